From an optimization exercise on the open Yosys and OpenROAD flow, aimed at small area; shortcuts taken in it are not production practice. RTL that was checked went through simulation tests only; none was proved equivalent to the original. Runs are listed by start time; runs that overlapped did not see each other's results, and the first one shown may already differ from the original design. The series may have gaps, and a smaller design here may also do less where the tests do not look. For run 1, only the layout was checked, not whether the RTL still works. In runs 14 to 22 the design's own scripts or RTL, not TritonCTS, make the clock network. The flow treats the clock pin as an ideal source. Dropping or thinning the clock tree relies on that and would not hold on a real chip.

==> flow/design.v <==
`timescale 1ns / 1ns
module Bin2BCD(Binary, BCD);
   input [9:0] Binary;
	output reg [15:0] BCD;
	reg [25:0] Temp;
   integer i;
	always @(Binary) begin
	   Temp = {16'h0000, Binary};
		for(i=0; i<9; i=i+1) begin
  	      Temp = Temp << 1;
			if(Temp[13:10] > 4) Temp[13:10] = Temp[13:10] + 3;
			if(Temp[17:14] > 4) Temp[17:14] = Temp[17:14] + 3;
			if(Temp[21:18] > 4) Temp[21:18] = Temp[21:18] + 3;
			if(Temp[25:22] > 4) Temp[25:22] = Temp[25:22] + 3;
		end
	   Temp = Temp << 1;
		BCD <= Temp[25:10];
	end
endmodule
`timescale 1ns/1ns
module LCDCntrl(Rst, Clk, Go, Display, DataValue, Command, Clear, Write, Busy, Ready);
   input Rst, Clk;
   input Go, Busy, Ready;
   input [8*16:1] Display;
   output reg [7:0] DataValue;
   output reg Command, Clear, Write;
	reg [4:0] CharsDisplayed;
   parameter S_Init0 = 0,
             S_Init1 = 1,
             S_PosInit = 2,
             S_PosWait = 3,
             S_PosAck = 4,
             S_PosDone = 5,
             S_StrInit = 6,
             S_StrWait = 7,
             S_StrAck = 8,
             S_StrIter = 9,
             S_Wait = 14;
   parameter C8_0 = 0;
   reg [3:0] State;
	reg [8*16:1] DisplayInt;
   always @ (posedge Clk) begin
      if( Rst == 1 ) begin
         DataValue <= 0;
         Clear <= 0;
         Command <= 0;
         Write <= 0;
         DisplayInt <= 0;
         CharsDisplayed <= 0;
         State <= S_Init0;
      end
      else begin
         DataValue <= 0;
         Clear <= 0;
         Command <= 0;
         Write <= 0;
         case( State )
            S_Init0: begin
               DisplayInt <= 0;
               CharsDisplayed <= 0;
               if( Busy == 0 ) State <= S_Init0;
               else State <= S_Init1;
            end
            S_Init1: begin
               if( Busy == 1 ) State <= S_Init1;
               else State <= S_PosInit;
            end
            S_PosInit: begin
               DataValue <= 8'b10000000;
               Command <= 1;
               Write <= 1;
               DisplayInt <= Display;
               State <= S_PosWait;
            end
            S_PosWait: begin
               DataValue <= 8'b10000000;
               Command <= 1;
               Write <= 1;
               if( Busy == 0 ) State <= S_PosWait;
               else State <= S_PosAck;
            end
            S_PosAck: begin
               DataValue <= 8'b10000000;
               Command <= 1;
               Write <= 1;
               if( Busy == 1 ) State <= S_PosAck;
               else State <= S_PosDone;
            end
            S_PosDone: begin
               Write <= 0;
               if( Ready == 0 ) begin
  					   CharsDisplayed <= 0;
                  State <= S_PosDone;
					end	
               else begin
                  State <= S_StrInit;
					end
            end
            S_StrInit: begin
		         DataValue <= DisplayInt[8*16:8*15+1];
               Command <= 0;
               Write <= 1;
               State <= S_StrWait;
            end
            S_StrWait: begin
               DataValue <= DisplayInt[8*16:8*15+1];
               Command <= 0;
               Write <= 1;
               if( Busy == 0 ) State <= S_StrWait;
               else State <= S_StrAck;
            end
            S_StrAck: begin
               DataValue <= DisplayInt[8*16:8*15+1];
               Command <= 0;
               Write <= 1;
               if( Busy == 1 ) State <= S_StrAck;
               else State <= S_StrIter;
            end
            S_StrIter: begin
               Write <= 0;
               if( Ready == 0 ) State <= S_StrIter;
               else begin
					   if( CharsDisplayed == 15 ) begin
						   State <= S_Wait;
						end
						else begin
						   CharsDisplayed <= CharsDisplayed + 1;
							DisplayInt <= DisplayInt << 8;
							State <= S_StrInit;
						end
					end
            end
            S_Wait: begin
				   if( Go == 1 ) State <= S_PosInit;
					else State <= S_Wait;
				end
        endcase
      end
   end
endmodule
`timescale 1ns/1ns
module LCDDriver(Rst, Clk, DataValue, Command, Clear, Write, Busy, Ready, LCD_Data, LCD_E, LCD_RS, LCD_RW);
   input Rst, Clk;
   input [7:0] DataValue;
   input Command, Clear, Write;
   output Busy, Ready;
   reg Busy, Ready;
   output reg [11:8] LCD_Data;
   output reg LCD_E, LCD_RS, LCD_RW;
   parameter INIT_S0    = 0;
   parameter INIT_S1    = 1;
   parameter INIT_S1e   = 41;
   parameter INIT_S2    = 2;
   parameter INIT_S3    = 3;
   parameter INIT_S4    = 4;
   parameter INIT_S5    = 5;
   parameter INIT_S6    = 6;
   parameter INIT_S7    = 7;
   parameter INIT_S7e   = 42;
   parameter INIT_S8    = 8;
   parameter INIT_S9    = 9;
   parameter INIT_S10   = 10;
   parameter INIT_S11   = 11;
   parameter INIT_S12   = 12;
   parameter INIT_S13   = 13;
   parameter INIT_S14   = 14;
   parameter INIT_S15   = 15;
   parameter INIT_S16   = 16;
   parameter INIT_S17   = 17;
   parameter INIT_S18   = 18;
   parameter INIT_S19   = 19;
   parameter INIT_S20   = 20;
   parameter INIT_S21   = 21;
   parameter INIT_S22   = 22;
   parameter INIT_S23   = 23;
   parameter INIT_S24   = 24;
   parameter WAIT       = 25;
   parameter Clear_S0   = 26;
   parameter Clear_S1   = 27;
   parameter Clear_S2   = 28;
   parameter Clear_S3   = 29;
   parameter Clear_S4   = 30;
   parameter WR_CMD_S0  = 31;
   parameter WR_CMD_S1  = 32;
   parameter WR_CMD_S2  = 33;
   parameter WR_CMD_S3  = 34;
   parameter WR_CMD_S4  = 35;
   parameter WR_DATA_S0 = 36;
   parameter WR_DATA_S1 = 37;
   parameter WR_DATA_S2 = 38;
   parameter WR_DATA_S3 = 39;
   parameter WR_DATA_S4 = 40;
   parameter C9_0   = 9'b000000000;
   parameter C9_2   = 9'b000000010;
   parameter C9_3   = 9'b000000011;
   parameter C9_42  = 9'b000101010;
   parameter C9_103 = 9'b001100111;
   parameter C9_200 = 9'b011001000;
   parameter C9_375 = 9'b101110111;
   reg [5:0] State;
   reg [8:0] Counter;
   always @ (posedge Clk) begin
      if( Rst == 1 ) begin
         Counter <= 0;
         State <= INIT_S0;
         Busy <= 0;
         Ready <= 0;
         LCD_E <= 0;
         LCD_RS <= 0;
         LCD_RW <= 0;
         LCD_Data <= 4'b0000;
      end
      else begin
         Busy <= 0;
         LCD_E <= 0;
         LCD_RS <= 0;
         LCD_RW <= 0;
         LCD_Data <= 4'b0000;
         Ready <= 0;
         case( State )
            INIT_S0: begin
               Busy <= 1;
               State <= INIT_S1;
            end
            INIT_S1: begin
               Counter <= C9_0;
               Busy <= 1;
               LCD_Data <= 4'b0011;
               State <= INIT_S1e;
            end
            INIT_S1e: begin
               Counter <= C9_0;
               Busy <= 1;
               LCD_Data <= 4'b0011;
               LCD_E <= 1;
               State <= INIT_S2;
            end
            INIT_S2: begin
               Busy <= 1;
               LCD_Data <= 4'b0011;
               LCD_E <= 0;
	            State <= INIT_S3;
            end
            INIT_S3: begin
               Counter <= C9_0;
               Busy <= 1;
               LCD_Data <= 4'b0011;
               LCD_E <= 1;
               State <= INIT_S4;
            end
            INIT_S4: begin
               Busy <= 1;
               LCD_E <= 0;
               LCD_Data <= 4'b0011;
               State <= INIT_S5;
            end
            INIT_S5: begin
               Busy <= 1;
               Counter <= C9_0;
               LCD_Data <= 4'b0011;
               LCD_E <= 1;
               State <= INIT_S6;
            end
            INIT_S6: begin
               Busy <= 1;
               LCD_Data <= 4'b0011;
               LCD_E <= 0;
               State <= INIT_S7;
            end
            INIT_S7: begin
               Counter <= C9_0;
               Busy <= 1;
               LCD_Data <= 4'b0010;
               State <= INIT_S7e;
            end
            INIT_S7e: begin
               Counter <= C9_0;
               Busy <= 1;
               LCD_Data <= 4'b0010;
               LCD_E <= 1;
               State <= INIT_S8;
            end
            INIT_S8: begin
               Busy <= 1;
               LCD_Data <= 4'b0010;
               LCD_E <= 0;
               State <= INIT_S9;
            end
            INIT_S9: begin
               Counter <= C9_0;
               Busy <= 1;
               LCD_Data <= 4'b0010;
               LCD_E <= 1;
               State <= INIT_S10;
            end
            INIT_S10: begin
               Busy <= 1;
               LCD_E <= 0;
               State <= INIT_S11;
            end
            INIT_S11: begin
               Busy <= 1;
               LCD_Data <= 4'b1000;
               LCD_E <= 1;
               State <= INIT_S12;
            end
            INIT_S12: begin
               Busy <= 1;
               LCD_E <= 0;
               State <= INIT_S13;
            end
            INIT_S13: begin
               Busy <= 1;
               LCD_Data <= 4'b0000;
               LCD_E <= 1;
               State <= INIT_S14;
            end
            INIT_S14: begin
               Busy <= 1;
               LCD_E <= 0;
               State <= INIT_S15;
            end
            INIT_S15: begin
               Busy <= 1;
               LCD_Data <= 4'b0110;
               LCD_E <= 1;
               State <= INIT_S16;
            end
            INIT_S16: begin
               Busy <= 1;
               LCD_E <= 0;
               State <= INIT_S17;
            end
            INIT_S17: begin
               Busy <= 1;
               LCD_Data <= 4'b0000;
               LCD_E <= 1;
               State <= INIT_S18;
            end
            INIT_S18: begin
               Busy <= 1;
               LCD_E <= 0;
               State <= INIT_S19;
            end
            INIT_S19: begin
               Busy <= 1;
               LCD_Data <= 4'b1100;
               LCD_E <= 1;
               State <= INIT_S20;
            end
            INIT_S20: begin
               Busy <= 1;
               LCD_E <= 0;
               State <= INIT_S21;
            end
            INIT_S21: begin
               Busy <= 1;
               LCD_Data <= 4'b0000;
               LCD_E <= 1;
               State <= INIT_S22;
            end
            INIT_S22: begin
               Busy <= 1;
               LCD_E <= 0;
               State <= INIT_S23;
            end
            INIT_S23: begin
               Counter <= C9_0;
               Busy <= 1;
               LCD_Data <= 4'b0001;
               LCD_E <= 1;
               State <= INIT_S24;
            end
            INIT_S24: begin
               Busy <= 1;
               LCD_E <= 0;
               if( Counter == C9_42 ) begin
                  State <= WAIT;
               end
               else begin
                  Counter <= Counter + 1;
                  State <= INIT_S24;
               end
            end
            WAIT: begin
               Busy <= 0;
               Ready <= 1;
               if( Clear == 1 ) begin
                  State <= Clear_S0;
               end
               else if( Command == 1 && Write == 1) begin
                  State <= WR_CMD_S0;
               end
               else if( Command == 0 && Write == 1) begin
                  State <= WR_DATA_S0;
               end
               else begin
                  State <= WAIT;
               end
            end
            Clear_S0: begin
               Busy <= 1;
               LCD_Data <= 4'b0000;
               LCD_E <= 1;
               State <= Clear_S1;
            end
            Clear_S1: begin
               Busy <= 1;
               LCD_E <= 0;
               State <= Clear_S2;
            end
            Clear_S2: begin
               Counter <= C9_0;
               Busy <= 1;
               LCD_Data <= 4'b0001;
               LCD_E <= 1;
               State <= Clear_S3;
            end
            Clear_S3: begin
               Busy <= 1;
               LCD_E <= 0;
               if( Counter == C9_42 ) begin
                  State <= Clear_S4;
               end
               else begin
                  Counter <= Counter + 1;
                  State <= Clear_S3;
               end
            end
            Clear_S4: begin
               Busy <= 0;
               if( Clear == 1 ) begin
                  State <= Clear_S4;
               end
               else begin
                  State <= WAIT;
               end
            end
            WR_CMD_S0: begin
               Busy <= 1;
               LCD_Data <= DataValue[7:4];
               LCD_RS <= 0;
               LCD_RW <= 0;
               LCD_E <= 1;
               State <= WR_CMD_S1;
            end
            WR_CMD_S1: begin
               Busy <= 1;
               LCD_E <= 0;
               State <= WR_CMD_S2;
            end
            WR_CMD_S2: begin
               Busy <= 1;
               LCD_Data <= DataValue[3:0];
               LCD_RS <= 0;
               LCD_RW <= 0;
               LCD_E <= 1;
               State <= WR_CMD_S3;
            end
            WR_CMD_S3: begin
               Busy <= 1;
               LCD_E <= 0;
               State <= WR_CMD_S4;
            end
            WR_CMD_S4: begin
               Busy <= 0;
               if( Write == 1 ) begin
                  State <= WR_CMD_S4;
               end
               else begin
                  State <= WAIT;
               end					
            end
            WR_DATA_S0: begin
               Busy <= 1;
               LCD_Data <= DataValue[7:4];
               LCD_RS <= 1;
               LCD_RW <= 0;
               LCD_E <= 1;
               State <= WR_DATA_S1;
            end
            WR_DATA_S1: begin
               Busy <= 1;
               LCD_RS <= 1;
               LCD_E <= 0;
               State <= WR_DATA_S2;
            end
            WR_DATA_S2: begin
               Busy <= 1;
               LCD_Data <= DataValue[3:0];
               LCD_RS <= 1;
               LCD_RW <= 0;
               LCD_E <= 1;
               State <= WR_DATA_S3;
            end
            WR_DATA_S3: begin
               Busy <= 1;
               LCD_RS <= 1;
               LCD_E <= 0;
               State <= WR_DATA_S4;
            end
            WR_DATA_S4: begin
               Busy <= 0;
               if( Write == 1 ) begin
                  State <= WR_DATA_S4;
               end
               else begin
                  State <= WAIT;
               end					
            end
         endcase
      end
   end
endmodule
`timescale 1ns / 1ns
module LcdInterface(Rst, Clk, Go, Display, LCD_Data, LCD_E, LCD_RS, LCD_RW);
   input Clk, Rst;
	input Go;
   input [8*16:1] Display;
   output [11:8] LCD_Data;
   output LCD_E, LCD_RS, LCD_RW;
   wire LCD_Clk;
   wire [7:0] DataValue;
   wire Command, Clear, Write, Busy, Ready;
   LCDCntrl LCDCntrl_0 (Rst, Clk, Go, Display, DataValue, Command, Clear, Write, Busy, Ready);
   LCDDriver LCDDriver_0 (Rst, Clk, DataValue, Command, Clear, Write, Busy, Ready, LCD_Data, LCD_E, LCD_RS, LCD_RW);
endmodule
`timescale 1ns / 1ns
module LCDDisplay(Clk, Rst, Cheat, Slow, Wait, ReactionTime, LCDUpdate, LCDAck, LCD_Data, LCD_E, LCD_RS, LCD_RW);
   input Clk, Rst;
	input Cheat, Slow, Wait;
   input [9:0] ReactionTime;
	input LCDUpdate;
   output reg LCDAck;
   output [11:8] LCD_Data;
   output LCD_E, LCD_RS, LCD_RW;
   parameter InitString =     "Reaction Timer  ";
   parameter CheatString =    "No Cheating!    ";
   parameter SlowString =     "Too Slow!       ";
   parameter WaitString =     "Wait for LEDs...";
   parameter ReactionString = "0.000 s         ";
   parameter S_Init = 0, 
	          S_Wait = 1, 
				 S_Reaction = 2, 
				 S_LCDAck = 3,
	          S_Cheat = 4,
				 S_Slow = 5,
				 S_WaitString = 6;
   reg [8*16:1] Display;
	wire [15:0] BCD;
   reg [3:0] State;
	reg GO;
   LcdInterface LcdInterface_0 (Rst, Clk, GO, Display, LCD_Data, LCD_E, LCD_RS, LCD_RW);
	Bin2BCD Bin2BCD_0 (ReactionTime, BCD);
   always @(posedge Clk) begin
      if( Rst == 1 ) begin
         State <= S_Init;
			LCDAck <= 0;
			GO <= 0;
		   Display <= InitString;
      end
      else begin
			LCDAck <= 0;
         case( State )
            S_Init: begin
				   Display <= InitString;
					GO <= 1;
					State <= S_Wait;
            end
            S_Wait: begin
					GO <= 0;
					if (Cheat == 1 && LCDUpdate == 1) begin
                  State <= S_Cheat;
					end
					else if (Slow == 1 && LCDUpdate == 1) begin
                  State <= S_Slow;
					end
					else if (Wait == 1 && LCDUpdate == 1) begin
                  State <= S_WaitString;
					end
					else if (LCDUpdate == 1) begin
                  State <= S_Reaction;
					end
					else begin
					   State <= S_Wait;
					end
            end
            S_Cheat: begin
					GO <= 1;
				   Display <= CheatString;
               State <= S_LCDAck;
            end
            S_Slow: begin
					GO <= 1;
				   Display <= SlowString;
               State <= S_LCDAck;
            end
            S_WaitString: begin
					GO <= 1;
				   Display <= WaitString;
               State <= S_LCDAck;
            end
            S_Reaction: begin
					GO <= 1;
				   Display <= ReactionString;
               Display[112:105] <= 8'h30 + BCD[11:8];
               Display[104:97]  <= 8'h30 + BCD[7:4];
               Display[96:89]   <= 8'h30 + BCD[3:0];
               State <= S_LCDAck;
            end
            S_LCDAck: begin
				   LCDAck <= 1;
				   if (LCDUpdate == 1) begin
                  State <= S_LCDAck;
					end
					else begin
					   State <= S_Wait;
					end
            end
         endcase
      end
   end
endmodule
==> flow/run.sh <==
#!/bin/bash
# synth_recipe.tcl (not shown) runs the flow's synth.tcl, then flattens the netlist and writes it again
# the make line also repeats each setting of config.mk as NAME=value (left out here)
make -C /OpenROAD-flow-scripts/flow DESIGN_CONFIG=/design/flow/config.mk WORK_HOME=/design/flow/orfs CLKGATE_MAP_FILE= SYNTH_SCRIPT=/design/flow/synth_recipe.tcl finish
==> flow/config.mk <==
export PLATFORM = sky130hd
export DESIGN_NAME = LCDDisplay
export DESIGN_NICKNAME = LCDDisplay
export VERILOG_FILES = /design/flow/design.v
export SDC_FILE = /design/flow/constraint.sdc
export NUM_CORES = 4
export LEC_CHECK = 0
export CAP_MARGIN = 20
export CORE_MARGIN = 2
export CORE_UTILIZATION = 40
export SLEW_MARGIN = 20
==> flow/constraint.sdc <==
create_clock -name core_clock -period 10.0 [get_ports {Clk}]
set_input_delay 2.0000 -clock core_clock [delete_from_list [all_inputs] [get_ports {Clk}]]
set_output_delay 2.0000 -clock core_clock [all_outputs]
set_load 0.01 [all_outputs]
==> results.rst, run 1 <==
.. list-table::
   :header-rows: 1

   * - Metric
     - Value
   * - Worst Setup Path Type
     - in2reg
   * - Total nets after synthesis
     - 1336
   * - Crit Path Max Fanout
     - 11
   * - WL final
     - 24200 µm
   * - Count of cells resized by post-cts repair
     - 0
   * - Fraction of registers with async set or reset after synthesis
     - 0
   * - Total negative slack for setup checks
     - 0 ps
   * - Port-buffer cells
     - 22
   * - Number of buffers created by CTS
     - 17
   * - Library cell used as clock root buffer
     - sky130_fd_sc_hd__clkbuf_16
   * - Remaining antenna violation count
     - 0
   * - Placement Rows
     - 57
   * - Class of the worst hold path
     - reg2reg
   * - Worst slew margin relative to its limit
     - 0.288
   * - Fin Hold WS
     - 440 ps
   * - Antenna violations before repair
     - 0
   * - Layout overhead on the synthesized area
     - 7.92%
   * - Initial core utilization
     - 0.405
   * - Number of maximum-capacitance constraint violations
     - 0
   * - Detailed-route vias per instance
     - 5.69
   * - Die height
     - 160 µm
   * - Total number of yosys warnings
     - 4
   * - CP Data Required Time
     - 10350 ps
   * - Status
     - complete, no violations
   * - Clock tree sinks
     - 179
   * - # diodes
     - 0
   * - Maximum number of pins on one net before global-route repair
     - 98
   * - Multi-input logic area
     - 0.00558 mm²
   * - Clock-pin slew on the worst setup and hold paths
     - 70 ps
   * - Hold-critical path depth
     - 2
   * - Layout cell share with drive strength beyond 1
     - 0.0716
   * - TritonCTS clock tree
     - yes
   * - Library cells used by synthesis
     - 98
   * - Die Width
     - 160 µm
   * - Gate count after technology mapping
     - 1300
   * - Setup repair after global routing missed its margin
     - false
   * - Fillers
     - 2460
   * - Syn Area/Cell
     - 7.54 µm²
   * - Final design area excluding fillers
     - 0.0106 mm²
   * - Share of the synthesized area in the top cell type
     - 0.366
   * - Maximum level of the CTS H-tree
     - 4
   * - Highest clock rate
     - 0.136 GHz
   * - Cell type with the largest total area after synthesis
     - sky130_fd_sc_hd__dfxtp_1
   * - Final core occ
     - 0.437
   * - Overflow left after global routing
     - 0
   * - Share of the yosys chip area belonging to registers
     - 0.366
   * - Final period utilization
     - 0.738
   * - Insertion delay of the later-clocked pin in the worst-skew pair
     - 430 ps
   * - Startpoint kind of the worst setup timing path
     - input port
   * - GRT Total Usage
     - 0.190
   * - Vias in the first global route
     - 8182
   * - Endpoint arrival time on the critical path
     - 7730 ps
   * - Least-Margin Pin Slew
     - 1070 ps
   * - Number of enable-type register cells in the synthesized netlist
     - 0
   * - Final number of hold-violating endpoints
     - 0
   * - Number of post-CTS setup repair buffers
     - 0
   * - Sort of element at the end of the critical path
     - register
   * - Seq cells post-synth
     - 179
   * - Cell types with the highest counts after synthesis
     - sky130_fd_sc_hd__nor2_1, sky130_fd_sc_hd__dfxtp_1, sky130_fd_sc_hd__a21oi_1
   * - Post-DP HPWL
     - 15600 µm
   * - Max-slew violation total from the final report
     - 0
   * - Total core area
     - 0.0242 mm²
   * - Drt drc
     - 0
   * - Register area
     - 0.00358 mm²
   * - Post-layout min period
     - 7380 ps
   * - Clock skew
     - 7.80 ps
   * - Detail-routed net length per standard cell
     - 15.3 µm
   * - Global-route wire length before repair
     - 41100 µm
   * - Overall die area
     - 0.0258 mm²
   * - Final Wtd Congestion
     - 0.887
   * - Number of optimization iterations in the first detailed-route pass
     - 5
   * - Buffer depth of the longest clock path
     - 2
   * - Via count of the routed design
     - 8994
   * - Number of hold-repair buffers added at the cts stage
     - 0
   * - Top_reg_cell synth
     - sky130_fd_sc_hd__dfxtp_1
   * - DRC violation total after the first TritonRoute iteration
     - 1169
   * - Final Setup Violations
     - 0
   * - Post-synthesis instance area
     - 0.00980 mm²
   * - Cell area reported after detailed placement
     - 0.0100 mm²
   * - Cell depth of the worst flop-to-flop path
     - 6
   * - Post-layout nets
     - 1281
   * - Most repeated cell in the gate-level netlist after synthesis
     - sky130_fd_sc_hd__nor2_1
   * - Synth top area cells
     - sky130_fd_sc_hd__dfxtp_1, sky130_fd_sc_hd__a21oi_1, sky130_fd_sc_hd__nor2_1
   * - I/O pin count
     - 24
==> final cells by class <==
type                       count  area share
timing repair buffer          38      0.0320
clock inverter                10     0.00734
sequential                   179       0.339
clock buffer                  21      0.0426
multi-input combinational    973       0.528
inverter                      36      0.0128
tap                          324      0.0383
==> cell families after synthesis <==
logic type | Yosys count | synth area share
mux | 9 | 0.0102
fa+ha+maj | 20 | 0.0255
compound gates | 397 | 0.264
simple gates | 526 | 0.249
other cells | 1 | 0.000383
xor+xnor | 20 | 0.0194
buf+inv | 148 | 0.0653
flops | 179 | 0.366
==> final timing paths <==
check                                                        to                                             start  slack (ps)
max                                    Display[91]$_SDFFE_PP1P_                                   ReactionTime[7]        2620
min                                    Display[94]$_SDFFE_PP1P_                          Display[94]$_SDFFE_PP1P_         440
max reg2reg  LcdInterface_0.LCDDriver_0.Counter[4]$_SDFFE_PP0P_  LcdInterface_0.LCDDriver_0.State[4]$_SDFFE_PP0P_        6830
min reg2reg                            Display[94]$_SDFFE_PP1P_                          Display[94]$_SDFFE_PP1P_         440
==> registers in the layout, summed over array words and instances, names as in the netlist <==
| name | cells |
|---|---|
| LcdInterface_0.LCDCntrl_0.DisplayInt | 99 |
| Display | 33 |
| LcdInterface_0.LCDDriver_0.Counter | 9 |
| LcdInterface_0.LCDCntrl_0.DataValue | 8 |
| LcdInterface_0.LCDDriver_0.State | 6 |
| LcdInterface_0.LCDCntrl_0.CharsDisplayed | 5 |
| LcdInterface_0.LCDCntrl_0.State | 4 |
| LcdInterface_0.LCDDriver_0.LCD_Data | 4 |
| State | 3 |
| GO | 1 |
| LCDAck | 1 |
| LcdInterface_0.LCDCntrl_0.Command | 1 |
| LcdInterface_0.LCDCntrl_0.Write | 1 |
| LcdInterface_0.LCDDriver_0.Busy | 1 |
| LcdInterface_0.LCDDriver_0.LCD_E | 1 |
| LcdInterface_0.LCDDriver_0.LCD_RS | 1 |
| LcdInterface_0.LCDDriver_0.Ready | 1 |
==> cell usage in the layout, fill, tap and decap left out, drive strengths merged, types with 8 or more instances in the layout <==
master           n
or2              8
a31oi           14
ha              20
and3            12
nor4            10
and2            12
nand3           36
clkdlybuf4s50   21
dfxtp          179
nor2           196
o31ai           12
inv             36
a22oi            8
xor2            11
xnor2            9
clkbuf          21
a211oi          23
nand2          104
nor3           104
o21ai           89
o22ai           12
buf             17
a21oi          152
clkinv           9
nor2b           13
==> layer usage <==
metal,part of all wire,vias to the layer above,track usage
met5,0,-,0
met4,0.021,0,0.0553
met3,0.039,39,0.0356
met2,0.46,219,0.298
met1,0.48,4203,0.265
li1,-,4533,-
==> worst max-delay path, stage by stage <==
cell,delay [ps]
sky130_fd_sc_hd__clkdlybuf4s50_1,660
sky130_fd_sc_hd__inv_1,100
sky130_fd_sc_hd__ha_1,250
sky130_fd_sc_hd__inv_1,70
sky130_fd_sc_hd__ha_1,420
sky130_fd_sc_hd__xor2_2,480
sky130_fd_sc_hd__o311ai_1,190
sky130_fd_sc_hd__a21oi_1,370
sky130_fd_sc_hd__o31a_1,480
sky130_fd_sc_hd__xnor2_1,120
sky130_fd_sc_hd__a221oi_1,510
sky130_fd_sc_hd__ha_1,320
sky130_fd_sc_hd__and2_1,140
sky130_fd_sc_hd__o21ai_0,70
sky130_fd_sc_hd__a21oi_1,200
sky130_fd_sc_hd__nor3_1,130
sky130_fd_sc_hd__xnor2_1,280
sky130_fd_sc_hd__ha_1,200
sky130_fd_sc_hd__inv_1,60
sky130_fd_sc_hd__a21boi_2,180
sky130_fd_sc_hd__mux2_2,360
sky130_fd_sc_hd__a22oi_1,130
==> through the flow <==
| stage | cells | setup WS [ps] |
|---|---|---|
| 3_3_place_gp | 1550 | 2360 |
| 4_1_cts | 1581 | 2670 |
| 6_report | 1581 | 2620 |
| 5_1_grt | 1581 | 2060 |
| 2_1_floorplan | 1300 | 3510 |
| 3_5_place_dp | 1550 | 2230 |
Power of run 1 is not shown: the default activity estimate is doubtful for this run.
==> run 2, diff against run 1 <==
==> flow/design.v (replaced) <==
`timescale 1ns / 1ns
module Bin2BCD(Binary, BCD);
   input [9:0] Binary;
   output reg [11:0] BCD;
   reg [23:0] Temp;
   integer i;
   always @(Binary) begin
      Temp = {14'd0, Binary};
      for (i = 0; i < 9; i = i + 1) begin
         Temp = Temp << 1;
         if (Temp[13:10] > 4) Temp[13:10] = Temp[13:10] + 3;
         if (Temp[17:14] > 4) Temp[17:14] = Temp[17:14] + 3;
         if (Temp[21:18] > 4) Temp[21:18] = Temp[21:18] + 3;
      end
      Temp = Temp << 1;
      BCD = Temp[21:10];
   end
endmodule
`timescale 1ns / 1ns
module LcdInterface(Rst, Clk, Go, DispType, DispTime, LCD_Data, LCD_E, LCD_RS, LCD_RW);
   input Clk, Rst;
   input Go;
   input [2:0] DispType;
   input [9:0] DispTime;
   output reg [11:8] LCD_Data;
   output reg LCD_E, LCD_RS;
   output LCD_RW;
   assign LCD_RW = 1'b0;
   reg [4:0] Slot;
   reg [3:0] Phase;
   reg [2:0] LineType;
   reg [9:0] LineTime;
   always @(posedge Clk) begin
      if (Rst) begin
         Slot <= 5'd9;
         Phase <= 4'd1;
      end
      else if (Slot == 5'd0) begin
         if (Go) Slot <= 5'd15;
      end
      else if (Phase == 4'd11) begin
         Phase <= 4'd0;
         Slot <= Slot + 5'd1;
      end
      else
         Phase <= Phase + 4'd1;
   end
   always @(posedge Clk)
      if (Slot == 5'd15 && Phase == 4'd0) begin
         LineType <= DispType;
         LineTime <= DispTime;
      end
   wire [11:0] BCD;
   Bin2BCD Bin2BCD_0 (LineTime, BCD);
   reg [7:0] Char;
   always @(*) begin
      Char = 8'h20;
      case (LineType)
         3'd0: case (Slot[3:0])    
            4'd0: Char = "R";  4'd1: Char = "e";  4'd2: Char = "a";  4'd3: Char = "c";
            4'd4: Char = "t";  4'd5: Char = "i";  4'd6: Char = "o";  4'd7: Char = "n";
            4'd8: Char = " ";  4'd9: Char = "T";  4'd10: Char = "i"; 4'd11: Char = "m";
            4'd12: Char = "e"; 4'd13: Char = "r"; 4'd14: Char = " "; 4'd15: Char = " ";
         endcase
         3'd1: case (Slot[3:0])    
            4'd0: Char = "N";  4'd1: Char = "o";  4'd2: Char = " ";  4'd3: Char = "C";
            4'd4: Char = "h";  4'd5: Char = "e";  4'd6: Char = "a";  4'd7: Char = "t";
            4'd8: Char = "i";  4'd9: Char = "n";  4'd10: Char = "g"; 4'd11: Char = "!";
            default: Char = " ";
         endcase
         3'd2: case (Slot[3:0])    
            4'd0: Char = "T";  4'd1: Char = "o";  4'd2: Char = "o";  4'd3: Char = " ";
            4'd4: Char = "S";  4'd5: Char = "l";  4'd6: Char = "o";  4'd7: Char = "w";
            4'd8: Char = "!";
            default: Char = " ";
         endcase
         3'd3: case (Slot[3:0])    
            4'd0: Char = "W";  4'd1: Char = "a";  4'd2: Char = "i";  4'd3: Char = "t";
            4'd4: Char = " ";  4'd5: Char = "f";  4'd6: Char = "o";  4'd7: Char = "r";
            4'd8: Char = " ";  4'd9: Char = "L";  4'd10: Char = "E"; 4'd11: Char = "D";
            4'd12: Char = "s"; 4'd13: Char = "."; 4'd14: Char = "."; 4'd15: Char = ".";
         endcase
         default: case (Slot[3:0])    
            4'd0: Char = "0";  4'd1: Char = ".";
            4'd2: Char = {4'h3, BCD[11:8]};
            4'd3: Char = {4'h3, BCD[7:4]};
            4'd4: Char = {4'h3, BCD[3:0]};
            4'd5: Char = " ";  4'd6: Char = "s";
            default: Char = " ";
         endcase
      endcase
   end
   always @(*) begin
      LCD_Data = 4'h0;
      LCD_E = 1'b0;
      LCD_RS = 1'b0;
      if (Slot[4]) begin
         LCD_RS = (Phase >= 4'd3 && Phase <= 4'd6);
         if (Phase == 4'd3) begin LCD_E = 1'b1; LCD_Data = Char[7:4]; end
         if (Phase == 4'd5) begin LCD_E = 1'b1; LCD_Data = Char[3:0]; end
      end
      else if (Slot == 5'd15) begin
         if (Phase == 4'd3) begin LCD_E = 1'b1; LCD_Data = 4'h8; end
         if (Phase == 4'd5) LCD_E = 1'b1;
      end
      else if (Slot != 5'd0) begin
         case ({Slot[2:0], Phase})
            {3'd1, 4'd3}: begin LCD_Data = 4'h3; end
            {3'd1, 4'd4}: begin LCD_E = 1'b1; LCD_Data = 4'h3; end
            {3'd1, 4'd5}: begin LCD_Data = 4'h3; end
            {3'd1, 4'd6}: begin LCD_E = 1'b1; LCD_Data = 4'h3; end
            {3'd1, 4'd7}: begin LCD_Data = 4'h3; end
            {3'd1, 4'd8}: begin LCD_E = 1'b1; LCD_Data = 4'h3; end
            {3'd1, 4'd9}: begin LCD_Data = 4'h3; end
            {3'd1, 4'd10}: begin LCD_Data = 4'h2; end
            {3'd1, 4'd11}: begin LCD_E = 1'b1; LCD_Data = 4'h2; end
            {3'd2, 4'd0}: begin LCD_Data = 4'h2; end
            {3'd2, 4'd1}: begin LCD_E = 1'b1; LCD_Data = 4'h2; end
            {3'd2, 4'd3}: begin LCD_E = 1'b1; LCD_Data = 4'h8; end
            {3'd2, 4'd5}: begin LCD_E = 1'b1; end
            {3'd2, 4'd7}: begin LCD_E = 1'b1; LCD_Data = 4'h6; end
            {3'd2, 4'd9}: begin LCD_E = 1'b1; end
            {3'd2, 4'd11}: begin LCD_E = 1'b1; LCD_Data = 4'hc; end
            {3'd3, 4'd1}: begin LCD_E = 1'b1; end
            {3'd3, 4'd3}: begin LCD_E = 1'b1; LCD_Data = 4'h1; end
            default: ;
         endcase
      end
   end
endmodule
`timescale 1ns / 1ns
module LCDDisplay(Clk, Rst, Cheat, Slow, Wait, ReactionTime, LCDUpdate, LCDAck, LCD_Data, LCD_E, LCD_RS, LCD_RW);
   input Clk, Rst;
   input Cheat, Slow, Wait;
   input [9:0] ReactionTime;
   input LCDUpdate;
   output reg LCDAck;
   output [11:8] LCD_Data;
   output LCD_E, LCD_RS, LCD_RW;
   localparam T_Init = 3'd0, T_Cheat = 3'd1, T_Slow = 3'd2, T_Wait = 3'd3, T_Reaction = 3'd4;
   localparam S_Wait = 3'd0,
              S_Cheat = 3'd1,
              S_Slow = 3'd2,
              S_WaitString = 3'd3,
              S_Reaction = 3'd4,
              S_LCDAck = 3'd5,
              S_Init = 3'd6;
   reg [2:0] State;
   reg [2:0] DispType;
   reg [9:0] DispTime;
   wire GO = (State == S_LCDAck) | LCDAck;
   LcdInterface LcdInterface_0 (Rst, Clk, GO, DispType, DispTime, LCD_Data, LCD_E, LCD_RS, LCD_RW);
   always @(posedge Clk) begin
      if (Rst) begin
         State <= S_Init;
         LCDAck <= 0;
         DispType <= T_Init;
      end
      else begin
         LCDAck <= (State == S_LCDAck);
         case (State)
            S_Wait: begin
               if (LCDUpdate) begin
                  if (Cheat) State <= S_Cheat;
                  else if (Slow) State <= S_Slow;
                  else if (Wait) State <= S_WaitString;
                  else State <= S_Reaction;
               end
            end
            S_Cheat, S_Slow, S_WaitString, S_Reaction: begin
               DispType <= State;
               State <= S_LCDAck;
            end
            S_LCDAck: begin
               if (!LCDUpdate) State <= S_Wait;
            end
            default: State <= S_Wait;
         endcase
      end
   end
   always @(posedge Clk)
      if (State == S_Reaction) DispTime <= ReactionTime;
endmodule
==> run 2 against run 1 <==
  * Still clean on timing, DRC and antenna
  * Die area fell by 47%
  * Sequential cell count fell by 112
  * Clock skew fell by 1.8 ps
  * Synthesized cell count fell by 53%
  * Critical endpoint is now LCD_Data[9]
  * Highest routed layer unchanged
==> results.rst, run 2 <==
.. list-table::
   :header-rows: 1

   * - Metric
     - Value
   * - Status
     - complete, no violations (unchanged)
   * - Post-DP HPWL
     - 9960 µm (was 15600 µm)
   * - Endpoint arrival time on the critical path
     - 7330 ps (was 7730 ps)
   * - Number of hold-repair buffers added at the cts stage
     - 0 (unchanged)
   * - DRT met1 WL
     - 5720 µm (was 11600 µm)
   * - Least-Margin Pin Slew
     - 1040 ps (was 1070 ps)
   * - I/O pin count
     - 24 (unchanged)
   * - Worst Setup Path Type
     - reg2out (was in2reg)
   * - Vias in the first global route
     - 4456 (was 8182)
   * - Met2 wirelength from detailed routing
     - 6740 µm (was 11100 µm)
   * - Fillers
     - 1254 (was 2460)
   * - Share of the synthesized area in the top cell type
     - 0.173 (was 0.366)
   * - Fraction of registers with async set or reset after synthesis
     - 0 (unchanged)
   * - Clock-pin slew on the worst setup and hold paths
     - 60 ps (was 70 ps)
   * - Total number of yosys warnings
     - 3 (was 4)
   * - Highest clock rate
     - 0.107 GHz (was 0.136 GHz)
   * - Final Wtd Congestion
     - 0.928 (was 0.887)
   * - Highest-count cells in the layout ignoring fill and taps
     - sky130_fd_sc_hd__nand2_1, sky130_fd_sc_hd__nor2_1, sky130_fd_sc_hd__dfxtp_1 (was sky130_fd_sc_hd__nor2_1, sky130_fd_sc_hd__dfxtp_1, sky130_fd_sc_hd__a21oi_1)
   * - Synth top area cells
     - sky130_fd_sc_hd__dfxtp_1, sky130_fd_sc_hd__edfxtp_1, sky130_fd_sc_hd__ha_1 (was sky130_fd_sc_hd__dfxtp_1, sky130_fd_sc_hd__a21oi_1, sky130_fd_sc_hd__nor2_1)
   * - Most repeated cell in the gate-level netlist after synthesis
     - sky130_fd_sc_hd__nand2_1 (was sky130_fd_sc_hd__nor2_1)
   * - Final Setup Violations
     - 0 (unchanged)
   * - Syn Area/Cell
     - 8.34 µm² (was 7.54 µm²)
   * - Total core area
     - 0.0125 mm² (was 0.0242 mm²)
   * - Worst flop-to-flop path startpoint
     - LcdInterface_0.Slot[1]$_SDFFE_PP0N_ (was LcdInterface_0.LCDDriver_0.State[4]$_SDFFE_PP0P_)
   * - Setup repair after global routing missed its margin
     - false (unchanged)
   * - Insertion delay of the later-clocked pin in the worst-skew pair
     - 330 ps (was 430 ps)
   * - Die Width
     - 117 µm (was 160 µm)
   * - GRT Total Usage
     - 0.204 (was 0.190)
   * - CP Data Required Time
     - 8000 ps (was 10350 ps)
   * - Top_reg_cell synth
     - sky130_fd_sc_hd__dfxtp_1 (unchanged)
   * - Number of maximum-capacitance constraint violations
     - 0 (unchanged)
   * - Number of optimization iterations in the first detailed-route pass
     - 7 (was 5)
   * - Initial core utilization
     - 0.407 (was 0.405)
   * - Commonest non-fill, non-tap cell in the layout
     - sky130_fd_sc_hd__nand2_1 (was sky130_fd_sc_hd__nor2_1)
   * - Number of buffers created by CTS
     - 9 (was 17)
   * - Highest metal layer with signal wires
     - met4 (unchanged)
   * - Placement Rows
     - 41 (was 57)
   * - Global-route wire length before repair
     - 22000 µm (was 41100 µm)
   * - Crit Path Max Fanout
     - 13 (was 11)
   * - Library cell used as clock root buffer
     - sky130_fd_sc_hd__clkbuf_16 (unchanged)
   * - Worst slew margin relative to its limit
     - 0.309 (was 0.288)
   * - Drt drc
     - 0 (unchanged)
   * - Port-buffer cells
     - 22 (unchanged)
   * - Hold-critical path depth
     - 0 (was 2)
   * - Startpoint kind of the worst setup timing path
     - register (was input port)
   * - Maximum number of pins on one net before global-route repair
     - 27 (was 98)
   * - Critical path origin
     - LcdInterface_0.LineTime[7]$_DFFE_PP_ (was ReactionTime[7])
   * - DRC violation total after the first TritonRoute iteration
     - 394 (was 1169)
   * - Seq cells post-synth
     - 67 (was 179)
   * - Final number of hold-violating endpoints
     - 0 (unchanged)
   * - Layout cell share with drive strength beyond 1
     - 0.0793 (was 0.0716)
   * - Share of the yosys chip area belonging to registers
     - 0.308 (was 0.366)
   * - Remaining antenna violation count
     - 0 (unchanged)
   * - Post-synthesis instance area
     - 0.00510 mm² (was 0.00980 mm²)
   * - Start point of the worst min-delay path
     - DispTime[0]$_DFFE_PN_ (was Display[94]$_SDFFE_PP1P_)
   * - Class of the worst hold path
     - reg2reg (unchanged)
   * - Post-layout min period
     - 9330 ps (was 7380 ps)
   * - Overall die area
     - 0.0137 mm² (was 0.0258 mm²)
   * - Detail-routed net length per standard cell
     - 16.8 µm (was 15.3 µm)
   * - Clock skew
     - 6.03 ps (was 7.80 ps)
   * - Count of cells resized by post-cts repair
     - 0 (unchanged)
   * - Cell type with the largest total area after synthesis
     - sky130_fd_sc_hd__dfxtp_1 (unchanged)
   * - TritonCTS clock tree
     - yes (unchanged)
   * - Number of post-CTS setup repair buffers
     - 0 (unchanged)
   * - WL final
     - 13300 µm (was 24200 µm)
   * - Met3 wire length
     - 534 µm (was 954 µm)
   * - Antenna violations before repair
     - 0 (unchanged)
   * - Overflow left after global routing
     - 0 (unchanged)
   * - Library cells used by synthesis
     - 84 (was 98)
   * - # diodes
     - 0 (unchanged)
   * - Die height
     - 117 µm (was 160 µm)
   * - Maximum level of the CTS H-tree
     - 3 (was 4)
   * - Layout overhead on the synthesized area
     - 12.0% (was 7.92%)
   * - Sort of element at the end of the critical path
     - output port (was register)
   * - Gate count after technology mapping
     - 611 (was 1300)
   * - Final period utilization
     - 0.933 (was 0.738)
   * - Post-layout nets
     - 659 (was 1281)
   * - Detailed-route vias per instance
     - 5.97 (was 5.69)
   * - Via count of the routed design
     - 4715 (was 8994)
   * - Buffer depth of the longest clock path
     - 2 (unchanged)
   * - Total nets after synthesis
     - 657 (was 1336)
   * - Cell depth of the worst flop-to-flop path
     - 12 (was 6)
   * - Total negative slack for setup checks
     - 0 ps (unchanged)
   * - Number of enable-type register cells in the synthesized netlist
     - 23 (was 0)
   * - Cell types with the highest counts after synthesis
     - sky130_fd_sc_hd__nand2_1, sky130_fd_sc_hd__nor2_1, sky130_fd_sc_hd__dfxtp_1 (was sky130_fd_sc_hd__nor2_1, sky130_fd_sc_hd__dfxtp_1, sky130_fd_sc_hd__a21oi_1)
   * - Max-slew violation total from the final report
     - 0 (unchanged)
   * - Clock tree sinks
     - 67 (was 179)
[run 2: worst max-delay path, cell delays in order, from the launching register on]
cell and delay (ps):
sky130_fd_sc_hd__edfxtp_1 490, sky130_fd_sc_hd__inv_1 120, sky130_fd_sc_hd__ha_1 190, sky130_fd_sc_hd__inv_1 50, sky130_fd_sc_hd__ha_1 340, sky130_fd_sc_hd__xnor2_1 410, sky130_fd_sc_hd__o21ai_0 240, sky130_fd_sc_hd__nand2_1 380
sky130_fd_sc_hd__nor2_1 150, sky130_fd_sc_hd__nand2_1 90, sky130_fd_sc_hd__o21ai_0 90, sky130_fd_sc_hd__a222oi_1 370, sky130_fd_sc_hd__ha_1 410, sky130_fd_sc_hd__inv_1 180, sky130_fd_sc_hd__o2bb2ai_1 160, sky130_fd_sc_hd__a211o_1 350
sky130_fd_sc_hd__and3_1 200, sky130_fd_sc_hd__nor2_1 180, sky130_fd_sc_hd__ha_1 210, sky130_fd_sc_hd__nor2_1 50, sky130_fd_sc_hd__mux2i_1 290, sky130_fd_sc_hd__ha_1 420, sky130_fd_sc_hd__nor3_1 110, sky130_fd_sc_hd__a311o_1 350
sky130_fd_sc_hd__a2111oi_4 260, sky130_fd_sc_hd__mux2i_1 230, sky130_fd_sc_hd__o32a_1 160, sky130_fd_sc_hd__clkdlybuf4s50_1 530
[run 2: path summary, 6_finish.rpt]
kind                                          endpoint  slack (ps)
hold / removal    LcdInterface_0.LineTime[0]$_DFFE_PP_         410
hold reg to reg   LcdInterface_0.LineTime[0]$_DFFE_PP_         410
setup reg to reg                              register        5640
setup / recovery                           LCD_Data[9]         670
[run 2: area by class of cell]
class | count | area, µm² | share of cell area
inverter | 30 | 113 | 0.0197
timing repair buffer | 26 | 250 | 0.0438
sequential | 67 | 1570 | 0.275
clock inverter | 7 | 81.3 | 0.0142
multi-input combinational | 479 | 3250 | 0.570
tap | 172 | 215 | 0.0377
clock buffer | 9 | 225 | 0.0395
[run 2: through the flow]
| stage | hold slack, ps | utilization | setup slack (ps) | area (µm²) | cells |
|---|---|---|---|---|---|
| CTS | 416 | 0.456 | 684 | 5710 | 790 |
| floorplan | 400 | - | 2390 | 5100 | 611 |
| detailed placement | 405 | 0.432 | 1070 | 5400 | 774 |
| global placement | 402 | 0.432 | 1280 | 5400 | 774 |
| finish | 412 | 0.456 | 668 | 5710 | 790 |
| global route | 424 | 0.456 | 22.2 | 5710 | 790 |
[run 2: metal layers]
metal  track usage  up-vias
met2         0.349      132
met1         0.263     2265
met3        0.0304       20
li1              -     2298
met5             0        -
met4        0.0729        0
[run 2: cells by family after synthesis]
| group | synth area share |
|---|---|
| XOR/XNOR | 0.0172 |
| buffers and inverters | 0.0538 |
| AO/OA/AOI/OAI | 0.266 |
| adder cells (fa/ha/maj) | 0.0736 |
| AND/OR/NAND/NOR | 0.220 |
| flip-flops | 0.308 |
| other | 0.000736 |
| multiplexers | 0.0601 |
Power of run 2 is not shown: the default activity estimate is doubtful for this run.
==> run 3, diff against run 2 <==
--- a/flow/design.v
+++ b/flow/design.v
@@ -1,20 +1,25 @@
 `timescale 1ns / 1ns
-module Bin2BCD(Binary, BCD);
-   input [9:0] Binary;
-   output reg [11:0] BCD;
-   reg [23:0] Temp;
-   integer i;
-   always @(Binary) begin
-      Temp = {14'd0, Binary};
-      for (i = 0; i < 9; i = i + 1) begin
-         Temp = Temp << 1;
-         if (Temp[13:10] > 4) Temp[13:10] = Temp[13:10] + 3;
-         if (Temp[17:14] > 4) Temp[17:14] = Temp[17:14] + 3;
-         if (Temp[21:18] > 4) Temp[21:18] = Temp[21:18] + 3;
+module Bin2BCD(Ring, Step, Next);
+   input [11:0] Ring;
+   input [3:0] Step;
+   output [11:0] Next;
+   function [3:0] fix;
+      input [3:0] d;
+      begin
+         fix[3] = d[3] | (d[2] & d[1]) | (d[2] & d[0]);
+         fix[2] = (d[3] & d[0]) | (d[2] & ~d[1] & ~d[0]);
+         fix[1] = (d[3] & ~d[0]) | (~d[2] & d[1]) | (d[1] & d[0]);
+         fix[0] = (d[3] & ~d[0]) | (~d[3] & ~d[2] & d[0]) | (d[2] & d[1] & ~d[0]);
       end
-      Temp = Temp << 1;
-      BCD = Temp[21:10];
-   end
+   endfunction
+   wire [3:0] Ones = {Ring[1:0], Ring[11:10]};
+   wire [3:0] Tens = Ring[5:2];
+   wire [3:0] FixOnes = (Step >= 4'd3) ? fix(Ones) : Ones;
+   wire [3:0] FixTens = (Step >= 4'd7) ? fix(Tens) : Tens;
+   wire [3:0] FixHund = fix({1'b0, Ring[8:6]});
+   wire [2:0] Hund = (Step == 4'd10) ? FixHund[2:0] : Ring[8:6];
+   wire [11:0] Fixed = {FixOnes[1:0], Ring[9], Hund, FixTens, FixOnes[3:2]};
+   assign Next = {Fixed[10:0], Fixed[11]};
 endmodule
 `timescale 1ns / 1ns
 module LcdInterface(Rst, Clk, Go, DispType, DispTime, LCD_Data, LCD_E, LCD_RS, LCD_RW);
@@ -29,7 +34,7 @@
    reg [4:0] Slot;
    reg [3:0] Phase;
    reg [2:0] LineType;
-   reg [9:0] LineTime;
+   reg [11:0] Digits;
    always @(posedge Clk) begin
       if (Rst) begin
          Slot <= 5'd9;
@@ -45,49 +50,37 @@
       else
          Phase <= Phase + 4'd1;
    end
+   wire Load = (Slot == 5'd15) && (Phase == 4'd0);
+   wire Step = (Slot == 5'd15) && (Phase != 4'd0) && (Phase != 4'd11);
+   wire [11:0] NextDigits;
+   Bin2BCD Bin2BCD_0 (Digits, Phase, NextDigits);
    always @(posedge Clk)
-      if (Slot == 5'd15 && Phase == 4'd0) begin
+      if (Load) begin
          LineType <= DispType;
-         LineTime <= DispTime;
+         Digits <= {2'b00, DispTime};
       end
-   wire [11:0] BCD;
-   Bin2BCD Bin2BCD_0 (LineTime, BCD);
+      else if (Step)
+         Digits <= NextDigits;
+   wire [11:0] BCD = {Digits[9:0], Digits[11:10]};
+   localparam [127:0] InitString = "Reaction Timer  ",
+                      CheatString = "No Cheating!    ",
+                      SlowString = "Too Slow!       ",
+                      WaitString = "Wait for LEDs...",
+                      ReactionString = "0.000 s         ";
+   wire [3:0] Idx = ~Slot[3:0];    
    reg [7:0] Char;
    always @(*) begin
-      Char = 8'h20;
       case (LineType)
-         3'd0: case (Slot[3:0])    
-            4'd0: Char = "R";  4'd1: Char = "e";  4'd2: Char = "a";  4'd3: Char = "c";
-            4'd4: Char = "t";  4'd5: Char = "i";  4'd6: Char = "o";  4'd7: Char = "n";
-            4'd8: Char = " ";  4'd9: Char = "T";  4'd10: Char = "i"; 4'd11: Char = "m";
-            4'd12: Char = "e"; 4'd13: Char = "r"; 4'd14: Char = " "; 4'd15: Char = " ";
-         endcase
-         3'd1: case (Slot[3:0])    
-            4'd0: Char = "N";  4'd1: Char = "o";  4'd2: Char = " ";  4'd3: Char = "C";
-            4'd4: Char = "h";  4'd5: Char = "e";  4'd6: Char = "a";  4'd7: Char = "t";
-            4'd8: Char = "i";  4'd9: Char = "n";  4'd10: Char = "g"; 4'd11: Char = "!";
-            default: Char = " ";
-         endcase
-         3'd2: case (Slot[3:0])    
-            4'd0: Char = "T";  4'd1: Char = "o";  4'd2: Char = "o";  4'd3: Char = " ";
-            4'd4: Char = "S";  4'd5: Char = "l";  4'd6: Char = "o";  4'd7: Char = "w";
-            4'd8: Char = "!";
-            default: Char = " ";
-         endcase
-         3'd3: case (Slot[3:0])    
-            4'd0: Char = "W";  4'd1: Char = "a";  4'd2: Char = "i";  4'd3: Char = "t";
-            4'd4: Char = " ";  4'd5: Char = "f";  4'd6: Char = "o";  4'd7: Char = "r";
-            4'd8: Char = " ";  4'd9: Char = "L";  4'd10: Char = "E"; 4'd11: Char = "D";
-            4'd12: Char = "s"; 4'd13: Char = "."; 4'd14: Char = "."; 4'd15: Char = ".";
-         endcase
-         default: case (Slot[3:0])    
-            4'd0: Char = "0";  4'd1: Char = ".";
-            4'd2: Char = {4'h3, BCD[11:8]};
-            4'd3: Char = {4'h3, BCD[7:4]};
-            4'd4: Char = {4'h3, BCD[3:0]};
-            4'd5: Char = " ";  4'd6: Char = "s";
-            default: Char = " ";
-         endcase
+         3'd0: Char = InitString[{Idx, 3'b000} +: 8];
+         3'd1: Char = CheatString[{Idx, 3'b000} +: 8];
+         3'd2: Char = SlowString[{Idx, 3'b000} +: 8];
+         3'd3: Char = WaitString[{Idx, 3'b000} +: 8];
+         default: begin
+            Char = ReactionString[{Idx, 3'b000} +: 8];
+            if (Slot[3:0] == 4'd2) Char[3:0] = BCD[11:8];
+            if (Slot[3:0] == 4'd3) Char[3:0] = BCD[7:4];
+            if (Slot[3:0] == 4'd4) Char[3:0] = BCD[3:0];
+         end
       endcase
    end
    always @(*) begin
--- a/flow/config.mk
+++ b/flow/config.mk
@@ -5,6 +5,7 @@
 export SDC_FILE = /design/flow/constraint.sdc
 export NUM_CORES = 4
 export LEC_CHECK = 0
+export ABC_AREA = 1
 export CAP_MARGIN = 20
 export CORE_MARGIN = 2
 export CORE_UTILIZATION = 40
==> run 3 against run 2 <==
  * Clock skew is 1.0 ps higher
  * Utilization is 0.23 points higher
  * Synthesized cell count is 23% lower
  * Critical path depth is 16 lower
  * Sequential share of layout area is 2.3 points higher
  * Global-route usage is 0.18 points higher
  * Largest cell class unchanged
==> results.rst, run 3 <==
.. list-table::
   :header-rows: 1

   * - Metric
     - Value
   * - Post-place setup slack
     - 5310 ps (was 1070 ps)
   * - Sort of element at the end of the critical path
     - output port (unchanged)
   * - Library cells used by synthesis
     - 38 (was 84)
   * - Largest delay share family, worst path
     - buffers and inverters (was compound AO/OA/AOI/OAI gates)
   * - Cell count after placement
     - 581 (was 774)
   * - Least-Margin Pin Slew
     - 965 ps (was 1040 ps)
   * - Cell type with the largest total area after synthesis
     - sky130_fd_sc_hd__edfxtp_1 (was sky130_fd_sc_hd__dfxtp_1)
   * - Worst slew margin relative to its limit
     - 0.356 (was 0.309)
   * - Die Width
     - 93.0 µm (was 117 µm)
   * - Top_reg_cell synth
     - sky130_fd_sc_hd__edfxtp_1 (was sky130_fd_sc_hd__dfxtp_1)
   * - Critical Path Stages
     - 11 (was 27)
   * - # diodes
     - 0 (unchanged)
   * - Endpoint arrival time on the critical path
     - 3060 ps (was 7330 ps)
   * - Fillers
     - 812 (was 1254)
   * - Share of the synthesized area in the top cell type
     - 0.218 (was 0.173)
   * - Placement Rows
     - 32 (was 41)
   * - Post-layout nets
     - 517 (was 659)
   * - Total number of yosys warnings
     - 3 (unchanged)
   * - Worst path bufs/invs
     - 3 (was 4)
   * - DRC violation total after the first TritonRoute iteration
     - 180 (was 394)
   * - Layout overhead on the synthesized area
     - 11.3% (was 12.0%)
   * - Cell types with the highest counts after synthesis
     - sky130_fd_sc_hd__nand2_1, sky130_fd_sc_hd__inv_1, sky130_fd_sc_hd__nor2_1 (was sky130_fd_sc_hd__nand2_1, sky130_fd_sc_hd__nor2_1, sky130_fd_sc_hd__dfxtp_1)
   * - WL final
     - 8520 µm (was 13300 µm)
   * - Final Wtd Congestion
     - 0.981 (was 0.928)
   * - Fraction of registers with async set or reset after synthesis
     - 0 (unchanged)
   * - Buffer depth of the longest clock path
     - 2 (unchanged)
   * - Port-buffer cells
     - 22 (unchanged)
   * - GRT Total Usage
     - 0.206 (was 0.204)
   * - Final core occ
     - 0.458 (was 0.456)
   * - Seq cells post-synth
     - 41 (was 67)
   * - Die height
     - 93.0 µm (was 117 µm)
   * - Overall die area
     - 0.00864 mm² (was 0.0137 mm²)
   * - Number of buffers created by CTS
     - 5 (was 9)
   * - TritonCTS clock tree
     - yes (unchanged)
   * - Startpoint kind of the worst setup timing path
     - register (unchanged)
   * - Number of optimization iterations in the first detailed-route pass
     - 5 (was 7)
   * - Detailed-route vias per instance
     - 5.32 (was 5.97)
   * - Number of post-CTS setup repair buffers
     - 0 (unchanged)
   * - Most repeated cell in the gate-level netlist after synthesis
     - sky130_fd_sc_hd__nand2_1 (unchanged)
   * - Worst Setup Path Type
     - reg2out (unchanged)
   * - Clock tree sinks
     - 41 (was 67)
   * - Registers with the highest flip-flop counts
     - DispTime (10), LcdInterface_0.Digits (10), LcdInterface_0.Slot (5)
   * - Drt drc
     - 0 (unchanged)
   * - Synth Area in XOR/XNOR
     - 0.00553 (was 0.0172)
   * - Count of non-filler cells in the finished layout
     - 589 (was 790)
   * - Clock-pin slew on the worst setup and hold paths
     - 80 ps (was 60 ps)
   * - Number of enable-type register cells in the synthesized netlist
     - 23 (unchanged)
   * - Overflow left after global routing
     - 0 (unchanged)
   * - Library cell used as clock root buffer
     - sky130_fd_sc_hd__clkbuf_8 (was sky130_fd_sc_hd__clkbuf_16)
   * - Total negative slack for setup checks
     - 0 ps (unchanged)
   * - Gate count after technology mapping
     - 472 (was 611)
   * - Simple-gate area share of the yosys netlist
     - 0.347 (was 0.220)
   * - Critical path origin
     - LcdInterface_0.Slot[3]$_SDFFE_PP1P_ (was LcdInterface_0.LineTime[7]$_DFFE_PP_)
   * - Max stage delay on crit path
     - 900 ps (was 530 ps)
   * - Max stage delay cell, worst path
     - sky130_fd_sc_hd__dfxtp_1 (was sky130_fd_sc_hd__clkdlybuf4s50_1)
   * - Crit Path Max Fanout
     - 24 (was 13)
   * - Layout cell share with drive strength beyond 1
     - 0.0513 (was 0.0793)
   * - Cell-by-cell listing of the critical path
     - inv_2 > nor2_1 > ha_1 > nor2_1 > nand2_1 > inv_1 > nand2_1 > nor2_1 > a21oi_1 > nand2_1 > clkdlybuf4s50_1
   * - Insertion delay of the later-clocked pin in the worst-skew pair
     - 300 ps (was 330 ps)
   * - Multiplexer area fraction after synthesis
     - 0 (was 0.0601)
   * - Status
     - complete, no violations (unchanged)
   * - Post-DP HPWL
     - 6610 µm (was 9960 µm)
   * - Highest-count cells in the layout ignoring fill and taps
     - sky130_fd_sc_hd__nand2_1, sky130_fd_sc_hd__inv_1, sky130_fd_sc_hd__nor2_1 (was sky130_fd_sc_hd__nand2_1, sky130_fd_sc_hd__nor2_1, sky130_fd_sc_hd__dfxtp_1)
   * - Commonest non-fill, non-tap cell in the layout
     - sky130_fd_sc_hd__nand2_1 (unchanged)
   * - Reg2Reg Setup Slack
     - 6880 ps (was 5640 ps)
   * - Post-layout min period
     - 5060 ps (was 9330 ps)
   * - Initial core utilization
     - 0.412 (was 0.407)
   * - Post-route worst setup slack
     - 4940 ps (was 668 ps)
   * - Detail-routed net length per standard cell
     - 14.5 µm (was 16.8 µm)
   * - Highest clock rate
     - 0.198 GHz (was 0.107 GHz)
   * - Number of hold-repair buffers added at the cts stage
     - 0 (unchanged)
   * - Dominant combinational cell family by area after synthesis
     - simple AND/OR/NAND/NOR gates (was compound AO/OA/AOI/OAI gates)
   * - Synthesized-area fraction occupied by adder cells
     - 0.0593 (was 0.0736)
   * - Count of cells resized by post-cts repair
     - 0 (unchanged)
   * - Setup repair after global routing missed its margin
     - false (unchanged)
   * - Post-synthesis instance area
     - 0.00317 mm² (was 0.00510 mm²)
   * - Class of the worst hold path
     - reg2reg (unchanged)
   * - Number of maximum-capacitance constraint violations
     - 0 (unchanged)
   * - Max-slew violation total from the final report
     - 0 (unchanged)
   * - Maximum level of the CTS H-tree
     - 2 (was 3)
   * - Synth top area cells
     - sky130_fd_sc_hd__edfxtp_1, sky130_fd_sc_hd__nand2_1, sky130_fd_sc_hd__dfxtp_1 (was sky130_fd_sc_hd__dfxtp_1, sky130_fd_sc_hd__edfxtp_1, sky130_fd_sc_hd__ha_1)
   * - Maximum number of pins on one net before global-route repair
     - 28 (was 27)
   * - Area fraction in compound gates after synthesis
     - 0.153 (was 0.266)
   * - I/O pin count
     - 24 (unchanged)
   * - Final period utilization
     - 0.506 (was 0.933)
   * - Total core area
     - 0.00769 mm² (was 0.0125 mm²)
   * - Final Setup Violations
     - 0 (unchanged)
   * - Total nets after synthesis
     - 503 (was 657)
   * - Share of the yosys chip area belonging to registers
     - 0.332 (was 0.308)
   * - Worst flop-to-flop path startpoint
     - LcdInterface_0.Slot[3]$_SDFFE_PP1P_ (was LcdInterface_0.Slot[1]$_SDFFE_PP0N_)
   * - Clock skew
     - 7.08 ps (was 6.03 ps)
   * - Remaining antenna violation count
     - 0 (unchanged)
   * - Final number of hold-violating endpoints
     - 0 (unchanged)
   * - CP Data Required Time
     - 8000 ps (about the same)
   * - Global-route wire length before repair
     - 14000 µm (was 22000 µm)
   * - Vias in the first global route
     - 2942 (was 4456)
   * - Cell depth of the worst flop-to-flop path
     - 7 (was 12)
   * - Via count of the routed design
     - 3132 (was 4715)
   * - Syn Area/Cell
     - 6.71 µm² (was 8.34 µm²)
   * - Antenna violations before repair
     - 0 (unchanged)
   * - Worst setup path endpoint
     - LCD_Data[8] (was LCD_Data[9])
==> run 3: kinds of logic after synthesis <==
family                   Yosys count
buffers and inverters             72
flip-flops                        41
other                              1
XOR/XNOR                           2
AO/OA/AOI/OAI                     88
adder cells (fa/ha/maj)           15
AND/OR/NAND/NOR                  253
==> run 3: area by class of cell <==
type                            instances  area (µm²)  area share
Clock inverter                          3        43.8      0.0124
Timing Repair Buffer                   22         220      0.0625
Sequential cell                        41        1050       0.298
Multi-Input combinational cell        359        1790       0.509
Inverter                               57         219      0.0621
Clock buffer                            5        68.8      0.0195
Tap cell                              102         128      0.0362
==> run 3: stage by stage <==
stage	hold slack, ps	area, µm²
floorplan	403	3170
global placement	419	3410
detailed placement	420	3410
CTS	443	3520
global route	459	3520
finish	439	3520
==> run 3: worst min-delay path by stage <==
| stage | to | depth (start not counted) | start |
|---|---|---|---|
| after floorplan | LcdInterface_0.LineType[2]$_DFFE_PP_ | 0 | DispType[2]$_SDFFE_PP0P_ |
| after global placement | LcdInterface_0.LineType[2]$_DFFE_PP_ | 0 | DispType[2]$_SDFFE_PP0P_ |
| after detailed placement | LcdInterface_0.LineType[2]$_DFFE_PP_ | 0 | DispType[2]$_SDFFE_PP0P_ |
| after CTS | LcdInterface_0.LineType[2]$_DFFE_PP_ | 0 | DispType[2]$_SDFFE_PP0P_ |
| after global routing | LcdInterface_0.LineType[2]$_DFFE_PP_ | 0 | DispType[2]$_SDFFE_PP0P_ |
| final | LcdInterface_0.LineType[2]$_DFFE_PP_ | 0 | DispType[2]$_SDFFE_PP0P_ |
==> run 3: per-layer routing <==
layer | GRT usage | up-vias | part of all wire | wire length, µm
li1 | - | 1585 | - | -
met1 | 0.263 | 1410 | 0.44 | 3780
met2 | 0.335 | 106 | 0.45 | 3860
met3 | 0.0220 | 31 | 0.047 | 402
met4 | 0.120 | 0 | 0.056 | 478
met5 | 0 | - | 0 | 0
==> run 3: worst register-to-register path, cell delays in order (launching register included) <==
cell	delay, ps
sky130_fd_sc_hd__dfxtp_1	900
sky130_fd_sc_hd__inv_2	390
sky130_fd_sc_hd__nor2_1	210
sky130_fd_sc_hd__ha_1	270
sky130_fd_sc_hd__inv_1	90
sky130_fd_sc_hd__nor2_2	500
sky130_fd_sc_hd__inv_2	260
sky130_fd_sc_hd__a31oi_1	230
Power of run 3 is not shown: the default activity estimate is doubtful for this run.
==> run 4, diff against run 3 <==
==> flow/flow/run.sh (new file) <==
#!/bin/bash
# Layout flow: the standard ORFS flow (standard.sh), with three changes
# that only affect how the logic is mapped to cells:
#  - synthesis maps the logic with an area-oriented ABC script (abc_area.script
#    here) instead of ORFS's delay-oriented one with up-sizing;
#  - Yosys's full/half-adder extraction is skipped (ADDER_MAP_FILE empty), so
#    ABC sees the counters as plain logic;
#  - the port buffers are the smallest buffer, sky130_fd_sc_hd__buf_1.
# Everything else (synthesis script, floorplan, power grid, tap cells,
# placement, CTS, routing) is ORFS's, run through standard.sh.
set -euo pipefail
W=$PWD
rm -rf "$W/scripts"
cp -r "$FLOW_HOME/scripts" "$W/scripts"
cp "$W/flow/abc_area.script" "$W/scripts/abc_area.script"
bash standard.sh SCRIPTS_DIR="$W/scripts" ABC_AREA=1 ADDER_MAP_FILE= \
  "BUFFER_PORTS_ARGS=-buffer_cell sky130_fd_sc_hd__buf_1" finish > "$W/flow.log" 2>&1
==> flow/flow/abc_area.script (new file) <==
strash
dc2
dch -f
map -a
topo
==> flow/standard.sh (new file) <==
#!/bin/bash
# synth_recipe.tcl (not shown) runs the flow's synth.tcl, then flattens the netlist and writes it again
# the make line also repeats each setting of config.mk as NAME=value (left out here)
make -C /OpenROAD-flow-scripts/flow DESIGN_CONFIG=/design/flow/config.mk WORK_HOME=/design/flow/orfs CLKGATE_MAP_FILE= SYNTH_SCRIPT=/design/flow/synth_recipe.tcl "${@:-finish}"
--- a/flow/config.mk
+++ b/flow/config.mk
@@ -5,7 +5,6 @@
 export SDC_FILE = /design/flow/constraint.sdc
 export NUM_CORES = 4
 export LEC_CHECK = 0
-export ABC_AREA = 1
 export CAP_MARGIN = 20
 export CORE_MARGIN = 2
 export CORE_UTILIZATION = 40
removed: flow/run.sh
==> run 4 against run 3 <==
  * First-iteration DRC count increased by 35%
  * Sequential cell count unchanged
  * Register-to-register slack got worse by 260 ps
  * Critical path depth unchanged
  * Clock skew decreased by 3.1 ps
  * Sequential share of layout area increased by 7.6 points
  * Clock-buffer cell count unchanged
  * Setup slack improved by 12 ps
  * Non-clock buffer count increased by 1
  * Largest cell class unchanged
==> results.rst, run 4 <==
.. list-table::
   :header-rows: 1

   * - Metric
     - Value
   * - Number of enable-type register cells in the synthesized netlist
     - 23 (unchanged)
   * - Library cells used by synthesis
     - 29 (was 38)
   * - Final Wtd Congestion
     - 1.04 (was 0.981)
   * - Commonest non-fill, non-tap cell in the layout
     - sky130_fd_sc_hd__nor2_1 (was sky130_fd_sc_hd__nand2_1)
   * - Total number of yosys warnings
     - 3 (unchanged)
   * - Gate count after technology mapping
     - 358 (was 472)
   * - Total core area
     - 0.00603 mm² (was 0.00769 mm²)
   * - Crit Path Max Fanout
     - 12 (was 24)
   * - Status
     - complete, no violations (unchanged)
   * - Layout overhead on the synthesized area
     - 11.3% (about the same)
   * - Cell-by-cell listing of the critical path
     - clkinv_1 > nor2_1 > clkinv_1 > nor2_1 > clkinv_1 > o21ai_0 > o22ai_1 > nand2_1 > o2111ai_1 > a221o_2 > buf_1 (was inv_2 > nor2_1 > ha_1 > nor2_1 > nand2_1 > inv_1 > nand2_1 > nor2_1 > a21oi_1 > nand2_1 > clkdlybuf4s50_1)
   * - DRC violation total after the first TritonRoute iteration
     - 243 (was 180)
   * - Register area
     - 0.00105 mm² (unchanged)
   * - Maximum number of pins on one net before global-route repair
     - 21 (was 28)
   * - Clock-pin slew on the worst setup and hold paths
     - 80 ps (about the same)
   * - GR peak layer
     - met2 (unchanged)
   * - Reg2Reg Setup Slack
     - 6620 ps (was 6880 ps)
   * - Remaining antenna violation count
     - 0 (unchanged)
   * - Post-layout nets
     - 403 (was 517)
   * - Final design area excluding fillers
     - 0.00281 mm² (was 0.00352 mm²)
   * - Max stage delay on crit path
     - 600 ps (was 900 ps)
   * - Die height
     - 83.5 µm (was 93.0 µm)
   * - Number of hold-repair buffers added at the cts stage
     - 0 (unchanged)
   * - Drt drc
     - 0 (unchanged)
   * - Highest-count cells in the layout ignoring fill and taps
     - sky130_fd_sc_hd__nor2_1, sky130_fd_sc_hd__clkinv_1, sky130_fd_sc_hd__nand2_1 (was sky130_fd_sc_hd__nand2_1, sky130_fd_sc_hd__inv_1, sky130_fd_sc_hd__nor2_1)
   * - Number of optimization iterations in the first detailed-route pass
     - 9 (was 5)
   * - Post-route worst setup slack
     - 4960 ps (was 4940 ps)
   * - Seq cells post-synth
     - 41 (unchanged)
   * - Final period utilization
     - 0.504 (was 0.506)
   * - Cell type with the largest total area after synthesis
     - sky130_fd_sc_hd__edfxtp_1 (unchanged)
   * - Final core occ
     - 0.467 (was 0.458)
   * - Share of the synthesized area in the top cell type
     - 0.274 (was 0.218)
   * - Sort of element at the end of the critical path
     - output port (unchanged)
   * - Antenna violations before repair
     - 0 (unchanged)
   * - Overall die area
     - 0.00696 mm² (was 0.00864 mm²)
   * - Highest clock rate
     - 0.198 GHz (about the same)
   * - Clock skew
     - 4.03 ps (was 7.08 ps)
   * - Max-slew violation total from the final report
     - 0 (unchanged)
   * - Maximum level of the CTS H-tree
     - 2 (unchanged)
   * - Layout cell share with drive strength beyond 1
     - 0.0309 (was 0.0513)
   * - Placement Rows
     - 28 (was 32)
   * - Worst reg2reg path endpoint
     - LcdInterface_0.Digits[10]$_SDFFE_PP0P_
   * - Met2 demand-to-capacity share in global routing
     - 0.342 (was 0.335)
   * - Via count of the routed design
     - 2643 (was 3132)
   * - Cell area reported after detailed placement
     - 0.00270 mm² (was 0.00341 mm²)
   * - Number of post-CTS setup repair buffers
     - 0 (unchanged)
   * - Total nets after synthesis
     - 374 (was 503)
   * - CP Data Required Time
     - 8000 ps (about the same)
   * - I/O pin count
     - 24 (unchanged)
   * - Cell depth of the worst flop-to-flop path
     - 11 (was 7)
   * - Cell types with the highest counts after synthesis
     - sky130_fd_sc_hd__nor2_1, sky130_fd_sc_hd__clkinv_1, sky130_fd_sc_hd__nand2_1 (was sky130_fd_sc_hd__nand2_1, sky130_fd_sc_hd__inv_1, sky130_fd_sc_hd__nor2_1)
   * - GRT Total Usage
     - 0.210 (was 0.206)
   * - Synth top area cells
     - sky130_fd_sc_hd__edfxtp_1, sky130_fd_sc_hd__dfxtp_1, sky130_fd_sc_hd__nor2_1 (was sky130_fd_sc_hd__edfxtp_1, sky130_fd_sc_hd__nand2_1, sky130_fd_sc_hd__dfxtp_1)
   * - # diodes
     - 0 (unchanged)
   * - Library cell used as clock root buffer
     - sky130_fd_sc_hd__clkbuf_8 (unchanged)
   * - Share of the yosys chip area belonging to registers
     - 0.416 (was 0.332)
   * - Count of cells resized by post-cts repair
     - 0 (unchanged)
   * - Syn Area/Cell
     - 7.05 µm² (was 6.71 µm²)
   * - Post-layout min period
     - 5040 ps (was 5060 ps)
   * - Global-route wire length before repair
     - 11900 µm (was 14000 µm)
   * - Buffer depth of the longest clock path
     - 2 (unchanged)
   * - Setup repair after global routing missed its margin
     - false (unchanged)
   * - Post-synthesis instance area
     - 0.00252 mm² (was 0.00317 mm²)
   * - Most numerous cell on the critical path
     - sky130_fd_sc_hd__clkinv_1
   * - Detail-routed net length per standard cell
     - 15.4 µm (was 14.5 µm)
   * - WL final
     - 7140 µm (was 8520 µm)
   * - Detailed-route vias per instance
     - 5.71 (was 5.32)
   * - Port-buffer cells
     - 22 (unchanged)
   * - Top_reg_cell synth
     - sky130_fd_sc_hd__edfxtp_1 (unchanged)
   * - Die Width
     - 83.5 µm (was 93.0 µm)
   * - Vias in the first global route
     - 2530 (was 2942)
   * - Insertion delay of the later-clocked pin in the worst-skew pair
     - 300 ps (about the same)
   * - Initial core utilization
     - 0.419 (was 0.412)
   * - Post-place setup slack
     - 5370 ps (was 5310 ps)
   * - Fillers
     - 627 (was 812)
   * - Start point of the worst min-delay path
     - DispType[2]$_SDFFE_PP0P_ (unchanged)
   * - Hold worst-path end
     - LcdInterface_0.LineType[2]$_DFFE_PP_ (unchanged)
   * - Clock tree sinks
     - 41 (unchanged)
   * - Max stage delay cell, worst path
     - sky130_fd_sc_hd__dfxtp_1 (unchanged)
   * - Overflow left after global routing
     - 0 (unchanged)
   * - Number of buffers created by CTS
     - 5 (unchanged)
   * - Fraction of met1 tracks used by global routing
     - 0.278 (was 0.263)
   * - Number of maximum-capacitance constraint violations
     - 0 (unchanged)
   * - Worst slew margin relative to its limit
     - 0.441 (was 0.356)
   * - Registers with the highest flip-flop counts
     - DispTime (10), LcdInterface_0.Digits (10), LcdInterface_0.Slot (5) (unchanged)
   * - Least-Margin Pin Slew
     - 836 ps (was 965 ps)
   * - Startpoint kind of the worst setup timing path
     - register (unchanged)
   * - Endpoint arrival time on the critical path
     - 3040 ps (was 3060 ps)
   * - Final number of hold-violating endpoints
     - 0 (unchanged)
   * - Post-DP HPWL
     - 5450 µm (was 6610 µm)
   * - TritonCTS clock tree
     - yes (unchanged)
   * - Met3 capacity usage during global routing
     - 0.0356 (was 0.0220)
   * - Multi-input logic area
     - 0.00125 mm² (was 0.00179 mm²)
   * - Final Setup Violations
     - 0 (unchanged)
   * - Total negative slack for setup checks
     - 0 ps (unchanged)
   * - Worst flop-to-flop path startpoint
     - LcdInterface_0.Slot[0]$_SDFFE_PP1P_ (was LcdInterface_0.Slot[3]$_SDFFE_PP1P_)
   * - Class of the worst hold path
     - reg2reg (unchanged)
   * - Worst Setup Path Type
     - reg2out (unchanged)
   * - Most repeated cell in the gate-level netlist after synthesis
     - sky130_fd_sc_hd__nor2_1 (was sky130_fd_sc_hd__nand2_1)
   * - Hold-critical path depth
     - 0 (unchanged)
   * - Fraction of registers with async set or reset after synthesis
     - 0 (unchanged)
==> run 4: cell count changes in the layout (fill, tap and decap cells not counted), moves of 27 or more <==
cell / previous run / this run
sky130_fd_sc_hd__nor2_1: 50 / 77
sky130_fd_sc_hd__clkinv_1: 0 / 58
sky130_fd_sc_hd__inv_1: 51 / 0
sky130_fd_sc_hd__nand2_1: 136 / 45
sky130_fd_sc_hd__nand3_1: 44 / 10
==> run 4: metal layers <==
metal	routed length (µm)	vias to the layer above
li1	-	1316
met5	0	-
met3	483	36
met1	3190	1156
met4	246	0
met2	3220	135
==> run 4: area by class of cell <==
type	count	share of cell area
Timing Repair Buffer	23	0.0320
Multi-Input combinational cell	259	0.445
Tap cell	75	0.0334
Inverter	57	0.0761
Sequential cell	41	0.374
Clock inverter	3	0.0147
Clock buffer	5	0.0245
==> run 4: cell families (layout without fill, tap and decap cells) <==
| kind of cell | after synthesis | in the layout | synth area share |
|---|---|---|---|
| buffers and inverters | 58 | 88 | 0.0877 |
| DFF | 41 | 41 | 0.416 |
| other | 1 | 1 | 0.00149 |
| and+or+nand+nor | 149 | 149 | 0.238 |
| AOI/OAI and AO/OA | 109 | 109 | 0.256 |
==> run 4: worst max-delay path by stage <==
stage | endpoint | slack (ps) | startpoint
3_5_place_dp | LCD_Data[9] | 5370 | LcdInterface_0.Slot[2]$_SDFFE_PP0P_
3_3_place_gp | LCD_Data[9] | 5240 | LcdInterface_0.Slot[2]$_SDFFE_PP0P_
6_report | LCD_Data[9] | 4960 | LcdInterface_0.Slot[2]$_SDFFE_PP0P_
4_1_cts | LCD_Data[9] | 5020 | LcdInterface_0.Slot[2]$_SDFFE_PP0P_
5_1_grt | LCD_Data[9] | 4710 | LcdInterface_0.Slot[2]$_SDFFE_PP0P_
2_1_floorplan | LCD_Data[9] | 6030 | LcdInterface_0.Slot[2]$_SDFFE_PP0P_
==> run 4: per-stage QoR <==
stage / instances / hold WS [ps]
floorplan: 358 / 402
global placement: 455 / 461
detailed placement: 455 / 454
CTS: 463 / 475
global route: 463 / 495
finish: 463 / 465
==> run 4: critical path: cells and delay by family (launching register included) <==
family,cells,cell delay (ps)
buffers and inverters,4,860
and+or+nand+nor,3,650
AOI/OAI and AO/OA,4,640
DFF,1,600
Power of run 4 is not shown: the default activity estimate is doubtful for this run.
==> run 5, diff against run 4 <==
--- a/flow/flow/run.sh
+++ b/flow/flow/run.sh
@@ -14,4 +14,5 @@
 cp -r "$FLOW_HOME/scripts" "$W/scripts"
 cp "$W/flow/abc_area.script" "$W/scripts/abc_area.script"
 bash standard.sh SCRIPTS_DIR="$W/scripts" ABC_AREA=1 ADDER_MAP_FILE= \
-  "BUFFER_PORTS_ARGS=-buffer_cell sky130_fd_sc_hd__buf_1" finish > "$W/flow.log" 2>&1
+  "BUFFER_PORTS_ARGS=-buffer_cell sky130_fd_sc_hd__buf_1" \
+  "CTS_ARGS=-sink_clustering_enable -repair_clock_nets -dont_use_dummy_load -buf_list sky130_fd_sc_hd__clkbuf_8 -sink_clustering_size 50 -sink_clustering_max_diameter 500" finish > "$W/flow.log" 2>&1
==> run 5 against run 4 <==
  * Critical path depth did not move
  * Cell count fell by 0.65%
  * Area after synthesis did not move
  * Setup slack got worse by 0.99 ps
  * Utilization fell by 0.69 points
  * Non-clock buffer count did not move
  * Clock-buffer cell count did not move
  * Clock skew rose by 8.9 ps
  * Sequential cell count did not move
  * Fmax barely moved
  * Routed wire length fell by 0.77%
==> results.rst, run 5 <==
.. list-table::
   :header-rows: 1

   * - Metric
     - Value
   * - Top_reg_cell synth
     - sky130_fd_sc_hd__edfxtp_1 (unchanged)
   * - Overflow left after global routing
     - 0 (unchanged)
   * - Dominant combinational cell family by area after synthesis
     - compound AO/OA/AOI/OAI gates (unchanged)
   * - DRC violation total after the first TritonRoute iteration
     - 276 (was 243)
   * - Class of the worst hold path
     - reg2reg (unchanged)
   * - TritonCTS clock tree
     - yes (unchanged)
   * - Synth top area cells
     - sky130_fd_sc_hd__edfxtp_1, sky130_fd_sc_hd__dfxtp_1, sky130_fd_sc_hd__nor2_1 (unchanged)
   * - Crit Path Max Fanout
     - 12 (unchanged)
   * - Synth Area in XOR/XNOR
     - 0 (unchanged)
   * - Insertion delay of the later-clocked pin in the worst-skew pair
     - 300 ps (about the same)
   * - Maximum number of pins on one net before global-route repair
     - 21 (unchanged)
   * - Fin Hold WS
     - 471 ps (was 465 ps)
   * - Highest-count cells in the layout ignoring fill and taps
     - sky130_fd_sc_hd__nor2_1, sky130_fd_sc_hd__clkinv_1, sky130_fd_sc_hd__nand2_1 (unchanged)
   * - Sort of element at the end of the critical path
     - output port (unchanged)
   * - Commonest non-fill, non-tap cell in the layout
     - sky130_fd_sc_hd__nor2_1 (unchanged)
   * - Synthesized-area fraction occupied by adder cells
     - 0 (unchanged)
   * - Die height
     - 83.5 µm (unchanged)
   * - Final period utilization
     - 0.505 (was 0.504)
   * - Total negative slack for setup checks
     - 0 ps (unchanged)
   * - Worst slew margin relative to its limit
     - 0.453 (was 0.441)
   * - Placement Rows
     - 28 (unchanged)
   * - Number of buffers created by CTS
     - 5 (unchanged)
   * - Simple-gate area share of the yosys netlist
     - 0.238 (unchanged)
   * - Share of the yosys chip area belonging to registers
     - 0.416 (unchanged)
   * - Max-slew violation total from the final report
     - 0 (unchanged)
   * - Highest clock rate
     - 0.198 GHz (about the same)
   * - Layout cell share with drive strength beyond 1
     - 0.0260 (was 0.0309)
   * - Fraction of registers with async set or reset after synthesis
     - 0 (unchanged)
   * - GRT Total Usage
     - 0.209 (was 0.210)
   * - Initial core utilization
     - 0.419 (unchanged)
   * - Clock skew
     - 13.0 ps (was 4.03 ps)
   * - Seq cells post-synth
     - 41 (unchanged)
   * - Startpoint kind of the worst setup timing path
     - register (unchanged)
   * - Number of optimization iterations in the first detailed-route pass
     - 7 (was 9)
   * - Total nets after synthesis
     - 374 (unchanged)
   * - Share of the synthesized area in the top cell type
     - 0.274 (unchanged)
   * - Layout overhead on the synthesized area
     - 9.71% (was 11.3%)
   * - # diodes
     - 0 (unchanged)
   * - Registers with the highest flip-flop counts
     - DispTime (10), LcdInterface_0.Digits (10), LcdInterface_0.Slot (5) (unchanged)
   * - Detail-routed net length per standard cell
     - 15.4 µm (about the same)
   * - Post-place setup slack
     - 5370 ps (unchanged)
   * - Gate count after technology mapping
     - 358 (unchanged)
   * - Number of enable-type register cells in the synthesized netlist
     - 23 (unchanged)
   * - Number of maximum-capacitance constraint violations
     - 0 (unchanged)
   * - Total core area
     - 0.00603 mm² (unchanged)
   * - Antenna violations before repair
     - 0 (unchanged)
   * - Endpoint arrival time on the critical path
     - 3050 ps (was 3040 ps)
   * - Total number of yosys warnings
     - 3 (unchanged)
   * - Post-layout nets
     - 403 (unchanged)
   * - Cell type with the largest total area after synthesis
     - sky130_fd_sc_hd__edfxtp_1 (unchanged)
   * - Maximum level of the CTS H-tree
     - 2 (unchanged)
   * - Final Setup Violations
     - 0 (unchanged)
   * - Cell types with the highest counts after synthesis
     - sky130_fd_sc_hd__nor2_1, sky130_fd_sc_hd__clkinv_1, sky130_fd_sc_hd__nand2_1 (unchanged)
   * - Least-Margin Pin Slew
     - 818 ps (was 836 ps)
   * - Final core occ
     - 0.460 (was 0.467)
   * - Buffer depth of the longest clock path
     - 2 (unchanged)
   * - Setup repair after global routing missed its margin
     - false (unchanged)
   * - Number of hold-repair buffers added at the cts stage
     - 0 (unchanged)
   * - Post-DP HPWL
     - 5450 µm (unchanged)
   * - Reg2Reg Setup Slack
     - 6610 ps (was 6620 ps)
   * - Count of cells resized by post-cts repair
     - 0 (unchanged)
   * - WL final
     - 7090 µm (was 7140 µm)
   * - Clock tree sinks
     - 41 (unchanged)
   * - Final Wtd Congestion
     - 1.04 (unchanged)
   * - Vias in the first global route
     - 2529 (was 2530)
   * - Overall die area
     - 0.00696 mm² (unchanged)
   * - Post-layout min period
     - 5050 ps (was 5040 ps)
   * - Remaining antenna violation count
     - 0 (unchanged)
   * - Port-buffer cells
     - 22 (unchanged)
   * - Via count of the routed design
     - 2642 (was 2643)
   * - Post-synthesis instance area
     - 0.00252 mm² (unchanged)
   * - Global-route wire length before repair
     - 11900 µm (about the same)
   * - Area fraction in compound gates after synthesis
     - 0.256 (unchanged)
   * - Multiplexer area fraction after synthesis
     - 0 (unchanged)
   * - Library cells used by synthesis
     - 29 (unchanged)
   * - Syn Area/Cell
     - 7.05 µm² (unchanged)
   * - Post-route worst setup slack
     - 4950 ps (was 4960 ps)
   * - Most repeated cell in the gate-level netlist after synthesis
     - sky130_fd_sc_hd__nor2_1 (unchanged)
   * - Clock-pin slew on the worst setup and hold paths
     - 70 ps (was 80 ps)
   * - Final number of hold-violating endpoints
     - 0 (unchanged)
   * - Worst Setup Path Type
     - reg2out (unchanged)
   * - Drt drc
     - 0 (unchanged)
   * - Number of post-CTS setup repair buffers
     - 0 (unchanged)
   * - CP Data Required Time
     - 8000 ps (about the same)
   * - Library cell used as clock root buffer
     - sky130_fd_sc_hd__clkbuf_8 (unchanged)
   * - I/O pin count
     - 24 (unchanged)
   * - Status
     - complete, no violations (unchanged)
   * - Die Width
     - 83.5 µm (unchanged)
   * - Detailed-route vias per instance
     - 5.74 (was 5.71)
## run 5: per-layer routing
metal,routed length [µm],share of wire,global-route usage,vias to the layer above
li1,-,-,-,1318
met1,3250,0.46,0.278,1156
met2,3150,0.44,0.340,135
met3,465,0.066,0.0356,33
met4,226,0.032,0.0836,0
met5,0,0,0,-
## run 5: kinds of logic after synthesis
logic type | count (synthesis)
compound gates | 109
buf+inv | 58
flops | 41
other cells | 1
simple gates | 149
## run 5: metrics by stage
| step | area, µm² | instances |
|---|---|---|
| final | 2770 | 460 |
| after global routing | 2770 | 460 |
| after CTS | 2770 | 460 |
| after detailed placement | 2700 | 455 |
| after global placement | 2700 | 455 |
| after floorplan | 2520 | 358 |
## run 5: area by class of cell
type	count	area (µm²)
repair buffers	23	90.1
multi-input cells	259	1250
inverters	57	214
fillers	629	3260
flip-flops and latches	41	1050
clock buffers	5	68.8
well taps	75	93.8
## run 5: final timing paths
check / start / endpoint / depth (start not counted)
worst max-delay path: LcdInterface_0.Slot[2]$_SDFFE_PP0P_ / LCD_Data[9] / 11
worst min-delay path: DispType[2]$_SDFFE_PP0P_ / LcdInterface_0.LineType[2]$_DFFE_PP_ / 0
worst max register to register: LcdInterface_0.Slot[0]$_SDFFE_PP1P_ / LcdInterface_0.Digits[11]$_SDFFE_PP0P_ / 10
worst min register to register: DispType[2]$_SDFFE_PP0P_ / LcdInterface_0.LineType[2]$_DFFE_PP_ / 0
## run 5: critical path, stage by stage (launching register included)
cell and delay (ps):
sky130_fd_sc_hd__dfxtp_1 610, sky130_fd_sc_hd__clkinv_1 440, sky130_fd_sc_hd__nor2_1 370, sky130_fd_sc_hd__clkinv_1 130, sky130_fd_sc_hd__nor2_1 210, sky130_fd_sc_hd__clkinv_1 150
sky130_fd_sc_hd__o21ai_0 100, sky130_fd_sc_hd__o22ai_1 90, sky130_fd_sc_hd__nand2_1 80, sky130_fd_sc_hd__o2111ai_1 120, sky130_fd_sc_hd__a221o_2 340, sky130_fd_sc_hd__buf_1 130
Power of run 5 is not shown: the default activity estimate is doubtful for this run.
==> run 6, diff against run 5 <==
--- a/flow/flow/run.sh
+++ b/flow/flow/run.sh
@@ -15,4 +15,4 @@
 cp "$W/flow/abc_area.script" "$W/scripts/abc_area.script"
 bash standard.sh SCRIPTS_DIR="$W/scripts" ABC_AREA=1 ADDER_MAP_FILE= \
   "BUFFER_PORTS_ARGS=-buffer_cell sky130_fd_sc_hd__buf_1" \
-  "CTS_ARGS=-sink_clustering_enable -repair_clock_nets -dont_use_dummy_load -buf_list sky130_fd_sc_hd__clkbuf_8 -sink_clustering_size 50 -sink_clustering_max_diameter 500" finish > "$W/flow.log" 2>&1
+  "CTS_ARGS=-sink_clustering_enable -repair_clock_nets -dont_use_dummy_load -buf_list sky130_fd_sc_hd__clkbuf_4" finish > "$W/flow.log" 2>&1
==> run 6 against run 5 <==
  * Utilization down 0.52 points
  * Still clean on timing, DRC and antenna
  * Area after synthesis unchanged
  * Synthesized cell count unchanged
  * Sequential share of layout area up 0.43 points
  * Worst hold slack better by 16 ps
  * Clock-buffer cell count unchanged
  * Setup slack worse by 37 ps
  * Highest routed layer unchanged
  * Sequential cell count unchanged
  * Design area down 1.1%
  * Register-to-register slack better by 20 ps
  * First-iteration DRC count down 8.7%
==> results.rst, run 6 <==
.. list-table::
   :header-rows: 1

   * - Metric
     - Value
   * - Max stage delay cell, worst path
     - sky130_fd_sc_hd__dfxtp_1 (unchanged)
   * - Synth top area cells
     - sky130_fd_sc_hd__edfxtp_1, sky130_fd_sc_hd__dfxtp_1, sky130_fd_sc_hd__nor2_1 (unchanged)
   * - Post-synthesis instance area
     - 0.00252 mm² (unchanged)
   * - Post-route worst setup slack
     - 4920 ps (was 4950 ps)
   * - Commonest non-fill, non-tap cell in the layout
     - sky130_fd_sc_hd__nor2_1 (unchanged)
   * - DRC violation total after the first TritonRoute iteration
     - 252 (was 276)
   * - Placement Rows
     - 28 (unchanged)
   * - Number of hold-repair buffers added at the cts stage
     - 0 (unchanged)
   * - Cell type with the largest total area after synthesis
     - sky130_fd_sc_hd__edfxtp_1 (unchanged)
   * - Start point of the worst min-delay path
     - DispType[2]$_SDFFE_PP0P_ (unchanged)
   * - Overall die area
     - 0.00696 mm² (unchanged)
   * - Registers with the highest flip-flop counts
     - DispTime (10), LcdInterface_0.Digits (10), LcdInterface_0.Slot (5) (unchanged)
   * - Die height
     - 83.5 µm (unchanged)
   * - Seq cells post-synth
     - 41 (unchanged)
   * - Number of maximum-capacitance constraint violations
     - 0 (unchanged)
   * - Drt drc
     - 0 (unchanged)
   * - Worst flop-to-flop path startpoint
     - LcdInterface_0.Slot[0]$_SDFFE_PP1P_ (unchanged)
   * - Gate count after technology mapping
     - 358 (unchanged)
   * - Status
     - complete, no violations (unchanged)
   * - Sort of element at the end of the critical path
     - output port (unchanged)
   * - Final core occ
     - 0.455 (was 0.460)
   * - Total negative slack for setup checks
     - 0 ps (unchanged)
   * - Startpoint kind of the worst setup timing path
     - register (unchanged)
   * - Buffer depth of the longest clock path
     - 2 (unchanged)
   * - Clock tree sinks
     - 41 (unchanged)
   * - Maximum level of the CTS H-tree
     - 2 (unchanged)
   * - Post-layout min period
     - 5080 ps (was 5050 ps)
   * - Crit Path Max Fanout
     - 12 (unchanged)
   * - Detailed-route vias per instance
     - 5.75 (was 5.74)
   * - Syn Area/Cell
     - 7.05 µm² (unchanged)
   * - WL final
     - 7080 µm (was 7090 µm)
   * - Global-route wire length before repair
     - 11900 µm (about the same)
   * - Worst Setup Path Type
     - reg2out (unchanged)
   * - Reg2Reg Setup Slack
     - 6630 ps (was 6610 ps)
   * - Post-place setup slack
     - 5370 ps (unchanged)
   * - TritonCTS clock tree
     - yes (unchanged)
   * - Final number of hold-violating endpoints
     - 0 (unchanged)
   * - CP Data Required Time
     - 8000 ps (about the same)
   * - Number of buffers created by CTS
     - 5 (unchanged)
   * - Maximum number of pins on one net before global-route repair
     - 21 (unchanged)
   * - Cell depth of the worst flop-to-flop path
     - 10 (unchanged)
   * - Overflow left after global routing
     - 0 (unchanged)
   * - Antenna violations before repair
     - 0 (unchanged)
   * - Die Width
     - 83.5 µm (unchanged)
   * - Library cells used by synthesis
     - 29 (unchanged)
   * - Number of post-CTS setup repair buffers
     - 0 (unchanged)
   * - Hold-critical path depth
     - 0 (unchanged)
   * - Highest clock rate
     - 0.197 GHz (was 0.198 GHz)
   * - # diodes
     - 0 (unchanged)
   * - Most numerous cell on the critical path
     - sky130_fd_sc_hd__clkinv_1 (unchanged)
   * - Hold worst-path end
     - LcdInterface_0.LineType[2]$_DFFE_PP_ (unchanged)
   * - Max-slew violation total from the final report
     - 0 (unchanged)
   * - Highest-count cells in the layout ignoring fill and taps
     - sky130_fd_sc_hd__nor2_1, sky130_fd_sc_hd__clkinv_1, sky130_fd_sc_hd__nand2_1 (unchanged)
   * - Layout overhead on the synthesized area
     - 8.47% (was 9.71%)
   * - Least-Margin Pin Slew
     - 816 ps (was 818 ps)
   * - Total core area
     - 0.00603 mm² (unchanged)
   * - Total number of yosys warnings
     - 3 (unchanged)
   * - Max stage delay on crit path
     - 620 ps (was 610 ps)
   * - Share of the synthesized area in the top cell type
     - 0.274 (unchanged)
   * - Endpoint arrival time on the critical path
     - 3080 ps (was 3050 ps)
   * - Total nets after synthesis
     - 374 (unchanged)
   * - Class of the worst hold path
     - reg2reg (unchanged)
   * - Final Wtd Congestion
     - 1.04 (unchanged)
   * - Insertion delay of the later-clocked pin in the worst-skew pair
     - 340 ps (was 300 ps)
   * - I/O pin count
     - 24 (unchanged)
   * - Worst slew margin relative to its limit
     - 0.454 (was 0.453)
   * - Most repeated cell in the gate-level netlist after synthesis
     - sky130_fd_sc_hd__nor2_1 (unchanged)
   * - Cell-by-cell listing of the critical path
     - clkinv_1 > nor2_1 > clkinv_1 > nor2_1 > clkinv_1 > o21ai_0 > o22ai_1 > nand2_1 > o2111ai_1 > a221o_2 > buf_1 (unchanged)
   * - Cell area reported after detailed placement
     - 0.00270 mm² (unchanged)
   * - Detail-routed net length per standard cell
     - 15.4 µm (about the same)
   * - Layout cell share with drive strength beyond 1
     - 0.0260 (unchanged)
   * - Cell types with the highest counts after synthesis
     - sky130_fd_sc_hd__nor2_1, sky130_fd_sc_hd__clkinv_1, sky130_fd_sc_hd__nand2_1 (unchanged)
   * - Final period utilization
     - 0.508 (was 0.505)
   * - GRT Total Usage
     - 0.208 (was 0.209)
   * - Remaining antenna violation count
     - 0 (unchanged)
   * - Vias in the first global route
     - 2528 (was 2529)
   * - Number of enable-type register cells in the synthesized netlist
     - 23 (unchanged)
   * - Clock-pin slew on the worst setup and hold paths
     - 110 ps (was 70 ps)
   * - Fillers
     - 631 (was 629)
   * - Top_reg_cell synth
     - sky130_fd_sc_hd__edfxtp_1 (unchanged)
   * - Count of cells resized by post-cts repair
     - 0 (unchanged)
   * - Post-DP HPWL
     - 5450 µm (unchanged)
   * - Library cell used as clock root buffer
     - sky130_fd_sc_hd__clkbuf_4 (was sky130_fd_sc_hd__clkbuf_8)
   * - Share of the yosys chip area belonging to registers
     - 0.416 (unchanged)
   * - Post-layout nets
     - 403 (unchanged)
   * - Port-buffer cells
     - 22 (unchanged)
   * - Setup repair after global routing missed its margin
     - false (unchanged)
   * - Clock skew
     - 20.4 ps (was 13.0 ps)
   * - Final Setup Violations
     - 0 (unchanged)
   * - Final design area excluding fillers
     - 0.00274 mm² (was 0.00277 mm²)
   * - Via count of the routed design
     - 2645 (was 2642)
   * - Worst reg2reg path endpoint
     - LcdInterface_0.Digits[11]$_SDFFE_PP0P_ (unchanged)
   * - Initial core utilization
     - 0.419 (unchanged)
   * - Fraction of registers with async set or reset after synthesis
     - 0 (unchanged)
   * - Number of optimization iterations in the first detailed-route pass
     - 6 (was 7)
## run 6: final cells by class
type,count,area [µm²],area share
multi-input cells,259,1250,0.457
flip-flops and latches,41,1050,0.384
inverters,57,214,0.0781
well taps,75,93.8,0.0343
repair buffers,23,90.1,0.0329
clock buffers,5,37.5,0.0137
## run 6: critical path: cells and delay by family, from the launching register on
family | cells | cell delay [ps]
and+or+nand+nor | 3 | 640
buffers and inverters | 4 | 840
AOI/OAI and AO/OA | 4 | 680
DFF | 1 | 620
## run 6: layer usage
metal / routed length (µm) / GRT usage / share of wire / vias up
li1: - / - / - / 1320
met1: 3180 / 0.278 / 0.45 / 1154
met2: 3200 / 0.341 / 0.45 / 138
met3: 502 / 0.0356 / 0.071 / 33
met4: 192 / 0.0748 / 0.027 / 0
met5: 0 / 0 / 0 / -
## run 6: kinds of logic after synthesis
logic type             share of synthesized area
AND/OR/NAND/NOR                            0.238
other                                    0.00149
buffers and inverters                     0.0877
AO/OA/AOI/OAI                              0.256
flip-flops                                 0.416
## run 6: worst max-delay path by stage
stage | startpoint | end | slack, ps | depth (start not counted)
final | LcdInterface_0.Slot[2]$_SDFFE_PP0P_ | LCD_Data[9] | 4920 | 11
after global routing | LcdInterface_0.Slot[2]$_SDFFE_PP0P_ | LCD_Data[9] | 4670 | 11
after CTS | LcdInterface_0.Slot[2]$_SDFFE_PP0P_ | LCD_Data[9] | 4990 | 11
after detailed placement | LcdInterface_0.Slot[2]$_SDFFE_PP0P_ | LCD_Data[9] | 5370 | 11
after global placement | LcdInterface_0.Slot[2]$_SDFFE_PP0P_ | LCD_Data[9] | 5240 | 11
after floorplan | LcdInterface_0.Slot[2]$_SDFFE_PP0P_ | LCD_Data[9] | 6030 | 10
## run 6: metrics by stage
stage	hold WS, ps	instances
6_report	488	460
5_1_grt	518	460
4_1_cts	498	460
3_5_place_dp	454	455
3_3_place_gp	461	455
2_1_floorplan	402	358
Power of run 6 is not shown: the default activity estimate is doubtful for this run.
==> run 7, diff against run 6 <==
==> flow/design.v (replaced) <==
`timescale 1ns / 1ns
module Bin2BCD(Clk, Load, Binary, En, Step, Ring);
   input Clk;
   input Load;
   input [11:0] Binary;
   input En;
   input [3:0] Step;
   output reg [11:0] Ring;
   wire [3:0] Ones = {Ring[1:0], Ring[11:10]};
   wire [3:0] Tens = Ring[5:2];
   wire [2:0] Hund = Ring[8:6];
   wire AddOnes = En && (Step >= 4'd3) && (Ones > 4'd4);
   wire AddTens = En && (Step >= 4'd7) && (Tens > 4'd4);
   wire [3:0] FixOnes = Ones + {2'b00, AddOnes, AddOnes};
   wire [3:0] FixTens = Tens + {2'b00, AddTens, AddTens};
   wire [2:0] FixHund = Hund & ~{3{En && (Step == 4'd10) && (Hund == 3'd5)}};
   wire [11:0] Fixed = {FixOnes[1:0], Ring[9], FixHund, FixTens, FixOnes[3:2]};
   always @(posedge Clk)
      if (Load) Ring <= Binary;
      else Ring <= {Fixed[10:0], Fixed[11]};
endmodule
`timescale 1ns / 1ns
module LcdInterface(Rst, Clk, Go, DispReact, DispTime, LCD_Data, LCD_E, LCD_RS, LCD_RW);
   input Clk, Rst;
   input Go;
   input DispReact;
   input [9:0] DispTime;
   output reg [11:8] LCD_Data;
   output reg LCD_E, LCD_RS;
   output LCD_RW;
   assign LCD_RW = 1'b0;
   reg [4:0] Slot;
   reg [3:0] Phase;
   reg LineReact;
   always @(posedge Clk) begin
      if (Rst) begin
         Slot <= 5'd9;
         Phase <= 4'd1;
      end
      else if (Slot == 5'd0) begin
         if (Go) Slot <= 5'd15;
      end
      else if (Phase == 4'd11) begin
         Phase <= 4'd0;
         Slot <= Slot + 5'd1;
      end
      else
         Phase <= Phase + 4'd1;
   end
   wire Load = (Slot == 5'd15) && (Phase == 4'd0);
   wire [11:0] Digits;
   Bin2BCD Bin2BCD_0 (Clk, Load, {DispTime[1:0] & {2{~DispReact}}, DispTime},
                      (Slot == 5'd15) && LineReact && (Phase != 4'd11), Phase, Digits);
   always @(posedge Clk)
      if (Load) LineReact <= DispReact;
   wire [1:0] LineCode = Digits[3:2];
   localparam [127:0] InitString = "Reaction Timer  ",
                      CheatString = "No Cheating!    ",
                      SlowString = "Too Slow!       ",
                      WaitString = "Wait for LEDs...",
                      ReactionString = "0.000 s         ";
   wire [3:0] Idx = ~Slot[3:0];    
   reg [7:0] Char;
   always @(*) begin
      if (LineReact) begin
         Char = ReactionString[{Idx, 3'b000} +: 8];
         if (Slot[3:0] == 4'd2) Char[3:0] = Digits[3:0];
         if (Slot[3:0] == 4'd3) Char[3:0] = Digits[11:8];
         if (Slot[3:0] == 4'd4) Char[3:0] = Digits[7:4];
      end
      else case (LineCode)
         2'd0: Char = InitString[{Idx, 3'b000} +: 8];
         2'd1: Char = CheatString[{Idx, 3'b000} +: 8];
         2'd2: Char = SlowString[{Idx, 3'b000} +: 8];
         default: Char = WaitString[{Idx, 3'b000} +: 8];
      endcase
   end
   always @(*) begin
      LCD_Data = 4'h0;
      LCD_E = 1'b0;
      LCD_RS = 1'b0;
      if (Slot[4]) begin
         LCD_RS = (Phase >= 4'd3 && Phase <= 4'd6);
         if (Phase == 4'd3) begin LCD_E = 1'b1; LCD_Data = Char[7:4]; end
         if (Phase == 4'd5) begin LCD_E = 1'b1; LCD_Data = Char[3:0]; end
      end
      else if (Slot == 5'd15) begin
         if (Phase == 4'd3) begin LCD_E = 1'b1; LCD_Data = 4'h8; end
         if (Phase == 4'd5) LCD_E = 1'b1;
      end
      else if (Slot != 5'd0) begin
         case ({Slot[2:0], Phase})
            {3'd1, 4'd3}: begin LCD_Data = 4'h3; end
            {3'd1, 4'd4}: begin LCD_E = 1'b1; LCD_Data = 4'h3; end
            {3'd1, 4'd5}: begin LCD_Data = 4'h3; end
            {3'd1, 4'd6}: begin LCD_E = 1'b1; LCD_Data = 4'h3; end
            {3'd1, 4'd7}: begin LCD_Data = 4'h3; end
            {3'd1, 4'd8}: begin LCD_E = 1'b1; LCD_Data = 4'h3; end
            {3'd1, 4'd9}: begin LCD_Data = 4'h3; end
            {3'd1, 4'd10}: begin LCD_Data = 4'h2; end
            {3'd1, 4'd11}: begin LCD_E = 1'b1; LCD_Data = 4'h2; end
            {3'd2, 4'd0}: begin LCD_Data = 4'h2; end
            {3'd2, 4'd1}: begin LCD_E = 1'b1; LCD_Data = 4'h2; end
            {3'd2, 4'd3}: begin LCD_E = 1'b1; LCD_Data = 4'h8; end
            {3'd2, 4'd5}: begin LCD_E = 1'b1; end
            {3'd2, 4'd7}: begin LCD_E = 1'b1; LCD_Data = 4'h6; end
            {3'd2, 4'd9}: begin LCD_E = 1'b1; end
            {3'd2, 4'd11}: begin LCD_E = 1'b1; LCD_Data = 4'hc; end
            {3'd3, 4'd1}: begin LCD_E = 1'b1; end
            {3'd3, 4'd3}: begin LCD_E = 1'b1; LCD_Data = 4'h1; end
            default: ;
         endcase
      end
   end
endmodule
`timescale 1ns / 1ns
module LCDDisplay(Clk, Rst, Cheat, Slow, Wait, ReactionTime, LCDUpdate, LCDAck, LCD_Data, LCD_E, LCD_RS, LCD_RW);
   input Clk, Rst;
   input Cheat, Slow, Wait;
   input [9:0] ReactionTime;
   input LCDUpdate;
   output reg LCDAck;
   output [11:8] LCD_Data;
   output LCD_E, LCD_RS, LCD_RW;
   localparam M_Init = 2'd0, M_Cheat = 2'd1, M_Slow = 2'd2, M_Wait = 2'd3;
   localparam S_Wait = 3'd0,
              S_LCDAck = 3'd1,
              S_Init = 3'd2,
              S_Reaction = {1'b1, M_Init},
              S_Cheat = {1'b1, M_Cheat},
              S_Slow = {1'b1, M_Slow},
              S_WaitString = {1'b1, M_Wait};
   reg [2:0] State;
   reg DispReact;
   reg [9:0] DispTime;
   wire GO = (State == S_LCDAck) | LCDAck;
   LcdInterface LcdInterface_0 (Rst, Clk, GO, DispReact, DispTime, LCD_Data, LCD_E, LCD_RS, LCD_RW);
   always @(posedge Clk) begin
      if (Rst) begin
         State <= S_Init;
         LCDAck <= 0;
      end
      else begin
         LCDAck <= (State == S_LCDAck);
         case (State)
            S_Wait: begin
               if (LCDUpdate) begin
                  if (Cheat) State <= S_Cheat;
                  else if (Slow) State <= S_Slow;
                  else if (Wait) State <= S_WaitString;
                  else State <= S_Reaction;
               end
            end
            S_LCDAck: begin
               if (!LCDUpdate) State <= S_Wait;
            end
            S_Init: State <= S_Wait;
            default: State <= S_LCDAck;    
         endcase
      end
   end
   always @(posedge Clk) begin
      if (Rst) begin
         DispReact <= 0;
         DispTime[1:0] <= M_Init;
      end
      else if (State[2]) begin
         DispReact <= (State == S_Reaction);
         DispTime[1:0] <= (State == S_Reaction) ? ReactionTime[1:0] : State[1:0];
      end
   end
   always @(posedge Clk)
      if (State == S_Reaction) DispTime[9:2] <= ReactionTime[9:2];
endmodule
==> flow/flow/run.sh (replaced) <==
#!/bin/bash
# Layout flow: the standard ORFS flow (standard.sh), with four changes
# that only affect which cells make up the layout:
#  - synthesis maps the logic with an area-oriented ABC script (abc_area.script
#    here) instead of ORFS's delay-oriented one with up-sizing;
#  - Yosys's full/half-adder extraction is skipped (ADDER_MAP_FILE empty), so
#    ABC sees the counters as plain logic;
#  - the port buffers are the smallest buffer, sky130_fd_sc_hd__buf_1;
#  - clock tree synthesis uses sky130_fd_sc_hd__clkbuf_8 and adds no dummy
#    loads.
# Everything else (synthesis script, floorplan, power grid, tap cells,
# placement, CTS, routing) is ORFS's, run through standard.sh.
set -euo pipefail
W=$PWD
rm -rf "$W/scripts"
cp -r "$FLOW_HOME/scripts" "$W/scripts"
cp "$W/flow/abc_area.script" "$W/scripts/abc_area.script"
bash standard.sh SCRIPTS_DIR="$W/scripts" ABC_AREA=1 ADDER_MAP_FILE= \
  "BUFFER_PORTS_ARGS=-buffer_cell sky130_fd_sc_hd__buf_1" \
  "CTS_ARGS=-sink_clustering_enable -repair_clock_nets -dont_use_dummy_load -buf_list sky130_fd_sc_hd__clkbuf_8 -sink_clustering_size 50 -sink_clustering_max_diameter 500" finish > "$W/flow.log" 2>&1
==> flow/flow/abc_area.script (replaced) <==
strash
&get -n
&deepsyn -T 60
&put
dch -f
map -a
topo
==> run 7 against run 6 <==
  * Routed wire length shrank 9.5%
  * Still clean on timing, DRC and antenna
  * Global-route usage grew 1.2 points
  * Via count shrank 8.2%
  * Largest cell class unchanged
==> results.rst, run 7 <==
.. list-table::
   :header-rows: 1

   * - Metric
     - Value
   * - Worst slew margin relative to its limit
     - 0.489 (was 0.454)
   * - Least-Margin Pin Slew
     - 764 ps (was 816 ps)
   * - Layout overhead on the synthesized area
     - 10.5% (was 8.47%)
   * - Count of cells resized by post-cts repair
     - 0 (unchanged)
   * - Startpoint kind of the worst setup timing path
     - register (unchanged)
   * - Number of maximum-capacitance constraint violations
     - 0 (unchanged)
   * - I/O pin count
     - 24 (unchanged)
   * - Number of hold-repair buffers added at the cts stage
     - 0 (unchanged)
   * - Fillers
     - 544 (was 631)
   * - Placement Rows
     - 26 (was 28)
   * - Share of the synthesized area in the top cell type
     - 0.255 (was 0.274)
   * - Total negative slack for setup checks
     - 0 ps (unchanged)
   * - Total core area
     - 0.00520 mm² (was 0.00603 mm²)
   * - Drt drc
     - 0 (unchanged)
   * - Layout cell share with drive strength beyond 1
     - 0.0171 (was 0.0260)
   * - Class of the worst hold path
     - reg2reg (unchanged)
   * - Die Width
     - 78.1 µm (was 83.5 µm)
   * - Detailed-route vias per instance
     - 5.78 (was 5.75)
   * - Registers with the highest flip-flop counts
     - LcdInterface_0.Bin2BCD_0.Ring (12), DispTime (10), LcdInterface_0.Slot (5) (was DispTime (10), LcdInterface_0.Digits (10), LcdInterface_0.Slot (5))
   * - Final Wtd Congestion
     - 1.01 (was 1.04)
   * - Total number of yosys warnings
     - 3 (unchanged)
   * - Hold-critical path depth
     - 2 (was 0)
   * - Syn Area/Cell
     - 6.78 µm² (was 7.05 µm²)
   * - Most repeated cell in the gate-level netlist after synthesis
     - sky130_fd_sc_hd__nor2_1 (unchanged)
   * - Clock tree sinks
     - 37 (was 41)
   * - Fraction of registers with async set or reset after synthesis
     - 0 (unchanged)
   * - Number of flip-flops in the largest register
     - 12
   * - Final period utilization
     - 0.503 (was 0.508)
   * - WL final
     - 6400 µm (was 7080 µm)
   * - Remaining antenna violation count
     - 0 (unchanged)
   * - Sort of element at the end of the critical path
     - output port (unchanged)
   * - Cell type with the largest total area after synthesis
     - sky130_fd_sc_hd__dfxtp_1 (was sky130_fd_sc_hd__edfxtp_1)
   * - Post-layout min period
     - 5030 ps (was 5080 ps)
   * - Top_reg_cell synth
     - sky130_fd_sc_hd__dfxtp_1 (was sky130_fd_sc_hd__edfxtp_1)
   * - Max-slew violation total from the final report
     - 0 (unchanged)
   * - Maximum number of pins on one net before global-route repair
     - 14 (was 21)
   * - Post-synthesis instance area
     - 0.00220 mm² (was 0.00252 mm²)
   * - Worst Setup Path Type
     - reg2out (unchanged)
   * - Endpoint arrival time on the critical path
     - 3030 ps (was 3080 ps)
   * - Status
     - complete, no violations (unchanged)
   * - Library cells used by synthesis
     - 34 (was 29)
   * - Overall die area
     - 0.00610 mm² (was 0.00696 mm²)
   * - Via count of the routed design
     - 2427 (was 2645)
   * - Final number of hold-violating endpoints
     - 0 (unchanged)
   * - Setup repair after global routing missed its margin
     - false (unchanged)
   * - Port-buffer cells
     - 22 (unchanged)
   * - Number of buffers created by CTS
     - 5 (unchanged)
   * - Clock-pin slew on the worst setup and hold paths
     - 70 ps (was 110 ps)
   * - Total nets after synthesis
     - 340 (was 374)
   * - CP Data Required Time
     - 8000 ps (about the same)
   * - Overflow left after global routing
     - 0 (unchanged)
   * - Highest clock rate
     - 0.199 GHz (was 0.197 GHz)
   * - Crit Path Max Fanout
     - 12 (unchanged)
   * - Number of optimization iterations in the first detailed-route pass
     - 6 (unchanged)
   * - Detail-routed net length per standard cell
     - 15.2 µm (was 15.4 µm)
   * - Highest-count cells in the layout ignoring fill and taps
     - sky130_fd_sc_hd__nor2_1, sky130_fd_sc_hd__clkinv_1, sky130_fd_sc_hd__nand2_1 (unchanged)
   * - Library cell used as clock root buffer
     - sky130_fd_sc_hd__clkbuf_8 (was sky130_fd_sc_hd__clkbuf_4)
   * - Cell types with the highest counts after synthesis
     - sky130_fd_sc_hd__nor2_1, sky130_fd_sc_hd__clkinv_1, sky130_fd_sc_hd__nand2_1 (unchanged)
   * - TritonCTS clock tree
     - yes (unchanged)
   * - Initial core utilization
     - 0.422 (was 0.419)
   * - Largest Register
     - LcdInterface_0.Bin2BCD_0.Ring
   * - GRT Total Usage
     - 0.220 (was 0.208)
   * - Vias in the first global route
     - 2203 (was 2528)
   * - Clock skew
     - 15.3 ps (was 20.4 ps)
   * - # diodes
     - 0 (unchanged)
   * - Antenna violations before repair
     - 0 (unchanged)
   * - Insertion delay of the later-clocked pin in the worst-skew pair
     - 280 ps (was 340 ps)
   * - Final Setup Violations
     - 0 (unchanged)
   * - Number of post-CTS setup repair buffers
     - 0 (unchanged)
   * - Cell depth of the worst flop-to-flop path
     - 16 (was 10)
   * - Maximum level of the CTS H-tree
     - 2 (unchanged)
   * - Post-DP HPWL
     - 4970 µm (was 5450 µm)
   * - Seq cells post-synth
     - 37 (was 41)
   * - Share of the yosys chip area belonging to registers
     - 0.378 (was 0.416)
   * - Commonest non-fill, non-tap cell in the layout
     - sky130_fd_sc_hd__nor2_1 (unchanged)
   * - Die height
     - 78.1 µm (was 83.5 µm)
   * - Post-layout nets
     - 368 (was 403)
   * - Number of enable-type register cells in the synthesized netlist
     - 9 (was 23)
   * - Synth top area cells
     - sky130_fd_sc_hd__dfxtp_1, sky130_fd_sc_hd__edfxtp_1, sky130_fd_sc_hd__nor2_1 (was sky130_fd_sc_hd__edfxtp_1, sky130_fd_sc_hd__dfxtp_1, sky130_fd_sc_hd__nor2_1)
   * - Gate count after technology mapping
     - 324 (was 358)
   * - Buffer depth of the longest clock path
     - 2 (unchanged)
   * - DRC violation total after the first TritonRoute iteration
     - 371 (was 252)
   * - Global-route wire length before repair
     - 10600 µm (was 11900 µm)
## run 7: cell count changes after synthesis, moves of 3 or more
cell / delta
sky130_fd_sc_hd__edfxtp_1: -14
sky130_fd_sc_hd__o21ai_0: -12
sky130_fd_sc_hd__dfxtp_1: +10
sky130_fd_sc_hd__nor2_1: -7
sky130_fd_sc_hd__a21oi_1: -4
sky130_fd_sc_hd__a31oi_1: -4
sky130_fd_sc_hd__nor3_1: -4
sky130_fd_sc_hd__o32ai_1: +3
sky130_fd_sc_hd__xor2_1: +3
## run 7: path summary, 6_finish.rpt
check                                            from                                  endpoint  slack [ps]
setup / recovery  LcdInterface_0.Slot[0]$_SDFFE_PP1P_                              LCD_Data[11]        4970
hold / removal                  DispTime[8]$_DFFE_PP_  LcdInterface_0.Bin2BCD_0.Ring[8]$_DFF_P_         440
setup reg to reg  LcdInterface_0.Slot[0]$_SDFFE_PP1P_  LcdInterface_0.Bin2BCD_0.Ring[0]$_DFF_P_        6480
hold reg to reg                 DispTime[8]$_DFFE_PP_  LcdInterface_0.Bin2BCD_0.Ring[8]$_DFF_P_         440
## run 7: cell type report
type	instances	area, µm²	share of cell area
inverter	55	206	0.0850
clock buffer	5	68.8	0.0283
sequential	37	831	0.342
timing repair buffer	22	82.6	0.0340
multi-input combinational	231	1150	0.474
tap	70	87.6	0.0361
## run 7: per-stage QoR
step                      hold WS [ps]  cells   util  worst slack (ps)  cell area, µm²
after global routing               484    420  0.467              4900            2430
after CTS                          442    420  0.467              5140            2430
after detailed placement           423    415  0.453              5450            2360
final                              444    420  0.467              4970            2430
after global placement             418    415  0.453              5340            2360
after floorplan                    412    324      -              6100            2200
## run 7: critical path, cell delays in order, from the launching register on
cell,delay [ps]
sky130_fd_sc_hd__dfxtp_1,590
sky130_fd_sc_hd__clkinv_1,360
sky130_fd_sc_hd__nor2_1,410
sky130_fd_sc_hd__clkinv_1,220
sky130_fd_sc_hd__nor2_1,130
sky130_fd_sc_hd__clkinv_1,140
sky130_fd_sc_hd__nor2_1,250
sky130_fd_sc_hd__nor2_1,70
sky130_fd_sc_hd__o22ai_1,200
sky130_fd_sc_hd__a32o_1,210
sky130_fd_sc_hd__buf_1,150
## run 7: cells by family (layout without fill, tap and decap cells)
kind of cell / count (synthesis) / after routing / synth area share
and+or+nand+nor: 132 / 132 / 0.238
buffers and inverters: 56 / 82 / 0.0974
other: 1 / 1 / 0.00171
AOI/OAI and AO/OA: 94 / 94 / 0.269
xor gates and xnor gates: 4 / 4 / 0.0159
DFF: 37 / 37 / 0.378
## run 7: per-layer routing
| layer | track usage | wire length (µm) | vias up |
|---|---|---|---|
| met3 | 0.0425 | 542 | 38 |
| met2 | 0.341 | 2750 | 161 |
| met5 | 0 | 0 | - |
| met1 | 0.288 | 2780 | 1060 |
| li1 | - | - | 1168 |
| met4 | 0.121 | 335 | 0 |
Power of run 7 is not shown: the default activity estimate is doubtful for this run.
==> run 8, diff against run 7 <==
--- a/flow/flow/run.sh
+++ b/flow/flow/run.sh
@@ -17,4 +17,4 @@
 cp "$W/flow/abc_area.script" "$W/scripts/abc_area.script"
 bash standard.sh SCRIPTS_DIR="$W/scripts" ABC_AREA=1 ADDER_MAP_FILE= \
   "BUFFER_PORTS_ARGS=-buffer_cell sky130_fd_sc_hd__buf_1" \
-  "CTS_ARGS=-sink_clustering_enable -repair_clock_nets -dont_use_dummy_load -buf_list sky130_fd_sc_hd__clkbuf_8 -sink_clustering_size 50 -sink_clustering_max_diameter 500" finish > "$W/flow.log" 2>&1
+  "CTS_ARGS=-sink_clustering_enable -repair_clock_nets -dont_use_dummy_load -buf_list sky130_fd_sc_hd__clkbuf_16 -sink_clustering_size 50 -sink_clustering_max_diameter 1000" finish > "$W/flow.log" 2>&1
==> run 8 against run 7 <==
  * Setup slack improved by 69 ps
  * Worst hold slack got worse by 1.7 ps
  * Cell count unchanged
  * Clock-buffer cell count unchanged
  * Critical path type unchanged
==> results.rst, run 8 <==
.. list-table::
   :header-rows: 1

   * - Metric
     - Value
   * - Status
     - complete, no violations (unchanged)
   * - Placement Rows
     - 26 (unchanged)
   * - Number of post-CTS setup repair buffers
     - 0 (unchanged)
   * - Via count of the routed design
     - 2420 (was 2427)
   * - Number of optimization iterations in the first detailed-route pass
     - 5 (was 6)
   * - Maximum level of the CTS H-tree
     - 2 (unchanged)
   * - Insertion delay of the later-clocked pin in the worst-skew pair
     - 280 ps (about the same)
   * - WL final
     - 6390 µm (was 6400 µm)
   * - Detail-routed net length per standard cell
     - 15.2 µm (about the same)
   * - Total core area
     - 0.00520 mm² (unchanged)
   * - Highest-count cells in the layout ignoring fill and taps
     - sky130_fd_sc_hd__nor2_1, sky130_fd_sc_hd__clkinv_1, sky130_fd_sc_hd__nand2_1 (unchanged)
   * - Library cells used by synthesis
     - 34 (unchanged)
   * - Drt drc
     - 0 (unchanged)
   * - Post-DP HPWL
     - 4970 µm (unchanged)
   * - Clock-pin slew on the worst setup and hold paths
     - 60 ps (was 70 ps)
   * - Total number of yosys warnings
     - 3 (unchanged)
   * - Synth top area cells
     - sky130_fd_sc_hd__dfxtp_1, sky130_fd_sc_hd__edfxtp_1, sky130_fd_sc_hd__nor2_1 (unchanged)
   * - Syn Area/Cell
     - 6.78 µm² (unchanged)
   * - Detailed-route vias per instance
     - 5.76 (was 5.78)
   * - Setup repair after global routing missed its margin
     - false (unchanged)
   * - Die height
     - 78.1 µm (unchanged)
   * - Sort of element at the end of the critical path
     - output port (unchanged)
   * - Worst Setup Path Type
     - reg2out (unchanged)
   * - Total negative slack for setup checks
     - 0 ps (unchanged)
   * - Final design area excluding fillers
     - 0.00248 mm² (was 0.00243 mm²)
   * - Cell area reported after detailed placement
     - 0.00236 mm² (unchanged)
   * - Fraction of registers with async set or reset after synthesis
     - 0 (unchanged)
   * - Max-slew violation total from the final report
     - 0 (unchanged)
   * - Post-layout min period
     - 4960 ps (was 5030 ps)
   * - Library cell used as clock root buffer
     - sky130_fd_sc_hd__clkbuf_16 (was sky130_fd_sc_hd__clkbuf_8)
   * - Top_reg_cell synth
     - sky130_fd_sc_hd__dfxtp_1 (unchanged)
   * - Initial core utilization
     - 0.422 (unchanged)
   * - Global-route wire length before repair
     - 10600 µm (about the same)
   * - Least-Margin Pin Slew
     - 767 ps (was 764 ps)
   * - Final Setup Violations
     - 0 (unchanged)
   * - Post-layout nets
     - 368 (unchanged)
   * - CP Data Required Time
     - 8000 ps (about the same)
   * - I/O pin count
     - 24 (unchanged)
   * - Layout cell share with drive strength beyond 1
     - 0.0171 (unchanged)
   * - Number of hold-repair buffers added at the cts stage
     - 0 (unchanged)
   * - Total nets after synthesis
     - 340 (unchanged)
   * - Antenna violations before repair
     - 0 (unchanged)
   * - Overflow left after global routing
     - 0 (unchanged)
   * - Cell type with the largest total area after synthesis
     - sky130_fd_sc_hd__dfxtp_1 (unchanged)
   * - Crit Path Max Fanout
     - 12 (unchanged)
   * - Clock skew
     - 14.0 ps (was 15.3 ps)
   * - Overall die area
     - 0.00610 mm² (unchanged)
   * - Worst slew margin relative to its limit
     - 0.487 (was 0.489)
   * - Number of buffers created by CTS
     - 5 (unchanged)
   * - Seq cells post-synth
     - 37 (unchanged)
   * - # diodes
     - 0 (unchanged)
   * - TritonCTS clock tree
     - yes (unchanged)
   * - Endpoint arrival time on the critical path
     - 2960 ps (was 3030 ps)
   * - Final number of hold-violating endpoints
     - 0 (unchanged)
   * - Number of enable-type register cells in the synthesized netlist
     - 9 (unchanged)
   * - DRC violation total after the first TritonRoute iteration
     - 375 (was 371)
   * - Gate count after technology mapping
     - 324 (unchanged)
   * - Number of maximum-capacitance constraint violations
     - 0 (unchanged)
   * - Most repeated cell in the gate-level netlist after synthesis
     - sky130_fd_sc_hd__nor2_1 (unchanged)
   * - Post-synthesis instance area
     - 0.00220 mm² (unchanged)
   * - Registers with the highest flip-flop counts
     - LcdInterface_0.Bin2BCD_0.Ring (12), DispTime (10), LcdInterface_0.Slot (5) (unchanged)
   * - Buffer depth of the longest clock path
     - 2 (unchanged)
   * - Port-buffer cells
     - 22 (unchanged)
   * - Die Width
     - 78.1 µm (unchanged)
   * - Cell types with the highest counts after synthesis
     - sky130_fd_sc_hd__nor2_1, sky130_fd_sc_hd__clkinv_1, sky130_fd_sc_hd__nand2_1 (unchanged)
   * - Vias in the first global route
     - 2194 (was 2203)
   * - Share of the synthesized area in the top cell type
     - 0.255 (unchanged)
   * - Remaining antenna violation count
     - 0 (unchanged)
   * - Number of flip-flops in the largest register
     - 12 (unchanged)
   * - Largest Register
     - LcdInterface_0.Bin2BCD_0.Ring (unchanged)
   * - Maximum number of pins on one net before global-route repair
     - 14 (unchanged)
   * - Share of the yosys chip area belonging to registers
     - 0.378 (unchanged)
   * - Class of the worst hold path
     - reg2reg (unchanged)
   * - Commonest non-fill, non-tap cell in the layout
     - sky130_fd_sc_hd__nor2_1 (unchanged)
   * - Layout overhead on the synthesized area
     - 13.1% (was 10.5%)
   * - GRT Total Usage
     - 0.220 (about the same)
   * - Startpoint kind of the worst setup timing path
     - register (unchanged)
   * - Count of cells resized by post-cts repair
     - 0 (unchanged)
   * - Highest clock rate
     - 0.202 GHz (was 0.199 GHz)
   * - Final Wtd Congestion
     - 1.01 (unchanged)
   * - Clock tree sinks
     - 37 (unchanged)
   * - Final period utilization
     - 0.496 (was 0.503)
==> run 8: cell types whose count changed in the layout (fill, tap and decap cells not counted) <==
cell                        delta
sky130_fd_sc_hd__clkbuf_16     +5
sky130_fd_sc_hd__clkbuf_8      -5
==> run 8: kinds of logic (layout without fill, tap and decap cells) <==
group	after synthesis	in the layout	share of synthesized area
XOR/XNOR	4	4	0.0159
buffers and inverters	56	82	0.0974
AO/OA/AOI/OAI	94	94	0.269
flip-flops	37	37	0.378
other	1	1	0.00171
AND/OR/NAND/NOR	132	132	0.238
==> run 8: routing by layer <==
layer / up-vias / GRT usage / wire length, µm
met3: 35 / 0.0333 / 457
met4: 0 / 0.114 / 283
met2: 141 / 0.351 / 2790
met1: 1071 / 0.289 / 2860
met5: - / 0 / 0
li1: 1173 / - / -
==> run 8: final cells by class <==
type,instances,area [µm²]
clock buffers,5,125
well taps,70,87.6
fillers,534,2720
inverters,55,206
repair buffers,22,82.6
multi-input cells,231,1150
flip-flops and latches,37,831
==> run 8: final timing paths <==
path,slack [ps],end,depth (start not counted),from
worst max-delay path,5040,LCD_Data[11],10,LcdInterface_0.Slot[0]$_SDFFE_PP1P_
worst max register to register,6500,LcdInterface_0.Bin2BCD_0.Ring[0]$_DFF_P_,16,LcdInterface_0.Slot[0]$_SDFFE_PP1P_
worst min register to register,440,LcdInterface_0.Bin2BCD_0.Ring[8]$_DFF_P_,2,DispTime[8]$_DFFE_PP_
worst min-delay path,440,LcdInterface_0.Bin2BCD_0.Ring[8]$_DFF_P_,2,DispTime[8]$_DFFE_PP_
==> run 8: worst max-delay path, cell delays in order, from the launching register on <==
cell and delay, ps:
sky130_fd_sc_hd__dfxtp_1 570, sky130_fd_sc_hd__clkinv_1 360, sky130_fd_sc_hd__nor2_1 380, sky130_fd_sc_hd__clkinv_1 210
sky130_fd_sc_hd__nor2_1 130, sky130_fd_sc_hd__clkinv_1 150, sky130_fd_sc_hd__nor2_1 260, sky130_fd_sc_hd__nor2_1 70
sky130_fd_sc_hd__o22ai_1 190, sky130_fd_sc_hd__a32o_1 210, sky130_fd_sc_hd__buf_1 150
==> run 8: through the flow <==
stage / setup slack, ps / utilization / instances / hold WS, ps
after CTS: 5150 / 0.477 / 420 / 437
after floorplan: 6100 / - / 324 / 412
final: 5040 / 0.477 / 420 / 443
after detailed placement: 5450 / 0.453 / 415 / 423
after global placement: 5340 / 0.453 / 415 / 418
after global routing: 4930 / 0.477 / 420 / 479
Power of run 8 is not shown: the default activity estimate is doubtful for this run.
==> run 9, diff against run 8 <==
--- a/flow/design.v
+++ b/flow/design.v
@@ -6,14 +6,24 @@
    input En;
    input [3:0] Step;
    output reg [11:0] Ring;
+   function [3:0] fix;
+      input [3:0] d;
+      input Add;
+      begin
+         fix[3] = d[3] | Add;
+         fix[2] = (~Add & d[2]) | (Add & d[3] & d[0]);
+         fix[1] = (~Add & d[1]) | (Add & ((d[2] & d[1] & d[0]) | (d[3] & ~d[0])));
+         fix[0] = (~Add & d[0]) | (Add & ~d[0] & (d[3] | (d[2] & d[1])));
+      end
+   endfunction
    wire [3:0] Ones = {Ring[1:0], Ring[11:10]};
    wire [3:0] Tens = Ring[5:2];
    wire [2:0] Hund = Ring[8:6];
-   wire AddOnes = En && (Step >= 4'd3) && (Ones > 4'd4);
-   wire AddTens = En && (Step >= 4'd7) && (Tens > 4'd4);
-   wire [3:0] FixOnes = Ones + {2'b00, AddOnes, AddOnes};
-   wire [3:0] FixTens = Tens + {2'b00, AddTens, AddTens};
-   wire [2:0] FixHund = Hund & ~{3{En && (Step == 4'd10) && (Hund == 3'd5)}};
+   wire AddOnes = En & (Step >= 4'd3) & (Ones[3] | (Ones[2] & (Ones[1] | Ones[0])));
+   wire AddTens = En & (Step >= 4'd7) & (Tens[3] | (Tens[2] & (Tens[1] | Tens[0])));
+   wire [3:0] FixOnes = fix(Ones, AddOnes);
+   wire [3:0] FixTens = fix(Tens, AddTens);
+   wire [2:0] FixHund = Hund & ~{3{En & (Step == 4'd10) & Hund[2] & ~Hund[1] & Hund[0]}};
    wire [11:0] Fixed = {FixOnes[1:0], Ring[9], FixHund, FixTens, FixOnes[3:2]};
    always @(posedge Clk)
       if (Load) Ring <= Binary;
==> flow/flow/run.sh (replaced) <==
#!/bin/bash
# Layout flow: the standard ORFS flow (standard.sh), with these changes,
# which only affect which cells make up the layout:
#  - synthesis maps the logic with an area-oriented ABC script (abc_area.script
#    here: deep AIG optimisation, then area mapping) instead of ORFS's
#    delay-oriented one with up-sizing. The synthesis is run three times, with
#    three random seeds for the AIG optimisation, each in its own ORFS work
#    folder (orfs_<seed>); the run with the smallest cell area is kept and the
#    layout continues from it in orfs/;
#  - Yosys's full/half-adder extraction is skipped (ADDER_MAP_FILE empty), so
#    ABC sees the counters as plain logic;
#  - the port buffers are the smallest buffer, sky130_fd_sc_hd__buf_1;
#  - clock tree synthesis uses sky130_fd_sc_hd__clkbuf_8 and adds no dummy
#    loads.
# Everything else (synthesis script, floorplan, power grid, tap cells,
# placement, routing) is ORFS's, run through standard.sh.
set -euo pipefail
W=$PWD
SEEDS="1 2 3"
for s in $SEEDS; do
  rm -rf "$W/scripts_$s" "$W/orfs_$s"
  cp -r "$FLOW_HOME/scripts" "$W/scripts_$s"
  sed "s/@SEED@/$s/" "$W/flow/abc_area.script" > "$W/scripts_$s/abc_area.script"
done
pids=""
for s in $SEEDS; do
  bash standard.sh WORK_HOME="$W/orfs_$s" SCRIPTS_DIR="$W/scripts_$s" ABC_AREA=1 \
    ADDER_MAP_FILE= synth > "$W/synth_$s.log" 2>&1 &
  pids="$pids $!"
done
for p in $pids; do wait "$p"; done
best=""
best_area=""
for s in $SEEDS; do
  a=$(grep "Chip area for module" "$W/orfs_$s/reports/sky130hd/LCDDisplay/base/synth_stat.txt" | awk '{print $NF}')
  echo "seed $s: synthesis cell area $a" | tee -a "$W/seeds.log"
  if [[ -z "$best" ]] || awk -v a="$a" -v b="$best_area" 'BEGIN { exit !(a < b) }'; then
    best=$s
    best_area=$a
  fi
done
echo "kept seed $best" | tee -a "$W/seeds.log"
rm -rf "$W/orfs"
cp -a "$W/orfs_$best" "$W/orfs"
bash standard.sh SCRIPTS_DIR="$W/scripts_$best" ABC_AREA=1 ADDER_MAP_FILE= \
  "BUFFER_PORTS_ARGS=-buffer_cell sky130_fd_sc_hd__buf_1" \
  "CTS_ARGS=-sink_clustering_enable -repair_clock_nets -dont_use_dummy_load -buf_list sky130_fd_sc_hd__clkbuf_8 -sink_clustering_size 50 -sink_clustering_max_diameter 500" \
  finish > "$W/flow.log" 2>&1
==> flow/flow/abc_area.script (replaced) <==
strash
&get -n
&deepsyn -T 240 -S @SEED@
&put
dch -f
map -a
topo
==> run 9 against run 8 <==
  * Critical path depth grew 2
  * Via count shrank 4.8%
  * First-iteration DRC count shrank 31%
  * Sequential share of layout area grew 1.7 points
  * Die area shrank 2.7%
  * Cell count shrank 3.6%
  * Worst hold slack lost 7.6 ps
  * Sequential cell count is the same
  * Clock skew shrank 6.0 ps
  * Routed wire length shrank 9.0%
  * Design area shrank 4.7%
  * Fmax shrank 4.3%
  * Highest routed layer unchanged
==> results.rst, run 9 <==
.. list-table::
   :header-rows: 1

   * - Metric
     - Value
   * - Status
     - complete, no violations (unchanged)
   * - Post-DP HPWL
     - 4520 µm (was 4970 µm)
   * - Layout cell share with drive strength beyond 1
     - 0.0179 (was 0.0171)
   * - Highest-count cells in the layout ignoring fill and taps
     - sky130_fd_sc_hd__nor2_1, sky130_fd_sc_hd__nand2_1, sky130_fd_sc_hd__clkinv_1 (was sky130_fd_sc_hd__nor2_1, sky130_fd_sc_hd__clkinv_1, sky130_fd_sc_hd__nand2_1)
   * - Endpoint arrival time on the critical path
     - 3180 ps (was 2960 ps)
   * - Total nets after synthesis
     - 325 (was 340)
   * - Final number of hold-violating endpoints
     - 0 (unchanged)
   * - Total number of yosys warnings
     - 3 (unchanged)
   * - Share of the synthesized area in the top cell type
     - 0.262 (was 0.255)
   * - Buffer depth of the longest clock path
     - 2 (unchanged)
   * - Detailed-route vias per instance
     - 5.69 (was 5.76)
   * - Fraction of registers with async set or reset after synthesis
     - 0 (unchanged)
   * - Least-Margin Pin Slew
     - 680 ps (was 767 ps)
   * - WL final
     - 5810 µm (was 6390 µm)
   * - Clock tree sinks
     - 37 (unchanged)
   * - Number of post-CTS setup repair buffers
     - 0 (unchanged)
   * - Clock skew
     - 7.97 ps (was 14.0 ps)
   * - Library cells used by synthesis
     - 33 (was 34)
   * - Post-layout nets
     - 353 (was 368)
   * - Drt drc
     - 0 (unchanged)
   * - Cell type with the largest total area after synthesis
     - sky130_fd_sc_hd__dfxtp_1 (unchanged)
   * - Maximum level of the CTS H-tree
     - 2 (unchanged)
   * - # diodes
     - 0 (unchanged)
   * - I/O pin count
     - 24 (unchanged)
   * - CP Data Required Time
     - 8000 ps (about the same)
   * - Layout overhead on the synthesized area
     - 10.8% (was 13.1%)
   * - Count of cells resized by post-cts repair
     - 0 (unchanged)
   * - Post-layout min period
     - 5180 ps (was 4960 ps)
   * - Registers with the highest flip-flop counts
     - LcdInterface_0.Bin2BCD_0.Ring (12), DispTime (10), LcdInterface_0.Slot (5) (unchanged)
   * - Maximum number of pins on one net before global-route repair
     - 18 (was 14)
   * - Final period utilization
     - 0.518 (was 0.496)
   * - Top_reg_cell synth
     - sky130_fd_sc_hd__dfxtp_1 (unchanged)
   * - Overflow left after global routing
     - 0 (unchanged)
   * - Seq cells post-synth
     - 37 (unchanged)
   * - Library cell used as clock root buffer
     - sky130_fd_sc_hd__clkbuf_8 (was sky130_fd_sc_hd__clkbuf_16)
   * - Cell types with the highest counts after synthesis
     - sky130_fd_sc_hd__nor2_1, sky130_fd_sc_hd__nand2_1, sky130_fd_sc_hd__clkinv_1 (was sky130_fd_sc_hd__nor2_1, sky130_fd_sc_hd__clkinv_1, sky130_fd_sc_hd__nand2_1)
   * - Via count of the routed design
     - 2304 (was 2420)
   * - TritonCTS clock tree
     - yes (unchanged)
   * - Total negative slack for setup checks
     - 0 ps (unchanged)
   * - Share of the yosys chip area belonging to registers
     - 0.389 (was 0.378)
   * - Number of optimization iterations in the first detailed-route pass
     - 5 (unchanged)
   * - Initial core utilization
     - 0.416 (was 0.422)
   * - GRT Total Usage
     - 0.195 (was 0.220)
   * - Post-synthesis instance area
     - 0.00214 mm² (was 0.00220 mm²)
   * - Number of buffers created by CTS
     - 5 (unchanged)
   * - Detail-routed net length per standard cell
     - 14.4 µm (was 15.2 µm)
   * - Commonest non-fill, non-tap cell in the layout
     - sky130_fd_sc_hd__nor2_1 (unchanged)
   * - Sort of element at the end of the critical path
     - output port (unchanged)
   * - Number of enable-type register cells in the synthesized netlist
     - 9 (unchanged)
   * - Vias in the first global route
     - 2015 (was 2194)
   * - DRC violation total after the first TritonRoute iteration
     - 257 (was 375)
   * - Most repeated cell in the gate-level netlist after synthesis
     - sky130_fd_sc_hd__nor2_1 (unchanged)
   * - Clock-pin slew on the worst setup and hold paths
     - 70 ps (was 60 ps)
   * - Global-route wire length before repair
     - 9380 µm (was 10600 µm)
   * - Die height
     - 77.1 µm (was 78.1 µm)
   * - Placement Rows
     - 26 (unchanged)
   * - Max-slew violation total from the final report
     - 0 (unchanged)
   * - Number of flip-flops in the largest register
     - 12 (unchanged)
   * - Crit Path Max Fanout
     - 11 (was 12)
   * - Setup repair after global routing missed its margin
     - false (unchanged)
   * - Worst slew margin relative to its limit
     - 0.545 (was 0.487)
   * - Die Width
     - 77.1 µm (was 78.1 µm)
   * - Overall die area
     - 0.00594 mm² (was 0.00610 mm²)
   * - Worst Setup Path Type
     - reg2out (unchanged)
   * - Total core area
     - 0.00514 mm² (was 0.00520 mm²)
   * - Port-buffer cells
     - 22 (unchanged)
   * - Gate count after technology mapping
     - 309 (was 324)
   * - Synth top area cells
     - sky130_fd_sc_hd__dfxtp_1, sky130_fd_sc_hd__edfxtp_1, sky130_fd_sc_hd__nor2_1 (unchanged)
   * - Antenna violations before repair
     - 0 (unchanged)
   * - Number of hold-repair buffers added at the cts stage
     - 0 (unchanged)
   * - Insertion delay of the later-clocked pin in the worst-skew pair
     - 280 ps (about the same)
   * - Syn Area/Cell
     - 6.91 µm² (was 6.78 µm²)
   * - Number of maximum-capacitance constraint violations
     - 0 (unchanged)
   * - Class of the worst hold path
     - reg2reg (unchanged)
   * - Highest clock rate
     - 0.193 GHz (was 0.202 GHz)
   * - Largest Register
     - LcdInterface_0.Bin2BCD_0.Ring (unchanged)
   * - Startpoint kind of the worst setup timing path
     - register (unchanged)
   * - Remaining antenna violation count
     - 0 (unchanged)
   * - Reg2Reg Setup Slack
     - 7160 ps (was 6500 ps)
   * - Final Setup Violations
     - 0 (unchanged)
   * - Final Wtd Congestion
     - 0.951 (was 1.01)
[run 9: cells by family after synthesis]
kind of cell,share of synthesized area
simple gates,0.238
compound gates,0.277
buf+inv,0.0773
flops,0.389
xor+xnor,0.0123
mux,0.00469
other cells,0.00176
[run 9: worst max-delay path, stage by stage, from the launching register on]
cell and delay, ps:
sky130_fd_sc_hd__dfxtp_1 530, sky130_fd_sc_hd__clkinv_1 390, sky130_fd_sc_hd__nor2_1 430, sky130_fd_sc_hd__o21ai_0 170, sky130_fd_sc_hd__o311ai_0 120, sky130_fd_sc_hd__o21ai_0 220, sky130_fd_sc_hd__a21oi_1 310, sky130_fd_sc_hd__nand2_1 90
sky130_fd_sc_hd__a21oi_1 180, sky130_fd_sc_hd__clkinv_1 110, sky130_fd_sc_hd__a31oi_1 140, sky130_fd_sc_hd__o21ai_0 90, sky130_fd_sc_hd__buf_1 130
[run 9: through the flow]
step | setup slack, ps | hold slack [ps] | util | cell area (µm²) | instances
2_1_floorplan | 5920 | 412 | - | 2140 | 309
3_3_place_gp | 5130 | 419 | 0.447 | 2300 | 400
3_5_place_dp | 5270 | 421 | 0.447 | 2300 | 400
4_1_cts | 4940 | 438 | 0.461 | 2370 | 405
5_1_grt | 4560 | 459 | 0.461 | 2370 | 405
6_report | 4820 | 435 | 0.461 | 2370 | 405
[run 9: worst paths after layout]
kind,start,cells after the start,end
worst max-delay path,LcdInterface_0.Slot[2]$_SDFFE_PP0P_,12,LCD_Data[8]
worst min register to register,DispTime[8]$_DFFE_PP_,2,LcdInterface_0.Bin2BCD_0.Ring[8]$_DFF_P_
worst min-delay path,DispTime[8]$_DFFE_PP_,2,LcdInterface_0.Bin2BCD_0.Ring[8]$_DFF_P_
worst max register to register,LcdInterface_0.Slot[0]$_SDFFE_PP1P_,9,LcdInterface_0.Bin2BCD_0.Ring[11]$_DFF_P_
[run 9: layout make-up]
| cell class | count | area (µm²) |
|---|---|---|
| Multi-Input combinational cell | 229 | 1140 |
| Timing Repair Buffer | 22 | 82.6 |
| Clock buffer | 5 | 68.8 |
| Sequential cell | 37 | 831 |
| Inverter | 42 | 158 |
| Fill cell | 571 | 2770 |
| Tap cell | 70 | 87.6 |
[run 9: layer usage]
layer  vias to the layer above  wire length [µm]  global-route usage
met4                         0                84              0.0607
li1                       1131                 -                   -
met5                         -                 0                   0
met2                       125              2650               0.316
met3                        12               409              0.0424
met1                      1036              2670               0.259
Power of run 9 is not shown: the default activity estimate is doubtful for this run.
==> run 10, diff against run 9 <==
==> flow/flow/run.sh (replaced) <==
#!/bin/bash
# Layout flow: the standard ORFS flow (standard.sh), with four changes
# that only affect which cells make up the layout:
#  - synthesis maps the logic with an area-oriented ABC script (abc_area.script
#    here) instead of ORFS's delay-oriented one with up-sizing;
#  - Yosys's full/half-adder extraction is skipped (ADDER_MAP_FILE empty), so
#    ABC sees the counters as plain logic;
#  - the port buffers are the smallest buffer, sky130_fd_sc_hd__buf_1;
#  - clock tree synthesis uses sky130_fd_sc_hd__clkbuf_8 and adds no dummy
#    loads.
# Everything else (synthesis script, floorplan, power grid, tap cells,
# placement, CTS, routing) is ORFS's, run through standard.sh.
set -euo pipefail
W=$PWD
rm -rf "$W/scripts"
cp -r "$FLOW_HOME/scripts" "$W/scripts"
cp "$W/flow/abc_area.script" "$W/scripts/abc_area.script"
bash standard.sh SCRIPTS_DIR="$W/scripts" ABC_AREA=1 ADDER_MAP_FILE= \
  "BUFFER_PORTS_ARGS=-buffer_cell sky130_fd_sc_hd__buf_1" \
  "CTS_ARGS=-repair_clock_nets -dont_use_dummy_load -buf_list sky130_fd_sc_hd__clkbuf_8" finish > "$W/flow.log" 2>&1
==> flow/flow/abc_area.script (replaced) <==
strash
dc2
dch -f
map -a
topo
==> run 10 against run 9 <==
  * Still clean on timing, DRC and antenna
  * Setup slack better by 81 ps
  * Sequential cell count is the same
  * Utilization is 0.23 points lower
  * Clock skew decreased by 1.6 ps
  * Sequential share of layout area decreased by 2.4 points
  * Routed wire length is 16% higher
  * Via count is 12% higher
  * Synthesized cell count is 14% higher
==> results.rst, run 10 <==
.. list-table::
   :header-rows: 1

   * - Metric
     - Value
   * - Highest metal layer with signal wires
     - met4 (unchanged)
   * - Library cell used as clock root buffer
     - sky130_fd_sc_hd__clkbuf_8 (unchanged)
   * - Final Setup Violations
     - 0 (unchanged)
   * - Detail-routed net length per standard cell
     - 15.0 µm (was 14.4 µm)
   * - Met2 wirelength from detailed routing
     - 3070 µm (was 2650 µm)
   * - Port-buffer cells
     - 22 (unchanged)
   * - Cell type with the largest total area after synthesis
     - sky130_fd_sc_hd__dfxtp_1 (unchanged)
   * - Die height
     - 79.9 µm (was 77.1 µm)
   * - Overall die area
     - 0.00638 mm² (was 0.00594 mm²)
   * - TritonCTS clock tree
     - yes (unchanged)
   * - Hold worst-path end
     - LcdInterface_0.Bin2BCD_0.Ring[4]$_DFF_P_ (was LcdInterface_0.Bin2BCD_0.Ring[8]$_DFF_P_)
   * - Placement Rows
     - 27 (was 26)
   * - Most repeated cell in the gate-level netlist after synthesis
     - sky130_fd_sc_hd__nor2_1 (unchanged)
   * - DRC violation total after the first TritonRoute iteration
     - 506 (was 257)
   * - Detailed-route vias per instance
     - 5.76 (was 5.69)
   * - Fillers
     - 608 (was 571)
   * - Number of maximum-capacitance constraint violations
     - 0 (unchanged)
   * - Registers with the highest flip-flop counts
     - LcdInterface_0.Bin2BCD_0.Ring (12), DispTime (10), LcdInterface_0.Slot (5) (unchanged)
   * - Clock skew
     - 6.35 ps (was 7.97 ps)
   * - Worst Setup Path Type
     - reg2out (unchanged)
   * - Total core area
     - 0.00554 mm² (was 0.00514 mm²)
   * - Maximum level of the CTS H-tree
     - 2 (unchanged)
   * - Endpoint arrival time on the critical path
     - 3100 ps (was 3180 ps)
   * - Overflow left after global routing
     - 0 (unchanged)
   * - DRT met1 WL
     - 2990 µm (was 2670 µm)
   * - Drt drc
     - 0 (unchanged)
   * - Class of the worst hold path
     - reg2reg (unchanged)
   * - Buffer depth of the longest clock path
     - 2 (unchanged)
   * - Library cells used by synthesis
     - 26 (was 33)
   * - Cell depth of the worst flop-to-flop path
     - 15 (was 9)
   * - Final Wtd Congestion
     - 0.932 (was 0.951)
   * - Share of the yosys chip area belonging to registers
     - 0.360 (was 0.389)
   * - Highest clock rate
     - 0.196 GHz (was 0.193 GHz)
   * - Reg2Reg Setup Slack
     - 6520 ps (was 7160 ps)
   * - Via count of the routed design
     - 2588 (was 2304)
   * - Least-Margin Pin Slew
     - 827 ps (was 680 ps)
   * - Syn Area/Cell
     - 6.57 µm² (was 6.91 µm²)
   * - Synth top area cells
     - sky130_fd_sc_hd__dfxtp_1, sky130_fd_sc_hd__nor2_1, sky130_fd_sc_hd__edfxtp_1 (was sky130_fd_sc_hd__dfxtp_1, sky130_fd_sc_hd__edfxtp_1, sky130_fd_sc_hd__nor2_1)
   * - Worst flop-to-flop path startpoint
     - LcdInterface_0.Slot[1]$_SDFFE_PP0P_ (was LcdInterface_0.Slot[0]$_SDFFE_PP1P_)
   * - WL final
     - 6750 µm (was 5810 µm)
   * - GRT Total Usage
     - 0.225 (was 0.195)
   * - Total negative slack for setup checks
     - 0 ps (unchanged)
   * - # diodes
     - 0 (unchanged)
   * - Startpoint kind of the worst setup timing path
     - register (unchanged)
   * - Final period utilization
     - 0.510 (was 0.518)
   * - Share of the synthesized area in the top cell type
     - 0.243 (was 0.262)
   * - Clock tree sinks
     - 37 (unchanged)
   * - Global-route wire length before repair
     - 11200 µm (was 9380 µm)
   * - Crit Path Max Fanout
     - 11 (unchanged)
   * - Layout cell share with drive strength beyond 1
     - 0.0159 (was 0.0179)
   * - Seq cells post-synth
     - 37 (unchanged)
   * - Number of post-CTS setup repair buffers
     - 0 (unchanged)
   * - Number of enable-type register cells in the synthesized netlist
     - 9 (unchanged)
   * - Setup repair after global routing missed its margin
     - false (unchanged)
   * - Maximum number of pins on one net before global-route repair
     - 17 (was 18)
   * - Total number of yosys warnings
     - 3 (unchanged)
   * - Highest-count cells in the layout ignoring fill and taps
     - sky130_fd_sc_hd__nor2_1, sky130_fd_sc_hd__clkinv_1, sky130_fd_sc_hd__nand2_1 (was sky130_fd_sc_hd__nor2_1, sky130_fd_sc_hd__nand2_1, sky130_fd_sc_hd__clkinv_1)
   * - Insertion delay of the later-clocked pin in the worst-skew pair
     - 290 ps (was 280 ps)
   * - Vias in the first global route
     - 2322 (was 2015)
   * - Final number of hold-violating endpoints
     - 0 (unchanged)
   * - Number of optimization iterations in the first detailed-route pass
     - 9 (was 5)
   * - Worst reg2reg path endpoint
     - LcdInterface_0.Bin2BCD_0.Ring[0]$_DFF_P_ (was LcdInterface_0.Bin2BCD_0.Ring[11]$_DFF_P_)
   * - Initial core utilization
     - 0.416 (about the same)
   * - Die Width
     - 79.9 µm (was 77.1 µm)
   * - Total nets after synthesis
     - 367 (was 325)
   * - Commonest non-fill, non-tap cell in the layout
     - sky130_fd_sc_hd__nor2_1 (unchanged)
   * - Sort of element at the end of the critical path
     - output port (unchanged)
   * - Antenna violations before repair
     - 0 (unchanged)
   * - Status
     - complete, no violations (unchanged)
   * - I/O pin count
     - 24 (unchanged)
   * - Gate count after technology mapping
     - 351 (was 309)
   * - CP Data Required Time
     - 8000 ps (about the same)
   * - Post-synthesis instance area
     - 0.00230 mm² (was 0.00214 mm²)
   * - Layout overhead on the synthesized area
     - 10.2% (was 10.8%)
   * - Cell types with the highest counts after synthesis
     - sky130_fd_sc_hd__nor2_1, sky130_fd_sc_hd__clkinv_1, sky130_fd_sc_hd__nand2_1 (was sky130_fd_sc_hd__nor2_1, sky130_fd_sc_hd__nand2_1, sky130_fd_sc_hd__clkinv_1)
   * - Number of hold-repair buffers added at the cts stage
     - 0 (unchanged)
   * - Largest Register
     - LcdInterface_0.Bin2BCD_0.Ring (unchanged)
   * - Start point of the worst min-delay path
     - DispTime[4]$_DFFE_PP_ (was DispTime[8]$_DFFE_PP_)
   * - Post-layout min period
     - 5100 ps (was 5180 ps)
   * - Number of flip-flops in the largest register
     - 12 (unchanged)
   * - Worst slew margin relative to its limit
     - 0.444 (was 0.545)
   * - Clock-pin slew on the worst setup and hold paths
     - 70 ps (about the same)
   * - Met3 wire length
     - 549 µm (was 409 µm)
   * - Count of cells resized by post-cts repair
     - 0 (unchanged)
   * - Hold-critical path depth
     - 2 (unchanged)
   * - Top_reg_cell synth
     - sky130_fd_sc_hd__dfxtp_1 (unchanged)
   * - Number of buffers created by CTS
     - 5 (unchanged)
   * - Fraction of registers with async set or reset after synthesis
     - 0 (unchanged)
   * - Post-DP HPWL
     - 5240 µm (was 4520 µm)
   * - Post-layout nets
     - 395 (was 353)
   * - Max-slew violation total from the final report
     - 0 (unchanged)
   * - Remaining antenna violation count
     - 0 (unchanged)
-- run 10: changes by cell type after synthesis, sizes merged, moves of 4 or more --
| cell | change |
|---|---|
| a21oi | +7 |
| clkinv | +14 |
| nand3 | -4 |
| nor2 | +20 |
| o21ai | +9 |
-- run 10: per-stage QoR --
step / std cells / utilization / area, µm² / setup WS [ps] / hold WS (ps)
after floorplan: 351 / - / 2300 / 6120 / 422
after global placement: 444 / 0.446 / 2470 / 5190 / 432
after detailed placement: 444 / 0.446 / 2470 / 5370 / 441
after CTS: 449 / 0.458 / 2540 / 5070 / 458
after global routing: 449 / 0.458 / 2540 / 4840 / 481
final: 449 / 0.458 / 2540 / 4900 / 456
-- run 10: critical path, stage by stage, from the launching register on --
cell                       delay, ps
sky130_fd_sc_hd__dfxtp_1         520
sky130_fd_sc_hd__clkinv_1        370
sky130_fd_sc_hd__nor2_1          420
sky130_fd_sc_hd__clkinv_1        250
sky130_fd_sc_hd__nor2_1          300
sky130_fd_sc_hd__clkinv_1        200
sky130_fd_sc_hd__nor3_1          240
sky130_fd_sc_hd__o21ai_0         130
sky130_fd_sc_hd__a21oi_1         120
sky130_fd_sc_hd__o21ai_0         120
sky130_fd_sc_hd__buf_1           150
-- run 10: layer usage --
| layer | GRT usage | up-vias |
|---|---|---|
| met1 | 0.304 | 1153 |
| met2 | 0.353 | 132 |
| li1 | - | 1283 |
| met4 | 0.0814 | 0 |
| met3 | 0.0452 | 20 |
| met5 | 0 | - |
-- run 10: how the worst max path moves through the flow --
| stage | endpoint | slack [ps] | cells after the start | start |
|---|---|---|---|---|
| floorplan | LCD_Data[11] | 6120 | 8 | LcdInterface_0.Slot[1]$_SDFFE_PP0P_ |
| global placement | LCD_Data[9] | 5190 | 10 | LcdInterface_0.Slot[2]$_SDFFE_PP0P_ |
| CTS | LCD_Data[9] | 5070 | 10 | LcdInterface_0.Slot[2]$_SDFFE_PP0P_ |
| detailed placement | LCD_Data[9] | 5370 | 10 | LcdInterface_0.Slot[2]$_SDFFE_PP0P_ |
| global route | LCD_Data[8] | 4840 | 10 | LcdInterface_0.Slot[2]$_SDFFE_PP0P_ |
| finish | LCD_Data[9] | 4900 | 10 | LcdInterface_0.Slot[2]$_SDFFE_PP0P_ |
-- run 10: kinds of logic (layout without fill, tap and decap cells) --
family | after synthesis | in the layout | synth area share
other | 1 | 1 | 0.00163
AO/OA/AOI/OAI | 117 | 117 | 0.301
AND/OR/NAND/NOR | 138 | 138 | 0.238
multiplexers | 1 | 1 | 0.00489
buffers and inverters | 57 | 83 | 0.0945
flip-flops | 37 | 37 | 0.360
-- run 10: final cells by class --
cell class | instances | area [µm²] | area share
well taps | 72 | 90.1 | 0.0355
multi-input cells | 257 | 1260 | 0.495
clock buffers | 5 | 68.8 | 0.0271
flip-flops and latches | 37 | 831 | 0.327
repair buffers | 22 | 82.6 | 0.0325
inverters | 56 | 210 | 0.0828
Power of run 10 is not shown: the default activity estimate is doubtful for this run.
==> run 11, diff against run 10 <==
--- a/flow/flow/run.sh
+++ b/flow/flow/run.sh
@@ -17,4 +17,4 @@
 cp "$W/flow/abc_area.script" "$W/scripts/abc_area.script"
 bash standard.sh SCRIPTS_DIR="$W/scripts" ABC_AREA=1 ADDER_MAP_FILE= \
   "BUFFER_PORTS_ARGS=-buffer_cell sky130_fd_sc_hd__buf_1" \
-  "CTS_ARGS=-repair_clock_nets -dont_use_dummy_load -buf_list sky130_fd_sc_hd__clkbuf_8" finish > "$W/flow.log" 2>&1
+  "CTS_ARGS=-sink_clustering_enable -repair_clock_nets -dont_use_dummy_load -buf_list sky130_fd_sc_hd__clkbuf_8 -sink_clustering_size 40 -sink_clustering_max_diameter 1000 -sink_buffer_max_cap_derate 1.0" finish > "$W/flow.log" 2>&1
==> run 11 against run 10 <==
  * Largest cell class unchanged
  * Design area did not move
  * Setup slack did not move
  * Sequential cell count unchanged
  * First-iteration DRC count did not move
  * Clock-buffer cell count unchanged
  * Sequential share of layout area unchanged
  * Utilization is the same
  * Non-clock buffer count unchanged
  * Global-route usage stayed put
  * Worst hold slack unchanged
  * Clock skew stayed put
  * Register-to-register slack is essentially flat
==> results.rst, run 11 <==
.. list-table::
   :header-rows: 1

   * - Metric
     - Value
   * - Clock tree sinks
     - 37 (unchanged)
   * - Antenna violations before repair
     - 0 (unchanged)
   * - Post-layout nets
     - 395 (unchanged)
   * - Cell types with the highest counts after synthesis
     - sky130_fd_sc_hd__nor2_1, sky130_fd_sc_hd__clkinv_1, sky130_fd_sc_hd__nand2_1 (unchanged)
   * - Highest clock rate
     - 0.196 GHz (unchanged)
   * - Number of optimization iterations in the first detailed-route pass
     - 9 (unchanged)
   * - WL final
     - 6750 µm (unchanged)
   * - Post-layout min period
     - 5100 ps (unchanged)
   * - Crit Path Max Fanout
     - 11 (unchanged)
   * - Buffer depth of the longest clock path
     - 2 (unchanged)
   * - Worst Setup Path Type
     - reg2out (unchanged)
   * - Class of the worst hold path
     - reg2reg (unchanged)
   * - Total nets after synthesis
     - 367 (unchanged)
   * - Most numerous cell on the critical path
     - sky130_fd_sc_hd__clkinv_1 (unchanged)
   * - Fraction of registers with async set or reset after synthesis
     - 0 (unchanged)
   * - Commonest non-fill, non-tap cell in the layout
     - sky130_fd_sc_hd__nor2_1 (unchanged)
   * - Clock skew
     - 6.35 ps (unchanged)
   * - Sort of element at the end of the critical path
     - output port (unchanged)
   * - Overall die area
     - 0.00638 mm² (unchanged)
   * - Insertion delay of the later-clocked pin in the worst-skew pair
     - 290 ps (about the same)
   * - Hold-critical path depth
     - 2 (unchanged)
   * - Total number of yosys warnings
     - 3 (unchanged)
   * - DRC violation total after the first TritonRoute iteration
     - 506 (unchanged)
   * - Worst slew margin relative to its limit
     - 0.444 (unchanged)
   * - Cell type with the largest total area after synthesis
     - sky130_fd_sc_hd__dfxtp_1 (unchanged)
   * - Share of the yosys chip area belonging to registers
     - 0.360 (unchanged)
   * - Seq cells post-synth
     - 37 (unchanged)
   * - Port-buffer cells
     - 22 (unchanged)
   * - Maximum level of the CTS H-tree
     - 2 (unchanged)
   * - Vias in the first global route
     - 2322 (unchanged)
   * - Largest Register
     - LcdInterface_0.Bin2BCD_0.Ring (unchanged)
   * - Final number of hold-violating endpoints
     - 0 (unchanged)
   * - Least-Margin Pin Slew
     - 827 ps (unchanged)
   * - Library cells used by synthesis
     - 26 (unchanged)
   * - Status
     - complete, no violations (unchanged)
   * - Critical Path Stages
     - 10 (unchanged)
   * - Registers with the highest flip-flop counts
     - LcdInterface_0.Bin2BCD_0.Ring (12), DispTime (10), LcdInterface_0.Slot (5) (unchanged)
   * - Library cell used as clock root buffer
     - sky130_fd_sc_hd__clkbuf_8 (unchanged)
   * - Layout cell share with drive strength beyond 1
     - 0.0159 (unchanged)
   * - Final period utilization
     - 0.510 (unchanged)
   * - Post-DP HPWL
     - 5240 µm (unchanged)
   * - Detail-routed net length per standard cell
     - 15.0 µm (unchanged)
   * - Number of flip-flops in the largest register
     - 12 (unchanged)
   * - Post-synthesis instance area
     - 0.00230 mm² (unchanged)
   * - CP Data Required Time
     - 8000 ps (about the same)
   * - Highest-count cells in the layout ignoring fill and taps
     - sky130_fd_sc_hd__nor2_1, sky130_fd_sc_hd__clkinv_1, sky130_fd_sc_hd__nand2_1 (unchanged)
   * - Max stage delay cell, worst path
     - sky130_fd_sc_hd__dfxtp_1 (unchanged)
   * - Max-slew violation total from the final report
     - 0 (unchanged)
   * - Number of enable-type register cells in the synthesized netlist
     - 9 (unchanged)
   * - Cell-by-cell listing of the critical path
     - clkinv_1 > nor2_1 > clkinv_1 > nor2_1 > clkinv_1 > nor3_1 > o21ai_0 > a21oi_1 > o21ai_0 > buf_1 (unchanged)
   * - Synth top area cells
     - sky130_fd_sc_hd__dfxtp_1, sky130_fd_sc_hd__nor2_1, sky130_fd_sc_hd__edfxtp_1 (unchanged)
   * - Die height
     - 79.9 µm (unchanged)
   * - Startpoint kind of the worst setup timing path
     - register (unchanged)
   * - Number of post-CTS setup repair buffers
     - 0 (unchanged)
   * - Most repeated cell in the gate-level netlist after synthesis
     - sky130_fd_sc_hd__nor2_1 (unchanged)
   * - Total core area
     - 0.00554 mm² (unchanged)
   * - Endpoint arrival time on the critical path
     - 3100 ps (about the same)
   * - Number of buffers created by CTS
     - 5 (unchanged)
   * - Max stage delay on crit path
     - 520 ps (about the same)
   * - Global-route wire length before repair
     - 11200 µm (unchanged)
   * - Number of maximum-capacitance constraint violations
     - 0 (unchanged)
   * - I/O pin count
     - 24 (unchanged)
   * - GRT Total Usage
     - 0.225 (unchanged)
   * - Drt drc
     - 0 (unchanged)
   * - Worst path bufs/invs
     - 4 (unchanged)
   * - Initial core utilization
     - 0.416 (unchanged)
   * - Share of the synthesized area in the top cell type
     - 0.243 (unchanged)
   * - Final Setup Violations
     - 0 (unchanged)
   * - Remaining antenna violation count
     - 0 (unchanged)
   * - Overflow left after global routing
     - 0 (unchanged)
   * - Syn Area/Cell
     - 6.57 µm² (unchanged)
   * - Cell depth of the worst flop-to-flop path
     - 15 (unchanged)
   * - Number of hold-repair buffers added at the cts stage
     - 0 (unchanged)
   * - Top_reg_cell synth
     - sky130_fd_sc_hd__dfxtp_1 (unchanged)
   * - Setup repair after global routing missed its margin
     - false (unchanged)
   * - Layout overhead on the synthesized area
     - 10.2% (unchanged)
   * - Clock-pin slew on the worst setup and hold paths
     - 70 ps (about the same)
   * - Die Width
     - 79.9 µm (unchanged)
   * - Total negative slack for setup checks
     - 0 ps (unchanged)
   * - Count of cells resized by post-cts repair
     - 0 (unchanged)
   * - Largest delay share family, worst path
     - buffers and inverters (unchanged)
   * - Maximum number of pins on one net before global-route repair
     - 17 (unchanged)
   * - Placement Rows
     - 27 (unchanged)
   * - # diodes
     - 0 (unchanged)
   * - Detailed-route vias per instance
     - 5.76 (unchanged)
   * - Gate count after technology mapping
     - 351 (unchanged)
   * - Final Wtd Congestion
     - 0.932 (unchanged)
   * - TritonCTS clock tree
     - yes (unchanged)
   * - Via count of the routed design
     - 2588 (unchanged)
[run 11: cell counts after synthesis]
No cell type changed its count.
[run 11: cells by family after synthesis]
group | synth area share
other | 0.00163
AOI/OAI and AO/OA | 0.301
and+or+nand+nor | 0.238
buffers and inverters | 0.0945
DFF | 0.360
muxes | 0.00489
[run 11: metrics by stage]
stage / instances / util / setup slack (ps) / hold slack (ps) / area, µm²
after detailed placement: 444 / 0.446 / 5370 / 441 / 2470
after global routing: 449 / 0.458 / 4840 / 481 / 2540
final: 449 / 0.458 / 4900 / 456 / 2540
after CTS: 449 / 0.458 / 5070 / 458 / 2540
after floorplan: 351 / - / 6120 / 422 / 2300
after global placement: 444 / 0.446 / 5190 / 432 / 2470
[run 11: worst register-to-register path, cell delays in order (launching register included)]
cell,delay [ps]
sky130_fd_sc_hd__dfxtp_1,430
sky130_fd_sc_hd__clkinv_1,420
sky130_fd_sc_hd__nor2_1,290
sky130_fd_sc_hd__clkinv_1,200
sky130_fd_sc_hd__nor3_1,370
sky130_fd_sc_hd__clkinv_1,130
sky130_fd_sc_hd__nor2_1,110
sky130_fd_sc_hd__clkinv_1,160
sky130_fd_sc_hd__nor3_1,230
sky130_fd_sc_hd__clkinv_1,130
sky130_fd_sc_hd__a21oi_1,290
sky130_fd_sc_hd__o21ai_0,270
sky130_fd_sc_hd__clkinv_1,110
sky130_fd_sc_hd__nand2_1,50
sky130_fd_sc_hd__o211ai_1,70
sky130_fd_sc_hd__o21ai_0,100
[run 11: layer usage]
layer  GRT usage  vias up  share of wire
met2       0.353      132           0.46
met1       0.304     1153           0.44
met4      0.0814        0          0.020
li1            -     1283              -
met3      0.0452       20          0.081
met5           0        -              0
[run 11: final cells by class]
class                   count  area, µm²
fillers                   608       3000
multi-input cells         257       1260
flip-flops and latches     37        831
inverters                  56        210
well taps                  72       90.1
repair buffers             22       82.6
clock buffers               5       68.8
[run 11: worst paths after layout]
check,startpoint,to,slack (ps)
worst max-delay path,LcdInterface_0.Slot[2]$_SDFFE_PP0P_,LCD_Data[9],4900
worst max register to register,LcdInterface_0.Slot[1]$_SDFFE_PP0P_,LcdInterface_0.Bin2BCD_0.Ring[0]$_DFF_P_,6520
worst min-delay path,DispTime[4]$_DFFE_PP_,LcdInterface_0.Bin2BCD_0.Ring[4]$_DFF_P_,460
worst min register to register,DispTime[4]$_DFFE_PP_,LcdInterface_0.Bin2BCD_0.Ring[4]$_DFF_P_,460
Power of run 11 is not shown: the default activity estimate is doubtful for this run.
==> run 12, diff against run 11 <==
--- a/flow/design.v
+++ b/flow/design.v
@@ -23,18 +23,20 @@
    wire AddTens = En & (Step >= 4'd7) & (Tens[3] | (Tens[2] & (Tens[1] | Tens[0])));
    wire [3:0] FixOnes = fix(Ones, AddOnes);
    wire [3:0] FixTens = fix(Tens, AddTens);
-   wire [2:0] FixHund = Hund & ~{3{En & (Step == 4'd10) & Hund[2] & ~Hund[1] & Hund[0]}};
+   wire HundFive = En & (Step == 4'd10) & Hund[2] & Hund[0];
+   wire [2:0] FixHund = {Hund[2] & ~HundFive, Hund[1], Hund[0] & ~HundFive};
    wire [11:0] Fixed = {FixOnes[1:0], Ring[9], FixHund, FixTens, FixOnes[3:2]};
    always @(posedge Clk)
       if (Load) Ring <= Binary;
       else Ring <= {Fixed[10:0], Fixed[11]};
 endmodule
 `timescale 1ns / 1ns
-module LcdInterface(Rst, Clk, Go, DispReact, DispTime, LCD_Data, LCD_E, LCD_RS, LCD_RW);
+module LcdInterface(Rst, Clk, Go, DispReact, DispTime, First, LCD_Data, LCD_E, LCD_RS, LCD_RW);
    input Clk, Rst;
    input Go;
    input DispReact;
    input [9:0] DispTime;
+   output First;    
    output reg [11:8] LCD_Data;
    output reg LCD_E, LCD_RS;
    output LCD_RW;
@@ -57,6 +59,7 @@
       else
          Phase <= Phase + 4'd1;
    end
+   assign First = (Slot == 5'd9) && (Phase == 4'd1);
    wire Load = (Slot == 5'd15) && (Phase == 4'd0);
    wire [11:0] Digits;
    Bin2BCD Bin2BCD_0 (Clk, Load, {DispTime[1:0] & {2{~DispReact}}, DispTime},
@@ -129,13 +132,14 @@
    input Cheat, Slow, Wait;
    input [9:0] ReactionTime;
    input LCDUpdate;
-   output reg LCDAck;
+   output LCDAck;
    output [11:8] LCD_Data;
    output LCD_E, LCD_RS, LCD_RW;
    localparam M_Init = 2'd0, M_Cheat = 2'd1, M_Slow = 2'd2, M_Wait = 2'd3;
    localparam S_Wait = 3'd0,
-              S_LCDAck = 3'd1,
-              S_Init = 3'd2,
+              S_WaitAck = 3'd1,
+              S_LCDAck = 3'd2,
+              S_LCDAckAck = 3'd3,
               S_Reaction = {1'b1, M_Init},
               S_Cheat = {1'b1, M_Cheat},
               S_Slow = {1'b1, M_Slow},
@@ -143,31 +147,25 @@
    reg [2:0] State;
    reg DispReact;
    reg [9:0] DispTime;
-   wire GO = (State == S_LCDAck) | LCDAck;
-   LcdInterface LcdInterface_0 (Rst, Clk, GO, DispReact, DispTime, LCD_Data, LCD_E, LCD_RS, LCD_RW);
+   assign LCDAck = ~State[2] & State[0];
+   wire GO = ~State[2] & (State[1] | State[0]);
+   wire First;
+   LcdInterface LcdInterface_0 (Rst, Clk, GO, DispReact, DispTime, First, LCD_Data, LCD_E, LCD_RS, LCD_RW);
    always @(posedge Clk) begin
-      if (Rst) begin
-         State <= S_Init;
-         LCDAck <= 0;
+      if (Rst)
+         State <= S_Wait;
+      else if (State[2])    
+         State <= S_LCDAck;
+      else if (State[1])    
+         State <= LCDUpdate ? S_LCDAckAck : S_WaitAck;
+      else if (LCDUpdate && !First) begin    
+         if (Cheat) State <= S_Cheat;
+         else if (Slow) State <= S_Slow;
+         else if (Wait) State <= S_WaitString;
+         else State <= S_Reaction;
       end
-      else begin
-         LCDAck <= (State == S_LCDAck);
-         case (State)
-            S_Wait: begin
-               if (LCDUpdate) begin
-                  if (Cheat) State <= S_Cheat;
-                  else if (Slow) State <= S_Slow;
-                  else if (Wait) State <= S_WaitString;
-                  else State <= S_Reaction;
-               end
-            end
-            S_LCDAck: begin
-               if (!LCDUpdate) State <= S_Wait;
-            end
-            S_Init: State <= S_Wait;
-            default: State <= S_LCDAck;    
-         endcase
-      end
+      else
+         State <= S_Wait;
    end
    always @(posedge Clk) begin
       if (Rst) begin
@@ -180,5 +178,5 @@
       end
    end
    always @(posedge Clk)
-      if (State == S_Reaction) DispTime[9:2] <= ReactionTime[9:2];
+      if (State[2]) DispTime[9:2] <= ReactionTime[9:2];
 endmodule
==> flow/flow/run.sh (replaced) <==
#!/bin/bash
# Layout flow: the standard ORFS flow (standard.sh), with these changes,
# which only affect which cells make up the layout:
#  - synthesis maps the logic with an area-oriented ABC script (abc_area.script
#    here: deep AIG optimisation, then area mapping) instead of ORFS's
#    delay-oriented one with up-sizing. The synthesis is run three times, with
#    three random seeds for the AIG optimisation, each in its own ORFS work
#    folder (orfs_<seed>); the run with the smallest cell area is kept and the
#    layout continues from it in orfs/;
#  - Yosys's full/half-adder extraction is skipped (ADDER_MAP_FILE empty), so
#    ABC sees the counters as plain logic;
#  - the port buffers are the smallest buffer, sky130_fd_sc_hd__buf_1;
#  - clock tree synthesis uses sky130_fd_sc_hd__clkbuf_8 and adds no dummy
#    loads.
# Everything else (synthesis script, floorplan, power grid, tap cells,
# placement, routing) is ORFS's, run through standard.sh.
set -euo pipefail
W=$PWD
SEEDS="1 2 3"
for s in $SEEDS; do
  rm -rf "$W/scripts_$s" "$W/orfs_$s"
  cp -r "$FLOW_HOME/scripts" "$W/scripts_$s"
  sed "s/@SEED@/$s/" "$W/flow/abc_area.script" > "$W/scripts_$s/abc_area.script"
done
pids=""
for s in $SEEDS; do
  bash standard.sh WORK_HOME="$W/orfs_$s" SCRIPTS_DIR="$W/scripts_$s" ABC_AREA=1 \
    ADDER_MAP_FILE= synth > "$W/synth_$s.log" 2>&1 &
  pids="$pids $!"
done
for p in $pids; do wait "$p"; done
best=""
best_area=""
for s in $SEEDS; do
  a=$(grep "Chip area for module" "$W/orfs_$s/reports/sky130hd/LCDDisplay/base/synth_stat.txt" | awk '{print $NF}')
  echo "seed $s: synthesis cell area $a" | tee -a "$W/seeds.log"
  if [[ -z "$best" ]] || awk -v a="$a" -v b="$best_area" 'BEGIN { exit !(a < b) }'; then
    best=$s
    best_area=$a
  fi
done
echo "kept seed $best" | tee -a "$W/seeds.log"
rm -rf "$W/orfs"
cp -a "$W/orfs_$best" "$W/orfs"
bash standard.sh SCRIPTS_DIR="$W/scripts_$best" ABC_AREA=1 ADDER_MAP_FILE= \
  "BUFFER_PORTS_ARGS=-buffer_cell sky130_fd_sc_hd__buf_1" \
  "CTS_ARGS=-sink_clustering_enable -repair_clock_nets -dont_use_dummy_load -buf_list sky130_fd_sc_hd__clkbuf_8 -sink_clustering_size 50 -sink_clustering_max_diameter 500" \
  finish > "$W/flow.log" 2>&1
==> flow/flow/abc_area.script (replaced) <==
strash
&get -n
&deepsyn -T 240 -S @SEED@
&put
dch -f
map -a
topo
==> run 12 against run 11 <==
  * Critical path depth up 2
  * Setup slack worse by 180 ps
  * Clock-buffer cell count unchanged
  * Routed wire length down 6.1%
  * Critical path type unchanged
  * Worst hold slack worse by 15 ps
  * Sequential cell count down 1
  * Via count down 12%
  * Area after synthesis down 7.9%
  * Synthesized cell count down 11%
  * Still clean on timing, DRC and antenna
==> results.rst, run 12 <==
.. list-table::
   :header-rows: 1

   * - Metric
     - Value
   * - Global-route wire length before repair
     - 10800 µm (was 11200 µm)
   * - Detailed-route vias per instance
     - 5.62 (was 5.76)
   * - Initial core utilization
     - 0.415 (was 0.416)
   * - Post-layout min period
     - 5270 ps (was 5100 ps)
   * - Fraction of registers with async set or reset after synthesis
     - 0 (unchanged)
   * - Total nets after synthesis
     - 327 (was 367)
   * - Endpoint arrival time on the critical path
     - 3270 ps (was 3100 ps)
   * - Buffer depth of the longest clock path
     - 2 (unchanged)
   * - Fillers
     - 547 (was 608)
   * - Post-layout nets
     - 355 (was 395)
   * - Number of buffers created by CTS
     - 5 (unchanged)
   * - Remaining antenna violation count
     - 0 (unchanged)
   * - Final number of hold-violating endpoints
     - 0 (unchanged)
   * - Fin Hold WS
     - 441 ps (was 456 ps)
   * - Status
     - complete, no violations (unchanged)
   * - Antenna violations before repair
     - 0 (unchanged)
   * - Number of flip-flops in the largest register
     - 12 (unchanged)
   * - Most repeated cell in the gate-level netlist after synthesis
     - sky130_fd_sc_hd__nor2_1 (unchanged)
   * - Worst Setup Path Type
     - reg2out (unchanged)
   * - Post-synthesis instance area
     - 0.00212 mm² (was 0.00230 mm²)
   * - Share of the synthesized area in the top cell type
     - 0.255 (was 0.243)
   * - Layout overhead on the synthesized area
     - 10.9% (was 10.2%)
   * - Clock-pin slew on the worst setup and hold paths
     - 70 ps (about the same)
   * - Largest Register
     - LcdInterface_0.Bin2BCD_0.Ring (unchanged)
   * - Worst slew margin relative to its limit
     - 0.551 (was 0.444)
   * - I/O pin count
     - 24 (unchanged)
   * - Die height
     - 76.8 µm (was 79.9 µm)
   * - Detail-routed net length per standard cell
     - 15.6 µm (was 15.0 µm)
   * - Maximum number of pins on one net before global-route repair
     - 18 (was 17)
   * - Top_reg_cell synth
     - sky130_fd_sc_hd__dfxtp_1 (unchanged)
   * - Reg2Reg Setup Slack
     - 6630 ps (was 6520 ps)
   * - Total negative slack for setup checks
     - 0 ps (unchanged)
   * - Sort of element at the end of the critical path
     - output port (unchanged)
   * - Final Setup Violations
     - 0 (unchanged)
   * - Highest clock rate
     - 0.190 GHz (was 0.196 GHz)
   * - Number of hold-repair buffers added at the cts stage
     - 0 (unchanged)
   * - Number of maximum-capacitance constraint violations
     - 0 (unchanged)
   * - Cell type with the largest total area after synthesis
     - sky130_fd_sc_hd__dfxtp_1 (unchanged)
   * - Number of enable-type register cells in the synthesized netlist
     - 9 (unchanged)
   * - Least-Margin Pin Slew
     - 672 ps (was 827 ps)
   * - Die Width
     - 76.8 µm (was 79.9 µm)
   * - Share of the yosys chip area belonging to registers
     - 0.382 (was 0.360)
   * - Worst path bufs/invs
     - 3 (was 4)
   * - Layout cell share with drive strength beyond 1
     - 0.0148 (was 0.0159)
   * - WL final
     - 6330 µm (was 6750 µm)
   * - GRT Total Usage
     - 0.228 (was 0.225)
   * - Number of post-CTS setup repair buffers
     - 0 (unchanged)
   * - Crit Path Max Fanout
     - 12 (was 11)
   * - Via count of the routed design
     - 2287 (was 2588)
   * - Registers with the highest flip-flop counts
     - LcdInterface_0.Bin2BCD_0.Ring (12), DispTime (10), LcdInterface_0.Slot (5) (unchanged)
   * - Library cell used as clock root buffer
     - sky130_fd_sc_hd__clkbuf_8 (unchanged)
   * - Max-slew violation total from the final report
     - 0 (unchanged)
   * - Syn Area/Cell
     - 6.82 µm² (was 6.57 µm²)
   * - Synth top area cells
     - sky130_fd_sc_hd__dfxtp_1, sky130_fd_sc_hd__edfxtp_1, sky130_fd_sc_hd__nor2_1 (was sky130_fd_sc_hd__dfxtp_1, sky130_fd_sc_hd__nor2_1, sky130_fd_sc_hd__edfxtp_1)
   * - Max stage delay cell, worst path
     - sky130_fd_sc_hd__dfxtp_1 (unchanged)
   * - # diodes
     - 0 (unchanged)
   * - Insertion delay of the later-clocked pin in the worst-skew pair
     - 280 ps (was 290 ps)
   * - Gate count after technology mapping
     - 311 (was 351)
   * - Final Wtd Congestion
     - 0.946 (was 0.932)
   * - Class of the worst hold path
     - reg2reg (unchanged)
   * - Library cells used by synthesis
     - 31 (was 26)
   * - Clock tree sinks
     - 36 (was 37)
   * - Overall die area
     - 0.00590 mm² (was 0.00638 mm²)
   * - Placement Rows
     - 26 (was 27)
   * - Drt drc
     - 0 (unchanged)
   * - DRC violation total after the first TritonRoute iteration
     - 238 (was 506)
   * - Startpoint kind of the worst setup timing path
     - register (unchanged)
   * - Seq cells post-synth
     - 36 (was 37)
   * - Setup repair after global routing missed its margin
     - false (unchanged)
   * - Total core area
     - 0.00511 mm² (was 0.00554 mm²)
   * - Cell count after placement
     - 402 (was 444)
   * - TritonCTS clock tree
     - yes (unchanged)
   * - Max stage delay on crit path
     - 430 ps (was 520 ps)
   * - Total number of yosys warnings
     - 3 (unchanged)
   * - Vias in the first global route
     - 2265 (was 2322)
   * - Cell types with the highest counts after synthesis
     - sky130_fd_sc_hd__nor2_1, sky130_fd_sc_hd__clkinv_1, sky130_fd_sc_hd__nand2_1 (unchanged)
   * - Port-buffer cells
     - 22 (unchanged)
   * - Overflow left after global routing
     - 0 (unchanged)
   * - Count of non-filler cells in the finished layout
     - 407 (was 449)
   * - Post-DP HPWL
     - 4900 µm (was 5240 µm)
   * - Final period utilization
     - 0.527 (was 0.510)
   * - Largest delay share family, worst path
     - compound AO/OA/AOI/OAI gates (was buffers and inverters)
   * - Maximum level of the CTS H-tree
     - 2 (unchanged)
   * - CP Data Required Time
     - 8000 ps (about the same)
   * - Cell-by-cell listing of the critical path
     - nor2_1 > clkinv_1 > nor3_1 > clkinv_1 > a21oi_1 > o22ai_1 > a31oi_1 > a21boi_0 > nand2_1 > a221oi_1 > o22ai_1 > buf_1 (was clkinv_1 > nor2_1 > clkinv_1 > nor2_1 > clkinv_1 > nor3_1 > o21ai_0 > a21oi_1 > o21ai_0 > buf_1)
   * - Commonest non-fill, non-tap cell in the layout
     - sky130_fd_sc_hd__nor2_1 (unchanged)
   * - Count of cells resized by post-cts repair
     - 0 (unchanged)
   * - Clock skew
     - 15.1 ps (was 6.35 ps)
   * - Number of optimization iterations in the first detailed-route pass
     - 5 (was 9)
   * - Highest-count cells in the layout ignoring fill and taps
     - sky130_fd_sc_hd__nor2_1, sky130_fd_sc_hd__clkinv_1, sky130_fd_sc_hd__nand2_1 (unchanged)
## run 12: changes by cell type in the layout (fill, tap and decap cells not counted), moves of 3 or more
cell,before,now
sky130_fd_sc_hd__o21ai_0,42,24
sky130_fd_sc_hd__nor2_1,73,58
sky130_fd_sc_hd__o22ai_1,0,7
sky130_fd_sc_hd__a31oi_1,8,3
sky130_fd_sc_hd__clkinv_1,56,51
sky130_fd_sc_hd__a21oi_1,35,31
sky130_fd_sc_hd__o211ai_1,8,5
sky130_fd_sc_hd__o311ai_0,4,1
## run 12: stage by stage
stage	utilization	worst slack, ps	cell area, µm²
4_1_cts	0.461	4780	2350
3_5_place_dp	0.447	5100	2280
3_3_place_gp	0.447	4950	2280
5_1_grt	0.461	4350	2350
2_1_floorplan	-	5730	2120
6_report	0.461	4730	2350
## run 12: worst register-to-register path, delay by kind of cell (launching register included)
kind | cells | cell delay (ps)
AO/OA/AOI/OAI | 1 | 130
flip-flops | 1 | 570
AND/OR/NAND/NOR | 9 | 1900
buffers and inverters | 3 | 670
## run 12: cells by family (layout without fill, tap and decap cells)
group	count (synthesis)	count (layout)	synth area share
simple gates	126	126	0.243
compound gates	94	94	0.271
buf+inv	52	78	0.0937
flops	36	36	0.382
xor+xnor	2	2	0.00826
other cells	1	1	0.00177
## run 12: layer usage
layer,global-route usage,vias up,wire length (µm)
li1,-,1144,-
met1,0.298,985,2830
met2,0.343,132,2700
met3,0.0541,26,543
met4,0.133,0,259
met5,0,-,0
## run 12: path summary, 6_finish.rpt
check                                                               from                                  endpoint  cells after the start
worst min-delay path            LcdInterface_0.Bin2BCD_0.Ring[8]$_DFF_P_  LcdInterface_0.Bin2BCD_0.Ring[7]$_DFF_P_                      1
worst max register to register       LcdInterface_0.Slot[0]$_SDFFE_PP1P_  LcdInterface_0.Bin2BCD_0.Ring[5]$_DFF_P_                     13
worst min register to register  LcdInterface_0.Bin2BCD_0.Ring[8]$_DFF_P_  LcdInterface_0.Bin2BCD_0.Ring[7]$_DFF_P_                      1
worst max-delay path                 LcdInterface_0.Slot[0]$_SDFFE_PP1P_                               LCD_Data[8]                     12
## run 12: area by class of cell
cell class / instances / area [µm²] / share of cell area
inverter: 51 / 191 / 0.0813
clock buffer: 5 / 68.8 / 0.0292
multi-input combinational: 223 / 1110 / 0.473
tap: 70 / 87.6 / 0.0372
sequential: 36 / 811 / 0.344
timing repair buffer: 22 / 82.6 / 0.0351
Power of run 12 is not shown: the default activity estimate is doubtful for this run.
==> run 13, diff against run 12 <==
==> flow/design.v: back to that of run 9 <==
==> flow/flow/run.sh (replaced) <==
#!/bin/bash
# Layout flow: the standard ORFS flow (standard.sh), with four changes
# that only affect which cells make up the layout:
#  - synthesis maps the logic with an area-oriented ABC script (abc_area.script
#    here) instead of ORFS's delay-oriented one with up-sizing;
#  - Yosys's full/half-adder extraction is skipped (ADDER_MAP_FILE empty), so
#    ABC sees the counters as plain logic;
#  - the port buffers are the smallest buffer, sky130_fd_sc_hd__buf_1;
#  - clock tree synthesis uses sky130_fd_sc_hd__clkbuf_8 and adds no dummy
#    loads.
# Everything else (synthesis script, floorplan, power grid, tap cells,
# placement, CTS, routing) is ORFS's, run through standard.sh.
set -euo pipefail
W=$PWD
rm -rf "$W/scripts"
cp -r "$FLOW_HOME/scripts" "$W/scripts"
cp "$W/flow/abc_area.script" "$W/scripts/abc_area.script"
bash standard.sh SCRIPTS_DIR="$W/scripts" ABC_AREA=1 ADDER_MAP_FILE= \
  "BUFFER_PORTS_ARGS=-buffer_cell sky130_fd_sc_hd__buf_1" \
  "CTS_ARGS=-sink_clustering_enable -repair_clock_nets -dont_use_dummy_load -buf_list sky130_fd_sc_hd__clkbuf_8 -sink_clustering_size 40 -sink_clustering_max_diameter 1000 -sink_clustering_levels 1 -sink_clustering_buffer sky130_fd_sc_hd__clkbuf_16 -root_buf sky130_fd_sc_hd__clkbuf_16" finish > "$W/flow.log" 2>&1
==> flow/flow/abc_area.script (replaced) <==
strash
dc2
dch -f
map -a
topo
==> run 13 against run 12 <==
  * Worst hold slack gained 11 ps
  * Die area up 8.2%
  * Cell count is 10% higher
  * First-iteration DRC count grew 130%
  * Routed wire length grew 7.2%
  * Sequential share of layout area decreased by 2.4 points
  * Via count grew 15%
  * Register-to-register slack lost 120 ps
  * Largest cell class unchanged
==> results.rst, run 13 <==
.. list-table::
   :header-rows: 1

   * - Metric
     - Value
   * - Number of flip-flops in the largest register
     - 12 (unchanged)
   * - Post-layout min period
     - 5060 ps (was 5270 ps)
   * - Largest delay share family, worst path
     - buffers and inverters (was compound AO/OA/AOI/OAI gates)
   * - Largest Register
     - LcdInterface_0.Bin2BCD_0.Ring (unchanged)
   * - Final Setup Violations
     - 0 (unchanged)
   * - Number of optimization iterations in the first detailed-route pass
     - 6 (was 5)
   * - Number of hold-repair buffers added at the cts stage
     - 0 (unchanged)
   * - Crit Path Max Fanout
     - 11 (was 12)
   * - Most repeated cell in the gate-level netlist after synthesis
     - sky130_fd_sc_hd__nor2_1 (unchanged)
   * - Final Wtd Congestion
     - 0.932 (was 0.946)
   * - Highest clock rate
     - 0.198 GHz (was 0.190 GHz)
   * - Overall die area
     - 0.00638 mm² (was 0.00590 mm²)
   * - Max-slew violation total from the final report
     - 0 (unchanged)
   * - Endpoint arrival time on the critical path
     - 3060 ps (was 3270 ps)
   * - Seq cells post-synth
     - 37 (was 36)
   * - Die height
     - 79.9 µm (was 76.8 µm)
   * - Gate count after technology mapping
     - 351 (was 311)
   * - Total number of yosys warnings
     - 3 (unchanged)
   * - Highest-count cells in the layout ignoring fill and taps
     - sky130_fd_sc_hd__nor2_1, sky130_fd_sc_hd__clkinv_1, sky130_fd_sc_hd__nand2_1 (unchanged)
   * - Syn Area/Cell
     - 6.57 µm² (was 6.82 µm²)
   * - GRT Total Usage
     - 0.229 (was 0.228)
   * - Number of enable-type register cells in the synthesized netlist
     - 9 (unchanged)
   * - Layout overhead on the synthesized area
     - 12.6% (was 10.9%)
   * - Maximum number of pins on one net before global-route repair
     - 17 (was 18)
   * - Global-route wire length before repair
     - 11300 µm (was 10800 µm)
   * - Worst Setup Path Type
     - reg2out (unchanged)
   * - Final period utilization
     - 0.506 (was 0.527)
   * - Share of the yosys chip area belonging to registers
     - 0.360 (was 0.382)
   * - Initial core utilization
     - 0.416 (was 0.415)
   * - Register area
     - 831 µm² (was 811 µm²)
   * - Overflow left after global routing
     - 0 (unchanged)
   * - Sort of element at the end of the critical path
     - output port (unchanged)
   * - Post-layout nets
     - 395 (was 355)
   * - Least-Margin Pin Slew
     - 830 ps (was 672 ps)
   * - Total core area
     - 0.00554 mm² (was 0.00511 mm²)
   * - Clock-pin slew on the worst setup and hold paths
     - 60 ps (was 70 ps)
   * - Maximum level of the CTS H-tree
     - 2 (unchanged)
   * - Via count of the routed design
     - 2629 (was 2287)
   * - Cell-by-cell listing of the critical path
     - clkinv_1 > nor2_1 > clkinv_1 > nor2_1 > clkinv_1 > nor3_1 > o21ai_0 > a21oi_1 > o21ai_0 > buf_1 (was nor2_1 > clkinv_1 > nor3_1 > clkinv_1 > a21oi_1 > o22ai_1 > a31oi_1 > a21boi_0 > nand2_1 > a221oi_1 > o22ai_1 > buf_1)
   * - Startpoint kind of the worst setup timing path
     - register (unchanged)
   * - # diodes
     - 0 (unchanged)
   * - Top_reg_cell synth
     - sky130_fd_sc_hd__dfxtp_1 (unchanged)
   * - Fillers
     - 606 (was 547)
   * - Worst slew margin relative to its limit
     - 0.443 (was 0.551)
   * - Multi-input logic area
     - 0.00126 mm² (was 0.00111 mm²)
   * - Remaining antenna violation count
     - 0 (unchanged)
   * - Class of the worst hold path
     - reg2reg (unchanged)
   * - Total nets after synthesis
     - 367 (was 327)
   * - Insertion delay of the later-clocked pin in the worst-skew pair
     - 280 ps (about the same)
   * - WL final
     - 6790 µm (was 6330 µm)
   * - Vias in the first global route
     - 2351 (was 2265)
   * - Final number of hold-violating endpoints
     - 0 (unchanged)
   * - Library cells used by synthesis
     - 26 (was 31)
   * - Antenna violations before repair
     - 0 (unchanged)
   * - Worst path bufs/invs
     - 4 (was 3)
   * - Share of the synthesized area in the top cell type
     - 0.243 (was 0.255)
   * - Post-synthesis instance area
     - 0.00230 mm² (was 0.00212 mm²)
   * - Total negative slack for setup checks
     - 0 ps (unchanged)
   * - Post-DP HPWL
     - 5240 µm (was 4900 µm)
   * - Layout cell share with drive strength beyond 1
     - 0.0159 (was 0.0148)
   * - I/O pin count
     - 24 (unchanged)
   * - Synth top area cells
     - sky130_fd_sc_hd__dfxtp_1, sky130_fd_sc_hd__nor2_1, sky130_fd_sc_hd__edfxtp_1 (was sky130_fd_sc_hd__dfxtp_1, sky130_fd_sc_hd__edfxtp_1, sky130_fd_sc_hd__nor2_1)
   * - Commonest non-fill, non-tap cell in the layout
     - sky130_fd_sc_hd__nor2_1 (unchanged)
   * - Port-buffer cells
     - 22 (unchanged)
   * - Most numerous cell on the critical path
     - sky130_fd_sc_hd__clkinv_1
   * - Buffer depth of the longest clock path
     - 2 (unchanged)
   * - CP Data Required Time
     - 8000 ps (about the same)
   * - Die Width
     - 79.9 µm (was 76.8 µm)
   * - DRC violation total after the first TritonRoute iteration
     - 549 (was 238)
   * - Clock tree sinks
     - 37 (was 36)
   * - Registers with the highest flip-flop counts
     - LcdInterface_0.Bin2BCD_0.Ring (12), DispTime (10), LcdInterface_0.Slot (5) (unchanged)
   * - TritonCTS clock tree
     - yes (unchanged)
   * - Library cell used as clock root buffer
     - sky130_fd_sc_hd__clkbuf_16 (was sky130_fd_sc_hd__clkbuf_8)
   * - Drt drc
     - 0 (unchanged)
   * - Setup repair after global routing missed its margin
     - false (unchanged)
   * - Clock skew
     - 6.92 ps (was 15.1 ps)
   * - Cell types with the highest counts after synthesis
     - sky130_fd_sc_hd__nor2_1, sky130_fd_sc_hd__clkinv_1, sky130_fd_sc_hd__nand2_1 (unchanged)
   * - Max stage delay on crit path
     - 520 ps (was 430 ps)
   * - Count of cells resized by post-cts repair
     - 0 (unchanged)
   * - Number of buffers created by CTS
     - 5 (unchanged)
   * - Status
     - complete, no violations (unchanged)
   * - Number of post-CTS setup repair buffers
     - 0 (unchanged)
   * - Fraction of registers with async set or reset after synthesis
     - 0 (unchanged)
   * - Placement Rows
     - 27 (was 26)
   * - Max stage delay cell, worst path
     - sky130_fd_sc_hd__dfxtp_1 (unchanged)
   * - Cell type with the largest total area after synthesis
     - sky130_fd_sc_hd__dfxtp_1 (unchanged)
   * - Number of maximum-capacitance constraint violations
     - 0 (unchanged)
   * - Detailed-route vias per instance
     - 5.86 (was 5.62)
   * - Detail-routed net length per standard cell
     - 15.1 µm (was 15.6 µm)
-- run 13: changes by cell type in the layout (fill, tap and decap cells not counted), moves of 5 or more --
cell                        previous run  this run
sky130_fd_sc_hd__o21ai_0              24        42
sky130_fd_sc_hd__nor2_1               58        73
sky130_fd_sc_hd__o22ai_1               7         0
sky130_fd_sc_hd__a31oi_1               3         8
sky130_fd_sc_hd__clkbuf_16             0         5
sky130_fd_sc_hd__clkbuf_8              5         0
sky130_fd_sc_hd__clkinv_1             51        56
-- run 13: worst paths after layout --
| path | cells after the start | from | slack, ps | end |
|---|---|---|---|---|
| max | 10 | LcdInterface_0.Slot[2]$_SDFFE_PP0P_ | 4940 | LCD_Data[9] |
| min | 2 | DispTime[4]$_DFFE_PP_ | 450 | LcdInterface_0.Bin2BCD_0.Ring[4]$_DFF_P_ |
| max reg2reg | 13 | LcdInterface_0.Slot[1]$_SDFFE_PP0P_ | 6510 | LcdInterface_0.Bin2BCD_0.Ring[1]$_DFF_P_ |
| min reg2reg | 2 | DispTime[4]$_DFFE_PP_ | 450 | LcdInterface_0.Bin2BCD_0.Ring[4]$_DFF_P_ |
-- run 13: stage by stage --
| step | cells | hold slack, ps | utilization | area [µm²] | setup slack (ps) |
|---|---|---|---|---|---|
| global placement | 444 | 432 | 0.446 | 2470 | 5190 |
| global route | 449 | 475 | 0.468 | 2590 | 4860 |
| detailed placement | 444 | 441 | 0.446 | 2470 | 5370 |
| finish | 449 | 452 | 0.468 | 2590 | 4940 |
| CTS | 449 | 454 | 0.468 | 2590 | 5090 |
| floorplan | 351 | 422 | - | 2300 | 6120 |
-- run 13: worst reg2reg max path, delay by kind of cell, from the launching register on --
family | cells | cell delay, ps
buf+inv | 5 | 1040
simple gates | 4 | 1000
compound gates | 4 | 890
flops | 1 | 440
-- run 13: logic make-up after synthesis --
logic type | after synthesis | share of synthesized area
buf+inv | 57 | 0.0945
mux | 1 | 0.00489
flops | 37 | 0.360
simple gates | 138 | 0.238
compound gates | 117 | 0.301
other cells | 1 | 0.00163
-- run 13: final cells by class --
class,count,area share
clock buffers,5,0.0482
inverters,56,0.0810
multi-input cells,257,0.484
flip-flops and latches,37,0.320
well taps,72,0.0347
repair buffers,22,0.0318
-- run 13: layer usage --
metal	wire length, µm	vias up	track usage
met5	0	-	0
met4	230	0	0.0983
met3	576	34	0.0464
met2	3050	142	0.356
met1	2940	1170	0.306
li1	-	1283	-
Power of run 13 is not shown: the default activity estimate is doubtful for this run.
==> run 14, diff against run 13 <==
==> flow/design.v: back to that of run 12 <==
==> flow/flow/run.sh (replaced) <==
#!/bin/bash
# Layout flow: the standard ORFS flow (standard.sh), with these changes,
# which only affect which cells make up the layout:
#  - synthesis maps the logic with an area-oriented ABC script (abc_area.script
#    here: deep AIG optimisation, then area mapping) instead of ORFS's
#    delay-oriented one with up-sizing. The synthesis is run three times, with
#    three random seeds for the AIG optimisation, each in its own ORFS work
#    folder (orfs_<seed>); the run with the smallest cell area is kept and the
#    layout continues from it in orfs/;
#  - Yosys's full/half-adder extraction is skipped (ADDER_MAP_FILE empty), so
#    ABC sees the counters as plain logic;
#  - the port buffers are the smallest buffer, sky130_fd_sc_hd__buf_1;
#  - clock tree synthesis uses sky130_fd_sc_hd__clkbuf_8 and adds no dummy
#    loads.
# Everything else (synthesis script, floorplan, power grid, tap cells,
# placement, routing) is ORFS's, run through standard.sh.
set -euo pipefail
W=$PWD
SEEDS="1"
for s in $SEEDS; do
  rm -rf "$W/scripts_$s" "$W/orfs_$s"
  cp -r "$FLOW_HOME/scripts" "$W/scripts_$s"
  sed "s/@SEED@/$s/" "$W/flow/abc_area.script" > "$W/scripts_$s/abc_area.script"
  sed -i "s|^log_cmd clock_tree_synthesis {\*}\$cts_args\$|source $W/flow/clock_buffer.tcl|" "$W/scripts_$s/cts.tcl"
done
pids=""
for s in $SEEDS; do
  bash standard.sh WORK_HOME="$W/orfs_$s" SCRIPTS_DIR="$W/scripts_$s" ABC_AREA=1 \
    ADDER_MAP_FILE= synth > "$W/synth_$s.log" 2>&1 &
  pids="$pids $!"
done
for p in $pids; do wait "$p"; done
best=""
best_area=""
for s in $SEEDS; do
  a=$(grep "Chip area for module" "$W/orfs_$s/reports/sky130hd/LCDDisplay/base/synth_stat.txt" | awk '{print $NF}')
  echo "seed $s: synthesis cell area $a" | tee -a "$W/seeds.log"
  if [[ -z "$best" ]] || awk -v a="$a" -v b="$best_area" 'BEGIN { exit !(a < b) }'; then
    best=$s
    best_area=$a
  fi
done
echo "kept seed $best" | tee -a "$W/seeds.log"
rm -rf "$W/orfs"
cp -a "$W/orfs_$best" "$W/orfs"
bash standard.sh SCRIPTS_DIR="$W/scripts_$best" ABC_AREA=1 ADDER_MAP_FILE= \
  "BUFFER_PORTS_ARGS=-buffer_cell sky130_fd_sc_hd__buf_1" \
  "CTS_ARGS=-sink_clustering_enable -repair_clock_nets -dont_use_dummy_load -buf_list sky130_fd_sc_hd__clkbuf_8 -sink_clustering_size 50 -sink_clustering_max_diameter 500" \
  finish > "$W/flow.log" 2>&1
==> flow/flow/clock_buffer.tcl (new file) <==
# Clock distribution for this small design: one sky130_fd_sc_hd__clkbuf_16,
# driven by the clock port, drives every register's clock pin. It is placed
# at the centre of the registers; detailed placement then legalises it.
set block [ord::get_db_block]
set clk_net [[$block findBTerm Clk] getNet]
set master [[ord::get_db] findMaster sky130_fd_sc_hd__clkbuf_16]
set buf [odb::dbInst_create $block $master clkbuf_root]
set net [odb::dbNet_create $block clknet_root]
$net setSigType CLOCK
set sx 0
set sy 0
set n 0
foreach it [$clk_net getITerms] {
  lassign [[$it getInst] getLocation] x y
  set sx [expr {$sx + $x}]
  set sy [expr {$sy + $y}]
  incr n
  $it disconnect
  $it connect $net
}
[$buf findITerm A] connect $clk_net
[$buf findITerm X] connect $net
$buf setLocation [expr {$sx / $n}] [expr {$sy / $n}]
$buf setPlacementStatus PLACED
puts "clock_buffer: clkbuf_root drives $n clock pins"
set_propagated_clock [all_clocks]
==> run 14 against run 13 <==
  * Sequential share of layout area up 1.0 points
  * Clock skew is essentially flat
  * Die area fell by 1.7%
  * Routed wire length is 0.28% lower
  * Critical path depth shrank 1
  * Register-to-register slack gained 440 ps
  * Utilization is 2.0 points lower
  * Fmax down 2.3%
  * Cell count fell by 1.1%
  * Sequential cell count is 1 lower
==> results.rst, run 14 <==
.. list-table::
   :header-rows: 1

   * - Metric
     - Value
   * - Start point of the worst min-delay path
     - DispTime[8]$_DFFE_PP_ (was DispTime[4]$_DFFE_PP_)
   * - Overflow left after global routing
     - 0 (unchanged)
   * - GRT Total Usage
     - 0.213 (was 0.229)
   * - Startpoint kind of the worst setup timing path
     - register (unchanged)
   * - Highest clock rate
     - 0.193 GHz (was 0.198 GHz)
   * - Total core area
     - 0.00547 mm² (was 0.00554 mm²)
   * - Final number of hold-violating endpoints
     - 0 (unchanged)
   * - Cell type with the largest total area after synthesis
     - sky130_fd_sc_hd__dfxtp_1 (unchanged)
   * - Initial core utilization
     - 0.414 (was 0.416)
   * - Status
     - complete, no violations (unchanged)
   * - Gate count after technology mapping
     - 350 (was 351)
   * - Cell area reported after detailed placement
     - 0.00243 mm² (was 0.00247 mm²)
   * - Commonest non-fill, non-tap cell in the layout
     - sky130_fd_sc_hd__nor2_1 (unchanged)
   * - Class of the worst hold path
     - reg2reg (unchanged)
   * - Registers with the highest flip-flop counts
     - LcdInterface_0.Bin2BCD_0.Ring (12), DispTime (10), LcdInterface_0.Slot (5) (unchanged)
   * - I/O pin count
     - 24 (unchanged)
   * - Setup repair after global routing missed its margin
     - false (unchanged)
   * - Reg2Reg Setup Slack
     - 6950 ps (was 6510 ps)
   * - Antenna violations before repair
     - 0 (unchanged)
   * - Die height
     - 79.2 µm (was 79.9 µm)
   * - Layout cell share with drive strength beyond 1
     - 0.00269 (was 0.0159)
   * - Clock-pin slew on the worst setup and hold paths
     - 120 ps (was 60 ps)
   * - Top_reg_cell synth
     - sky130_fd_sc_hd__dfxtp_1 (unchanged)
   * - Remaining antenna violation count
     - 0 (unchanged)
   * - Drt drc
     - 0 (unchanged)
   * - Cell types with the highest counts after synthesis
     - sky130_fd_sc_hd__nor2_1, sky130_fd_sc_hd__clkinv_1, sky130_fd_sc_hd__nand2_1 (unchanged)
   * - Detail-routed net length per standard cell
     - 15.2 µm (was 15.1 µm)
   * - Final Setup Violations
     - 0 (unchanged)
   * - Placement Rows
     - 27 (unchanged)
   * - Least-Margin Pin Slew
     - 684 ps (was 830 ps)
   * - Cell depth of the worst flop-to-flop path
     - 11 (was 13)
   * - Final design area excluding fillers
     - 0.00245 mm² (was 0.00259 mm²)
   * - Worst reg2reg path endpoint
     - LcdInterface_0.Bin2BCD_0.Ring[5]$_DFF_P_ (was LcdInterface_0.Bin2BCD_0.Ring[1]$_DFF_P_)
   * - Detailed-route vias per instance
     - 5.89 (was 5.86)
   * - Number of flip-flops in the largest register
     - 12 (unchanged)
   * - Post-layout min period
     - 5180 ps (was 5060 ps)
   * - Library cells used by synthesis
     - 27 (was 26)
   * - Max-slew violation total from the final report
     - 0 (unchanged)
   * - Worst flop-to-flop path startpoint
     - LcdInterface_0.Slot[1]$_SDFFE_PP0P_ (unchanged)
   * - Number of enable-type register cells in the synthesized netlist
     - 9 (unchanged)
   * - DRC violation total after the first TritonRoute iteration
     - 340 (was 549)
   * - Post-synthesis instance area
     - 0.00226 mm² (was 0.00230 mm²)
   * - Total nets after synthesis
     - 366 (was 367)
   * - Highest-count cells in the layout ignoring fill and taps
     - sky130_fd_sc_hd__nor2_1, sky130_fd_sc_hd__clkinv_1, sky130_fd_sc_hd__nand2_1 (unchanged)
   * - Seq cells post-synth
     - 36 (was 37)
   * - Post-DP HPWL
     - 5240 µm (about the same)
   * - Sort of element at the end of the critical path
     - output port (unchanged)
   * - Number of maximum-capacitance constraint violations
     - 0 (unchanged)
   * - Post-layout nets
     - 390 (was 395)
   * - Worst slew margin relative to its limit
     - 0.540 (was 0.443)
   * - Overall die area
     - 0.00628 mm² (was 0.00638 mm²)
   * - Number of post-CTS setup repair buffers
     - 0 (unchanged)
   * - Syn Area/Cell
     - 6.47 µm² (was 6.57 µm²)
   * - Die Width
     - 79.2 µm (was 79.9 µm)
   * - Count of cells resized by post-cts repair
     - 0 (unchanged)
   * - Via count of the routed design
     - 2615 (was 2629)
   * - Total number of yosys warnings
     - 3 (unchanged)
   * - CP Data Required Time
     - 8000 ps (about the same)
   * - Share of the synthesized area in the top cell type
     - 0.239 (was 0.243)
   * - Share of the yosys chip area belonging to registers
     - 0.358 (was 0.360)
   * - WL final
     - 6770 µm (was 6790 µm)
   * - Final period utilization
     - 0.518 (was 0.506)
   * - Hold worst-path end
     - LcdInterface_0.Bin2BCD_0.Ring[8]$_DFF_P_ (was LcdInterface_0.Bin2BCD_0.Ring[4]$_DFF_P_)
   * - Total negative slack for setup checks
     - 0 ps (unchanged)
   * - Worst Setup Path Type
     - reg2out (unchanged)
   * - Fin Hold WS
     - 458 ps (was 452 ps)
   * - Synth top area cells
     - sky130_fd_sc_hd__dfxtp_1, sky130_fd_sc_hd__edfxtp_1, sky130_fd_sc_hd__nor2_1 (was sky130_fd_sc_hd__dfxtp_1, sky130_fd_sc_hd__nor2_1, sky130_fd_sc_hd__edfxtp_1)
   * - Maximum number of pins on one net before global-route repair
     - 37 (was 17)
   * - Crit Path Max Fanout
     - 8 (was 11)
   * - Insertion delay of the later-clocked pin in the worst-skew pair
     - 180 ps (was 280 ps)
   * - Vias in the first global route
     - 2257 (was 2351)
   * - Endpoint arrival time on the critical path
     - 3180 ps (was 3060 ps)
   * - Clock skew
     - 6.74 ps (was 6.92 ps)
   * - Largest Register
     - LcdInterface_0.Bin2BCD_0.Ring (unchanged)
   * - Number of optimization iterations in the first detailed-route pass
     - 5 (was 6)
   * - Port-buffer cells
     - 22 (unchanged)
   * - Most repeated cell in the gate-level netlist after synthesis
     - sky130_fd_sc_hd__nor2_1 (unchanged)
   * - Hold-critical path depth
     - 2 (unchanged)
   * - Number of hold-repair buffers added at the cts stage
     - 0 (unchanged)
   * - Fraction of registers with async set or reset after synthesis
     - 0 (unchanged)
   * - Global-route wire length before repair
     - 10900 µm (was 11300 µm)
   * - Layout overhead on the synthesized area
     - 8.40% (was 12.6%)
   * - Final Wtd Congestion
     - 1.08 (was 0.932)
   * - # diodes
     - 0 (unchanged)
[run 14: cell count changes in the layout (fill, tap and decap cells not counted), moves of 3 or more]
| cell | previous run | this run |
|---|---|---|
| sky130_fd_sc_hd__nand3_1 | 8 | 19 |
| sky130_fd_sc_hd__o21ai_0 | 42 | 37 |
| sky130_fd_sc_hd__o211ai_1 | 8 | 3 |
| sky130_fd_sc_hd__o221ai_1 | 4 | 1 |
| sky130_fd_sc_hd__nor2_1 | 73 | 70 |
| sky130_fd_sc_hd__clkbuf_16 | 5 | 1 |
| sky130_fd_sc_hd__a21oi_1 | 35 | 29 |
| sky130_fd_sc_hd__a31oi_1 | 8 | 13 |
| sky130_fd_sc_hd__o22ai_1 | 0 | 7 |
[run 14: metrics by stage]
stage	setup WS (ps)	utilization	cells
after floorplan	5880	-	350
after global placement	5330	0.444	443
after detailed placement	5140	0.444	443
after CTS	4910	0.448	444
after global routing	4540	0.448	444
final	4820	0.448	444
[run 14: layer usage]
layer | track usage | vias up | routed length [µm]
li1 | - | 1268 | -
met1 | 0.295 | 1173 | 2920
met4 | 0.0534 | 0 | 163
met5 | 0 | - | 0
met3 | 0.0227 | 17 | 545
met2 | 0.356 | 157 | 3140
[run 14: how the worst max path moves through the flow]
stage	endpoint	start	slack, ps	cells after the start
final	LCD_Data[10]	LcdInterface_0.Slot[2]$_SDFFE_PP0P_	4820	9
after global routing	LCD_Data[10]	LcdInterface_0.Slot[2]$_SDFFE_PP0P_	4540	9
after CTS	LCD_Data[10]	LcdInterface_0.Slot[2]$_SDFFE_PP0P_	4910	9
after detailed placement	LCD_Data[10]	LcdInterface_0.Slot[2]$_SDFFE_PP0P_	5140	9
after global placement	LCD_Data[10]	LcdInterface_0.Slot[2]$_SDFFE_PP0P_	5330	9
after floorplan	LCD_Data[10]	LcdInterface_0.Slot[2]$_SDFFE_PP0P_	5880	8
[run 14: cells by family after synthesis]
family,after synthesis,synth area share
simple gates,151,0.273
compound gates,105,0.269
buf+inv,56,0.0945
xor+xnor,1,0.00387
flops,36,0.358
other cells,1,0.00166
[run 14: layout make-up]
class / instances / area, µm²
plain buffers: 1 / 25.0
fillers: 599 / 3020
inverters: 55 / 206
multi-input cells: 258 / 1240
flip-flops and latches: 36 / 811
well taps: 72 / 90.1
repair buffers: 22 / 82.6
[run 14: worst max-delay path, stage by stage, from the launching register on]
cell,delay [ps]
sky130_fd_sc_hd__dfxtp_1,400
sky130_fd_sc_hd__nor2_1,460
sky130_fd_sc_hd__clkinv_1,400
sky130_fd_sc_hd__nor3_1,620
sky130_fd_sc_hd__clkinv_1,330
sky130_fd_sc_hd__nand3_1,220
sky130_fd_sc_hd__clkinv_1,120
sky130_fd_sc_hd__o211ai_1,100
sky130_fd_sc_hd__o311ai_0,170
sky130_fd_sc_hd__buf_1,170
Power of run 14 is not shown: the default activity estimate is doubtful for this run.
==> run 15, diff against run 14 <==
==> flow/flow/clock_buffer.tcl (replaced) <==
# Clock distribution for this small design, in place of a clock tree: the
# registers are split by position into three groups of about the same size,
# and one sky130_fd_sc_hd__clkbuf_8, driven by the clock port, drives the
# clock pins of each group. Each buffer is placed at the centre of its group;
# detailed placement then legalises it.
set groups 3
set block [ord::get_db_block]
set clk_net [[$block findBTerm Clk] getNet]
set master [[ord::get_db] findMaster sky130_fd_sc_hd__clkbuf_8]
set sinks {}
foreach it [$clk_net getITerms] {
  lassign [[$it getInst] getLocation] x y
  lappend sinks [list $x $y $it]
}
set sinks [lsort -integer -index 0 $sinks]
set n [llength $sinks]
for {set g 0} {$g < $groups} {incr g} {
  set buf [odb::dbInst_create $block $master clkbuf_$g]
  set net [odb::dbNet_create $block clknet_$g]
  $net setSigType CLOCK
  set from [expr {$g * $n / $groups}]
  set to [expr {($g + 1) * $n / $groups - 1}]
  set sx 0
  set sy 0
  foreach s [lrange $sinks $from $to] {
    lassign $s x y it
    set sx [expr {$sx + $x}]
    set sy [expr {$sy + $y}]
    $it disconnect
    $it connect $net
  }
  set k [expr {$to - $from + 1}]
  [$buf findITerm A] connect $clk_net
  [$buf findITerm X] connect $net
  $buf setLocation [expr {$sx / $k}] [expr {$sy / $k}]
  $buf setPlacementStatus PLACED
  puts "clock_buffer: clkbuf_$g drives $k clock pins"
}
set_propagated_clock [all_clocks]
==> run 15 against run 14 <==
  * Global-route usage increased by 0.24 points
  * First-iteration DRC count increased by 14%
  * Via count decreased by 0.76%
  * Sequential share of layout area decreased by 0.22 points
  * Highest routed layer unchanged
  * Critical endpoint unchanged
  * Design area increased by 0.66%
  * Die area unchanged
  * Worst hold slack got worse by 21 ps
  * Clock skew increased by 12 ps
  * Cell count increased by 0.45%
  * Fmax increased by 1.8%
  * Area after synthesis unchanged
==> results.rst, run 15 <==
.. list-table::
   :header-rows: 1

   * - Metric
     - Value
   * - Worst slew margin relative to its limit
     - 0.535 (was 0.540)
   * - Post-layout nets
     - 392 (was 390)
   * - Number of flip-flops in the largest register
     - 12 (unchanged)
   * - Post-DP HPWL
     - 5240 µm (unchanged)
   * - Post-synthesis instance area
     - 0.00226 mm² (unchanged)
   * - Placement Rows
     - 27 (unchanged)
   * - Share of the yosys chip area belonging to registers
     - 0.358 (unchanged)
   * - Clock-pin slew on the worst setup and hold paths
     - 90 ps (was 120 ps)
   * - Startpoint kind of the worst setup timing path
     - register (unchanged)
   * - Max stage delay on crit path
     - 620 ps (about the same)
   * - Fillers
     - 603 (was 599)
   * - Port-buffer cells
     - 22 (unchanged)
   * - Commonest non-fill, non-tap cell in the layout
     - sky130_fd_sc_hd__nor2_1 (unchanged)
   * - Cell type with the largest total area after synthesis
     - sky130_fd_sc_hd__dfxtp_1 (unchanged)
   * - Most repeated cell in the gate-level netlist after synthesis
     - sky130_fd_sc_hd__nor2_1 (unchanged)
   * - CP Data Required Time
     - 8000 ps (about the same)
   * - Setup repair after global routing missed its margin
     - false (unchanged)
   * - Max-slew violation total from the final report
     - 0 (unchanged)
   * - Cell area reported after detailed placement
     - 0.00243 mm² (unchanged)
   * - Cell-by-cell listing of the critical path
     - nor2_1 > clkinv_1 > nor3_1 > clkinv_1 > nand3_1 > clkinv_1 > o211ai_1 > o311ai_0 > buf_1 (unchanged)
   * - Number of post-CTS setup repair buffers
     - 0 (unchanged)
   * - Overflow left after global routing
     - 0 (unchanged)
   * - Status
     - complete, no violations (unchanged)
   * - Count of cells resized by post-cts repair
     - 0 (unchanged)
   * - GRT Total Usage
     - 0.216 (was 0.213)
   * - Final Setup Violations
     - 0 (unchanged)
   * - Via count of the routed design
     - 2595 (was 2615)
   * - Final Wtd Congestion
     - 1.08 (unchanged)
   * - Endpoint arrival time on the critical path
     - 3080 ps (was 3180 ps)
   * - Detail-routed net length per standard cell
     - 15.2 µm (about the same)
   * - Hold-critical path depth
     - 2 (unchanged)
   * - Seq cells post-synth
     - 36 (unchanged)
   * - Number of hold-repair buffers added at the cts stage
     - 0 (unchanged)
   * - Sort of element at the end of the critical path
     - output port (unchanged)
   * - Die height
     - 79.2 µm (unchanged)
   * - Clock skew
     - 19.1 ps (was 6.74 ps)
   * - Max stage delay cell, worst path
     - sky130_fd_sc_hd__nor3_1 (unchanged)
   * - I/O pin count
     - 24 (unchanged)
   * - Total number of yosys warnings
     - 3 (unchanged)
   * - Library cells used by synthesis
     - 27 (unchanged)
   * - Vias in the first global route
     - 2276 (was 2257)
   * - Most numerous cell on the critical path
     - sky130_fd_sc_hd__clkinv_1 (unchanged)
   * - Die Width
     - 79.2 µm (unchanged)
   * - Cell types with the highest counts after synthesis
     - sky130_fd_sc_hd__nor2_1, sky130_fd_sc_hd__clkinv_1, sky130_fd_sc_hd__nand2_1 (unchanged)
   * - Detailed-route vias per instance
     - 5.82 (was 5.89)
   * - Number of maximum-capacitance constraint violations
     - 0 (unchanged)
   * - Fin Hold WS
     - 437 ps (was 458 ps)
   * - Share of the synthesized area in the top cell type
     - 0.239 (unchanged)
   * - Total nets after synthesis
     - 366 (unchanged)
   * - Class of the worst hold path
     - reg2reg (unchanged)
   * - Maximum number of pins on one net before global-route repair
     - 18 (was 37)
   * - Global-route wire length before repair
     - 11000 µm (was 10900 µm)
   * - Largest Register
     - LcdInterface_0.Bin2BCD_0.Ring (unchanged)
   * - # diodes
     - 0 (unchanged)
   * - Number of optimization iterations in the first detailed-route pass
     - 5 (unchanged)
   * - Final period utilization
     - 0.508 (was 0.518)
   * - Crit Path Max Fanout
     - 8 (unchanged)
   * - Top_reg_cell synth
     - sky130_fd_sc_hd__dfxtp_1 (unchanged)
   * - Final number of hold-violating endpoints
     - 0 (unchanged)
   * - WL final
     - 6780 µm (was 6770 µm)
   * - Least-Margin Pin Slew
     - 692 ps (was 684 ps)
   * - Highest-count cells in the layout ignoring fill and taps
     - sky130_fd_sc_hd__nor2_1, sky130_fd_sc_hd__clkinv_1, sky130_fd_sc_hd__nand2_1 (unchanged)
   * - Cell depth of the worst flop-to-flop path
     - 11 (unchanged)
   * - Highest clock rate
     - 0.197 GHz (was 0.193 GHz)
   * - DRC violation total after the first TritonRoute iteration
     - 387 (was 340)
   * - Gate count after technology mapping
     - 350 (unchanged)
   * - Post-layout min period
     - 5080 ps (was 5180 ps)
   * - Registers with the highest flip-flop counts
     - LcdInterface_0.Bin2BCD_0.Ring (12), DispTime (10), LcdInterface_0.Slot (5) (unchanged)
   * - Layout cell share with drive strength beyond 1
     - 0.00802 (was 0.00269)
   * - Remaining antenna violation count
     - 0 (unchanged)
   * - Antenna violations before repair
     - 0 (unchanged)
   * - Total negative slack for setup checks
     - 0 ps (unchanged)
   * - Insertion delay of the later-clocked pin in the worst-skew pair
     - 150 ps (was 180 ps)
   * - Syn Area/Cell
     - 6.47 µm² (unchanged)
   * - Fraction of registers with async set or reset after synthesis
     - 0 (unchanged)
   * - Worst Setup Path Type
     - reg2out (unchanged)
   * - Drt drc
     - 0 (unchanged)
   * - Final design area excluding fillers
     - 0.00247 mm² (was 0.00245 mm²)
   * - Synth top area cells
     - sky130_fd_sc_hd__dfxtp_1, sky130_fd_sc_hd__edfxtp_1, sky130_fd_sc_hd__nor2_1 (unchanged)
   * - Layout overhead on the synthesized area
     - 9.12% (was 8.40%)
   * - Overall die area
     - 0.00628 mm² (unchanged)
   * - Initial core utilization
     - 0.414 (unchanged)
   * - Number of enable-type register cells in the synthesized netlist
     - 9 (unchanged)
   * - Total core area
     - 0.00547 mm² (unchanged)
[run 15: cell counts after synthesis]
Identical to the previous run, type by type.
[run 15: kinds of logic after synthesis]
family | share of synthesized area
buffers and inverters | 0.0945
other | 0.00166
flip-flops | 0.358
AND/OR/NAND/NOR | 0.273
XOR/XNOR | 0.00387
AO/OA/AOI/OAI | 0.269
[run 15: cell type report]
cell class                      count  area [µm²]  share of cell area
Tap cell                           72        90.1              0.0365
Inverter                           55         206              0.0836
Buffer                              3        41.3              0.0167
Timing Repair Buffer               22        82.6              0.0334
Multi-Input combinational cell    258        1240               0.502
Sequential cell                    36         811               0.328
[run 15: worst paths after layout]
path                                                          start                                       end  slack [ps]
worst max register to register  LcdInterface_0.Slot[0]$_SDFFE_PP1P_  LcdInterface_0.Bin2BCD_0.Ring[5]$_DFF_P_        6950
worst max-delay path            LcdInterface_0.Slot[2]$_SDFFE_PP0P_                              LCD_Data[10]        4920
worst min register to register                DispTime[8]$_DFFE_PP_  LcdInterface_0.Bin2BCD_0.Ring[8]$_DFF_P_         440
worst min-delay path                          DispTime[8]$_DFFE_PP_  LcdInterface_0.Bin2BCD_0.Ring[8]$_DFF_P_         440
[run 15: per-stage QoR]
| stage | worst slack (ps) | std cells | util |
|---|---|---|---|
| finish | 4920 | 446 | 0.451 |
| global route | 4590 | 446 | 0.451 |
| CTS | 4950 | 446 | 0.451 |
| detailed placement | 5140 | 443 | 0.444 |
| global placement | 5330 | 443 | 0.444 |
| floorplan | 5880 | 350 | - |
[run 15: layer usage]
| metal | vias to the layer above | GRT usage | share of wire |
|---|---|---|---|
| met1 | 1162 | 0.292 | 0.43 |
| met3 | 21 | 0.0261 | 0.079 |
| li1 | 1265 | - | - |
| met2 | 147 | 0.366 | 0.47 |
| met4 | 0 | 0.0517 | 0.026 |
| met5 | - | 0 | 0 |
[run 15: critical path, delay by kind of cell, from the launching register on]
family	cells	cell delay [ps]
buffers and inverters	4	990
AO/OA/AOI/OAI	2	270
AND/OR/NAND/NOR	3	1270
flip-flops	1	390
Power of run 15 is not shown: the default activity estimate is doubtful for this run.
==> run 16, diff against run 15 <==
--- a/flow/flow/run.sh
+++ b/flow/flow/run.sh
@@ -10,18 +10,24 @@
 #  - Yosys's full/half-adder extraction is skipped (ADDER_MAP_FILE empty), so
 #    ABC sees the counters as plain logic;
 #  - the port buffers are the smallest buffer, sky130_fd_sc_hd__buf_1;
-#  - clock tree synthesis uses sky130_fd_sc_hd__clkbuf_8 and adds no dummy
-#    loads.
+#  - the clock step builds the clock network with clock_buffer.tcl here (three
+#    clock buffers driven by the clock port, each driving a third of the
+#    registers) in place of ORFS's clock tree synthesis; the rest of that step
+#    (legalisation, timing repair) is ORFS's.
 # Everything else (synthesis script, floorplan, power grid, tap cells,
-# placement, routing) is ORFS's, run through standard.sh.
+# placement, routing) is ORFS's, run through standard.sh. Each tool's output
+# is in the ORFS logs of orfs/ (and orfs_<seed>/ for the synthesis runs);
+# synth_<seed>.log and flow.log hold what the make runs print.
 set -euo pipefail
 W=$PWD
-SEEDS="1"
+SEEDS="1 2 3"
 for s in $SEEDS; do
   rm -rf "$W/scripts_$s" "$W/orfs_$s"
   cp -r "$FLOW_HOME/scripts" "$W/scripts_$s"
   sed "s/@SEED@/$s/" "$W/flow/abc_area.script" > "$W/scripts_$s/abc_area.script"
-  sed -i "s|^log_cmd clock_tree_synthesis {\*}\$cts_args\$|source $W/flow/clock_buffer.tcl|" "$W/scripts_$s/cts.tcl"
+  sed -i "s|^log_cmd clock_tree_synthesis {\*}\$cts_args\$|source $W/flow/clock_buffer.tcl|" \
+    "$W/scripts_$s/cts.tcl"
+  grep -q "clock_buffer.tcl" "$W/scripts_$s/cts.tcl"
 done
 pids=""
 for s in $SEEDS; do
@@ -45,5 +51,4 @@
 cp -a "$W/orfs_$best" "$W/orfs"
 bash standard.sh SCRIPTS_DIR="$W/scripts_$best" ABC_AREA=1 ADDER_MAP_FILE= \
   "BUFFER_PORTS_ARGS=-buffer_cell sky130_fd_sc_hd__buf_1" \
-  "CTS_ARGS=-sink_clustering_enable -repair_clock_nets -dont_use_dummy_load -buf_list sky130_fd_sc_hd__clkbuf_8 -sink_clustering_size 50 -sink_clustering_max_diameter 500" \
   finish > "$W/flow.log" 2>&1
==> flow/flow/abc_area.script (replaced) <==
strash
&get -n
&deepsyn -T 240 -S @SEED@
&put
dch -f
map -a
topo
==> run 16 against run 15 <==
  * Global-route usage is 0.21 points higher
  * Sequential cell count stayed put
  * Critical path type unchanged
  * Still clean
  * Register-to-register slack worse by 350 ps
  * Cell count is 9.2% lower
  * Routed wire length fell by 6.3%
  * Setup slack lost 93 ps
  * Synthesized cell count is 11% lower
  * Area after synthesis is 6.2% lower
  * Design area decreased by 5.8%
  * Via count down 10%
  * Die area down 5.9%
  * Critical endpoint is now LCD_Data[8]
==> results.rst, run 16 <==
.. list-table::
   :header-rows: 1

   * - Metric
     - Value
   * - Clock-pin slew on the worst setup and hold paths
     - 90 ps (about the same)
   * - Worst path bufs/invs
     - 3 (was 4)
   * - Endpoint arrival time on the critical path
     - 3180 ps (was 3080 ps)
   * - Final number of hold-violating endpoints
     - 0 (unchanged)
   * - Post-place setup slack
     - 5100 ps (was 5140 ps)
   * - Layout overhead on the synthesized area
     - 9.61% (was 9.12%)
   * - Max-slew violation total from the final report
     - 0 (unchanged)
   * - Least-Margin Pin Slew
     - 667 ps (was 692 ps)
   * - Multi-input logic area
     - 0.00111 mm² (was 0.00124 mm²)
   * - Number of post-CTS setup repair buffers
     - 0 (unchanged)
   * - Detail-routed net length per standard cell
     - 15.7 µm (was 15.2 µm)
   * - Gate count after technology mapping
     - 311 (was 350)
   * - Syn Area/Cell
     - 6.82 µm² (was 6.47 µm²)
   * - Library cells used by synthesis
     - 31 (was 27)
   * - Initial core utilization
     - 0.415 (was 0.414)
   * - Synthesized-area fraction occupied by adder cells
     - 0 (unchanged)
   * - Fillers
     - 548 (was 603)
   * - Final period utilization
     - 0.518 (was 0.508)
   * - Largest delay share family, worst path
     - compound AO/OA/AOI/OAI gates (was simple AND/OR/NAND/NOR gates)
   * - Final Wtd Congestion
     - 0.946 (was 1.08)
   * - DRT met1 WL
     - 2790 µm (was 2910 µm)
   * - Total number of yosys warnings
     - 3 (unchanged)
   * - Total negative slack for setup checks
     - 0 ps (unchanged)
   * - Synth Area in XOR/XNOR
     - 0.00825 (was 0.00387)
   * - Met2 wirelength from detailed routing
     - 2710 µm (was 3160 µm)
   * - Overflow left after global routing
     - 0 (unchanged)
   * - Antenna violations before repair
     - 0 (unchanged)
   * - Met3 wire length
     - 507 µm (was 538 µm)
   * - # diodes
     - 0 (unchanged)
   * - Maximum number of pins on one net before global-route repair
     - 18 (unchanged)
   * - Die height
     - 76.8 µm (was 79.2 µm)
   * - Worst slew margin relative to its limit
     - 0.555 (was 0.535)
   * - Highest metal layer with signal wires
     - met4 (unchanged)
   * - CP Data Required Time
     - 8000 ps (about the same)
   * - WL final
     - 6350 µm (was 6780 µm)
   * - Drt drc
     - 0 (unchanged)
   * - Start point of the worst min-delay path
     - DispTime[8]$_DFFE_PP_ (unchanged)
   * - Register area
     - 811 µm² (unchanged)
   * - Insertion delay of the later-clocked pin in the worst-skew pair
     - 150 ps (about the same)
   * - Share of the yosys chip area belonging to registers
     - 0.382 (was 0.358)
   * - I/O pin count
     - 24 (unchanged)
   * - DRC violation total after the first TritonRoute iteration
     - 276 (was 387)
   * - Status
     - complete, no violations (unchanged)
   * - Area fraction in compound gates after synthesis
     - 0.271 (was 0.269)
   * - Post-route worst setup slack
     - 4820 ps (was 4920 ps)
   * - Number of optimization iterations in the first detailed-route pass
     - 7 (was 5)
   * - Sort of element at the end of the critical path
     - output port (unchanged)
   * - Post-layout min period
     - 5180 ps (was 5080 ps)
   * - Overall die area
     - 0.00590 mm² (was 0.00628 mm²)
   * - Class of the worst hold path
     - reg2reg (unchanged)
   * - Placement Rows
     - 26 (was 27)
   * - Worst reg2reg path endpoint
     - LcdInterface_0.Bin2BCD_0.Ring[5]$_DFF_P_ (unchanged)
   * - Commonest non-fill, non-tap cell in the layout
     - sky130_fd_sc_hd__nor2_1 (unchanged)
   * - Highest clock rate
     - 0.193 GHz (was 0.197 GHz)
   * - Remaining antenna violation count
     - 0 (unchanged)
   * - Cell-by-cell listing of the critical path
     - nor2_1 > clkinv_1 > nor3_1 > clkinv_1 > a21oi_1 > o22ai_1 > a31oi_1 > a21boi_0 > nand2_1 > a221oi_1 > o22ai_1 > buf_1 (was nor2_1 > clkinv_1 > nor3_1 > clkinv_1 > nand3_1 > clkinv_1 > o211ai_1 > o311ai_0 > buf_1)
   * - Fraction of registers with async set or reset after synthesis
     - 0 (unchanged)
   * - Cell depth of the worst flop-to-flop path
     - 13 (was 11)
   * - Count of cells resized by post-cts repair
     - 0 (unchanged)
   * - Critical Path Stages
     - 12 (was 9)
   * - Post-layout nets
     - 353 (was 392)
   * - Top_reg_cell synth
     - sky130_fd_sc_hd__dfxtp_1 (unchanged)
   * - Total core area
     - 0.00511 mm² (was 0.00547 mm²)
   * - Fin Hold WS
     - 439 ps (was 437 ps)
   * - Final Setup Violations
     - 0 (unchanged)
   * - Share of the synthesized area in the top cell type
     - 0.255 (was 0.239)
   * - Synth top area cells
     - sky130_fd_sc_hd__dfxtp_1, sky130_fd_sc_hd__edfxtp_1, sky130_fd_sc_hd__nor2_1 (unchanged)
   * - Max stage delay cell, worst path
     - sky130_fd_sc_hd__dfxtp_1 (was sky130_fd_sc_hd__nor3_1)
   * - Crit Path Max Fanout
     - 12 (was 8)
   * - Startpoint kind of the worst setup timing path
     - register (unchanged)
   * - Post-synthesis instance area
     - 0.00212 mm² (was 0.00226 mm²)
   * - Clock skew
     - 18.0 ps (was 19.1 ps)
   * - GRT Total Usage
     - 0.218 (was 0.216)
   * - Setup repair after global routing missed its margin
     - false (unchanged)
   * - Die Width
     - 76.8 µm (was 79.2 µm)
   * - Via count of the routed design
     - 2333 (was 2595)
   * - Post-DP HPWL
     - 4900 µm (was 5240 µm)
   * - Vias in the first global route
     - 2278 (was 2276)
   * - Critical path origin
     - LcdInterface_0.Slot[0]$_SDFFE_PP1P_ (was LcdInterface_0.Slot[2]$_SDFFE_PP0P_)
   * - Number of hold-repair buffers added at the cts stage
     - 0 (unchanged)
   * - Worst setup path endpoint
     - LCD_Data[8] (was LCD_Data[10])
   * - Seq cells post-synth
     - 36 (unchanged)
   * - Reg2Reg Setup Slack
     - 6600 ps (was 6950 ps)
   * - Most repeated cell in the gate-level netlist after synthesis
     - sky130_fd_sc_hd__nor2_1 (unchanged)
   * - Detailed-route vias per instance
     - 5.76 (was 5.82)
   * - Worst Setup Path Type
     - reg2out (unchanged)
   * - Cell type with the largest total area after synthesis
     - sky130_fd_sc_hd__dfxtp_1 (unchanged)
   * - Largest Register
     - LcdInterface_0.Bin2BCD_0.Ring (unchanged)
   * - Highest-count cells in the layout ignoring fill and taps
     - sky130_fd_sc_hd__nor2_1, sky130_fd_sc_hd__clkinv_1, sky130_fd_sc_hd__nand2_1 (unchanged)
   * - Worst flop-to-flop path startpoint
     - LcdInterface_0.Slot[0]$_SDFFE_PP1P_ (unchanged)
   * - Number of maximum-capacitance constraint violations
     - 0 (unchanged)
   * - Registers with the highest flip-flop counts
     - LcdInterface_0.Bin2BCD_0.Ring (12), DispTime (10), LcdInterface_0.Slot (5) (unchanged)
   * - Dominant combinational cell family by area after synthesis
     - compound AO/OA/AOI/OAI gates (was simple AND/OR/NAND/NOR gates)
   * - Global-route wire length before repair
     - 10800 µm (was 11000 µm)
   * - Port-buffer cells
     - 22 (unchanged)
   * - Layout cell share with drive strength beyond 1
     - 0.00896 (was 0.00802)
   * - Number of enable-type register cells in the synthesized netlist
     - 9 (unchanged)
   * - Number of flip-flops in the largest register
     - 12 (unchanged)
   * - Max stage delay on crit path
     - 440 ps (was 620 ps)
   * - Multiplexer area fraction after synthesis
     - 0 (unchanged)
   * - Cell types with the highest counts after synthesis
     - sky130_fd_sc_hd__nor2_1, sky130_fd_sc_hd__clkinv_1, sky130_fd_sc_hd__nand2_1 (unchanged)
   * - Total nets after synthesis
     - 327 (was 366)
   * - Simple-gate area share of the yosys netlist
     - 0.243 (was 0.273)
## run 16: cell families (layout without fill, tap and decap cells)
logic type,Yosys count,count (layout)
AO/OA/AOI/OAI,94,94
XOR/XNOR,2,2
buffers and inverters,52,76
flip-flops,36,36
other,1,1
AND/OR/NAND/NOR,126,126
## run 16: layer usage
| metal | track usage | vias up |
|---|---|---|
| met5 | 0 | - |
| met4 | 0.102 | 0 |
| met3 | 0.0306 | 39 |
| met2 | 0.353 | 132 |
| met1 | 0.286 | 1020 |
| li1 | - | 1142 |
## run 16: worst min-delay path by stage
stage,to,slack [ps],cells past startpoint
2_1_floorplan,LcdInterface_0.Bin2BCD_0.Ring[8]$_DFF_P_,410,2
3_3_place_gp,LcdInterface_0.Bin2BCD_0.Ring[8]$_DFF_P_,430,2
3_5_place_dp,LcdInterface_0.Bin2BCD_0.Ring[8]$_DFF_P_,430,2
4_1_cts,LcdInterface_0.Bin2BCD_0.Ring[8]$_DFF_P_,450,2
5_1_grt,LcdInterface_0.Bin2BCD_0.Ring[8]$_DFF_P_,480,2
6_report,LcdInterface_0.Bin2BCD_0.Ring[8]$_DFF_P_,440,2
## run 16: worst min-delay path, stage by stage, from the launching register on
cell	delay (ps)
sky130_fd_sc_hd__edfxtp_1	330
sky130_fd_sc_hd__nand2_1	50
sky130_fd_sc_hd__nand2_1	40
## run 16: cell type report
class,instances,area share
plain buffers,3,0.0178
inverters,51,0.0823
multi-input cells,223,0.478
flip-flops and latches,36,0.349
well taps,70,0.0377
repair buffers,22,0.0355
## run 16: per-stage QoR
step                      area, µm²  utilization  instances
after floorplan                2120            -        311
after global placement         2280        0.447        402
after detailed placement       2280        0.447        402
after CTS                      2330        0.455        405
after global routing           2330        0.455        405
final                          2330        0.455        405
Power of run 16 is not shown: the default activity estimate is doubtful for this run.
==> run 17, diff against run 16 <==
--- a/flow/design.v
+++ b/flow/design.v
@@ -1,10 +1,9 @@
 `timescale 1ns / 1ns
-module Bin2BCD(Clk, Load, Binary, En, Step, Ring);
+module Bin2BCD(Clk, Load, Binary, FixOnes, FixTens, FixHund, Ring);
    input Clk;
    input Load;
    input [11:0] Binary;
-   input En;
-   input [3:0] Step;
+   input FixOnes, FixTens, FixHund;
    output reg [11:0] Ring;
    function [3:0] fix;
       input [3:0] d;
@@ -19,13 +18,13 @@
    wire [3:0] Ones = {Ring[1:0], Ring[11:10]};
    wire [3:0] Tens = Ring[5:2];
    wire [2:0] Hund = Ring[8:6];
-   wire AddOnes = En & (Step >= 4'd3) & (Ones[3] | (Ones[2] & (Ones[1] | Ones[0])));
-   wire AddTens = En & (Step >= 4'd7) & (Tens[3] | (Tens[2] & (Tens[1] | Tens[0])));
-   wire [3:0] FixOnes = fix(Ones, AddOnes);
-   wire [3:0] FixTens = fix(Tens, AddTens);
-   wire HundFive = En & (Step == 4'd10) & Hund[2] & Hund[0];
-   wire [2:0] FixHund = {Hund[2] & ~HundFive, Hund[1], Hund[0] & ~HundFive};
-   wire [11:0] Fixed = {FixOnes[1:0], Ring[9], FixHund, FixTens, FixOnes[3:2]};
+   wire AddOnes = FixOnes & (Ones[3] | (Ones[2] & (Ones[1] | Ones[0])));
+   wire AddTens = FixTens & (Tens[3] | (Tens[2] & (Tens[1] | Tens[0])));
+   wire [3:0] NewOnes = fix(Ones, AddOnes);
+   wire [3:0] NewTens = fix(Tens, AddTens);
+   wire HundFive = FixHund & Hund[2] & Hund[0];
+   wire [2:0] NewHund = {Hund[2] & ~HundFive, Hund[1], Hund[0] & ~HundFive};
+   wire [11:0] Fixed = {NewOnes[1:0], Ring[9], NewHund, NewTens, NewOnes[3:2]};
    always @(posedge Clk)
       if (Load) Ring <= Binary;
       else Ring <= {Fixed[10:0], Fixed[11]};
@@ -44,26 +43,39 @@
    reg [4:0] Slot;
    reg [3:0] Phase;
    reg LineReact;
+   wire Idle = ~Slot[4] & ~Slot[3];                          
+   wire AddrSlot = (Slot == 5'd15);
+   wire InitSlot = ~Slot[4] & Slot[3] & ~AddrSlot;          
+   wire Ph0 = (Phase == 4'd0);
+   wire Ph3 = (Phase == 4'd3);
+   wire Ph5 = Phase[2] & ~Phase[1] & Phase[0];
+   wire Ph3to6 = ~Phase[3] & (Phase[2] ^ (Phase[1] & Phase[0]));
+   wire Ph10 = Phase[3] & Phase[1] & ~Phase[0];
+   wire Ph11 = Phase[3] & Phase[1] & Phase[0];
    always @(posedge Clk) begin
       if (Rst) begin
          Slot <= 5'd9;
          Phase <= 4'd1;
       end
-      else if (Slot == 5'd0) begin
+      else if (Idle) begin
          if (Go) Slot <= 5'd15;
       end
-      else if (Phase == 4'd11) begin
-         Phase <= 4'd0;
-         Slot <= Slot + 5'd1;
+      else begin
+         Phase[0] <= ~Phase[0];
+         Phase[1] <= Phase[1] ^ Phase[0];
+         Phase[2] <= (Phase[2] ^ (Phase[1] & Phase[0])) & ~Phase[3];
+         Phase[3] <= (Phase[3] & ~(Phase[1] & Phase[0])) | (Phase[2] & Phase[1] & Phase[0]);
+         if (Ph11) Slot <= Slot + 5'd1;
       end
-      else
-         Phase <= Phase + 4'd1;
    end
-   assign First = (Slot == 5'd9) && (Phase == 4'd1);
-   wire Load = (Slot == 5'd15) && (Phase == 4'd0);
+   assign First = ~Slot[4] & ~Slot[2] & ~Slot[1] & Slot[0] & (Phase == 4'd1);    
+   wire Load = AddrSlot & Ph0;
+   wire Convert = AddrSlot & LineReact & ~Ph11;
    wire [11:0] Digits;
    Bin2BCD Bin2BCD_0 (Clk, Load, {DispTime[1:0] & {2{~DispReact}}, DispTime},
-                      (Slot == 5'd15) && LineReact && (Phase != 4'd11), Phase, Digits);
+                      Convert & (Phase[3] | Phase[2] | (Phase[1] & Phase[0])),    
+                      Convert & (Phase[3] | (Phase[2] & Phase[1] & Phase[0])),    
+                      Convert & Ph10, Digits);
    always @(posedge Clk)
       if (Load) LineReact <= DispReact;
    wire [1:0] LineCode = Digits[3:2];
@@ -93,15 +105,15 @@
       LCD_E = 1'b0;
       LCD_RS = 1'b0;
       if (Slot[4]) begin
-         LCD_RS = (Phase >= 4'd3 && Phase <= 4'd6);
-         if (Phase == 4'd3) begin LCD_E = 1'b1; LCD_Data = Char[7:4]; end
-         if (Phase == 4'd5) begin LCD_E = 1'b1; LCD_Data = Char[3:0]; end
+         LCD_RS = Ph3to6;
+         if (Ph3) begin LCD_E = 1'b1; LCD_Data = Char[7:4]; end
+         if (Ph5) begin LCD_E = 1'b1; LCD_Data = Char[3:0]; end
       end
-      else if (Slot == 5'd15) begin
-         if (Phase == 4'd3) begin LCD_E = 1'b1; LCD_Data = 4'h8; end
-         if (Phase == 4'd5) LCD_E = 1'b1;
+      else if (AddrSlot) begin
+         if (Ph3) begin LCD_E = 1'b1; LCD_Data = 4'h8; end
+         if (Ph5) LCD_E = 1'b1;
       end
-      else if (Slot != 5'd0) begin
+      else if (InitSlot) begin
          case ({Slot[2:0], Phase})
             {3'd1, 4'd3}: begin LCD_Data = 4'h3; end
             {3'd1, 4'd4}: begin LCD_E = 1'b1; LCD_Data = 4'h3; end
==> run 17 against run 16 <==
  * Highest routed layer unchanged
  * Worst hold slack improved by 20 ps
  * Via count decreased by 2.7%
  * Critical path depth unchanged
==> results.rst, run 17 <==
.. list-table::
   :header-rows: 1

   * - Metric
     - Value
   * - Status
     - complete, no violations (unchanged)
   * - Final Setup Violations
     - 0 (unchanged)
   * - Synth Area in XOR/XNOR
     - 0.0125 (was 0.00825)
   * - Final core occ
     - 0.453 (was 0.455)
   * - Met2 wirelength from detailed routing
     - 2780 µm (was 2710 µm)
   * - Number of hold-repair buffers added at the cts stage
     - 0 (unchanged)
   * - Detail-routed net length per standard cell
     - 15.1 µm (was 15.7 µm)
   * - Clock-pin slew on the worst setup and hold paths
     - 90 ps (about the same)
   * - Hold-critical path depth
     - 2 (unchanged)
   * - Total nets after synthesis
     - 326 (was 327)
   * - Class of the worst hold path
     - reg2reg (unchanged)
   * - Final period utilization
     - 0.489 (was 0.518)
   * - Vias in the first global route
     - 2102 (was 2278)
   * - I/O pin count
     - 24 (unchanged)
   * - Multiplexer area fraction after synthesis
     - 0 (unchanged)
   * - Post-synthesis instance area
     - 0.00211 mm² (was 0.00212 mm²)
   * - Dominant combinational cell family by area after synthesis
     - compound AO/OA/AOI/OAI gates (unchanged)
   * - Number of optimization iterations in the first detailed-route pass
     - 5 (was 7)
   * - Number of enable-type register cells in the synthesized netlist
     - 9 (unchanged)
   * - Sort of element at the end of the critical path
     - output port (unchanged)
   * - Highest clock rate
     - 0.204 GHz (was 0.193 GHz)
   * - Total number of yosys warnings
     - 3 (unchanged)
   * - Met3 wire length
     - 348 µm (was 507 µm)
   * - Final Wtd Congestion
     - 0.950 (was 0.946)
   * - Crit Path Max Fanout
     - 14 (was 12)
   * - Layout cell share with drive strength beyond 1
     - 0.0120 (was 0.00896)
   * - Max-slew violation total from the final report
     - 0 (unchanged)
   * - Worst slew margin relative to its limit
     - 0.649 (was 0.555)
   * - Worst Setup Path Type
     - reg2out (unchanged)
   * - Fin Hold WS
     - 459 ps (was 439 ps)
   * - Top_reg_cell synth
     - sky130_fd_sc_hd__dfxtp_1 (unchanged)
   * - Cell types with the highest counts after synthesis
     - sky130_fd_sc_hd__nor2_1, sky130_fd_sc_hd__clkinv_1, sky130_fd_sc_hd__nand2_1 (unchanged)
   * - DRT met1 WL
     - 2870 µm (was 2790 µm)
   * - Worst reg2reg path endpoint
     - LcdInterface_0.Bin2BCD_0.Ring[11]$_DFF_P_ (was LcdInterface_0.Bin2BCD_0.Ring[5]$_DFF_P_)
   * - Most repeated cell in the gate-level netlist after synthesis
     - sky130_fd_sc_hd__nor2_1 (unchanged)
   * - Library cells used by synthesis
     - 30 (was 31)
   * - Reg2Reg Setup Slack
     - 6940 ps (was 6600 ps)
   * - Synthesized-area fraction occupied by adder cells
     - 0 (unchanged)
   * - Maximum number of pins on one net before global-route repair
     - 15 (was 18)
   * - Remaining antenna violation count
     - 0 (unchanged)
   * - Antenna violations before repair
     - 0 (unchanged)
   * - Placement Rows
     - 26 (unchanged)
   * - Critical path origin
     - LcdInterface_0.Slot[2]$_SDFFE_PP0P_ (was LcdInterface_0.Slot[0]$_SDFFE_PP1P_)
   * - Count of non-filler cells in the finished layout
     - 404 (was 405)
   * - Initial core utilization
     - 0.413 (was 0.415)
   * - Number of flip-flops in the largest register
     - 12 (unchanged)
   * - Area fraction in compound gates after synthesis
     - 0.262 (was 0.271)
   * - Count of cells resized by post-cts repair
     - 0 (unchanged)
   * - Post-layout min period
     - 4890 ps (was 5180 ps)
   * - Cell type with the largest total area after synthesis
     - sky130_fd_sc_hd__dfxtp_1 (unchanged)
   * - Fraction of registers with async set or reset after synthesis
     - 0 (unchanged)
   * - Cell depth of the worst flop-to-flop path
     - 11 (was 13)
   * - Synth top area cells
     - sky130_fd_sc_hd__dfxtp_1, sky130_fd_sc_hd__edfxtp_1, sky130_fd_sc_hd__nor2_1 (unchanged)
   * - Endpoint arrival time on the critical path
     - 2890 ps (was 3180 ps)
   * - Total negative slack for setup checks
     - 0 ps (unchanged)
   * - Simple-gate area share of the yosys netlist
     - 0.258 (was 0.243)
   * - Highest metal layer with signal wires
     - met4 (unchanged)
   * - Highest-count cells in the layout ignoring fill and taps
     - sky130_fd_sc_hd__nor2_1, sky130_fd_sc_hd__clkinv_1, sky130_fd_sc_hd__nand2_1 (unchanged)
   * - Total core area
     - 0.00511 mm² (unchanged)
   * - Fillers
     - 558 (was 548)
   * - Global-route wire length before repair
     - 10300 µm (was 10800 µm)
   * - Largest Register
     - LcdInterface_0.Bin2BCD_0.Ring (unchanged)
   * - Number of maximum-capacitance constraint violations
     - 0 (unchanged)
   * - Startpoint kind of the worst setup timing path
     - register (unchanged)
   * - Share of the synthesized area in the top cell type
     - 0.256 (was 0.255)
   * - Worst setup path endpoint
     - LCD_Data[9] (was LCD_Data[8])
   * - Insertion delay of the later-clocked pin in the worst-skew pair
     - 150 ps (about the same)
   * - Port-buffer cells
     - 22 (unchanged)
   * - Setup repair after global routing missed its margin
     - false (unchanged)
   * - CP Data Required Time
     - 8000 ps (about the same)
   * - # diodes
     - 0 (unchanged)
   * - Commonest non-fill, non-tap cell in the layout
     - sky130_fd_sc_hd__nor2_1 (unchanged)
   * - Gate count after technology mapping
     - 310 (was 311)
   * - Post-layout nets
     - 352 (was 353)
   * - Overflow left after global routing
     - 0 (unchanged)
   * - Worst flop-to-flop path startpoint
     - LcdInterface_0.Slot[1]$_SDFFE_PP0P_ (was LcdInterface_0.Slot[0]$_SDFFE_PP1P_)
   * - Layout overhead on the synthesized area
     - 9.67% (was 9.61%)
   * - Share of the yosys chip area belonging to registers
     - 0.385 (was 0.382)
   * - DRC violation total after the first TritonRoute iteration
     - 221 (was 276)
   * - Drt drc
     - 0 (unchanged)
   * - Number of post-CTS setup repair buffers
     - 0 (unchanged)
   * - Die height
     - 76.6 µm (was 76.8 µm)
   * - Seq cells post-synth
     - 36 (unchanged)
   * - Registers with the highest flip-flop counts
     - LcdInterface_0.Bin2BCD_0.Ring (12), DispTime (10), LcdInterface_0.Slot (5) (unchanged)
   * - Clock skew
     - 17.2 ps (was 18.0 ps)
   * - Die Width
     - 76.6 µm (was 76.8 µm)
   * - Via count of the routed design
     - 2271 (was 2333)
   * - Overall die area
     - 0.00587 mm² (was 0.00590 mm²)
   * - Final number of hold-violating endpoints
     - 0 (unchanged)
   * - WL final
     - 6120 µm (was 6350 µm)
   * - Syn Area/Cell
     - 6.80 µm² (was 6.82 µm²)
   * - Detailed-route vias per instance
     - 5.62 (was 5.76)
   * - Least-Margin Pin Slew
     - 525 ps (was 667 ps)
   * - Post-DP HPWL
     - 4840 µm (was 4900 µm)
   * - Cell count after placement
     - 401 (was 402)
   * - GRT Total Usage
     - 0.209 (was 0.218)
==> run 17: cells by family after synthesis <==
family	Yosys count
other	1
XOR/XNOR	3
buffers and inverters	45
flip-flops	36
AO/OA/AOI/OAI	92
AND/OR/NAND/NOR	133
==> run 17: area by class of cell <==
| type | count | area [µm²] | share of cell area |
|---|---|---|---|
| Buffer | 3 | 41.3 | 0.0179 |
| Timing Repair Buffer | 22 | 82.6 | 0.0357 |
| Multi-Input combinational cell | 229 | 1120 | 0.486 |
| Inverter | 44 | 165 | 0.0714 |
| Tap cell | 70 | 87.6 | 0.0379 |
| Sequential cell | 36 | 811 | 0.351 |
==> run 17: worst min path at each step <==
stage	from	endpoint	slack (ps)
final	DispTime[8]$_DFFE_PP_	LcdInterface_0.Bin2BCD_0.Ring[8]$_DFF_P_	460
after floorplan	DispTime[8]$_DFFE_PP_	LcdInterface_0.Bin2BCD_0.Ring[8]$_DFF_P_	410
after CTS	DispTime[8]$_DFFE_PP_	LcdInterface_0.Bin2BCD_0.Ring[8]$_DFF_P_	470
after detailed placement	DispTime[8]$_DFFE_PP_	LcdInterface_0.Bin2BCD_0.Ring[8]$_DFF_P_	450
after global placement	DispTime[8]$_DFFE_PP_	LcdInterface_0.Bin2BCD_0.Ring[8]$_DFF_P_	450
after global routing	LcdInterface_0.Bin2BCD_0.Ring[6]$_DFF_P_	LcdInterface_0.Bin2BCD_0.Ring[7]$_DFF_P_	510
==> run 17: routing by layer <==
metal	vias to the layer above	global-route usage
li1	1128	-
met2	88	0.359
met4	0	0.0309
met3	14	0.0107
met5	-	0
met1	1041	0.298
==> run 17: through the flow <==
step,area [µm²],worst slack [ps]
global route,2310,4910
detailed placement,2270,5370
global placement,2270,5420
CTS,2310,5170
floorplan,2110,5980
finish,2310,5110
==> run 17: worst max-delay path, cell delays in order (launching register included) <==
cell and delay, ps:
sky130_fd_sc_hd__dfxtp_1 640, sky130_fd_sc_hd__clkinv_1 380, sky130_fd_sc_hd__nor2_1 280, sky130_fd_sc_hd__clkinv_1 180, sky130_fd_sc_hd__nor2_1 160, sky130_fd_sc_hd__clkinv_1 100, sky130_fd_sc_hd__nand2_1 70, sky130_fd_sc_hd__a221oi_1 70
sky130_fd_sc_hd__or2_2 290, sky130_fd_sc_hd__a31oi_1 180, sky130_fd_sc_hd__o21ai_0 110, sky130_fd_sc_hd__o2111ai_1 110, sky130_fd_sc_hd__buf_1 180
Power of run 17 is not shown: the default activity estimate is doubtful for this run.
==> run 18, diff against run 17 <==
--- a/flow/design.v
+++ b/flow/design.v
@@ -114,25 +114,23 @@
          if (Ph5) LCD_E = 1'b1;
       end
       else if (InitSlot) begin
-         case ({Slot[2:0], Phase})
-            {3'd1, 4'd3}: begin LCD_Data = 4'h3; end
-            {3'd1, 4'd4}: begin LCD_E = 1'b1; LCD_Data = 4'h3; end
-            {3'd1, 4'd5}: begin LCD_Data = 4'h3; end
-            {3'd1, 4'd6}: begin LCD_E = 1'b1; LCD_Data = 4'h3; end
-            {3'd1, 4'd7}: begin LCD_Data = 4'h3; end
-            {3'd1, 4'd8}: begin LCD_E = 1'b1; LCD_Data = 4'h3; end
-            {3'd1, 4'd9}: begin LCD_Data = 4'h3; end
-            {3'd1, 4'd10}: begin LCD_Data = 4'h2; end
-            {3'd1, 4'd11}: begin LCD_E = 1'b1; LCD_Data = 4'h2; end
-            {3'd2, 4'd0}: begin LCD_Data = 4'h2; end
-            {3'd2, 4'd1}: begin LCD_E = 1'b1; LCD_Data = 4'h2; end
-            {3'd2, 4'd3}: begin LCD_E = 1'b1; LCD_Data = 4'h8; end
-            {3'd2, 4'd5}: begin LCD_E = 1'b1; end
-            {3'd2, 4'd7}: begin LCD_E = 1'b1; LCD_Data = 4'h6; end
-            {3'd2, 4'd9}: begin LCD_E = 1'b1; end
-            {3'd2, 4'd11}: begin LCD_E = 1'b1; LCD_Data = 4'hc; end
-            {3'd3, 4'd1}: begin LCD_E = 1'b1; end
-            {3'd3, 4'd3}: begin LCD_E = 1'b1; LCD_Data = 4'h1; end
+         case (Slot[2:0])
+            3'd1: begin    
+               LCD_E = (~Phase[0] & (Phase[2] | (Phase[3] & ~Phase[1]))) | Ph11;    
+               LCD_Data[9] = Phase[3] | Phase[2] | (Phase[1] & Phase[0]);         
+               LCD_Data[8] = Phase[3] ? ~Phase[1] : (Phase[2] | (Phase[1] & Phase[0]));    
+            end
+            3'd2: begin    
+               LCD_E = Phase[0];                                                  
+               if (~Phase[3] & ~Phase[2] & ~Phase[1]) LCD_Data = 4'h2;           
+               if (Ph3) LCD_Data = 4'h8;
+               if (Phase[2] & Phase[1] & Phase[0]) LCD_Data = 4'h6;              
+               if (Ph11) LCD_Data = 4'hc;
+            end
+            3'd3: begin    
+               LCD_E = ~Phase[3] & ~Phase[2] & Phase[0];                         
+               if (Ph3) LCD_Data = 4'h1;
+            end
             default: ;
          endcase
       end
--- a/flow/flow/run.sh
+++ b/flow/flow/run.sh
@@ -3,8 +3,8 @@
 # which only affect which cells make up the layout:
 #  - synthesis maps the logic with an area-oriented ABC script (abc_area.script
 #    here: deep AIG optimisation, then area mapping) instead of ORFS's
-#    delay-oriented one with up-sizing. The synthesis is run three times, with
-#    three random seeds for the AIG optimisation, each in its own ORFS work
+#    delay-oriented one with up-sizing. The synthesis is run four times, with
+#    four random seeds for the AIG optimisation, each in its own ORFS work
 #    folder (orfs_<seed>); the run with the smallest cell area is kept and the
 #    layout continues from it in orfs/;
 #  - Yosys's full/half-adder extraction is skipped (ADDER_MAP_FILE empty), so
@@ -20,7 +20,7 @@
 # synth_<seed>.log and flow.log hold what the make runs print.
 set -euo pipefail
 W=$PWD
-SEEDS="1 2 3"
+SEEDS="1 2 3 4"
 for s in $SEEDS; do
   rm -rf "$W/scripts_$s" "$W/orfs_$s"
   cp -r "$FLOW_HOME/scripts" "$W/scripts_$s"
==> flow/flow/abc_area.script (replaced) <==
strash
&get -n
&deepsyn -T 300 -S @SEED@
&put
dch -f
map -a
topo
==> run 18 against run 17 <==
  * Design area about the same
  * Cell count down 0.99%
  * Highest routed layer unchanged
  * Sequential cell count unchanged
  * Worst hold slack worse by 14 ps
  * Global-route usage down 0.30 points
  * Synthesized cell count down 1.3%
  * Sequential share of layout area about the same
==> results.rst, run 18 <==
.. list-table::
   :header-rows: 1

   * - Metric
     - Value
   * - Detail-routed net length per standard cell
     - 15.6 µm (was 15.1 µm)
   * - Least-Margin Pin Slew
     - 561 ps (was 525 ps)
   * - Worst slew margin relative to its limit
     - 0.625 (was 0.649)
   * - I/O pin count
     - 24 (unchanged)
   * - Fraction of registers with async set or reset after synthesis
     - 0 (unchanged)
   * - Vias in the first global route
     - 2111 (was 2102)
   * - Antenna violations before repair
     - 0 (unchanged)
   * - Share of the synthesized area in the top cell type
     - 0.256 (about the same)
   * - Setup repair after global routing missed its margin
     - false (unchanged)
   * - Max stage delay cell, worst path
     - sky130_fd_sc_hd__dfxtp_1 (unchanged)
   * - Die Width
     - 76.6 µm (about the same)
   * - Library cells used by synthesis
     - 31 (was 30)
   * - Number of optimization iterations in the first detailed-route pass
     - 6 (was 5)
   * - Largest Register
     - LcdInterface_0.Bin2BCD_0.Ring (unchanged)
   * - Final Setup Violations
     - 0 (unchanged)
   * - Highest-count cells in the layout ignoring fill and taps
     - sky130_fd_sc_hd__clkinv_1, sky130_fd_sc_hd__nor2_1, sky130_fd_sc_hd__a21oi_1 (was sky130_fd_sc_hd__nor2_1, sky130_fd_sc_hd__clkinv_1, sky130_fd_sc_hd__nand2_1)
   * - Class of the worst hold path
     - reg2reg (unchanged)
   * - Number of maximum-capacitance constraint violations
     - 0 (unchanged)
   * - Syn Area/Cell
     - 6.89 µm² (was 6.80 µm²)
   * - Crit Path Max Fanout
     - 12 (was 14)
   * - Startpoint kind of the worst setup timing path
     - register (unchanged)
   * - Global-route wire length before repair
     - 10100 µm (was 10300 µm)
   * - Post-layout nets
     - 348 (was 352)
   * - Max stage delay on crit path
     - 520 ps (was 640 ps)
   * - Seq cells post-synth
     - 36 (unchanged)
   * - Placement Rows
     - 26 (unchanged)
   * - Final number of hold-violating endpoints
     - 0 (unchanged)
   * - Max-slew violation total from the final report
     - 0 (unchanged)
   * - Worst Setup Path Type
     - reg2out (unchanged)
   * - Commonest non-fill, non-tap cell in the layout
     - sky130_fd_sc_hd__clkinv_1 (was sky130_fd_sc_hd__nor2_1)
   * - Number of post-CTS setup repair buffers
     - 0 (unchanged)
   * - Total core area
     - 0.00511 mm² (unchanged)
   * - Clock skew
     - 21.1 ps (was 17.2 ps)
   * - Layout overhead on the synthesized area
     - 9.67% (about the same)
   * - Cell types with the highest counts after synthesis
     - sky130_fd_sc_hd__clkinv_1, sky130_fd_sc_hd__nor2_1, sky130_fd_sc_hd__a21oi_1 (was sky130_fd_sc_hd__nor2_1, sky130_fd_sc_hd__clkinv_1, sky130_fd_sc_hd__nand2_1)
   * - Gate count after technology mapping
     - 306 (was 310)
   * - Total negative slack for setup checks
     - 0 ps (unchanged)
   * - Via count of the routed design
     - 2344 (was 2271)
   * - Cell-by-cell listing of the critical path
     - clkinv_1 > nor2_1 > nand2_1 > clkinv_1 > o21ai_0 > o21ai_0 > a21oi_1 > o21ai_0 > a22oi_1 > a221oi_1 > o22ai_1 > or2_2 > a31oi_1 > nor2_1 > a21oi_1 > buf_1 (was clkinv_1 > nor2_1 > clkinv_1 > nor2_1 > clkinv_1 > nand2_1 > a221oi_1 > or2_2 > a31oi_1 > o21ai_0 > o2111ai_1 > buf_1)
   * - Most numerous cell on the critical path
     - sky130_fd_sc_hd__o21ai_0 (was sky130_fd_sc_hd__clkinv_1)
   * - Die height
     - 76.6 µm (about the same)
   * - DRC violation total after the first TritonRoute iteration
     - 346 (was 221)
   * - Registers with the highest flip-flop counts
     - LcdInterface_0.Bin2BCD_0.Ring (12), DispTime (10), LcdInterface_0.Slot (5) (unchanged)
   * - Initial core utilization
     - 0.413 (about the same)
   * - Number of flip-flops in the largest register
     - 12 (unchanged)
   * - Number of enable-type register cells in the synthesized netlist
     - 9 (unchanged)
   * - Post-synthesis instance area
     - 0.00211 mm² (about the same)
   * - Most repeated cell in the gate-level netlist after synthesis
     - sky130_fd_sc_hd__clkinv_1 (was sky130_fd_sc_hd__nor2_1)
   * - Port-buffer cells
     - 22 (unchanged)
   * - Highest clock rate
     - 0.189 GHz (was 0.204 GHz)
   * - Cell type with the largest total area after synthesis
     - sky130_fd_sc_hd__dfxtp_1 (unchanged)
   * - Status
     - complete, no violations (unchanged)
   * - Overflow left after global routing
     - 0 (unchanged)
   * - Layout cell share with drive strength beyond 1
     - 0.0182 (was 0.0120)
   * - Insertion delay of the later-clocked pin in the worst-skew pair
     - 150 ps (about the same)
   * - Endpoint arrival time on the critical path
     - 3300 ps (was 2890 ps)
   * - Drt drc
     - 0 (unchanged)
   * - Total number of yosys warnings
     - 3 (unchanged)
   * - # diodes
     - 0 (unchanged)
   * - CP Data Required Time
     - 8000 ps (about the same)
   * - Final period utilization
     - 0.530 (was 0.489)
   * - Remaining antenna violation count
     - 0 (unchanged)
   * - Maximum number of pins on one net before global-route repair
     - 15 (unchanged)
   * - Number of hold-repair buffers added at the cts stage
     - 0 (unchanged)
   * - Count of cells resized by post-cts repair
     - 0 (unchanged)
   * - Overall die area
     - 0.00587 mm² (about the same)
   * - Total nets after synthesis
     - 322 (was 326)
   * - WL final
     - 6230 µm (was 6120 µm)
   * - Detailed-route vias per instance
     - 5.86 (was 5.62)
   * - Share of the yosys chip area belonging to registers
     - 0.384 (was 0.385)
   * - Sort of element at the end of the critical path
     - output port (unchanged)
   * - Clock-pin slew on the worst setup and hold paths
     - 90 ps (about the same)
   * - Final Wtd Congestion
     - 0.971 (was 0.950)
   * - GRT Total Usage
     - 0.206 (was 0.209)
   * - Post-layout min period
     - 5300 ps (was 4890 ps)
   * - Post-DP HPWL
     - 4820 µm (was 4840 µm)
   * - Synth top area cells
     - sky130_fd_sc_hd__dfxtp_1, sky130_fd_sc_hd__edfxtp_1, sky130_fd_sc_hd__clkinv_1 (was sky130_fd_sc_hd__dfxtp_1, sky130_fd_sc_hd__edfxtp_1, sky130_fd_sc_hd__nor2_1)
   * - Top_reg_cell synth
     - sky130_fd_sc_hd__dfxtp_1 (unchanged)
-- run 18: through the flow --
step / hold WS, ps / area [µm²] / utilization / instances / setup slack (ps)
2_1_floorplan: 416 / 2110 / - / 306 / 5430
3_3_place_gp: 425 / 2270 / 0.445 / 397 / 5030
3_5_place_dp: 431 / 2270 / 0.445 / 397 / 4930
4_1_cts: 453 / 2310 / 0.453 / 400 / 4740
5_1_grt: 465 / 2310 / 0.453 / 400 / 4280
6_report: 445 / 2310 / 0.453 / 400 / 4700
-- run 18: final timing paths --
check                           slack [ps]  cells past startpoint                           startpoint                                        to
worst min-delay path                   440                      0               DispReact$_SDFFE_PP0P_        LcdInterface_0.LineReact$_DFFE_PP_
worst max register to register        6940                     13  LcdInterface_0.Slot[2]$_SDFFE_PP0P_  LcdInterface_0.Bin2BCD_0.Ring[5]$_DFF_P_
worst max-delay path                  4700                     16  LcdInterface_0.Slot[1]$_SDFFE_PP0P_                              LCD_Data[10]
worst min register to register         440                      0               DispReact$_SDFFE_PP0P_        LcdInterface_0.LineReact$_DFFE_PP_
-- run 18: logic make-up (layout without fill, tap and decap cells) --
group	Yosys count	in the layout	synth area share
simple gates	112	112	0.223
compound gates	100	100	0.283
buf+inv	55	79	0.0996
flops	36	36	0.384
xor+xnor	2	2	0.00831
other cells	1	1	0.00178
-- run 18: per-layer routing --
| layer | wire [µm] | global-route usage | up-vias |
|---|---|---|---|
| met1 | 2800 | 0.279 | 1052 |
| li1 | - | - | 1132 |
| met4 | 242 | 0.0709 | 0 |
| met2 | 2740 | 0.335 | 131 |
| met3 | 441 | 0.0320 | 29 |
| met5 | 0 | 0 | - |
-- run 18: critical path: cells and delay by family, from the launching register on --
| family | cells | cell delay (ps) |
|---|---|---|
| buffers and inverters | 3 | 570 |
| DFF | 1 | 520 |
| and+or+nand+nor | 4 | 830 |
| AOI/OAI and AO/OA | 9 | 1230 |
-- run 18: cell type report --
| cell class | count | area (µm²) |
|---|---|---|
| repair buffers | 22 | 82.6 |
| well taps | 70 | 87.6 |
| fillers | 556 | 2790 |
| plain buffers | 3 | 41.3 |
| flip-flops and latches | 36 | 811 |
| multi-input cells | 215 | 1090 |
| inverters | 54 | 203 |
Power of run 18 is not shown: the default activity estimate is doubtful for this run.
==> run 19, diff against run 18 <==
--- a/flow/flow/run.sh
+++ b/flow/flow/run.sh
@@ -20,7 +20,7 @@
 # synth_<seed>.log and flow.log hold what the make runs print.
 set -euo pipefail
 W=$PWD
-SEEDS="1 2 3 4"
+SEEDS="1"
 for s in $SEEDS; do
   rm -rf "$W/scripts_$s" "$W/orfs_$s"
   cp -r "$FLOW_HOME/scripts" "$W/scripts_$s"
==> flow/flow/abc_area.script (replaced) <==
strash
dc2
dch -f
map -a
topo
--- a/flow/flow/clock_buffer.tcl
+++ b/flow/flow/clock_buffer.tcl
@@ -6,7 +6,7 @@
 set groups 3
 set block [ord::get_db_block]
 set clk_net [[$block findBTerm Clk] getNet]
-set master [[ord::get_db] findMaster sky130_fd_sc_hd__clkbuf_8]
+set master [[ord::get_db] findMaster sky130_fd_sc_hd__buf_6]
 set sinks {}
 foreach it [$clk_net getITerms] {
   lassign [[$it getInst] getLocation] x y
==> run 19 against run 18 <==
  * Still clean
  * Global-route usage up 0.30 points
  * Routed wire length increased by 5.9%
  * Synthesized cell count increased by 10%
  * Die area is 6.1% higher
  * Sequential cell count is the same
  * Worst hold slack got worse by 7.5 ps
  * Critical path type unchanged
  * Critical endpoint is now LCD_Data[8]
==> results.rst, run 19 <==
.. list-table::
   :header-rows: 1

   * - Metric
     - Value
   * - Reg2Reg Setup Slack
     - 6260 ps (was 6940 ps)
   * - Final design area excluding fillers
     - 0.00245 mm² (was 0.00231 mm²)
   * - WL final
     - 6590 µm (was 6230 µm)
   * - Number of hold-repair buffers added at the cts stage
     - 0 (unchanged)
   * - Number of maximum-capacitance constraint violations
     - 0 (unchanged)
   * - Layout overhead on the synthesized area
     - 9.20% (was 9.67%)
   * - Overflow left after global routing
     - 0 (unchanged)
   * - Fillers
     - 593 (was 556)
   * - Initial core utilization
     - 0.410 (was 0.413)
   * - Cell depth of the worst flop-to-flop path
     - 15 (was 13)
   * - Cell types with the highest counts after synthesis
     - sky130_fd_sc_hd__nor2_1, sky130_fd_sc_hd__clkinv_1, sky130_fd_sc_hd__nand2_1 (was sky130_fd_sc_hd__clkinv_1, sky130_fd_sc_hd__nor2_1, sky130_fd_sc_hd__a21oi_1)
   * - Post-layout min period
     - 4830 ps (was 5300 ps)
   * - Detail-routed net length per standard cell
     - 15.2 µm (was 15.6 µm)
   * - Start point of the worst min-delay path
     - DispTime[3]$_DFFE_PP_ (was DispReact$_SDFFE_PP0P_)
   * - Multi-input logic area
     - 0.00122 mm² (was 0.00109 mm²)
   * - Worst slew margin relative to its limit
     - 0.550 (was 0.625)
   * - DRC violation total after the first TritonRoute iteration
     - 451 (was 346)
   * - Cell area reported after detailed placement
     - 0.00242 mm² (was 0.00227 mm²)
   * - Die height
     - 78.9 µm (was 76.6 µm)
   * - Insertion delay of the later-clocked pin in the worst-skew pair
     - 130 ps (was 150 ps)
   * - Endpoint arrival time on the critical path
     - 2830 ps (was 3300 ps)
   * - Layout cell share with drive strength beyond 1
     - 0.0110 (was 0.0182)
   * - Drt drc
     - 0 (unchanged)
   * - Number of post-CTS setup repair buffers
     - 0 (unchanged)
   * - Worst flop-to-flop path startpoint
     - LcdInterface_0.Slot[0]$_SDFFE_PP1P_ (was LcdInterface_0.Slot[2]$_SDFFE_PP0P_)
   * - Count of cells resized by post-cts repair
     - 0 (unchanged)
   * - Final Wtd Congestion
     - 0.998 (was 0.971)
   * - Critical path origin
     - LcdInterface_0.Slot[2]$_SDFFE_PP0P_ (was LcdInterface_0.Slot[1]$_SDFFE_PP0P_)
   * - Via count of the routed design
     - 2584 (was 2344)
   * - I/O pin count
     - 24 (unchanged)
   * - Total negative slack for setup checks
     - 0 ps (unchanged)
   * - Number of flip-flops in the largest register
     - 12 (unchanged)
   * - Highest clock rate
     - 0.207 GHz (was 0.189 GHz)
   * - Highest-count cells in the layout ignoring fill and taps
     - sky130_fd_sc_hd__nor2_1, sky130_fd_sc_hd__clkinv_1, sky130_fd_sc_hd__nand2_1 (was sky130_fd_sc_hd__clkinv_1, sky130_fd_sc_hd__nor2_1, sky130_fd_sc_hd__a21oi_1)
   * - Total nets after synthesis
     - 354 (was 322)
   * - Maximum number of pins on one net before global-route repair
     - 18 (was 15)
   * - Top_reg_cell synth
     - sky130_fd_sc_hd__dfxtp_1 (unchanged)
   * - Share of the yosys chip area belonging to registers
     - 0.361 (was 0.384)
   * - GRT Total Usage
     - 0.209 (was 0.206)
   * - Commonest non-fill, non-tap cell in the layout
     - sky130_fd_sc_hd__nor2_1 (was sky130_fd_sc_hd__clkinv_1)
   * - Cell type with the largest total area after synthesis
     - sky130_fd_sc_hd__dfxtp_1 (unchanged)
   * - Die Width
     - 78.9 µm (was 76.6 µm)
   * - Fraction of registers with async set or reset after synthesis
     - 0 (unchanged)
   * - # diodes
     - 0 (unchanged)
   * - Gate count after technology mapping
     - 338 (was 306)
   * - Crit Path Max Fanout
     - 13 (was 12)
   * - Share of the synthesized area in the top cell type
     - 0.241 (was 0.256)
   * - Detailed-route vias per instance
     - 5.94 (was 5.86)
   * - Remaining antenna violation count
     - 0 (unchanged)
   * - Post-place setup slack
     - 5420 ps (was 4930 ps)
   * - Syn Area/Cell
     - 6.64 µm² (was 6.89 µm²)
   * - Sort of element at the end of the critical path
     - output port (unchanged)
   * - Worst setup path endpoint
     - LCD_Data[8] (was LCD_Data[10])
   * - Final Setup Violations
     - 0 (unchanged)
   * - CP Data Required Time
     - 8000 ps (about the same)
   * - Library cells used by synthesis
     - 28 (was 31)
   * - Final core occ
     - 0.448 (was 0.453)
   * - Startpoint kind of the worst setup timing path
     - register (unchanged)
   * - Post-synthesis instance area
     - 0.00224 mm² (was 0.00211 mm²)
   * - Class of the worst hold path
     - reg2reg (unchanged)
   * - Setup repair after global routing missed its margin
     - false (unchanged)
   * - Overall die area
     - 0.00623 mm² (was 0.00587 mm²)
   * - Post-route worst setup slack
     - 5170 ps (was 4700 ps)
   * - Worst reg2reg path endpoint
     - LcdInterface_0.Bin2BCD_0.Ring[0]$_DFF_P_ (was LcdInterface_0.Bin2BCD_0.Ring[5]$_DFF_P_)
   * - Port-buffer cells
     - 22 (unchanged)
   * - Worst Setup Path Type
     - reg2out (unchanged)
   * - Seq cells post-synth
     - 36 (unchanged)
   * - Registers with the highest flip-flop counts
     - LcdInterface_0.Bin2BCD_0.Ring (12), DispTime (10), LcdInterface_0.Slot (5) (unchanged)
   * - Clock skew
     - 20.2 ps (was 21.1 ps)
   * - Placement Rows
     - 27 (was 26)
   * - Number of enable-type register cells in the synthesized netlist
     - 9 (unchanged)
   * - Least-Margin Pin Slew
     - 673 ps (was 561 ps)
   * - Max-slew violation total from the final report
     - 0 (unchanged)
   * - Global-route wire length before repair
     - 10900 µm (was 10100 µm)
   * - Clock-pin slew on the worst setup and hold paths
     - 100 ps (was 90 ps)
   * - Synth top area cells
     - sky130_fd_sc_hd__dfxtp_1, sky130_fd_sc_hd__edfxtp_1, sky130_fd_sc_hd__nor2_1 (was sky130_fd_sc_hd__dfxtp_1, sky130_fd_sc_hd__edfxtp_1, sky130_fd_sc_hd__clkinv_1)
   * - Register area
     - 811 µm² (unchanged)
   * - Total number of yosys warnings
     - 3 (unchanged)
   * - Final period utilization
     - 0.483 (was 0.530)
   * - Total core area
     - 0.00547 mm² (was 0.00511 mm²)
   * - Number of optimization iterations in the first detailed-route pass
     - 7 (was 6)
   * - Post-layout nets
     - 381 (was 348)
   * - Status
     - complete, no violations (unchanged)
   * - Vias in the first global route
     - 2299 (was 2111)
   * - Antenna violations before repair
     - 0 (unchanged)
   * - Final number of hold-violating endpoints
     - 0 (unchanged)
   * - Largest Register
     - LcdInterface_0.Bin2BCD_0.Ring (unchanged)
   * - Post-DP HPWL
     - 5090 µm (was 4820 µm)
   * - Most repeated cell in the gate-level netlist after synthesis
     - sky130_fd_sc_hd__nor2_1 (was sky130_fd_sc_hd__clkinv_1)
## run 19: changes by cell type after synthesis, sizes merged, moves of 5 or more
cell | previous run | this run
nor2 | 53 | 59
o22ai | 14 | 4
nand2 | 28 | 40
nand3 | 7 | 15
nor3 | 17 | 8
a31oi | 3 | 12
a21oi | 31 | 36
o21ai | 28 | 38
## run 19: cells by family (layout without fill, tap and decap cells)
group,count (synthesis),after routing,share of synthesized area
AO/OA/AOI/OAI,116,116,0.305
buffers and inverters,57,82,0.0970
flip-flops,36,36,0.361
other,1,1,0.00167
AND/OR/NAND/NOR,128,128,0.235
## run 19: worst max-delay path, stage by stage (launching register included)
cell	delay (ps)
sky130_fd_sc_hd__dfxtp_1	530
sky130_fd_sc_hd__clkinv_1	410
sky130_fd_sc_hd__nor2_1	400
sky130_fd_sc_hd__clkinv_1	200
sky130_fd_sc_hd__nor2_1	300
sky130_fd_sc_hd__nand2_1	80
sky130_fd_sc_hd__a31oi_1	240
sky130_fd_sc_hd__a21oi_1	80
sky130_fd_sc_hd__nor3_1	140
sky130_fd_sc_hd__nor2_1	60
sky130_fd_sc_hd__o21ai_0	90
sky130_fd_sc_hd__buf_1	170
## run 19: worst min path at each step
stage | to | slack (ps) | depth (start not counted)
6_report | LcdInterface_0.Bin2BCD_0.Ring[3]$_DFF_P_ | 440 | 2
5_1_grt | LcdInterface_0.Bin2BCD_0.Ring[7]$_DFF_P_ | 470 | 2
4_1_cts | LcdInterface_0.Bin2BCD_0.Ring[3]$_DFF_P_ | 440 | 2
3_5_place_dp | LcdInterface_0.Bin2BCD_0.Ring[7]$_DFF_P_ | 430 | 2
3_3_place_gp | LcdInterface_0.Bin2BCD_0.Ring[4]$_DFF_P_ | 430 | 2
2_1_floorplan | LcdInterface_0.Bin2BCD_0.Ring[8]$_DFF_P_ | 420 | 2
## run 19: final cells by class
class                           count  share of cell area
Buffer                              3              0.0138
Multi-Input combinational cell    245               0.496
Tap cell                           72              0.0368
Sequential cell                    36               0.331
Timing Repair Buffer               23              0.0368
Inverter                           56              0.0858
## run 19: through the flow
step / hold WS [ps] / instances
floorplan: 419 / 338
global route: 468 / 435
detailed placement: 430 / 432
CTS: 439 / 435
finish: 437 / 435
global placement: 430 / 432
## run 19: routing by layer
metal | vias up | wire (µm) | GRT usage
met4 | 0 | 284 | 0.0759
met1 | 1132 | 2790 | 0.290
met3 | 37 | 559 | 0.0205
met2 | 168 | 2960 | 0.340
li1 | 1247 | - | -
met5 | - | 0 | 0
Power of run 19 is not shown: the default activity estimate is doubtful for this run.
==> run 20, diff against run 19 <==
--- a/flow/flow/clock_buffer.tcl
+++ b/flow/flow/clock_buffer.tcl
@@ -3,10 +3,10 @@
 # and one sky130_fd_sc_hd__clkbuf_8, driven by the clock port, drives the
 # clock pins of each group. Each buffer is placed at the centre of its group;
 # detailed placement then legalises it.
-set groups 3
+set groups 4
 set block [ord::get_db_block]
 set clk_net [[$block findBTerm Clk] getNet]
-set master [[ord::get_db] findMaster sky130_fd_sc_hd__buf_6]
+set master [[ord::get_db] findMaster sky130_fd_sc_hd__buf_4]
 set sinks {}
 foreach it [$clk_net getITerms] {
   lassign [[$it getInst] getLocation] x y
==> run 20 against run 19 <==
  * First-iteration DRC count rose by 6.2%
  * Via count increased by 0.50%
  * Critical path type unchanged
  * Register-to-register slack gained 60 ps
  * Clock skew up 5.8 ps
  * Highest routed layer unchanged
  * Critical endpoint unchanged
  * Design area decreased by 0.15%
  * Fmax is 0.10% lower
  * Still clean on timing, DRC and antenna
  * Setup slack got worse by 5.0 ps
  * Critical path depth stayed put
  * Largest cell class unchanged
  * Sequential share of layout area up 0.051 points
  * Area after synthesis unchanged
==> results.rst, run 20 <==
.. list-table::
   :header-rows: 1

   * - Metric
     - Value
   * - Status
     - complete, no violations (unchanged)
   * - Cell depth of the worst flop-to-flop path
     - 16 (was 15)
   * - Highest-count cells in the layout ignoring fill and taps
     - sky130_fd_sc_hd__nor2_1, sky130_fd_sc_hd__clkinv_1, sky130_fd_sc_hd__nand2_1 (unchanged)
   * - Final period utilization
     - 0.484 (was 0.483)
   * - Post-synthesis instance area
     - 0.00224 mm² (unchanged)
   * - Overflow left after global routing
     - 0 (unchanged)
   * - Post-DP HPWL
     - 5090 µm (unchanged)
   * - Worst reg2reg path endpoint
     - LcdInterface_0.Bin2BCD_0.Ring[4]$_DFF_P_ (was LcdInterface_0.Bin2BCD_0.Ring[0]$_DFF_P_)
   * - Number of maximum-capacitance constraint violations
     - 0 (unchanged)
   * - Post-layout nets
     - 382 (was 381)
   * - Vias in the first global route
     - 2323 (was 2299)
   * - Count of cells resized by post-cts repair
     - 0 (unchanged)
   * - Layout cell share with drive strength beyond 1
     - 0.0137 (was 0.0110)
   * - Die Width
     - 78.9 µm (unchanged)
   * - Number of flip-flops in the largest register
     - 12 (unchanged)
   * - Worst flop-to-flop path startpoint
     - LcdInterface_0.Slot[0]$_SDFFE_PP1P_ (unchanged)
   * - Number of post-CTS setup repair buffers
     - 0 (unchanged)
   * - CP Data Required Time
     - 8000 ps (about the same)
   * - Library cells used by synthesis
     - 28 (unchanged)
   * - Insertion delay of the later-clocked pin in the worst-skew pair
     - 150 ps (was 130 ps)
   * - Drt drc
     - 0 (unchanged)
   * - Max stage delay on crit path
     - 540 ps (was 530 ps)
   * - I/O pin count
     - 24 (unchanged)
   * - Overall die area
     - 0.00623 mm² (unchanged)
   * - Most numerous cell on the critical path
     - sky130_fd_sc_hd__nor2_1 (unchanged)
   * - Seq cells post-synth
     - 36 (unchanged)
   * - Commonest non-fill, non-tap cell in the layout
     - sky130_fd_sc_hd__nor2_1 (unchanged)
   * - Clock skew
     - 26.0 ps (was 20.2 ps)
   * - Detail-routed net length per standard cell
     - 15.3 µm (was 15.2 µm)
   * - Die height
     - 78.9 µm (unchanged)
   * - Setup repair after global routing missed its margin
     - false (unchanged)
   * - Largest Register
     - LcdInterface_0.Bin2BCD_0.Ring (unchanged)
   * - Gate count after technology mapping
     - 338 (unchanged)
   * - Least-Margin Pin Slew
     - 645 ps (was 673 ps)
   * - Total number of yosys warnings
     - 3 (unchanged)
   * - Antenna violations before repair
     - 0 (unchanged)
   * - Reg2Reg Setup Slack
     - 6320 ps (was 6260 ps)
   * - Total nets after synthesis
     - 354 (unchanged)
   * - Port-buffer cells
     - 22 (unchanged)
   * - Fillers
     - 596 (was 593)
   * - Final Wtd Congestion
     - 0.998 (unchanged)
   * - Final design area excluding fillers
     - 0.00245 mm² (about the same)
   * - Via count of the routed design
     - 2597 (was 2584)
   * - Final core occ
     - 0.447 (was 0.448)
   * - Placement Rows
     - 27 (unchanged)
   * - Fraction of registers with async set or reset after synthesis
     - 0 (unchanged)
   * - Cell area reported after detailed placement
     - 0.00242 mm² (unchanged)
   * - Worst slew margin relative to its limit
     - 0.569 (was 0.550)
   * - Hold-critical path depth
     - 2 (unchanged)
   * - Total negative slack for setup checks
     - 0 ps (unchanged)
   * - Detailed-route vias per instance
     - 5.96 (was 5.94)
   * - Clock-pin slew on the worst setup and hold paths
     - 110 ps (was 100 ps)
   * - Endpoint arrival time on the critical path
     - 2840 ps (was 2830 ps)
   * - Final Setup Violations
     - 0 (unchanged)
   * - Most repeated cell in the gate-level netlist after synthesis
     - sky130_fd_sc_hd__nor2_1 (unchanged)
   * - Global-route wire length before repair
     - 11000 µm (was 10900 µm)
   * - Worst path bufs/invs
     - 3 (unchanged)
   * - Number of hold-repair buffers added at the cts stage
     - 0 (unchanged)
   * - Post-layout min period
     - 4840 ps (was 4830 ps)
   * - Maximum number of pins on one net before global-route repair
     - 18 (unchanged)
   * - Syn Area/Cell
     - 6.64 µm² (unchanged)
   * - DRC violation total after the first TritonRoute iteration
     - 479 (was 451)
   * - Startpoint kind of the worst setup timing path
     - register (unchanged)
   * - Synth top area cells
     - sky130_fd_sc_hd__dfxtp_1, sky130_fd_sc_hd__edfxtp_1, sky130_fd_sc_hd__nor2_1 (unchanged)
   * - Number of optimization iterations in the first detailed-route pass
     - 6 (was 7)
   * - Initial core utilization
     - 0.410 (unchanged)
   * - Registers with the highest flip-flop counts
     - LcdInterface_0.Bin2BCD_0.Ring (12), DispTime (10), LcdInterface_0.Slot (5) (unchanged)
   * - Share of the yosys chip area belonging to registers
     - 0.361 (unchanged)
   * - Largest delay share family, worst path
     - simple AND/OR/NAND/NOR gates (unchanged)
   * - # diodes
     - 0 (unchanged)
   * - Sort of element at the end of the critical path
     - output port (unchanged)
   * - Class of the worst hold path
     - reg2reg (unchanged)
   * - Worst Setup Path Type
     - reg2out (unchanged)
   * - Crit Path Max Fanout
     - 13 (unchanged)
   * - Cell-by-cell listing of the critical path
     - clkinv_1 > nor2_1 > clkinv_1 > nor2_1 > nand2_1 > a31oi_1 > a21oi_1 > nor3_1 > nor2_1 > o21ai_0 > buf_1 (unchanged)
   * - Share of the synthesized area in the top cell type
     - 0.241 (unchanged)
   * - Cell type with the largest total area after synthesis
     - sky130_fd_sc_hd__dfxtp_1 (unchanged)
   * - Max stage delay cell, worst path
     - sky130_fd_sc_hd__dfxtp_1 (unchanged)
   * - Total core area
     - 0.00547 mm² (unchanged)
   * - Hold worst-path end
     - LcdInterface_0.Bin2BCD_0.Ring[7]$_DFF_P_ (was LcdInterface_0.Bin2BCD_0.Ring[3]$_DFF_P_)
   * - Cell types with the highest counts after synthesis
     - sky130_fd_sc_hd__nor2_1, sky130_fd_sc_hd__clkinv_1, sky130_fd_sc_hd__nand2_1 (unchanged)
   * - Layout overhead on the synthesized area
     - 9.03% (was 9.20%)
   * - Final number of hold-violating endpoints
     - 0 (unchanged)
   * - Number of enable-type register cells in the synthesized netlist
     - 9 (unchanged)
   * - WL final
     - 6680 µm (was 6590 µm)
   * - GRT Total Usage
     - 0.212 (was 0.209)
   * - Remaining antenna violation count
     - 0 (unchanged)
   * - Max-slew violation total from the final report
     - 0 (unchanged)
   * - Highest clock rate
     - 0.207 GHz (about the same)
   * - Top_reg_cell synth
     - sky130_fd_sc_hd__dfxtp_1 (unchanged)
   * - Start point of the worst min-delay path
     - DispTime[7]$_DFFE_PP_ (was DispTime[3]$_DFFE_PP_)
## run 20: cell counts after synthesis
Identical to the previous run, type by type.
## run 20: metal layers
layer	global-route usage	vias to the layer above	wire, µm
li1	-	1250	-
met1	0.289	1153	2840
met2	0.349	156	3010
met3	0.0216	38	548
met4	0.0759	0	285
met5	0	-	0
## run 20: final cells by class
type	count	area, µm²	share of cell area
plain buffers	4	30.0	0.0123
inverters	56	210	0.0859
multi-input cells	245	1220	0.497
flip-flops and latches	36	811	0.331
well taps	72	90.1	0.0368
repair buffers	23	90.1	0.0368
## run 20: worst max path at each step
stage | startpoint | end | cells after the start
2_1_floorplan | LcdInterface_0.Slot[0]$_SDFFE_PP1P_ | LCD_Data[11] | 10
3_5_place_dp | LcdInterface_0.Slot[2]$_SDFFE_PP0P_ | LCD_Data[8] | 11
3_3_place_gp | LcdInterface_0.Slot[2]$_SDFFE_PP0P_ | LCD_Data[8] | 11
4_1_cts | LcdInterface_0.Slot[2]$_SDFFE_PP0P_ | LCD_Data[8] | 11
6_report | LcdInterface_0.Slot[2]$_SDFFE_PP0P_ | LCD_Data[8] | 11
5_1_grt | LcdInterface_0.Slot[2]$_SDFFE_PP0P_ | LCD_Data[8] | 11
## run 20: kinds of logic after synthesis
logic type	count (synthesis)	share of synthesized area
compound gates	116	0.305
buf+inv	57	0.0970
other cells	1	0.00167
flops	36	0.361
simple gates	128	0.235
## run 20: worst register-to-register path: cells and delay by family (launching register included)
kind                   cells  cell delay (ps)
AOI/OAI and AO/OA          5              810
buffers and inverters      6             1210
DFF                        1              600
and+or+nand+nor            5              970
## run 20: metrics by stage
step | setup WS (ps) | hold WS [ps] | cells
6_report | 5160 | 428 | 436
5_1_grt | 4810 | 453 | 436
4_1_cts | 5240 | 435 | 436
3_5_place_dp | 5420 | 430 | 432
3_3_place_gp | 5350 | 430 | 432
2_1_floorplan | 6060 | 419 | 338
Power of run 20 is not shown: the default activity estimate is doubtful for this run.
==> run 21, diff against run 20 <==
--- a/flow/flow/run.sh
+++ b/flow/flow/run.sh
@@ -20,7 +20,7 @@
 # synth_<seed>.log and flow.log hold what the make runs print.
 set -euo pipefail
 W=$PWD
-SEEDS="1"
+SEEDS="1 2 3 4"
 for s in $SEEDS; do
   rm -rf "$W/scripts_$s" "$W/orfs_$s"
   cp -r "$FLOW_HOME/scripts" "$W/scripts_$s"
==> flow/flow/abc_area.script (replaced) <==
strash
&get -n
&deepsyn -T 300 -S @SEED@
&put
dch -f
map -a
topo
--- a/flow/flow/clock_buffer.tcl
+++ b/flow/flow/clock_buffer.tcl
@@ -1,12 +1,12 @@
 # Clock distribution for this small design, in place of a clock tree: the
 # registers are split by position into three groups of about the same size,
-# and one sky130_fd_sc_hd__clkbuf_8, driven by the clock port, drives the
-# clock pins of each group. Each buffer is placed at the centre of its group;
+# and one sky130_fd_sc_hd__buf_6, driven by the clock port, drives the clock
+# pins of each group. Each buffer is placed at the centre of its group;
 # detailed placement then legalises it.
-set groups 4
+set groups 3
 set block [ord::get_db_block]
 set clk_net [[$block findBTerm Clk] getNet]
-set master [[ord::get_db] findMaster sky130_fd_sc_hd__buf_4]
+set master [[ord::get_db] findMaster sky130_fd_sc_hd__buf_6]
 set sinks {}
 foreach it [$clk_net getITerms] {
   lassign [[$it getInst] getLocation] x y
==> run 21 against run 20 <==
  * Critical path depth up 5
  * Setup slack worse by 430 ps
  * Cell count down 8.3%
  * Global-route usage down 0.60 points
  * Area after synthesis down 6.0%
  * Via count down 11%
  * Still clean
  * Largest cell class unchanged
  * Critical path type unchanged
==> results.rst, run 21 <==
.. list-table::
   :header-rows: 1

   * - Metric
     - Value
   * - Top_reg_cell synth
     - sky130_fd_sc_hd__dfxtp_1 (unchanged)
   * - Number of post-CTS setup repair buffers
     - 0 (unchanged)
   * - Final Wtd Congestion
     - 0.971 (was 0.998)
   * - I/O pin count
     - 24 (unchanged)
   * - Total core area
     - 0.00511 mm² (was 0.00547 mm²)
   * - DRC violation total after the first TritonRoute iteration
     - 337 (was 479)
   * - Cell type with the largest total area after synthesis
     - sky130_fd_sc_hd__dfxtp_1 (unchanged)
   * - Largest Register
     - LcdInterface_0.Bin2BCD_0.Ring (unchanged)
   * - Post-layout min period
     - 5270 ps (was 4840 ps)
   * - Post-layout nets
     - 348 (was 382)
   * - Share of the synthesized area in the top cell type
     - 0.256 (was 0.241)
   * - Final design area excluding fillers
     - 0.00231 mm² (was 0.00245 mm²)
   * - Detail-routed net length per standard cell
     - 15.6 µm (was 15.3 µm)
   * - Die Width
     - 76.6 µm (was 78.9 µm)
   * - Reg2Reg Setup Slack
     - 6940 ps (was 6320 ps)
   * - Cell area reported after detailed placement
     - 0.00227 mm² (was 0.00242 mm²)
   * - Met3 wire length
     - 535 µm (was 548 µm)
   * - Synth top area cells
     - sky130_fd_sc_hd__dfxtp_1, sky130_fd_sc_hd__edfxtp_1, sky130_fd_sc_hd__clkinv_1 (was sky130_fd_sc_hd__dfxtp_1, sky130_fd_sc_hd__edfxtp_1, sky130_fd_sc_hd__nor2_1)
   * - Fin Hold WS
     - 446 ps (was 428 ps)
   * - Commonest non-fill, non-tap cell in the layout
     - sky130_fd_sc_hd__clkinv_1 (was sky130_fd_sc_hd__nor2_1)
   * - Global-route wire length before repair
     - 10000 µm (was 11000 µm)
   * - Fraction of registers with async set or reset after synthesis
     - 0 (unchanged)
   * - Setup repair after global routing missed its margin
     - false (unchanged)
   * - Number of hold-repair buffers added at the cts stage
     - 0 (unchanged)
   * - Status
     - complete, no violations (unchanged)
   * - Cell depth of the worst flop-to-flop path
     - 13 (was 16)
   * - Start point of the worst min-delay path
     - DispReact$_SDFFE_PP0P_ (was DispTime[7]$_DFFE_PP_)
   * - Synth Area in XOR/XNOR
     - 0.00830 (was 0)
   * - GRT Total Usage
     - 0.206 (was 0.212)
   * - Gate count after technology mapping
     - 306 (was 338)
   * - Number of maximum-capacitance constraint violations
     - 0 (unchanged)
   * - Highest-count cells in the layout ignoring fill and taps
     - sky130_fd_sc_hd__clkinv_1, sky130_fd_sc_hd__nor2_1, sky130_fd_sc_hd__a21oi_1 (was sky130_fd_sc_hd__nor2_1, sky130_fd_sc_hd__clkinv_1, sky130_fd_sc_hd__nand2_1)
   * - Number of flip-flops in the largest register
     - 12 (unchanged)
   * - Overall die area
     - 0.00587 mm² (was 0.00623 mm²)
   * - Total nets after synthesis
     - 322 (was 354)
   * - Port-buffer cells
     - 22 (unchanged)
   * - Post-DP HPWL
     - 4820 µm (was 5090 µm)
   * - # diodes
     - 0 (unchanged)
   * - CP Data Required Time
     - 8000 ps (about the same)
   * - Number of optimization iterations in the first detailed-route pass
     - 5 (was 6)
   * - Worst slew margin relative to its limit
     - 0.621 (was 0.569)
   * - Layout overhead on the synthesized area
     - 9.31% (was 9.03%)
   * - Register area
     - 811 µm² (unchanged)
   * - Startpoint kind of the worst setup timing path
     - register (unchanged)
   * - Dominant combinational cell family by area after synthesis
     - compound AO/OA/AOI/OAI gates (unchanged)
   * - Endpoint arrival time on the critical path
     - 3270 ps (was 2840 ps)
   * - Number of enable-type register cells in the synthesized netlist
     - 9 (unchanged)
   * - Drt drc
     - 0 (unchanged)
   * - Highest metal layer with signal wires
     - met4 (unchanged)
   * - Antenna violations before repair
     - 0 (unchanged)
   * - Fillers
     - 558 (was 596)
   * - Class of the worst hold path
     - reg2reg (unchanged)
   * - Die height
     - 76.6 µm (was 78.9 µm)
   * - Placement Rows
     - 26 (was 27)
   * - Post-synthesis instance area
     - 0.00211 mm² (was 0.00224 mm²)
   * - Initial core utilization
     - 0.413 (was 0.410)
   * - Max-slew violation total from the final report
     - 0 (unchanged)
   * - Vias in the first global route
     - 2105 (was 2323)
   * - Hold-critical path depth
     - 0 (was 2)
   * - Sort of element at the end of the critical path
     - output port (unchanged)
   * - Insertion delay of the later-clocked pin in the worst-skew pair
     - 120 ps (was 150 ps)
   * - Worst Setup Path Type
     - reg2out (unchanged)
   * - Least-Margin Pin Slew
     - 568 ps (was 645 ps)
   * - Highest clock rate
     - 0.190 GHz (was 0.207 GHz)
   * - DRT met1 WL
     - 2720 µm (was 2840 µm)
   * - Seq cells post-synth
     - 36 (unchanged)
   * - Worst reg2reg path endpoint
     - LcdInterface_0.Bin2BCD_0.Ring[5]$_DFF_P_ (was LcdInterface_0.Bin2BCD_0.Ring[4]$_DFF_P_)
   * - Maximum number of pins on one net before global-route repair
     - 15 (was 18)
   * - Area fraction in compound gates after synthesis
     - 0.283 (was 0.305)
   * - Hold worst-path end
     - LcdInterface_0.LineReact$_DFFE_PP_ (was LcdInterface_0.Bin2BCD_0.Ring[7]$_DFF_P_)
   * - Syn Area/Cell
     - 6.89 µm² (was 6.64 µm²)
   * - Simple-gate area share of the yosys netlist
     - 0.223 (was 0.235)
   * - Total number of yosys warnings
     - 3 (unchanged)
   * - Remaining antenna violation count
     - 0 (unchanged)
   * - Final number of hold-violating endpoints
     - 0 (unchanged)
   * - Final Setup Violations
     - 0 (unchanged)
   * - Most repeated cell in the gate-level netlist after synthesis
     - sky130_fd_sc_hd__clkinv_1 (was sky130_fd_sc_hd__nor2_1)
   * - Worst flop-to-flop path startpoint
     - LcdInterface_0.Slot[2]$_SDFFE_PP0P_ (was LcdInterface_0.Slot[0]$_SDFFE_PP1P_)
   * - Crit Path Max Fanout
     - 12 (was 13)
   * - Layout cell share with drive strength beyond 1
     - 0.0182 (was 0.0137)
   * - Clock skew
     - 19.3 ps (was 26.0 ps)
   * - Library cells used by synthesis
     - 31 (was 28)
   * - Multi-input logic area
     - 0.00109 mm² (was 0.00122 mm²)
   * - Via count of the routed design
     - 2313 (was 2597)
   * - WL final
     - 6230 µm (was 6680 µm)
   * - Cell types with the highest counts after synthesis
     - sky130_fd_sc_hd__clkinv_1, sky130_fd_sc_hd__nor2_1, sky130_fd_sc_hd__a21oi_1 (was sky130_fd_sc_hd__nor2_1, sky130_fd_sc_hd__clkinv_1, sky130_fd_sc_hd__nand2_1)
   * - Clock-pin slew on the worst setup and hold paths
     - 90 ps (was 110 ps)
   * - Met2 wirelength from detailed routing
     - 2760 µm (was 3010 µm)
   * - Registers with the highest flip-flop counts
     - LcdInterface_0.Bin2BCD_0.Ring (12), DispTime (10), LcdInterface_0.Slot (5) (unchanged)
   * - Count of cells resized by post-cts repair
     - 0 (unchanged)
   * - Final period utilization
     - 0.527 (was 0.484)
   * - Detailed-route vias per instance
     - 5.78 (was 5.96)
   * - Total negative slack for setup checks
     - 0 ps (unchanged)
   * - Multiplexer area fraction after synthesis
     - 0 (unchanged)
   * - Share of the yosys chip area belonging to registers
     - 0.384 (was 0.361)
   * - Synthesized-area fraction occupied by adder cells
     - 0 (unchanged)
   * - Overflow left after global routing
     - 0 (unchanged)
## run 21: worst max path at each step
stage | start | slack, ps | cells after the start | end
after global placement | LcdInterface_0.Slot[1]$_SDFFE_PP0P_ | 5030 | 16 | LCD_Data[10]
after floorplan | LcdInterface_0.Slot[1]$_SDFFE_PP0P_ | 5430 | 15 | LCD_Data[10]
final | LcdInterface_0.Slot[1]$_SDFFE_PP0P_ | 4730 | 16 | LCD_Data[10]
after CTS | LcdInterface_0.Slot[1]$_SDFFE_PP0P_ | 4760 | 16 | LCD_Data[10]
after detailed placement | LcdInterface_0.Slot[1]$_SDFFE_PP0P_ | 4930 | 16 | LCD_Data[10]
after global routing | LcdInterface_0.Slot[1]$_SDFFE_PP0P_ | 4300 | 16 | LCD_Data[10]
## run 21: metrics by stage
step	std cells	util	setup slack (ps)
2_1_floorplan	306	-	5430
3_3_place_gp	397	0.445	5030
3_5_place_dp	397	0.445	4930
4_1_cts	400	0.451	4760
5_1_grt	400	0.451	4300
6_report	400	0.451	4730
## run 21: cell families after synthesis
logic type | count (synthesis)
buffers and inverters | 55
AND/OR/NAND/NOR | 112
other | 1
AO/OA/AOI/OAI | 100
XOR/XNOR | 2
flip-flops | 36
## run 21: area by class of cell
cell class,instances,area share
multi-input combinational,215,0.472
buffer,3,0.0147
tap,70,0.0380
inverter,54,0.0879
sequential,36,0.352
timing repair buffer,22,0.0358
## run 21: critical path, stage by stage (launching register included)
cell and delay [ps]:
sky130_fd_sc_hd__dfxtp_1 520, sky130_fd_sc_hd__clkinv_1 340, sky130_fd_sc_hd__nor2_1 340, sky130_fd_sc_hd__nand2_1 130, sky130_fd_sc_hd__clkinv_1 70, sky130_fd_sc_hd__o21ai_0 80, sky130_fd_sc_hd__o21ai_0 110, sky130_fd_sc_hd__a21oi_1 100
sky130_fd_sc_hd__o21ai_0 150, sky130_fd_sc_hd__a22oi_1 80, sky130_fd_sc_hd__a221oi_1 290, sky130_fd_sc_hd__o22ai_1 130, sky130_fd_sc_hd__or2_2 290, sky130_fd_sc_hd__a31oi_1 180, sky130_fd_sc_hd__nor2_1 60, sky130_fd_sc_hd__a21oi_1 110
sky130_fd_sc_hd__buf_1 160
## run 21: routing by layer
| metal | vias to the layer above | track usage |
|---|---|---|
| li1 | 1129 | - |
| met1 | 1035 | 0.279 |
| met2 | 120 | 0.336 |
| met3 | 29 | 0.0320 |
| met4 | 0 | 0.0655 |
| met5 | - | 0 |
Power of run 21 is not shown: the default activity estimate is doubtful for this run.
==> run 22, diff against run 21 <==
--- a/flow/design.v
+++ b/flow/design.v
@@ -73,7 +73,7 @@
    wire Convert = AddrSlot & LineReact & ~Ph11;
    wire [11:0] Digits;
    Bin2BCD Bin2BCD_0 (Clk, Load, {DispTime[1:0] & {2{~DispReact}}, DispTime},
-                      Convert & (Phase[3] | Phase[2] | (Phase[1] & Phase[0])),    
+                      Convert & (Phase[3] | Phase[2]),                         
                       Convert & (Phase[3] | (Phase[2] & Phase[1] & Phase[0])),    
                       Convert & Ph10, Digits);
    always @(posedge Clk)
==> run 22 against run 21 <==
  * Still clean on timing, DRC and antenna
  * Design area up 0.81%
  * Sequential cell count unchanged
  * Area after synthesis up 0.53%
  * Critical path depth down 4
  * Sequential share of layout area down 0.28 points
  * Global-route usage up 1.8 points
  * Synthesized cell count up 0.33%
  * Cell count up 0.50%
  * Clock skew up 1.0 ps
==> results.rst, run 22 <==
.. list-table::
   :header-rows: 1

   * - Metric
     - Value
   * - Insertion delay of the later-clocked pin in the worst-skew pair
     - 130 ps (was 120 ps)
   * - Total nets after synthesis
     - 323 (was 322)
   * - Number of optimization iterations in the first detailed-route pass
     - 5 (unchanged)
   * - Highest clock rate
     - 0.181 GHz (was 0.190 GHz)
   * - Max stage delay on crit path
     - 600 ps (was 520 ps)
   * - Layout cell share with drive strength beyond 1
     - 0.0151 (was 0.0182)
   * - Setup repair after global routing missed its margin
     - false (unchanged)
   * - Cell-by-cell listing of the critical path
     - clkinv_1 > nor2_1 > clkinv_1 > nor4_1 > nand2_1 > nand2_1 > nor4_1 > o22ai_1 > o2111ai_1 > o41ai_1 > o211ai_1 > buf_1 (was clkinv_1 > nor2_1 > nand2_1 > clkinv_1 > o21ai_0 > o21ai_0 > a21oi_1 > o21ai_0 > a22oi_1 > a221oi_1 > o22ai_1 > or2_2 > a31oi_1 > nor2_1 > a21oi_1 > buf_1)
   * - Library cells used by synthesis
     - 30 (was 31)
   * - Count of cells resized by post-cts repair
     - 0 (unchanged)
   * - Worst slew margin relative to its limit
     - 0.330 (was 0.621)
   * - DRC violation total after the first TritonRoute iteration
     - 368 (was 337)
   * - Gate count after technology mapping
     - 307 (was 306)
   * - Simple-gate area share of the yosys netlist
     - 0.231 (was 0.223)
   * - Sort of element at the end of the critical path
     - output port (unchanged)
   * - Detail-routed net length per standard cell
     - 16.6 µm (was 15.6 µm)
   * - Cell types with the highest counts after synthesis
     - sky130_fd_sc_hd__nor2_1, sky130_fd_sc_hd__clkinv_1, sky130_fd_sc_hd__a21oi_1 (was sky130_fd_sc_hd__clkinv_1, sky130_fd_sc_hd__nor2_1, sky130_fd_sc_hd__a21oi_1)
   * - Final core occ
     - 0.455 (was 0.451)
   * - Drt drc
     - 0 (unchanged)
   * - Die height
     - 76.8 µm (was 76.6 µm)
   * - Die Width
     - 76.8 µm (was 76.6 µm)
   * - Final Wtd Congestion
     - 0.947 (was 0.971)
   * - Worst path bufs/invs
     - 3 (unchanged)
   * - Critical path origin
     - LcdInterface_0.Slot[1]$_SDFFE_PP0P_ (unchanged)
   * - Critical Path Stages
     - 12 (was 16)
   * - Highest-count cells in the layout ignoring fill and taps
     - sky130_fd_sc_hd__nor2_1, sky130_fd_sc_hd__clkinv_1, sky130_fd_sc_hd__a21oi_1 (was sky130_fd_sc_hd__clkinv_1, sky130_fd_sc_hd__nor2_1, sky130_fd_sc_hd__a21oi_1)
   * - Number of enable-type register cells in the synthesized netlist
     - 9 (unchanged)
   * - Detailed-route vias per instance
     - 5.88 (was 5.78)
   * - Final Setup Violations
     - 0 (unchanged)
   * - Top_reg_cell synth
     - sky130_fd_sc_hd__dfxtp_1 (unchanged)
   * - Number of post-CTS setup repair buffers
     - 0 (unchanged)
   * - Worst setup path endpoint
     - LCD_Data[10] (unchanged)
   * - Post-layout nets
     - 350 (was 348)
   * - Max-slew violation total from the final report
     - 0 (unchanged)
   * - GRT Total Usage
     - 0.224 (was 0.206)
   * - Via count of the routed design
     - 2365 (was 2313)
   * - Remaining antenna violation count
     - 0 (unchanged)
   * - Worst flop-to-flop path startpoint
     - LcdInterface_0.Slot[1]$_SDFFE_PP0P_ (was LcdInterface_0.Slot[2]$_SDFFE_PP0P_)
   * - Number of hold-repair buffers added at the cts stage
     - 0 (unchanged)
   * - Clock skew
     - 20.4 ps (was 19.3 ps)
   * - Area fraction in compound gates after synthesis
     - 0.279 (was 0.283)
   * - Worst Setup Path Type
     - reg2out (unchanged)
   * - Seq cells post-synth
     - 36 (unchanged)
   * - Share of the synthesized area in the top cell type
     - 0.255 (was 0.256)
   * - Final period utilization
     - 0.553 (was 0.527)
   * - Post-route worst setup slack
     - 4470 ps (was 4730 ps)
   * - Least-Margin Pin Slew
     - 980 ps (was 568 ps)
   * - Final number of hold-violating endpoints
     - 0 (unchanged)
   * - Initial core utilization
     - 0.415 (was 0.413)
   * - Total core area
     - 0.00511 mm² (unchanged)
   * - Overall die area
     - 0.00590 mm² (was 0.00587 mm²)
   * - Total negative slack for setup checks
     - 0 ps (unchanged)
   * - Post-synthesis instance area
     - 0.00212 mm² (was 0.00211 mm²)
   * - Worst reg2reg path endpoint
     - LcdInterface_0.Bin2BCD_0.Ring[11]$_DFF_P_ (was LcdInterface_0.Bin2BCD_0.Ring[5]$_DFF_P_)
   * - Port-buffer cells
     - 22 (unchanged)
   * - Total number of yosys warnings
     - 3 (unchanged)
   * - Max stage delay cell, worst path
     - sky130_fd_sc_hd__dfxtp_1 (unchanged)
   * - Antenna violations before repair
     - 0 (unchanged)
   * - Endpoint arrival time on the critical path
     - 3530 ps (was 3270 ps)
   * - Synth Area in XOR/XNOR
     - 0.0124 (was 0.00830)
   * - Fin Hold WS
     - 453 ps (was 446 ps)
   * - Clock-pin slew on the worst setup and hold paths
     - 100 ps (was 90 ps)
   * - Global-route wire length before repair
     - 10900 µm (was 10000 µm)
   * - Number of maximum-capacitance constraint violations
     - 0 (unchanged)
   * - Layout overhead on the synthesized area
     - 9.62% (was 9.31%)
   * - Post-DP HPWL
     - 5190 µm (was 4820 µm)
   * - Maximum number of pins on one net before global-route repair
     - 19 (was 15)
   * - Largest delay share family, worst path
     - simple AND/OR/NAND/NOR gates (was compound AO/OA/AOI/OAI gates)
   * - Crit Path Max Fanout
     - 12 (unchanged)
   * - WL final
     - 6680 µm (was 6230 µm)
   * - Cell depth of the worst flop-to-flop path
     - 11 (was 13)
   * - Reg2Reg Setup Slack
     - 6140 ps (was 6940 ps)
   * - Cell type with the largest total area after synthesis
     - sky130_fd_sc_hd__dfxtp_1 (unchanged)
   * - Dominant combinational cell family by area after synthesis
     - compound AO/OA/AOI/OAI gates (unchanged)
   * - Number of flip-flops in the largest register
     - 12 (unchanged)
   * - Post-place setup slack
     - 4790 ps (was 4930 ps)
   * - Registers with the highest flip-flop counts
     - LcdInterface_0.Bin2BCD_0.Ring (12), DispTime (10), LcdInterface_0.Slot (5) (unchanged)
   * - Fraction of registers with async set or reset after synthesis
     - 0 (unchanged)
   * - Synth top area cells
     - sky130_fd_sc_hd__dfxtp_1, sky130_fd_sc_hd__edfxtp_1, sky130_fd_sc_hd__nor2_1 (was sky130_fd_sc_hd__dfxtp_1, sky130_fd_sc_hd__edfxtp_1, sky130_fd_sc_hd__clkinv_1)
   * - Fillers
     - 562 (was 558)
   * - Commonest non-fill, non-tap cell in the layout
     - sky130_fd_sc_hd__nor2_1 (was sky130_fd_sc_hd__clkinv_1)
   * - Synthesized-area fraction occupied by adder cells
     - 0 (unchanged)
   * - Post-layout min period
     - 5530 ps (was 5270 ps)
   * - CP Data Required Time
     - 8000 ps (about the same)
   * - # diodes
     - 0 (unchanged)
   * - Largest Register
     - LcdInterface_0.Bin2BCD_0.Ring (unchanged)
   * - Multiplexer area fraction after synthesis
     - 0 (unchanged)
   * - I/O pin count
     - 24 (unchanged)
   * - Startpoint kind of the worst setup timing path
     - register (unchanged)
   * - Overflow left after global routing
     - 0 (unchanged)
   * - Share of the yosys chip area belonging to registers
     - 0.382 (was 0.384)
   * - Syn Area/Cell
     - 6.91 µm² (was 6.89 µm²)
   * - Most repeated cell in the gate-level netlist after synthesis
     - sky130_fd_sc_hd__nor2_1 (was sky130_fd_sc_hd__clkinv_1)
   * - Status
     - complete, no violations (unchanged)
   * - Placement Rows
     - 26 (unchanged)
   * - Class of the worst hold path
     - reg2reg (unchanged)
   * - Vias in the first global route
     - 2177 (was 2105)
==> run 22: cell types whose count changed after synthesis, sizes merged, moves of 3 or more <==
cell     delta
nand2       -3
o21ai       -8
clkinv      -3
nor2       +15
o22ai       -6
nor3        -5
o2111ai     +3
nand3       +4
a2111oi     +3
==> run 22: cells by family (layout without fill, tap and decap cells) <==
| family | Yosys count | count (layout) |
|---|---|---|
| xor gates and xnor gates | 3 | 3 |
| other | 1 | 1 |
| and+or+nand+nor | 120 | 120 |
| buffers and inverters | 52 | 77 |
| AOI/OAI and AO/OA | 95 | 95 |
| DFF | 36 | 36 |
==> run 22: routing by layer <==
metal | GRT usage | part of all wire | up-vias
met3 | 0.0165 | 0.070 | 20
li1 | - | - | 1143
met2 | 0.375 | 0.46 | 129
met5 | 0 | 0 | -
met4 | 0.0818 | 0.038 | 0
met1 | 0.303 | 0.43 | 1073
==> run 22: how the worst min path moves through the flow <==
| stage | startpoint | end | cells after the start |
|---|---|---|---|
| after global routing | DispReact$_SDFFE_PP0P_ | LcdInterface_0.LineReact$_DFFE_PP_ | 0 |
| after CTS | DispReact$_SDFFE_PP0P_ | LcdInterface_0.LineReact$_DFFE_PP_ | 0 |
| final | DispReact$_SDFFE_PP0P_ | LcdInterface_0.LineReact$_DFFE_PP_ | 0 |
| after detailed placement | DispReact$_SDFFE_PP0P_ | LcdInterface_0.LineReact$_DFFE_PP_ | 0 |
| after global placement | DispReact$_SDFFE_PP0P_ | LcdInterface_0.LineReact$_DFFE_PP_ | 0 |
| after floorplan | DispReact$_SDFFE_PP0P_ | LcdInterface_0.LineReact$_DFFE_PP_ | 0 |
==> run 22: final cells by class <==
cell class / instances / area, µm² / area share
plain buffers: 3 / 33.8 / 0.0145
well taps: 70 / 87.6 / 0.0377
multi-input cells: 219 / 1110 / 0.478
inverters: 51 / 191 / 0.0823
flip-flops and latches: 36 / 811 / 0.349
repair buffers: 23 / 90.1 / 0.0388
==> run 22: per-stage QoR <==
step	instance area, µm²	cells
global placement	2290	399
finish	2320	402
detailed placement	2290	399
floorplan	2120	307
global route	2320	402
CTS	2320	402
Power of run 22 is not shown: the default activity estimate is doubtful for this run.

==> port drivers added, routing unchanged <==
The results above use ideal ports. As a check the final layouts listed here were re-extracted and re-timed, cells and wires unchanged.
Step 1, drivers: a clkbuf_16 drives Clk and a buf_2 each remaining input, both assumed.
Step 2 times the ports against the registers' clock, not the clock port: input delays grow and output delays shrink by t, the midpoint of the rising clock arrivals with the driver on.
Slacks: ideal ports / drivers / drivers and shift; pairs: ideal ports / drivers.
run | shift t [ns] | setup WS [ns] | latest minus earliest clock arrival (ns) | worst slew at a driven data input, ns | pins driven straight from the clock port
run 1 | 0.472 | 2.622 / 2.643 / 2.171 | 0.011 / 0.012 | 0.04 | 1
run 2 | 0.366 | 0.668 / 0.630 / 0.996 | 0.006 / 0.007 | 0.03 | 1
run 3 | 0.324 | 4.944 / 4.916 / 5.239 | 0.007 / 0.007 | 0.03 | 1
run 4 | 0.323 | 4.956 / 4.928 / 5.251 | 0.004 / 0.004 | 0.03 | 1
run 5 | 0.318 | 4.955 / 4.927 / 5.245 | 0.013 / 0.013 | 0.03 | 1
run 6 | 0.357 | 4.918 / 4.892 / 5.250 | 0.020 / 0.021 | 0.03 | 1
run 7 | 0.304 | 4.975 / 4.947 / 5.251 | 0.016 / 0.016 | 0.03 | 1
run 8 | 0.304 | 5.044 / 5.012 / 5.316 | 0.014 / 0.014 | 0.03 | 1
run 9 | 0.300 | 4.822 / 4.798 / 5.098 | 0.008 / 0.008 | 0.03 | 1
run 10 | 0.309 | 4.903 / 4.876 / 5.185 | 0.006 / 0.007 | 0.03 | 1
run 11 | 0.309 | 4.903 / 4.876 / 5.185 | 0.006 / 0.007 | 0.03 | 1
run 12 | 0.299 | 4.726 / 4.699 / 4.998 | 0.015 / 0.015 | 0.03 | 1
run 13 | 0.311 | 4.944 / 4.909 / 5.220 | 0.007 / 0.008 | 0.03 | 1
run 14 | 0.209 | 4.824 / 4.794 / 5.003 | 0.007 / 0.007 | 0.03 | 1
run 15 | 0.181 | 4.916 / 4.876 / 5.057 | 0.019 / 0.019 | 0.03 | 3
run 16 | 0.180 | 4.823 / 4.783 / 4.963 | 0.018 / 0.018 | 0.03 | 3
run 17 | 0.182 | 5.108 / 5.065 / 5.247 | 0.017 / 0.017 | 0.03 | 3
run 18 | 0.185 | 4.697 / 4.653 / 4.839 | 0.021 / 0.021 | 0.03 | 3
run 19 | 0.161 | 5.169 / 5.125 / 5.286 | 0.020 / 0.021 | 0.03 | 3
run 20 | 0.177 | 5.164 / 5.121 / 5.299 | 0.026 / 0.027 | 0.03 | 4
run 21 | 0.161 | 4.729 / 4.683 / 4.843 | 0.019 / 0.019 | 0.03 | 3
run 22 | 0.161 | 4.466 / 4.422 / 4.583 | 0.020 / 0.020 | 0.03 | 3
After both steps every run listed still meets setup and hold. For run 1, which loses most, drivers alone change the setup slack by +0.021 ns; drivers and shift together by -0.451 ns.
